This is an optimization exercise on Yosys and OpenROAD, whose aim is small area, a short achievable clock period and few clock cycles per item, not a production implementation. RTL that was checked went through simulation tests only; none was proved equivalent to the original. Order is by start time. A run may have started before the one above it ended, and the first run may already hold edits. The series may have gaps, and a smaller design here may also do less where the tests do not look. Function not checked in runs 5, 7, 12, 13, 15 to 18, 23, 37 and 38: the RTL went through the layout flow alone. The clock port is modelled as an ideal driver; clocking choices that lean on that would not hold on a real chip. Power figures rest on the tool's default switching activity, not on a simulated workload.

==> flow/design.v <==
`timescale 1ns/1ps
module ma_core_ema(clk, rst, in_valid, in_price, out_valid, out_avg);
  parameter ALPHA_SH = 4;   
  input clk;
  input rst;
  input in_valid;
  input  [31:0] in_price;    
  output        out_valid;
  output [31:0] out_avg;     
  reg out_valid;
  reg [31:0] out_avg;
  reg seeded;
  reg [47:0] avg48, x48, delta48, step48, next48;
  task arshift48;
    inout [47:0] v;
    input integer sh;
    integer k;
    begin
      for (k = 0; k < sh; k = k + 1)
        v = {v[47], v[47:1]};   
    end
  endtask
  always @(posedge clk) begin
    if (rst) begin
      out_valid <= 1'b0;
      out_avg   <= 32'd0;
      seeded    <= 1'b0;
    end else begin
      out_valid <= 1'b0;
      if (in_valid) begin
        avg48   = {{16{out_avg[31]}}, out_avg};
        x48     = {{16{in_price[31]}}, in_price};
        delta48 = x48 + (~avg48 + 48'd1);
        step48  = delta48;
        arshift48(step48, ALPHA_SH);
        if (!seeded) begin
          out_avg <= in_price;
          seeded  <= 1'b1;
        end else begin
          next48  = avg48 + step48;
          out_avg <= next48[31:0];
        end
        out_valid <= 1'b1;
      end
    end
  end
endmodule
`timescale 1ns/1ps
module tick_pipeline(
  clk, rst, in_valid, in_price, out_valid, out_signal, fast_dbg, slow_dbg
);
  parameter FAST_ALPHA_SH = 1;  
  parameter SLOW_ALPHA_SH = 6;  
  input clk;
  input rst;
  input in_valid;
  input  [31:0] in_price;    
  output        out_valid;
  output [1:0]  out_signal;  
  output [31:0] fast_dbg;    
  output [31:0] slow_dbg;    
  wire v_fast, v_slow;
  wire [31:0] fast_avg, slow_avg;
  ma_core_ema #(.ALPHA_SH(FAST_ALPHA_SH)) u_fast (
    .clk(clk),
    .rst(rst),
    .in_valid(in_valid),
    .in_price(in_price),
    .out_valid(v_fast),
    .out_avg(fast_avg)
  );
  ma_core_ema #(.ALPHA_SH(SLOW_ALPHA_SH)) u_slow (
    .clk(clk),
    .rst(rst),
    .in_valid(in_valid),
    .in_price(in_price),
    .out_valid(v_slow),
    .out_avg(slow_avg)
  );
  wire v_both = v_fast & v_slow;   
  reg        out_valid_r;
  reg [1:0]  signal_r;
  reg [31:0] fast_q, slow_q;   
  always @(posedge clk) begin
    if (rst) begin
      fast_q      <= 32'd0;
      slow_q      <= 32'd0;
      out_valid_r <= 1'b0;
      signal_r    <= 2'b00;
    end else begin
      if (v_both) begin
        fast_q <= fast_avg;
        slow_q <= slow_avg;
      end
      if (v_both) begin
        if (fast_q > slow_q)
          signal_r <= 2'b01;       
        else if (fast_q < slow_q)
          signal_r <= 2'b11;       
        else
          signal_r <= 2'b00;       
        out_valid_r <= 1'b1;
      end else begin
        out_valid_r <= 1'b0;
      end
    end
  end
  assign out_valid  = out_valid_r;
  assign out_signal = signal_r;
  assign fast_dbg   = fast_q;
  assign slow_dbg   = slow_q;
endmodule
==> flow/run.sh <==
#!/bin/bash
# synth_recipe.tcl (not shown) runs the flow's synth.tcl, then flattens the netlist and writes it again
# the make line also repeats each setting of config.mk as NAME=value (left out here)
make -C /OpenROAD-flow-scripts/flow DESIGN_CONFIG=/design/flow/config.mk WORK_HOME=/design/flow/orfs CLKGATE_MAP_FILE= SYNTH_SCRIPT=/design/flow/synth_recipe.tcl finish
==> flow/config.mk <==
export PLATFORM = sky130hd
export DESIGN_NAME = tick_pipeline
export DESIGN_NICKNAME = tick_pipeline
export VERILOG_FILES = /design/flow/design.v
export SDC_FILE = /design/flow/constraint.sdc
export NUM_CORES = 4
export LEC_CHECK = 0
export CAP_MARGIN = 20
export CORE_MARGIN = 2
export CORE_UTILIZATION = 40
export SLEW_MARGIN = 20
==> flow/constraint.sdc <==
create_clock -name core_clock -period 5.5 [get_ports {clk}]
set_input_delay 1.1000 -clock core_clock [delete_from_list [all_inputs] [get_ports {clk}]]
set_output_delay 1.1000 -clock core_clock [all_outputs]
set_load 0.01 [all_outputs]
==> run notes, run 1 <==
- Most frequent cell after synthesis: nor2_1
- Type of the worst setup path: in -> reg
- CP Max Fanout: 4
- Hold WC Path Type: reg -> reg
- Syn. warnings: 3
- Initial antenna violation count: 0
- CTS tree: done
- Clk latency of the worst-skew pair: 0.44 ns
- Post-synth top area share: approximately 22%
- Met3 wire length: approximately 1.1 mm
- Root buffer cell: clkbuf_16
- Fraction of layout cells with a size suffix above 1: approximately 20%
- Most used DFF post-synth: dfxtp_1
- Max_cap viols: 0
- Post-synth top cells: nor2_1, ha_1, dfxtp_1, a21oi_1, inv_1
- Max VDD drop: 248 uV
- Met2 Wirelength: 17.0 mm
- Tcrit/Tclk final: around 96%
- Post-layout min period: 5.27 ns
- Post-route cell area: 16,000 um2
- Clock transition at path regs: around 0.060 ns
- # fillers: between 2,000 and 3,000
- Port bufs: between 100 and 150
- Initial Utilization: approximately 40%
- Htree depth: 4
- Crit path DAT: around 5.6 ns
- Worst-Margin Slew: 0.719 ns
- Iter 0 DRT Violations: around 630
- Placed insts: 2,180
- Final layout net count: slightly above 2,000
- Max-slew headroom: between 50% and 60%
- PwrDens: 332 nW/um2
- R2R Path Start: u_fast.out_avg[1]$_SDFFE_PP0P_
- Hold depth: 1
- Die Width: roughly 180 um
- Post-synth net total: 1,689
- GRT Total Usage: a little under a quarter
- Grt ovf: 0
- Worst setup skew after layout: 0.0108 ns
- Top post-synthesis cells by area: dfxtp_1, ha_1, mux2i_1
- Sequential share of the synthesized area: 22.4%
- Io pins: a little over 100
- DP Worst Slack: -0.602 ns
- Clk sinks: roughly 130
- Startpoint class of the critical path: input pin
- Wirelength per Cell: 16.2 um
- Vias in the first global route: 11,200
- Drt drc: 0
- Highest Signal Layer: met4
- Vias post-DR: 11,700
- Reg2Reg Depth: 23
- Synth unique cells: 76
- Hold Vio Cnt, Final: 0
- Core Footprint: 29,400 um2
- Reg2reg setup slack: 0.65 ns
- Drt pass-1 iters: 5
- Largest area contributor in the netlist: dfxtp_1
- Static leakage: between 7 and 8 nW
- Die area: 31,100 um2
- Syn Inst Count: 1,491
- FF+latch count, synth: 133
- Number of synthesized flops with an enable pin: 0
- Largest net degree at the start of global routing: 67
- Max Buffers Root-to-Sink: 2
- Dpl cell area: 15,000 um2
- DP Wirelength: 28.0 mm
- Slew Viols, Final: 0
- Sequential Area: 2670 um2
- WL met1: about 17 mm
- PnR worst setup slack: 0.230 ns
- Setup crit end kind: register
- Die Y: 176 um
- Post-route insts no fill: 2,218
- Status: complete, no violations
- Area taken by multi-input logic gates: 8820 um2
- Final setup vio count: 0
- Total wire length: 35.9 mm
- Synthesis-to-finish area growth: 34.5%
- Reg2reg end: u_fast.out_avg[31]$_SDFFE_PP0P_
- Average size of a mapped cell: between 7 and 8 um2
- Synth async-reset ratio: 0%
- First-pass GRT wire length: 57.7 mm
- FP Rows: 63
- Vias per inst: 5.28
- Post-route ant nets: 0
- Area of the mapped netlist: 11,900 um2
- CTS hold repair buffers: 0
- Hold-critical path endpoint: signal_r[1]$_SDFFE_PP0P_
- WP data required: 5.80 ns
- Max Freq: around 190 MHz
- Diodes inserted: 0
- CTS buffer count: 17
- Hold_sp: signal_r[1]$_SDFFE_PP0P_
- GP Congestion: 0.897
==> sequential cells by signal (all words and copies together) (netlist names) <==
name / flops
fast_q: 32
slow_q: 32
u_fast.out_avg: 32
u_slow.out_avg: 32
signal_r: 2
out_valid_r: 1
u_fast.seeded: 1
u_slow.out_valid: 1
==> layout by cell type (no fill, tap or decap), drive strengths merged, types with 15 or more instances in the layout <==
cell type and instances:
o21bai 17, nor2b 35, nand2 72, a311oi 18, nand3 25, buf 257
nand2b 30, a211oi 42, inv 126, xnor2 70, a21o 57, a21oi 129
xor2 32, nand4 15, nor2 188, ha 160, mux2i 81, nor3 26
o21a 17, clkbuf 19, clkdlybuf4s50 84, o21ai 58, dfxtp 133
==> kinds of logic after synthesis <==
logic type                 after synthesis  share of synthesized area, %
and+or+nand+nor                        440                          17.5
AOI/OAI and AO/OA                      399                          22.8
buffers and inverters                  172                          5.47
adders and majority gates              163                          17.4
DFF                                    133                          22.4
xor gates and xnor gates               102                          7.53
muxes                                   82                          6.93
==> per-layer routing <==
metal	track usage, %	vias to the layer above
met2	39.2	222
met3	2.63	29
li1	-	5978
met4	5.51	0
met1	31.3	5471
met5	0	-
==> worst max-delay path: stages <==
cell and delay (ns):
dlygate4sd2_1 0.29, ha_1 0.30, nand2_1 0.06, o21ai_2 0.13, a41oi_1 0.13, buf_4 0.16
a22o_4 0.23, buf_4 0.14, o21ba_2 0.20, o21bai_1 0.19, a21oi_1 0.11, xnor2_1 0.16
ha_1 0.34, a41o_1 0.22, nor3b_1 0.06, o31a_1 0.28, o31a_1 0.32, o21a_1 0.20
nand2b_1 0.17, a31oi_2 0.22, buf_4 0.16, o41ai_4 0.06, xor2_1 0.24, o22ai_1 0.12
==> repair_timing <==
item                                    CTS  global route
resized for setup                        16            55
buffers inserted                          1             5
endpoints found under the setup margin   13            26
pin swaps                                 8            33
==> cell type report <==
type	count	share of cell area (%)
Timing Repair Buffer	356	18.5
Multi-Input combinational cell	1186	55.2
Sequential cell	133	16.7
Clock buffer	19	2.85
Inverter	121	2.85
Clock inverter	13	0.752
Tap cell	390	3.06
==> metrics by stage <==
step                util (%)  power, W   TNS, ns  hold slack [ns]
global placement        51.2   0.00401    -10.08            0.481
global route            54.3   0.00566   -0.0274            0.535
finish                  54.3   0.00530         0            0.507
floorplan                  -   0.00287         0            0.481
detailed placement      51.2   0.00404    -11.21            0.489
CTS                     53.3   0.00524  -0.00256            0.507
==> where the power goes <==
part / leakage [nW] / internal (W) / switching, W / total [W]
Sequential: 1.09 / 0.00104 / 0.000113 / 0.00115
Clock: 0.284 / 0.000654 / 0.000497 / 0.00115
Combinational: 5.85 / 0.00152 / 0.00148 / 0.00299
Total: 7.23 / 0.00321 / 0.00209 / 0.00530
==> worst max path at each step <==
stage,from,end,cells after the start
2_1_floorplan,in_price[2],u_slow.out_avg[25]$_SDFFE_PP0P_,23
3_3_place_gp,in_price[1],u_slow.out_avg[30]$_SDFFE_PP0P_,26
3_5_place_dp,in_price[1],u_slow.out_avg[30]$_SDFFE_PP0P_,27
4_1_cts,in_price[2],u_slow.out_avg[30]$_SDFFE_PP0P_,24
5_1_grt,in_price[1],u_slow.out_avg[31]$_SDFFE_PP0P_,25
6_report,in_price[1],u_slow.out_avg[30]$_SDFFE_PP0P_,24
Testbench counts, summed over its fixed seeds: cycles 32,016, items 32,000.
==> run 2, diff against run 1 <==
==> flow/design.v (replaced) <==
`timescale 1ns/1ps
module ma_core_ema(clk, in_valid, seeded, in_price, out_avg);
  parameter ALPHA_SH = 4;
  localparam W = 32 + ALPHA_SH;
  input clk;
  input in_valid;
  input seeded;
  input  [31:0] in_price;
  output [31:0] out_avg;
  reg [31:0] out_avg;
  wire [W-1:0] x_ext = {{ALPHA_SH{in_price[31]}}, in_price};
  wire [W-1:0] a_ext = {{ALPHA_SH{out_avg[31]}}, out_avg};
  wire [W-1:0] t;
  generate
    if (ALPHA_SH == 1) begin : g_two
      assign t = x_ext + a_ext;
    end else begin : g_csa
      wire [W-1:0] p = {out_avg, {ALPHA_SH{1'b0}}};
      wire [W-1:0] n = ~a_ext;
      wire [W-1:0] s = x_ext ^ p ^ n;
      wire [W-1:0] c = (x_ext & p) | (x_ext & n) | (p & n);
      assign t = s + {c[W-2:0], 1'b1};
    end
  endgenerate
  always @(posedge clk)
    if (in_valid)
      out_avg <= seeded ? t[W-1:ALPHA_SH] : in_price;
endmodule
`timescale 1ns/1ps
module tick_pipeline(
  clk, rst, in_valid, in_price, out_valid, out_signal, fast_dbg, slow_dbg
);
  parameter FAST_ALPHA_SH = 1;
  parameter SLOW_ALPHA_SH = 6;
  input clk;
  input rst;
  input in_valid;
  input  [31:0] in_price;
  output        out_valid;
  output [1:0]  out_signal;
  output [31:0] fast_dbg;
  output [31:0] slow_dbg;
  wire accept = in_valid & ~rst;
  reg seeded;
  reg out_valid_r;
  reg [1:0] signal_r;
  wire [31:0] fast_avg, slow_avg;
  ma_core_ema #(.ALPHA_SH(FAST_ALPHA_SH)) u_fast (
    .clk(clk), .in_valid(accept), .seeded(seeded),
    .in_price(in_price), .out_avg(fast_avg)
  );
  ma_core_ema #(.ALPHA_SH(SLOW_ALPHA_SH)) u_slow (
    .clk(clk), .in_valid(accept), .seeded(seeded),
    .in_price(in_price), .out_avg(slow_avg)
  );
  always @(posedge clk) begin
    out_valid_r <= accept;
    seeded      <= ~rst & (seeded | in_valid);
    if (!seeded)
      signal_r <= 2'b00;
    else if (fast_avg > slow_avg)
      signal_r <= 2'b01;
    else if (fast_avg < slow_avg)
      signal_r <= 2'b11;
    else
      signal_r <= 2'b00;
  end
  assign out_valid  = out_valid_r;
  assign out_signal = signal_r;
  assign fast_dbg   = fast_avg;
  assign slow_dbg   = slow_avg;
endmodule
==> run notes, run 2 <==
- Max VDD drop: approximately 160 uV
- DP Wirelength: 18.6 mm
- Max Buffers Root-to-Sink: 2
- Total wire length: 23.0 mm
- CTS hold repair buffers: 0
- Synth async-reset ratio: 0%
- PwrDens: 277 nW/um2
- Final layout net count: about 1,200
- Post-CTS Setup Bufs: 0
- Mux share of post-synthesis cell area: under 10%
- Worst setup skew after layout: 0.00748 ns
- Post-layout min period: 4.52 ns
- Port bufs: 101
- Commonest non-fill, non-tap cells in the layout: inv_1, ha_1, nand2_1, clkdlybuf4s50_1, a21oi_1
- Syn Inst Count: 921
- Io pins: 102
- Clk sinks: 68
- Reg2Reg Depth: 13
- Simple-Gate Fraction of Synth Area: roughly an eighth
- Average size of a mapped cell: 8.62 um2
- Worst-Margin Slew: 0.901 ns
- Final setup vio count: 0
- Type of the worst setup path: in -> reg
- Adder-cell share of the synthesized area: 24.8%
- PnR worst setup slack: ~0.98 ns
- Max-slew headroom: 40.0%
- Most frequent cell after synthesis: inv_1
- FP Rows: 51
- CTS tree: done
- XOR/XNOR Fraction of Synth Area: 6.29%
- Largest net degree at the start of global routing: 86
- Status: complete, no violations
- Vias post-DR: 6,835
- Reg2reg end: u_slow.out_avg[19]$_DFFE_PP_
- Post-synth top area share: 24.2%
- Commonest non-fill, non-tap cell in the layout: inv_1
- Tcrit/Tclk final: just over 80%
- Hold WC Path Type: reg -> reg
- Hold depth: 3
- Synth unique cells: between 60 and 70
- FF+latch count, synth: roughly 70
- Sequential share of the synthesized area: between 20% and 30%
- RSZ-0062 raised after global routing: no
- Vias per inst: 5.34
- Post-route insts no fill: 1,281
- First-pass GRT wire length: 36.0 mm
- Reg2reg setup slack: around 1.8 ns
- Hold_sp: u_fast.out_avg[1]$_DFFE_PP_
- Initial antenna violation count: 0
- Htree depth: 3
- Placed insts: 1,265
- Regs by FF count: u_fast.out_avg (32), u_slow.out_avg (32), signal_r (2)
- Slew Viols, Final: 0
- Synthesis-to-finish area growth: 19.4%
- WP data required: 5.60 ns
- Vias in the first global route: 6,788
- CP Max Fanout: 7
- Die Y: 145 um
- Syn. warnings: 3
- Grt ovf: 0
- Die Width: 145 um
- Diodes inserted: 0
- Area of the mapped netlist: 7940 um2
- Number of synthesized flops with an enable pin: 64
- Root buffer cell: clkbuf_16
- Hold-critical path endpoint: u_fast.out_avg[0]$_DFFE_PP_
- R2R Path Start: u_slow.out_avg[6]$_DFFE_PP_
- Crit path DAT: 4.62 ns
- Post-synth top cells: inv_1, ha_1, nand2_1, a21oi_1, edfxtp_1
- Max Freq: 221 MHz
- Die area: about 21,000 um2
- Post_cts resized: 0
- Drt pass-1 iters: 5
- TNS Setup: 0 ns
- Static leakage: 4.37 nW
- Post-synth net total: 1,094
- Iter 0 DRT Violations: 309
- Largest area contributor in the netlist: edfxtp_1
- Drt drc: 0
- Fraction of layout cells with a size suffix above 1: between 2 and 3%
- GRT Total Usage: between 20 and 25%
- Clk latency of the worst-skew pair: 0.35 ns
- Core Footprint: ~20,000 um2
- Hold Vio Cnt, Final: 0
- Setup crit end kind: register
- Most used DFF post-synth: edfxtp_1
- Max_cap viols: 0
- Startpoint class of the critical path: input pin
- DP Worst Slack: 0.659 ns
- Clock transition at path regs: roughly 0.06 ns
- Synth Area in Compound Gates: a little over a fifth
- Largest family of logic cells by synthesized area: adder cells
- CTS buffer count: 9
- Top post-synthesis cells by area: edfxtp_1, ha_1, fa_1
- Post-route ant nets: 0
- Initial Utilization: 40.8%
- GP Congestion: 0.864
- Wirelength per Cell: 17.9 um
-- run 2: changes by cell type after synthesis, moves of 23 or more --
cell      change
edfxtp_1     +64
a211oi_1     -34
mux2i_1      -72
nor2b_1      -27
xnor2_1      -32
a21oi_1      -45
dfxtp_1     -129
fa_1         +29
ha_1         -54
nor3_1       -23
nand2_1      +30
nor2_1      -145
-- run 2: cells by family after synthesis --
| group | after synthesis |
|---|---|
| AOI/OAI and AO/OA | 257 |
| and+or+nand+nor | 225 |
| buffers and inverters | 165 |
| adders and majority gates | 138 |
| DFF | 68 |
| xor gates and xnor gates | 57 |
| muxes | 11 |
-- run 2: metrics by stage --
step / util (%) / total power [W] / hold slack [ns] / instance area (um2)
after floorplan: - / 0.00169 / 0.628 / 7940
after global placement: 47.3 / 0.00207 / 0.854 / 9210
after detailed placement: 47.3 / 0.00208 / 0.847 / 9210
after CTS: 48.7 / 0.00265 / 0.865 / 9480
after global routing: 48.7 / 0.00284 / 0.919 / 9480
final: 48.7 / 0.00263 / 0.851 / 9480
-- run 2: worst max-delay path, cell delays in order --
cell and delay, ns:
clkdlybuf4s50_1 0.48, inv_1 0.11, fa_1 0.54, inv_1 0.04
ha_1 0.35, a21oi_1 0.17, nor2b_1 0.18, and4bb_2 0.26
o31ai_4 0.40, a21oi_1 0.18, o21bai_1 0.28, a21oi_1 0.13
xnor2_1 0.13, mux2_2 0.26
-- run 2: worst max path at each step --
| stage | startpoint | end | cells after the start |
|---|---|---|---|
| detailed placement | in_price[12] | u_slow.out_avg[19]$_DFFE_PP_ | 14 |
| global placement | in_price[12] | u_slow.out_avg[19]$_DFFE_PP_ | 14 |
| global route | in_price[21] | u_slow.out_avg[27]$_DFFE_PP_ | 14 |
| CTS | in_price[12] | u_slow.out_avg[19]$_DFFE_PP_ | 14 |
| floorplan | rst | u_fast.out_avg[0]$_DFFE_PP_ | 1 |
| finish | in_price[12] | u_slow.out_avg[19]$_DFFE_PP_ | 14 |
-- run 2: cell type report --
class	instances	area (um2)
clock buffers	11	233
clock inverters	5	28.8
fillers	1943	9990
inverters	141	529
multi-input cells	688	5320
flip-flops and latches	68	2010
well taps	265	332
repair buffers	103	1030
-- run 2: power by group --
| part | switching, W | internal, W | total, W | leakage, nW |
|---|---|---|---|---|
| sequential | 0.0000607 | 0.000635 | 0.000696 | 0.637 |
| clock | 0.000251 | 0.000303 | 0.000554 | 0.123 |
| combinational | 0.000780 | 0.000598 | 0.00138 | 3.61 |
-- run 2: routing by layer --
layer / wire length (um) / track usage (%)
met1: 9790 / 27.3
met2: 11600 / 42.1
met3: 1020 / 3.39
met4: 563 / 6.75
met5: 0 / 0
Testbench counts for the RTL of run 2, summed over its fixed seeds: cycles 32,008, items 32,000.
==> run 3, diff against run 2 <==
--- a/flow/config.mk
+++ b/flow/config.mk
@@ -7,2 +7,3 @@
 export LEC_CHECK = 0
+export ABC_CLOCK_PERIOD_IN_PS = 3500
 export CAP_MARGIN = 20
@@ -10,2 +11,3 @@
 export CORE_UTILIZATION = 40
+export SETUP_SLACK_MARGIN = 1.5
 export SLEW_MARGIN = 20
==> run notes, run 3 <==
- Post-route ant nets: 0
- Slowest-stage cell, CP: fa_1
- Max_cap viols: 0
- Wirelength per Cell: 18.5 um
- Max-slew headroom: about half
- Crit-path leading delay family: adder cells
- Critical Path, Cell by Cell: clkdlybuf4s50_1 > inv_1 > fa_1 > inv_1 > ha_4 > nand4_1 > nand2b_4 > o31ai_4 > buf_6 > a21oi_2 > o21bai_2 > a21oi_2 > xnor2_1 > mux2_2
- Startpoint class of the critical path: input pin
- CTS buffer count: 9
- Clk latency of the worst-skew pair: 0.36 ns
- Worst-Margin Slew: 0.754 ns
- Average size of a mapped cell: ~8.6 um2
- Max Freq: 251 MHz
- Final setup vio count: 0
- Htree depth: 3
- Drt drc: 0
- Clock transition at path regs: roughly 0.060 ns
- Io pins: roughly 100
- RSZ-0062 raised after global routing: yes
- Post-synth net total: 1,094
- Initial antenna violation count: 0
- Commonest non-fill, non-tap cells in the layout: inv_1, nand2_1, ha_1, clkdlybuf4s50_1, a21oi_1
- Vias post-DR: ~7,100
- DP Worst Slack: 0.694 ns
- Worst setup skew after layout: between 0.008 and 0.009 ns
- Initial Utilization: 40.8%
- Total wire length: 24.0 mm
- Die area: 21,000 um2
- Post-layout min period: 3.99 ns
- # fillers: 1,831
- Fin util: 51.6%
- Setup crit end kind: register
- Synthesis-to-finish area growth: 26.6%
- Core Footprint: 19,500 um2
- CP Max Fanout: 5
- Type of the worst setup path: in -> reg
- Post-synth top area share: 24.2%
- Synth async-reset ratio: 0%
- Vias in the first global route: 7,087
- Die Y: 145 um
- Iter 0 DRT Violations: 353
- Largest net degree at the start of global routing: 60
- CP bufs+invs: 4
- DP Wirelength: about 19 mm
- Most used DFF post-synth: edfxtp_1
- Clk sinks: 68
- Final layout net count: 1,204
- PwrDens: 291 nW/um2
- Max VDD drop: 180 uV
- Slowest Stage Delay on Critical Path: 0.54 ns
- Most frequent cell after synthesis: inv_1
- Slew Viols, Final: 0
- GP Congestion: 0.886
- CTS hold repair buffers: 0
- Fraction of layout cells with a size suffix above 1: between 10% and 20%
- Sequential share of the synthesized area: between 20% and 30%
- Vias per inst: 5.43
- Syn. warnings: 3
- Synth unique cells: 62
- Root buffer cell: clkbuf_16
- Port bufs: 101
- Syn Inst Count: 921
- PnR worst setup slack: 1.51 ns
- Largest area contributor in the netlist: edfxtp_1
- Top post-synthesis cells by area: edfxtp_1, ha_1, fa_1
- Hold WC Path Type: reg -> reg
- Area of the mapped netlist: 7940 um2
- First-pass GRT wire length: 37.2 mm
- CTS tree: done
- Static leakage: around 4.6 nW
- Post-synth top cells: inv_1, ha_1, nand2_1, a21oi_1, edfxtp_1
- TNS Setup: 0 ns
- FP Rows: 51
- Max Buffers Root-to-Sink: 2
- Die Width: 145 um
- Diodes inserted: 0
- Status: complete, no violations
- Grt ovf: 0
- Tcrit/Tclk final: 72.5%
- Commonest non-fill, non-tap cell in the layout: inv_1
- Dpl cell area: 9210 um2
- Post-route cell area: between 10,000 and 15,000 um2
- Crit path DAT: between 4 and 5 ns
- Drt pass-1 iters: 5
- FF+latch count, synth: 68
- Regs by FF count: u_fast.out_avg (32), u_slow.out_avg (32), signal_r (2)
- Number of synthesized flops with an enable pin: between 60 and 70
- WP data required: 5.60 ns
- Hold Vio Cnt, Final: 0
- GRT Total Usage: 23.5%
run 3: logic make-up (layout without fill, tap and decap cells):
kind of cell    after synthesis  count (layout)  share of synthesized area (%)
buf+inv                     165             280                           7.81
compound gates              257             257                           21.3
fa+ha+maj                   138             138                           24.8
xor+xnor                     57              57                           6.29
simple gates                225             225                           13.2
flops                        68              68                           25.2
mux                          11              11                           1.42
run 3: cell type report:
class | instances | area [um2] | share of cell area, %
Multi-Input combinational cell | 688 | 5700 | 56.7
Tap cell | 265 | 332 | 3.30
Clock inverter | 5 | 52.6 | 0.523
Clock buffer | 11 | 233 | 2.32
Timing Repair Buffer | 123 | 1190 | 11.9
Sequential cell | 68 | 2010 | 20.0
Inverter | 141 | 529 | 5.27
run 3: stage by stage:
step | hold WS (ns) | cells | total power [W]
floorplan | 0.628 | 921 | 0.00169
global placement | 0.782 | 1265 | 0.00207
detailed placement | 0.775 | 1265 | 0.00207
CTS | 0.791 | 1297 | 0.00285
global route | 0.846 | 1301 | 0.00312
finish | 0.779 | 1301 | 0.00292
run 3: power breakdown:
group | internal [W] | switching (W)
clock | 0.000349 | 0.000261
combinational | 0.000747 | 0.000874
sequential | 0.000635 | 0.0000562
total | 0.00173 | 0.00119
run 3: metal layers:
layer / global-route usage (%) / wire length [um]
met1: 27.9 / 9800
met2: 42.1 / 12000
met3: 3.92 / 1300
met4: 9.71 / 932
met5: 0 / 0
run 3: path summary, 6_finish.rpt:
kind	start	to	slack, ns	depth (start not counted)
max reg2reg	u_slow.out_avg[6]$_DFFE_PP_	u_slow.out_avg[19]$_DFFE_PP_	2.10	14
min reg2reg	seeded$_DFF_P_	seeded$_DFF_P_	0.78	2
max	in_price[16]	u_slow.out_avg[19]$_DFFE_PP_	1.51	14
min	seeded$_DFF_P_	seeded$_DFF_P_	0.78	2
run 3: worst reg2reg max path: stages (launching register included):
cell and delay (ns):
edfxtp_1 0.46, inv_1 0.13, fa_1 0.52, inv_1 0.07, ha_4 0.31, a21oi_4 0.08
nor2b_2 0.16, and4bb_2 0.25, o31ai_4 0.25, buf_6 0.16, a21oi_2 0.08, o21bai_2 0.22
a21oi_2 0.09, xnor2_1 0.13, mux2_2 0.26
run 3: timing repair:
| item | 4_1_cts | 5_1_grt |
|---|---|---|
| setup buffers | 16 | 4 |
| pin swaps | 21 | 12 |
| gates cloned | 0 | 0 |
| setup endpoints to repair | 28 | 25 |
| resized for setup | 65 | 38 |
==> run 4, diff against run 3 <==
--- a/flow/config.mk
+++ b/flow/config.mk
@@ -7,3 +7,3 @@
 export LEC_CHECK = 0
-export ABC_CLOCK_PERIOD_IN_PS = 3500
+export ABC_CLOCK_PERIOD_IN_PS = 2500
 export CAP_MARGIN = 20
@@ -11,3 +11,3 @@
 export CORE_UTILIZATION = 40
-export SETUP_SLACK_MARGIN = 1.5
+export SETUP_SLACK_MARGIN = 2.5
 export SLEW_MARGIN = 20
==> run notes, run 4 <==
- Status: complete, no violations
- Clock transition at path regs: approximately 0.070 ns
- Core Footprint: about 19,000 um2
- Sw frac: 40.1%
- Critical Path, Cell by Cell: clkdlybuf4s15_2 > inv_2 > fa_1 > inv_1 > ha_4 > a21oi_4 > o22ai_2 > nor2_2 > o31ai_4 > buf_6 > a31oi_4 > o21ai_4 > a21oi_2 > xor2_1 > mux2i_1
- Startpoint class of the critical path: input pin
- Total wire length: 26.8 mm
- Most frequent cell after synthesis: inv_1
- TNS Setup: 0 ns
- FF+latch count, synth: 68
- Number of synthesized flops with an enable pin: 64
- Fin util: 59.9%
- Root buffer cell: clkbuf_16
- Vias per inst: 5.45
- Grt ovf: 0
- Max VDD drop: approximately 190 uV
- Combinational share of power: 62.7%
- Slowest Stage Delay on Critical Path: 0.54 ns
- Setup crit end kind: register
- Static leakage: between 5 and 6 nW
- Syn Inst Count: 921
- Type of the worst setup path: in -> reg
- GP Congestion: 0.905
- Worst setup skew after layout: 0.0147 ns
- Synth async-reset ratio: 0%
- Post-synth top cells: inv_1, ha_1, nand2_1, a21oi_1, edfxtp_1
- Iter 0 DRT Violations: 370
- Slew Viols, Final: 0
- Max-slew headroom: 48.1%
- Port bufs: around 100
- RSZ-0062 raised after global routing: yes
- Final layout net count: 1,272
- Max Buffers Root-to-Sink: 2
- Tcrit/Tclk final: 65.4%
- Sequential Area: 2010 um2
- Average size of a mapped cell: 8.62 um2
- Max_cap viols: 0
- CTS tree: done
- Die area: 21,000 um2
- # fillers: 1,683
- Net switching power: 0.00141 W
- Clock Power Share: between 10% and 20%
- Hold depth: 1
- Regs by FF count: u_fast.out_avg (32), u_slow.out_avg (32), signal_r (2)
- Drt pass-1 iters: 4
- Initial antenna violation count: 0
- Drt drc: 0
- DP Wirelength: 19.5 mm
- Vias in the first global route: 7,404
- Reg2Reg Depth: 13
- Post-synth top area share: 24.2%
- Wirelength per Cell: 19.6 um
- FP Rows: 51
- Synth unique cells: 62
- Tot Pwr: 0.00351 W
- Flop pwr share: about a fifth
- Top post-synthesis cells by area: edfxtp_1, ha_1, fa_1
- First-pass GRT wire length: 40.1 mm
- Htree depth: 3
- Post-route ant nets: 0
- Largest area contributor in the netlist: edfxtp_1
- Clk latency of the worst-skew pair: 0.35 ns
- Worst-Margin Slew: 0.778 ns
- CP Max Fanout: 5
- Hold Vio Cnt, Final: 0
- Largest net degree at the start of global routing: 65
- Sequential share of the synthesized area: 25.2%
- Post-layout min period: 3.59 ns
- WP data required: approximately 5.6 ns
- Hold WC Path Type: reg -> reg
- Io pins: 102
- GRT Total Usage: between 20 and 30%
- Max Freq: about 280 MHz
- Fraction of layout cells with a size suffix above 1: between 30 and 40%
- Area taken by multi-input logic gates: 6640 um2
- Die Width: 145 um
- Clk sinks: a little under 70
- Post-synth net total: around 1,100
- PwrDens: around 300 nW/um2
- Vias post-DR: 7,459
- Commonest non-fill, non-tap cells in the layout: inv_1, nand2_1, clkdlybuf4s50_1, edfxtp_1, buf_4
- Power Internal: 0.00210 W
- Syn. warnings: 3
- Crit path DAT: between 3 and 4 ns
- Synthesis-to-finish area growth: 47.0%
- Area of the mapped netlist: 7940 um2
- Most used DFF post-synth: edfxtp_1
- Final setup vio count: 0
- CTS buffer count: 9
- Die Y: 145 um
- Slowest-stage cell, CP: fa_1
- Initial Utilization: 40.8%
- Commonest non-fill, non-tap cell in the layout: inv_1
- Diodes inserted: 0
[run 4: changes by cell type in the layout (fill, tap and decap cells not counted), moves of 13 or more]
cell,change
inv_1,-21
buf_6,+36
ha_4,+31
o21ai_0,-24
buf_4,+42
ha_1,-31
a21oi_1,-18
xnor2_2,+13
xnor2_1,-13
[run 4: final cells by class]
type | count | area share [%]
multi-input combinational | 688 | 57.0
sequential | 68 | 17.2
timing repair buffer | 191 | 15.5
inverter | 141 | 4.97
tap | 265 | 2.84
clock buffer | 13 | 2.15
clock inverter | 3 | 0.343
[run 4: power groups by stage]
stage | registers [W] | clock network, W | logic [W]
floorplan | 0.000696 | 0 | 0.00112
global placement | 0.000707 | 0 | 0.00148
finish | 0.000697 | 0.000611 | 0.00220
global route | 0.000702 | 0.000632 | 0.00238
CTS | 0.000696 | 0.000612 | 0.00198
detailed placement | 0.000706 | 0 | 0.00149
[run 4: critical path: cells and delay by family]
kind,cells,cell delay [ns]
buf+inv,4,0.49
xor+xnor,1,0.20
fa+ha+maj,2,0.80
mux,1,0.09
simple gates,1,0.16
compound gates,6,0.82
[run 4: layer usage]
metal / vias to the layer above / track usage (%) / part of all wire, %
li1: 3580 / - / -
met1: 3583 / 28.7 / 39
met2: 235 / 47.7 / 52
met3: 61 / 3.13 / 4.5
met4: 0 / 12.4 / 4.6
met5: - / 0 / 0
[run 4: final timing paths]
path / start / slack, ns / endpoint
hold reg to reg: seeded$_DFF_P_ / 0.85 / signal_r[0]$_SDFF_PN0_
hold / removal: seeded$_DFF_P_ / 0.85 / signal_r[0]$_SDFF_PN0_
setup reg to reg: u_slow.out_avg[3]$_DFFE_PP_ / 2.19 / u_slow.out_avg[20]$_DFFE_PP_
setup / recovery: in_price[14] / 1.91 / u_slow.out_avg[27]$_DFFE_PP_
[run 4: logic make-up after synthesis]
family	after synthesis	synth area share (%)
xor+xnor	57	6.29
fa+ha+maj	138	24.8
simple gates	225	13.2
flops	68	25.2
mux	11	1.42
compound gates	257	21.3
buf+inv	165	7.81
[run 4: stage by stage]
step	worst slack (ns)	area (um2)	std cells	hold WS (ns)
after global routing	1.80	11700	1369	0.895
after floorplan	1.76	8410	921	0.628
after detailed placement	0.834	9620	1265	0.827
final	1.91	11700	1369	0.853
after global placement	0.884	9620	1265	0.828
after CTS	1.85	11200	1343	0.858
[run 4: what timing repair did]
item	4_1_cts	5_1_grt
endpoints found under the hold margin	0	0
hold buffers	0	0
setup buffers	62	26
setup endpoints to repair	56	52
gates resized for setup	314	66
pin swaps	98	64
==> run 5, diff against run 4 <==
--- a/flow/design.v
+++ b/flow/design.v
@@ -42,3 +42,8 @@
   output [31:0] slow_dbg;
-  wire accept = in_valid & ~rst;
+  reg        tick_v;
+  reg [31:0] tick_x;
+  always @(posedge clk) begin
+    tick_v <= in_valid & ~rst;
+    tick_x <= in_price;
+  end
   reg seeded;
@@ -48,12 +53,12 @@
   ma_core_ema #(.ALPHA_SH(FAST_ALPHA_SH)) u_fast (
-    .clk(clk), .in_valid(accept), .seeded(seeded),
-    .in_price(in_price), .out_avg(fast_avg)
+    .clk(clk), .in_valid(tick_v), .seeded(seeded),
+    .in_price(tick_x), .out_avg(fast_avg)
   );
   ma_core_ema #(.ALPHA_SH(SLOW_ALPHA_SH)) u_slow (
-    .clk(clk), .in_valid(accept), .seeded(seeded),
-    .in_price(in_price), .out_avg(slow_avg)
+    .clk(clk), .in_valid(tick_v), .seeded(seeded),
+    .in_price(tick_x), .out_avg(slow_avg)
   );
   always @(posedge clk) begin
-    out_valid_r <= accept;
-    seeded      <= ~rst & (seeded | in_valid);
+    out_valid_r <= tick_v & ~rst;
+    seeded      <= ~rst & (seeded | tick_v);
     if (!seeded)
--- a/flow/config.mk
+++ b/flow/config.mk
@@ -7,3 +7,3 @@
 export LEC_CHECK = 0
-export ABC_CLOCK_PERIOD_IN_PS = 2500
+export ABC_CLOCK_PERIOD_IN_PS = 3500
 export CAP_MARGIN = 20
@@ -11,3 +11,3 @@
 export CORE_UTILIZATION = 40
-export SETUP_SLACK_MARGIN = 2.5
+export SETUP_SLACK_MARGIN = 1.5
 export SLEW_MARGIN = 20
==> run notes, run 5 <==
- Max Buffers Root-to-Sink: 2
- Clk latency of the worst-skew pair: 0.37 ns
- XOR/XNOR Fraction of Synth Area: 4.73%
- Diodes inserted: 0
- Sequential share of the synthesized area: just under 30%
- GP Congestion: 0.898
- Slowest Stage Delay on Critical Path: about 0.61 ns
- Iter 0 DRT Violations: 662
- Crit-path leading delay family: adder cells
- Hold Vio Cnt, Final: 0
- Startpoint class of the critical path: register
- Core Footprint: 22,400 um2
- Max-slew headroom: 36.5%
- PnR worst setup slack: between 1.5 and 2 ns
- Combinational share of power: 45.0%
- Adder-cell share of the synthesized area: 21.7%
- Max Freq: 272 MHz
- Initial Utilization: approximately two fifths
- Post-synth top cells: inv_1, ha_1, a21oi_1, nand2_1, o21ai_0
- Sw frac: about two fifths
- Post_cts resized: 0
- Slowest-stage cell, CP: nor4_1
- Synth Area in Compound Gates: between 20 and 25%
- Critical Path, Cell by Cell: inv_1 > fa_1 > inv_1 > ha_1 > nand2_1 > nor4_1 > nand2_1 > a211o_1 > a21oi_1 > o21a_1 > o31ai_1
- Drt pass-1 iters: 5
- Flop pwr share: 32.3%
- # fillers: 2,181
- DP Wirelength: 22.0 mm
- Setup crit end kind: register
- Worst setup skew after layout: 0.0104 ns
- Port bufs: between 100 and 150
- CP Max Fanout: 8
- Top post-synthesis cells by area: edfxtp_1, ha_1, dfxtp_1
- TNS Setup: 0 ns
- RSZ-0062 raised after global routing: no
- Mux share of post-synthesis cell area: around 1.4%
- Fraction of layout cells with a size suffix above 1: 3.91%
- Synth unique cells: 76
- Post-CTS Setup Bufs: 0
- Initial antenna violation count: 0
- Post-layout min period: 3.68 ns
- CP bufs+invs: 2
- Post-route cell area: around 11,000 um2
- Dpl cell area: 10,300 um2
- Power Internal: 0.00172 W
- Post-route ant nets: 0
- Die area: 23,900 um2
- Type of the worst setup path: reg -> reg
- Synth async-reset ratio: 0%
- Final layout net count: ~1,300
- GRT Total Usage: approximately 23%
- CTS buffer count: 9
- Vias in the first global route: 7,630
- Average size of a mapped cell: 8.97 um2
- Largest net degree at the start of global routing: 71
- Area of the mapped netlist: 9070 um2
- Max VDD drop: ~160 uV
- Htree depth: 3
- FP Rows: 55
- Net switching power: ~0.0012 W
- Syn Inst Count: 1,011
- Clock transition at path regs: 0.08 ns
- Most frequent cell after synthesis: inv_1
- Total wire length: roughly 27 mm
- Post-synth top area share: 21.2%
- Hold WC Path Type: reg -> reg
- Syn. warnings: 3
- WP data required: roughly 5.6 ns
- Worst-Margin Slew: 0.953 ns
- Clock Power Share: 22.6%
- Die Width: 155 um
- PwrDens: 272 nW/um2
- First-pass GRT wire length: 42.6 mm
- Tcrit/Tclk final: 66.9%
- Commonest non-fill, non-tap cell in the layout: inv_1
- Clk sinks: 101
- Regs by FF count: tick_x (32), u_fast.out_avg (32), u_slow.out_avg (32)
- Slew Viols, Final: 0
- Drt drc: 0
- CTS hold repair buffers: 0
- Vias per inst: 5.69
- Vias post-DR: 7,883
- Static leakage: 4.71 nW
- Post-synth net total: around 1,200
- Max_cap viols: 0
- DP Worst Slack: 1.86 ns
- Wirelength per Cell: 19.8 um
- Grt ovf: 0
- CTS tree: done
- Largest area contributor in the netlist: edfxtp_1
- Status: complete, no violations
- Fin util: 47.1%
- Synthesis-to-finish area growth: 16.5%
- Simple-Gate Fraction of Synth Area: 13.2%
- Io pins: a little over 100
- Number of synthesized flops with an enable pin: 64
- Root buffer cell: clkbuf_16
- Tot Pwr: between 0.002 and 0.003 W
- Die Y: around 150 um
- Commonest non-fill, non-tap cells in the layout: inv_1, ha_1, clkdlybuf4s50_1, nand2_1, a21oi_1
- Largest family of logic cells by synthesized area: compound AO/OA/AOI/OAI gates
- Final setup vio count: 0
- Most used DFF post-synth: edfxtp_1
- Crit path DAT: between 3 and 4 ns
- FF+latch count, synth: 101
-- run 5: kinds of logic after synthesis --
group / Yosys count
adder cells (fa/ha/maj): 138
AND/OR/NAND/NOR: 247
XOR/XNOR: 49
buffers and inverters: 163
multiplexers: 12
flip-flops: 101
AO/OA/AOI/OAI: 301
-- run 5: through the flow --
step                hold slack (ns)  std cells
finish                        0.556       1385
global route                  0.573       1385
CTS                           0.555       1385
detailed placement            0.541       1369
global placement              0.537       1369
floorplan                     0.539       1011
-- run 5: routing by layer --
| metal | vias up | track usage (%) | share of wire, % |
|---|---|---|---|
| met5 | - | 0 | 0 |
| met4 | 0 | 6.17 | 1.8 |
| met2 | 232 | 34.0 | 42 |
| met3 | 27 | 2.02 | 4.7 |
| li1 | 3803 | - | - |
| met1 | 3821 | 35.9 | 51 |
-- run 5: final cells by class --
type | instances | area, um2 | share of cell area, %
Tap cell | 285 | 357 | 3.38
Multi-Input combinational cell | 747 | 5720 | 54.1
Clock buffer | 9 | 225 | 2.13
Sequential cell | 101 | 2670 | 25.2
Clock inverter | 7 | 68.8 | 0.651
Timing Repair Buffer | 104 | 1030 | 9.78
Inverter | 132 | 495 | 4.69
-- run 5: power by group through the flow --
| stage | combinational (W) | sequential [W] | clock, W |
|---|---|---|---|
| final | 0.00129 | 0.000928 | 0.000650 |
| after global routing | 0.00143 | 0.000935 | 0.000692 |
| after CTS | 0.00128 | 0.000928 | 0.000662 |
| after detailed placement | 0.00127 | 0.000945 | 0 |
| after global placement | 0.00127 | 0.000945 | 0 |
| after floorplan | 0.000913 | 0.000945 | 0 |
-- run 5: path summary, 6_finish.rpt --
check	depth (start not counted)	to	slack, ns	startpoint
max	11	u_slow.out_avg[31]$_DFFE_PP_	1.82	u_slow.out_avg[15]$_DFFE_PP_
min	2	seeded$_DFF_P_	0.56	seeded$_DFF_P_
max reg2reg	11	u_slow.out_avg[31]$_DFFE_PP_	1.82	u_slow.out_avg[15]$_DFFE_PP_
min reg2reg	2	seeded$_DFF_P_	0.56	seeded$_DFF_P_
-- run 5: worst reg2reg max path: stages, from the launching register on --
cell and delay (ns):
edfxtp_1 0.48, inv_1 0.14, fa_1 0.54, inv_1 0.04, ha_1 0.45, nand2_1 0.20
nor4_1 0.61, nand2_1 0.15, a211o_1 0.37, a21oi_1 0.21, o21a_1 0.16, o31ai_1 0.07
==> run 6, diff against run 5 <==
--- a/flow/design.v
+++ b/flow/design.v
@@ -42,8 +42,3 @@
   output [31:0] slow_dbg;
-  reg        tick_v;
-  reg [31:0] tick_x;
-  always @(posedge clk) begin
-    tick_v <= in_valid & ~rst;
-    tick_x <= in_price;
-  end
+  wire accept = in_valid & ~rst;
   reg seeded;
@@ -53,12 +48,12 @@
   ma_core_ema #(.ALPHA_SH(FAST_ALPHA_SH)) u_fast (
-    .clk(clk), .in_valid(tick_v), .seeded(seeded),
-    .in_price(tick_x), .out_avg(fast_avg)
+    .clk(clk), .in_valid(accept), .seeded(seeded),
+    .in_price(in_price), .out_avg(fast_avg)
   );
   ma_core_ema #(.ALPHA_SH(SLOW_ALPHA_SH)) u_slow (
-    .clk(clk), .in_valid(tick_v), .seeded(seeded),
-    .in_price(tick_x), .out_avg(slow_avg)
+    .clk(clk), .in_valid(accept), .seeded(seeded),
+    .in_price(in_price), .out_avg(slow_avg)
   );
   always @(posedge clk) begin
-    out_valid_r <= tick_v & ~rst;
-    seeded      <= ~rst & (seeded | tick_v);
+    out_valid_r <= accept;
+    seeded      <= ~rst & (seeded | in_valid);
     if (!seeded)
==> flow/flow/run.sh (new file) <==
#!/bin/bash
set -euo pipefail
bash standard.sh "BUFFER_PORTS_ARGS=-buffer_cell sky130_fd_sc_hd__buf_2" finish > flow.log 2>&1
==> flow/standard.sh (new file) <==
#!/bin/bash
# synth_recipe.tcl (not shown) runs the flow's synth.tcl, then flattens the netlist and writes it again
# the make line also repeats each setting of config.mk as NAME=value (left out here)
make -C /OpenROAD-flow-scripts/flow DESIGN_CONFIG=/design/flow/config.mk WORK_HOME=/design/flow/orfs CLKGATE_MAP_FILE= SYNTH_SCRIPT=/design/flow/synth_recipe.tcl "${@:-finish}"
removed: flow/run.sh
==> run notes, run 6 <==
- Final setup vio count: 0
- Reg2reg setup slack: 1.99 ns
- Area of the mapped netlist: 7940 um2
- Type of the worst setup path: in -> reg
- R2R Path Start: u_slow.out_avg[6]$_DFFE_PP_
- Critical Path Source: in_price[12]
- Max VDD drop: roughly 160 uV
- CTS tree: done
- Tcrit/Tclk final: between 70 and 80%
- Max-slew headroom: 35.2%
- Vias post-DR: 6,988
- Placed insts: 1,265
- Post-synth net total: 1,094
- Synth async-reset ratio: 0%
- Worst setup skew after layout: 0.0103 ns
- Setup crit end kind: register
- Slew Viols, Final: 0
- Average size of a mapped cell: 8.62 um2
- Hold depth: 2
- Max_cap viols: 0
- Hold_sp: seeded$_DFF_P_
- Clk sinks: 68
- Io pins: ~100
- Drt pass-1 iters: 5
- Clock transition at path regs: roughly 0.070 ns
- Core Footprint: 19,500 um2
- Post-synth top cells: inv_1, ha_1, nand2_1, a21oi_1, edfxtp_1
- PnR worst setup slack: 1.61 ns
- Post-route insts no fill: 1,286
- CP Max Fanout: 7
- Iter 0 DRT Violations: 429
- Wirelength per Cell: 18.0 um
- Max Buffers Root-to-Sink: 2
- GRT Total Usage: 22.7%
- Status: complete, no violations
- Static leakage: 4.44 nW
- Largest area contributor in the netlist: edfxtp_1
- Port bufs: 101
- Regs by FF count: u_fast.out_avg (32), u_slow.out_avg (32), signal_r (2)
- Dpl cell area: just under 9000 um2
- Commonest non-fill, non-tap cell in the layout: inv_1
- Commonest non-fill, non-tap cells in the layout: inv_1, ha_1, nand2_1, buf_2, a21oi_1
- Hold-critical path endpoint: seeded$_DFF_P_
- Worst-Margin Slew: 0.970 ns
- Post-layout min period: 3.89 ns
- First-pass GRT wire length: 36.2 mm
- Top post-synthesis cells by area: edfxtp_1, ha_1, fa_1
- WP data required: 5.58 ns
- Post-route ant nets: 0
- Syn. warnings: 3
- TNS Setup: 0 ns
- Die area: 21,000 um2
- Synthesis-to-finish area growth: 15.4%
- Final layout net count: about 1,200
- FP Rows: 51
- Drt drc: 0
- Synth unique cells: 62
- Most frequent cell after synthesis: inv_1
- Die Y: 145 um
- Syn Inst Count: 921
- Tot Pwr: 0.00275 W
- PwrDens: approximately 300 nW/um2
- Clk latency of the worst-skew pair: 0.35 ns
- RSZ-0062 raised after global routing: yes
- Post-synth top area share: 24.2%
- Number of synthesized flops with an enable pin: 64
- Hold WC Path Type: reg -> reg
- GP Congestion: 0.902
- Reg2Reg Depth: 15
- Hold Vio Cnt, Final: 0
- Largest net degree at the start of global routing: 72
- Initial Utilization: 40.8%
- Grt ovf: 0
- Vias per inst: between 5 and 6
- FF+latch count, synth: 68
- Post-route cell area: 9160 um2
- Root buffer cell: clkbuf_16
- Die Width: 145 um
- Vias in the first global route: 6,923
- Initial antenna violation count: 0
- Crit path DAT: 3.97 ns
- CTS hold repair buffers: 0
- Reg2reg end: u_slow.out_avg[28]$_DFFE_PP_
- DP Worst Slack: 1.06 ns
- Startpoint class of the critical path: input pin
- Fraction of layout cells with a size suffix above 1: 15.0%
- # fillers: 1,936
- Htree depth: 3
- Diodes inserted: 0
- Sequential share of the synthesized area: 25.2%
- Max Freq: about 260 MHz
- Sequential Area: 2010 um2
- Total wire length: 23.1 mm
- CTS buffer count: 9
- Most used DFF post-synth: edfxtp_1
- DP Wirelength: approximately 19 mm
- Area taken by multi-input logic gates: 5420 um2
## run 6: changes by cell type in the layout (fill, tap and decap cells not counted), sizes merged, moves of 7 or more
cell,previous run,this run
buf,3,108
nand2b,3,11
nand4,32,22
a21o,57,50
o21a,17,6
clkdlybuf4s50,101,0
dfxtp,37,4
o21ai,68,56
nor3,17,3
nand2,78,102
nor2,64,42
xnor2,30,38
## run 6: where the power goes
group | internal [W] | leakage (nW) | switching [W] | total, W
registers | 0.000635 | 0.637 | 0.0000535 | 0.000689
clock network | 0.000397 | 0.150 | 0.000254 | 0.000651
logic | 0.000591 | 3.65 | 0.000815 | 0.00141
total | 0.00162 | 4.44 | 0.00112 | 0.00275
## run 6: critical path, stage by stage
cell      delay [ns]
buf_2           0.09
inv_1           0.09
fa_1            0.54
inv_1           0.06
ha_2            0.32
a21oi_4         0.23
nor2b_2         0.19
and4bb_2        0.28
o31ai_4         0.08
buf_4           0.17
buf_4           0.13
a21o_4          0.21
a21oi_2         0.18
o211ai_1        0.11
nand3_1         0.10
o21ai_0         0.08
## run 6: metrics by stage
step	hold slack [ns]	utilization [%]
after floorplan	0.628	-
after global placement	0.723	44.7
after detailed placement	0.742	44.7
after CTS	0.754	46.5
after global routing	0.781	47.1
final	0.741	47.1
## run 6: area by class of cell
class | count | area share [%]
Clock buffer | 11 | 2.54
Clock inverter | 5 | 0.847
Inverter | 141 | 5.78
Multi-Input combinational cell | 688 | 59.2
Sequential cell | 68 | 21.9
Tap cell | 265 | 3.62
Timing Repair Buffer | 108 | 6.09
## run 6: timing repair
| item | in CTS | in global routing |
|---|---|---|
| pin swaps | 2 | 7 |
| gates resized for setup | 1 | 19 |
| gates cloned | 0 | 0 |
| endpoints found under the setup margin | 4 | 17 |
| buffers inserted | 3 | 2 |
## run 6: cell families after synthesis
kind of cell | synth area share (%)
AND/OR/NAND/NOR | 13.2
AO/OA/AOI/OAI | 21.3
adder cells (fa/ha/maj) | 24.8
XOR/XNOR | 6.29
multiplexers | 1.42
flip-flops | 25.2
buffers and inverters | 7.81
## run 6: per-layer routing
layer	wire length (um)	part of all wire, %	track usage (%)	vias up
li1	-	-	-	3421
met2	11500	50	41.1	215
met5	0	0	0	-
met3	1200	5.2	3.88	48
met4	779	3.4	8.12	0
met1	9690	42	27.0	3304
## run 6: worst max-delay path by stage
stage,endpoint,depth (start not counted)
3_5_place_dp,u_slow.out_avg[19]$_DFFE_PP_,14
2_1_floorplan,u_slow.out_avg[19]$_DFFE_PP_,13
4_1_cts,u_slow.out_avg[19]$_DFFE_PP_,14
5_1_grt,u_slow.out_avg[29]$_DFFE_PP_,16
6_report,u_slow.out_avg[28]$_DFFE_PP_,16
3_3_place_gp,u_slow.out_avg[19]$_DFFE_PP_,14
Testbench counts for the RTL of run 6, summed over its fixed seeds: cycles 32,008, items 32,000.
==> run 7, diff against run 6 <==
==> flow/design.v (replaced) <==
`timescale 1ns/1ps
module ma_core_ema(clk, upd, ld, in_price, out_avg);
  parameter ALPHA_SH = 4;
  localparam W = 32 + ALPHA_SH;
  input clk;
  input upd;                
  input ld;                 
  input  [31:0] in_price;
  output [31:0] out_avg;
  reg [31:0] out_avg;
  wire [W-1:0] x_ext = {{ALPHA_SH{in_price[31]}}, in_price};
  wire [W-1:0] x_shl = {in_price, {ALPHA_SH{1'b0}}};
  wire [W-1:0] a_ext = {{ALPHA_SH{out_avg[31]}}, out_avg};
  wire [W-1:0] a_shl = {out_avg, {ALPHA_SH{1'b0}}};
  wire [W-1:0] t;
  wire [W-1:0] opx = ({W{upd}} & x_ext) | ({W{ld}} & x_shl);
  generate
    if (ALPHA_SH == 1) begin : g_two
      wire [W-1:0] opa = ({W{upd}} & a_ext) | ({W{~upd & ~ld}} & a_shl);
      assign t = opx + opa;
    end else begin : g_csa
      wire [W-1:0] p = {W{~ld}} & a_shl;
      wire [W-1:0] n = {W{upd}} & ~a_ext;
      wire [W-1:0] s = opx ^ p ^ n;
      wire [W-1:0] c = (opx & p) | (opx & n) | (p & n);
      assign t = s + {c[W-2:0], upd};
    end
  endgenerate
  always @(posedge clk)
    out_avg <= t[W-1:ALPHA_SH];
endmodule
`timescale 1ns/1ps
module tick_pipeline(
  clk, rst, in_valid, in_price, out_valid, out_signal, fast_dbg, slow_dbg
);
  parameter FAST_ALPHA_SH = 1;
  parameter SLOW_ALPHA_SH = 6;
  input clk;
  input rst;
  input in_valid;
  input  [31:0] in_price;
  output        out_valid;
  output [1:0]  out_signal;
  output [31:0] fast_dbg;
  output [31:0] slow_dbg;
  reg seeded;
  wire accept   = in_valid & ~rst;
  wire tick_upd = accept & seeded;
  wire tick_ld  = accept & ~seeded;
  wire [31:0] tick_x = in_price;
  always @(posedge clk)
    seeded <= ~rst & (seeded | in_valid);
  reg out_valid_r;
  reg [1:0] signal_r;
  wire [31:0] fast_avg, slow_avg;
  ma_core_ema #(.ALPHA_SH(FAST_ALPHA_SH)) u_fast (
    .clk(clk), .upd(tick_upd), .ld(tick_ld),
    .in_price(tick_x), .out_avg(fast_avg)
  );
  ma_core_ema #(.ALPHA_SH(SLOW_ALPHA_SH)) u_slow (
    .clk(clk), .upd(tick_upd), .ld(tick_ld),
    .in_price(tick_x), .out_avg(slow_avg)
  );
  always @(posedge clk) begin
    out_valid_r <= (tick_upd | tick_ld) & ~rst;
    if (!tick_upd)
      signal_r <= 2'b00;
    else if (fast_avg > slow_avg)
      signal_r <= 2'b01;
    else if (fast_avg < slow_avg)
      signal_r <= 2'b11;
    else
      signal_r <= 2'b00;
  end
  assign out_valid  = out_valid_r;
  assign out_signal = signal_r;
  assign fast_dbg   = fast_avg;
  assign slow_dbg   = slow_avg;
endmodule
==> run notes, run 7 <==
- Io pins: 102
- Fin util: about 49%
- Htree depth: 3
- Die area: about 20,000 um2
- Regs by FF count: u_fast.out_avg (32), u_slow.out_avg (32), signal_r (2)
- Hold Vio Cnt, Final: 0
- Root buffer cell: clkbuf_16
- Synth unique cells: 55
- Grt ovf: 0
- Average size of a mapped cell: 7.63 um2
- CTS buffer count: 9
- Crit path DAT: 4.21 ns
- GP Congestion: between 0.9 and 1
- Hold WC Path Type: reg -> reg
- Max Buffers Root-to-Sink: 2
- CTS tree: done
- Synthesis-to-finish area growth: 21.2%
- Vias post-DR: about 7,400
- Max-slew headroom: 57.6%
- GRT Total Usage: 23.4%
- Tcrit/Tclk final: a little over 70%
- # fillers: roughly 1,900
- Fraction of layout cells with a size suffix above 1: 19.5%
- Hold_sp: u_fast.out_avg[0]$_DFF_P_
- Max VDD drop: 237 uV
- Clock transition at path regs: roughly 0.070 ns
- Slew Viols, Final: 0
- Area of the mapped netlist: 7600 um2
- Die Width: 142 um
- Most used DFF post-synth: dfxtp_1
- Worst setup skew after layout: 0.0122 ns
- Core Footprint: about 19,000 um2
- Total wire length: around 24 mm
- CP bufs+invs: 2
- Clk sinks: 68
- R2R Path Start: seeded$_DFF_P_
- FP Rows: 50
- TNS Setup: 0 ns
- Worst-Margin Slew: 0.630 ns
- Synth async-reset ratio: 0%
- Drt drc: 0
- Diodes inserted: 0
- Top post-synthesis cells by area: dfxtp_1, ha_1, fa_1
- Critical Path, Cell by Cell: buf_8 > nand2b_4 > nor2_4 > buf_12 > nor2_4 > fa_1 > ha_4 > nand4_1 > nor2_2 > a21o_1 > a41oi_2 > o21ai_1 > o211ai_1 > o31ai_1 > xor2_1
- WP data required: roughly 5.8 ns
- Commonest non-fill, non-tap cell in the layout: nand2_1
- Static leakage: around 4.7 nW
- Post-synth top area share: 17.9%
- Max Freq: 255 MHz
- Wirelength per Cell: 17.9 um
- CTS hold repair buffers: 0
- Global routing usage on met1: 30.2%
- Initial Utilization: between 40 and 50%
- Critical Path Source: rst
- Commonest non-fill, non-tap cells in the layout: nand2_1, a21oi_1, buf_2, nor2_1, ha_1
- DP Wirelength: 18.5 mm
- FF+latch count, synth: just under 70
- Largest area contributor in the netlist: dfxtp_1
- Slowest-stage cell, CP: fa_1
- Largest net degree at the start of global routing: 61
- Syn. warnings: 3
- Vias in the first global route: 6,992
- Post-route ant nets: 0
- Post-layout min period: 3.93 ns
- Post-synth top cells: nand2_1, a21oi_1, ha_1, nor2_1, dfxtp_1
- Initial antenna violation count: 0
- Port bufs: 101
- Post-synth net total: 1,168
- PwrDens: 461 nW/um2
- M3 GR Usage: 3.24%
- Max_cap viols: 0
- Die Y: 142 um
- Sequential share of the synthesized area: 17.9%
- First-pass GRT wire length: approximately 37 mm
- Final setup vio count: 0
- Final layout net count: 1,271
- Type of the worst setup path: in -> reg
- Clk latency of the worst-skew pair: about 0.35 ns
- Met2 Use GR: 41.0%
- Slowest Stage Delay on Critical Path: 0.48 ns
- Number of synthesized flops with an enable pin: 0
- CP Max Fanout: 8
- RSZ-0062 raised after global routing: yes
- Startpoint class of the critical path: input pin
- Drt pass-1 iters: 5
- Iter 0 DRT Violations: between 400 and 500
- Most frequent cell after synthesis: nand2_1
- Vias per inst: 5.53
- Most used routing layer: met2
- Setup crit end kind: register
- Most frequent CP cell: nor2_4
- Status: complete, no violations
- Crit-path leading delay family: compound AO/OA/AOI/OAI gates
- Syn Inst Count: 996
-- run 7: worst reg2reg max path, stage by stage, from the launching register on --
cell and delay, ns:
dfxtp_4 0.56, buf_4 0.42, nand2_1 0.16, a21oi_1 0.29, fa_1 0.44, ha_1 0.36, and4_1 0.22, a221oi_2 0.34
o21ai_2 0.15, a21o_1 0.21, a21oi_2 0.18, o211ai_1 0.11, xor2_1 0.15
-- run 7: area by class of cell --
cell class	count	area (um2)	area share, %
Clock buffer	10	239	2.59
Clock inverter	6	63.8	0.693
Inverter	52	208	2.25
Multi-Input combinational cell	839	6220	67.5
Sequential cell	68	1370	14.8
Tap cell	234	293	3.18
Timing Repair Buffer	129	827	8.98
-- run 7: worst paths after layout --
check                                     to  slack [ns]  cells past startpoint
hold reg to reg    u_fast.out_avg[0]$_DFF_P_        0.66                      3
hold / removal     u_fast.out_avg[0]$_DFF_P_        0.66                      3
setup / recovery  u_slow.out_avg[22]$_DFF_P_        1.57                     15
setup reg to reg  u_slow.out_avg[21]$_DFF_P_        1.77                     12
-- run 7: logic make-up after synthesis --
kind of cell / share of synthesized area, %
AOI/OAI and AO/OA: 22.7
xor gates and xnor gates: 6.57
adders and majority gates: 25.7
buffers and inverters: 4.51
DFF: 17.9
and+or+nand+nor: 22.6
-- run 7: routing by layer --
metal / up-vias / wire length [um]
li1: 3713 / -
met1: 3435 / 10700
met2: 221 / 11600
met3: 36 / 1130
met4: 0 / 512
met5: - / 0
-- run 7: per-stage QoR --
step           cell area (um2)  setup slack, ns  hold slack, ns  std cells  power, W
4_1_cts                   8780             1.51           0.661       1321   0.00413
5_1_grt                   9210             1.41           0.708       1338   0.00461
3_5_place_dp              8380            0.699           0.652       1298   0.00349
3_3_place_gp              8380            0.816           0.645       1298   0.00349
2_1_floorplan             7730             1.51           0.626        996   0.00270
6_report                  9210             1.57           0.660       1338   0.00425
-- run 7: what timing repair did --
| action | 4_1_cts | 5_1_grt |
|---|---|---|
| gates cloned | 2 | 2 |
| gates resized for setup | 11 | 61 |
| setup endpoints to repair | 27 | 23 |
| buffers inserted | 5 | 15 |
| hold endpoints to repair | 0 | 0 |
| pin swaps | 4 | 26 |
-- run 7: power by group --
group	total [W]	internal (W)	switching [W]
Combinational	0.00254	0.00112	0.00143
Sequential	0.00110	0.000745	0.000351
Clock	0.000607	0.000363	0.000245
==> run 8, diff against run 7 <==
--- a/flow/design.v
+++ b/flow/design.v
@@ -45,9 +45,13 @@
   output [31:0] slow_dbg;
-  reg seeded;
-  wire accept   = in_valid & ~rst;
-  wire tick_upd = accept & seeded;
-  wire tick_ld  = accept & ~seeded;
-  wire [31:0] tick_x = in_price;
-  always @(posedge clk)
-    seeded <= ~rst & (seeded | in_valid);
+  reg        seeded;
+  reg        tick_upd, tick_ld;
+  reg [31:0] tick_x;
+  wire accept = in_valid & ~rst;
+  wire seen   = seeded | tick_upd | tick_ld;
+  always @(posedge clk) begin
+    tick_upd <= accept & seen;
+    tick_ld  <= accept & ~seen;
+    tick_x   <= in_price;
+    seeded   <= ~rst & seen;
+  end
   reg out_valid_r;
==> run notes, run 8 <==
- Clock transition at path regs: 0.07 ns
- GP Congestion: 0.897
- FF+latch count, synth: 102
- Setup crit end kind: register
- Max_cap viols: 0
- Vias in the first global route: 6,734
- GRT Total Usage: 20.8%
- Worst setup skew after layout: 0.00854 ns
- CTS tree: done
- Synth async-reset ratio: 0%
- Initial antenna violation count: 0
- R2R Path Start: tick_upd$_DFF_P_
- CP bufs+invs: 1
- Startpoint class of the critical path: register
- Hold Vio Cnt, Final: 0
- Post-synth net total: 1,121
- CTS hold repair buffers: 0
- Post-synth top cells: nand2_1, ha_1, dfxtp_1, a21oi_1, nor2_1
- Syn. warnings: 3
- Max Buffers Root-to-Sink: 2
- Most frequent cell after synthesis: nand2_1
- Regs by FF count: tick_x (32), u_fast.out_avg (32), u_slow.out_avg (32)
- Most used DFF post-synth: dfxtp_1
- Core Footprint: 19,600 um2
- Max-slew headroom: 62.6%
- Post-layout min period: 3.73 ns
- Slowest-stage cell, CP: dfxtp_4
- Port bufs: 101
- Crit path DAT: 4.02 ns
- Die Width: roughly 150 um
- Post-route insts no fill: 1,305
- Grt ovf: 0
- Static leakage: 4.95 nW
- Iter 0 DRT Violations: about 280
- Clock Power Share: between 10% and 20%
- Post-route ant nets: 0
- Net switching power: 0.00210 W
- First-pass GRT wire length: between 30 and 40 mm
- Initial Utilization: roughly two fifths
- Slowest Stage Delay on Critical Path: 0.61 ns
- PwrDens: 501 nW/um2
- Clk latency of the worst-skew pair: 0.36 ns
- Die area: 21,300 um2
- Worst-Margin Slew: between 0.5 and 0.6 ns
- Vias post-DR: 6,928
- Tcrit/Tclk final: 67.8%
- RSZ-0062 raised after global routing: no
- Sw frac: a little under half
- Final setup vio count: 0
- Status: complete, no violations
- Average size of a mapped cell: ~8.5 um2
- Final layout net count: 1,208
- Area of the mapped netlist: 8050 um2
- Max VDD drop: 272 uV
- TNS Setup: 0 ns
- Commonest non-fill, non-tap cells in the layout: nand2_1, ha_1, buf_2, dfxtp_1, a21oi_1
- Hold_sp: seeded$_DFF_P_
- Root buffer cell: clkbuf_16
- Largest area contributor in the netlist: dfxtp_1
- Post-synth top area share: 25.4%
- DP Wirelength: 17.7 mm
- Critical Path, Cell by Cell: buf_6 > nor2b_1 > fa_1 > ha_1 > or4_1 > o21ai_0 > nor3b_1 > a211oi_2 > a21oi_2 > a31oi_2 > o21bai_1 > a21oi_1 > xnor2_1
- CTS buffer count: 9
- Placed insts: 1,289
- Synthesis-to-finish area growth: 13.2%
- FP Rows: 51
- Slew Viols, Final: 0
- Largest net degree at the start of global routing: 49
- Vias per inst: between 5 and 6
- Die Y: 146 um
- Syn Inst Count: 949
- Hold WC Path Type: reg -> reg
- Combinational share of power: 56.9%
- Top post-synthesis cells by area: dfxtp_1, ha_1, fa_1
- Clk sinks: 102
- Power Internal: 0.00247 W
- Fraction of layout cells with a size suffix above 1: 13.5%
- Max Freq: between 200 and 300 MHz
- Total wire length: 22.0 mm
- CP Max Fanout: 37
- Drt drc: 0
- Flop pwr share: 29.6%
- Htree depth: 3
- Critical Path Source: tick_upd$_DFF_P_
- Drt pass-1 iters: 5
- Crit-path leading delay family: compound AO/OA/AOI/OAI gates
- Io pins: 102
- Diodes inserted: 0
- Type of the worst setup path: reg -> reg
- WP data required: 5.79 ns
- Commonest non-fill, non-tap cell in the layout: nand2_1
- Wirelength per Cell: 16.8 um
- Number of synthesized flops with an enable pin: 0
- Sequential share of the synthesized area: about 25%
- Synth unique cells: 57
## run 8: cell count changes after synthesis, sizes merged, moves of 18 or more
| cell | previous run | this run |
|---|---|---|
| nor2 | 99 | 53 |
| dfxtp | 68 | 102 |
| nor2b | 6 | 41 |
| nand3 | 45 | 18 |
| a21oi | 120 | 69 |
| a22o | 0 | 31 |
| nand2b | 34 | 16 |
## run 8: per-layer routing
metal | share of wire, % | global-route usage, % | up-vias | wire length [um]
met5 | 0 | 0 | - | 0
met4 | 1.6 | 4.80 | 0 | 359
met3 | 3.5 | 3.42 | 20 | 771
met2 | 50 | 37.2 | 147 | 11000
met1 | 45 | 26.0 | 3252 | 9810
li1 | - | - | 3509 | -
## run 8: repair_timing
item | CTS | global route
pin swaps | 0 | 0
endpoints found under the hold margin | 0 | 0
setup buffers | 1 | 0
endpoints found under the setup margin | 7 | 4
gates resized for setup | 1 | 2
## run 8: cells by family after synthesis
logic type,after synthesis,synth area share (%)
flops,102,25.4
xor+xnor,63,6.86
buf+inv,80,3.73
compound gates,244,20.9
simple gates,323,18.8
fa+ha+maj,137,24.3
## run 8: power groups by stage
stage	Combinational [W]	Clock [W]	Sequential, W
CTS	0.00261	0.000635	0.00136
finish	0.00260	0.000618	0.00135
floorplan	0.00180	0	0.00133
global placement	0.00256	0	0.00139
global route	0.00294	0.000666	0.00139
detailed placement	0.00259	0	0.00138
## run 8: through the flow
stage | power [W] | setup WS [ns] | hold slack, ns | utilization [%] | instance area, um2
4_1_cts | 0.00461 | 1.67 | 0.415 | 46.5 | 9100
3_5_place_dp | 0.00397 | 1.45 | 0.406 | 44.9 | 8800
5_1_grt | 0.00500 | 1.51 | 0.434 | 46.5 | 9110
6_report | 0.00457 | 1.77 | 0.424 | 46.5 | 9110
2_1_floorplan | 0.00313 | 1.67 | 0.399 | - | 8050
3_3_place_gp | 0.00395 | 1.47 | 0.416 | 44.9 | 8800
## run 8: worst paths after layout
kind              depth (start not counted)  slack, ns                          to
setup reg to reg                         13       1.77  u_slow.out_avg[28]$_DFF_P_
hold / removal                            1       0.42             tick_ld$_DFF_P_
hold reg to reg                           1       0.42             tick_ld$_DFF_P_
setup / recovery                         13       1.77  u_slow.out_avg[28]$_DFF_P_
## run 8: layout make-up
class | instances | area (um2)
timing repair buffer | 105 | 552
sequential | 102 | 2050
tap | 265 | 332
clock inverter | 5 | 35.0
multi-input combinational | 767 | 5710
fill | 1985 | 10500
inverter | 51 | 191
clock buffer | 10 | 239
## run 8: worst register-to-register path, delay by kind of cell, from the launching register on
| family | cells | cell delay, ns |
|---|---|---|
| AOI/OAI and AO/OA | 6 | 1.15 |
| and+or+nand+nor | 3 | 0.81 |
| adders and majority gates | 2 | 0.68 |
| DFF | 1 | 0.61 |
| buffers and inverters | 1 | 0.31 |
| xor gates and xnor gates | 1 | 0.13 |
Testbench counts for the RTL of run 8, summed over its fixed seeds: cycles 32,016, items 32,000.
==> run 9, diff against run 8 <==
--- a/flow/config.mk
+++ b/flow/config.mk
@@ -7,3 +7,3 @@
 export LEC_CHECK = 0
-export ABC_CLOCK_PERIOD_IN_PS = 3500
+export ABC_CLOCK_PERIOD_IN_PS = 2500
 export CAP_MARGIN = 20
@@ -11,3 +11,3 @@
 export CORE_UTILIZATION = 40
-export SETUP_SLACK_MARGIN = 1.5
+export SETUP_SLACK_MARGIN = 2.5
 export SLEW_MARGIN = 20
==> run notes, run 9 <==
- Status: complete, no violations
- PwrDens: 488 nW/um2
- Clk latency of the worst-skew pair: 0.37 ns
- Slowest Stage Delay on Critical Path: roughly 0.53 ns
- Worst-Margin Slew: approximately 0.5 ns
- Syn. warnings: 3
- CP Max Fanout: 7
- GRT Total Usage: 23.3%
- Hold depth: 1
- Max Freq: 303 MHz
- Post-route ant nets: 0
- R2R Path Start: tick_upd$_DFF_P_
- Post-layout min period: 3.30 ns
- Hold WC Path Type: reg -> reg
- Hold_sp: seeded$_DFF_P_
- Post-route cell area: 10,800 um2
- Vias post-DR: 7,361
- FP Rows: 51
- Port bufs: just over 100
- CP bufs+invs: 4
- GP Congestion: 0.836
- Static leakage: 5.38 nW
- Clock transition at path regs: ~0.080 ns
- Post-synth net total: ~1,100
- Htree depth: 3
- Drt pass-1 iters: 5
- FF+latch count, synth: roughly 100
- Post-synth top cells: nand2_1, ha_1, dfxtp_1, a21oi_1, nor2_1
- First-pass GRT wire length: ~39 mm
- Top post-synthesis cells by area: dfxtp_1, ha_1, fa_1
- Reg2reg end: u_slow.out_avg[27]$_DFF_P_
- Die area: 21,300 um2
- Syn Inst Count: about 950
- Grt ovf: 0
- Most frequent cell after synthesis: nand2_1
- Synth async-reset ratio: 0%
- Final layout net count: 1,261
- Post-synth top area share: 25.4%
- Max-slew headroom: 65.8%
- Number of synthesized flops with an enable pin: 0
- Crit path DAT: 3.60 ns
- Crit-path leading delay family: adder cells
- Io pins: 102
- Sequential Area: 2050 um2
- Diodes inserted: 0
- Setup crit end kind: register
- Most used DFF post-synth: dfxtp_1
- Largest net degree at the start of global routing: 44
- Clk sinks: ~100
- Slowest-stage cell, CP: fa_1
- Type of the worst setup path: reg -> reg
- RSZ-0062 raised after global routing: yes
- WP data required: 5.80 ns
- Sequential share of the synthesized area: 25.4%
- Area taken by multi-input logic gates: 6670 um2
- Tcrit/Tclk final: between 60% and 70%
- Core Footprint: slightly below 20,000 um2
- CTS buffer count: 9
- Startpoint class of the critical path: register
- TNS Setup: 0 ns
- Reg2reg setup slack: around 2.2 ns
- Critical Path, Cell by Cell: buf_12 > buf_16 > nand2_2 > nand2_2 > fa_1 > ha_4 > inv_1 > or3_4 > nor3_4 > a211oi_4 > a21oi_2 > a31oi_4 > o21bai_1 > buf_4 > xor2_1
- Initial antenna violation count: 0
- Vias in the first global route: about 7,400
- Synth unique cells: 57
- Initial Utilization: 41.1%
- Hold Vio Cnt, Final: 0
- Hold-critical path endpoint: tick_ld$_DFF_P_
- Root buffer cell: clkbuf_16
- Drt drc: 0
- Final setup vio count: 0
- Die Width: 146 um
- Largest area contributor in the netlist: dfxtp_1
- Vias per inst: approximately 5.4
- Max Buffers Root-to-Sink: 2
- Slew Viols, Final: 0
- Wirelength per Cell: 18.5 um
- Commonest non-fill, non-tap cells in the layout: nand2_1, buf_2, dfxtp_1, ha_1, nor2_1
- Reg2Reg Depth: 15
- Synthesis-to-finish area growth: 33.7%
- Tot Pwr: between 0.005 and 0.006 W
- Area of the mapped netlist: a little over 8000 um2
- Iter 0 DRT Violations: 365
- CTS tree: done
- Critical Path Source: tick_upd$_DFF_P_
- Fraction of layout cells with a size suffix above 1: 31.4%
- Regs by FF count: tick_x (32), u_fast.out_avg (32), u_slow.out_avg (32)
- DP Wirelength: 18.0 mm
- Average size of a mapped cell: around 8.5 um2
- Worst setup skew after layout: 0.0119 ns
- Die Y: approximately 150 um
- Total wire length: 25.2 mm
- Dpl cell area: ~9000 um2
- Commonest non-fill, non-tap cell in the layout: nand2_1
- Most frequent CP cell: nand2_2
- Max VDD drop: ~240 uV
- Max_cap viols: 0
- # fillers: 1,818
==> run 9: layout make-up <==
class | count | share of cell area [%]
clock inverter | 7 | 0.605
tap | 265 | 3.08
clock buffer | 9 | 2.09
timing repair buffer | 158 | 11.3
inverter | 51 | 1.80
multi-input combinational | 767 | 62.0
sequential | 102 | 19.1
==> run 9: timing repair <==
item,CTS,global route
cloned,6,0
hold buffers,0,0
resized for setup,124,50
pin swaps,70,39
endpoints found under the setup margin,54,37
buffers inserted,41,8
==> run 9: cell families after synthesis <==
| logic type | after synthesis | synth area share, % |
|---|---|---|
| AOI/OAI and AO/OA | 244 | 20.9 |
| xor gates and xnor gates | 63 | 6.86 |
| adders and majority gates | 137 | 24.3 |
| buffers and inverters | 80 | 3.73 |
| DFF | 102 | 25.4 |
| and+or+nand+nor | 323 | 18.8 |
==> run 9: worst max-delay path by stage <==
| stage | slack [ns] | to | cells after the start |
|---|---|---|---|
| floorplan | 2.27 | u_slow.out_avg[25]$_DFF_P_ | 16 |
| detailed placement | 1.37 | u_fast.out_avg[26]$_DFF_P_ | 13 |
| global placement | 1.50 | u_fast.out_avg[22]$_DFF_P_ | 13 |
| global route | 2.10 | u_slow.out_avg[27]$_DFF_P_ | 15 |
| finish | 2.20 | u_slow.out_avg[27]$_DFF_P_ | 15 |
| CTS | 2.23 | u_slow.out_avg[27]$_DFF_P_ | 15 |
==> run 9: power breakdown <==
group          total [W]  switching, W  leakage (nW)  internal [W]
Sequential       0.00137      0.000359         0.859       0.00101
Combinational    0.00323       0.00171          4.37       0.00151
Clock           0.000653      0.000334         0.142      0.000319
Total            0.00525       0.00240          5.38       0.00285
==> run 9: routing by layer <==
layer	vias to the layer above	routed length (um)	track usage, %	share of wire [%]
li1	3606	-	-	-
met4	0	715	8.04	2.8
met3	46	1040	3.48	4.1
met2	199	12800	42.3	51
met1	3510	10700	28.0	42
met5	-	0	0	0
==> run 9: per-stage QoR <==
step	setup WS (ns)	hold WS, ns	utilization [%]	std cells
after CTS	2.23	0.420	53.4	1351
after global placement	1.50	0.400	45.9	1288
after floorplan	2.27	0.399	-	949
final	2.20	0.440	54.9	1359
after global routing	2.10	0.473	54.9	1359
after detailed placement	1.37	0.406	45.9	1288
==> run 10, diff against run 9 <==
==> flow/flow/run.sh (replaced) <==
#!/bin/bash
# The standard layout (standard.sh), with extra ORFS make variables, one per
# line, from flow/extra.txt: the port buffer cell, adder mapping and the like.
set -euo pipefail
args=()
if [[ -f flow/extra.txt ]]; then
  while IFS= read -r line; do
    [[ -n "$line" && "$line" != \#* ]] && args+=("$line")
  done < flow/extra.txt
fi
bash standard.sh "${args[@]}" finish > flow.log 2>&1
==> flow/flow/extra.txt (new file) <==
BUFFER_PORTS_ARGS=-buffer_cell sky130_fd_sc_hd__buf_2
ADDER_MAP_FILE=
--- a/flow/config.mk
+++ b/flow/config.mk
@@ -7,3 +7,2 @@
 export LEC_CHECK = 0
-export ABC_CLOCK_PERIOD_IN_PS = 2500
 export CAP_MARGIN = 20
@@ -11,3 +10,3 @@
 export CORE_UTILIZATION = 40
-export SETUP_SLACK_MARGIN = 2.5
+export SETUP_SLACK_MARGIN = 1.5
 export SLEW_MARGIN = 20
==> run notes, run 10 <==
- Largest net degree at the start of global routing: 70
- Htree depth: 3
- Most frequent cell after synthesis: a21oi_1
- Core Footprint: 29,600 um2
- Drt drc: 0
- Post-synth top area share: 17.0%
- Max-slew headroom: 37.2%
- Number of synthesized flops with an enable pin: 0
- WP data required: 5.76 ns
- Hold Vio Cnt, Final: 0
- Vias post-DR: roughly 13,000
- Clock transition at path regs: 0.08 ns
- GP Congestion: between 0.9 and 1
- Type of the worst setup path: reg -> reg
- Post-synth top cells: a21oi_1, nand2_1, nor2_1, dfxtp_1, clkbuf_1
- RSZ-0062 raised after global routing: no
- Commonest non-fill, non-tap cells in the layout: a21oi_1, nand2_1, nor2_1, buf_2, dfxtp_1
- Wirelength per Cell: 19.7 um
- Largest area contributor in the netlist: dfxtp_1
- Most used DFF post-synth: dfxtp_1
- Grt ovf: 0
- Diodes inserted: 0
- Slew Viols, Final: 0
- GRT Total Usage: 24.9%
- Drt pass-1 iters: 5
- Vias in the first global route: 11,000
- Initial Utilization: 40.6%
- Tot Pwr: roughly 0.006 W
- Top post-synthesis cells by area: dfxtp_1, a21oi_1, nand2_1
- Regs by FF count: tick_x (32), u_fast.out_avg (32), u_slow.out_avg (32)
- FP Rows: between 60 and 70
- Fraction of layout cells with a size suffix above 1: 13.7%
- Static leakage: 4.60 nW
- PwrDens: a little under 500 nW/um2
- # fillers: 3,058
- Hold_sp: seeded$_DFF_P_
- Max VDD drop: approximately 170 uV
- Fin util: 42.9%
- Hold WC Path Type: reg -> reg
- Total wire length: roughly 40 mm
- Iter 0 DRT Violations: 1,380
- Synthesis-to-finish area growth: 5.69%
- Port bufs: 101
- Critical Path Source: tick_ld$_DFF_P_
- First-pass GRT wire length: about 62 mm
- TNS Setup: 0 ns
- Max Buffers Root-to-Sink: 2
- CTS buffer count: 9
- FF+latch count, synth: 102
- Post-synth net total: 1,717
- Max Freq: approximately 250 MHz
- Setup crit end kind: register
- Final setup vio count: 0
- Root buffer cell: clkbuf_16
- Tcrit/Tclk final: between 70% and 80%
- Die Width: roughly 180 um
- Sequential share of the synthesized area: 17.0%
- Worst-Margin Slew: 0.930 ns
- Synth unique cells: 96
- Area of the mapped netlist: 12,000 um2
- Max_cap viols: 0
- R2R Path Start: tick_ld$_DFF_P_
- Post-route ant nets: 0
- Initial antenna violation count: 0
- Synth async-reset ratio: 0%
- Status: complete, no violations
- CTS hold repair buffers: 0
- Crit path DAT: roughly 4.2 ns
- Post-layout min period: 3.93 ns
- DP Wirelength: 28.5 mm
- Commonest non-fill, non-tap cell in the layout: a21oi_1
- CP Max Fanout: 67
- Clk latency of the worst-skew pair: 0.38 ns
- Die area: between 30,000 and 40,000 um2
- Final layout net count: approximately 1,700
- Startpoint class of the critical path: register
- Io pins: 102
- Syn. warnings: 3
- Syn Inst Count: 1,682
- Clk sinks: slightly above 100
- Average size of a mapped cell: 7.13 um2
- Vias per inst: 6.14
- CTS tree: done
- Worst setup skew after layout: 0.0104 ns
- Die Y: 177 um
==> run 10: logic make-up after synthesis <==
logic type / synth area share, %
buffers and inverters: 8.88
xor gates and xnor gates: 7.81
AOI/OAI and AO/OA: 32.2
and+or+nand+nor: 26.6
DFF: 17.0
adders and majority gates: 3.06
muxes: 4.43
==> run 10: critical path, stage by stage (launching register included) <==
cell	delay [ns]
dfxtp_4	0.49
buf_12	0.30
or4b_2	0.61
a31oi_1	0.23
nor3_1	0.10
xor2_1	0.34
nand4_1	0.21
or4_1	0.54
o221a_1	0.30
a21oi_2	0.26
a211o_1	0.21
a21oi_1	0.09
xnor2_1	0.12
==> run 10: timing repair <==
item / in CTS / in global routing
setup endpoints to repair: 9 / 8
pin swaps: 0 / 0
buffers inserted: 3 / 2
resized for setup: 1 / 15
==> run 10: per-layer routing <==
| layer | part of all wire, % | GRT usage (%) | wire (um) |
|---|---|---|---|
| met5 | 0 | 0 | 0 |
| met4 | 1.8 | 6.34 | 716 |
| met3 | 8.1 | 3.69 | 3250 |
| met2 | 40 | 34.8 | 16200 |
| met1 | 50 | 38.9 | 20000 |
==> run 10: path summary, 6_finish.rpt <==
kind / slack (ns) / end / cells after the start
setup / recovery: 1.57 / u_slow.out_avg[28]$_DFF_P_ / 12
hold / removal: 0.42 / tick_ld$_DFF_P_ / 1
setup reg to reg: 1.57 / u_slow.out_avg[28]$_DFF_P_ / 12
hold reg to reg: 0.42 / tick_ld$_DFF_P_ / 1
==> run 10: stage by stage <==
stage / hold slack (ns) / worst slack (ns) / instances / cell area (um2)
finish: 0.419 / 1.57 / 2041 / 12700
global route: 0.449 / 1.44 / 2041 / 12700
CTS: 0.421 / 1.54 / 2039 / 12600
detailed placement: 0.408 / 1.29 / 2020 / 12200
global placement: 0.402 / 1.33 / 2020 / 12200
floorplan: 0.399 / 2.20 / 1682 / 12000
==> run 10: power by group <==
group	internal [W]	switching [W]
clock network	0.000317	0.000341
registers	0.00101	0.000922
logic	0.00159	0.00200
total	0.00291	0.00327
==> run 10: area by class of cell <==
| class | count | area [um2] | share of cell area, % |
|---|---|---|---|
| sequential | 102 | 2060 | 16.3 |
| inverter | 54 | 206 | 1.63 |
| multi-input combinational | 1359 | 8910 | 70.3 |
| timing repair buffer | 120 | 724 | 5.72 |
| clock inverter | 6 | 52.6 | 0.415 |
| tap | 390 | 488 | 3.85 |
| clock buffer | 10 | 229 | 1.81 |
==> run 11, diff against run 10 <==
==> flow/flow/extra.txt (replaced) <==
BUFFER_PORTS_ARGS=-buffer_cell sky130_fd_sc_hd__buf_2
ABC_AREA=1
==> run notes, run 11 <==
- Die Y: 160 um
- Number of synthesized flops with an enable pin: 0
- FF+latch count, synth: 102
- Final setup vio count: 0
- Fraction of layout cells with a size suffix above 1: 11.1%
- Max-slew headroom: 34.3%
- Post-synth top cells: nand2_1, inv_1, nor2_1, ha_1, dfxtp_1
- RSZ-0062 raised after global routing: no
- Most frequent cell after synthesis: nand2_1
- Worst-Margin Slew: 0.984 ns
- Worst setup skew after layout: 0.0101 ns
- Wirelength per Cell: 16.0 um
- Largest net degree at the start of global routing: 91
- Post-layout min period: around 3.5 ns
- Die Width: 160 um
- Port bufs: 101
- Largest area contributor in the netlist: dfxtp_1
- Startpoint class of the critical path: register
- Area of the mapped netlist: around 10000 um2
- Initial Utilization: 40.4%
- Post-synth net total: 1,682
- First-pass GRT wire length: 49.2 mm
- Post-CTS Setup Bufs: 0
- Die area: 25,600 um2
- Commonest non-fill, non-tap cell in the layout: nand2_1
- Synth async-reset ratio: 0%
- TNS Setup: 0 ns
- CTS buffer count: 9
- Synthesis-to-finish area growth: 11.4%
- Top post-synthesis cells by area: dfxtp_1, nand2_1, ha_1
- Syn Inst Count: 1,510
- Initial antenna violation count: 0
- Type of the worst setup path: reg -> reg
- Diodes inserted: 0
- Max Buffers Root-to-Sink: 2
- Hold WC Path Type: reg -> reg
- DP Wirelength: 25.5 mm
- Post-route cell area: 10,800 um2
- CP Max Fanout: 63
- FP Rows: 57
- PnR worst setup slack: 2.04 ns
- WP data required: ~5.8 ns
- Post_cts resized: 0
- Max VDD drop: 218 uV
- Tcrit/Tclk final: 62.8%
- Setup crit end kind: register
- Iter 0 DRT Violations: 759
- Grt ovf: 0
- Post-synth top area share: 21.0%
- CTS tree: done
- Commonest non-fill, non-tap cells in the layout: nand2_1, inv_1, nor2_1, ha_1, dfxtp_1
- Regs by FF count: tick_x (32), u_fast.out_avg (32), u_slow.out_avg (32)
- M3 GR Usage: 3.45%
- Root buffer cell: clkbuf_16
- Vias post-DR: about 9,600
- CTS hold repair buffers: 0
- Syn. warnings: 3
- Most used DFF post-synth: dfxtp_1
- DP Worst Slack: around 2.2 ns
- Clk sinks: 102
- Vias per inst: 4.96
- Drt pass-1 iters: 7
- Io pins: 102
- Average size of a mapped cell: 6.44 um2
- Max Freq: 289 MHz
- PwrDens: around 470 nW/um2
- Vias in the first global route: 9,368
- Post-route ant nets: 0
- Sequential share of the synthesized area: 21.0%
- Slew Viols, Final: 0
- Most used routing layer: met2
- Tot Pwr: between 0.005 and 0.006 W
- Dpl cell area: 10,600 um2
- Hold_ws: 0.439 ns
- Clk latency of the worst-skew pair: 0.37 ns
- Crit path DAT: 3.72 ns
- Met2 Use GR: about two fifths
- GRT Total Usage: 24.4%
- Total wire length: 30.7 mm
- Max_cap viols: 0
- Synth unique cells: 39
- Final layout net count: 1,770
- Status: complete, no violations
- Clock transition at path regs: approximately 0.070 ns
- # fillers: 2,623
- Hold Vio Cnt, Final: 0
- Global routing usage on met1: 32.6%
- Htree depth: 3
- Static leakage: a little over 6 nW
- Area taken by multi-input logic gates: 6500 um2
- Core Footprint: approximately 24,000 um2
- Drt drc: 0
- Sequential Area: 2040 um2
- GP Congestion: 0.966
## run 11: worst max-delay path, stage by stage (launching register included)
cell     delay (ns)
dfxtp_1        0.32
inv_2          0.69
o22ai_1        0.28
fa_1           0.52
ha_1           0.37
a21oi_1        0.25
o21ai_0        0.20
a21oi_1        0.29
nor2_1         0.10
nor2_1         0.14
nand2_1        0.08
nand2_1        0.05
nand2_1        0.05
## run 11: cell families (layout without fill, tap and decap cells)
group	Yosys count	in the layout	synth area share, %
buf+inv	312	405	12.2
compound gates	243	243	14.1
xor+xnor	36	36	3.24
fa+ha+maj	137	137	20.1
flops	102	102	21.0
simple gates	680	680	29.4
## run 11: path summary, 6_finish.rpt
check	start	endpoint	slack, ns	cells past startpoint
worst max-delay path	tick_ld$_DFF_P_	u_slow.out_avg[26]$_DFF_P_	2.04	12
worst min-delay path	seeded$_DFF_P_	tick_ld$_DFF_P_	0.44	1
worst max register to register	tick_ld$_DFF_P_	u_slow.out_avg[26]$_DFF_P_	2.04	12
worst min register to register	seeded$_DFF_P_	tick_ld$_DFF_P_	0.44	1
## run 11: layout make-up
class,instances,area share (%)
timing repair buffer,104,4.99
inverter,285,9.88
multi-input combinational,1096,60.0
clock inverter,6,0.485
tap,324,3.74
clock buffer,10,2.11
sequential,102,18.8
## run 11: stage by stage
stage,cells,util (%)
final,1927,45.0
after global routing,1927,45.0
after CTS,1927,45.0
after detailed placement,1911,43.8
after global placement,1911,43.8
after floorplan,1510,-
## run 11: per-layer routing
metal	up-vias	wire length, um
met4	0	945
met2	284	13800
met5	-	0
li1	4966	-
met1	4257	14500
met3	53	1520
## run 11: power by group
group / internal (W) / switching (W) / total, W
sequential: 0.00102 / 0.000331 / 0.00135
combinational: 0.00113 / 0.00201 / 0.00314
clock: 0.000316 / 0.000344 / 0.000660
total: 0.00246 / 0.00268 / 0.00515
==> run 12, diff against run 11 <==
--- a/flow/design.v
+++ b/flow/design.v
@@ -1,11 +1,27 @@
 `timescale 1ns/1ps
-module ma_core_ema(clk, upd, ld, in_price, out_avg);
+module ma_core_ema(clk, rst, in_valid, seeded, in_price, out_avg);
   parameter ALPHA_SH = 4;
+  parameter NC = 4;
   localparam W = 32 + ALPHA_SH;
   input clk;
-  input upd;                
-  input ld;                 
-  input  [31:0] in_price;
+  input rst;
+  input in_valid;           
+  input seeded;             
+  input  [31:0] in_price;   
   output [31:0] out_avg;
   reg [31:0] out_avg;
+  reg [NC-1:0] upd_c, ld_c;
+  wire [NC-1:0] seen_c = {NC{seeded}} | upd_c | ld_c;
+  always @(posedge clk) begin
+    upd_c <= {NC{in_valid & ~rst}} & seen_c;
+    ld_c  <= {NC{in_valid & ~rst}} & ~seen_c;
+  end
+  wire [W-1:0] upd, ld;
+  genvar i;
+  generate
+    for (i = 0; i < W; i = i + 1) begin : g_mode
+      assign upd[i] = upd_c[i * NC / W];
+      assign ld[i]  = ld_c[i * NC / W];
+    end
+  endgenerate
   wire [W-1:0] x_ext = {{ALPHA_SH{in_price[31]}}, in_price};
@@ -15,13 +31,13 @@
   wire [W-1:0] t;
-  wire [W-1:0] opx = ({W{upd}} & x_ext) | ({W{ld}} & x_shl);
+  wire [W-1:0] opx = (upd & x_ext) | (ld & x_shl);
   generate
     if (ALPHA_SH == 1) begin : g_two
-      wire [W-1:0] opa = ({W{upd}} & a_ext) | ({W{~upd & ~ld}} & a_shl);
+      wire [W-1:0] opa = (upd & a_ext) | (~upd & ~ld & a_shl);
       assign t = opx + opa;
     end else begin : g_csa
-      wire [W-1:0] p = {W{~ld}} & a_shl;
-      wire [W-1:0] n = {W{upd}} & ~a_ext;
+      wire [W-1:0] p = ~ld & a_shl;
+      wire [W-1:0] n = upd & ~a_ext;
       wire [W-1:0] s = opx ^ p ^ n;
       wire [W-1:0] c = (opx & p) | (opx & n) | (p & n);
-      assign t = s + {c[W-2:0], upd};
+      assign t = s + {c[W-2:0], upd[0]};
     end
@@ -59,8 +75,8 @@
   wire [31:0] fast_avg, slow_avg;
-  ma_core_ema #(.ALPHA_SH(FAST_ALPHA_SH)) u_fast (
-    .clk(clk), .upd(tick_upd), .ld(tick_ld),
+  ma_core_ema #(.ALPHA_SH(FAST_ALPHA_SH), .NC(2)) u_fast (
+    .clk(clk), .rst(rst), .in_valid(in_valid), .seeded(seeded),
     .in_price(tick_x), .out_avg(fast_avg)
   );
-  ma_core_ema #(.ALPHA_SH(SLOW_ALPHA_SH)) u_slow (
-    .clk(clk), .upd(tick_upd), .ld(tick_ld),
+  ma_core_ema #(.ALPHA_SH(SLOW_ALPHA_SH), .NC(4)) u_slow (
+    .clk(clk), .rst(rst), .in_valid(in_valid), .seeded(seeded),
     .in_price(tick_x), .out_avg(slow_avg)
==> flow/flow/run.sh (replaced) <==
#!/bin/bash
set -euo pipefail
bash standard.sh "BUFFER_PORTS_ARGS=-buffer_cell sky130_fd_sc_hd__buf_2" finish > flow.log 2>&1
--- a/flow/config.mk
+++ b/flow/config.mk
@@ -10,3 +10,3 @@
 export CORE_UTILIZATION = 40
-export SETUP_SLACK_MARGIN = 1.5
+export SETUP_SLACK_MARGIN = 2.5
 export SLEW_MARGIN = 20
removed: flow/flow/extra.txt
==> run notes, run 12 <==
- Tcrit/Tclk final: 54.7%
- Sequential Area: 2330 um2
- WP data required: 5.87 ns
- Post-layout min period: 3.01 ns
- Critical Path Source: tick_x[10]$_DFF_P_
- Post-synth top area share: between 20% and 30%
- Final layout net count: 1,293
- Post-synth net total: 1,172
- WL met1: ~11 mm
- Die Y: 152 um
- Worst setup skew after layout: 0.00889 ns
- Most frequent cell after synthesis: dfxtp_1
- Commonest non-fill, non-tap cell in the layout: buf_2
- Synth unique cells: 65
- R2R Path Start: tick_x[10]$_DFF_P_
- Area taken by multi-input logic gates: 6560 um2
- Clk sinks: approximately 110
- CTS tree: done
- GP Congestion: 0.849
- Static leakage: between 5 and 6 nW
- Top post-synthesis cells by area: dfxtp_1, ha_1, a22o_1
- Post-route cell area: 10,900 um2
- Dpl cell area: 9510 um2
- Reg2reg end: u_slow.out_avg[26]$_DFF_P_
- Max_cap viols: 0
- Type of the worst setup path: reg -> reg
- Hold Vio Cnt, Final: 0
- Crit path DAT: 3.38 ns
- DP Worst Slack: between 1.5 and 2 ns
- Die area: 23,100 um2
- Iter 0 DRT Violations: between 400 and 500
- Reg2reg setup slack: about 2.5 ns
- Total wire length: about 26 mm
- # fillers: 2,042
- Hold WC Path Type: reg -> reg
- Post-route ant nets: 0
- Max Buffers Root-to-Sink: 2
- Htree depth: 4
- Vias per inst: roughly 5.6
- Max VDD drop: 267 uV
- Initial antenna violation count: 1
- CTS hold repair buffers: 0
- Most used DFF post-synth: dfxtp_1
- Clock transition at path regs: approximately 0.06 ns
- Wirelength per Cell: 18.4 um
- Syn. warnings: 3
- Drt pass-1 iters: 5
- Number of synthesized flops with an enable pin: 0
- Drt drc: 0
- Tot Pwr: 0.00572 W
- Die Width: 152 um
- FP Rows: 54
- Vias in the first global route: 7,669
- Vias post-DR: slightly below 8,000
- Grt ovf: 0
- Setup crit end kind: register
- Io pins: 102
- Startpoint class of the critical path: register
- Average size of a mapped cell: slightly below 9 um2
- Setup crit end: u_slow.out_avg[26]$_DFF_P_
- TNS Setup: 0 ns
- Reg2Reg Depth: 12
- Max-slew headroom: 55.7%
- Diodes inserted: 0
- Fraction of layout cells with a size suffix above 1: roughly 25%
- Clk latency of the worst-skew pair: 0.43 ns
- Post-synth top cells: dfxtp_1, ha_1, nor2_1, a22o_1, a21oi_1
- Synth async-reset ratio: 0%
- Port bufs: 101
- Commonest non-fill, non-tap cells in the layout: buf_2, dfxtp_1, a22o_1, ha_1, nor2_1
- Synthesis-to-finish area growth: 24.8%
- DP Wirelength: between 15 and 20 mm
- Core Footprint: between 20,000 and 25,000 um2
- Largest net degree at the start of global routing: 36
- Met3 wire length: about 1.1 mm
- Met2 Wirelength: about 13 mm
- FF+latch count, synth: around 110
- Status: complete, no violations
- Area of the mapped netlist: 8770 um2
- Final setup vio count: 0
- CTS buffer count: 17
- Sequential share of the synthesized area: 26.0%
- Root buffer cell: clkbuf_16
- Highest Signal Layer: met4
- Initial Utilization: 40.5%
- PwrDens: about 520 nW/um2
- PnR worst setup slack: about 2.5 ns
- First-pass GRT wire length: 40.4 mm
- Largest area contributor in the netlist: dfxtp_1
- GRT Total Usage: 21.8%
- Max Freq: around 330 MHz
- Slew Viols, Final: 0
- Syn Inst Count: 1,000
- Regs by FF count: tick_x (32), u_fast.out_avg (32), u_slow.out_avg (32)
- RSZ-0062 raised after global routing: yes
- Worst-Margin Slew: 0.665 ns
- CP Max Fanout: 8
run 12: changes by cell type in the layout (fill, tap and decap cells not counted), sizes merged, moves of 34 or more:
cell and delta:
nor2b +50, nor2 -88, o22ai -79, inv -229
nand2 -361, a22o +86, buf +35, nand3 -34
run 12: worst min-delay path by stage:
stage,start,end,cells after the start
finish,tick_ld$_DFF_P_,out_valid_r$_DFF_P_,2
global route,tick_ld$_DFF_P_,out_valid_r$_DFF_P_,2
CTS,tick_ld$_DFF_P_,out_valid_r$_DFF_P_,2
detailed placement,tick_ld$_DFF_P_,out_valid_r$_DFF_P_,2
global placement,tick_ld$_DFF_P_,seeded$_DFF_P_,2
floorplan,tick_ld$_DFF_P_,out_valid_r$_DFF_P_,2
run 12: layout make-up:
class	count	area share (%)
Clock buffer	22	4.33
Clock inverter	9	1.19
Inverter	59	2.06
Multi-Input combinational cell	789	59.9
Sequential cell	114	21.3
Tap cell	280	3.20
Timing Repair Buffer	140	8.00
run 12: timing repair:
item,4_1_cts,5_1_grt
setup buffers,11,25
endpoints found under the setup margin,45,29
pin swaps,16,39
endpoints found under the hold margin,0,0
cloned,1,1
resized for setup,53,77
run 12: per-layer routing:
metal	track usage, %	vias up
met4	5.38	0
met1	27.5	3753
li1	-	3867
met2	38.4	193
met3	4.31	30
met5	0	-
run 12: metrics by stage:
stage / util, % / cells / hold slack (ns)
6_report: 50.5 / 1413 / 0.488
5_1_grt: 50.5 / 1413 / 0.537
4_1_cts: 48.1 / 1387 / 0.485
3_5_place_dp: 43.9 / 1344 / 0.467
3_3_place_gp: 43.9 / 1344 / 0.479
2_1_floorplan: - / 1000 / 0.435
run 12: cells by family (layout without fill, tap and decap cells):
group / count (synthesis) / in the layout / synth area share [%]
compound gates: 299 / 299 / 24.8
simple gates: 293 / 294 / 16.7
fa+ha+maj: 137 / 137 / 22.3
flops: 114 / 114 / 26.0
buf+inv: 98 / 230 / 4.29
xor+xnor: 56 / 56 / 5.59
mux: 3 / 3 / 0.342
run 12: power by group:
part	internal (W)	switching, W	leakage [nW]
registers	0.00111	0.000390	0.963
clock network	0.000743	0.000412	0.284
logic	0.00140	0.00167	3.88
run 12: worst max-delay path, stage by stage (launching register included):
cell	delay [ns]
dfxtp_2	0.37
a22o_1	0.27
fa_1	0.59
ha_4	0.24
a21oi_2	0.13
nor2_1	0.07
a211oi_2	0.24
o21ai_2	0.12
a31oi_4	0.22
buf_12	0.15
o21ai_4	0.07
or4_1	0.40
nand4_1	0.09
==> run 13, diff against run 12 <==
--- a/flow/config.mk
+++ b/flow/config.mk
@@ -10,3 +10,3 @@
 export CORE_UTILIZATION = 40
-export SETUP_SLACK_MARGIN = 2.5
+export SETUP_SLACK_MARGIN = 1.5
 export SLEW_MARGIN = 20
==> run notes, run 13 <==
- Status: complete, no violations
- Worst setup skew after layout: 0.00854 ns
- Largest family of logic cells by synthesized area: compound AO/OA/AOI/OAI gates
- Average size of a mapped cell: between 8 and 9 um2
- Mux share of post-synthesis cell area: less than 1%
- FF+latch count, synth: 114
- Final layout net count: 1,255
- Synth unique cells: 65
- Die Y: 152 um
- First-pass GRT wire length: roughly 39 mm
- Max-slew headroom: 32.1%
- Initial antenna violation count: 0
- Vias in the first global route: 7,363
- Post-synth top area share: a little over a quarter
- Hold Vio Cnt, Final: 0
- Largest net degree at the start of global routing: 36
- Static leakage: 4.89 nW
- Vias post-DR: 7,584
- Slew Viols, Final: 0
- Synth Area in Compound Gates: 24.8%
- Iter 0 DRT Violations: 495
- Area of the mapped netlist: 8770 um2
- Root buffer cell: clkbuf_16
- Max_cap viols: 0
- FP Rows: 54
- Commonest non-fill, non-tap cells in the layout: dfxtp_1, ha_1, buf_2, a22o_1, nor2_1
- Die Width: 152 um
- CTS buffer count: 17
- Tcrit/Tclk final: 67.3%
- Hold WC Path Type: reg -> reg
- Post-synth net total: 1,172
- Total wire length: 24.4 mm
- Largest area contributor in the netlist: dfxtp_1
- Synth async-reset ratio: 0%
- PwrDens: 522 nW/um2
- XOR/XNOR Fraction of Synth Area: between 5 and 6%
- Syn Inst Count: 1,000
- Wirelength per Cell: 17.8 um
- Crit path DAT: 4.06 ns
- Htree depth: 4
- CTS hold repair buffers: 0
- Drt pass-1 iters: 5
- Io pins: between 100 and 150
- Clock transition at path regs: ~0.060 ns
- Sequential share of the synthesized area: 26.0%
- Max Buffers Root-to-Sink: 2
- Synthesis-to-finish area growth: 14.3%
- # fillers: roughly 2,100
- Vias per inst: 5.52
- TNS Setup: 0 ns
- Max VDD drop: about 260 uV
- Top post-synthesis cells by area: dfxtp_1, ha_1, a22o_1
- Fraction of layout cells with a size suffix above 1: 14.1%
- Type of the worst setup path: reg -> reg
- Syn. warnings: 3
- Setup crit end kind: register
- CTS tree: done
- Adder-cell share of the synthesized area: 22.3%
- Most frequent cell after synthesis: dfxtp_1
- Grt ovf: 0
- Final setup vio count: 0
- Port bufs: 101
- Diodes inserted: 0
- Post-route ant nets: 0
- GP Congestion: 0.832
- Most used DFF post-synth: dfxtp_1
- Initial Utilization: 40.5%
- Regs by FF count: tick_x (32), u_fast.out_avg (32), u_slow.out_avg (32)
- CP Max Fanout: 22
- Startpoint class of the critical path: register
- Hold_ws: 0.492 ns
- Commonest non-fill, non-tap cell in the layout: dfxtp_1
- Simple-Gate Fraction of Synth Area: around 17%
- DP Wirelength: 19.3 mm
- Number of synthesized flops with an enable pin: 0
- Core Footprint: 21,700 um2
- Clk sinks: 114
- Die area: 23,100 um2
- GRT Total Usage: 21.1%
- Clk latency of the worst-skew pair: roughly 0.42 ns
- Drt drc: 0
- Post-synth top cells: dfxtp_1, ha_1, nor2_1, a22o_1, a21oi_1
- Post-layout min period: about 3.7 ns
- Max Freq: 270 MHz
- RSZ-0062 raised after global routing: no
- WP data required: 5.86 ns
- Worst-Margin Slew: 1.01 ns
## run 13: cell types whose count changed in the layout (fill, tap and decap cells not counted), sizes merged
cell and delta:
clkinvlp -5, buf -36, bufinv -2, clkinv +4, nor2 -1, inv +1, clkbuf -1
## run 13: stage by stage
step / total power (W) / setup slack (ns) / utilization [%] / instance area (um2) / instances
floorplan: 0.00335 / 2.22 / - / 8770 / 1000
CTS: 0.00527 / 1.78 / 46.2 / 10000 / 1373
detailed placement: 0.00421 / 1.85 / 43.8 / 9490 / 1344
finish: 0.00523 / 1.80 / 46.2 / 10000 / 1373
global placement: 0.00419 / 1.92 / 43.8 / 9490 / 1344
global route: 0.00568 / 1.53 / 46.2 / 10000 / 1373
## run 13: layout make-up
type / count / area [um2] / share of cell area (%)
multi-input combinational: 788 / 6120 / 61.0
timing repair buffer: 103 / 520 / 5.19
sequential: 114 / 2280 / 22.8
clock buffer: 22 / 474 / 4.73
clock inverter: 7 / 60.1 / 0.599
inverter: 59 / 221 / 2.21
tap: 280 / 350 / 3.49
## run 13: path summary, 6_finish.rpt
path	cells after the start	to	startpoint	slack [ns]
setup reg to reg	12	u_slow.out_avg[26]$_DFF_P_	u_slow.upd_c[0]$_DFF_P_	1.80
hold reg to reg	2	seeded$_DFF_P_	tick_ld$_DFF_P_	0.49
hold / removal	2	seeded$_DFF_P_	tick_ld$_DFF_P_	0.49
setup / recovery	12	u_slow.out_avg[26]$_DFF_P_	u_slow.upd_c[0]$_DFF_P_	1.80
## run 13: power by group
group | total, W | switching [W] | internal, W
Clock | 0.00103 | 0.000392 | 0.000643
Sequential | 0.00149 | 0.000384 | 0.00111
Combinational | 0.00271 | 0.00152 | 0.00118
Total | 0.00523 | 0.00230 | 0.00293
## run 13: routing by layer
| layer | vias to the layer above | global-route usage [%] | part of all wire, % |
|---|---|---|---|
| li1 | 3785 | - | - |
| met5 | - | 0 | 0 |
| met1 | 3565 | 26.6 | 44 |
| met2 | 204 | 36.6 | 49 |
| met4 | 0 | 5.30 | 1.5 |
| met3 | 30 | 4.68 | 5.2 |
## run 13: what timing repair did
item	in CTS	in global routing
endpoints found under the setup margin	0	2
buffers inserted	0	0
gates resized for setup	0	1
## run 13: worst max-delay path: stages (launching register included)
cell and delay [ns]:
dfxtp_1 0.69, a22oi_1 0.22, fa_1 0.56, inv_1 0.04, ha_1 0.34, nand4_1 0.13
a211oi_1 0.05, nor3_1 0.42, o21ai_2 0.18, a31oi_4 0.34, o21ai_2 0.14, or4_1 0.42
nand4_1 0.10
## run 13: kinds of logic (layout without fill, tap and decap cells)
logic type | Yosys count | count (layout)
buffers and inverters | 98 | 191
adders and majority gates | 137 | 137
and+or+nand+nor | 293 | 293
AOI/OAI and AO/OA | 299 | 299
DFF | 114 | 114
muxes | 3 | 3
xor gates and xnor gates | 56 | 56
==> run 14, diff against run 13 <==
--- a/flow/design.v
+++ b/flow/design.v
@@ -1,27 +1,11 @@
 `timescale 1ns/1ps
-module ma_core_ema(clk, rst, in_valid, seeded, in_price, out_avg);
+module ma_core_ema(clk, upd, ld, in_price, out_avg);
   parameter ALPHA_SH = 4;
-  parameter NC = 4;
   localparam W = 32 + ALPHA_SH;
   input clk;
-  input rst;
-  input in_valid;           
-  input seeded;             
-  input  [31:0] in_price;   
+  input upd;                
+  input ld;                 
+  input  [31:0] in_price;
   output [31:0] out_avg;
   reg [31:0] out_avg;
-  reg [NC-1:0] upd_c, ld_c;
-  wire [NC-1:0] seen_c = {NC{seeded}} | upd_c | ld_c;
-  always @(posedge clk) begin
-    upd_c <= {NC{in_valid & ~rst}} & seen_c;
-    ld_c  <= {NC{in_valid & ~rst}} & ~seen_c;
-  end
-  wire [W-1:0] upd, ld;
-  genvar i;
-  generate
-    for (i = 0; i < W; i = i + 1) begin : g_mode
-      assign upd[i] = upd_c[i * NC / W];
-      assign ld[i]  = ld_c[i * NC / W];
-    end
-  endgenerate
   wire [W-1:0] x_ext = {{ALPHA_SH{in_price[31]}}, in_price};
@@ -31,13 +15,13 @@
   wire [W-1:0] t;
-  wire [W-1:0] opx = (upd & x_ext) | (ld & x_shl);
+  wire [W-1:0] opx = ({W{upd}} & x_ext) | ({W{ld}} & x_shl);
   generate
     if (ALPHA_SH == 1) begin : g_two
-      wire [W-1:0] opa = (upd & a_ext) | (~upd & ~ld & a_shl);
+      wire [W-1:0] opa = ({W{upd}} & a_ext) | ({W{~upd & ~ld}} & a_shl);
       assign t = opx + opa;
     end else begin : g_csa
-      wire [W-1:0] p = ~ld & a_shl;
-      wire [W-1:0] n = upd & ~a_ext;
+      wire [W-1:0] p = {W{~ld}} & a_shl;
+      wire [W-1:0] n = {W{upd}} & ~a_ext;
       wire [W-1:0] s = opx ^ p ^ n;
       wire [W-1:0] c = (opx & p) | (opx & n) | (p & n);
-      assign t = s + {c[W-2:0], upd[0]};
+      assign t = s + {c[W-2:0], upd};
     end
@@ -75,8 +59,8 @@
   wire [31:0] fast_avg, slow_avg;
-  ma_core_ema #(.ALPHA_SH(FAST_ALPHA_SH), .NC(2)) u_fast (
-    .clk(clk), .rst(rst), .in_valid(in_valid), .seeded(seeded),
+  ma_core_ema #(.ALPHA_SH(FAST_ALPHA_SH)) u_fast (
+    .clk(clk), .upd(tick_upd), .ld(tick_ld),
     .in_price(tick_x), .out_avg(fast_avg)
   );
-  ma_core_ema #(.ALPHA_SH(SLOW_ALPHA_SH), .NC(4)) u_slow (
-    .clk(clk), .rst(rst), .in_valid(in_valid), .seeded(seeded),
+  ma_core_ema #(.ALPHA_SH(SLOW_ALPHA_SH)) u_slow (
+    .clk(clk), .upd(tick_upd), .ld(tick_ld),
     .in_price(tick_x), .out_avg(slow_avg)
--- a/flow/config.mk
+++ b/flow/config.mk
@@ -10,3 +10,3 @@
 export CORE_UTILIZATION = 40
-export SETUP_SLACK_MARGIN = 1.5
+export SETUP_SLACK_MARGIN = 2.0
 export SLEW_MARGIN = 20
==> run notes, run 14 <==
- Reg2reg setup slack: approximately 2 ns
- PnR worst setup slack: 2.05 ns
- Die area: 21,300 um2
- Post-synth net total: between 1,000 and 1,500
- Critical Path Source: tick_upd$_DFF_P_
- Syn Inst Count: around 950
- Status: complete, no violations
- Simple-Gate Fraction of Synth Area: 18.8%
- R2R Path Start: tick_upd$_DFF_P_
- Root buffer cell: clkbuf_16
- GP Congestion: 0.877
- Hold WC Path Type: reg -> reg
- Drt drc: 0
- Clk sinks: 102
- Hold_sp: seeded$_DFF_P_
- Vias in the first global route: 6,940
- Port bufs: around 100
- Sequential share of the synthesized area: 25.4%
- Grt ovf: 0
- Die Y: 146 um
- DP Wirelength: between 15 and 20 mm
- Max-slew headroom: 42.8%
- Placed insts: 1,288
- Hold depth: 1
- Initial antenna violation count: 0
- FF+latch count, synth: 102
- CTS buffer count: 9
- Core Footprint: between 15,000 and 20,000 um2
- Clk latency of the worst-skew pair: 0.36 ns
- Fin util: a little under half
- Reg2reg end: u_slow.out_avg[28]$_DFF_P_
- Final setup vio count: 0
- Average size of a mapped cell: 8.48 um2
- Diodes inserted: 0
- Die Width: 146 um
- Max_cap viols: 0
- Type of the worst setup path: reg -> reg
- Worst-Margin Slew: 0.856 ns
- Synth async-reset ratio: 0%
- Iter 0 DRT Violations: 328
- Most used DFF post-synth: dfxtp_1
- Drt pass-1 iters: 4
- Post-layout min period: roughly 3.4 ns
- Wirelength per Cell: 17.1 um
- Most frequent CP cell: nand2_1
- Post-synth top cells: nand2_1, ha_1, dfxtp_1, a21oi_1, nor2_1
- # fillers: 1,984
- Largest net degree at the start of global routing: 54
- Commonest non-fill, non-tap cells in the layout: nand2_1, ha_1, buf_2, dfxtp_1, a21oi_1
- WP data required: 5.75 ns
- Final layout net count: 1,221
- Fraction of layout cells with a size suffix above 1: 15.4%
- Synthesis-to-finish area growth: 16.1%
- Synth unique cells: 57
- PwrDens: 497 nW/um2
- CTS tree: done
- RSZ-0062 raised after global routing: yes
- Setup crit end kind: register
- Top post-synthesis cells by area: dfxtp_1, ha_1, fa_1
- Max VDD drop: 216 uV
- Hold-critical path endpoint: tick_ld$_DFF_P_
- TNS Setup: 0 ns
- Hold Vio Cnt, Final: 0
- CP Max Fanout: 27
- Initial Utilization: 41.1%
- Total wire length: between 20 and 25 mm
- Max Buffers Root-to-Sink: 2
- XOR/XNOR Fraction of Synth Area: 6.86%
- Io pins: 102
- First-pass GRT wire length: 35.9 mm
- Slew Viols, Final: 0
- Largest family of logic cells by synthesized area: adder cells
- Htree depth: 3
- Number of synthesized flops with an enable pin: 0
- Slowest-stage cell, CP: fa_1
- FP Rows: 51
- Static leakage: 5.06 nW
- DP Worst Slack: 1.46 ns
- Commonest non-fill, non-tap cell in the layout: nand2_1
- Largest area contributor in the netlist: dfxtp_1
- Tcrit/Tclk final: 62.7%
- Regs by FF count: tick_x (32), u_fast.out_avg (32), u_slow.out_avg (32)
- Vias post-DR: 7,047
- Post-synth top area share: 25.4%
- Synth Area in Compound Gates: 20.9%
- Mux share of post-synthesis cell area: 0%
- Syn. warnings: 3
- Most frequent cell after synthesis: nand2_1
- Crit path DAT: approximately 3.7 ns
- Reg2Reg Depth: 15
- Worst setup skew after layout: 0.0101 ns
- Tot Pwr: between 0.004 and 0.005 W
- Critical Path, Cell by Cell: buf_4 > buf_8 > nand2_1 > nand2_1 > fa_1 > ha_1 > inv_1 > or3_1 > nor3_2 > a211oi_4 > a21oi_4 > a31oi_4 > o21bai_1 > a21oi_2 > xnor2_1
- Slowest Stage Delay on Critical Path: 0.44 ns
- GRT Total Usage: between 20% and 30%
- Vias per inst: 5.34
- Post-route ant nets: 0
- Adder-cell share of the synthesized area: about 24%
- Area of the mapped netlist: just over 8000 um2
- Max Freq: 290 MHz
- Clock transition at path regs: 0.07 ns
- Startpoint class of the critical path: register
- Post-route insts no fill: ~1,300
run 14: cell types whose count changed in the layout (fill, tap and decap cells not counted), sizes merged, moves of 9 or more:
cell    change
a21o       +15
a22o       -55
buf        +15
clkbuf     -11
dfxtp      -12
nand2      +86
nor2       -34
nor2b       -9
nor3       -11
run 14: how the worst max path moves through the flow:
stage                     slack (ns)  depth (start not counted)                          to
after detailed placement        1.46                         12  u_slow.out_avg[30]$_DFF_P_
final                           2.05                         15  u_slow.out_avg[28]$_DFF_P_
after floorplan                 2.00                         14  u_slow.out_avg[28]$_DFF_P_
after global routing            1.89                         13  u_slow.out_avg[28]$_DFF_P_
after global placement          1.53                         12  u_slow.out_avg[28]$_DFF_P_
after CTS                       2.01                         13  u_slow.out_avg[30]$_DFF_P_
run 14: cell families after synthesis:
family	Yosys count
simple gates	323
fa+ha+maj	137
flops	102
xor+xnor	63
buf+inv	80
compound gates	244
run 14: layout make-up:
class                   instances  area [um2]  area share, %
clock buffers                  11         243           2.60
clock inverters                 5        35.0          0.375
inverters                      51         191           2.05
multi-input cells             767        5790           62.0
flip-flops and latches        102        2050           21.9
well taps                     265         332           3.55
repair buffers                118         698           7.48
run 14: metal layers:
layer / part of all wire [%] / vias to the layer above / global-route usage (%)
li1: - / 3527 / -
met1: 43 / 3328 / 25.7
met2: 51 / 168 / 38.4
met3: 4.4 / 24 / 3.45
met4: 1.9 / 0 / 6.62
met5: 0 / - / 0
run 14: worst max-delay path: cells and delay by family (launching register included):
kind                     cells  cell delay [ns]
adder cells (fa/ha/maj)      2             0.79
flip-flops                   1             0.38
XOR/XNOR                     1             0.12
AO/OA/AOI/OAI                5             0.80
AND/OR/NAND/NOR              4             0.87
buffers and inverters        3             0.37
run 14: timing repair:
action                                  4_1_cts  5_1_grt
hold buffers                                  0        0
endpoints found under the setup margin       39       17
buffers inserted                              4       11
pin swaps                                     1        9
resized for setup                             4       19
gates cloned                                  0        0
run 14: per-stage QoR:
stage	cell area, um2	hold slack [ns]
detailed placement	8800	0.400
CTS	9140	0.407
global placement	8800	0.394
global route	9340	0.444
finish	9340	0.410
floorplan	8070	0.399
run 14: power breakdown:
group | internal, W | switching (W)
clock | 0.000320 | 0.000306
combinational | 0.00116 | 0.00151
sequential | 0.00101 | 0.000336
Testbench counts for the RTL of run 14, summed over its fixed seeds: cycles 32,016, items 32,000.
==> run 15, diff against run 14 <==
--- a/flow/design.v
+++ b/flow/design.v
@@ -1,11 +1,27 @@
 `timescale 1ns/1ps
-module ma_core_ema(clk, upd, ld, in_price, out_avg);
+module ma_core_ema(clk, rst, in_valid, seeded, in_price, out_avg);
   parameter ALPHA_SH = 4;
+  parameter NC = 4;
   localparam W = 32 + ALPHA_SH;
   input clk;
-  input upd;                
-  input ld;                 
-  input  [31:0] in_price;
+  input rst;
+  input in_valid;           
+  input seeded;             
+  input  [31:0] in_price;   
   output [31:0] out_avg;
   reg [31:0] out_avg;
+  reg [NC-1:0] upd_c, ld_c;
+  wire [NC-1:0] seen_c = {NC{seeded}} | upd_c | ld_c;
+  always @(posedge clk) begin
+    upd_c <= {NC{in_valid & ~rst}} & seen_c;
+    ld_c  <= {NC{in_valid & ~rst}} & ~seen_c;
+  end
+  wire [W-1:0] upd, ld;
+  genvar i;
+  generate
+    for (i = 0; i < W; i = i + 1) begin : g_mode
+      assign upd[i] = upd_c[i * NC / W];
+      assign ld[i]  = ld_c[i * NC / W];
+    end
+  endgenerate
   wire [W-1:0] x_ext = {{ALPHA_SH{in_price[31]}}, in_price};
@@ -15,13 +31,13 @@
   wire [W-1:0] t;
-  wire [W-1:0] opx = ({W{upd}} & x_ext) | ({W{ld}} & x_shl);
+  wire [W-1:0] opx = (upd & x_ext) | (ld & x_shl);
   generate
     if (ALPHA_SH == 1) begin : g_two
-      wire [W-1:0] opa = ({W{upd}} & a_ext) | ({W{~upd & ~ld}} & a_shl);
+      wire [W-1:0] opa = (upd & a_ext) | (~upd & ~ld & a_shl);
       assign t = opx + opa;
     end else begin : g_csa
-      wire [W-1:0] p = {W{~ld}} & a_shl;
-      wire [W-1:0] n = {W{upd}} & ~a_ext;
+      wire [W-1:0] p = ~ld & a_shl;
+      wire [W-1:0] n = upd & ~a_ext;
       wire [W-1:0] s = opx ^ p ^ n;
       wire [W-1:0] c = (opx & p) | (opx & n) | (p & n);
-      assign t = s + {c[W-2:0], upd};
+      assign t = s + {c[W-2:0], upd[0]};
     end
@@ -59,8 +75,8 @@
   wire [31:0] fast_avg, slow_avg;
-  ma_core_ema #(.ALPHA_SH(FAST_ALPHA_SH)) u_fast (
-    .clk(clk), .upd(tick_upd), .ld(tick_ld),
+  ma_core_ema #(.ALPHA_SH(FAST_ALPHA_SH), .NC(2)) u_fast (
+    .clk(clk), .rst(rst), .in_valid(in_valid), .seeded(seeded),
     .in_price(tick_x), .out_avg(fast_avg)
   );
-  ma_core_ema #(.ALPHA_SH(SLOW_ALPHA_SH)) u_slow (
-    .clk(clk), .upd(tick_upd), .ld(tick_ld),
+  ma_core_ema #(.ALPHA_SH(SLOW_ALPHA_SH), .NC(4)) u_slow (
+    .clk(clk), .rst(rst), .in_valid(in_valid), .seeded(seeded),
     .in_price(tick_x), .out_avg(slow_avg)
==> run notes, run 15 <==
- TNS Setup: 0 ns
- Setup crit end kind: register
- CTS tree: done
- Worst setup skew after layout: around 0.009 ns
- Reg2reg end: u_slow.out_avg[26]$_DFF_P_
- Tcrit/Tclk final: 61.1%
- Static leakage: between 4 and 5 nW
- Global routing usage on met1: 26.7%
- Max VDD drop: 262 uV
- Final layout net count: 1,258
- Sequential share of the synthesized area: 26.0%
- Most used DFF post-synth: dfxtp_1
- Hold WC Path Type: reg -> reg
- Syn Inst Count: 1,000
- Worst-Margin Slew: just over 0.7 ns
- Initial antenna violation count: 0
- Average size of a mapped cell: 8.77 um2
- Type of the worst setup path: reg -> reg
- Total wire length: 24.5 mm
- WP data required: 5.86 ns
- Setup crit end: u_slow.out_avg[26]$_DFF_P_
- Drt pass-1 iters: 6
- Vias in the first global route: about 7,400
- Commonest non-fill, non-tap cells in the layout: dfxtp_1, ha_1, buf_2, a22o_1, nor2_1
- Post-synth top area share: about a quarter
- CP Max Fanout: 22
- Post-synth net total: about 1,200
- Reg2reg setup slack: 2.14 ns
- Post-synth top cells: dfxtp_1, ha_1, nor2_1, a22o_1, a21oi_1
- Fraction of layout cells with a size suffix above 1: ~15%
- CP bufs+invs: 1
- FP Rows: 54
- Wirelength per Cell: 17.8 um
- Clock transition at path regs: 0.06 ns
- Syn. warnings: 3
- Die Width: 152 um
- Slowest-stage cell, CP: fa_1
- Most frequent cell after synthesis: dfxtp_1
- Synth unique cells: 65
- Top post-synthesis cells by area: dfxtp_1, ha_1, a22o_1
- FF+latch count, synth: 114
- Hold Vio Cnt, Final: 0
- Clk latency of the worst-skew pair: around 0.42 ns
- Crit-path leading delay family: simple AND/OR/NAND/NOR gates
- GP Congestion: 0.832
- Clk sinks: ~110
- Post-route ant nets: 0
- Max Buffers Root-to-Sink: 2
- Die Y: 152 um
- Iter 0 DRT Violations: roughly 480
- Slowest Stage Delay on Critical Path: 0.55 ns
- Status: complete, no violations
- Area taken by multi-input logic gates: approximately 6100 um2
- Grt ovf: 0
- CTS buffer count: 17
- Largest area contributor in the netlist: dfxtp_1
- Htree depth: 4
- Post-layout min period: 3.36 ns
- RSZ-0062 raised after global routing: yes
- Largest net degree at the start of global routing: 36
- Port bufs: approximately 100
- R2R Path Start: u_slow.upd_c[0]$_DFF_P_
- PwrDens: 520 nW/um2
- # fillers: 2,136
- DP Wirelength: around 19 mm
- Tot Pwr: roughly 0.0052 W
- Critical Path Source: u_slow.upd_c[0]$_DFF_P_
- Max Freq: between 200 and 300 MHz
- Drt drc: 0
- Vias per inst: 5.51
- Worst path depth: 12
- Synthesis-to-finish area growth: 14.7%
- Number of synthesized flops with an enable pin: 0
- Max_cap viols: 0
- Root buffer cell: clkbuf_16
- Io pins: around 100
- Reg2Reg Depth: 12
- Vias post-DR: 7,587
- Diodes inserted: 0
- Startpoint class of the critical path: register
- Area of the mapped netlist: 8770 um2
- Most used routing layer: met2
- Core Footprint: 21,700 um2
- Commonest non-fill, non-tap cell in the layout: dfxtp_1
- Crit path DAT: 3.72 ns
- Synth async-reset ratio: 0%
- Met2 Use GR: 36.6%
- Max-slew headroom: between 50% and 60%
- Initial Utilization: about two fifths
- GRT Total Usage: 21.1%
- Final setup vio count: 0
- Slew Viols, Final: 0
- Sequential Area: between 2000 and 2500 um2
- Critical Path, Cell by Cell: a22oi_1 > fa_1 > inv_1 > ha_1 > nand4_1 > a211oi_1 > nor3_2 > o21ai_2 > a31oi_4 > o21ai_2 > or4_1 > nand4_1
- M3 GR Usage: 4.68%
- First-pass GRT wire length: 39.0 mm
- Die area: about 23,000 um2
- Regs by FF count: tick_x (32), u_fast.out_avg (32), u_slow.out_avg (32)
==> run 15: cell types whose count changed after synthesis, moves of 9 or more <==
cell	previous run	this run
nor3_1	8	20
a22o_1	31	86
a21o_1	46	30
dfxtp_1	102	114
nor2_1	53	87
inv_1	50	59
nand2_1	142	57
clkbuf_1	25	35
==> run 15: stage by stage <==
step | hold WS [ns] | util, % | instance area [um2] | std cells | setup WS, ns
after global placement | 0.478 | 43.8 | 9490 | 1344 | 1.92
after CTS | 0.501 | 46.3 | 10000 | 1373 | 2.02
after floorplan | 0.435 | - | 8770 | 1000 | 2.22
after detailed placement | 0.487 | 43.8 | 9490 | 1344 | 1.85
after global routing | 0.521 | 46.4 | 10100 | 1376 | 1.89
final | 0.491 | 46.4 | 10100 | 1376 | 2.14
==> run 15: how the worst min path moves through the flow <==
| stage | end | cells after the start | start |
|---|---|---|---|
| 5_1_grt | tick_upd$_DFF_P_ | 2 | tick_ld$_DFF_P_ |
| 4_1_cts | tick_upd$_DFF_P_ | 2 | tick_ld$_DFF_P_ |
| 6_report | seeded$_DFF_P_ | 2 | tick_ld$_DFF_P_ |
| 3_3_place_gp | out_valid_r$_DFF_P_ | 2 | tick_ld$_DFF_P_ |
| 3_5_place_dp | tick_upd$_DFF_P_ | 2 | tick_ld$_DFF_P_ |
| 2_1_floorplan | out_valid_r$_DFF_P_ | 2 | tick_ld$_DFF_P_ |
==> run 15: area by class of cell <==
class	count	area share (%)
clock inverters	7	0.596
flip-flops and latches	114	22.7
repair buffers	105	5.32
inverters	59	2.20
well taps	280	3.48
multi-input cells	789	61.0
clock buffers	22	4.71
==> run 15: tightest hold or removal path: cells and delay by family, from the launching register on <==
kind	cells	cell delay, ns
flip-flops	1	0.32
AND/OR/NAND/NOR	2	0.13
==> run 15: per-layer routing <==
metal,up-vias,share of wire [%]
li1,3796,-
met1,3565,44
met2,200,49
met3,26,5.3
met4,0,1.4
met5,-,0
==> run 15: power by group <==
group,total [W],switching [W],internal [W]
Clock,0.00103,0.000389,0.000643
Sequential,0.00149,0.000387,0.00111
Combinational,0.00271,0.00152,0.00119
Total,0.00523,0.00230,0.00293
==> run 15: timing repair <==
action                     in CTS  in global routing
pin swaps                       0                  1
setup endpoints to repair      20                 22
cloned                          0                  1
resized for setup               4                  7
hold buffers                    0                  0
buffers inserted                0                  2
==> run 15: cells by family after synthesis <==
logic type,synth area share (%)
AOI/OAI and AO/OA,24.8
and+or+nand+nor,16.7
adders and majority gates,22.3
DFF,26.0
buffers and inverters,4.29
xor gates and xnor gates,5.59
muxes,0.342
==> run 16, diff against run 15 <==
--- a/flow/config.mk
+++ b/flow/config.mk
@@ -10,3 +10,3 @@
 export CORE_UTILIZATION = 40
-export SETUP_SLACK_MARGIN = 2.0
+export SETUP_SLACK_MARGIN = 3.0
 export SLEW_MARGIN = 20
==> run notes, run 16 <==
- Status: complete, no violations
- Worst-Margin Slew: between 0.6 and 0.7 ns
- Met3 wire length: 1.45 mm
- Type of the worst setup path: reg -> reg
- PwrDens: 519 nW/um2
- Max VDD drop: 247 uV
- Total wire length: 28.0 mm
- Post-synth net total: 1,172
- Reg2reg setup slack: around 2.5 ns
- Most frequent cell after synthesis: dfxtp_1
- Post-synth top cells: dfxtp_1, ha_1, nor2_1, a22o_1, a21oi_1
- CTS buffer count: 17
- Vias post-DR: roughly 8,300
- RSZ-0062 raised after global routing: yes
- DP Wirelength: 19.4 mm
- Syn Inst Count: around 1,000
- Fraction of layout cells with a size suffix above 1: 37.0%
- Reg2Reg Depth: 12
- Clk sinks: 114
- Clk latency of the worst-skew pair: between 0.4 and 0.5 ns
- Average size of a mapped cell: 8.77 um2
- Critical Path, Cell by Cell: buf_4 > a22o_1 > fa_1 > ha_4 > inv_1 > o31ai_1 > o21a_1 > a31oi_4 > buf_4 > buf_6 > o21bai_4 > xor2_1
- Io pins: between 100 and 150
- Commonest non-fill, non-tap cells in the layout: buf_2, dfxtp_1, a22o_1, nor2_1, ha_1
- Final layout net count: 1,349
- Max Freq: 334 MHz
- Iter 0 DRT Violations: just under 500
- CP Max Fanout: 7
- Root buffer cell: clkbuf_16
- Highest Signal Layer: met4
- Reg2reg end: u_slow.out_avg[16]$_DFF_P_
- WP data required: 5.84 ns
- R2R Path Start: u_slow.ld_c[2]$_DFF_P_
- Hold_sp: tick_ld$_DFF_P_
- Htree depth: 4
- Vias per inst: 5.67
- Largest net degree at the start of global routing: 35
- Tcrit/Tclk final: 54.4%
- Area of the mapped netlist: between 8000 and 9000 um2
- Flop pwr share: 23.8%
- Setup crit end kind: register
- FP Rows: 54
- Drt drc: 0
- GRT Total Usage: 23.1%
- Sw frac: 43.4%
- Die area: 23,100 um2
- CTS hold repair buffers: 0
- GP Congestion: 0.878
- Post-route insts no fill: 1,470
- Static leakage: 5.56 nW
- FF+latch count, synth: 114
- Post-synth top area share: 26.0%
- Grt ovf: 0
- Synth async-reset ratio: 0%
- Hold WC Path Type: reg -> reg
- Hold Vio Cnt, Final: 0
- Power Internal: 0.00359 W
- Hold-critical path endpoint: out_valid_r$_DFF_P_
- CTS tree: done
- Max-slew headroom: 56.2%
- Most used DFF post-synth: dfxtp_1
- Net switching power: 0.00275 W
- Slowest-stage cell, CP: fa_1
- Die Y: 152 um
- Die Width: 152 um
- Diodes inserted: 0
- Core Footprint: about 22,000 um2
- Sequential share of the synthesized area: a little over a quarter
- Post-route ant nets: 0
- Port bufs: 101
- Largest area contributor in the netlist: dfxtp_1
- Final setup vio count: 0
- Clock transition at path regs: roughly 0.060 ns
- Crit-path leading delay family: compound AO/OA/AOI/OAI gates
- Synthesis-to-finish area growth: 39.1%
- Regs by FF count: tick_x (32), u_fast.out_avg (32), u_slow.out_avg (32)
- Slew Viols, Final: 0
- Worst setup skew after layout: 0.0118 ns
- First-pass GRT wire length: 42.7 mm
- Drt pass-1 iters: 7
- Met2 Wirelength: 14.1 mm
- Synth unique cells: 65
- Commonest non-fill, non-tap cell in the layout: buf_2
- Most frequent CP cell: buf_4
- Syn. warnings: 3
- Hold depth: 2
- WL met1: 11.7 mm
- Post-layout min period: between 2 and 3 ns
- Startpoint class of the critical path: register
- Wirelength per Cell: around 19 um
- Clock Power Share: 19.5%
- Top post-synthesis cells by area: dfxtp_1, ha_1, a22o_1
- Vias in the first global route: 8,013
- Number of synthesized flops with an enable pin: 0
- Placed insts: 1,344
- Initial Utilization: 40.5%
- CP bufs+invs: 4
- Crit path DAT: approximately 3.3 ns
- Combinational share of power: between 50% and 60%
- TNS Setup: 0 ns
- Initial antenna violation count: 0
- Slowest Stage Delay on Critical Path: 0.49 ns
- Max Buffers Root-to-Sink: 2
- Max_cap viols: 0
==> run 16: cell types whose count changed in the layout (fill, tap and decap cells not counted), sizes merged <==
cell,previous run,this run
buf,105,194
inv,59,67
clkbuf,22,17
clkinv,6,2
bufinv,1,4
bufbuf,0,2
clkinvlp,0,1
==> run 16: area by class of cell <==
| type | instances | area [um2] |
|---|---|---|
| sequential | 114 | 2350 |
| clock inverter | 15 | 218 |
| timing repair buffer | 196 | 1410 |
| clock buffer | 17 | 425 |
| tap | 280 | 350 |
| fill | 1902 | 9490 |
| multi-input combinational | 789 | 7230 |
| inverter | 59 | 221 |
==> run 16: how the worst max path moves through the flow <==
stage / startpoint / end / slack (ns) / cells past startpoint
floorplan: u_slow.upd_c[1]$_DFF_P_ / u_slow.out_avg[26]$_DFF_P_ / 2.54 / 14
global placement: u_slow.upd_c[0]$_DFF_P_ / u_slow.out_avg[26]$_DFF_P_ / 2.11 / 12
detailed placement: u_slow.upd_c[0]$_DFF_P_ / u_slow.out_avg[26]$_DFF_P_ / 2.05 / 12
CTS: u_slow.upd_c[0]$_DFF_P_ / u_slow.out_avg[26]$_DFF_P_ / 2.57 / 11
global route: u_slow.ld_c[2]$_DFF_P_ / u_slow.out_avg[17]$_DFF_P_ / 2.43 / 13
finish: u_slow.ld_c[2]$_DFF_P_ / u_slow.out_avg[16]$_DFF_P_ / 2.51 / 12
==> run 16: timing repair <==
action / in CTS / in global routing
pin swaps: 76 / 85
endpoints found under the hold margin: 0 / 0
resized for setup: 130 / 137
setup buffers: 55 / 36
setup endpoints to repair: 56 / 50
gates cloned: 3 / 0
==> run 16: power groups by stage <==
| stage | sequential, W | clock, W | combinational (W) |
|---|---|---|---|
| 2_1_floorplan | 0.00143 | 0 | 0.00210 |
| 3_3_place_gp | 0.00153 | 0 | 0.00280 |
| 3_5_place_dp | 0.00152 | 0 | 0.00284 |
| 4_1_cts | 0.00150 | 0.00125 | 0.00321 |
| 5_1_grt | 0.00153 | 0.00129 | 0.00396 |
| 6_report | 0.00150 | 0.00124 | 0.00359 |
==> run 16: kinds of logic (layout without fill, tap and decap cells) <==
| group | after synthesis | count (layout) | synth area share [%] |
|---|---|---|---|
| xor+xnor | 56 | 56 | 5.59 |
| buf+inv | 98 | 287 | 4.29 |
| flops | 114 | 114 | 26.0 |
| fa+ha+maj | 137 | 137 | 22.3 |
| mux | 3 | 3 | 0.342 |
| compound gates | 299 | 299 | 24.8 |
| simple gates | 293 | 294 | 16.7 |
==> run 16: per-stage QoR <==
stage	hold slack, ns	util, %	total power, W	worst slack [ns]	instance area, um2
after floorplan	0.435	-	0.00353	2.54	9190
after detailed placement	0.485	44.9	0.00436	2.05	9740
after CTS	0.494	52.6	0.00596	2.57	11400
final	0.491	56.3	0.00633	2.51	12200
after global routing	0.522	56.3	0.00678	2.43	12200
after global placement	0.476	44.9	0.00433	2.11	9740
==> run 16: tightest hold or removal path: cells and delay by family (launching register included) <==
family	cells	cell delay [ns]
flops	1	0.33
simple gates	2	0.13
==> run 16: metal layers <==
metal	GRT usage, %	vias up
li1	-	3979
met1	28.7	4028
met2	40.5	271
met3	4.71	63
met4	6.45	0
met5	0	-
==> run 17, diff against run 16 <==
==> flow/design.v (replaced) <==
`timescale 1ns/1ps
module ma_core_ema(clk, upd, ld, in_price, out_avg);
  parameter ALPHA_SH = 4;
  parameter ARCH = 3;
  localparam W = 32 + ALPHA_SH;
  input clk;
  input upd;                
  input ld;                 
  input  [31:0] in_price;
  output [31:0] out_avg;
  reg [31:0] out_avg;
  wire [W-1:0] x_ext = {{ALPHA_SH{in_price[31]}}, in_price};
  wire [W-1:0] x_shl = {in_price, {ALPHA_SH{1'b0}}};
  wire [W-1:0] a_ext = {{ALPHA_SH{out_avg[31]}}, out_avg};
  wire [W-1:0] a_shl = {out_avg, {ALPHA_SH{1'b0}}};
  wire [W-1:0] t;
  wire [W-1:0] opx = ({W{upd}} & x_ext) | ({W{ld}} & x_shl);
  generate
    if (ALPHA_SH == 1) begin : g_two
      wire [W-1:0] opa = ({W{upd}} & a_ext) | ({W{~upd & ~ld}} & a_shl);
      prefix_add #(.W(W), .ARCH(ARCH)) u_add (.a(opx), .b(opa), .ci(1'b0), .s(t));
    end else begin : g_csa
      wire [W-1:0] p = {W{~ld}} & a_shl;
      wire [W-1:0] n = {W{upd}} & ~a_ext;
      wire [W-1:0] s = opx ^ p ^ n;
      wire [W-1:0] c = (opx & p) | (opx & n) | (p & n);
      prefix_add #(.W(W), .ARCH(ARCH)) u_add (.a(s), .b({c[W-2:0], 1'b0}), .ci(upd), .s(t));
    end
  endgenerate
  always @(posedge clk)
    out_avg <= t[W-1:ALPHA_SH];
endmodule
module prefix_add(a, b, ci, s);
  parameter W = 32;
  parameter ARCH = 3;
  localparam L = $clog2(W + 1);
  input  [W-1:0] a, b;
  input          ci;
  output [W-1:0] s;
  reg [W:0] g, p, gn, pn;
  integer k, i, j;
  always @* begin
    g = {a & b, ci};
    p = {a ^ b, 1'b0};
    if (ARCH == 0) begin
      for (k = 0; k < L; k = k + 1) begin
        gn = g; pn = p;
        for (i = 0; i <= W; i = i + 1)
          if ((i >> k) & 1) begin
            j = ((i >> k) << k) - 1;
            gn[i] = g[i] | (p[i] & g[j]);
            pn[i] = p[i] & p[j];
          end
        g = gn; p = pn;
      end
    end else if (ARCH == 1) begin
      for (k = 0; k < L; k = k + 1) begin
        gn = g; pn = p;
        for (i = 1 << k; i <= W; i = i + 1) begin
          gn[i] = g[i] | (p[i] & g[i - (1 << k)]);
          pn[i] = p[i] & p[i - (1 << k)];
        end
        g = gn; p = pn;
      end
    end else if (ARCH == 2) begin
      for (k = 0; k < L; k = k + 1)
        for (i = (2 << k) - 1; i <= W; i = i + (2 << k)) begin
          g[i] = g[i] | (p[i] & g[i - (1 << k)]);
          p[i] = p[i] & p[i - (1 << k)];
        end
      for (k = L - 1; k > 0; k = k - 1)
        for (i = (3 << (k - 1)) - 1; i <= W; i = i + (2 << (k - 1)))
          if (((i + 1) >> (k - 1)) % 2 == 1 && i >= (2 << (k - 1))) begin
            g[i] = g[i] | (p[i] & g[i - (1 << (k - 1))]);
            p[i] = p[i] & p[i - (1 << (k - 1))];
          end
    end else begin
      for (k = 0; k < L; k = k + 1) begin
        gn = g; pn = p;
        for (i = 1; i <= W; i = i + 2)
          if (i >= (1 << k)) begin
            gn[i] = g[i] | (p[i] & g[i - (1 << k)]);
            pn[i] = p[i] & p[i - (1 << k)];
          end
        g = gn; p = pn;
      end
      for (i = 2; i <= W; i = i + 2) begin
        g[i] = g[i] | (p[i] & g[i - 1]);
        p[i] = p[i] & p[i - 1];
      end
    end
  end
  assign s = (a ^ b) ^ g[W-1:0];
endmodule
`timescale 1ns/1ps
module tick_pipeline(
  clk, rst, in_valid, in_price, out_valid, out_signal, fast_dbg, slow_dbg
);
  parameter FAST_ALPHA_SH = 1;
  parameter SLOW_ALPHA_SH = 6;
  input clk;
  input rst;
  input in_valid;
  input  [31:0] in_price;
  output        out_valid;
  output [1:0]  out_signal;
  output [31:0] fast_dbg;
  output [31:0] slow_dbg;
  reg        seeded;
  reg        tick_upd, tick_ld;
  reg [31:0] tick_x;
  wire accept = in_valid & ~rst;
  wire seen   = seeded | tick_upd | tick_ld;
  always @(posedge clk) begin
    tick_upd <= accept & seen;
    tick_ld  <= accept & ~seen;
    tick_x   <= in_price;
    seeded   <= ~rst & seen;
  end
  reg out_valid_r;
  reg [1:0] signal_r;
  wire [31:0] fast_avg, slow_avg;
  ma_core_ema #(.ALPHA_SH(FAST_ALPHA_SH)) u_fast (
    .clk(clk), .upd(tick_upd), .ld(tick_ld),
    .in_price(tick_x), .out_avg(fast_avg)
  );
  ma_core_ema #(.ALPHA_SH(SLOW_ALPHA_SH)) u_slow (
    .clk(clk), .upd(tick_upd), .ld(tick_ld),
    .in_price(tick_x), .out_avg(slow_avg)
  );
  always @(posedge clk) begin
    out_valid_r <= (tick_upd | tick_ld) & ~rst;
    if (!tick_upd)
      signal_r <= 2'b00;
    else if (fast_avg > slow_avg)
      signal_r <= 2'b01;
    else if (fast_avg < slow_avg)
      signal_r <= 2'b11;
    else
      signal_r <= 2'b00;
  end
  assign out_valid  = out_valid_r;
  assign out_signal = signal_r;
  assign fast_dbg   = fast_avg;
  assign slow_dbg   = slow_avg;
endmodule
--- a/flow/config.mk
+++ b/flow/config.mk
@@ -10,3 +10,3 @@
 export CORE_UTILIZATION = 40
-export SETUP_SLACK_MARGIN = 3.0
+export SETUP_SLACK_MARGIN = 2.0
 export SLEW_MARGIN = 20
==> run notes, run 17 <==
- PwrDens: 486 nW/um2
- Slowest-stage cell, CP: fa_1
- Max VDD drop: roughly 230 uV
- Simple-Gate Fraction of Synth Area: 16.7%
- Vias in the first global route: 6,724
- TNS Setup: 0 ns
- Sequential share of the synthesized area: 26.2%
- Top post-synthesis cells by area: dfxtp_1, ha_1, fa_1
- Drt pass-1 iters: 5
- Most used DFF post-synth: dfxtp_1
- Worst setup skew after layout: 0.00907 ns
- Post-synth top area share: 26.2%
- Max-slew headroom: 63.0%
- Post-synth top cells: nand2_1, ha_1, dfxtp_1, inv_1, fa_1
- Global routing usage on met1: 28.7%
- Post-synth net total: 1,073
- Average size of a mapped cell: around 8.9 um2
- Most frequent cell after synthesis: nand2_1
- Worst-Margin Slew: between 0.5 and 0.6 ns
- Tcrit/Tclk final: 66.2%
- FF+latch count, synth: 102
- M3 GR Usage: between 3 and 4%
- Initial Utilization: 40.5%
- Regs by FF count: tick_x (32), u_fast.out_avg (32), u_slow.out_avg (32)
- Io pins: 102
- Type of the worst setup path: reg -> reg
- RSZ-0062 raised after global routing: yes
- Largest family of logic cells by synthesized area: adder cells
- Most used routing layer: met2
- Drt drc: 0
- GP Congestion: 0.922
- CTS tree: done
- Root buffer cell: clkbuf_16
- Die Width: 144 um
- Crit-path leading delay family: adder cells
- Synthesis-to-finish area growth: 22.9%
- Grt ovf: 0
- CP Max Fanout: 8
- Number of synthesized flops with an enable pin: 0
- Diodes inserted: 0
- First-pass GRT wire length: 34.9 mm
- Met2 Use GR: 38.7%
- Vias post-DR: 6,564
- Vias per inst: 5.18
- Port bufs: 101
- Area of the mapped netlist: 7800 um2
- Post-route ant nets: 0
- Hold Vio Cnt, Final: 0
- Commonest non-fill, non-tap cell in the layout: nand2_1
- Die Y: 144 um
- Initial antenna violation count: 0
- Final layout net count: about 1,200
- GRT Total Usage: ~22%
- Slowest Stage Delay on Critical Path: 0.49 ns
- CP bufs+invs: 3
- Die area: 20,600 um2
- Wirelength per Cell: 17.8 um
- Critical Path, Cell by Cell: buf_8 > nor2b_4 > fa_2 > ha_4 > nand2_4 > a21o_1 > a211oi_2 > o31a_1 > a21oi_4 > o21ai_4 > a41oi_2 > buf_4 > fa_1 > inv_1
- Placed insts: 1,218
- Max Buffers Root-to-Sink: 2
- Synth unique cells: 55
- XOR/XNOR Fraction of Synth Area: 3.82%
- Synth async-reset ratio: 0%
- Crit path DAT: 3.90 ns
- Clock transition at path regs: 0.07 ns
- Hold WC Path Type: reg -> reg
- Largest net degree at the start of global routing: 40
- Iter 0 DRT Violations: 330
- DP Wirelength: 17.0 mm
- Htree depth: 3
- Largest area contributor in the netlist: dfxtp_1
- Slew Viols, Final: 0
- Max_cap viols: 0
- Post-layout min period: 3.64 ns
- Clk sinks: approximately 100
- Setup crit end kind: register
- Total wire length: 22.5 mm
- Mux share of post-synthesis cell area: 0.128%
- Clk latency of the worst-skew pair: 0.36 ns
- FP Rows: just over 50
- Status: complete, no violations
- Static leakage: 4.99 nW
- Fraction of layout cells with a size suffix above 1: 21.9%
- Core Footprint: 19,300 um2
- CTS buffer count: 9
- Commonest non-fill, non-tap cells in the layout: nand2_1, buf_2, dfxtp_1, inv_1, ha_1
- Synth Area in Compound Gates: 14.7%
- Post-route insts no fill: 1,267
- Adder-cell share of the synthesized area: 32.6%
- Final setup vio count: 0
- WP data required: 5.76 ns
- Max Freq: 275 MHz
- Syn. warnings: 5
- Syn Inst Count: just under 900
- Startpoint class of the critical path: register
-- run 17: what timing repair did --
item	4_1_cts	5_1_grt
setup buffers	24	9
setup endpoints to repair	38	24
hold buffers	0	0
gates resized for setup	37	40
endpoints found under the hold margin	0	0
cloned	2	1
pin swaps	23	19
-- run 17: power breakdown --
part	internal, W	switching, W	leakage (nW)
Combinational	0.00121	0.00148	4.01
Sequential	0.00102	0.000362	0.859
Clock	0.000300	0.000290	0.117
Total	0.00253	0.00213	4.99
-- run 17: worst paths after layout --
kind,start,to,slack [ns],cells past startpoint
worst max register to register,tick_upd$_DFF_P_,u_slow.out_avg[27]$_DFF_P_,1.86,14
worst min-delay path,seeded$_DFF_P_,tick_ld$_DFF_P_,0.41,1
worst min register to register,seeded$_DFF_P_,tick_ld$_DFF_P_,0.41,1
worst max-delay path,tick_upd$_DFF_P_,u_slow.out_avg[27]$_DFF_P_,1.86,14
-- run 17: cells by family (layout without fill, tap and decap cells) --
kind of cell             Yosys count  after routing
AND/OR/NAND/NOR                  283            284
XOR/XNOR                          34             34
buffers and inverters            122            251
flip-flops                       102            102
AO/OA/AOI/OAI                    164            164
adder cells (fa/ha/maj)          166            166
multiplexers                       1              1
-- run 17: routing by layer --
layer,vias up,share of wire [%]
met2,160,49
met1,3207,44
met3,37,4.4
li1,3160,-
met4,0,2.3
met5,-,0
-- run 17: worst reg2reg max path: stages (launching register included) --
cell and delay [ns]:
dfxtp_4 0.46, buf_8 0.18, nor2b_4 0.17, fa_2 0.47, ha_4 0.30, nand2_4 0.05
a21o_1 0.18, a211oi_2 0.17, o31a_1 0.33, a21oi_4 0.13, o21ai_4 0.20, a41oi_2 0.20
buf_4 0.18, fa_1 0.49, inv_1 0.04
-- run 17: area by class of cell --
type                       count  area, um2
inverter                     100        375
fill                        1904       9680
sequential                   102       2050
timing repair buffer         138        926
multi-input combinational    649       5670
tap                          265        332
clock inverter                 2       12.5
clock buffer                  11        233
-- run 17: stage by stage --
stage	setup WS (ns)	area (um2)	util [%]	hold WS, ns	total power, W
final	1.86	9590	49.8	0.407	0.00466
after global routing	1.77	9590	49.8	0.459	0.00511
after CTS	1.84	9320	48.3	0.415	0.00458
after detailed placement	1.29	8640	44.8	0.402	0.00382
after global placement	1.37	8640	44.8	0.398	0.00378
after floorplan	2.00	7910	-	0.399	0.00300
==> run 18, diff against run 17 <==
--- a/flow/design.v
+++ b/flow/design.v
@@ -3,3 +3,3 @@
   parameter ALPHA_SH = 4;
-  parameter ARCH = 3;
+  parameter ARCH = 0;
   localparam W = 32 + ALPHA_SH;
@@ -34,3 +34,3 @@
   parameter W = 32;
-  parameter ARCH = 3;
+  parameter ARCH = 0;
   localparam L = $clog2(W + 1);
==> run notes, run 18 <==
- Status: complete, no violations
- GP Congestion: 0.852
- Most frequent cell after synthesis: ha_1
- Slew Viols, Final: 0
- First-pass GRT wire length: 36.6 mm
- CP Max Fanout: 7
- Sequential share of the synthesized area: 25.5%
- FP Rows: 51
- Setup crit end kind: register
- Top post-synthesis cells by area: dfxtp_1, ha_1, fa_1
- Iter 0 DRT Violations: 422
- Drt drc: 0
- Wirelength per Cell: 18.4 um
- Hold Vio Cnt, Final: 0
- Tot Pwr: 0.00500 W
- GRT Total Usage: 21.7%
- Synthesis-to-finish area growth: 24.5%
- Syn Inst Count: between 900 and 1,000
- Post-synth top cells: ha_1, dfxtp_1, inv_1, nand2_1, nor2_1
- Synth unique cells: 70
- Static leakage: 4.94 nW
- Max VDD drop: 209 uV
- Critical Path Source: tick_upd$_DFF_P_
- Post-route ant nets: 0
- Startpoint class of the critical path: register
- Max Buffers Root-to-Sink: 2
- Largest net degree at the start of global routing: 49
- Worst-Margin Slew: between 0.5 and 0.6 ns
- Final setup vio count: 0
- Final layout net count: 1,214
- Hold WC Path Type: reg -> reg
- RSZ-0062 raised after global routing: yes
- Area of the mapped netlist: about 8000 um2
- WP data required: 5.75 ns
- Post-synth net total: 1,095
- Most used DFF post-synth: dfxtp_1
- Core Footprint: 19,600 um2
- Type of the worst setup path: reg -> reg
- Root buffer cell: clkbuf_16
- Vias in the first global route: around 7,000
- Worst setup skew after layout: around 0.016 ns
- Total wire length: 24.0 mm
- Syn. warnings: 5
- Fraction of layout cells with a size suffix above 1: 21.9%
- Grt ovf: 0
- DP Wirelength: 17.5 mm
- Drt pass-1 iters: 5
- Number of synthesized flops with an enable pin: 0
- Die Width: between 100 and 150 um
- Crit path DAT: 3.69 ns
- Die area: ~21,000 um2
- FF+latch count, synth: 102
- R2R Path Start: tick_upd$_DFF_P_
- Initial Utilization: just over 40%
- Post-layout min period: 3.44 ns
- Max Freq: 290 MHz
- Synth async-reset ratio: 0%
- Vias post-DR: 7,111
- CTS tree: done
- Max_cap viols: 0
- Commonest non-fill, non-tap cells in the layout: buf_2, dfxtp_1, inv_1, nand2_1, ha_1
- Port bufs: 101
- Diodes inserted: 0
- PwrDens: 502 nW/um2
- Die Y: about 150 um
- Vias per inst: 5.44
- Post-synth top area share: between 20% and 30%
- CTS buffer count: 9
- Io pins: 102
- Clock transition at path regs: 0.07 ns
- Average size of a mapped cell: 8.74 um2
- Regs by FF count: tick_x (32), u_fast.out_avg (32), u_slow.out_avg (32)
- TNS Setup: 0 ns
- Clk sinks: roughly 100
- Initial antenna violation count: 0
- Tcrit/Tclk final: 62.6%
- Clk latency of the worst-skew pair: 0.36 ns
- Commonest non-fill, non-tap cell in the layout: buf_2
- Htree depth: 3
- Max-slew headroom: 61.9%
- Hold_sp: seeded$_DFF_P_
- Largest area contributor in the netlist: dfxtp_1
-- run 18: cell types whose count changed after synthesis, sizes merged, moves of 7 or more --
cell,previous run,this run
nor3,3,16
nand2b,15,23
fa,62,39
nor2b,37,30
nand3,6,15
a22oi,2,10
nand2,136,91
a22o,31,46
xnor2,21,29
-- run 18: cell families (layout without fill, tap and decap cells) --
| kind of cell | Yosys count | in the layout | share of synthesized area, % |
|---|---|---|---|
| AOI/OAI and AO/OA | 222 | 222 | 20.6 |
| buffers and inverters | 121 | 245 | 5.71 |
| DFF | 102 | 102 | 25.5 |
| muxes | 2 | 2 | 0.250 |
| and+or+nand+nor | 285 | 285 | 17.4 |
| adders and majority gates | 143 | 143 | 26.0 |
| xor gates and xnor gates | 42 | 42 | 4.59 |
-- run 18: area by class of cell --
class,instances,area (um2)
clock buffers,11,253
clock inverters,5,32.5
well taps,265,332
inverters,94,353
multi-input cells,694,5990
fillers,1897,9610
repair buffers,135,965
flip-flops and latches,102,2050
-- run 18: report_power, final --
group	switching (W)	internal, W
Combinational	0.00164	0.00136
Sequential	0.000352	0.00102
Clock	0.000302	0.000332
Total	0.00229	0.00271
-- run 18: path summary, 6_finish.rpt --
check,end,slack (ns),depth (start not counted)
setup / recovery,u_slow.out_avg[26]$_DFF_P_,2.06,14
hold / removal,tick_ld$_DFF_P_,0.42,1
setup reg to reg,u_slow.out_avg[26]$_DFF_P_,2.06,14
hold reg to reg,tick_ld$_DFF_P_,0.42,1
-- run 18: metal layers --
metal  global-route usage (%)  up-vias  wire, um
li1                         -     3447         -
met1                     29.9     3415     10900
met2                     35.4      224     11300
met3                     3.73       25      1440
met4                     5.54        0       297
met5                        0        -         0
-- run 18: what timing repair did --
action | 4_1_cts | 5_1_grt
hold buffers | 0 | 0
pin swaps | 8 | 34
cloned | 0 | 4
buffers inserted | 13 | 13
endpoints found under the setup margin | 40 | 14
resized for setup | 25 | 66
-- run 18: critical path: stages (launching register included) --
cell and delay (ns):
dfxtp_4 0.38, buf_12 0.15, clkbuf_16 0.15, nand2_1 0.07, fa_1 0.58, inv_1 0.05, ha_1 0.33, nand2_4 0.10
nor4_4 0.31, a2111oi_4 0.08, buf_6 0.16, a211oi_4 0.35, nor3_1 0.11, fa_1 0.39, xnor2_1 0.13
-- run 18: stage by stage --
stage | worst slack [ns] | utilization (%) | area [um2] | cells | hold WS [ns]
after floorplan | 2.01 | - | 8040 | 917 | 0.399
after global placement | 1.29 | 44.9 | 8790 | 1260 | 0.426
after detailed placement | 1.19 | 44.9 | 8790 | 1260 | 0.415
after CTS | 2.00 | 47.9 | 9380 | 1289 | 0.425
after global routing | 1.91 | 50.9 | 9980 | 1306 | 0.445
final | 2.06 | 50.9 | 9980 | 1306 | 0.424
==> run 19, diff against run 18 <==
==> flow/design.v: back to that of run 8 <==
--- a/flow/config.mk
+++ b/flow/config.mk
@@ -9,3 +9,4 @@
 export CORE_MARGIN = 2
-export CORE_UTILIZATION = 40
+export CORE_UTILIZATION = 65
+export PLACE_DENSITY = 0.8
 export SETUP_SLACK_MARGIN = 2.0
==> run notes, run 19 <==
- Drt pass-1 iters: 5
- Number of synthesized flops with an enable pin: 0
- Largest area contributor in the netlist: dfxtp_1
- DP Wirelength: 16.4 mm
- Post-synth top area share: between 20% and 30%
- Top post-synthesis cells by area: dfxtp_1, ha_1, fa_1
- Most used DFF post-synth: dfxtp_1
- Post-route insts no fill: 1,230
- Flop pwr share: between 20% and 30%
- Commonest non-fill, non-tap cell in the layout: nand2_1
- Slew Viols, Final: 0
- Max VDD drop: 305 uV
- CP Max Fanout: 7
- Post-route cell area: about 9300 um2
- First-pass GRT wire length: 34.2 mm
- Net switching power: ~0.0022 W
- Initial antenna violation count: 0
- WP data required: 5.79 ns
- CTS tree: done
- Critical Path, Cell by Cell: clkbuf_4 > nand2_1 > nand2_1 > fa_1 > ha_1 > nor4_1 > o221ai_1 > nor3b_1 > a211oi_2 > a21oi_2 > a31oi_4 > o21bai_2 > a21oi_2 > xnor2_1
- Port bufs: 101
- FP Rows: 40
- Core Footprint: about 12,000 um2
- Crit-path leading delay family: compound AO/OA/AOI/OAI gates
- Average size of a mapped cell: ~8.5 um2
- Commonest non-fill, non-tap cells in the layout: nand2_1, buf_2, ha_1, dfxtp_1, a21oi_1
- GRT Total Usage: around a third
- Type of the worst setup path: reg -> reg
- Synthesis-to-finish area growth: 16.1%
- Startpoint class of the critical path: register
- Drt drc: 0
- Fraction of layout cells with a size suffix above 1: between 10% and 20%
- Regs by FF count: tick_x (32), u_fast.out_avg (32), u_slow.out_avg (32)
- Die Y: ~120 um
- Wirelength per Cell: about 18 um
- Power Internal: about 0.0025 W
- Synth unique cells: 57
- Vias in the first global route: 7,070
- PwrDens: 503 nW/um2
- Crit path DAT: 3.67 ns
- Status: complete, no violations
- GP Congestion: 0.940
- FF+latch count, synth: just over 100
- Hold Vio Cnt, Final: 0
- Htree depth: 3
- Max Freq: around 300 MHz
- Post-synth net total: 1,121
- Hold WC Path Type: reg -> reg
- Diodes inserted: 0
- Root buffer cell: clkbuf_16
- TNS Setup: 0 ns
- Slowest Stage Delay on Critical Path: 0.49 ns
- Grt ovf: 0
- RSZ-0062 raised after global routing: yes
- Max-slew headroom: between 60% and 70%
- Vias post-DR: 7,352
- CTS hold repair buffers: 0
- Post-synth top cells: nand2_1, ha_1, dfxtp_1, a21oi_1, nor2_1
- PnR worst setup slack: about 2.1 ns
- Initial Utilization: 66.7%
- Max_cap viols: 0
- Most frequent cell after synthesis: nand2_1
- Iter 0 DRT Violations: 662
- Clk latency of the worst-skew pair: between 0.3 and 0.4 ns
- Synth async-reset ratio: 0%
- Largest net degree at the start of global routing: 46
- Area of the mapped netlist: 8050 um2
- Worst setup skew after layout: roughly 0.014 ns
- Max Buffers Root-to-Sink: 2
- Syn. warnings: 3
- Combinational share of power: 58.3%
- Placed insts: 1,192
- Sequential share of the synthesized area: 25.4%
- Sw frac: approximately 46%
- Dpl cell area: 8690 um2
- Final layout net count: 1,229
- Clk sinks: 102
- Post-route ant nets: 0
- Vias per inst: 5.98
- Worst-Margin Slew: about 0.57 ns
- Die area: approximately 13,000 um2
- Tcrit/Tclk final: approximately three fifths
- Slowest-stage cell, CP: fa_1
- Die Width: 115 um
- CP bufs+invs: 1
- Setup crit end kind: register
- Static leakage: ~5.1 nW
- Total wire length: 22.0 mm
- Clock transition at path regs: 0.07 ns
- Final setup vio count: 0
- CTS buffer count: 9
- DP Worst Slack: 1.47 ns
- Fin util: 77.5%
- Syn Inst Count: 949
- Clock Power Share: 13.2%
- Io pins: 102
- Post-layout min period: 3.38 ns
## run 19: cell types whose count changed after synthesis, sizes merged, moves of 9 or more
| cell | previous run | this run |
|---|---|---|
| a21o | 25 | 46 |
| a21oi | 50 | 69 |
| a22o | 46 | 31 |
| a22oi | 10 | 1 |
| inv | 94 | 51 |
| nand2 | 91 | 143 |
| nor2b | 30 | 41 |
| o21ai | 31 | 40 |
| xnor2 | 29 | 41 |
| xor2 | 13 | 22 |
## run 19: path summary, 6_finish.rpt
path / start / to / slack (ns) / cells past startpoint
max: tick_ld$_DFF_P_ / u_slow.out_avg[28]$_DFF_P_ / 2.12 / 14
min: seeded$_DFF_P_ / tick_ld$_DFF_P_ / 0.43 / 1
max reg2reg: tick_ld$_DFF_P_ / u_slow.out_avg[28]$_DFF_P_ / 2.12 / 14
min reg2reg: seeded$_DFF_P_ / tick_ld$_DFF_P_ / 0.43 / 1
## run 19: area by class of cell
type,instances,area [um2]
clock buffers,11,253
clock inverters,5,33.8
fillers,925,2720
inverters,51,191
multi-input cells,767,5820
flip-flops and latches,102,2050
well taps,168,210
repair buffers,126,785
## run 19: worst register-to-register path, stage by stage (launching register included)
cell      delay [ns]
dfxtp_4         0.40
clkbuf_4        0.19
nand2_1         0.12
nand2_1         0.09
fa_1            0.49
ha_1            0.26
nor4_1          0.37
o221ai_1        0.20
nor3b_1         0.18
a211oi_2        0.24
a21oi_2         0.14
a31oi_4         0.24
o21bai_2        0.11
a21oi_2         0.16
xnor2_1         0.12
## run 19: metrics by stage
step | hold slack (ns) | power, W
after floorplan | 0.399 | 0.00313
after global placement | 0.397 | 0.00388
after detailed placement | 0.419 | 0.00393
after CTS | 0.428 | 0.00459
after global routing | 0.454 | 0.00507
final | 0.432 | 0.00470
## run 19: kinds of logic after synthesis
family                   Yosys count  share of synthesized area [%]
XOR/XNOR                          63                           6.86
flip-flops                       102                           25.4
adder cells (fa/ha/maj)          137                           24.3
buffers and inverters             80                           3.73
AO/OA/AOI/OAI                    244                           20.9
AND/OR/NAND/NOR                  323                           18.8
## run 19: layer usage
metal	wire [um]	up-vias	global-route usage, %
li1	-	3542	-
met1	8620	3438	37.4
met2	11100	292	60.0
met3	1180	80	6.22
met4	1110	0	15.9
met5	0	-	0
## run 19: power by group through the flow
| stage | Combinational (W) | Sequential (W) | Clock, W |
|---|---|---|---|
| 2_1_floorplan | 0.00180 | 0.00133 | 0 |
| 3_3_place_gp | 0.00253 | 0.00135 | 0 |
| 3_5_place_dp | 0.00258 | 0.00135 | 0 |
| 4_1_cts | 0.00263 | 0.00133 | 0.000634 |
| 5_1_grt | 0.00306 | 0.00135 | 0.000660 |
| 6_report | 0.00274 | 0.00134 | 0.000623 |
## run 19: timing repair
action | in CTS | in global routing
setup buffers | 4 | 16
endpoints found under the setup margin | 35 | 14
gates cloned | 1 | 1
pin swaps | 1 | 11
gates resized for setup | 8 | 21
Testbench counts for the RTL of run 19, summed over its fixed seeds: cycles 32,016, items 32,000.
==> run 20, diff against run 19 <==
--- a/flow/config.mk
+++ b/flow/config.mk
@@ -10,3 +10,2 @@
 export CORE_UTILIZATION = 65
-export PLACE_DENSITY = 0.8
 export SETUP_SLACK_MARGIN = 2.0
==> run notes, run 20 <==
- Drt pass-1 iters: 7
- Die area: 13,300 um2
- CTS tree: done
- Max Buffers Root-to-Sink: 2
- Clock transition at path regs: 0.07 ns
- Vias per inst: 5.92
- RSZ-0062 raised after global routing: no
- Hold WC Path Type: reg -> reg
- Wirelength per Cell: around 18 um
- Synth unique cells: 57
- Max Freq: between 200 and 300 MHz
- FP Rows: 40
- Static leakage: 5.02 nW
- Worst-Margin Slew: roughly 0.51 ns
- Post-synth top cells: nand2_1, ha_1, dfxtp_1, a21oi_1, nor2_1
- Reg2Reg Depth: 13
- CTS hold repair buffers: 0
- Root buffer cell: clkbuf_16
- Largest area contributor in the netlist: dfxtp_1
- GP Congestion: 0.937
- Worst setup skew after layout: 0.00849 ns
- Htree depth: 3
- Hold_ws: between 0.4 and 0.5 ns
- Average size of a mapped cell: around 8.5 um2
- Die Width: 115 um
- Status: complete, no violations
- Regs by FF count: tick_x (32), u_fast.out_avg (32), u_slow.out_avg (32)
- First-pass GRT wire length: 33.3 mm
- Grt ovf: 0
- Post-route insts no fill: 1,220
- DP Wirelength: 16.5 mm
- Total wire length: 21.6 mm
- Vias in the first global route: approximately 6,800
- Hold Vio Cnt, Final: 0
- Diodes inserted: 0
- Port bufs: 101
- Vias post-DR: 7,228
- Post-layout min period: 3.41 ns
- R2R Path Start: tick_upd$_DFF_P_
- Final layout net count: 1,220
- Commonest non-fill, non-tap cell in the layout: nand2_1
- Startpoint class of the critical path: register
- Setup crit end kind: register
- Clk sinks: 102
- Max VDD drop: 312 uV
- Final setup vio count: 0
- GRT Total Usage: 32.5%
- PnR worst setup slack: 2.09 ns
- Post-route ant nets: 0
- DP Worst Slack: between 1 and 1.5 ns
- WP data required: between 5 and 6 ns
- Io pins: 102
- Top post-synthesis cells by area: dfxtp_1, ha_1, fa_1
- Crit path DAT: 3.66 ns
- Max_cap viols: 0
- Reg2reg end: u_slow.out_avg[19]$_DFF_P_
- Type of the worst setup path: reg -> reg
- Number of synthesized flops with an enable pin: 0
- Setup crit end: u_slow.out_avg[19]$_DFF_P_
- Sequential share of the synthesized area: 25.4%
- Initial Utilization: 66.7%
- Drt drc: 0
- Placed insts: 1,193
- PwrDens: 504 nW/um2
- Max-slew headroom: 66.0%
- Fraction of layout cells with a size suffix above 1: 15.8%
- Slew Viols, Final: 0
- TNS Setup: 0 ns
- Reg2reg setup slack: 2.09 ns
- Synth async-reset ratio: 0%
- CP Max Fanout: 10
- Clk latency of the worst-skew pair: 0.36 ns
- Area of the mapped netlist: 8050 um2
- FF+latch count, synth: 102
- Post-synth net total: 1,121
- Post-synth top area share: roughly a quarter
- Most frequent cell after synthesis: nand2_1
- Die Y: 115 um
- Syn. warnings: 3
- CTS buffer count: 9
- Largest net degree at the start of global routing: 36
- Core Footprint: around 12,000 um2
- Hold depth: 1
- Most used DFF post-synth: dfxtp_1
- Critical Path Source: tick_upd$_DFF_P_
- Synthesis-to-finish area growth: 14.5%
- Tcrit/Tclk final: slightly above 60%
- Syn Inst Count: 949
- Commonest non-fill, non-tap cells in the layout: nand2_1, buf_2, ha_1, dfxtp_1, a21oi_1
- Iter 0 DRT Violations: 511
- Initial antenna violation count: 0
-- run 20: cell counts after synthesis --
No cell type changed its count.
-- run 20: area by class of cell --
cell class | instances | area, um2
clock buffer | 14 | 264
clock inverter | 1 | 5.00
fill | 960 | 2850
inverter | 51 | 191
multi-input combinational | 767 | 5820
sequential | 102 | 2050
tap | 168 | 210
timing repair buffer | 117 | 678
-- run 20: worst max-delay path: stages, from the launching register on --
cell and delay [ns]:
dfxtp_4 0.42, buf_6 0.16, a22oi_1 0.11, fa_1 0.55, inv_1 0.05, ha_1 0.31
and3_1 0.18, a211o_1 0.35, a31o_2 0.32, a21oi_4 0.25, o21ai_1 0.17, a21oi_2 0.21
o21bai_1 0.09, xor2_1 0.14
-- run 20: logic make-up after synthesis --
family	count (synthesis)	share of synthesized area [%]
XOR/XNOR	63	6.86
buffers and inverters	80	3.73
flip-flops	102	25.4
adder cells (fa/ha/maj)	137	24.3
AO/OA/AOI/OAI	244	20.9
AND/OR/NAND/NOR	323	18.8
-- run 20: routing by layer --
layer	part of all wire (%)	global-route usage (%)	vias up
met5	0	0	-
met4	4.4	16.0	0
met3	5.8	5.90	67
met2	51	58.9	288
met1	39	36.5	3348
li1	-	-	3525
-- run 20: power breakdown --
| group | total, W | internal (W) | switching, W |
|---|---|---|---|
| clock network | 0.000613 | 0.000330 | 0.000284 |
| logic | 0.00270 | 0.00119 | 0.00152 |
| registers | 0.00133 | 0.00101 | 0.000314 |
| total | 0.00464 | 0.00253 | 0.00211 |
-- run 20: worst min-delay path by stage --
stage / start / endpoint / slack, ns
after global placement: seeded$_DFF_P_ / tick_ld$_DFF_P_ / 0.41
after detailed placement: seeded$_DFF_P_ / tick_ld$_DFF_P_ / 0.41
after floorplan: seeded$_DFF_P_ / tick_ld$_DFF_P_ / 0.40
final: seeded$_DFF_P_ / tick_ld$_DFF_P_ / 0.44
after global routing: seeded$_DFF_P_ / tick_ld$_DFF_P_ / 0.46
after CTS: seeded$_DFF_P_ / tick_ld$_DFF_P_ / 0.43
-- run 20: what timing repair did --
| item | in CTS | in global routing |
|---|---|---|
| resized for setup | 5 | 27 |
| buffers inserted | 6 | 6 |
| pin swaps | 1 | 9 |
| cloned | 0 | 0 |
| endpoints found under the setup margin | 41 | 21 |
-- run 20: through the flow --
stage,util [%],instance area [um2],total power [W]
final,76.4,9220,0.00464
after global routing,76.4,9220,0.00502
after CTS,75.0,9050,0.00456
after detailed placement,72.0,8690,0.00392
after global placement,72.0,8690,0.00389
after floorplan,-,8070,0.00313
==> run 21, diff against run 20 <==
==> flow/flow/run.sh (replaced) <==
#!/bin/bash
set -euo pipefail
bash standard.sh "BUFFER_PORTS_ARGS=-buffer_cell sky130_fd_sc_hd__buf_1" finish > flow.log 2>&1
--- a/flow/config.mk
+++ b/flow/config.mk
@@ -10,3 +10,4 @@
 export CORE_UTILIZATION = 65
-export SETUP_SLACK_MARGIN = 2.0
+export CTS_BUF_LIST = sky130_fd_sc_hd__clkbuf_4 sky130_fd_sc_hd__clkbuf_8
+export SETUP_SLACK_MARGIN = 1.5
 export SLEW_MARGIN = 20
==> run notes, run 21 <==
- Status: complete, no violations
- DP Wirelength: 16.6 mm
- First-pass GRT wire length: 33.3 mm
- Diodes inserted: 0
- Max_cap viols: 0
- Startpoint class of the critical path: register
- Die Width: 115 um
- CP bufs+invs: 1
- Syn Inst Count: 949
- CTS tree: done
- Met3 wire length: 956 um
- Final setup vio count: 0
- Flop pwr share: 30.1%
- Sequential share of the synthesized area: 25.4%
- Vias post-DR: between 7,000 and 8,000
- TNS Setup: 0 ns
- Post-route ant nets: 0
- Critical Path, Cell by Cell: buf_6 > nor2b_1 > fa_1 > ha_1 > a21o_1 > a21o_1 > a21o_1 > nor3_1 > a21oi_2 > a31oi_2 > o21bai_1 > a21oi_1 > xnor2_1
- Die area: 13,300 um2
- Crit path DAT: 4.03 ns
- CTS buffer count: 9
- Post-layout min period: 3.70 ns
- Drt drc: 0
- Clock Power Share: 12.6%
- Most frequent CP cell: a21o_1
- Hold Vio Cnt, Final: 0
- Commonest non-fill, non-tap cell in the layout: nand2_1
- Most used DFF post-synth: dfxtp_1
- Post-synth top area share: around 25%
- Root buffer cell: clkbuf_8
- Commonest non-fill, non-tap cells in the layout: nand2_1, ha_1, buf_1, dfxtp_1, a21oi_1
- Total wire length: 20.7 mm
- Worst path depth: 13
- Tcrit/Tclk final: 67.3%
- Post-synth top cells: nand2_1, ha_1, dfxtp_1, a21oi_1, nor2_1
- Combinational share of power: between 50% and 60%
- CP Max Fanout: between 40 and 50
- Slowest Stage Delay on Critical Path: 0.63 ns
- Die Y: approximately 120 um
- Largest area contributor in the netlist: dfxtp_1
- Initial antenna violation count: 0
- CTS hold repair buffers: 0
- DP Worst Slack: around 1.5 ns
- WL met1: 8.37 mm
- FP Rows: 40
- Fin util: 73.1%
- Most frequent cell after synthesis: nand2_1
- Io pins: 102
- Number of synthesized flops with an enable pin: 0
- Syn. warnings: 3
- GRT Total Usage: 32.4%
- Drt pass-1 iters: 7
- Top post-synthesis cells by area: dfxtp_1, ha_1, fa_1
- Setup crit end kind: register
- RSZ-0062 raised after global routing: yes
- Post-synth net total: 1,121
- Net switching power: roughly 0.0021 W
- FF+latch count, synth: 102
- Clock transition at path regs: 0.10 ns
- Hold_ws: 0.423 ns
- Fraction of layout cells with a size suffix above 1: 3.84%
- Static leakage: approximately 4.6 nW
- Synthesis-to-finish area growth: 9.61%
- Core Footprint: between 10,000 and 15,000 um2
- Worst setup skew after layout: around 0.017 ns
- Vias per inst: 5.88
- Average size of a mapped cell: 8.48 um2
- Synth unique cells: 57
- Hold depth: 1
- Worst-Margin Slew: approximately 0.84 ns
- Tot Pwr: 0.00443 W
- Reg2Reg Depth: 13
- Area of the mapped netlist: a little over 8000 um2
- Final layout net count: 1,209
- Clk sinks: 102
- Crit-path leading delay family: compound AO/OA/AOI/OAI gates
- Clk latency of the worst-skew pair: 0.40 ns
- Largest net degree at the start of global routing: between 40 and 50
- Type of the worst setup path: reg -> reg
- Hold WC Path Type: reg -> reg
- WP data required: 5.83 ns
- PwrDens: between 500 and 600 nW/um2
- Grt ovf: 0
- Max-slew headroom: 43.9%
- Power Internal: around 0.0024 W
- Slew Viols, Final: 0
- Max VDD drop: 375 uV
- Synth async-reset ratio: 0%
- Iter 0 DRT Violations: 458
- Met2 Wirelength: around 10 mm
- GP Congestion: around 0.94
- Post-CTS Setup Bufs: 0
- Wirelength per Cell: roughly 17 um
- Max Freq: 270 MHz
- Htree depth: 3
- Highest Signal Layer: met4
- Sw frac: around 47%
- Port bufs: 101
- Vias in the first global route: between 6,000 and 7,000
- Initial Utilization: 66.7%
- Max Buffers Root-to-Sink: 2
- Slowest-stage cell, CP: dfxtp_4
- Regs by FF count: tick_x (32), u_fast.out_avg (32), u_slow.out_avg (32)
- PnR worst setup slack: about 1.8 ns
==> run 21: cell counts after synthesis <==
No cell type changed its count.
==> run 21: cells by family (layout without fill, tap and decap cells) <==
| family | Yosys count | in the layout | share of synthesized area, % |
|---|---|---|---|
| simple gates | 323 | 323 | 18.8 |
| buf+inv | 80 | 173 | 3.73 |
| flops | 102 | 102 | 25.4 |
| compound gates | 244 | 244 | 20.9 |
| xor+xnor | 63 | 63 | 6.86 |
| fa+ha+maj | 137 | 137 | 24.3 |
==> run 21: power by group through the flow <==
stage	clock network (W)	logic, W	registers [W]
global route	0.000595	0.00287	0.00136
global placement	0	0.00248	0.00135
floorplan	0	0.00180	0.00133
finish	0.000557	0.00254	0.00134
CTS	0.000567	0.00254	0.00133
detailed placement	0	0.00252	0.00135
==> run 21: layer usage <==
metal	global-route usage [%]	up-vias
met4	14.6	0
met1	36.9	3304
met3	5.75	58
met2	59.1	240
met5	0	-
li1	-	3518
==> run 21: final timing paths <==
path,startpoint,to,slack [ns]
setup / recovery,tick_upd$_DFF_P_,u_slow.out_avg[28]$_DFF_P_,1.80
hold / removal,seeded$_DFF_P_,tick_ld$_DFF_P_,0.42
setup reg to reg,tick_upd$_DFF_P_,u_slow.out_avg[28]$_DFF_P_,1.80
hold reg to reg,seeded$_DFF_P_,tick_ld$_DFF_P_,0.42
==> run 21: final cells by class <==
cell class	instances	area, um2
Fill cell	1018	3240
Clock buffer	11	151
Inverter	51	191
Timing Repair Buffer	106	424
Sequential cell	102	2050
Multi-Input combinational cell	767	5710
Tap cell	168	210
Clock inverter	5	81.3
==> run 21: metrics by stage <==
step / area [um2] / cells
2_1_floorplan: 8050 / 949
5_1_grt: 8820 / 1210
3_5_place_dp: 8570 / 1194
3_3_place_gp: 8570 / 1194
6_report: 8820 / 1210
4_1_cts: 8800 / 1210
==> run 21: timing repair <==
| action | in CTS | in global routing |
|---|---|---|
| gates cloned | 0 | 0 |
| pin swaps | 0 | 0 |
| resized for setup | 1 | 4 |
| endpoints found under the setup margin | 2 | 10 |
==> run 21: worst register-to-register path: cells and delay by family (launching register included) <==
kind | cells | cell delay, ns
XOR/XNOR | 1 | 0.14
AND/OR/NAND/NOR | 2 | 0.46
adder cells (fa/ha/maj) | 2 | 0.83
flip-flops | 1 | 0.63
buffers and inverters | 1 | 0.33
AO/OA/AOI/OAI | 7 | 1.26
==> run 22, diff against run 21 <==
--- a/flow/config.mk
+++ b/flow/config.mk
@@ -11,3 +11,3 @@
 export CTS_BUF_LIST = sky130_fd_sc_hd__clkbuf_4 sky130_fd_sc_hd__clkbuf_8
-export SETUP_SLACK_MARGIN = 1.5
+export SETUP_SLACK_MARGIN = 2.5
 export SLEW_MARGIN = 20
==> run notes, run 22 <==
- Status: complete, no violations
- Reg2reg setup slack: 2.20 ns
- Crit-path leading delay family: compound AO/OA/AOI/OAI gates
- Slew Viols, Final: 0
- Die Width: 115 um
- Number of synthesized flops with an enable pin: 0
- Clk sinks: 102
- Post-synth top area share: 25.4%
- Initial Utilization: about 67%
- Die area: roughly 13,000 um2
- Slowest Stage Delay on Critical Path: between 0.5 and 0.6 ns
- Startpoint class of the critical path: register
- CP Max Fanout: 14
- First-pass GRT wire length: 35.5 mm
- Hold depth: 1
- Fraction of layout cells with a size suffix above 1: 12.5%
- CTS tree: done
- Flop pwr share: 28.6%
- Clk latency of the worst-skew pair: 0.40 ns
- R2R Path Start: tick_upd$_DFF_P_
- GP Congestion: 0.965
- Clock transition at path regs: 0.10 ns
- Combinational share of power: around 61%
- Wirelength per Cell: 18.3 um
- Area of the mapped netlist: 8050 um2
- Most frequent cell after synthesis: nand2_1
- CTS hold repair buffers: 0
- Grt ovf: 0
- Max-slew headroom: 64.9%
- Syn. warnings: 3
- Synth async-reset ratio: 0%
- Vias in the first global route: 7,088
- Slowest-stage cell, CP: fa_1
- GRT Total Usage: 34.5%
- Root buffer cell: clkbuf_8
- Largest net degree at the start of global routing: 54
- Drt drc: 0
- Most used DFF post-synth: dfxtp_1
- Syn Inst Count: 949
- Io pins: 102
- Final layout net count: ~1,200
- Regs by FF count: tick_x (32), u_fast.out_avg (32), u_slow.out_avg (32)
- Setup crit end kind: register
- DP Wirelength: 16.7 mm
- TNS Setup: 0 ns
- Post-layout min period: roughly 3.3 ns
- Hold Vio Cnt, Final: 0
- PwrDens: roughly 500 nW/um2
- Synth unique cells: 57
- Net switching power: between 0.002 and 0.0025 W
- Die Y: 115 um
- CP bufs+invs: 3
- Clock Power Share: 10.5%
- Core Footprint: approximately 12,000 um2
- RSZ-0062 raised after global routing: yes
- Type of the worst setup path: reg -> reg
- Hold WC Path Type: reg -> reg
- Largest area contributor in the netlist: dfxtp_1
- Vias per inst: 5.98
- Fin util: between 70% and 80%
- Total wire length: 22.7 mm
- Sequential share of the synthesized area: 25.4%
- Max_cap viols: 0
- Synthesis-to-finish area growth: 18.8%
- CTS buffer count: 9
- Reg2reg end: u_slow.out_avg[27]$_DFF_P_
- Max VDD drop: 320 uV
- Hold-critical path endpoint: tick_ld$_DFF_P_
- Average size of a mapped cell: 8.48 um2
- WP data required: 5.79 ns
- Static leakage: between 4 and 5 nW
- Post-synth top cells: nand2_1, ha_1, dfxtp_1, a21oi_1, nor2_1
- Max Buffers Root-to-Sink: 2
- Reg2Reg Depth: 13
- FF+latch count, synth: about 100
- Vias post-DR: 7,423
- Iter 0 DRT Violations: 470
- Top post-synthesis cells by area: dfxtp_1, ha_1, fa_1
- Htree depth: 3
- Port bufs: roughly 100
- Area taken by multi-input logic gates: 6130 um2
- Sequential Area: roughly 2000 um2
- Post-route ant nets: 0
- FP Rows: 40
- Commonest non-fill, non-tap cells in the layout: nand2_1, buf_1, dfxtp_1, ha_1, a21oi_1
- Critical Path, Cell by Cell: buf_12 > nand2_4 > fa_1 > inv_2 > ha_4 > and3_4 > a2111o_1 > a211oi_4 > a21oi_4 > a31oi_4 > o21bai_2 > buf_4 > xor2_1
- Worst setup skew after layout: between 0.01 and 0.015 ns
- Power Internal: 0.00248 W
- Hold_sp: seeded$_DFF_P_
- Post-synth net total: 1,121
- Tcrit/Tclk final: 60.0%
- Commonest non-fill, non-tap cell in the layout: nand2_1
- Crit path DAT: ~3.6 ns
- Initial antenna violation count: 0
- Final setup vio count: 0
- Worst-Margin Slew: 0.527 ns
- Max Freq: 303 MHz
- Drt pass-1 iters: 5
- Sw frac: 47.2%
- # fillers: 867
- Diodes inserted: 0
==> run 22: cell counts after synthesis <==
No cell type changed its count.
==> run 22: cell families after synthesis <==
family,count (synthesis),share of synthesized area (%)
simple gates,323,18.8
compound gates,244,20.9
fa+ha+maj,137,24.3
flops,102,25.4
buf+inv,80,3.73
xor+xnor,63,6.86
==> run 22: cell type report <==
| class | instances | area share, % |
|---|---|---|
| Clock buffer | 16 | 2.04 |
| Inverter | 51 | 2.00 |
| Multi-Input combinational cell | 767 | 64.1 |
| Sequential cell | 102 | 21.4 |
| Tap cell | 168 | 2.20 |
| Timing Repair Buffer | 137 | 8.17 |
==> run 22: repair_timing <==
action                     in CTS  in global routing
setup endpoints to repair      53                 36
gates cloned                    0                  1
setup buffers                  22                 11
pin swaps                      21                 12
hold endpoints to repair        0                  0
resized for setup              29                 23
==> run 22: worst max path at each step <==
stage / start / end / slack [ns] / depth (start not counted)
after global placement: tick_upd$_DFF_P_ / u_fast.out_avg[22]$_DFF_P_ / 1.64 / 12
final: tick_upd$_DFF_P_ / u_slow.out_avg[27]$_DFF_P_ / 2.20 / 13
after global routing: tick_upd$_DFF_P_ / u_slow.out_avg[25]$_DFF_P_ / 2.08 / 13
after CTS: tick_upd$_DFF_P_ / u_slow.out_avg[28]$_DFF_P_ / 2.26 / 13
after floorplan: tick_upd$_DFF_P_ / u_slow.out_avg[25]$_DFF_P_ / 2.27 / 16
after detailed placement: tick_upd$_DFF_P_ / u_fast.out_avg[22]$_DFF_P_ / 1.58 / 12
==> run 22: metal layers <==
layer / share of wire [%] / GRT usage [%]
met5: 0 / 0
met4: 5.0 / 17.0
met3: 5.1 / 5.01
met2: 50 / 60.4
met1: 40 / 41.4
==> run 22: stage by stage <==
step / instance area (um2) / std cells / setup slack, ns / hold slack (ns) / power, W
2_1_floorplan: 8320 / 949 / 2.27 / 0.399 / 0.00325
3_3_place_gp: 8750 / 1191 / 1.64 / 0.396 / 0.00393
3_5_place_dp: 8750 / 1191 / 1.58 / 0.407 / 0.00397
4_1_cts: 9350 / 1229 / 2.26 / 0.419 / 0.00458
5_1_grt: 9560 / 1241 / 2.08 / 0.451 / 0.00506
6_report: 9560 / 1241 / 2.20 / 0.428 / 0.00470
==> run 22: power groups by stage <==
stage	Sequential (W)	Combinational [W]	Clock, W
floorplan	0.00134	0.00191	0
global placement	0.00136	0.00257	0
detailed placement	0.00136	0.00261	0
CTS	0.00133	0.00276	0.000499
global route	0.00136	0.00318	0.000523
finish	0.00134	0.00286	0.000493
==> run 23, diff against run 22 <==
--- a/flow/design.v
+++ b/flow/design.v
@@ -1,11 +1,27 @@
 `timescale 1ns/1ps
-module ma_core_ema(clk, upd, ld, in_price, out_avg);
+module ma_core_ema(clk, rst, in_valid, seeded, in_price, out_avg);
   parameter ALPHA_SH = 4;
+  parameter NC = 4;
   localparam W = 32 + ALPHA_SH;
   input clk;
-  input upd;                
-  input ld;                 
-  input  [31:0] in_price;
+  input rst;
+  input in_valid;           
+  input seeded;             
+  input  [31:0] in_price;   
   output [31:0] out_avg;
   reg [31:0] out_avg;
+  reg [NC-1:0] upd_c, ld_c;
+  wire [NC-1:0] seen_c = {NC{seeded}} | upd_c | ld_c;
+  always @(posedge clk) begin
+    upd_c <= {NC{in_valid & ~rst}} & seen_c;
+    ld_c  <= {NC{in_valid & ~rst}} & ~seen_c;
+  end
+  wire [W-1:0] upd, ld;
+  genvar i;
+  generate
+    for (i = 0; i < W; i = i + 1) begin : g_mode
+      assign upd[i] = upd_c[i * NC / W];
+      assign ld[i]  = ld_c[i * NC / W];
+    end
+  endgenerate
   wire [W-1:0] x_ext = {{ALPHA_SH{in_price[31]}}, in_price};
@@ -15,13 +31,13 @@
   wire [W-1:0] t;
-  wire [W-1:0] opx = ({W{upd}} & x_ext) | ({W{ld}} & x_shl);
+  wire [W-1:0] opx = (upd & x_ext) | (ld & x_shl);
   generate
     if (ALPHA_SH == 1) begin : g_two
-      wire [W-1:0] opa = ({W{upd}} & a_ext) | ({W{~upd & ~ld}} & a_shl);
+      wire [W-1:0] opa = (upd & a_ext) | (~upd & ~ld & a_shl);
       assign t = opx + opa;
     end else begin : g_csa
-      wire [W-1:0] p = {W{~ld}} & a_shl;
-      wire [W-1:0] n = {W{upd}} & ~a_ext;
+      wire [W-1:0] p = ~ld & a_shl;
+      wire [W-1:0] n = upd & ~a_ext;
       wire [W-1:0] s = opx ^ p ^ n;
       wire [W-1:0] c = (opx & p) | (opx & n) | (p & n);
-      assign t = s + {c[W-2:0], upd};
+      assign t = s + {c[W-2:0], upd[0]};
     end
@@ -59,8 +75,8 @@
   wire [31:0] fast_avg, slow_avg;
-  ma_core_ema #(.ALPHA_SH(FAST_ALPHA_SH)) u_fast (
-    .clk(clk), .upd(tick_upd), .ld(tick_ld),
+  ma_core_ema #(.ALPHA_SH(FAST_ALPHA_SH), .NC(2)) u_fast (
+    .clk(clk), .rst(rst), .in_valid(in_valid), .seeded(seeded),
     .in_price(tick_x), .out_avg(fast_avg)
   );
-  ma_core_ema #(.ALPHA_SH(SLOW_ALPHA_SH)) u_slow (
-    .clk(clk), .upd(tick_upd), .ld(tick_ld),
+  ma_core_ema #(.ALPHA_SH(SLOW_ALPHA_SH), .NC(4)) u_slow (
+    .clk(clk), .rst(rst), .in_valid(in_valid), .seeded(seeded),
     .in_price(tick_x), .out_avg(slow_avg)
--- a/flow/config.mk
+++ b/flow/config.mk
@@ -11,3 +11,3 @@
 export CTS_BUF_LIST = sky130_fd_sc_hd__clkbuf_4 sky130_fd_sc_hd__clkbuf_8
-export SETUP_SLACK_MARGIN = 2.5
+export SETUP_SLACK_MARGIN = 2.0
 export SLEW_MARGIN = 20
==> run notes, run 23 <==
- Slowest Stage Delay on Critical Path: approximately 0.55 ns
- RSZ-0062 raised after global routing: yes
- Static leakage: 4.52 nW
- Post-route insts no fill: 1,271
- Max_cap viols: 0
- Commonest non-fill, non-tap cell in the layout: dfxtp_1
- R2R Path Start: u_slow.upd_c[0]$_DFF_P_
- Critical Path Source: u_slow.upd_c[0]$_DFF_P_
- Die Width: 120 um
- Max-slew headroom: between 50% and 60%
- Syn Inst Count: around 1,000
- Io pins: 102
- Final setup vio count: 0
- CTS buffer count: 17
- DP Wirelength: 17.9 mm
- Average size of a mapped cell: about 8.8 um2
- Dpl cell area: 9230 um2
- Max Buffers Root-to-Sink: 2
- CTS hold repair buffers: 0
- CP bufs+invs: 1
- Final layout net count: 1,255
- Area of the mapped netlist: between 8000 and 9000 um2
- Vias in the first global route: 7,154
- Sequential share of the synthesized area: 26.0%
- Iter 0 DRT Violations: 647
- Post_cts resized: 3
- Drt drc: 0
- Initial Utilization: 66.5%
- Worst setup skew after layout: approximately 0.0092 ns
- Crit-path leading delay family: simple AND/OR/NAND/NOR gates
- Fraction of layout cells with a size suffix above 1: 5.84%
- Die area: 14,400 um2
- Max Freq: 296 MHz
- Syn. warnings: 3
- Synthesis-to-finish area growth: 9.63%
- Post-synth net total: 1,172
- CTS tree: done
- GRT Total Usage: 32.4%
- Crit path DAT: 3.79 ns
- Post-CTS Setup Bufs: 0
- Clk sinks: 114
- Top post-synthesis cells by area: dfxtp_1, ha_1, a22o_1
- Diodes inserted: 0
- Startpoint class of the critical path: register
- Clock transition at path regs: 0.07 ns
- FP Rows: between 40 and 50
- Post-synth top cells: dfxtp_1, ha_1, nor2_1, a22o_1, a21oi_1
- Regs by FF count: tick_x (32), u_fast.out_avg (32), u_slow.out_avg (32)
- Post-route cell area: 9620 um2
- Placed insts: 1,240
- TNS Setup: 0 ns
- Synth async-reset ratio: 0%
- DP Worst Slack: ~1.8 ns
- PnR worst setup slack: ~2.1 ns
- Tcrit/Tclk final: roughly three fifths
- Vias post-DR: 7,893
- Hold_sp: tick_ld$_DFF_P_
- Most used DFF post-synth: dfxtp_1
- Initial antenna violation count: 0
- Post-route ant nets: 0
- PwrDens: 509 nW/um2
- Core Footprint: 13,200 um2
- Port bufs: about 100
- Critical Path, Cell by Cell: a22oi_1 > fa_1 > inv_1 > ha_1 > nand4_1 > a211oi_1 > nor3_2 > o21ai_2 > a31oi_4 > o21ai_2 > or4_1 > nand4_1
- Die Y: between 100 and 150 um
- Most frequent cell after synthesis: dfxtp_1
- GP Congestion: 0.976
- Slowest-stage cell, CP: fa_1
- Number of synthesized flops with an enable pin: 0
- First-pass GRT wire length: roughly 36 mm
- Setup crit end kind: register
- FF+latch count, synth: 114
- Post-synth top area share: 26.0%
- Type of the worst setup path: reg -> reg
- Status: complete, no violations
- Htree depth: 4
- Synth unique cells: 65
- Post-layout min period: 3.38 ns
- CP Max Fanout: 22
- Grt ovf: 0
- Largest area contributor in the netlist: dfxtp_1
- Hold Vio Cnt, Final: 0
- Max VDD drop: 340 uV
- Commonest non-fill, non-tap cells in the layout: dfxtp_1, ha_1, buf_1, a22o_1, nor2_1
- Slew Viols, Final: 0
- Drt pass-1 iters: 5
- WP data required: 5.91 ns
- Root buffer cell: clkbuf_8
- Clk latency of the worst-skew pair: 0.47 ns
- Hold WC Path Type: reg -> reg
- Total wire length: between 20 and 25 mm
- Largest net degree at the start of global routing: 36
- Vias per inst: 6.21
- Wirelength per Cell: 18.3 um
- Worst-Margin Slew: 0.627 ns
run 23: cell types whose count changed in the layout (fill, tap and decap cells not counted), sizes merged, moves of 9 or more:
cell,before,now
nand2,143,57
a22o,31,86
nor2,53,87
buf,136,103
a21o,46,31
dfxtp,102,114
nor3,9,20
clkbuf,17,26
nor2b,41,50
run 23: worst min-delay path: cells and delay by family, from the launching register on:
family / cells / cell delay [ns]
flip-flops: 1 / 0.34
AND/OR/NAND/NOR: 2 / 0.13
run 23: final cells by class:
cell class	instances	area, um2
clock buffer	26	339
clock inverter	5	25.0
fill	1091	3570
inverter	59	221
multi-input combinational	788	6130
sequential	114	2290
tap	176	220
timing repair buffer	103	394
run 23: power by group:
part | internal (W) | leakage (nW) | switching (W)
sequential | 0.00110 | 0.958 | 0.000377
combinational | 0.00113 | 3.36 | 0.00154
clock | 0.000392 | 0.199 | 0.000354
total | 0.00262 | 4.52 | 0.00227
run 23: cells by family (layout without fill, tap and decap cells):
| family | Yosys count | after routing | synth area share (%) |
|---|---|---|---|
| flops | 114 | 114 | 26.0 |
| simple gates | 293 | 293 | 16.7 |
| buf+inv | 98 | 193 | 4.29 |
| fa+ha+maj | 137 | 137 | 22.3 |
| xor+xnor | 56 | 56 | 5.59 |
| compound gates | 299 | 299 | 24.8 |
| mux | 3 | 3 | 0.342 |
run 23: metal layers:
metal,vias up,routed length (um),global-route usage [%]
li1,3774,-,-
met1,3715,9510,39.2
met2,337,11600,56.7
met3,67,1470,6.46
met4,0,737,12.4
met5,-,0,0
run 23: metrics by stage:
step | hold WS (ns) | util, % | total power, W
after floorplan | 0.435 | - | 0.00335
after global placement | 0.461 | 70.0 | 0.00407
after detailed placement | 0.470 | 70.0 | 0.00412
after CTS | 0.502 | 72.8 | 0.00488
after global routing | 0.538 | 72.9 | 0.00527
final | 0.507 | 72.9 | 0.00490
run 23: final timing paths:
path,cells after the start,slack (ns),end
worst min-delay path,2,0.51,out_valid_r$_DFF_P_
worst min register to register,2,0.51,out_valid_r$_DFF_P_
worst max register to register,12,2.12,u_slow.out_avg[26]$_DFF_P_
worst max-delay path,12,2.12,u_slow.out_avg[26]$_DFF_P_
==> run 24, diff against run 23 <==
--- a/flow/design.v
+++ b/flow/design.v
@@ -1,27 +1,11 @@
 `timescale 1ns/1ps
-module ma_core_ema(clk, rst, in_valid, seeded, in_price, out_avg);
+module ma_core_ema(clk, upd, ld, in_price, out_avg);
   parameter ALPHA_SH = 4;
-  parameter NC = 4;
   localparam W = 32 + ALPHA_SH;
   input clk;
-  input rst;
-  input in_valid;           
-  input seeded;             
-  input  [31:0] in_price;   
+  input upd;                
+  input ld;                 
+  input  [31:0] in_price;
   output [31:0] out_avg;
   reg [31:0] out_avg;
-  reg [NC-1:0] upd_c, ld_c;
-  wire [NC-1:0] seen_c = {NC{seeded}} | upd_c | ld_c;
-  always @(posedge clk) begin
-    upd_c <= {NC{in_valid & ~rst}} & seen_c;
-    ld_c  <= {NC{in_valid & ~rst}} & ~seen_c;
-  end
-  wire [W-1:0] upd, ld;
-  genvar i;
-  generate
-    for (i = 0; i < W; i = i + 1) begin : g_mode
-      assign upd[i] = upd_c[i * NC / W];
-      assign ld[i]  = ld_c[i * NC / W];
-    end
-  endgenerate
   wire [W-1:0] x_ext = {{ALPHA_SH{in_price[31]}}, in_price};
@@ -31,13 +15,13 @@
   wire [W-1:0] t;
-  wire [W-1:0] opx = (upd & x_ext) | (ld & x_shl);
+  wire [W-1:0] opx = ({W{upd}} & x_ext) | ({W{ld}} & x_shl);
   generate
     if (ALPHA_SH == 1) begin : g_two
-      wire [W-1:0] opa = (upd & a_ext) | (~upd & ~ld & a_shl);
+      wire [W-1:0] opa = ({W{upd}} & a_ext) | ({W{~upd & ~ld}} & a_shl);
       assign t = opx + opa;
     end else begin : g_csa
-      wire [W-1:0] p = ~ld & a_shl;
-      wire [W-1:0] n = upd & ~a_ext;
+      wire [W-1:0] p = {W{~ld}} & a_shl;
+      wire [W-1:0] n = {W{upd}} & ~a_ext;
       wire [W-1:0] s = opx ^ p ^ n;
       wire [W-1:0] c = (opx & p) | (opx & n) | (p & n);
-      assign t = s + {c[W-2:0], upd[0]};
+      assign t = s + {c[W-2:0], upd};
     end
@@ -75,8 +59,8 @@
   wire [31:0] fast_avg, slow_avg;
-  ma_core_ema #(.ALPHA_SH(FAST_ALPHA_SH), .NC(2)) u_fast (
-    .clk(clk), .rst(rst), .in_valid(in_valid), .seeded(seeded),
+  ma_core_ema #(.ALPHA_SH(FAST_ALPHA_SH)) u_fast (
+    .clk(clk), .upd(tick_upd), .ld(tick_ld),
     .in_price(tick_x), .out_avg(fast_avg)
   );
-  ma_core_ema #(.ALPHA_SH(SLOW_ALPHA_SH), .NC(4)) u_slow (
-    .clk(clk), .rst(rst), .in_valid(in_valid), .seeded(seeded),
+  ma_core_ema #(.ALPHA_SH(SLOW_ALPHA_SH)) u_slow (
+    .clk(clk), .upd(tick_upd), .ld(tick_ld),
     .in_price(tick_x), .out_avg(slow_avg)
--- a/flow/config.mk
+++ b/flow/config.mk
@@ -11,3 +11,3 @@
 export CTS_BUF_LIST = sky130_fd_sc_hd__clkbuf_4 sky130_fd_sc_hd__clkbuf_8
-export SETUP_SLACK_MARGIN = 2.0
+export SETUP_SLACK_MARGIN = 2.2
 export SLEW_MARGIN = 20
==> run notes, run 24 <==
- Port bufs: 101
- Total wire length: around 23 mm
- Startpoint class of the critical path: register
- Core Footprint: 12,100 um2
- Io pins: 102
- Htree depth: 3
- Post-synth top cells: nand2_1, ha_1, dfxtp_1, a21oi_1, nor2_1
- Final layout net count: 1,236
- Synthesis-to-finish area growth: 17.1%
- Final setup vio count: 0
- Worst setup skew after layout: around 0.021 ns
- Vias in the first global route: between 7,000 and 8,000
- Max-slew headroom: 64.8%
- Top post-synthesis cells by area: dfxtp_1, ha_1, fa_1
- CTS tree: done
- Post-synth net total: 1,121
- Hold Vio Cnt, Final: 0
- Commonest non-fill, non-tap cells in the layout: nand2_1, buf_1, dfxtp_1, ha_1, a21oi_1
- Hold WC Path Type: reg -> reg
- Initial antenna violation count: 0
- R2R Path Start: tick_ld$_DFF_P_
- Wirelength per Cell: 18.6 um
- FF+latch count, synth: 102
- GRT Total Usage: 33.3%
- Max Freq: 300 MHz
- Die area: 13,300 um2
- Sequential share of the synthesized area: approximately 25%
- DP Worst Slack: 1.59 ns
- Synth unique cells: 57
- Largest area contributor in the netlist: dfxtp_1
- CTS buffer count: 9
- Sequential Area: 2050 um2
- PwrDens: ~490 nW/um2
- Syn Inst Count: 949
- Tcrit/Tclk final: approximately three fifths
- WP data required: 5.78 ns
- Fraction of layout cells with a size suffix above 1: 11.6%
- Grt ovf: 0
- Static leakage: 4.78 nW
- Post-layout min period: 3.33 ns
- Hold_ws: 0.418 ns
- Drt pass-1 iters: 5
- Crit path DAT: 3.61 ns
- Status: complete, no violations
- Die Width: roughly 120 um
- Clk sinks: 102
- Most frequent cell after synthesis: nand2_1
- Tot Pwr: 0.00463 W
- Critical Path Source: tick_ld$_DFF_P_
- Post-synth top area share: 25.4%
- Clk latency of the worst-skew pair: 0.40 ns
- Post-route ant nets: 0
- Regs by FF count: tick_x (32), u_fast.out_avg (32), u_slow.out_avg (32)
- Area taken by multi-input logic gates: 6030 um2
- Hold_sp: seeded$_DFF_P_
- Max Buffers Root-to-Sink: 2
- TNS Setup: 0 ns
- CP Max Fanout: 7
- Slew Viols, Final: 0
- Vias per inst: about 6.1
- CTS hold repair buffers: 0
- Drt drc: 0
- Die Y: 115 um
- Average size of a mapped cell: approximately 8.5 um2
- Synth async-reset ratio: 0%
- Area of the mapped netlist: 8050 um2
- Diodes inserted: 0
- Most used DFF post-synth: dfxtp_1
- Max VDD drop: 318 uV
- Syn. warnings: 3
- GP Congestion: 0.929
- RSZ-0062 raised after global routing: yes
- Iter 0 DRT Violations: 658
- First-pass GRT wire length: 34.5 mm
- Setup crit end kind: register
- Vias post-DR: 7,561
- Commonest non-fill, non-tap cell in the layout: nand2_1
- Type of the worst setup path: reg -> reg
- # fillers: 876
- Worst-Margin Slew: 0.523 ns
- FP Rows: 40
- Clock transition at path regs: 0.11 ns
- Max_cap viols: 0
- DP Wirelength: 16.6 mm
- Fin util: 78.1%
- PnR worst setup slack: 2.17 ns
- Initial Utilization: 66.7%
- Largest net degree at the start of global routing: 38
- Number of synthesized flops with an enable pin: 0
- Root buffer cell: clkbuf_8
==> run 24: cell count changes after synthesis, sizes merged, moves of 6 or more <==
cell    before  now
nand2       57  143
a22o        86   31
nor2        87   53
a21o        31   46
dfxtp      114  102
nor3        20    9
clkbuf      35   25
nor2b       50   41
a31oi       14    6
inv         59   51
nand2b       8   16
and3         3   10
a211oi      11    5
==> run 24: report_power, final <==
group	internal, W	total [W]	switching [W]
registers	0.00101	0.00135	0.000341
logic	0.00122	0.00283	0.00160
clock network	0.000181	0.000453	0.000272
total	0.00241	0.00463	0.00222
==> run 24: cell families (layout without fill, tap and decap cells) <==
| logic type | after synthesis | after routing | synth area share, % |
|---|---|---|---|
| buf+inv | 80 | 200 | 3.73 |
| simple gates | 323 | 323 | 18.8 |
| compound gates | 244 | 244 | 20.9 |
| flops | 102 | 102 | 25.4 |
| fa+ha+maj | 137 | 137 | 24.3 |
| xor+xnor | 63 | 63 | 6.86 |
==> run 24: path summary, 6_finish.rpt <==
check / to / slack (ns) / depth (start not counted)
min reg2reg: tick_ld$_DFF_P_ / 0.42 / 1
max reg2reg: u_slow.out_avg[27]$_DFF_P_ / 2.17 / 13
min: tick_ld$_DFF_P_ / 0.42 / 1
max: u_slow.out_avg[27]$_DFF_P_ / 2.17 / 13
==> run 24: layout make-up <==
cell class	count	share of cell area (%)
inverters	51	2.03
multi-input cells	767	64.0
well taps	168	2.23
repair buffers	133	8.13
clock inverters	5	0.372
flip-flops and latches	102	21.7
clock buffers	11	1.54
==> run 24: through the flow <==
stage | std cells | cell area (um2)
floorplan | 949 | 8180
global placement | 1193 | 8650
detailed placement | 1193 | 8650
CTS | 1223 | 9030
global route | 1237 | 9420
finish | 1237 | 9420
==> run 24: worst max-delay path, stage by stage (launching register included) <==
cell and delay (ns):
dfxtp_4 0.41, clkbuf_4 0.19, nand2b_1 0.17, fa_1 0.51, inv_1 0.06, ha_4 0.22, and3_1 0.17, a2111o_1 0.41
a211oi_2 0.27, a21oi_2 0.12, a31oi_2 0.26, o21bai_1 0.14, buf_4 0.15, xor2_1 0.13
==> run 24: per-layer routing <==
metal	part of all wire, %	wire [um]	vias up	global-route usage, %
li1	-	-	3554	-
met1	39	9010	3562	38.8
met2	50	11400	355	59.6
met3	6.2	1420	90	5.32
met4	4.8	1100	0	16.1
met5	0	0	-	0
==> run 24: what timing repair did <==
action                                 CTS  global route
pin swaps                                9            26
resized for setup                       19            58
setup buffers                           13            11
setup endpoints to repair               41            26
gates cloned                             1             3
endpoints found under the hold margin    0             0
Testbench counts for the RTL of run 24, summed over its fixed seeds: cycles 32,016, items 32,000.
==> run 25, diff against run 24 <==
--- a/flow/config.mk
+++ b/flow/config.mk
@@ -11,3 +11,3 @@
 export CTS_BUF_LIST = sky130_fd_sc_hd__clkbuf_4 sky130_fd_sc_hd__clkbuf_8
-export SETUP_SLACK_MARGIN = 2.2
+export SETUP_SLACK_MARGIN = 2.0
 export SLEW_MARGIN = 20
==> run notes, run 25 <==
- Status: complete, no violations
- Number of synthesized flops with an enable pin: 0
- Clock transition at path regs: ~0.10 ns
- Max_cap viols: 0
- Die area: 13,300 um2
- Post-route ant nets: 0
- Global routing usage on met1: 37.8%
- Mux share of post-synthesis cell area: 0%
- Core Footprint: between 10,000 and 15,000 um2
- GP Congestion: 0.970
- Critical Path Source: tick_upd$_DFF_P_
- Largest family of logic cells by synthesized area: adder cells
- Startpoint class of the critical path: register
- GRT Total Usage: 33.0%
- Synth unique cells: 57
- WP data required: 5.77 ns
- CP Max Fanout: 15
- Diodes inserted: 0
- Hold_sp: seeded$_DFF_P_
- Top post-synthesis cells by area: dfxtp_1, ha_1, fa_1
- Synthesis-to-finish area growth: 12.7%
- Final layout net count: 1,223
- Syn Inst Count: around 950
- Synth Area in Compound Gates: 20.9%
- Average size of a mapped cell: approximately 8.5 um2
- Tcrit/Tclk final: 61.5%
- Regs by FF count: tick_x (32), u_fast.out_avg (32), u_slow.out_avg (32)
- FF+latch count, synth: 102
- Simple-Gate Fraction of Synth Area: a little under a fifth
- R2R Path Start: tick_upd$_DFF_P_
- Slowest Stage Delay on Critical Path: roughly 0.48 ns
- Max VDD drop: 313 uV
- First-pass GRT wire length: 33.7 mm
- Htree depth: 3
- CTS hold repair buffers: 0
- CTS tree: done
- Drt pass-1 iters: 5
- Type of the worst setup path: reg -> reg
- DP Wirelength: 16.7 mm
- Post-synth top area share: 25.4%
- Initial Utilization: 66.7%
- Total wire length: approximately 22 mm
- Max Buffers Root-to-Sink: 2
- Most used DFF post-synth: dfxtp_1
- Worst-Margin Slew: 0.500 ns
- Drt drc: 0
- CTS buffer count: 9
- Clk latency of the worst-skew pair: 0.40 ns
- Static leakage: between 4 and 5 nW
- Largest net degree at the start of global routing: 33
- Crit path DAT: 3.65 ns
- Vias in the first global route: 6,916
- Met2 Use GR: 58.5%
- Final setup vio count: 0
- Slew Viols, Final: 0
- Port bufs: 101
- Vias post-DR: 7,257
- Largest area contributor in the netlist: dfxtp_1
- Iter 0 DRT Violations: 481
- Post-synth top cells: nand2_1, ha_1, dfxtp_1, a21oi_1, nor2_1
- Hold Vio Cnt, Final: 0
- FP Rows: 40
- Initial antenna violation count: 0
- RSZ-0062 raised after global routing: yes
- Vias per inst: 5.94
- Clk sinks: 102
- Wirelength per Cell: 17.7 um
- Setup crit end kind: register
- Placed insts: about 1,200
- Post-layout min period: 3.38 ns
- TNS Setup: 0 ns
- Sequential share of the synthesized area: 25.4%
- M3 GR Usage: roughly 5.4%
- Die Width: 115 um
- Grt ovf: 0
- XOR/XNOR Fraction of Synth Area: under 10%
- Hold WC Path Type: reg -> reg
- Post-synth net total: 1,121
- Most used routing layer: met2
- Area of the mapped netlist: 8050 um2
- Most frequent cell after synthesis: nand2_1
- Die Y: 115 um
- Adder-cell share of the synthesized area: 24.3%
- Synth async-reset ratio: 0%
- Critical Path, Cell by Cell: buf_6 > nand2_1 > fa_1 > inv_1 > ha_1 > and3_1 > a211o_1 > a31o_2 > a21oi_4 > o21ai_1 > nor4b_2 > a311oi_2 > xor2_1
- Root buffer cell: clkbuf_8
- Post-route insts no fill: 1,222
- Max-slew headroom: 66.4%
- Syn. warnings: 3
- Commonest non-fill, non-tap cells in the layout: nand2_1, buf_1, dfxtp_1, ha_1, a21oi_1
- Worst setup skew after layout: ~0.015 ns
- PwrDens: ~500 nW/um2
- Io pins: 102
- Slowest-stage cell, CP: fa_1
- Commonest non-fill, non-tap cell in the layout: nand2_1
- Fraction of layout cells with a size suffix above 1: approximately 7%
- Max Freq: 296 MHz
==> run 25: changes by cell type in the layout (fill, tap and decap cells not counted), moves of 5 or more <==
cell	change
nor2b_2	-6
nor2b_1	+7
o21ai_2	-5
a21oi_2	-5
buf_4	-8
a21oi_1	+5
ha_1	+8
buf_12	-5
==> run 25: logic make-up (layout without fill, tap and decap cells) <==
family          after synthesis  in the layout
simple gates                323            324
compound gates              244            244
fa+ha+maj                   137            137
flops                       102            102
buf+inv                      80            184
xor+xnor                     63             63
==> run 25: what timing repair did <==
| action | CTS | global route |
|---|---|---|
| setup endpoints to repair | 38 | 21 |
| gates cloned | 0 | 1 |
| endpoints found under the hold margin | 0 | 0 |
| pin swaps | 1 | 6 |
| resized for setup | 4 | 35 |
| setup buffers | 4 | 10 |
==> run 25: final timing paths <==
path | to | slack [ns] | cells past startpoint
min reg2reg | tick_ld$_DFF_P_ | 0.43 | 1
max | u_slow.out_avg[25]$_DFF_P_ | 2.12 | 13
max reg2reg | u_slow.out_avg[25]$_DFF_P_ | 2.12 | 13
min | tick_ld$_DFF_P_ | 0.43 | 1
==> run 25: power by group <==
part           total [W]  internal, W  switching [W]
registers        0.00133      0.00101       0.000318
clock network   0.000484     0.000217       0.000266
logic            0.00268      0.00114        0.00155
==> run 25: routing by layer <==
layer / part of all wire, % / wire [um]
met5: 0 / 0
met4: 5.0 / 1080
met3: 5.5 / 1200
met2: 50 / 10800
met1: 40 / 8590
==> run 25: through the flow <==
stage	cell area (um2)	power (W)	setup slack [ns]	util (%)	hold slack (ns)
6_report	9070	0.00450	2.12	75.2	0.430
4_1_cts	8810	0.00438	2.00	73.0	0.420
3_5_place_dp	8560	0.00388	1.42	71.0	0.405
2_1_floorplan	8070	0.00313	2.00	-	0.399
3_3_place_gp	8560	0.00384	1.51	71.0	0.397
5_1_grt	9070	0.00489	1.94	75.2	0.470
==> run 25: critical path, delay by kind of cell (launching register included) <==
| kind | cells | cell delay, ns |
|---|---|---|
| buf+inv | 2 | 0.25 |
| xor+xnor | 1 | 0.16 |
| fa+ha+maj | 2 | 0.78 |
| simple gates | 3 | 0.53 |
| compound gates | 5 | 1.11 |
| flops | 1 | 0.43 |
==> run 25: final cells by class <==
class / instances / area, um2
multi-input cells: 768 / 5890
fillers: 991 / 2990
flip-flops and latches: 102 / 2050
repair buffers: 119 / 541
well taps: 168 / 210
inverters: 51 / 191
clock buffers: 10 / 138
clock inverters: 4 / 48.8
==> run 26, diff against run 25 <==
==> flow/flow/run.sh (replaced) <==
#!/bin/bash
# The standard layout (standard.sh), with small port buffers, and a post-CTS
# hook (flow/skew.tcl) that clocks the input-stage registers from their own
# clock buffer ahead of the tree's leaves.
set -euo pipefail
bash standard.sh "BUFFER_PORTS_ARGS=-buffer_cell sky130_fd_sc_hd__buf_1" \
  "POST_CTS_TCL=$(pwd)/flow/skew.tcl" finish > flow.log 2>&1
==> flow/flow/skew.tcl (new file) <==
# Post-CTS hook: clock the input-stage registers (the registered tick and its
# mode: tick_x, tick_upd, tick_ld, seeded) from their own clock buffer on the
# clock port, ahead of the tree's leaves. Their inputs come from the ports,
# where slack is ample; their outputs feed only the EMA registers inside the
# design, whose paths from them gain the time. Then repair timing again.
set block [ord::get_db_block]
set db [ord::get_db]
set master [$db findMaster sky130_fd_sc_hd__clkbuf_16]
set clknet [$block findNet clk]
if { $clknet == "NULL" } { error "skew.tcl: no clk net" }

set flops {}
foreach inst [$block getInsts] {
  set name [$inst getName]
  if { [regexp {^(tick_x|tick_upd|tick_ld|seeded)[\[$]} $name] } {
    lappend flops $inst
  }
}
puts "skew.tcl: [llength $flops] input-stage registers"
if { [llength $flops] == 0 } { error "skew.tcl: no input-stage registers found" }

# place the buffer at the registers' centroid; detailed placement legalizes it
set sx 0
set sy 0
foreach f $flops {
  set loc [$f getLocation]
  set sx [expr { $sx + [lindex $loc 0] }]
  set sy [expr { $sy + [lindex $loc 1] }]
}
set n [llength $flops]
set buf [odb::dbInst_create $block $master clkbuf_early]
$buf setLocation [expr { int($sx / $n) }] [expr { int($sy / $n) }]
$buf setPlacementStatus PLACED
set early [odb::dbNet_create $block clknet_early]
$early setSigType CLOCK
[$buf findITerm A] connect $clknet
[$buf findITerm X] connect $early
foreach f $flops {
  set it [$f findITerm CLK]
  $it disconnect
  $it connect $early
}
global_connect

detailed_placement
check_placement -verbose
estimate_parasitics -placement
report_clock_skew
repair_timing_helper
detailed_placement
check_placement -verbose
==> run notes, run 26 <==
- Port bufs: 101
- Status: complete, no violations
- Post-route ant nets: 0
- # fillers: 1,027
- Vias post-DR: approximately 7,000
- Post-layout min period: 3.26 ns
- Average size of a mapped cell: 8.48 um2
- FP Rows: 40
- Core Footprint: approximately 12,000 um2
- Synth async-reset ratio: 0%
- Crit path DAT: roughly 3.6 ns
- Syn Inst Count: 949
- Diodes inserted: 0
- Most used routing layer: met2
- Vias in the first global route: 6,919
- Synth unique cells: 57
- M3 GR Usage: 5.43%
- Max VDD drop: a little over 300 uV
- Initial antenna violation count: 0
- Setup crit end kind: register
- Max Freq: 307 MHz
- Global routing usage on met1: 37.8%
- Regs by FF count: tick_x (32), u_fast.out_avg (32), u_slow.out_avg (32)
- Clk sinks: 102
- Grt ovf: 0
- Post-synth net total: 1,121
- WP data required: between 5 and 6 ns
- Top post-synthesis cells by area: dfxtp_1, ha_1, fa_1
- DP Wirelength: 16.7 mm
- Met2 Use GR: between 50% and 60%
- PwrDens: approximately 500 nW/um2
- Iter 0 DRT Violations: roughly 520
- Most frequent cell after synthesis: nand2_1
- Drt pass-1 iters: 5
- Max-slew headroom: 45.0%
- TNS Setup: 0 ns
- FF+latch count, synth: 102
- Drt drc: 0
- Initial Utilization: 66.7%
- Largest net degree at the start of global routing: 33
- Type of the worst setup path: reg -> reg
- Die Y: around 120 um
- Startpoint class of the critical path: register
- CTS tree: done
- Wirelength per Cell: 17.4 um
- Worst-Margin Slew: 0.824 ns
- Io pins: roughly 100
- Final setup vio count: 0
- Static leakage: 4.66 nW
- Post-synth top area share: 25.4%
- Vias per inst: between 5 and 6
- Area of the mapped netlist: approximately 8000 um2
- GRT Total Usage: 33.1%
- Post-route cell area: 8870 um2
- Commonest non-fill, non-tap cell in the layout: nand2_1
- Largest area contributor in the netlist: dfxtp_1
- Max_cap viols: 0
- Commonest non-fill, non-tap cells in the layout: nand2_1, ha_1, buf_1, dfxtp_1, a21oi_1
- Clock transition at path regs: roughly 0.090 ns
- Number of synthesized flops with an enable pin: 0
- Total wire length: between 20 and 25 mm
- Worst setup skew after layout: around 0.29 ns
- Syn. warnings: 3
- Synthesis-to-finish area growth: 10.3%
- Dpl cell area: 8560 um2
- Final layout net count: between 1,000 and 1,500
- Hold_ws: approximately 0.44 ns
- Hold Vio Cnt, Final: 0
- Clk latency of the worst-skew pair: 0.39 ns
- First-pass GRT wire length: 33.7 mm
- Tcrit/Tclk final: 59.3%
- Most used DFF post-synth: dfxtp_1
- CP Max Fanout: 6
- Fraction of layout cells with a size suffix above 1: under 10%
- Die area: about 13,000 um2
- RSZ-0062 raised after global routing: no
- Slew Viols, Final: 0
- Die Width: 115 um
- Post-synth top cells: nand2_1, ha_1, dfxtp_1, a21oi_1, nor2_1
- Hold WC Path Type: reg -> reg
- Sequential share of the synthesized area: 25.4%
- GP Congestion: 0.970
## run 26: cell types whose count changed in the layout (fill, tap and decap cells not counted), sizes merged
cell | previous run | this run
buf | 118 | 110
nor2 | 54 | 53
## run 26: final cells by class, without the clock buffers
cell class	count	area, um2	share of cell area (%)
buffer	1	25.0	0.282
timing repair buffer	110	469	5.29
tap	168	210	2.37
clock inverter	4	48.8	0.550
multi-input combinational	767	5740	64.7
sequential	102	2050	23.1
inverter	51	191	2.16
## run 26: worst max-delay path, cell delays in order, from the launching register on
cell and delay, ns:
dfxtp_1 0.39, inv_1 0.12, nor2_2 0.14, fa_1 0.43, ha_2 0.41, nand3_1 0.11, or3_1 0.37, nor3_1 0.25
a211oi_2 0.13, a21oi_2 0.27, a31oi_4 0.14, o21bai_2 0.19, a21oi_1 0.10, xnor2_1 0.12
## run 26: final timing paths
| check | startpoint | to | slack [ns] | depth (start not counted) |
|---|---|---|---|---|
| max | u_slow.out_avg[5]$_DFF_P_ | u_slow.out_avg[28]$_DFF_P_ | 2.24 | 13 |
| min | seeded$_DFF_P_ | tick_ld$_DFF_P_ | 0.44 | 1 |
| max reg2reg | u_slow.out_avg[5]$_DFF_P_ | u_slow.out_avg[28]$_DFF_P_ | 2.24 | 13 |
| min reg2reg | seeded$_DFF_P_ | tick_ld$_DFF_P_ | 0.44 | 1 |
## run 26: metal layers
metal  part of all wire [%]  wire, um  up-vias
met5                      0         0        -
met3                    4.6       963       67
met2                     51     10700      254
met4                    4.7       996        0
li1                       -         -     3511
met1                     40      8480     3329
## run 26: power by group
| part | switching (W) | total (W) | internal, W |
|---|---|---|---|
| clock | 0.000262 | 0.000510 | 0.000248 |
| sequential | 0.000317 | 0.00133 | 0.00101 |
| combinational | 0.00150 | 0.00259 | 0.00109 |
| total | 0.00208 | 0.00443 | 0.00235 |
## run 26: through the flow
stage | setup slack [ns] | std cells | utilization (%) | power [W]
after floorplan | 2.00 | 949 | - | 0.00313
after global placement | 1.51 | 1193 | 71.0 | 0.00384
after detailed placement | 1.42 | 1193 | 71.0 | 0.00388
after global routing | 2.06 | 1213 | 73.6 | 0.00483
final | 2.24 | 1213 | 73.6 | 0.00443
## run 26: kinds of logic (layout without fill, tap and decap cells)
| group | Yosys count | count (layout) | share of synthesized area (%) |
|---|---|---|---|
| compound gates | 244 | 244 | 20.9 |
| xor+xnor | 63 | 63 | 6.86 |
| fa+ha+maj | 137 | 137 | 24.3 |
| buf+inv | 80 | 176 | 3.73 |
| flops | 102 | 102 | 25.4 |
| simple gates | 323 | 323 | 18.8 |
==> run 27, diff against run 26 <==
==> flow/flow/skew.tcl (replaced) <==
# Post-CTS hook: clock the input-stage registers (the registered tick and its
# mode: tick_x, tick_upd, tick_ld, seeded) from two clock buffers of their own on the
# clock port, ahead of the tree's leaves. Their inputs come from the ports,
# where slack is ample; their outputs feed only the EMA registers inside the
# design, whose paths from them gain the time. Then repair timing again.
set block [ord::get_db_block]
set db [ord::get_db]
set master [$db findMaster sky130_fd_sc_hd__clkbuf_16]
set clknet [$block findNet clk]
if { $clknet == "NULL" } { error "skew.tcl: no clk net" }

set flops {}
foreach inst [$block getInsts] {
  set name [$inst getName]
  if { [regexp {^(tick_x|tick_upd|tick_ld|seeded)\M} $name] } {
    lappend flops $inst
  }
}
puts "skew.tcl: [llength $flops] input-stage registers"
if { [llength $flops] == 0 } { error "skew.tcl: no input-stage registers found" }

# two buffers, each for the registers on one side of the group, placed at
# their centroid; detailed placement legalizes them
set sorted [lsort -command {apply {{a b} {
  expr { [lindex [$a getLocation] 0] - [lindex [$b getLocation] 0] }
}}} $flops]
set half [expr { ([llength $sorted] + 1) / 2 }]
set groups [list [lrange $sorted 0 [expr { $half - 1 }]] [lrange $sorted $half end]]
set k 0
foreach grp $groups {
  set sx 0
  set sy 0
  foreach f $grp {
    set loc [$f getLocation]
    set sx [expr { $sx + [lindex $loc 0] }]
    set sy [expr { $sy + [lindex $loc 1] }]
  }
  set n [llength $grp]
  set buf [odb::dbInst_create $block $master clkbuf_early_$k]
  $buf setLocation [expr { int($sx / $n) }] [expr { int($sy / $n) }]
  $buf setPlacementStatus PLACED
  set early [odb::dbNet_create $block clknet_early_$k]
  $early setSigType CLOCK
  [$buf findITerm A] connect $clknet
  [$buf findITerm X] connect $early
  foreach f $grp {
    set it [$f findITerm CLK]
    $it disconnect
    $it connect $early
  }
  incr k
}
global_connect

detailed_placement
check_placement -verbose
estimate_parasitics -placement
report_clock_skew
repair_timing_helper
detailed_placement
check_placement -verbose
--- a/flow/config.mk
+++ b/flow/config.mk
@@ -11,3 +11,3 @@
 export CTS_BUF_LIST = sky130_fd_sc_hd__clkbuf_4 sky130_fd_sc_hd__clkbuf_8
-export SETUP_SLACK_MARGIN = 2.0
+export SETUP_SLACK_MARGIN = 2.3
 export SLEW_MARGIN = 20
==> run notes, run 27 <==
- Status: complete, no violations
- Synthesis-to-finish area growth: 15.9%
- Final setup vio count: 0
- Synth unique cells: 57
- Largest area contributor in the netlist: dfxtp_1
- Die area: approximately 13,000 um2
- Io pins: around 100
- Fraction of layout cells with a size suffix above 1: 9.84%
- CP Max Fanout: 4
- Slowest-stage cell, CP: fa_1
- Syn. warnings: 3
- Hold WC Path Type: reg -> reg
- Worst-Margin Slew: 0.567 ns
- WP data required: 5.76 ns
- Startpoint class of the critical path: register
- Top post-synthesis cells by area: dfxtp_1, ha_1, fa_1
- Wirelength per Cell: 18.2 um
- CP bufs+invs: 2
- Critical Path, Cell by Cell: inv_1 > nor2_1 > fa_1 > ha_4 > or4_1 > o21ai_2 > nor3b_2 > a211oi_2 > a21oi_2 > a31oi_2 > o21bai_1 > buf_4 > xor2_1
- Post-route cell area: just over 9000 um2
- FF+latch count, synth: 102
- Vias post-DR: 7,285
- Vias per inst: 5.95
- Die Y: 115 um
- Initial Utilization: 66.7%
- DP Wirelength: 16.7 mm
- Max Freq: ~320 MHz
- Setup crit end kind: register
- CTS tree: done
- PwrDens: 497 nW/um2
- Hold Vio Cnt, Final: 0
- Average size of a mapped cell: approximately 8.5 um2
- Max-slew headroom: 62.2%
- Post-layout min period: 3.10 ns
- GRT Total Usage: approximately 35%
- Regs by FF count: tick_x (32), u_fast.out_avg (32), u_slow.out_avg (32)
- RSZ-0062 raised after global routing: no
- Vias in the first global route: 7,093
- Commonest non-fill, non-tap cells in the layout: nand2_1, buf_1, dfxtp_1, ha_1, a21oi_1
- Static leakage: about 4.7 nW
- Synth async-reset ratio: 0%
- Drt pass-1 iters: 5
- Syn Inst Count: 949
- Port bufs: 101
- Post-synth net total: 1,121
- Sequential share of the synthesized area: 25.4%
- Most used DFF post-synth: dfxtp_1
- Post-synth top area share: 25.4%
- Final layout net count: 1,225
- Diodes inserted: 0
- Iter 0 DRT Violations: roughly 650
- Clk sinks: 102
- First-pass GRT wire length: 35.2 mm
- Crit-path leading delay family: compound AO/OA/AOI/OAI gates
- Worst setup skew after layout: 0.245 ns
- Clk latency of the worst-skew pair: 0.39 ns
- Total wire length: 22.3 mm
- Max VDD drop: between 300 and 400 uV
- Largest net degree at the start of global routing: 37
- Dpl cell area: 8680 um2
- Grt ovf: 0
- Slew Viols, Final: 0
- Most frequent cell after synthesis: nand2_1
- TNS Setup: 0 ns
- FP Rows: 40
- Type of the worst setup path: reg -> reg
- Slowest Stage Delay on Critical Path: 0.48 ns
- Number of synthesized flops with an enable pin: 0
- Commonest non-fill, non-tap cell in the layout: nand2_1
- Initial antenna violation count: 0
- Post-synth top cells: nand2_1, ha_1, dfxtp_1, a21oi_1, nor2_1
- Crit path DAT: between 3 and 4 ns
- Die Width: 115 um
- Area of the mapped netlist: about 8000 um2
- Core Footprint: 12,100 um2
- Tcrit/Tclk final: roughly 56%
- Clock transition at path regs: approximately 0.090 ns
- Drt drc: 0
- Max_cap viols: 0
- Post-route ant nets: 0
- GP Congestion: 1.03
run 27: layout make-up, without the clock buffers:
cell class	count	area [um2]
Fill cell	944	2740
Sequential cell	102	2060
Timing Repair Buffer	120	637
Buffer	2	50.0
Clock inverter	4	22.5
Tap cell	168	210
Multi-Input combinational cell	767	6010
Inverter	51	191
run 27: through the flow:
stage | hold slack, ns | utilization (%) | setup slack (ns) | std cells | total power (W)
after floorplan | 0.399 | - | 2.25 | 949 | 0.00320
after global placement | 0.403 | 72.0 | 1.69 | 1192 | 0.00390
after detailed placement | 0.403 | 72.0 | 1.65 | 1192 | 0.00394
after global routing | 0.447 | 77.3 | 2.29 | 1225 | 0.00502
final | 0.414 | 77.3 | 2.40 | 1225 | 0.00464
run 27: report_power, final:
part | leakage [nW] | internal [W] | switching (W)
Sequential | 0.859 | 0.00102 | 0.000328
Clock | 0.116 | 0.000249 | 0.000280
Combinational | 3.77 | 0.00120 | 0.00156
Total | 4.74 | 0.00247 | 0.00217
run 27: path summary, 6_finish.rpt:
| check | startpoint | end | slack (ns) | cells after the start |
|---|---|---|---|---|
| max | u_slow.out_avg[7]$_DFF_P_ | u_slow.out_avg[27]$_DFF_P_ | 2.40 | 13 |
| min | seeded$_DFF_P_ | tick_ld$_DFF_P_ | 0.41 | 1 |
| max reg2reg | u_slow.out_avg[7]$_DFF_P_ | u_slow.out_avg[27]$_DFF_P_ | 2.40 | 13 |
| min reg2reg | seeded$_DFF_P_ | tick_ld$_DFF_P_ | 0.41 | 1 |
run 27: logic make-up (layout without fill, tap and decap cells):
kind of cell	Yosys count	after routing	share of synthesized area, %
simple gates	323	323	18.8
compound gates	244	244	20.9
flops	102	102	25.4
fa+ha+maj	137	137	24.3
xor+xnor	63	63	6.86
buf+inv	80	188	3.73
run 27: routing by layer:
layer / global-route usage, % / share of wire [%]
met5: 0 / 0
met4: 20.8 / 5.7
met3: 6.38 / 5.6
met2: 61.3 / 50
met1: 38.7 / 38
run 27: worst register-to-register path: stages, from the launching register on:
cell	delay, ns
dfxtp_1	0.41
inv_1	0.10
nor2_1	0.14
fa_1	0.48
ha_4	0.20
or4_1	0.48
o21ai_2	0.10
nor3b_2	0.07
a211oi_2	0.23
a21oi_2	0.12
a31oi_2	0.24
o21bai_1	0.13
buf_4	0.15
xor2_1	0.13
==> run 28, diff against run 27 <==
--- a/flow/config.mk
+++ b/flow/config.mk
@@ -11,3 +11,3 @@
 export CTS_BUF_LIST = sky130_fd_sc_hd__clkbuf_4 sky130_fd_sc_hd__clkbuf_8
-export SETUP_SLACK_MARGIN = 2.3
+export SETUP_SLACK_MARGIN = 2.0
 export SLEW_MARGIN = 20
==> run notes, run 28 <==
- Port bufs: 101
- Number of synthesized flops with an enable pin: 0
- FP Rows: 40
- Die Width: 115 um
- Synth unique cells: 57
- Largest net degree at the start of global routing: 33
- CTS tree: done
- Average size of a mapped cell: 8.48 um2
- Post-synth net total: 1,121
- Total wire length: around 21 mm
- TNS Setup: 0 ns
- Post-route insts no fill: between 1,000 and 1,500
- Core Footprint: 12,100 um2
- GP Congestion: approximately 0.97
- FF+latch count, synth: 102
- Type of the worst setup path: reg -> reg
- Slew Viols, Final: 0
- Largest area contributor in the netlist: dfxtp_1
- CP Max Fanout: 6
- Wirelength per Cell: 17.5 um
- Commonest non-fill, non-tap cell in the layout: nand2_1
- Status: complete, no violations
- Drt pass-1 iters: 5
- Syn Inst Count: 949
- Most frequent cell after synthesis: nand2_1
- Hold WC Path Type: reg -> reg
- Area of the mapped netlist: 8050 um2
- Iter 0 DRT Violations: approximately 520
- Crit path DAT: ~3.6 ns
- Initial Utilization: around 67%
- Vias in the first global route: 6,960
- GRT Total Usage: 33.3%
- Io pins: 102
- Placed insts: 1,193
- Hold_sp: seeded$_DFF_P_
- Critical Path Source: u_slow.out_avg[5]$_DFF_P_
- Synth async-reset ratio: 0%
- Tcrit/Tclk final: 59.8%
- Die area: 13,300 um2
- Post-synth top area share: 25.4%
- Fin util: 73.8%
- Fraction of layout cells with a size suffix above 1: under 10%
- Syn. warnings: 3
- WP data required: 5.76 ns
- Static leakage: 4.66 nW
- Clock transition at path regs: 0.08 ns
- Final setup vio count: 0
- Clk sinks: 102
- Startpoint class of the critical path: register
- Max-slew headroom: between 40% and 50%
- Max_cap viols: 0
- Vias per inst: 5.91
- Sequential share of the synthesized area: between 20% and 30%
- Most used DFF post-synth: dfxtp_1
- Commonest non-fill, non-tap cells in the layout: nand2_1, ha_1, buf_1, dfxtp_1, a21oi_1
- Max Freq: about 300 MHz
- Drt drc: 0
- Setup crit end kind: register
- First-pass GRT wire length: ~34 mm
- DP Wirelength: 16.7 mm
- Regs by FF count: tick_x (32), u_fast.out_avg (32), u_slow.out_avg (32)
- RSZ-0062 raised after global routing: no
- Worst-Margin Slew: 0.846 ns
- Synthesis-to-finish area growth: 10.6%
- Post-synth top cells: nand2_1, ha_1, dfxtp_1, a21oi_1, nor2_1
- Die Y: 115 um
- Initial antenna violation count: 0
- Worst setup skew after layout: 0.235 ns
- Vias post-DR: about 7,200
- Hold Vio Cnt, Final: 0
- Clk latency of the worst-skew pair: between 0.3 and 0.4 ns
- Final layout net count: 1,214
- PwrDens: 503 nW/um2
- Max VDD drop: 312 uV
- Top post-synthesis cells by area: dfxtp_1, ha_1, fa_1
- Post-route ant nets: 0
- Grt ovf: 0
- R2R Path Start: u_slow.out_avg[5]$_DFF_P_
- Post-layout min period: ~3.3 ns
[run 28: cell counts after synthesis]
No cell type changed its count.
[run 28: layout make-up, without the clock buffers]
| class | count | area, um2 |
|---|---|---|
| multi-input cells | 767 | 5740 |
| fillers | 1025 | 3170 |
| flip-flops and latches | 102 | 2050 |
| repair buffers | 109 | 465 |
| well taps | 168 | 210 |
| inverters | 51 | 191 |
| plain buffers | 2 | 50.0 |
| clock inverters | 4 | 48.8 |
| diodes | 1 | 2.50 |
[run 28: power by group]
part           leakage [nW]  switching, W  total (W)  internal, W
Sequential            0.859      0.000319    0.00133      0.00101
Combinational          3.68       0.00150    0.00259      0.00109
Clock                 0.123      0.000269   0.000551     0.000282
Total                  4.66       0.00209    0.00447      0.00238
[run 28: critical path: stages, from the launching register on]
cell and delay (ns):
dfxtp_1 0.38, inv_1 0.12, nor2_2 0.13, fa_1 0.43, ha_2 0.41, nand3_1 0.11
or3_1 0.37, nor3_1 0.25, a211oi_2 0.12, a21oi_2 0.26, a31oi_4 0.14, o21bai_1 0.23
a21oi_1 0.11, xnor2_1 0.13
[run 28: path summary, 6_finish.rpt]
check                           depth (start not counted)  slack (ns)                    endpoint
worst min register to register                          1        0.43             tick_ld$_DFF_P_
worst min-delay path                                    1        0.43             tick_ld$_DFF_P_
worst max-delay path                                   13        2.21  u_slow.out_avg[28]$_DFF_P_
worst max register to register                         13        2.21  u_slow.out_avg[28]$_DFF_P_
[run 28: stage by stage]
stage | instance area (um2) | total power [W] | hold slack [ns] | worst slack, ns
floorplan | 8070 | 0.00313 | 0.399 | 2.00
global placement | 8560 | 0.00384 | 0.397 | 1.51
detailed placement | 8560 | 0.00388 | 0.405 | 1.42
global route | 8890 | 0.00486 | 0.460 | 2.00
finish | 8900 | 0.00447 | 0.427 | 2.21
[run 28: cells by family after synthesis]
logic type	after synthesis	synth area share, %
AOI/OAI and AO/OA	244	20.9
adders and majority gates	137	24.3
and+or+nand+nor	323	18.8
xor gates and xnor gates	63	6.86
DFF	102	25.4
buffers and inverters	80	3.73
[run 28: per-layer routing]
metal | share of wire [%] | GRT usage, % | up-vias
met5 | 0 | 0 | -
met4 | 4.7 | 18.2 | 0
met3 | 5.9 | 6.64 | 71
met2 | 50 | 59.2 | 298
met1 | 39 | 37.5 | 3299
li1 | - | - | 3512
==> run 29, diff against run 28 <==
--- a/flow/flow/run.sh
+++ b/flow/flow/run.sh
@@ -2,3 +2,3 @@
 # The standard layout (standard.sh), with small port buffers, and a post-CTS
-# hook (flow/skew.tcl) that clocks the input-stage registers from their own
+# hook (flow/skew.tcl) that clocks the tick-mode registers from their own
 # clock buffer ahead of the tree's leaves.
==> flow/flow/skew.tcl (replaced) <==
# Post-CTS hook: clock the registers of the tick's mode (tick_upd, tick_ld,
# seeded) from their own clock buffer on the clock port, ahead of the tree's
# leaves. Their inputs come from the ports, where slack is ample; their
# outputs feed only registers inside the design (the EMAs and out_valid),
# whose paths from them gain the time. Then repair timing again.
set block [ord::get_db_block]
set db [ord::get_db]
set master [$db findMaster sky130_fd_sc_hd__clkbuf_16]
set clknet [$block findNet clk]
if { $clknet == "NULL" } { error "skew.tcl: no clk net" }

set flops {}
foreach inst [$block getInsts] {
  set name [$inst getName]
  if { [regexp {^(tick_upd|tick_ld|seeded)\$} $name] } {
    lappend flops $inst
  }
}
puts "skew.tcl: [llength $flops] mode registers"
if { [llength $flops] == 0 } { error "skew.tcl: no mode registers found" }

# place the buffer at the registers' centroid; detailed placement legalizes it
set sx 0
set sy 0
foreach f $flops {
  set loc [$f getLocation]
  set sx [expr { $sx + [lindex $loc 0] }]
  set sy [expr { $sy + [lindex $loc 1] }]
}
set n [llength $flops]
set buf [odb::dbInst_create $block $master clkbuf_early]
$buf setLocation [expr { int($sx / $n) }] [expr { int($sy / $n) }]
$buf setPlacementStatus PLACED
set early [odb::dbNet_create $block clknet_early]
$early setSigType CLOCK
[$buf findITerm A] connect $clknet
[$buf findITerm X] connect $early
foreach f $flops {
  set it [$f findITerm CLK]
  $it disconnect
  $it connect $early
}
global_connect

detailed_placement
check_placement -verbose
estimate_parasitics -placement
report_clock_skew
repair_timing_helper
detailed_placement
check_placement -verbose
==> run notes, run 29 <==
- Status: complete, no violations
- CP Max Fanout: 6
- Worst setup skew after layout: 0.290 ns
- Setup crit end kind: register
- Hold WC Path Type: reg -> reg
- Max-slew headroom: 45.0%
- Number of synthesized flops with an enable pin: 0
- Syn Inst Count: 949
- Sequential share of the synthesized area: 25.4%
- Regs by FF count: tick_x (32), u_fast.out_avg (32), u_slow.out_avg (32)
- Die Width: between 100 and 150 um
- Crit path DAT: 3.55 ns
- Hold Vio Cnt, Final: 0
- GRT Total Usage: 33.1%
- Reg2reg setup slack: 2.24 ns
- Grt ovf: 0
- Fraction of layout cells with a size suffix above 1: between 4 and 5%
- Clk latency of the worst-skew pair: 0.39 ns
- Total wire length: 21.1 mm
- Slowest Stage Delay on Critical Path: 0.43 ns
- Area of the mapped netlist: 8050 um2
- Drt drc: 0
- Vias in the first global route: ~6,900
- Crit-path leading delay family: simple AND/OR/NAND/NOR gates
- Hold-critical path endpoint: tick_ld$_DFF_P_
- Slowest-stage cell, CP: fa_1
- Synth unique cells: 57
- Static leakage: 4.66 nW
- Post-layout min period: 3.26 ns
- Port bufs: 101
- WP data required: 5.78 ns
- Max_cap viols: 0
- R2R Path Start: u_slow.out_avg[5]$_DFF_P_
- Post-route ant nets: 0
- Most used DFF post-synth: dfxtp_1
- Die Y: 115 um
- First-pass GRT wire length: 33.7 mm
- Max Freq: around 300 MHz
- Vias per inst: 5.90
- Hold_sp: seeded$_DFF_P_
- Syn. warnings: 3
- Clock transition at path regs: 0.09 ns
- Die area: approximately 13,000 um2
- CTS tree: done
- Synthesis-to-finish area growth: 10.3%
- Largest net degree at the start of global routing: 33
- Post-synth top cells: nand2_1, ha_1, dfxtp_1, a21oi_1, nor2_1
- Commonest non-fill, non-tap cell in the layout: nand2_1
- TNS Setup: 0 ns
- Diodes inserted: 0
- Initial antenna violation count: 0
- Average size of a mapped cell: about 8.5 um2
- Final setup vio count: 0
- Clk sinks: 102
- DP Wirelength: 16.7 mm
- Max VDD drop: 310 uV
- Largest area contributor in the netlist: dfxtp_1
- Top post-synthesis cells by area: dfxtp_1, ha_1, fa_1
- Wirelength per Cell: 17.4 um
- DP Worst Slack: 1.42 ns
- Initial Utilization: about two thirds
- Tcrit/Tclk final: between 50 and 60%
- # fillers: 1,027
- Most frequent cell after synthesis: nand2_1
- CP bufs+invs: 1
- Final layout net count: about 1,200
- Reg2reg end: u_slow.out_avg[28]$_DFF_P_
- FF+latch count, synth: about 100
- PnR worst setup slack: 2.24 ns
- Startpoint class of the critical path: register
- Commonest non-fill, non-tap cells in the layout: nand2_1, ha_1, buf_1, dfxtp_1, a21oi_1
- Post-synth top area share: 25.4%
- Type of the worst setup path: reg -> reg
- Hold depth: 1
- Slew Viols, Final: 0
- GP Congestion: roughly 0.97
- Reg2Reg Depth: 13
- FP Rows: 40
- Drt pass-1 iters: 5
- RSZ-0062 raised after global routing: no
- Post-synth net total: 1,121
- Io pins: between 100 and 150
- Core Footprint: 12,100 um2
- Critical Path, Cell by Cell: inv_1 > nor2_2 > fa_1 > ha_2 > nand3_1 > or3_1 > nor3_1 > a211oi_2 > a21oi_2 > a31oi_4 > o21bai_2 > a21oi_1 > xnor2_1
- Synth async-reset ratio: 0%
- Worst-Margin Slew: 0.824 ns
- Vias post-DR: 7,161
- PwrDens: 499 nW/um2
- Iter 0 DRT Violations: 518
run 29: worst max path at each step:
stage	from	to	slack (ns)	cells after the start
floorplan	tick_ld$_DFF_P_	u_slow.out_avg[28]$_DFF_P_	2.00	14
global placement	tick_upd$_DFF_P_	u_slow.out_avg[28]$_DFF_P_	1.51	14
detailed placement	tick_upd$_DFF_P_	u_slow.out_avg[28]$_DFF_P_	1.42	14
global route	u_slow.out_avg[5]$_DFF_P_	u_slow.out_avg[28]$_DFF_P_	2.06	13
finish	u_slow.out_avg[5]$_DFF_P_	u_slow.out_avg[28]$_DFF_P_	2.24	13
run 29: routing by layer:
layer  part of all wire (%)  routed length (um)  vias up  global-route usage, %
li1                       -                   -     3511                      -
met1                     40                8480     3329                   37.8
met2                     51               10700      254                   58.7
met3                    4.6                 963       67                   5.43
met4                    4.7                 996        0                   18.4
met5                      0                   0        -                      0
run 29: cells by family after synthesis:
family / synth area share [%]
AO/OA/AOI/OAI: 20.9
AND/OR/NAND/NOR: 18.8
XOR/XNOR: 6.86
adder cells (fa/ha/maj): 24.3
flip-flops: 25.4
buffers and inverters: 3.73
run 29: cell type report, without the clock buffers:
class	count	area, um2	share of cell area [%]
inverters	51	191	2.16
well taps	168	210	2.37
clock inverters	4	48.8	0.550
plain buffers	1	25.0	0.282
repair buffers	110	469	5.29
multi-input cells	767	5740	64.7
flip-flops and latches	102	2050	23.1
run 29: through the flow:
step	instance area (um2)	hold WS [ns]	std cells	total power (W)	util, %
after floorplan	8070	0.399	949	0.00313	-
after global placement	8560	0.397	1193	0.00384	71.0
after detailed placement	8560	0.405	1193	0.00388	71.0
after global routing	8870	0.467	1213	0.00483	73.6
final	8870	0.435	1213	0.00443	73.6
run 29: power by group:
group | switching [W] | internal [W]
combinational | 0.00150 | 0.00109
sequential | 0.000317 | 0.00101
clock | 0.000262 | 0.000248
==> run 30, diff against run 29 <==
==> flow/flow/run.sh (replaced) <==
#!/bin/bash
# The standard layout (standard.sh), with: the standard flow's synthesis except that ABC
# maps with flow/abc_a.script (flow/my_synth.tcl); small port buffers; and a
# post-CTS hook (flow/skew.tcl) that clocks the input-stage registers from
# clock buffers of their own ahead of the tree's leaves.
set -euo pipefail
export MY_ABC_SCRIPT=$(pwd)/flow/abc_a.script
bash standard.sh "SYNTH_SCRIPT=$(pwd)/flow/my_synth.tcl" \
  "BUFFER_PORTS_ARGS=-buffer_cell sky130_fd_sc_hd__buf_1" \
  "POST_CTS_TCL=$(pwd)/flow/skew.tcl" finish > flow.log 2>&1
==> flow/flow/abc_a.script (new file) <==
strash
dch
map {D}
topo
stime -c
buffer -c
upsize {D} -c
dnsize {D} -c
==> flow/flow/my_synth.tcl (new file) <==
# The standard synthesis (synth_recipe.tcl), except that ABC runs the
# script named by MY_ABC_SCRIPT instead of ORFS's abc_speed.script.
proc synth {args} { yosys synth -nofsm -noshare {*}$args }
set f [open $::env(SCRIPTS_DIR)/synth.tcl]
set txt [read $f]
close $f
set from {log_cmd abc {*}$abc_args}
set to {log_cmd abc {*}[lreplace $abc_args 1 1 $::env(MY_ABC_SCRIPT)]}
if { [string first $from $txt] < 0 } { error "my_synth.tcl: abc call not found in synth.tcl" }
eval [string map [list $from $to] $txt]
# left out here: clear keep_hierarchy, flatten, clean up, hide names made inside functions, write 1_2_yosys.v
==> flow/flow/skew.tcl (replaced) <==
# Post-CTS hook: clock the input-stage registers (the registered tick and its
# mode: tick_x, tick_upd, tick_ld, seeded) from two clock buffers of their own on the
# clock port, ahead of the tree's leaves. Their inputs come from the ports,
# where slack is ample; their outputs feed only the EMA registers inside the
# design, whose paths from them gain the time. Then repair timing again.
set block [ord::get_db_block]
set db [ord::get_db]
set master [$db findMaster sky130_fd_sc_hd__clkbuf_16]
set clknet [$block findNet clk]
if { $clknet == "NULL" } { error "skew.tcl: no clk net" }

set flops {}
foreach inst [$block getInsts] {
  set name [$inst getName]
  if { [regexp {^(tick_x|tick_upd|tick_ld|seeded)\M} $name] } {
    lappend flops $inst
  }
}
puts "skew.tcl: [llength $flops] input-stage registers"
if { [llength $flops] == 0 } { error "skew.tcl: no input-stage registers found" }

# two buffers, each for the registers on one side of the group, placed at
# their centroid; detailed placement legalizes them
set sorted [lsort -command {apply {{a b} {
  expr { [lindex [$a getLocation] 0] - [lindex [$b getLocation] 0] }
}}} $flops]
set half [expr { ([llength $sorted] + 1) / 2 }]
set groups [list [lrange $sorted 0 [expr { $half - 1 }]] [lrange $sorted $half end]]
set k 0
foreach grp $groups {
  set sx 0
  set sy 0
  foreach f $grp {
    set loc [$f getLocation]
    set sx [expr { $sx + [lindex $loc 0] }]
    set sy [expr { $sy + [lindex $loc 1] }]
  }
  set n [llength $grp]
  set buf [odb::dbInst_create $block $master clkbuf_early_$k]
  $buf setLocation [expr { int($sx / $n) }] [expr { int($sy / $n) }]
  $buf setPlacementStatus PLACED
  set early [odb::dbNet_create $block clknet_early_$k]
  $early setSigType CLOCK
  [$buf findITerm A] connect $clknet
  [$buf findITerm X] connect $early
  foreach f $grp {
    set it [$f findITerm CLK]
    $it disconnect
    $it connect $early
  }
  incr k
}
global_connect

detailed_placement
check_placement -verbose
estimate_parasitics -placement
report_clock_skew
repair_timing_helper
detailed_placement
check_placement -verbose
--- a/flow/config.mk
+++ b/flow/config.mk
@@ -11,3 +11,3 @@
 export CTS_BUF_LIST = sky130_fd_sc_hd__clkbuf_4 sky130_fd_sc_hd__clkbuf_8
-export SETUP_SLACK_MARGIN = 2.0
+export SETUP_SLACK_MARGIN = 2.3
 export SLEW_MARGIN = 20
==> run notes, run 30 <==
- Status: complete, no violations
- Vias post-DR: 10,000
- Drt pass-1 iters: 14
- Critical Path, Cell by Cell: inv_1 > nand2_1 > clkinvlp_4 > buf_4 > fa_1 > ha_4 > nand2_1 > nor3_4 > nand2_1 > nor4_1 > nand2_1 > nand3_1 > nand2_1 > nand2_1
- Die area: ~15,000 um2
- Grt ovf: 0
- GP Congestion: 0.990
- Initial Utilization: 66.8%
- CP Max Fanout: 6
- Slowest-stage cell, CP: fa_1
- RSZ-0062 raised after global routing: yes
- Most frequent cell after synthesis: nand2_1
- Die Width: 124 um
- Final setup vio count: 0
- Post-route ant nets: 0
- CTS tree: done
- First-pass GRT wire length: between 40 and 50 mm
- Number of synthesized flops with an enable pin: 0
- Max_cap viols: 0
- Initial antenna violation count: 0
- Final layout net count: 1,579
- Iter 0 DRT Violations: 1,169
- Largest area contributor in the netlist: dfxtp_1
- Slew Viols, Final: 0
- Vias in the first global route: 9,033
- Hold WC Path Type: reg -> reg
- Type of the worst setup path: reg -> reg
- TNS Setup: 0 ns
- Post-synth top area share: between 20% and 30%
- Max Freq: roughly 320 MHz
- Fraction of layout cells with a size suffix above 1: approximately 5.8%
- Synth async-reset ratio: 0%
- Synth unique cells: 56
- Diodes inserted: 0
- PwrDens: 507 nW/um2
- Post-synth top cells: nand2_1, inv_1, nor2_1, a21oi_1, ha_1
- Sequential share of the synthesized area: 21.9%
- Die Y: 124 um
- Most used DFF post-synth: dfxtp_1
- Clk sinks: 102
- Worst setup skew after layout: 0.267 ns
- GRT Total Usage: 41.6%
- Regs by FF count: tick_x (32), u_fast.out_avg (32), u_slow.out_avg (32)
- Slowest Stage Delay on Critical Path: 0.52 ns
- Top post-synthesis cells by area: dfxtp_1, ha_1, nand2_1
- Worst-Margin Slew: 0.617 ns
- Max VDD drop: 358 uV
- DP Worst Slack: approximately 1.9 ns
- Hold_ws: 0.481 ns
- Core Footprint: 13,900 um2
- FP Rows: 43
- PnR worst setup slack: 2.36 ns
- Global routing usage on met1: 55.5%
- Io pins: 102
- WP data required: 5.86 ns
- Most used routing layer: met2
- Wirelength per Cell: 19.7 um
- DP Wirelength: 24.6 mm
- Largest net degree at the start of global routing: between 60 and 70
- Post-synth net total: 1,482
- Syn. warnings: 3
- Most frequent CP cell: nand2_1
- Vias per inst: ~6.3
- Static leakage: 4.79 nW
- Post-layout min period: 3.14 ns
- Port bufs: 101
- Clk latency of the worst-skew pair: approximately 0.4 ns
- Area of the mapped netlist: 9310 um2
- Drt drc: 0
- Average size of a mapped cell: 7.11 um2
- Crit path DAT: 3.51 ns
- Tcrit/Tclk final: 57.1%
- Fin util: 73.5%
- Commonest non-fill, non-tap cells in the layout: nand2_1, inv_1, nor2_1, a21oi_1, dfxtp_1
- M3 GR Usage: 9.66%
- Clock transition at path regs: 0.11 ns
- Startpoint class of the critical path: register
- Commonest non-fill, non-tap cell in the layout: nand2_1
- Syn Inst Count: 1,310
- Total wire length: 31.4 mm
- FF+latch count, synth: 102
- Met2 Use GR: 64.3%
- Synthesis-to-finish area growth: 10.0%
- Hold Vio Cnt, Final: 0
- Max-slew headroom: 58.9%
- Setup crit end kind: register
[run 30: cell types whose count changed after synthesis, sizes merged, moves of 30 or more]
| cell | change |
|---|---|
| nor2 | +101 |
| nor2b | -41 |
| a21o | -30 |
| inv | +119 |
| a21oi | +64 |
| o22ai | +85 |
| a22o | -31 |
| nand2 | +58 |
| o21ai | +49 |
[run 30: cell families (layout without fill, tap and decap cells)]
logic type / after synthesis / count (layout) / share of synthesized area, %
AOI/OAI and AO/OA: 394 / 394 / 25.6
xor gates and xnor gates: 32 / 32 / 3.01
adders and majority gates: 137 / 137 / 21.0
buffers and inverters: 201 / 303 / 8.32
DFF: 102 / 102 / 21.9
and+or+nand+nor: 444 / 444 / 20.1
[run 30: worst max-delay path, delay by kind of cell (launching register included)]
| kind | cells | cell delay [ns] |
|---|---|---|
| fa+ha+maj | 2 | 0.84 |
| flops | 1 | 0.39 |
| simple gates | 9 | 1.30 |
| buf+inv | 3 | 0.54 |
[run 30: path summary, 6_finish.rpt]
kind | depth (start not counted) | slack [ns] | start | end
max | 14 | 2.36 | u_slow.out_avg[31]$_DFF_P_ | u_slow.out_avg[30]$_DFF_P_
min | 1 | 0.48 | seeded$_DFF_P_ | tick_ld$_DFF_P_
max reg2reg | 14 | 2.36 | u_slow.out_avg[31]$_DFF_P_ | u_slow.out_avg[30]$_DFF_P_
min reg2reg | 1 | 0.48 | seeded$_DFF_P_ | tick_ld$_DFF_P_
[run 30: layout make-up, without the clock buffers]
cell class,count,area [um2]
multi-input combinational,1007,6560
inverter,170,652
tap,180,225
timing repair inverter,1,7.51
timing repair buffer,114,509
clock inverter,7,78.8
buffer,2,50.0
sequential,102,2040
fill,1177,3690
[run 30: through the flow]
| stage | area, um2 | std cells | power, W |
|---|---|---|---|
| after floorplan | 9310 | 1310 | 0.00343 |
| after global placement | 9820 | 1565 | 0.00435 |
| after detailed placement | 9820 | 1565 | 0.00440 |
| after global routing | 10200 | 1592 | 0.00557 |
| final | 10200 | 1592 | 0.00520 |
[run 30: power by group]
group	leakage (nW)	switching, W	internal [W]
Clock	0.130	0.000336	0.000283
Combinational	3.80	0.00210	0.00114
Sequential	0.858	0.000319	0.00102
Total	4.79	0.00275	0.00244
[run 30: layer usage]
metal	wire length [um]	vias up
met3	3530	94
met1	12900	4541
met4	1270	0
met5	0	-
met2	13600	645
li1	-	4728
==> run 31, diff against run 30 <==
==> flow/flow/run.sh (replaced) <==
#!/bin/bash
# The standard layout (standard.sh), with small port buffers, and a post-CTS
# hook (flow/skew.tcl) that clocks the tick-mode registers from their own
# clock buffer ahead of the tree's leaves.
set -euo pipefail
bash standard.sh "BUFFER_PORTS_ARGS=-buffer_cell sky130_fd_sc_hd__buf_1" \
  "POST_CTS_TCL=$(pwd)/flow/skew.tcl" finish > flow.log 2>&1
==> flow/flow/skew.tcl (replaced) <==
# Post-CTS hook: clock the registers of the tick's mode (tick_upd, tick_ld,
# seeded) from their own clock buffer on the clock port, ahead of the tree's
# leaves. Their inputs come from the ports, where slack is ample; their
# outputs feed only registers inside the design (the EMAs and out_valid),
# whose paths from them gain the time. Then repair timing again.
set block [ord::get_db_block]
set db [ord::get_db]
set master [$db findMaster sky130_fd_sc_hd__clkbuf_16]
set clknet [$block findNet clk]
if { $clknet == "NULL" } { error "skew.tcl: no clk net" }

set flops {}
foreach inst [$block getInsts] {
  set name [$inst getName]
  if { [regexp {^(tick_upd|tick_ld|seeded)\$} $name] } {
    lappend flops $inst
  }
}
puts "skew.tcl: [llength $flops] mode registers"
if { [llength $flops] == 0 } { error "skew.tcl: no mode registers found" }

# place the buffer at the registers' centroid; detailed placement legalizes it
set sx 0
set sy 0
foreach f $flops {
  set loc [$f getLocation]
  set sx [expr { $sx + [lindex $loc 0] }]
  set sy [expr { $sy + [lindex $loc 1] }]
}
set n [llength $flops]
set buf [odb::dbInst_create $block $master clkbuf_early]
$buf setLocation [expr { int($sx / $n) }] [expr { int($sy / $n) }]
$buf setPlacementStatus PLACED
set early [odb::dbNet_create $block clknet_early]
$early setSigType CLOCK
[$buf findITerm A] connect $clknet
[$buf findITerm X] connect $early
foreach f $flops {
  set it [$f findITerm CLK]
  $it disconnect
  $it connect $early
}
global_connect

detailed_placement
check_placement -verbose
estimate_parasitics -placement
report_clock_skew
repair_timing_helper
detailed_placement
check_placement -verbose
--- a/flow/config.mk
+++ b/flow/config.mk
@@ -9,5 +9,5 @@
 export CORE_MARGIN = 2
-export CORE_UTILIZATION = 65
+export CORE_UTILIZATION = 80
 export CTS_BUF_LIST = sky130_fd_sc_hd__clkbuf_4 sky130_fd_sc_hd__clkbuf_8
-export SETUP_SLACK_MARGIN = 2.3
+export SETUP_SLACK_MARGIN = 2.0
 export SLEW_MARGIN = 20
removed: flow/flow/abc_a.script
removed: flow/flow/my_synth.tcl
==> run notes, run 31 <==
- Clk latency of the worst-skew pair: 0.41 ns
- TNS Setup: 0 ns
- Status: complete, no violations
- Vias post-DR: 8,134
- Reg2reg end: u_slow.out_avg[30]$_DFF_P_
- Max VDD drop: around 410 uV
- Most used DFF post-synth: dfxtp_1
- Hold-critical path endpoint: tick_ld$_DFF_P_
- Sequential share of the synthesized area: roughly 25%
- Synth async-reset ratio: 0%
- Setup crit end kind: register
- Iter 0 DRT Violations: roughly 960
- Post-layout min period: between 3 and 4 ns
- Wirelength per Cell: about 21 um
- Worst setup skew after layout: 0.306 ns
- Commonest non-fill, non-tap cell in the layout: nand2_1
- Initial antenna violation count: 0
- Slew Viols, Final: 0
- Startpoint class of the critical path: register
- Number of synthesized flops with an enable pin: 0
- Hold WC Path Type: reg -> reg
- R2R Path Start: u_slow.out_avg[4]$_DFF_P_
- CP Max Fanout: 6
- Fin util: 91.0%
- Post-synth top cells: nand2_1, ha_1, dfxtp_1, a21oi_1, nor2_1
- Drt pass-1 iters: 7
- Commonest non-fill, non-tap cells in the layout: nand2_1, ha_1, buf_1, dfxtp_1, a21oi_1
- Die area: 10,900 um2
- Grt ovf: 0
- Port bufs: just over 100
- Hold depth: 1
- Post-synth top area share: 25.4%
- Average size of a mapped cell: between 8 and 9 um2
- Worst-Margin Slew: 0.882 ns
- Diodes inserted: 0
- Drt drc: 0
- Io pins: between 100 and 150
- Final layout net count: 1,213
- Post-route ant nets: 0
- Synth unique cells: 57
- Synthesis-to-finish area growth: 10.6%
- Max_cap viols: 0
- Max Freq: 292 MHz
- Largest net degree at the start of global routing: 69
- GP Congestion: approximately 1
- Fraction of layout cells with a size suffix above 1: 5.26%
- Top post-synthesis cells by area: dfxtp_1, ha_1, fa_1
- PwrDens: 533 nW/um2
- RSZ-0062 raised after global routing: yes
- Largest area contributor in the netlist: dfxtp_1
- First-pass GRT wire length: 39.2 mm
- WP data required: 5.80 ns
- Crit path DAT: 3.73 ns
- # fillers: 446
- Final setup vio count: 0
- Area taken by multi-input logic gates: 5750 um2
- DP Wirelength: 16.8 mm
- FF+latch count, synth: 102
- Clk sinks: 102
- Initial Utilization: 82.3%
- Syn. warnings: 3
- Static leakage: 4.68 nW
- Post-synth net total: 1,121
- Die Y: between 100 and 150 um
- Clock transition at path regs: 0.10 ns
- Hold Vio Cnt, Final: 0
- Reg2Reg Depth: 13
- Max-slew headroom: between 40% and 50%
- Regs by FF count: tick_x (32), u_fast.out_avg (32), u_slow.out_avg (32)
- Hold_sp: seeded$_DFF_P_
- Total wire length: roughly 25 mm
- CTS tree: done
- FP Rows: 36
- Tot Pwr: 0.00474 W
- Reg2reg setup slack: around 2.1 ns
- Tcrit/Tclk final: 62.2%
- Area of the mapped netlist: between 8000 and 9000 um2
- GRT Total Usage: 45.7%
- Die Width: 104 um
- Vias per inst: 6.90
- Sequential Area: roughly 2100 um2
- Type of the worst setup path: reg -> reg
- Core Footprint: 9770 um2
- Most frequent cell after synthesis: nand2_1
- Syn Inst Count: approximately 950
- Vias in the first global route: 7,961
## run 31: cell count changes in the layout (fill, tap and decap cells not counted), sizes merged, moves of 11 or more
cell and delta:
inv -121, nor2 -101, o22ai -85, a21oi -64, nand2 -58, o21ai -49
nor2b +41, a22o +31, a21o +30, xnor2 +28, nand3 -20, nand2b +16
nand4 -11
## run 31: logic make-up (layout without fill, tap and decap cells)
kind of cell    Yosys count  in the layout  share of synthesized area (%)
buf+inv                  80            177                           3.73
simple gates            323            323                           18.8
flops                   102            102                           25.4
compound gates          244            244                           20.9
fa+ha+maj               137            137                           24.3
xor+xnor                 63             63                           6.86
## run 31: how the worst max path moves through the flow
stage                     cells after the start                 startpoint                    endpoint  slack (ns)
after global routing                         13  u_slow.out_avg[4]$_DFF_P_  u_slow.out_avg[31]$_DFF_P_        1.83
after detailed placement                     14           tick_upd$_DFF_P_  u_slow.out_avg[25]$_DFF_P_        1.42
after global placement                       14           tick_upd$_DFF_P_  u_slow.out_avg[28]$_DFF_P_        1.54
after floorplan                              14            tick_ld$_DFF_P_  u_slow.out_avg[28]$_DFF_P_        2.00
final                                        13  u_slow.out_avg[4]$_DFF_P_  u_slow.out_avg[30]$_DFF_P_        2.08
## run 31: through the flow
step                std cells  hold WS [ns]  area (um2)  worst slack, ns
global placement         1157         0.393        8510             1.54
floorplan                 949         0.399        8070             2.00
finish                   1179         0.450        8900             2.08
global route             1179         0.454        8900             1.83
detailed placement       1157         0.414        8510             1.42
## run 31: report_power, final
group / switching, W / total, W / internal [W]
registers: 0.000337 / 0.00135 / 0.00101
logic: 0.00167 / 0.00278 / 0.00111
clock network: 0.000279 / 0.000609 / 0.000330
total: 0.00229 / 0.00474 / 0.00245
## run 31: critical path: stages, from the launching register on
cell and delay (ns):
dfxtp_1 0.38, inv_1 0.13, nor2_2 0.20, fa_1 0.47, ha_1 0.41, nand3_1 0.13
or3_1 0.37, nor3_1 0.23, a211oi_2 0.13, a21oi_2 0.29, a31oi_4 0.16, o21ai_2 0.18
a21oi_1 0.10, xnor2_1 0.12
## run 31: layout make-up, without the clock buffers
class | count | area share [%]
sequential | 102 | 23.1
timing repair buffer | 109 | 5.30
inverter | 51 | 2.15
buffer | 1 | 0.281
multi-input combinational | 767 | 64.7
tap | 133 | 1.87
clock inverter | 7 | 1.27
## run 31: routing by layer
metal | vias to the layer above | track usage (%) | wire (um)
met5 | - | 0 | 0
met2 | 665 | 78.5 | 12200
li1 | 3523 | - | -
met3 | 230 | 9.77 | 2330
met4 | 0 | 33.1 | 2170
met1 | 3716 | 49.5 | 8390
==> run 32, diff against run 31 <==
--- a/flow/config.mk
+++ b/flow/config.mk
@@ -9,5 +9,5 @@
 export CORE_MARGIN = 2
-export CORE_UTILIZATION = 80
+export CORE_UTILIZATION = 65
 export CTS_BUF_LIST = sky130_fd_sc_hd__clkbuf_4 sky130_fd_sc_hd__clkbuf_8
-export SETUP_SLACK_MARGIN = 2.0
+export SETUP_SLACK_MARGIN = 2.3
 export SLEW_MARGIN = 20
==> run notes, run 32 <==
- Status: complete, no violations
- Die Y: 115 um
- RSZ-0062 raised after global routing: no
- Worst setup skew after layout: about 0.3 ns
- PwrDens: 493 nW/um2
- Clk sinks: 102
- Static leakage: around 4.7 nW
- Largest area contributor in the netlist: dfxtp_1
- Most used DFF post-synth: dfxtp_1
- Number of synthesized flops with an enable pin: 0
- Core Footprint: 12,100 um2
- Dpl cell area: ~8700 um2
- Wirelength per Cell: 17.9 um
- Initial antenna violation count: 0
- Hold WC Path Type: reg -> reg
- Drt pass-1 iters: 5
- Post-synth net total: 1,121
- Fraction of layout cells with a size suffix above 1: 9.56%
- Startpoint class of the critical path: register
- Area of the mapped netlist: 8050 um2
- Iter 0 DRT Violations: slightly below 700
- DP Wirelength: 16.7 mm
- Slew Viols, Final: 0
- Commonest non-fill, non-tap cell in the layout: nand2_1
- Top post-synthesis cells by area: dfxtp_1, ha_1, fa_1
- Total wire length: around 22 mm
- Post-synth top cells: nand2_1, ha_1, dfxtp_1, a21oi_1, nor2_1
- Port bufs: 101
- Clk latency of the worst-skew pair: 0.40 ns
- CP Max Fanout: 4
- Diodes inserted: 0
- Worst-Margin Slew: ~0.57 ns
- GRT Total Usage: 34.3%
- CTS tree: done
- Synthesis-to-finish area growth: 15.5%
- TNS Setup: 0 ns
- Die area: roughly 13,000 um2
- Post-synth top area share: 25.4%
- Synth async-reset ratio: 0%
- Post-route cell area: 9290 um2
- Vias post-DR: 7,298
- Type of the worst setup path: reg -> reg
- Commonest non-fill, non-tap cells in the layout: nand2_1, buf_1, dfxtp_1, ha_1, a21oi_1
- Vias in the first global route: about 7,100
- Syn. warnings: 3
- Synth unique cells: 57
- Regs by FF count: tick_x (32), u_fast.out_avg (32), u_slow.out_avg (32)
- Clock transition at path regs: ~0.09 ns
- Average size of a mapped cell: roughly 8.5 um2
- First-pass GRT wire length: 34.9 mm
- Grt ovf: 0
- Die Width: 115 um
- Largest net degree at the start of global routing: 37
- Reg2reg setup slack: 2.40 ns
- Final setup vio count: 0
- Sequential share of the synthesized area: 25.4%
- GP Congestion: 1.03
- Crit path DAT: between 3 and 4 ns
- # fillers: 949
- Slowest Stage Delay on Critical Path: about 0.54 ns
- Max VDD drop: around 320 uV
- Max-slew headroom: approximately 62%
- Sequential Area: 2050 um2
- Max Freq: 322 MHz
- FF+latch count, synth: a little over 100
- Setup crit end kind: register
- Final layout net count: 1,224
- Drt drc: 0
- Post-layout min period: 3.10 ns
- Initial Utilization: 66.7%
- Hold Vio Cnt, Final: 0
- Syn Inst Count: 949
- Vias per inst: around 6.0
- Io pins: 102
- Area taken by multi-input logic gates: 6000 um2
- Tcrit/Tclk final: 56.4%
- Max_cap viols: 0
- Slowest-stage cell, CP: or4_1
- Most frequent cell after synthesis: nand2_1
- Post-route ant nets: 0
- WP data required: 5.79 ns
- FP Rows: 40
- Critical Path, Cell by Cell: inv_1 > nor2_1 > fa_1 > ha_2 > or4_1 > o21ai_2 > nor3b_2 > a211oi_2 > a21oi_2 > a31oi_2 > o21bai_1 > buf_4 > xor2_1
[run 32: cell families (layout without fill, tap and decap cells)]
kind of cell	after synthesis	in the layout	share of synthesized area [%]
xor gates and xnor gates	63	63	6.86
DFF	102	102	25.4
and+or+nand+nor	323	323	18.8
buffers and inverters	80	187	3.73
adders and majority gates	137	137	24.3
AOI/OAI and AO/OA	244	244	20.9
[run 32: worst max-delay path: cells and delay by family (launching register included)]
kind / cells / cell delay [ns]
compound gates: 5 / 0.82
xor+xnor: 1 / 0.13
fa+ha+maj: 2 / 0.64
buf+inv: 2 / 0.26
flops: 1 / 0.40
simple gates: 3 / 0.75
[run 32: layout make-up, without the clock buffers]
class / count / share of cell area, %
plain buffers: 1 / 0.269
repair buffers: 120 / 6.85
inverters: 51 / 2.06
clock inverters: 4 / 0.242
flip-flops and latches: 102 / 22.1
well taps: 168 / 2.26
multi-input cells: 767 / 64.6
[run 32: metrics by stage]
| step | hold slack [ns] | util, % | power (W) | std cells | setup slack, ns |
|---|---|---|---|---|---|
| finish | 0.407 | 77.0 | 0.00458 | 1224 | 2.40 |
| global route | 0.439 | 77.0 | 0.00498 | 1224 | 2.29 |
| detailed placement | 0.403 | 72.0 | 0.00394 | 1192 | 1.65 |
| global placement | 0.403 | 72.0 | 0.00390 | 1192 | 1.69 |
| floorplan | 0.399 | - | 0.00320 | 949 | 2.25 |
[run 32: path summary, 6_finish.rpt]
path,from,endpoint,cells after the start
min reg2reg,seeded$_DFF_P_,tick_ld$_DFF_P_,1
max reg2reg,u_slow.out_avg[9]$_DFF_P_,u_slow.out_avg[27]$_DFF_P_,13
max,u_slow.out_avg[9]$_DFF_P_,u_slow.out_avg[27]$_DFF_P_,13
min,seeded$_DFF_P_,tick_ld$_DFF_P_,1
[run 32: power breakdown]
group          internal, W  switching, W  total (W)
Sequential         0.00102      0.000320    0.00134
Combinational      0.00120       0.00156    0.00276
Clock             0.000216      0.000270   0.000486
[run 32: metal layers]
| metal | up-vias | share of wire [%] | GRT usage (%) |
|---|---|---|---|
| li1 | 3548 | - | - |
| met1 | 3394 | 39 | 38.7 |
| met2 | 274 | 50 | 61.5 |
| met3 | 82 | 5.4 | 6.06 |
| met4 | 0 | 5.5 | 18.1 |
| met5 | - | 0 | 0 |
==> run 33, diff against run 32 <==
==> flow/flow/run.sh (replaced) <==
#!/bin/bash
# The standard layout (standard.sh), with small port buffers, a
# post-floorplan hook (flow/restructure.tcl) that resynthesizes the slowest
# paths for timing, and a post-CTS hook (flow/skew.tcl) that clocks the
# tick-mode registers from their own clock buffer ahead of the tree's leaves.
set -euo pipefail
export RST_WORK=$(pwd)/rst RST_SLACK=${RST_SLACK:-2.6} RST_DEPTH=${RST_DEPTH:-4}
bash standard.sh "BUFFER_PORTS_ARGS=-buffer_cell sky130_fd_sc_hd__buf_1" \
  "POST_FLOORPLAN_TCL=$(pwd)/flow/restructure.tcl" \
  "POST_CTS_TCL=$(pwd)/flow/skew.tcl" finish > flow.log 2>&1
==> flow/flow/restructure.tcl (new file) <==
# Post-floorplan hook: resynthesize the logic on the slowest paths for timing
# (OpenROAD's restructure), since synthesis maps for a period far above the
# one this design reaches.
set tielo "[lindex $::env(TIELO_CELL_AND_PORT) 0]/[lindex $::env(TIELO_CELL_AND_PORT) 1]"
set tiehi "[lindex $::env(TIEHI_CELL_AND_PORT) 0]/[lindex $::env(TIEHI_CELL_AND_PORT) 1]"
file mkdir $::env(RST_WORK)
report_worst_slack
report_design_area
restructure -target timing -liberty_file [lindex $::env(LIB_FILES) 0] \
  -slack_threshold $::env(RST_SLACK) -depth_threshold $::env(RST_DEPTH) \
  -tielo_port $tielo -tiehi_port $tiehi -work_dir $::env(RST_WORK) \
  -abc_logfile $::env(RST_WORK)/abc.log
report_worst_slack
report_design_area
--- a/flow/config.mk
+++ b/flow/config.mk
@@ -11,3 +11,3 @@
 export CTS_BUF_LIST = sky130_fd_sc_hd__clkbuf_4 sky130_fd_sc_hd__clkbuf_8
-export SETUP_SLACK_MARGIN = 2.3
+export SETUP_SLACK_MARGIN = 2.0
 export SLEW_MARGIN = 20
==> run notes, run 33 <==
- Status: complete, no violations
- DP Worst Slack: 1.42 ns
- Largest area contributor in the netlist: dfxtp_1
- Max Freq: slightly above 300 MHz
- Tcrit/Tclk final: approximately three fifths
- Hold Vio Cnt, Final: 0
- Synthesis-to-finish area growth: 10.3%
- Reg2Reg Depth: 13
- Area of the mapped netlist: around 8000 um2
- Iter 0 DRT Violations: 518
- Synth unique cells: 57
- WP data required: 5.78 ns
- Final setup vio count: 0
- Synth async-reset ratio: 0%
- Syn Inst Count: 949
- Die Y: 115 um
- Synth Area in Compound Gates: 20.9%
- Reg2reg end: u_slow.out_avg[28]$_DFF_P_
- Worst setup skew after layout: ~0.29 ns
- Average size of a mapped cell: 8.48 um2
- Sw frac: 47.0%
- CTS tree: done
- Startpoint class of the critical path: register
- Clk sinks: roughly 100
- Combinational share of power: 58.5%
- Simple-Gate Fraction of Synth Area: 18.8%
- Slew Viols, Final: 0
- Diodes inserted: 0
- Static leakage: between 4 and 5 nW
- Top post-synthesis cells by area: dfxtp_1, ha_1, fa_1
- Initial Utilization: 66.7%
- DP Wirelength: 16.7 mm
- Worst-Margin Slew: between 0.8 and 0.9 ns
- GRT Total Usage: between 30% and 40%
- Vias per inst: 5.90
- Core Footprint: 12,100 um2
- Syn. warnings: 3
- PwrDens: 499 nW/um2
- Initial antenna violation count: 0
- Fraction of layout cells with a size suffix above 1: 4.69%
- FP Rows: 40
- Power Internal: between 0.002 and 0.0025 W
- Drt pass-1 iters: 5
- Number of synthesized flops with an enable pin: 0
- Vias in the first global route: approximately 7,000
- Commonest non-fill, non-tap cell in the layout: nand2_1
- Largest family of logic cells by synthesized area: adder cells
- Mux share of post-synthesis cell area: 0%
- Final layout net count: between 1,000 and 1,500
- Crit path DAT: 3.55 ns
- Total wire length: 21.1 mm
- Most used DFF post-synth: dfxtp_1
- XOR/XNOR Fraction of Synth Area: 6.86%
- Largest net degree at the start of global routing: 33
- Hold_sp: seeded$_DFF_P_
- Sequential share of the synthesized area: 25.4%
- CP Max Fanout: 6
- Hold-critical path endpoint: tick_ld$_DFF_P_
- Post-layout min period: roughly 3.3 ns
- Most frequent cell after synthesis: nand2_1
- Reg2reg setup slack: 2.24 ns
- Die Width: between 100 and 150 um
- Io pins: 102
- Clk latency of the worst-skew pair: 0.39 ns
- Drt drc: 0
- Commonest non-fill, non-tap cells in the layout: nand2_1, ha_1, buf_1, dfxtp_1, a21oi_1
- RSZ-0062 raised after global routing: no
- R2R Path Start: u_slow.out_avg[5]$_DFF_P_
- Post-route ant nets: 0
- Grt ovf: 0
- Post-synth top cells: nand2_1, ha_1, dfxtp_1, a21oi_1, nor2_1
- Flop pwr share: a little under a third
- PnR worst setup slack: 2.24 ns
- GP Congestion: 0.970
- Max_cap viols: 0
- Critical Path Source: u_slow.out_avg[5]$_DFF_P_
- Post-synth top area share: 25.4%
- Setup crit end kind: register
- Max VDD drop: around 310 uV
- Port bufs: 101
- Vias post-DR: 7,161
- Wirelength per Cell: 17.4 um
- Net switching power: roughly 0.0021 W
- Clock transition at path regs: 0.09 ns
- Type of the worst setup path: reg -> reg
- Regs by FF count: tick_x (32), u_fast.out_avg (32), u_slow.out_avg (32)
- Die area: 13,300 um2
- Adder-cell share of the synthesized area: 24.3%
- Clock Power Share: a little under an eighth
- First-pass GRT wire length: ~34 mm
- FF+latch count, synth: 102
- Max-slew headroom: 45.0%
- TNS Setup: 0 ns
- Post-synth net total: about 1,100
- Hold WC Path Type: reg -> reg
- Hold depth: 1
run 33: cell counts after synthesis:
No cell type changed its count.
run 33: power groups by stage:
stage          clock [W]  combinational [W]  sequential (W)
3_3_place_gp           0            0.00249         0.00135
2_1_floorplan          0            0.00180         0.00133
5_1_grt         0.000549            0.00292         0.00136
6_report        0.000510            0.00259         0.00133
3_5_place_dp           0            0.00253         0.00135
run 33: final cells by class, without the clock buffers:
class | count | area (um2)
buffer | 1 | 25.0
clock inverter | 4 | 48.8
fill | 1027 | 3190
inverter | 51 | 191
multi-input combinational | 767 | 5740
sequential | 102 | 2050
tap | 168 | 210
timing repair buffer | 110 | 469
run 33: cells by family (layout without fill, tap and decap cells):
family | count (synthesis) | count (layout)
and+or+nand+nor | 323 | 323
AOI/OAI and AO/OA | 244 | 244
buffers and inverters | 80 | 176
DFF | 102 | 102
adders and majority gates | 137 | 137
xor gates and xnor gates | 63 | 63
run 33: how the worst max path moves through the flow:
stage,to,slack [ns],depth (start not counted)
2_1_floorplan,u_slow.out_avg[28]$_DFF_P_,2.00,14
3_5_place_dp,u_slow.out_avg[28]$_DFF_P_,1.42,14
6_report,u_slow.out_avg[28]$_DFF_P_,2.24,13
5_1_grt,u_slow.out_avg[28]$_DFF_P_,2.06,13
3_3_place_gp,u_slow.out_avg[28]$_DFF_P_,1.51,14
run 33: per-stage QoR:
step	hold slack [ns]	cell area (um2)	cells	power, W	utilization [%]
detailed placement	0.405	8560	1193	0.00388	71.0
global route	0.467	8870	1213	0.00483	73.6
finish	0.435	8870	1213	0.00443	73.6
global placement	0.397	8560	1193	0.00384	71.0
floorplan	0.399	8070	949	0.00313	-
run 33: metal layers:
layer  part of all wire (%)  vias up  global-route usage, %  wire, um
met1                     40     3329                   37.8      8480
met4                    4.7        0                   18.4       996
met2                     51      254                   58.7     10700
met5                      0        -                      0         0
li1                       -     3511                      -         -
met3                    4.6       67                   5.43       963
run 33: worst max-delay path: stages, from the launching register on:
cell      delay [ns]
dfxtp_1         0.39
inv_1           0.12
nor2_2          0.14
fa_1            0.43
ha_2            0.41
nand3_1         0.11
or3_1           0.37
nor3_1          0.25
a211oi_2        0.13
a21oi_2         0.27
a31oi_4         0.14
o21bai_2        0.19
a21oi_1         0.10
xnor2_1         0.12
==> run 34, diff against run 33 <==
==> flow/flow/run.sh (replaced) <==
#!/bin/bash
# The standard layout (standard.sh), with small port buffers, and a post-CTS
# hook (flow/skew.tcl) that clocks the input-stage registers from their own
# clock buffer ahead of the tree's leaves.
set -euo pipefail
bash standard.sh "BUFFER_PORTS_ARGS=-buffer_cell sky130_fd_sc_hd__buf_1" \
  "POST_CTS_TCL=$(pwd)/flow/skew.tcl" finish > flow.log 2>&1
==> flow/flow/skew.tcl (replaced) <==
# Post-CTS hook: clock the input-stage registers (the registered tick and its
# mode: tick_x, tick_upd, tick_ld, seeded) from two clock buffers of their own on the
# clock port, ahead of the tree's leaves. Their inputs come from the ports,
# where slack is ample; their outputs feed only the EMA registers inside the
# design, whose paths from them gain the time. Then repair timing again.
set block [ord::get_db_block]
set db [ord::get_db]
set master [$db findMaster sky130_fd_sc_hd__clkbuf_16]
set clknet [$block findNet clk]
if { $clknet == "NULL" } { error "skew.tcl: no clk net" }

set flops {}
foreach inst [$block getInsts] {
  set name [$inst getName]
  if { [regexp {^(tick_x|tick_upd|tick_ld|seeded)\M} $name] } {
    lappend flops $inst
  }
}
puts "skew.tcl: [llength $flops] input-stage registers"
if { [llength $flops] == 0 } { error "skew.tcl: no input-stage registers found" }

# two buffers, each for the registers on one side of the group, placed at
# their centroid; detailed placement legalizes them
set sorted [lsort -command {apply {{a b} {
  expr { [lindex [$a getLocation] 0] - [lindex [$b getLocation] 0] }
}}} $flops]
set half [expr { ([llength $sorted] + 1) / 2 }]
set groups [list [lrange $sorted 0 [expr { $half - 1 }]] [lrange $sorted $half end]]
set k 0
foreach grp $groups {
  set sx 0
  set sy 0
  foreach f $grp {
    set loc [$f getLocation]
    set sx [expr { $sx + [lindex $loc 0] }]
    set sy [expr { $sy + [lindex $loc 1] }]
  }
  set n [llength $grp]
  set buf [odb::dbInst_create $block $master clkbuf_early_$k]
  $buf setLocation [expr { int($sx / $n) }] [expr { int($sy / $n) }]
  $buf setPlacementStatus PLACED
  set early [odb::dbNet_create $block clknet_early_$k]
  $early setSigType CLOCK
  [$buf findITerm A] connect $clknet
  [$buf findITerm X] connect $early
  foreach f $grp {
    set it [$f findITerm CLK]
    $it disconnect
    $it connect $early
  }
  incr k
}
global_connect

detailed_placement
check_placement -verbose
estimate_parasitics -placement
report_clock_skew
repair_timing_helper
detailed_placement
check_placement -verbose
--- a/flow/config.mk
+++ b/flow/config.mk
@@ -11,3 +11,3 @@
 export CTS_BUF_LIST = sky130_fd_sc_hd__clkbuf_4 sky130_fd_sc_hd__clkbuf_8
-export SETUP_SLACK_MARGIN = 2.0
+export SETUP_SLACK_MARGIN = 2.5
 export SLEW_MARGIN = 20
removed: flow/flow/restructure.tcl
==> run notes, run 34 <==
- FP Rows: 40
- First-pass GRT wire length: 36.7 mm
- Commonest non-fill, non-tap cells in the layout: nand2_1, buf_1, dfxtp_1, ha_1, a21oi_1
- Combinational share of power: 61.1%
- Placed insts: 1,191
- Type of the worst setup path: reg -> reg
- Static leakage: between 4 and 5 nW
- WP data required: 5.77 ns
- Final layout net count: ~1,200
- Critical Path Source: u_slow.out_avg[6]$_DFF_P_
- CP Max Fanout: 3
- Drt drc: 0
- Post-synth net total: around 1,100
- # fillers: 808
- Synth unique cells: 57
- Net switching power: 0.00233 W
- Hold WC Path Type: reg -> reg
- Commonest non-fill, non-tap cell in the layout: nand2_1
- PwrDens: 506 nW/um2
- GRT Total Usage: 35.9%
- Tot Pwr: 0.00499 W
- Port bufs: 101
- Vias in the first global route: 7,408
- Post-layout min period: approximately 3.1 ns
- Synthesis-to-finish area growth: 22.5%
- Clk sinks: 102
- Total wire length: 24.0 mm
- Grt ovf: 0
- Post-synth top cells: nand2_1, ha_1, dfxtp_1, a21oi_1, nor2_1
- Regs by FF count: tick_x (32), u_fast.out_avg (32), u_slow.out_avg (32)
- RSZ-0062 raised after global routing: yes
- Syn Inst Count: 949
- Vias per inst: 6.14
- Hold_sp: seeded$_DFF_P_
- Sequential share of the synthesized area: 25.4%
- TNS Setup: 0 ns
- Die area: 13,300 um2
- Hold Vio Cnt, Final: 0
- Vias post-DR: 7,673
- Fraction of layout cells with a size suffix above 1: 17.9%
- Power Internal: 0.00266 W
- Number of synthesized flops with an enable pin: 0
- DP Wirelength: 16.7 mm
- Max VDD drop: 316 uV
- Sw frac: 46.6%
- Most frequent cell after synthesis: nand2_1
- Tcrit/Tclk final: between 50% and 60%
- Top post-synthesis cells by area: dfxtp_1, ha_1, fa_1
- Diodes inserted: 0
- Post-synth top area share: between 20% and 30%
- Status: complete, no violations
- Flop pwr share: 27.3%
- Io pins: just over 100
- Post-route ant nets: 0
- Sequential Area: between 2000 and 2500 um2
- Core Footprint: 12,100 um2
- Largest area contributor in the netlist: dfxtp_1
- Setup crit end kind: register
- Max_cap viols: 0
- Max-slew headroom: 64.2%
- Die Width: around 120 um
- Hold_ws: 0.426 ns
- Slew Viols, Final: 0
- Worst-Margin Slew: 0.536 ns
- PnR worst setup slack: 2.43 ns
- Die Y: 115 um
- Clock transition at path regs: 0.08 ns
- CTS tree: done
- Area taken by multi-input logic gates: 6320 um2
- GP Congestion: roughly 0.97
- Clk latency of the worst-skew pair: 0.39 ns
- Initial Utilization: between 60% and 70%
- Post-route insts no fill: 1,249
- Iter 0 DRT Violations: 561
- Wirelength per Cell: 19.2 um
- Worst setup skew after layout: 0.242 ns
- Startpoint class of the critical path: register
- Syn. warnings: 3
- Crit path DAT: 3.34 ns
- Max Freq: 325 MHz
- FF+latch count, synth: 102
- Area of the mapped netlist: about 8000 um2
- Most used DFF post-synth: dfxtp_1
- DP Worst Slack: about 1.6 ns
- Final setup vio count: 0
- Synth async-reset ratio: 0%
- R2R Path Start: u_slow.out_avg[6]$_DFF_P_
- Largest net degree at the start of global routing: 54
- Drt pass-1 iters: 4
- Initial antenna violation count: 0
- Clock Power Share: between 10% and 20%
- Average size of a mapped cell: ~8.5 um2
[run 34: area by class of cell, without the clock buffers]
cell class | instances | share of cell area (%)
buffer | 2 | 0.508
inverter | 51 | 1.97
multi-input combinational | 767 | 64.2
sequential | 102 | 21.0
tap | 168 | 2.13
timing repair buffer | 143 | 8.28
[run 34: routing by layer]
layer	wire length (um)	global-route usage [%]
met1	9380	41.5
met2	11800	62.5
met3	1410	6.22
met4	1370	20.9
met5	0	0
[run 34: metrics by stage]
stage / cell area, um2 / utilization (%)
after floorplan: 8320 / -
after global placement: 8750 / 72.5
after detailed placement: 8750 / 72.5
after global routing: 9860 / 81.7
final: 9860 / 81.7
[run 34: path summary, 6_finish.rpt]
path / slack (ns) / cells after the start / end
worst max register to register: 2.43 / 13 / u_slow.out_avg[27]$_DFF_P_
worst min-delay path: 0.43 / 1 / tick_ld$_DFF_P_
worst min register to register: 0.43 / 1 / tick_ld$_DFF_P_
worst max-delay path: 2.43 / 13 / u_slow.out_avg[27]$_DFF_P_
[run 34: power by group through the flow]
stage               clock network, W  registers, W  logic [W]
floorplan                          0       0.00134    0.00191
global placement                   0       0.00136    0.00257
detailed placement                 0       0.00136    0.00261
global route                0.000605       0.00138    0.00335
finish                      0.000575       0.00136    0.00305
[run 34: worst max-delay path, stage by stage, from the launching register on]
cell and delay (ns):
dfxtp_2 0.34, inv_4 0.08, nand2_4 0.05, fa_1 0.52, inv_2 0.05, ha_4 0.22, and3_4 0.16, a2111o_1 0.48
a211oi_4 0.34, a21oi_4 0.12, a31oi_4 0.22, o21bai_2 0.11, buf_4 0.14, xor2_1 0.13
[run 34: logic make-up after synthesis]
group | Yosys count | synth area share, %
simple gates | 323 | 18.8
compound gates | 244 | 20.9
fa+ha+maj | 137 | 24.3
xor+xnor | 63 | 6.86
flops | 102 | 25.4
buf+inv | 80 | 3.73
==> run 35, diff against run 34 <==
--- a/flow/flow/run.sh
+++ b/flow/flow/run.sh
@@ -2,3 +2,3 @@
 # The standard layout (standard.sh), with small port buffers, and a post-CTS
-# hook (flow/skew.tcl) that clocks the input-stage registers from their own
+# hook (flow/skew.tcl) that clocks the tick-mode registers from their own
 # clock buffer ahead of the tree's leaves.
==> flow/flow/skew.tcl (replaced) <==
# Post-CTS hook: clock the registers of the tick's mode (tick_upd, tick_ld,
# seeded) from their own clock buffer on the clock port, ahead of the tree's
# leaves. Their inputs come from the ports, where slack is ample; their
# outputs feed only registers inside the design (the EMAs and out_valid),
# whose paths from them gain the time. Then repair timing again.
set block [ord::get_db_block]
set db [ord::get_db]
set master [$db findMaster sky130_fd_sc_hd__clkbuf_16]
set clknet [$block findNet clk]
if { $clknet == "NULL" } { error "skew.tcl: no clk net" }

set flops {}
foreach inst [$block getInsts] {
  set name [$inst getName]
  if { [regexp {^(tick_upd|tick_ld|seeded)\$} $name] } {
    lappend flops $inst
  }
}
puts "skew.tcl: [llength $flops] mode registers"
if { [llength $flops] == 0 } { error "skew.tcl: no mode registers found" }

# place the buffer at the registers' centroid; detailed placement legalizes it
set sx 0
set sy 0
foreach f $flops {
  set loc [$f getLocation]
  set sx [expr { $sx + [lindex $loc 0] }]
  set sy [expr { $sy + [lindex $loc 1] }]
}
set n [llength $flops]
set buf [odb::dbInst_create $block $master clkbuf_early]
$buf setLocation [expr { int($sx / $n) }] [expr { int($sy / $n) }]
$buf setPlacementStatus PLACED
set early [odb::dbNet_create $block clknet_early]
$early setSigType CLOCK
[$buf findITerm A] connect $clknet
[$buf findITerm X] connect $early
foreach f $flops {
  set it [$f findITerm CLK]
  $it disconnect
  $it connect $early
}
global_connect

detailed_placement
check_placement -verbose
estimate_parasitics -placement
report_clock_skew
repair_timing_helper
detailed_placement
check_placement -verbose
--- a/flow/config.mk
+++ b/flow/config.mk
@@ -11,3 +11,3 @@
 export CTS_BUF_LIST = sky130_fd_sc_hd__clkbuf_4 sky130_fd_sc_hd__clkbuf_8
-export SETUP_SLACK_MARGIN = 2.5
+export SETUP_SLACK_MARGIN = 2.7
 export SLEW_MARGIN = 20
==> run notes, run 35 <==
- Vias per inst: ~6.5
- Slowest Stage Delay on Critical Path: 0.49 ns
- GRT Total Usage: about 39%
- Post-layout min period: around 3.3 ns
- Max-slew headroom: 60.4%
- Startpoint class of the critical path: register
- Type of the worst setup path: reg -> reg
- Max VDD drop: 387 uV
- Wirelength per Cell: approximately 22 um
- Combinational share of power: 62.7%
- Worst path depth: 13
- Worst setup skew after layout: 0.298 ns
- Number of synthesized flops with an enable pin: 0
- Grt ovf: 0
- Die area: 13,300 um2
- Reg2reg end: u_slow.out_avg[27]$_DFF_P_
- Initial antenna violation count: 1
- Hold WC Path Type: reg -> reg
- Core Footprint: 12,100 um2
- Clock Power Share: a little over a tenth
- R2R Path Start: tick_x[6]$_DFF_P_
- Port bufs: 101
- Worst-Margin Slew: 0.594 ns
- Setup crit end: u_slow.out_avg[27]$_DFF_P_
- Slew Viols, Final: 0
- Drt pass-1 iters: 8
- Slowest-stage cell, CP: fa_1
- Regs by FF count: tick_x (32), u_fast.out_avg (32), u_slow.out_avg (32)
- Vias post-DR: 8,250
- Commonest non-fill, non-tap cells in the layout: nand2_1, buf_1, dfxtp_1, ha_1, a21oi_1
- Most frequent cell after synthesis: nand2_1
- Hold Vio Cnt, Final: 0
- Area of the mapped netlist: 8050 um2
- Global routing usage on met1: 41.1%
- Most used routing layer: met2
- DP Wirelength: 16.7 mm
- TNS Setup: 0 ns
- # fillers: 677
- PnR worst setup slack: between 2 and 2.5 ns
- Post-route ant nets: 0
- Reg2Reg Depth: 13
- CP Max Fanout: 3
- GP Congestion: between 0.9 and 1
- FP Rows: 40
- M3 GR Usage: 11.5%
- Die Y: 115 um
- Critical Path Source: tick_x[6]$_DFF_P_
- Crit-path leading delay family: compound AO/OA/AOI/OAI gates
- Synth async-reset ratio: 0%
- Met2 Use GR: 68.6%
- RSZ-0062 raised after global routing: yes
- Synthesis-to-finish area growth: 28.1%
- Final setup vio count: 0
- Max Freq: 307 MHz
- Drt drc: 0
- Post-route insts no fill: about 1,300
- Final layout net count: ~1,300
- Clk sinks: 102
- Commonest non-fill, non-tap cell in the layout: nand2_1
- Crit path DAT: 3.55 ns
- Vias in the first global route: 7,833
- Fraction of layout cells with a size suffix above 1: 23.1%
- Die Width: 115 um
- Reg2reg setup slack: 2.24 ns
- Flop pwr share: 26.3%
- Tcrit/Tclk final: 59.3%
- Post-synth net total: 1,121
- Power Internal: 0.00281 W
- Clock transition at path regs: 0.10 ns
- DP Worst Slack: 1.60 ns
- CTS tree: done
- Post-synth top cells: nand2_1, ha_1, dfxtp_1, a21oi_1, nor2_1
- Largest net degree at the start of global routing: 36
- FF+latch count, synth: just over 100
- Iter 0 DRT Violations: 771
- Net switching power: 0.00254 W
- PwrDens: 519 nW/um2
- WP data required: 5.79 ns
- Synth unique cells: 57
- Post-synth top area share: 25.4%
- Top post-synthesis cells by area: dfxtp_1, ha_1, fa_1
- Static leakage: 5.06 nW
- Max_cap viols: 0
- Status: complete, no violations
- Largest area contributor in the netlist: dfxtp_1
- Io pins: 102
- Syn. warnings: 3
- Sw frac: 47.5%
- Syn Inst Count: 949
- Setup crit end kind: register
- CP bufs+invs: 2
- Total wire length: 28.2 mm
- Placed insts: between 1,000 and 1,500
- Initial Utilization: 66.7%
- First-pass GRT wire length: 39.9 mm
- Critical Path, Cell by Cell: a22oi_2 > fa_1 > inv_2 > ha_4 > o21ai_1 > nor2_1 > a2111o_1 > a211oi_2 > a21oi_2 > a31oi_4 > o21bai_2 > buf_4 > xor2_1
- Most used DFF post-synth: dfxtp_1
- Clk latency of the worst-skew pair: 0.40 ns
- Average size of a mapped cell: 8.48 um2
- Sequential share of the synthesized area: about a quarter
run 35: cell counts after synthesis:
No cell type changed its count.
run 35: stage by stage:
stage / utilization, % / hold WS, ns / cell area (um2) / total power, W
after detailed placement: 72.7 / 0.403 / 8770 / 0.00399
final: 85.4 / 0.449 / 10300 / 0.00535
after global placement: 72.7 / 0.399 / 8770 / 0.00395
after global routing: 85.4 / 0.453 / 10300 / 0.00565
after floorplan: - / 0.399 / 8350 / 0.00326
run 35: kinds of logic after synthesis:
logic type               synth area share [%]
flip-flops                               25.4
buffers and inverters                    3.73
AO/OA/AOI/OAI                            20.9
adder cells (fa/ha/maj)                  24.3
XOR/XNOR                                 6.86
AND/OR/NAND/NOR                          18.8
run 35: cell type report, without the clock buffers:
type / count / area, um2 / share of cell area, %
diodes: 1 / 2.50 / 0.0243
plain buffers: 1 / 25.0 / 0.243
multi-input cells: 767 / 6500 / 63.1
clock inverters: 5 / 82.6 / 0.801
repair buffers: 165 / 1050 / 10.2
well taps: 168 / 210 / 2.04
flip-flops and latches: 102 / 2090 / 20.2
inverters: 51 / 204 / 1.98
run 35: worst reg2reg max path, stage by stage, from the launching register on:
cell,delay (ns)
dfxtp_2,0.37
a22oi_2,0.29
fa_1,0.49
inv_2,0.08
ha_4,0.20
o21ai_1,0.09
nor2_1,0.09
a2111o_1,0.41
a211oi_2,0.35
a21oi_2,0.15
a31oi_4,0.25
o21bai_2,0.10
buf_4,0.14
xor2_1,0.13
run 35: per-layer routing:
layer | wire, um | share of wire, % | up-vias
li1 | - | - | 3626
met1 | 9820 | 35 | 3875
met2 | 13800 | 49 | 571
met3 | 2550 | 9.0 | 178
met4 | 2090 | 7.4 | 0
met5 | 0 | 0 | -
run 35: worst min-delay path by stage:
stage,start,end,depth (start not counted)
2_1_floorplan,seeded$_DFF_P_,tick_ld$_DFF_P_,1
3_3_place_gp,seeded$_DFF_P_,tick_ld$_DFF_P_,1
3_5_place_dp,seeded$_DFF_P_,tick_ld$_DFF_P_,1
5_1_grt,seeded$_DFF_P_,tick_ld$_DFF_P_,1
6_report,seeded$_DFF_P_,tick_ld$_DFF_P_,1
run 35: power groups by stage:
stage	Clock, W	Sequential (W)	Combinational [W]
after global placement	0	0.00136	0.00259
final	0.000587	0.00141	0.00335
after floorplan	0	0.00134	0.00192
after detailed placement	0	0.00136	0.00262
after global routing	0.000615	0.00141	0.00362
==> run 36, diff against run 35 <==
--- a/flow/config.mk
+++ b/flow/config.mk
@@ -11,3 +11,3 @@
 export CTS_BUF_LIST = sky130_fd_sc_hd__clkbuf_4 sky130_fd_sc_hd__clkbuf_8
-export SETUP_SLACK_MARGIN = 2.7
+export SETUP_SLACK_MARGIN = 2.5
 export SLEW_MARGIN = 20
==> run notes, run 36 <==
- Hold depth: 1
- Adder-cell share of the synthesized area: 24.3%
- GRT Total Usage: 35.6%
- Iter 0 DRT Violations: 633
- Max-slew headroom: 65.4%
- Area of the mapped netlist: 8050 um2
- Synthesis-to-finish area growth: 23.6%
- Worst-Margin Slew: 0.517 ns
- Regs by FF count: tick_x (32), u_fast.out_avg (32), u_slow.out_avg (32)
- Status: complete, no violations
- Largest family of logic cells by synthesized area: adder cells
- Reg2Reg Depth: 13
- Diodes inserted: 0
- Type of the worst setup path: reg -> reg
- Mux share of post-synthesis cell area: 0%
- FP Rows: 40
- Most used DFF post-synth: dfxtp_1
- Commonest non-fill, non-tap cell in the layout: nand2_1
- Syn Inst Count: 949
- Initial antenna violation count: 0
- Drt drc: 0
- Tcrit/Tclk final: 58.7%
- Vias post-DR: about 7,800
- Die Width: 115 um
- Commonest non-fill, non-tap cells in the layout: nand2_1, buf_1, ha_1, dfxtp_1, a21oi_1
- Vias in the first global route: roughly 7,300
- Clock transition at path regs: 0.10 ns
- Post-synth net total: 1,121
- Max VDD drop: 324 uV
- Initial Utilization: ~67%
- Hold_ws: between 0.4 and 0.5 ns
- Port bufs: 101
- FF+latch count, synth: 102
- Vias per inst: 6.22
- GP Congestion: between 0.9 and 1
- Die area: 13,300 um2
- Post-route ant nets: 0
- Drt pass-1 iters: 7
- Crit path DAT: 3.56 ns
- Synth async-reset ratio: 0%
- Setup crit end kind: register
- CP Max Fanout: 3
- Average size of a mapped cell: around 8.5 um2
- Syn. warnings: 3
- Most frequent cell after synthesis: nand2_1
- # fillers: 769
- Max_cap viols: 0
- Sequential share of the synthesized area: 25.4%
- Die Y: between 100 and 150 um
- Final layout net count: between 1,000 and 1,500
- Top post-synthesis cells by area: dfxtp_1, ha_1, fa_1
- Worst setup skew after layout: 0.296 ns
- RSZ-0062 raised after global routing: yes
- Core Footprint: 12,100 um2
- Tot Pwr: roughly 0.0050 W
- Final setup vio count: 0
- Clk latency of the worst-skew pair: 0.40 ns
- Number of synthesized flops with an enable pin: 0
- Post-layout min period: approximately 3.2 ns
- TNS Setup: 0 ns
- Largest area contributor in the netlist: dfxtp_1
- WP data required: 5.83 ns
- Max Freq: 310 MHz
- Total wire length: 24.3 mm
- Post-synth top area share: between 20% and 30%
- Synth Area in Compound Gates: between 20% and 30%
- Io pins: 102
- Slew Viols, Final: 0
- DP Wirelength: about 17 mm
- Hold WC Path Type: reg -> reg
- Post-synth top cells: nand2_1, ha_1, dfxtp_1, a21oi_1, nor2_1
- Grt ovf: 0
- Largest net degree at the start of global routing: 54
- Clk sinks: 102
- PwrDens: 504 nW/um2
- Wirelength per Cell: between 15 and 20 um
- Startpoint class of the critical path: register
- Synth unique cells: between 50 and 60
- CTS tree: done
- XOR/XNOR Fraction of Synth Area: 6.86%
- Static leakage: around 5 nW
- Hold Vio Cnt, Final: 0
- Fraction of layout cells with a size suffix above 1: 19.9%
- Simple-Gate Fraction of Synth Area: 18.8%
- First-pass GRT wire length: approximately 37 mm
[run 36: changes by cell type in the layout (fill, tap and decap cells not counted), moves of 6 or more]
cell / change
ha_1: +10
buf_4: -9
a21oi_1: +7
a21oi_2: -6
[run 36: layer usage]
metal  GRT usage, %  up-vias  wire [um]
met5              0        -          0
met4           20.0        0       1480
met3           5.43      126       1510
met2           62.3      411      11900
met1           41.5     3678       9420
li1               -     3603          -
[run 36: final cells by class, without the clock buffers]
class	count	area [um2]	area share, %
Multi-Input combinational cell	767	6320	63.6
Tap cell	168	210	2.11
Timing Repair Buffer	152	901	9.06
Inverter	51	199	2.00
Buffer	1	25.0	0.252
Sequential cell	102	2090	21.0
[run 36: final timing paths]
check | startpoint | endpoint | slack (ns)
worst max register to register | tick_x[6]$_DFF_P_ | u_slow.out_avg[28]$_DFF_P_ | 2.27
worst min register to register | seeded$_DFF_P_ | tick_ld$_DFF_P_ | 0.44
worst max-delay path | tick_x[6]$_DFF_P_ | u_slow.out_avg[28]$_DFF_P_ | 2.27
worst min-delay path | seeded$_DFF_P_ | tick_ld$_DFF_P_ | 0.44
[run 36: kinds of logic after synthesis]
kind of cell,count (synthesis)
fa+ha+maj,137
buf+inv,80
flops,102
compound gates,244
simple gates,323
xor+xnor,63
[run 36: through the flow]
| stage | instance area [um2] | instances | util (%) | worst slack, ns |
|---|---|---|---|---|
| finish | 9940 | 1257 | 82.4 | 2.27 |
| global route | 9940 | 1257 | 82.4 | 2.20 |
| detailed placement | 8750 | 1191 | 72.5 | 1.58 |
| global placement | 8750 | 1191 | 72.5 | 1.64 |
| floorplan | 8320 | 949 | - | 2.27 |
[run 36: critical path: stages (launching register included)]
cell and delay [ns]:
dfxtp_4 0.37, a22oi_2 0.24, fa_1 0.44, inv_2 0.08
ha_4 0.20, o21ai_1 0.11, nor2_1 0.11, a2111o_1 0.47
a211oi_2 0.33, a21oi_2 0.16, a31oi_4 0.27, o21bai_4 0.09
a21oi_2 0.17, xnor2_1 0.14
[run 36: power by group]
part | switching [W] | internal (W) | total (W)
logic | 0.00174 | 0.00139 | 0.00313
registers | 0.000338 | 0.00103 | 0.00137
clock network | 0.000264 | 0.000254 | 0.000518
==> run 37, diff against run 36 <==
--- a/flow/design.v
+++ b/flow/design.v
@@ -67,12 +67,7 @@
   );
+  wire gt = fast_avg > slow_avg;
+  wire eq = fast_avg == slow_avg;
   always @(posedge clk) begin
     out_valid_r <= (tick_upd | tick_ld) & ~rst;
-    if (!tick_upd)
-      signal_r <= 2'b00;
-    else if (fast_avg > slow_avg)
-      signal_r <= 2'b01;
-    else if (fast_avg < slow_avg)
-      signal_r <= 2'b11;
-    else
-      signal_r <= 2'b00;
+    signal_r    <= {tick_upd & ~gt & ~eq, tick_upd & ~eq};
   end
--- a/flow/config.mk
+++ b/flow/config.mk
@@ -11,3 +11,3 @@
 export CTS_BUF_LIST = sky130_fd_sc_hd__clkbuf_4 sky130_fd_sc_hd__clkbuf_8
-export SETUP_SLACK_MARGIN = 2.5
+export SETUP_SLACK_MARGIN = 2.0
 export SLEW_MARGIN = 20
==> run notes, run 37 <==
- Drt drc: 0
- Type of the worst setup path: reg -> reg
- Max-slew headroom: 66.5%
- DP Wirelength: between 15 and 20 mm
- Static leakage: ~4.6 nW
- Crit-path leading delay family: compound AO/OA/AOI/OAI gates
- Worst-Margin Slew: ~0.5 ns
- Core Footprint: 12,500 um2
- Slew Viols, Final: 0
- DP Worst Slack: approximately 1.5 ns
- Die area: 13,500 um2
- Placed insts: 1,236
- CP Max Fanout: 7
- Hold Vio Cnt, Final: 0
- Clock transition at path regs: 0.10 ns
- Final setup vio count: 0
- First-pass GRT wire length: about 36 mm
- PnR worst setup slack: 2.21 ns
- TNS Setup: 0 ns
- Total wire length: 22.3 mm
- Die Width: 116 um
- CTS tree: done
- Crit path DAT: ~3.6 ns
- Max_cap viols: 0
- Final layout net count: 1,253
- Synth async-reset ratio: 0%
- Synth unique cells: 63
- PwrDens: about 520 nW/um2
- Grt ovf: 0
- GP Congestion: 0.927
- Largest net degree at the start of global routing: 37
- Average size of a mapped cell: 8.20 um2
- WP data required: 5.80 ns
- Vias in the first global route: 7,197
- Sw frac: 48.0%
- Critical Path, Cell by Cell: inv_1 > nor2_1 > fa_1 > ha_1 > a21oi_1 > o21ai_0 > a21oi_1 > o21ai_1 > a311o_1 > a31oi_1 > o21ai_1 > xor2_1
- RSZ-0062 raised after global routing: no
- Startpoint class of the critical path: register
- Status: complete, no violations
- Iter 0 DRT Violations: 583
- Top post-synthesis cells by area: dfxtp_1, ha_1, fa_1
- Hold WC Path Type: reg -> reg
- Io pins: 102
- Die Y: 116 um
- Vias post-DR: 7,615
- Combinational share of power: 58.6%
- Drt pass-1 iters: 5
- Initial antenna violation count: 0
- Most frequent cell after synthesis: nand2_1
- Regs by FF count: tick_x (32), u_fast.out_avg (32), u_slow.out_avg (32)
- Area of the mapped netlist: 8200 um2
- Commonest non-fill, non-tap cells in the layout: nand2_1, ha_1, buf_1, dfxtp_1, nor2_1
- Sequential share of the synthesized area: about a quarter
- Setup crit end kind: register
- FF+latch count, synth: 102
- Number of synthesized flops with an enable pin: 0
- Vias per inst: 6.05
- Worst setup skew after layout: between 0.3 and 0.4 ns
- Max VDD drop: ~320 uV
- Max Freq: 304 MHz
- Syn Inst Count: 1,000
- Tcrit/Tclk final: around three fifths
- Syn. warnings: 3
- Net switching power: 0.00225 W
- Clk sinks: roughly 100
- Flop pwr share: 29.0%
- GRT Total Usage: 34.3%
- Slowest Stage Delay on Critical Path: roughly 0.46 ns
- Post-layout min period: roughly 3.3 ns
- Power Internal: 0.00244 W
- Commonest non-fill, non-tap cell in the layout: nand2_1
- Post-route ant nets: 0
- Synthesis-to-finish area growth: 10.1%
- Diodes inserted: 0
- Largest area contributor in the netlist: dfxtp_1
- Clk latency of the worst-skew pair: 0.40 ns
- Post-route insts no fill: 1,258
- Port bufs: roughly 100
- Post-synth top cells: nand2_1, ha_1, dfxtp_1, nor2_1, a21oi_1
- Most used DFF post-synth: dfxtp_1
- Post-synth top area share: 24.9%
- Post-synth net total: ~1,200
- Slowest-stage cell, CP: fa_1
- Wirelength per Cell: ~18 um
- CP bufs+invs: 1
- Initial Utilization: about 66%
- FP Rows: 41
- Fraction of layout cells with a size suffix above 1: 4.05%
- Clock Power Share: 12.4%
## run 37: kinds of logic (layout without fill, tap and decap cells)
logic type | after synthesis | after routing | share of synthesized area (%)
adder cells (fa/ha/maj) | 137 | 137 | 23.8
buffers and inverters | 84 | 170 | 3.97
flip-flops | 102 | 102 | 24.9
AND/OR/NAND/NOR | 359 | 359 | 19.4
multiplexers | 1 | 1 | 0.122
AO/OA/AOI/OAI | 256 | 256 | 21.3
XOR/XNOR | 61 | 61 | 6.51
## run 37: layer usage
metal	GRT usage (%)	up-vias	wire length (um)
li1	-	3705	-
met4	16.3	0	920
met3	7.16	66	1230
met1	39.9	3558	9010
met5	0	-	0
met2	60.4	286	11100
## run 37: per-stage QoR
step | hold slack (ns) | utilization (%) | instance area [um2] | power (W)
finish | 0.485 | 72.5 | 9030 | 0.00469
global route | 0.545 | 72.5 | 9030 | 0.00510
detailed placement | 0.470 | 69.5 | 8670 | 0.00405
global placement | 0.452 | 69.5 | 8670 | 0.00403
floorplan | 0.433 | - | 8200 | 0.00327
## run 37: path summary, 6_finish.rpt
check	startpoint	to	slack (ns)	depth (start not counted)
hold reg to reg	seeded$_DFF_P_	seeded$_DFF_P_	0.48	2
setup / recovery	u_slow.out_avg[7]$_DFF_P_	u_slow.out_avg[30]$_DFF_P_	2.21	12
setup reg to reg	u_slow.out_avg[7]$_DFF_P_	u_slow.out_avg[30]$_DFF_P_	2.21	12
hold / removal	seeded$_DFF_P_	seeded$_DFF_P_	0.48	2
## run 37: final cells by class, without the clock buffers
| class | count | area, um2 |
|---|---|---|
| fill | 1081 | 3430 |
| inverter | 44 | 169 |
| tap | 172 | 215 |
| timing repair inverter | 1 | 7.51 |
| sequential | 102 | 2050 |
| timing repair buffer | 108 | 480 |
| multi-input combinational | 814 | 5860 |
| clock inverter | 5 | 82.6 |
| buffer | 1 | 25.0 |
## run 37: worst register-to-register path: stages, from the launching register on
cell	delay [ns]
dfxtp_1	0.36
inv_1	0.08
nor2_1	0.16
fa_1	0.46
ha_1	0.40
a21oi_1	0.23
o21ai_0	0.14
a21oi_1	0.28
o21ai_1	0.15
a311o_1	0.37
a31oi_1	0.31
o21ai_1	0.12
xor2_1	0.15
## run 37: power groups by stage
stage	Clock (W)	Combinational [W]	Sequential, W
2_1_floorplan	0	0.00193	0.00134
6_report	0.000584	0.00275	0.00136
3_3_place_gp	0	0.00265	0.00138
5_1_grt	0.000621	0.00309	0.00138
3_5_place_dp	0	0.00267	0.00137
==> run 38, diff against run 37 <==
--- a/flow/config.mk
+++ b/flow/config.mk
@@ -11,3 +11,3 @@
 export CTS_BUF_LIST = sky130_fd_sc_hd__clkbuf_4 sky130_fd_sc_hd__clkbuf_8
-export SETUP_SLACK_MARGIN = 2.0
+export SETUP_SLACK_MARGIN = 2.3
 export SLEW_MARGIN = 20
==> run notes, run 38 <==
- Wirelength per Cell: 18.8 um
- Max Freq: 319 MHz
- First-pass GRT wire length: 37.6 mm
- Diodes inserted: 0
- Commonest non-fill, non-tap cells in the layout: nand2_1, buf_1, ha_1, nor2_1, dfxtp_1
- Initial Utilization: between 60% and 70%
- Final setup vio count: 0
- Die area: 13,500 um2
- Tcrit/Tclk final: 57.0%
- Clk latency of the worst-skew pair: 0.40 ns
- Die Y: around 120 um
- Total wire length: 24.0 mm
- Crit path DAT: 3.47 ns
- Type of the worst setup path: reg -> reg
- Core Footprint: ~12,000 um2
- Dpl cell area: 8740 um2
- Status: complete, no violations
- DP Wirelength: approximately 18 mm
- Most used DFF post-synth: dfxtp_1
- Vias per inst: between 6 and 7
- PnR worst setup slack: 2.36 ns
- # fillers: approximately 960
- GP Congestion: 0.956
- Largest area contributor in the netlist: dfxtp_1
- Top post-synthesis cells by area: dfxtp_1, ha_1, fa_1
- CTS tree: done
- Post-synth net total: 1,172
- Placed insts: 1,237
- GRT Total Usage: 36.1%
- Post-route cell area: approximately 9600 um2
- Area of the mapped netlist: 8200 um2
- Power Internal: between 0.002 and 0.003 W
- Io pins: 102
- Port bufs: 101
- Syn Inst Count: 1,000
- Average size of a mapped cell: 8.20 um2
- Most frequent cell after synthesis: nand2_1
- PwrDens: 511 nW/um2
- Post-layout min period: 3.14 ns
- Iter 0 DRT Violations: 696
- Clk sinks: between 100 and 150
- Static leakage: about 4.8 nW
- TNS Setup: 0 ns
- Max_cap viols: 0
- Fraction of layout cells with a size suffix above 1: 13.8%
- Vias post-DR: 7,933
- Area taken by multi-input logic gates: 6200 um2
- Synth unique cells: 63
- Worst-Margin Slew: 0.441 ns
- Reg2Reg Depth: 12
- Sequential share of the synthesized area: approximately 25%
- Hold WC Path Type: reg -> reg
- Flop pwr share: 28.4%
- Largest net degree at the start of global routing: 36
- Fin util: 77.0%
- RSZ-0062 raised after global routing: no
- WP data required: 5.83 ns
- Slew Viols, Final: 0
- Max VDD drop: 402 uV
- Post-route insts no fill: between 1,000 and 1,500
- Syn. warnings: 3
- Regs by FF count: tick_x (32), u_fast.out_avg (32), u_slow.out_avg (32)
- Number of synthesized flops with an enable pin: 0
- Sequential Area: 2080 um2
- Drt drc: 0
- Final layout net count: 1,277
- Worst setup skew after layout: 0.295 ns
- Post-route ant nets: 0
- Clock Power Share: 9.8%
- Max-slew headroom: approximately 70%
- Synthesis-to-finish area growth: 17.0%
- Startpoint class of the critical path: register
- Combinational share of power: 61.8%
- DP Worst Slack: ~1.5 ns
- Hold Vio Cnt, Final: 0
- Setup crit end kind: register
- Initial antenna violation count: 0
- Vias in the first global route: between 7,000 and 8,000
- Synth async-reset ratio: 0%
- FF+latch count, synth: 102
- Die Width: 116 um
- Hold depth: 3
- Drt pass-1 iters: 7
- Net switching power: 0.00238 W
- Sw frac: about half
- FP Rows: 41
- Grt ovf: 0
- CP Max Fanout: 4
- Post-synth top cells: nand2_1, ha_1, dfxtp_1, nor2_1, a21oi_1
- Commonest non-fill, non-tap cell in the layout: nand2_1
- Post-synth top area share: 24.9%
- Clock transition at path regs: 0.10 ns
[run 38: cell count changes in the layout (fill, tap and decap cells not counted), moves of 12 or more]
cell,change
dfxtp_1,-21
nand2_2,+17
dfxtp_2,+18
ha_1,-14
nand2_1,-19
buf_4,+20
ha_4,+12
nor2_1,-13
[run 38: kinds of logic (layout without fill, tap and decap cells)]
family	count (synthesis)	after routing	share of synthesized area, %
AND/OR/NAND/NOR	359	359	19.4
AO/OA/AOI/OAI	256	256	21.3
adder cells (fa/ha/maj)	137	137	23.8
flip-flops	102	102	24.9
buffers and inverters	84	193	3.97
XOR/XNOR	61	61	6.51
multiplexers	1	1	0.122
[run 38: area by class of cell, without the clock buffers]
cell class | instances | share of cell area, %
plain buffers | 1 | 0.261
clock inverters | 5 | 0.365
inverters | 44 | 1.76
multi-input cells | 814 | 64.6
flip-flops and latches | 102 | 21.7
well taps | 172 | 2.24
repair buffers | 132 | 7.61
repair inverters | 1 | 0.0782
[run 38: power by group through the flow]
stage                     combinational, W  clock [W]  sequential [W]
after floorplan                    0.00200          0         0.00134
after global placement             0.00268          0         0.00138
after detailed placement           0.00273          0         0.00138
after global routing               0.00337   0.000505         0.00141
final                              0.00303   0.000481         0.00139
[run 38: per-layer routing]
layer | vias up | share of wire [%] | global-route usage (%)
met1 | 3754 | 39 | 41.0
met3 | 87 | 5.5 | 5.76
met2 | 355 | 51 | 65.3
li1 | 3737 | - | -
met4 | 0 | 4.6 | 18.3
met5 | - | 0 | 0
[run 38: worst paths after layout]
check | slack, ns | startpoint | end
max reg2reg | 2.36 | tick_x[1]$_DFF_P_ | u_slow.out_avg[28]$_DFF_P_
min | 0.45 | tick_upd$_DFF_P_ | signal_r[0]$_DFF_P_
min reg2reg | 0.45 | tick_upd$_DFF_P_ | signal_r[0]$_DFF_P_
max | 2.36 | tick_x[1]$_DFF_P_ | u_slow.out_avg[28]$_DFF_P_
[run 38: worst max-delay path: stages, from the launching register on]
cell and delay [ns]:
dfxtp_1 0.33, nand2_1 0.10, nand2_1 0.10, fa_1 0.56, ha_4 0.23, a21o_1 0.24, a31oi_1 0.15, nand3_1 0.14
a41o_1 0.30, o31ai_4 0.34, o31ai_4 0.12, a221oi_2 0.29, xnor2_1 0.15
[run 38: per-stage QoR]
step / hold WS (ns) / total power (W)
6_report: 0.448 / 0.00491
5_1_grt: 0.450 / 0.00529
3_5_place_dp: 0.462 / 0.00410
3_3_place_gp: 0.458 / 0.00406
2_1_floorplan: 0.433 / 0.00334
==> run 39, diff against run 38 <==
--- a/flow/design.v
+++ b/flow/design.v
@@ -67,7 +67,12 @@
   );
-  wire gt = fast_avg > slow_avg;
-  wire eq = fast_avg == slow_avg;
   always @(posedge clk) begin
     out_valid_r <= (tick_upd | tick_ld) & ~rst;
-    signal_r    <= {tick_upd & ~gt & ~eq, tick_upd & ~eq};
+    if (!tick_upd)
+      signal_r <= 2'b00;
+    else if (fast_avg > slow_avg)
+      signal_r <= 2'b01;
+    else if (fast_avg < slow_avg)
+      signal_r <= 2'b11;
+    else
+      signal_r <= 2'b00;
   end
--- a/flow/config.mk
+++ b/flow/config.mk
@@ -11,3 +11,4 @@
 export CTS_BUF_LIST = sky130_fd_sc_hd__clkbuf_4 sky130_fd_sc_hd__clkbuf_8
-export SETUP_SLACK_MARGIN = 2.3
+export GPL_TIMING_DRIVEN = 1
+export SETUP_SLACK_MARGIN = 2.0
 export SLEW_MARGIN = 20
==> run notes, run 39 <==
- Area of the mapped netlist: 8050 um2
- Area taken by multi-input logic gates: 5740 um2
- Clock Power Share: roughly 12%
- GRT Total Usage: 33.1%
- RSZ-0062 raised after global routing: no
- Sequential share of the synthesized area: between 20% and 30%
- Flop pwr share: 30.0%
- Hold depth: 1
- Commonest non-fill, non-tap cells in the layout: nand2_1, ha_1, buf_1, dfxtp_1, a21oi_1
- Syn Inst Count: 949
- Post-synth net total: 1,121
- Total wire length: between 20 and 25 mm
- Vias in the first global route: 6,919
- Number of synthesized flops with an enable pin: 0
- WP data required: 5.78 ns
- FF+latch count, synth: 102
- Global routing usage on met1: 37.8%
- Max Freq: 307 MHz
- Max VDD drop: 310 uV
- Hold WC Path Type: reg -> reg
- Final setup vio count: 0
- Vias post-DR: 7,161
- Drt pass-1 iters: 5
- Max-slew headroom: between 40% and 50%
- Largest area contributor in the netlist: dfxtp_1
- Grt ovf: 0
- Initial antenna violation count: 0
- First-pass GRT wire length: roughly 34 mm
- Regs by FF count: tick_x (32), u_fast.out_avg (32), u_slow.out_avg (32)
- Sequential Area: 2050 um2
- Drt drc: 0
- Hold_sp: seeded$_DFF_P_
- Clk latency of the worst-skew pair: between 0.3 and 0.4 ns
- Most used DFF post-synth: dfxtp_1
- Die Y: 115 um
- DP Wirelength: 16.7 mm
- Most frequent cell after synthesis: nand2_1
- Static leakage: 4.66 nW
- Post-route ant nets: 0
- Wirelength per Cell: between 15 and 20 um
- Power Internal: 0.00235 W
- Post-synth top cells: nand2_1, ha_1, dfxtp_1, a21oi_1, nor2_1
- # fillers: 1,027
- Most used routing layer: met2
- Slew Viols, Final: 0
- M3 GR Usage: 5.43%
- Reg2reg end: u_slow.out_avg[28]$_DFF_P_
- Combinational share of power: 58.5%
- Hold-critical path endpoint: tick_ld$_DFF_P_
- Initial Utilization: 66.7%
- Fraction of layout cells with a size suffix above 1: 4.69%
- Startpoint class of the critical path: register
- Port bufs: 101
- Reg2Reg Depth: 13
- Worst setup skew after layout: 0.290 ns
- DP Worst Slack: 1.42 ns
- Post-layout min period: 3.26 ns
- Average size of a mapped cell: 8.48 um2
- Core Footprint: 12,100 um2
- Fin util: 73.6%
- Synth unique cells: 57
- Iter 0 DRT Violations: 518
- Hold Vio Cnt, Final: 0
- Clk sinks: 102
- PnR worst setup slack: between 2 and 2.5 ns
- Diodes inserted: 0
- Final layout net count: 1,214
- Synth async-reset ratio: 0%
- GP Congestion: 0.970
- Synthesis-to-finish area growth: 10.3%
- Worst-Margin Slew: 0.824 ns
- Net switching power: 0.00208 W
- Type of the worst setup path: reg -> reg
- Max_cap viols: 0
- Syn. warnings: 3
- Clock transition at path regs: 0.09 ns
- Met2 Use GR: 58.7%
- Reg2reg setup slack: between 2 and 2.5 ns
- Vias per inst: 5.90
- Setup crit end kind: register
- Top post-synthesis cells by area: dfxtp_1, ha_1, fa_1
- PwrDens: approximately 500 nW/um2
- Largest net degree at the start of global routing: 33
- CP Max Fanout: 6
- Io pins: 102
- Status: complete, no violations
- Die Width: between 100 and 150 um
- Tot Pwr: 0.00443 W
- Post-synth top area share: 25.4%
- R2R Path Start: u_slow.out_avg[5]$_DFF_P_
- Die area: 13,300 um2
- CTS tree: done
- Crit path DAT: 3.55 ns
- Sw frac: around 47%
- FP Rows: 40
- Commonest non-fill, non-tap cell in the layout: nand2_1
- TNS Setup: 0 ns
- Tcrit/Tclk final: 59.3%
[run 39: kinds of logic after synthesis]
group / synth area share (%)
xor gates and xnor gates: 6.86
and+or+nand+nor: 18.8
buffers and inverters: 3.73
adders and majority gates: 24.3
DFF: 25.4
AOI/OAI and AO/OA: 20.9
[run 39: final cells by class, without the clock buffers]
type | count | area share, %
buffer | 1 | 0.282
clock inverter | 4 | 0.550
inverter | 51 | 2.16
multi-input combinational | 767 | 64.7
sequential | 102 | 23.1
tap | 168 | 2.37
timing repair buffer | 110 | 5.29
[run 39: per-layer routing]
layer | up-vias | share of wire [%]
met4 | 0 | 4.7
met2 | 254 | 51
li1 | 3511 | -
met5 | - | 0
met3 | 67 | 4.6
met1 | 3329 | 40
[run 39: power by group through the flow]
stage                     Sequential, W  Combinational, W  Clock (W)
final                           0.00133           0.00259   0.000510
after global routing            0.00136           0.00292   0.000549
after detailed placement        0.00135           0.00253          0
after global placement          0.00135           0.00249          0
after floorplan                 0.00133           0.00180          0
[run 39: worst max-delay path by stage]
stage | from | end | slack [ns] | cells past startpoint
3_5_place_dp | tick_upd$_DFF_P_ | u_slow.out_avg[28]$_DFF_P_ | 1.42 | 14
5_1_grt | u_slow.out_avg[5]$_DFF_P_ | u_slow.out_avg[28]$_DFF_P_ | 2.06 | 13
2_1_floorplan | tick_ld$_DFF_P_ | u_slow.out_avg[28]$_DFF_P_ | 2.00 | 14
3_3_place_gp | tick_upd$_DFF_P_ | u_slow.out_avg[28]$_DFF_P_ | 1.51 | 14
6_report | u_slow.out_avg[5]$_DFF_P_ | u_slow.out_avg[28]$_DFF_P_ | 2.24 | 13
[run 39: through the flow]
| stage | hold WS, ns | cell area [um2] | std cells |
|---|---|---|---|
| 3_3_place_gp | 0.397 | 8560 | 1193 |
| 6_report | 0.435 | 8870 | 1213 |
| 5_1_grt | 0.467 | 8870 | 1213 |
| 2_1_floorplan | 0.399 | 8070 | 949 |
| 3_5_place_dp | 0.405 | 8560 | 1193 |
[run 39: worst max-delay path, stage by stage (launching register included)]
cell and delay (ns):
dfxtp_1 0.39, inv_1 0.12, nor2_2 0.14, fa_1 0.43
ha_2 0.41, nand3_1 0.11, or3_1 0.37, nor3_1 0.25
a211oi_2 0.13, a21oi_2 0.27, a31oi_4 0.14, o21bai_2 0.19
a21oi_1 0.10, xnor2_1 0.12
Testbench counts for the RTL of run 39, summed over its fixed seeds: cycles 32,016, items 32,000.
==> run 40, diff against run 39 <==
--- a/flow/config.mk
+++ b/flow/config.mk
@@ -12,3 +12,3 @@
 export GPL_TIMING_DRIVEN = 1
-export SETUP_SLACK_MARGIN = 2.0
+export SETUP_SLACK_MARGIN = 2.3
 export SLEW_MARGIN = 20
==> run notes, run 40 <==
- Status: complete, no violations
- Vias in the first global route: between 7,000 and 8,000
- Synth unique cells: between 50 and 60
- Port bufs: 101
- Synth async-reset ratio: 0%
- Final setup vio count: 0
- Slowest Stage Delay on Critical Path: between 0.5 and 0.6 ns
- Io pins: 102
- Commonest non-fill, non-tap cell in the layout: nand2_1
- Iter 0 DRT Violations: 675
- FF+latch count, synth: 102
- Hold depth: 1
- Total wire length: 22.0 mm
- Area of the mapped netlist: 8050 um2
- Post-synth top cells: nand2_1, ha_1, dfxtp_1, a21oi_1, nor2_1
- Drt drc: 0
- Sequential share of the synthesized area: 25.4%
- Commonest non-fill, non-tap cells in the layout: nand2_1, buf_1, dfxtp_1, ha_1, a21oi_1
- Drt pass-1 iters: 5
- Wirelength per Cell: between 15 and 20 um
- GRT Total Usage: between 30% and 40%
- Power Internal: 0.00243 W
- First-pass GRT wire length: 34.9 mm
- Clk latency of the worst-skew pair: ~0.40 ns
- PnR worst setup slack: between 2 and 2.5 ns
- Vias post-DR: ~7,300
- Diodes inserted: 0
- Worst-Margin Slew: between 0.5 and 0.6 ns
- FP Rows: 40
- Final layout net count: 1,224
- PwrDens: 493 nW/um2
- Slowest-stage cell, CP: or4_1
- Average size of a mapped cell: 8.48 um2
- Max Freq: 322 MHz
- Worst setup skew after layout: approximately 0.30 ns
- Max_cap viols: 0
- Reg2Reg Depth: 13
- Clk sinks: 102
- GP Congestion: 1.03
- Startpoint class of the critical path: register
- R2R Path Start: u_slow.out_avg[9]$_DFF_P_
- Static leakage: 4.73 nW
- Core Footprint: 12,100 um2
- Sw frac: a little under half
- Fraction of layout cells with a size suffix above 1: a little under a tenth
- Tcrit/Tclk final: a little under three fifths
- Most used DFF post-synth: dfxtp_1
- Max-slew headroom: 61.9%
- Grt ovf: 0
- Die area: roughly 13,000 um2
- Vias per inst: 5.96
- TNS Setup: 0 ns
- Largest net degree at the start of global routing: 37
- Clock Power Share: 10.6%
- Crit-path leading delay family: compound AO/OA/AOI/OAI gates
- Setup crit end kind: register
- Reg2reg end: u_slow.out_avg[27]$_DFF_P_
- Regs by FF count: tick_x (32), u_fast.out_avg (32), u_slow.out_avg (32)
- Top post-synthesis cells by area: dfxtp_1, ha_1, fa_1
- Net switching power: 0.00215 W
- CP Max Fanout: 4
- Most frequent cell after synthesis: nand2_1
- Largest area contributor in the netlist: dfxtp_1
- DP Wirelength: 16.7 mm
- Post-route ant nets: 0
- Syn. warnings: 3
- Type of the worst setup path: reg -> reg
- DP Worst Slack: 1.65 ns
- Die Y: around 120 um
- Flop pwr share: 29.1%
- CP bufs+invs: 2
- Synthesis-to-finish area growth: 15.5%
- Number of synthesized flops with an enable pin: 0
- Die Width: 115 um
- Reg2reg setup slack: 2.40 ns
- Hold WC Path Type: reg -> reg
- Hold Vio Cnt, Final: 0
- RSZ-0062 raised after global routing: no
- Post-layout min period: 3.10 ns
- Max VDD drop: 324 uV
- Crit path DAT: 3.39 ns
- Hold_sp: seeded$_DFF_P_
- Hold-critical path endpoint: tick_ld$_DFF_P_
- Initial Utilization: 66.7%
- Clock transition at path regs: about 0.09 ns
- Slew Viols, Final: 0
- Critical Path, Cell by Cell: inv_1 > nor2_1 > fa_1 > ha_2 > or4_1 > o21ai_2 > nor3b_2 > a211oi_2 > a21oi_2 > a31oi_2 > o21bai_1 > buf_4 > xor2_1
- Combinational share of power: 60.2%
- Syn Inst Count: 949
- Initial antenna violation count: 0
- WP data required: 5.79 ns
- CTS tree: done
- Post-synth net total: 1,121
- Post-synth top area share: 25.4%
==> run 40: metrics by stage <==
stage / power (W) / cell area, um2 / std cells / util (%) / hold WS, ns
3_5_place_dp: 0.00394 / 8680 / 1192 / 72.0 / 0.403
2_1_floorplan: 0.00320 / 8230 / 949 / - / 0.399
5_1_grt: 0.00498 / 9290 / 1224 / 77.0 / 0.439
3_3_place_gp: 0.00390 / 8680 / 1192 / 72.0 / 0.403
6_report: 0.00458 / 9290 / 1224 / 77.0 / 0.407
==> run 40: layout make-up, without the clock buffers <==
cell class / count / area, um2
buffer: 1 / 25.0
clock inverter: 4 / 22.5
fill: 949 / 2770
inverter: 51 / 191
multi-input combinational: 767 / 6000
sequential: 102 / 2050
tap: 168 / 210
timing repair buffer: 120 / 637
==> run 40: per-layer routing <==
metal	wire length, um	track usage [%]	up-vias
li1	-	-	3548
met1	8480	38.7	3394
met2	11100	61.5	274
met3	1200	6.06	82
met4	1220	18.1	0
met5	0	0	-
==> run 40: worst max-delay path by stage <==
stage	depth (start not counted)	slack (ns)	start	endpoint
after floorplan	15	2.25	tick_upd$_DFF_P_	u_slow.out_avg[28]$_DFF_P_
after global placement	12	1.69	tick_upd$_DFF_P_	u_slow.out_avg[31]$_DFF_P_
after detailed placement	14	1.65	tick_ld$_DFF_P_	u_slow.out_avg[28]$_DFF_P_
after global routing	13	2.29	u_slow.out_avg[9]$_DFF_P_	u_slow.out_avg[28]$_DFF_P_
final	13	2.40	u_slow.out_avg[9]$_DFF_P_	u_slow.out_avg[27]$_DFF_P_
==> run 40: worst register-to-register path: cells and delay by family, from the launching register on <==
family / cells / cell delay (ns)
AOI/OAI and AO/OA: 5 / 0.82
xor gates and xnor gates: 1 / 0.13
adders and majority gates: 2 / 0.64
buffers and inverters: 2 / 0.26
DFF: 1 / 0.40
and+or+nand+nor: 3 / 0.75
==> run 40: cells by family (layout without fill, tap and decap cells) <==
family	count (synthesis)	after routing	share of synthesized area [%]
and+or+nand+nor	323	323	18.8
xor gates and xnor gates	63	63	6.86
buffers and inverters	80	187	3.73
DFF	102	102	25.4
AOI/OAI and AO/OA	244	244	20.9
adders and majority gates	137	137	24.3
==> run 40: power groups by stage <==
| stage | sequential [W] | clock [W] | combinational, W |
|---|---|---|---|
| finish | 0.00134 | 0.000486 | 0.00276 |
| global route | 0.00136 | 0.000515 | 0.00310 |
| detailed placement | 0.00135 | 0 | 0.00259 |
| global placement | 0.00135 | 0 | 0.00254 |
| floorplan | 0.00133 | 0 | 0.00187 |
==> run 41, diff against run 40 <==
--- a/flow/config.mk
+++ b/flow/config.mk
@@ -9,6 +9,5 @@
 export CORE_MARGIN = 2
-export CORE_UTILIZATION = 65
+export CORE_UTILIZATION = 55
 export CTS_BUF_LIST = sky130_fd_sc_hd__clkbuf_4 sky130_fd_sc_hd__clkbuf_8
-export GPL_TIMING_DRIVEN = 1
-export SETUP_SLACK_MARGIN = 2.3
+export SETUP_SLACK_MARGIN = 2.1
 export SLEW_MARGIN = 20
==> run notes, run 41 <==
- Status: complete, no violations
- Static leakage: about 4.7 nW
- First-pass GRT wire length: 34.8 mm
- WL met1: 8.94 mm
- Drt pass-1 iters: 5
- Diodes inserted: 0
- Area of the mapped netlist: 8050 um2
- GP Congestion: 0.904
- Tcrit/Tclk final: 59.0%
- Max_cap viols: 0
- DP Wirelength: 17.3 mm
- Critical Path, Cell by Cell: a22oi_2 > fa_1 > inv_1 > ha_1 > o21ai_0 > nor2_1 > a211o_1 > a31o_4 > a21oi_4 > o21ai_1 > nor4b_2 > a311oi_1 > xor2_1
- Startpoint class of the critical path: register
- Tot Pwr: 0.00458 W
- Max-slew headroom: 67.7%
- WP data required: 5.76 ns
- Final setup vio count: 0
- Sw frac: 46.1%
- Wirelength per Cell: between 15 and 20 um
- Fraction of layout cells with a size suffix above 1: a little over 6%
- Top post-synthesis cells by area: dfxtp_1, ha_1, fa_1
- Regs by FF count: tick_x (32), u_fast.out_avg (32), u_slow.out_avg (32)
- Final layout net count: between 1,000 and 1,500
- Largest net degree at the start of global routing: 36
- CP Max Fanout: 5
- Grt ovf: 0
- Hold Vio Cnt, Final: 0
- Commonest non-fill, non-tap cells in the layout: nand2_1, ha_1, buf_1, dfxtp_1, a21oi_1
- Post-synth top cells: nand2_1, ha_1, dfxtp_1, a21oi_1, nor2_1
- FF+latch count, synth: about 100
- Slew Viols, Final: 0
- Most frequent cell after synthesis: nand2_1
- Post-layout min period: 3.25 ns
- Initial Utilization: roughly 56%
- Commonest non-fill, non-tap cell in the layout: nand2_1
- Met3 wire length: about 880 um
- Clock transition at path regs: 0.10 ns
- Type of the worst setup path: reg -> reg
- Max VDD drop: 326 uV
- Worst setup skew after layout: 0.299 ns
- Post-route insts no fill: 1,235
- Post-synth net total: 1,121
- Die Y: 125 um
- Vias in the first global route: 6,806
- Iter 0 DRT Violations: 483
- Crit path DAT: 3.51 ns
- Hold WC Path Type: reg -> reg
- Area taken by multi-input logic gates: between 5000 and 6000 um2
- Slowest Stage Delay on Critical Path: 0.54 ns
- Die area: 15,600 um2
- # fillers: 1,350
- Io pins: 102
- Core Footprint: between 10,000 and 15,000 um2
- Vias per inst: 5.71
- Post-synth top area share: 25.4%
- Max Freq: slightly above 300 MHz
- Die Width: between 100 and 150 um
- Syn. warnings: 3
- Synth async-reset ratio: 0%
- Clock Power Share: about 14%
- Sequential share of the synthesized area: 25.4%
- Number of synthesized flops with an enable pin: 0
- Syn Inst Count: 949
- Placed insts: 1,211
- Power Internal: 0.00247 W
- TNS Setup: 0 ns
- Post-route ant nets: 0
- Synth unique cells: 57
- Port bufs: 101
- CTS tree: done
- Highest Signal Layer: met4
- Met2 Wirelength: around 11 mm
- Vias post-DR: 7,046
- Flop pwr share: between 20% and 30%
- Clk sinks: about 100
- Initial antenna violation count: 0
- Hold depth: 1
- Average size of a mapped cell: between 8 and 9 um2
- Largest area contributor in the netlist: dfxtp_1
- FP Rows: 44
- Setup crit end kind: register
- Sequential Area: 2050 um2
- Drt drc: 0
- GRT Total Usage: 28.2%
- Most used DFF post-synth: dfxtp_1
- RSZ-0062 raised after global routing: yes
- PwrDens: 507 nW/um2
- Combinational share of power: 57.1%
- Clk latency of the worst-skew pair: 0.40 ns
- Reg2Reg Depth: 13
- Worst-Margin Slew: 0.480 ns
- Synthesis-to-finish area growth: 12.3%
- Slowest-stage cell, CP: fa_1
- Total wire length: 21.8 mm
- Net switching power: 0.00211 W
-- run 41: cell counts after synthesis --
Identical to the previous run, type by type.
-- run 41: power by group through the flow --
stage	Clock (W)	Combinational [W]	Sequential, W
after global routing	0.000666	0.00295	0.00137
after global placement	0	0.00253	0.00136
final	0.000623	0.00262	0.00134
after detailed placement	0	0.00254	0.00136
after floorplan	0	0.00181	0.00133
-- run 41: cells by family (layout without fill, tap and decap cells) --
| group | after synthesis | in the layout | share of synthesized area (%) |
|---|---|---|---|
| flip-flops | 102 | 102 | 25.4 |
| AND/OR/NAND/NOR | 323 | 323 | 18.8 |
| XOR/XNOR | 63 | 63 | 6.86 |
| AO/OA/AOI/OAI | 244 | 244 | 20.9 |
| buffers and inverters | 80 | 182 | 3.73 |
| adder cells (fa/ha/maj) | 137 | 137 | 24.3 |
-- run 41: area by class of cell, without the clock buffers --
| type | count | area share, % |
|---|---|---|
| sequential | 102 | 22.7 |
| clock inverter | 4 | 1.05 |
| buffer | 1 | 0.277 |
| timing repair buffer | 115 | 5.61 |
| tap | 184 | 2.55 |
| inverter | 51 | 2.12 |
| multi-input combinational | 767 | 64.1 |
-- run 41: path summary, 6_finish.rpt --
kind	from	to	slack, ns
min reg2reg	seeded$_DFF_P_	tick_ld$_DFF_P_	0.45
min	seeded$_DFF_P_	tick_ld$_DFF_P_	0.45
max	tick_x[6]$_DFF_P_	u_slow.out_avg[25]$_DFF_P_	2.25
max reg2reg	tick_x[6]$_DFF_P_	u_slow.out_avg[25]$_DFF_P_	2.25
-- run 41: worst max-delay path: cells and delay by family, from the launching register on --
| family | cells | cell delay [ns] |
|---|---|---|
| fa+ha+maj | 2 | 0.85 |
| simple gates | 2 | 0.36 |
| compound gates | 7 | 1.30 |
| xor+xnor | 1 | 0.16 |
| flops | 1 | 0.40 |
| buf+inv | 1 | 0.04 |
-- run 41: through the flow --
stage	setup WS, ns	area, um2	util, %	hold slack (ns)
2_1_floorplan	2.10	8100	-	0.399
3_3_place_gp	1.74	8610	59.7	0.424
3_5_place_dp	1.67	8610	59.7	0.430
5_1_grt	2.09	9040	62.7	0.466
6_report	2.25	9040	62.7	0.451
-- run 41: metal layers --
metal,track usage [%],vias up
met5,0,-
met4,12.9,0
met3,4.24,55
met2,51.0,202
met1,33.1,3268
li1,-,3521
==> run 42, diff against run 41 <==
==> flow/flow/run.sh (replaced) <==
#!/bin/bash
# The standard layout (standard.sh), with: the platform's don't-use cells
# plus slow many-input gates (flow/dont_use.txt), so that synthesis and repair
# build the adders from faster small gates; small port buffers; and a post-CTS
# hook (flow/skew.tcl) that clocks the tick-mode registers from their own
# clock buffer ahead of the tree's leaves.
set -euo pipefail
dont_use=$(tr '\n' ' ' < flow/dont_use.txt)
bash standard.sh "DONT_USE_CELLS=$dont_use" \
  "BUFFER_PORTS_ARGS=-buffer_cell sky130_fd_sc_hd__buf_1" \
  "POST_CTS_TCL=$(pwd)/flow/skew.tcl" finish > flow.log 2>&1
==> flow/flow/dont_use.txt (new file) <==
sky130_fd_sc_hd__probe_p_8
sky130_fd_sc_hd__probec_p_8
sky130_fd_sc_hd__lpflow_bleeder_1
sky130_fd_sc_hd__lpflow_clkbufkapwr_1
sky130_fd_sc_hd__lpflow_clkbufkapwr_16
sky130_fd_sc_hd__lpflow_clkbufkapwr_2
sky130_fd_sc_hd__lpflow_clkbufkapwr_4
sky130_fd_sc_hd__lpflow_clkbufkapwr_8
sky130_fd_sc_hd__lpflow_clkinvkapwr_1
sky130_fd_sc_hd__lpflow_clkinvkapwr_16
sky130_fd_sc_hd__lpflow_clkinvkapwr_2
sky130_fd_sc_hd__lpflow_clkinvkapwr_4
sky130_fd_sc_hd__lpflow_clkinvkapwr_8
sky130_fd_sc_hd__lpflow_decapkapwr_12
sky130_fd_sc_hd__lpflow_decapkapwr_3
sky130_fd_sc_hd__lpflow_decapkapwr_4
sky130_fd_sc_hd__lpflow_decapkapwr_6
sky130_fd_sc_hd__lpflow_decapkapwr_8
sky130_fd_sc_hd__lpflow_inputiso0n_1
sky130_fd_sc_hd__lpflow_inputiso0p_1
sky130_fd_sc_hd__lpflow_inputiso1n_1
sky130_fd_sc_hd__lpflow_inputiso1p_1
sky130_fd_sc_hd__lpflow_inputisolatch_1
sky130_fd_sc_hd__lpflow_isobufsrc_1
sky130_fd_sc_hd__lpflow_isobufsrc_16
sky130_fd_sc_hd__lpflow_isobufsrc_2
sky130_fd_sc_hd__lpflow_isobufsrc_4
sky130_fd_sc_hd__lpflow_isobufsrc_8
sky130_fd_sc_hd__lpflow_isobufsrckapwr_16
sky130_fd_sc_hd__lpflow_lsbuf_lh_hl_isowell_tap_1
sky130_fd_sc_hd__lpflow_lsbuf_lh_hl_isowell_tap_2
sky130_fd_sc_hd__lpflow_lsbuf_lh_hl_isowell_tap_4
sky130_fd_sc_hd__lpflow_lsbuf_lh_isowell_4
sky130_fd_sc_hd__lpflow_lsbuf_lh_isowell_tap_1
sky130_fd_sc_hd__lpflow_lsbuf_lh_isowell_tap_2
sky130_fd_sc_hd__lpflow_lsbuf_lh_isowell_tap_4
sky130_fd_sc_hd__fill_1
sky130_fd_sc_hd__fill_2
sky130_fd_sc_hd__fill_4
sky130_fd_sc_hd__fill_8
sky130_fd_sc_hd__a2111o_1
sky130_fd_sc_hd__a2111o_2
sky130_fd_sc_hd__a2111o_4
sky130_fd_sc_hd__a2111oi_0
sky130_fd_sc_hd__a2111oi_1
sky130_fd_sc_hd__a2111oi_2
sky130_fd_sc_hd__a2111oi_4
sky130_fd_sc_hd__a221o_1
sky130_fd_sc_hd__a221o_2
sky130_fd_sc_hd__a221o_4
sky130_fd_sc_hd__a221oi_1
sky130_fd_sc_hd__a221oi_2
sky130_fd_sc_hd__a221oi_4
sky130_fd_sc_hd__a222oi_1
sky130_fd_sc_hd__a2bb2o_1
sky130_fd_sc_hd__a2bb2o_2
sky130_fd_sc_hd__a2bb2o_4
sky130_fd_sc_hd__a2bb2oi_1
sky130_fd_sc_hd__a2bb2oi_2
sky130_fd_sc_hd__a2bb2oi_4
sky130_fd_sc_hd__a311o_1
sky130_fd_sc_hd__a311o_2
sky130_fd_sc_hd__a311o_4
sky130_fd_sc_hd__a311oi_1
sky130_fd_sc_hd__a311oi_2
sky130_fd_sc_hd__a311oi_4
sky130_fd_sc_hd__a31o_1
sky130_fd_sc_hd__a31o_2
sky130_fd_sc_hd__a31o_4
sky130_fd_sc_hd__a31oi_1
sky130_fd_sc_hd__a31oi_2
sky130_fd_sc_hd__a31oi_4
sky130_fd_sc_hd__a32o_1
sky130_fd_sc_hd__a32o_2
sky130_fd_sc_hd__a32o_4
sky130_fd_sc_hd__a32oi_1
sky130_fd_sc_hd__a32oi_2
sky130_fd_sc_hd__a32oi_4
sky130_fd_sc_hd__a41o_1
sky130_fd_sc_hd__a41o_2
sky130_fd_sc_hd__a41o_4
sky130_fd_sc_hd__a41oi_1
sky130_fd_sc_hd__a41oi_2
sky130_fd_sc_hd__a41oi_4
sky130_fd_sc_hd__and4_1
sky130_fd_sc_hd__and4_2
sky130_fd_sc_hd__and4_4
sky130_fd_sc_hd__and4b_1
sky130_fd_sc_hd__and4b_2
sky130_fd_sc_hd__and4b_4
sky130_fd_sc_hd__and4bb_1
sky130_fd_sc_hd__and4bb_2
sky130_fd_sc_hd__and4bb_4
sky130_fd_sc_hd__nand4_1
sky130_fd_sc_hd__nand4_2
sky130_fd_sc_hd__nand4_4
sky130_fd_sc_hd__nand4b_1
sky130_fd_sc_hd__nand4b_2
sky130_fd_sc_hd__nand4b_4
sky130_fd_sc_hd__nand4bb_1
sky130_fd_sc_hd__nand4bb_2
sky130_fd_sc_hd__nand4bb_4
sky130_fd_sc_hd__nor4_1
sky130_fd_sc_hd__nor4_2
sky130_fd_sc_hd__nor4_4
sky130_fd_sc_hd__nor4b_1
sky130_fd_sc_hd__nor4b_2
sky130_fd_sc_hd__nor4b_4
sky130_fd_sc_hd__nor4bb_1
sky130_fd_sc_hd__nor4bb_2
sky130_fd_sc_hd__nor4bb_4
sky130_fd_sc_hd__o2111a_1
sky130_fd_sc_hd__o2111a_2
sky130_fd_sc_hd__o2111a_4
sky130_fd_sc_hd__o2111ai_1
sky130_fd_sc_hd__o2111ai_2
sky130_fd_sc_hd__o2111ai_4
sky130_fd_sc_hd__o221a_1
sky130_fd_sc_hd__o221a_2
sky130_fd_sc_hd__o221a_4
sky130_fd_sc_hd__o221ai_1
sky130_fd_sc_hd__o221ai_2
sky130_fd_sc_hd__o221ai_4
sky130_fd_sc_hd__o2bb2a_1
sky130_fd_sc_hd__o2bb2a_2
sky130_fd_sc_hd__o2bb2a_4
sky130_fd_sc_hd__o2bb2ai_1
sky130_fd_sc_hd__o2bb2ai_2
sky130_fd_sc_hd__o2bb2ai_4
sky130_fd_sc_hd__o311a_1
sky130_fd_sc_hd__o311a_2
sky130_fd_sc_hd__o311a_4
sky130_fd_sc_hd__o311ai_0
sky130_fd_sc_hd__o311ai_1
sky130_fd_sc_hd__o311ai_2
sky130_fd_sc_hd__o311ai_4
sky130_fd_sc_hd__o31a_1
sky130_fd_sc_hd__o31a_2
sky130_fd_sc_hd__o31a_4
sky130_fd_sc_hd__o31ai_1
sky130_fd_sc_hd__o31ai_2
sky130_fd_sc_hd__o31ai_4
sky130_fd_sc_hd__o32a_1
sky130_fd_sc_hd__o32a_2
sky130_fd_sc_hd__o32a_4
sky130_fd_sc_hd__o32ai_1
sky130_fd_sc_hd__o32ai_2
sky130_fd_sc_hd__o32ai_4
sky130_fd_sc_hd__o41a_1
sky130_fd_sc_hd__o41a_2
sky130_fd_sc_hd__o41a_4
sky130_fd_sc_hd__o41ai_1
sky130_fd_sc_hd__o41ai_2
sky130_fd_sc_hd__o41ai_4
sky130_fd_sc_hd__or4_1
sky130_fd_sc_hd__or4_2
sky130_fd_sc_hd__or4_4
sky130_fd_sc_hd__or4b_1
sky130_fd_sc_hd__or4b_2
sky130_fd_sc_hd__or4b_4
sky130_fd_sc_hd__or4bb_1
sky130_fd_sc_hd__or4bb_2
sky130_fd_sc_hd__or4bb_4
--- a/flow/config.mk
+++ b/flow/config.mk
@@ -9,5 +9,5 @@
 export CORE_MARGIN = 2
-export CORE_UTILIZATION = 55
+export CORE_UTILIZATION = 65
 export CTS_BUF_LIST = sky130_fd_sc_hd__clkbuf_4 sky130_fd_sc_hd__clkbuf_8
-export SETUP_SLACK_MARGIN = 2.1
+export SETUP_SLACK_MARGIN = 2.0
 export SLEW_MARGIN = 20
==> run notes, run 42 <==
- Syn Inst Count: ~1,100
- Worst setup skew after layout: about 0.30 ns
- TNS Setup: 0 ns
- Slew Viols, Final: 0
- Fraction of layout cells with a size suffix above 1: 3.44%
- Vias in the first global route: 7,673
- DP Wirelength: 18.1 mm
- Fin util: about three quarters
- Static leakage: between 4 and 5 nW
- Synthesis-to-finish area growth: 9.53%
- Type of the worst setup path: reg -> reg
- Sequential share of the synthesized area: 23.8%
- WP data required: ~5.8 ns
- Post-synth top area share: 23.8%
- Average size of a mapped cell: approximately 8 um2
- Startpoint class of the critical path: register
- Crit path DAT: between 3 and 4 ns
- Initial antenna violation count: 0
- Largest net degree at the start of global routing: 39
- Clk sinks: 102
- GP Congestion: around 0.9
- PwrDens: 482 nW/um2
- Sequential Area: 2050 um2
- Post-route insts no fill: 1,336
- GRT Total Usage: 33.3%
- Regs by FF count: tick_x (32), u_fast.out_avg (32), u_slow.out_avg (32)
- Most frequent cell after synthesis: nand2_1
- Total wire length: 23.2 mm
- Diodes inserted: 0
- Post-layout min period: 3.35 ns
- Hold_ws: 0.449 ns
- Io pins: 102
- Die Y: 119 um
- First-pass GRT wire length: 37.4 mm
- Post-route ant nets: 0
- Die Width: 119 um
- # fillers: 1,066
- CTS tree: done
- Syn. warnings: 3
- Drt pass-1 iters: 5
- Top post-synthesis cells by area: dfxtp_1, ha_1, nand2_1
- Die area: 14,100 um2
- Post-synth top cells: nand2_1, ha_1, dfxtp_1, a21oi_1, nor2_1
- Commonest non-fill, non-tap cell in the layout: nand2_1
- Final setup vio count: 0
- Worst-Margin Slew: 0.866 ns
- Clock transition at path regs: 0.10 ns
- Iter 0 DRT Violations: about 710
- Initial Utilization: 67.3%
- Most used DFF post-synth: dfxtp_1
- FF+latch count, synth: 102
- Synth unique cells: 52
- Hold Vio Cnt, Final: 0
- Post-synth net total: 1,243
- Wirelength per Cell: 17.4 um
- Largest area contributor in the netlist: dfxtp_1
- Hold WC Path Type: reg -> reg
- Max-slew headroom: 42.2%
- Status: complete, no violations
- Vias post-DR: just under 8,000
- Core Footprint: 12,700 um2
- Port bufs: 101
- Max VDD drop: 301 uV
- Area taken by multi-input logic gates: between 6000 and 7000 um2
- Clk latency of the worst-skew pair: about 0.40 ns
- Grt ovf: 0
- CP Max Fanout: 6
- Area of the mapped netlist: ~8600 um2
- Setup crit end kind: register
- Placed insts: 1,318
- Number of synthesized flops with an enable pin: 0
- Commonest non-fill, non-tap cells in the layout: nand2_1, ha_1, buf_1, dfxtp_1, a21oi_1
- Drt drc: 0
- Tcrit/Tclk final: about three fifths
- RSZ-0062 raised after global routing: no
- Max Freq: 299 MHz
- FP Rows: a little over 40
- Final layout net count: 1,332
- Max_cap viols: 0
- Synth async-reset ratio: 0%
- Vias per inst: 5.95
[run 42: cell count changes in the layout (fill, tap and decap cells not counted), moves of 9 or more]
cell      before  now
a21oi_1       65   79
nor3_1         8   27
nor2_1        49   77
nand4_1       13    0
a211oi_1       4   13
nand2_1      142  174
[run 42: final timing paths]
| kind | depth (start not counted) | slack, ns | to | from |
|---|---|---|---|---|
| worst min register to register | 1 | 0.45 | tick_ld$_DFF_P_ | seeded$_DFF_P_ |
| worst max-delay path | 12 | 2.15 | u_slow.out_avg[19]$_DFF_P_ | u_slow.out_avg[5]$_DFF_P_ |
| worst max register to register | 12 | 2.15 | u_slow.out_avg[19]$_DFF_P_ | u_slow.out_avg[5]$_DFF_P_ |
| worst min-delay path | 1 | 0.45 | tick_ld$_DFF_P_ | seeded$_DFF_P_ |
[run 42: layout make-up, without the clock buffers]
class | count | share of cell area, %
plain buffers | 1 | 0.267
inverters | 57 | 2.28
flip-flops and latches | 102 | 21.8
multi-input cells | 882 | 66.0
clock inverters | 6 | 1.19
repair buffers | 107 | 4.82
well taps | 172 | 2.29
[run 42: layer usage]
layer | wire length (um) | up-vias | GRT usage [%]
met5 | 0 | - | 0
met4 | 735 | 0 | 12.8
met3 | 1320 | 55 | 4.92
met2 | 11600 | 314 | 60.3
met1 | 9520 | 3709 | 39.5
li1 | - | 3875 | -
[run 42: stage by stage]
stage	setup slack [ns]	area, um2	power (W)
after detailed placement	1.50	9070	0.00387
after global placement	1.62	9070	0.00382
after floorplan	2.01	8570	0.00313
final	2.15	9380	0.00452
after global routing	2.01	9380	0.00489
[run 42: cells by family after synthesis]
group	share of synthesized area, %
AOI/OAI and AO/OA	20.4
xor gates and xnor gates	5.01
adders and majority gates	22.8
buffers and inverters	3.99
DFF	23.8
muxes	0.730
and+or+nand+nor	23.2
[run 42: power breakdown]
group	leakage, nW	total, W	internal, W	switching, W
clock	0.128	0.000613	0.000331	0.000282
combinational	3.91	0.00260	0.00109	0.00152
sequential	0.857	0.00130	0.000993	0.000312
total	4.90	0.00452	0.00241	0.00211
[run 42: critical path, cell delays in order, from the launching register on]
cell      delay, ns
dfxtp_1        0.39
inv_1          0.11
nor2_1         0.14
fa_1           0.43
ha_1           0.37
a21oi_1        0.28
o22ai_1        0.15
o21ai_0        0.24
o21ai_2        0.14
a211oi_2       0.38
o21ai_1        0.17
a21oi_1        0.25
xnor2_1        0.18
==> run 43, diff against run 42 <==
--- a/flow/config.mk
+++ b/flow/config.mk
@@ -11,3 +11,3 @@
 export CTS_BUF_LIST = sky130_fd_sc_hd__clkbuf_4 sky130_fd_sc_hd__clkbuf_8
-export SETUP_SLACK_MARGIN = 2.0
+export SETUP_SLACK_MARGIN = 2.6
 export SLEW_MARGIN = 20
==> run notes, run 43 <==
- Post-synth top area share: 23.8%
- Static leakage: between 5 and 6 nW
- Post-layout min period: 3.17 ns
- Clock transition at path regs: 0.10 ns
- Clk latency of the worst-skew pair: 0.40 ns
- Regs by FF count: tick_x (32), u_fast.out_avg (32), u_slow.out_avg (32)
- Met2 Use GR: 63.0%
- Setup crit end kind: register
- GRT Total Usage: 35.9%
- Iter 0 DRT Violations: 872
- Wirelength per Cell: 20.4 um
- Most frequent cell after synthesis: nand2_1
- Top post-synthesis cells by area: dfxtp_1, ha_1, nand2_1
- Tot Pwr: 0.00508 W
- Type of the worst setup path: reg -> reg
- Post-synth net total: 1,243
- FP Rows: around 40
- TNS Setup: 0 ns
- Tcrit/Tclk final: 57.7%
- DP Wirelength: 18.3 mm
- Max-slew headroom: 71.9%
- Post-route ant nets: 0
- Area of the mapped netlist: 8560 um2
- WP data required: 5.78 ns
- Vias in the first global route: 8,053
- Most used routing layer: met2
- Vias per inst: 6.34
- Status: complete, no violations
- Most used DFF post-synth: dfxtp_1
- Commonest non-fill, non-tap cells in the layout: nand2_1, buf_1, ha_1, dfxtp_1, a21oi_1
- Vias post-DR: 8,673
- Drt drc: 0
- Grt ovf: 0
- Final layout net count: 1,363
- Fraction of layout cells with a size suffix above 1: between 10% and 20%
- Average size of a mapped cell: 8.00 um2
- Initial Utilization: 67.3%
- Startpoint class of the critical path: register
- Initial antenna violation count: 0
- M3 GR Usage: 5.84%
- Synth unique cells: 52
- Worst-Margin Slew: 0.417 ns
- Largest area contributor in the netlist: dfxtp_1
- Clk sinks: 102
- CTS tree: done
- Die Y: ~120 um
- Die area: 14,100 um2
- Syn. warnings: 3
- Commonest non-fill, non-tap cell in the layout: nand2_1
- PwrDens: 490 nW/um2
- Largest net degree at the start of global routing: 38
- Hold Vio Cnt, Final: 0
- Slew Viols, Final: 0
- FF+latch count, synth: roughly 100
- GP Congestion: 0.948
- Crit path DAT: ~3.5 ns
- Io pins: 102
- Reg2reg setup slack: 2.33 ns
- Die Width: 119 um
- Synth async-reset ratio: 0%
- Hold WC Path Type: reg -> reg
- First-pass GRT wire length: around 40 mm
- Sequential share of the synthesized area: 23.8%
- Core Footprint: 12,700 um2
- CP Max Fanout: 3
- Synthesis-to-finish area growth: 21.1%
- Worst setup skew after layout: ~0.30 ns
- RSZ-0062 raised after global routing: yes
- Max Freq: 315 MHz
- Global routing usage on met1: 40.6%
- Max_cap viols: 0
- Drt pass-1 iters: 6
- Final setup vio count: 0
- Number of synthesized flops with an enable pin: 0
- Diodes inserted: 0
- Post-synth top cells: nand2_1, ha_1, dfxtp_1, a21oi_1, nor2_1
- Max VDD drop: between 300 and 400 uV
- Syn Inst Count: around 1,100
- Port bufs: ~100
- Total wire length: 27.9 mm
-- run 43: area by class of cell, without the clock buffers --
| class | instances | area [um2] |
|---|---|---|
| Multi-Input combinational cell | 882 | 6810 |
| Fill cell | 824 | 2350 |
| Sequential cell | 102 | 2080 |
| Timing Repair Buffer | 138 | 800 |
| Inverter | 57 | 221 |
| Tap cell | 172 | 215 |
| Clock inverter | 4 | 70.1 |
| Buffer | 1 | 25.0 |
-- run 43: per-stage QoR --
step | instances | hold WS, ns | instance area [um2] | worst slack [ns] | util (%)
floorplan | 1071 | 0.397 | 8720 | 2.40 | -
global placement | 1318 | 0.397 | 9170 | 1.77 | 72.1
detailed placement | 1318 | 0.406 | 9170 | 1.70 | 72.1
global route | 1368 | 0.435 | 10400 | 2.22 | 81.5
finish | 1368 | 0.410 | 10400 | 2.33 | 81.5
-- run 43: cells by family after synthesis --
group                    after synthesis  synth area share, %
AND/OR/NAND/NOR                      423                 23.2
buffers and inverters                 87                 3.99
flip-flops                           102                 23.8
XOR/XNOR                              49                 5.01
adder cells (fa/ha/maj)              137                 22.8
multiplexers                           6                0.730
AO/OA/AOI/OAI                        267                 20.4
-- run 43: worst paths after layout --
check	startpoint	endpoint	depth (start not counted)
min	seeded$_DFF_P_	tick_ld$_DFF_P_	1
min reg2reg	seeded$_DFF_P_	tick_ld$_DFF_P_	1
max	tick_x[9]$_DFF_P_	u_slow.out_avg[24]$_DFF_P_	12
max reg2reg	tick_x[9]$_DFF_P_	u_slow.out_avg[24]$_DFF_P_	12
-- run 43: worst max-delay path, stage by stage (launching register included) --
cell and delay (ns):
dfxtp_1 0.43, nand2_2 0.10, nand2_1 0.12, fa_1 0.47, ha_4 0.21, nor3_4 0.40, nand2b_1 0.18, o21ai_2 0.19
o21ai_4 0.11, a211o_1 0.33, a211oi_2 0.26, o21ai_1 0.12, xor2_1 0.15
-- run 43: where the power goes --
group	leakage, nW	internal [W]	switching [W]	total, W
Combinational	4.15	0.00135	0.00180	0.00315
Clock	0.130	0.000309	0.000281	0.000590
Sequential	0.859	0.00101	0.000331	0.00134
Total	5.14	0.00267	0.00241	0.00508
-- run 43: metal layers --
layer  wire (um)  vias to the layer above
met2       13300                      518
met5           0                        -
li1            -                     3953
met1       10300                     4023
met3        2260                      179
met4        2090                        0
==> run 44, diff against run 43 <==
--- a/flow/config.mk
+++ b/flow/config.mk
@@ -11,3 +11,3 @@
 export CTS_BUF_LIST = sky130_fd_sc_hd__clkbuf_4 sky130_fd_sc_hd__clkbuf_8
-export SETUP_SLACK_MARGIN = 2.6
+export SETUP_SLACK_MARGIN = 2.3
 export SLEW_MARGIN = 20
==> run notes, run 44 <==
- Most frequent CP cell: and3_1
- Post-synth top area share: a little under a quarter
- # fillers: 1,043
- Max-slew headroom: around 65%
- Vias per inst: 5.87
- Setup crit end kind: register
- Crit-path leading delay family: simple AND/OR/NAND/NOR gates
- First-pass GRT wire length: 36.7 mm
- Max_cap viols: 0
- Type of the worst setup path: reg -> reg
- Vias post-DR: 7,863
- Vias in the first global route: 7,515
- Synth unique cells: 52
- Regs by FF count: tick_x (32), u_fast.out_avg (32), u_slow.out_avg (32)
- Static leakage: ~4.9 nW
- Tcrit/Tclk final: a little under three fifths
- Post-synth net total: around 1,200
- Clk sinks: slightly above 100
- Syn Inst Count: ~1,100
- Average size of a mapped cell: 8.00 um2
- Drt pass-1 iters: 5
- Port bufs: 101
- Critical Path, Cell by Cell: inv_1 > nor2_1 > fa_1 > ha_4 > and3_1 > and3_1 > nand2_1 > o21ai_4 > a211oi_4 > o21a_1 > or3_1 > nand3_1
- Largest area contributor in the netlist: dfxtp_1
- Wirelength per Cell: approximately 17 um
- Hold Vio Cnt, Final: 0
- Slowest Stage Delay on Critical Path: 0.49 ns
- Iter 0 DRT Violations: just over 600
- Hold WC Path Type: reg -> reg
- Core Footprint: roughly 13,000 um2
- CP bufs+invs: 1
- Most frequent cell after synthesis: nand2_1
- Fraction of layout cells with a size suffix above 1: approximately 4.5%
- CTS tree: done
- Post-synth top cells: nand2_1, ha_1, dfxtp_1, a21oi_1, nor2_1
- Hold_ws: 0.413 ns
- DP Wirelength: around 18 mm
- Clock transition at path regs: 0.09 ns
- FP Rows: 41
- Commonest non-fill, non-tap cell in the layout: nand2_1
- Post-route ant nets: 0
- TNS Setup: 0 ns
- Post-route insts no fill: 1,339
- Total wire length: 22.7 mm
- Crit path DAT: 3.42 ns
- GP Congestion: around 0.92
- Area of the mapped netlist: between 8000 and 9000 um2
- Initial antenna violation count: 0
- Synth async-reset ratio: 0%
- GRT Total Usage: 32.7%
- PwrDens: 473 nW/um2
- RSZ-0062 raised after global routing: no
- Die area: 14,100 um2
- FF+latch count, synth: 102
- Slew Viols, Final: 0
- Drt drc: 0
- Slowest-stage cell, CP: fa_1
- Fin util: 74.3%
- Clk latency of the worst-skew pair: 0.40 ns
- Post-layout min period: about 3.1 ns
- Io pins: 102
- Startpoint class of the critical path: register
- Commonest non-fill, non-tap cells in the layout: nand2_1, ha_1, buf_1, dfxtp_1, nor2_1
- Largest net degree at the start of global routing: 62
- Worst setup skew after layout: 0.296 ns
- Placed insts: 1,317
- Final layout net count: 1,334
- Top post-synthesis cells by area: dfxtp_1, ha_1, nand2_1
- Grt ovf: 0
- Die Width: 119 um
- CP Max Fanout: 6
- Syn. warnings: 3
- Most used DFF post-synth: dfxtp_1
- Die Y: 119 um
- Number of synthesized flops with an enable pin: 0
- Max VDD drop: 385 uV
- Worst-Margin Slew: between 0.5 and 0.6 ns
- WP data required: between 5 and 6 ns
- Sequential share of the synthesized area: 23.8%
- Max Freq: 324 MHz
- Initial Utilization: roughly two thirds
- Final setup vio count: 0
- Diodes inserted: 0
- Synthesis-to-finish area growth: 10.3%
- Status: complete, no violations
run 44: cell count changes in the layout (fill, tap and decap cells not counted), sizes merged:
cell | previous run | this run
buf | 136 | 109
bufbuf | 1 | 0
bufinv | 2 | 1
clkbuf | 14 | 12
clkinv | 2 | 3
clkinvlp | 0 | 1
run 44: final timing paths:
check	startpoint	slack [ns]	endpoint	depth (start not counted)
worst min register to register	seeded$_DFF_P_	0.41	tick_ld$_DFF_P_	1
worst max-delay path	u_slow.out_avg[4]$_DFF_P_	2.42	u_slow.out_avg[31]$_DFF_P_	12
worst min-delay path	seeded$_DFF_P_	0.41	tick_ld$_DFF_P_	1
worst max register to register	u_slow.out_avg[4]$_DFF_P_	2.42	u_slow.out_avg[31]$_DFF_P_	12
run 44: kinds of logic after synthesis:
kind of cell	synth area share [%]
flops	23.8
simple gates	23.2
buf+inv	3.99
compound gates	20.4
mux	0.730
xor+xnor	5.01
fa+ha+maj	22.8
run 44: power breakdown:
group / switching (W) / internal, W / leakage, nW / total [W]
combinational: 0.00153 / 0.00111 / 3.93 / 0.00264
sequential: 0.000306 / 0.000993 / 0.857 / 0.00130
clock: 0.000276 / 0.000253 / 0.113 / 0.000529
run 44: area by class of cell, without the clock buffers:
cell class                 instances  area [um2]  share of cell area (%)
multi-input combinational        882        6270                    66.4
sequential                       102        2050                    21.7
timing repair buffer             109         470                    4.98
tap                              172         215                    2.28
inverter                          57         214                    2.26
clock inverter                     5        60.1                   0.636
buffer                             1        25.0                   0.265
run 44: per-stage QoR:
| stage | area (um2) | setup slack [ns] | power, W |
|---|---|---|---|
| after floorplan | 8620 | 2.32 | 0.00315 |
| after global placement | 9100 | 1.74 | 0.00383 |
| after detailed placement | 9100 | 1.66 | 0.00387 |
| after global routing | 9450 | 2.31 | 0.00485 |
| final | 9450 | 2.42 | 0.00447 |
run 44: layer usage:
metal	global-route usage [%]	routed length [um]	vias to the layer above
met5	0	0	-
met4	13.1	892	0
met3	5.45	1210	66
met2	58.6	11300	288
met1	38.7	9310	3617
li1	-	-	3892
==> run 45, diff against run 44 <==
==> flow/flow/run.sh (replaced) <==
#!/bin/bash
# The standard layout (standard.sh), with small port buffers, and a post-CTS
# hook (flow/skew.tcl) that clocks the tick-mode registers from their own
# clock buffer ahead of the tree's leaves.
set -euo pipefail
bash standard.sh "BUFFER_PORTS_ARGS=-buffer_cell sky130_fd_sc_hd__buf_1" \
  "POST_CTS_TCL=$(pwd)/flow/skew.tcl" finish > flow.log 2>&1
--- a/flow/flow/skew.tcl
+++ b/flow/flow/skew.tcl
@@ -7,3 +7,3 @@
 set db [ord::get_db]
-set master [$db findMaster sky130_fd_sc_hd__clkbuf_16]
+set master [$db findMaster sky130_fd_sc_hd__clkbuf_4]
 set clknet [$block findNet clk]
--- a/flow/config.mk
+++ b/flow/config.mk
@@ -11,3 +11,3 @@
 export CTS_BUF_LIST = sky130_fd_sc_hd__clkbuf_4 sky130_fd_sc_hd__clkbuf_8
-export SETUP_SLACK_MARGIN = 2.3
+export SETUP_SLACK_MARGIN = 2.0
 export SLEW_MARGIN = 20
removed: flow/flow/dont_use.txt
==> run notes, run 45 <==
- Status: complete, no violations
- Vias per inst: 5.89
- Post-route ant nets: 0
- RSZ-0062 raised after global routing: no
- Syn Inst Count: 949
- GP Congestion: 0.970
- Average size of a mapped cell: 8.48 um2
- Grt ovf: 0
- Port bufs: roughly 100
- Synth async-reset ratio: 0%
- Worst setup skew after layout: 0.282 ns
- WP data required: 5.79 ns
- Area of the mapped netlist: 8050 um2
- DP Wirelength: 16.7 mm
- Fraction of layout cells with a size suffix above 1: 4.59%
- Initial Utilization: 66.7%
- Max_cap viols: 0
- Sequential share of the synthesized area: between 20% and 30%
- Commonest non-fill, non-tap cells in the layout: nand2_1, ha_1, buf_1, dfxtp_1, a21oi_1
- Total wire length: 21.1 mm
- Startpoint class of the critical path: register
- Drt drc: 0
- Clk latency of the worst-skew pair: 0.39 ns
- Type of the worst setup path: reg -> reg
- Die Width: 115 um
- Vias post-DR: 7,150
- Io pins: 102
- Synthesis-to-finish area growth: 10.0%
- Diodes inserted: 0
- Final setup vio count: 0
- Largest net degree at the start of global routing: 33
- Most used DFF post-synth: dfxtp_1
- Largest area contributor in the netlist: dfxtp_1
- Synth unique cells: 57
- TNS Setup: 0 ns
- Static leakage: 4.65 nW
- CP Max Fanout: 6
- Wirelength per Cell: ~17 um
- Hold_ws: 0.419 ns
- Clk sinks: 102
- Tcrit/Tclk final: roughly three fifths
- Worst-Margin Slew: 0.845 ns
- Syn. warnings: 3
- Post-synth top cells: nand2_1, ha_1, dfxtp_1, a21oi_1, nor2_1
- Hold WC Path Type: reg -> reg
- Final layout net count: around 1,200
- Max Freq: 301 MHz
- First-pass GRT wire length: 33.7 mm
- Most frequent cell after synthesis: nand2_1
- GRT Total Usage: around a third
- Max VDD drop: 313 uV
- Commonest non-fill, non-tap cell in the layout: nand2_1
- Core Footprint: approximately 12,000 um2
- Initial antenna violation count: 0
- Max-slew headroom: 43.5%
- Post-layout min period: 3.32 ns
- Fin util: 73.4%
- CTS tree: done
- Slew Viols, Final: 0
- Iter 0 DRT Violations: between 500 and 600
- Drt pass-1 iters: 5
- Clock transition at path regs: 0.09 ns
- FF+latch count, synth: 102
- Die Y: 115 um
- Crit path DAT: 3.61 ns
- Die area: about 13,000 um2
- FP Rows: 40
- Post-synth net total: around 1,100
- PwrDens: approximately 500 nW/um2
- Post-synth top area share: 25.4%
- Regs by FF count: tick_x (32), u_fast.out_avg (32), u_slow.out_avg (32)
- Hold Vio Cnt, Final: 0
- Number of synthesized flops with an enable pin: 0
- Vias in the first global route: 6,920
- Top post-synthesis cells by area: dfxtp_1, ha_1, fa_1
- Setup crit end kind: register
run 45: changes by cell type after synthesis, moves of 8 or more:
cell	before	now
a211oi_1	13	4
a21oi_1	79	67
nand2_1	174	142
nand3_1	26	18
nand4_1	0	13
nor2_1	78	53
nor3_1	27	8
o21a_1	13	5
run 45: per-stage QoR:
stage          setup WS (ns)  area [um2]  total power, W  std cells
3_3_place_gp            1.51        8560         0.00384       1193
5_1_grt                 1.99        8850         0.00480       1213
6_report                2.18        8850         0.00441       1213
3_5_place_dp            1.42        8560         0.00388       1193
2_1_floorplan           2.00        8070         0.00313        949
run 45: area by class of cell, without the clock buffers:
type | count | area, um2
tap | 168 | 210
inverter | 51 | 191
timing repair buffer | 110 | 469
clock inverter | 4 | 48.8
fill | 1026 | 3210
buffer | 1 | 7.51
sequential | 102 | 2050
multi-input combinational | 767 | 5740
run 45: final timing paths:
path | startpoint | end | slack [ns] | depth (start not counted)
max | u_slow.out_avg[5]$_DFF_P_ | u_slow.out_avg[28]$_DFF_P_ | 2.18 | 13
min | seeded$_DFF_P_ | tick_ld$_DFF_P_ | 0.42 | 1
max reg2reg | u_slow.out_avg[5]$_DFF_P_ | u_slow.out_avg[28]$_DFF_P_ | 2.18 | 13
min reg2reg | seeded$_DFF_P_ | tick_ld$_DFF_P_ | 0.42 | 1
run 45: where the power goes:
group | leakage [nW] | total (W) | switching (W) | internal [W]
combinational | 3.69 | 0.00259 | 0.00150 | 0.00109
sequential | 0.859 | 0.00133 | 0.000318 | 0.00101
clock | 0.103 | 0.000489 | 0.000263 | 0.000225
run 45: critical path, cell delays in order (launching register included):
cell      delay [ns]
dfxtp_1         0.40
inv_1           0.12
nor2_2          0.13
fa_1            0.43
ha_2            0.41
nand3_1         0.11
or3_1           0.37
nor3_1          0.25
a211oi_2        0.13
a21oi_2         0.27
a31oi_4         0.14
o21bai_1        0.23
a21oi_1         0.12
xnor2_1         0.13
run 45: per-layer routing:
layer / vias up / global-route usage, % / routed length (um)
li1: 3508 / - / -
met1: 3293 / 37.9 / 8360
met2: 285 / 58.5 / 10600
met3: 64 / 5.43 / 1100
met4: 0 / 18.4 / 994
met5: - / 0 / 0
run 45: logic make-up (layout without fill, tap and decap cells):
family / Yosys count / after routing / share of synthesized area (%)
xor gates and xnor gates: 63 / 63 / 6.86
buffers and inverters: 80 / 176 / 3.73
adders and majority gates: 137 / 137 / 24.3
and+or+nand+nor: 323 / 323 / 18.8
AOI/OAI and AO/OA: 244 / 244 / 20.9
DFF: 102 / 102 / 25.4
==> run 46, diff against run 45 <==
--- a/flow/flow/skew.tcl
+++ b/flow/flow/skew.tcl
@@ -7,3 +7,3 @@
 set db [ord::get_db]
-set master [$db findMaster sky130_fd_sc_hd__clkbuf_4]
+set master [$db findMaster sky130_fd_sc_hd__clkbuf_16]
 set clknet [$block findNet clk]
--- a/flow/config.mk
+++ b/flow/config.mk
@@ -11,3 +11,3 @@
 export CTS_BUF_LIST = sky130_fd_sc_hd__clkbuf_4 sky130_fd_sc_hd__clkbuf_8
-export SETUP_SLACK_MARGIN = 2.0
+export SETUP_SLACK_MARGIN = 2.15
 export SLEW_MARGIN = 20
==> run notes, run 46 <==
- Status: complete, no violations
- Final layout net count: 1,219
- Post-synth net total: 1,121
- Slowest Stage Delay on Critical Path: about 0.46 ns
- Die Y: about 120 um
- Area taken by multi-input logic gates: 5850 um2
- TNS Setup: 0 ns
- Fin util: approximately three quarters
- Synthesis-to-finish area growth: 13.3%
- Max_cap viols: 0
- Slew Viols, Final: 0
- Largest area contributor in the netlist: dfxtp_1
- Io pins: 102
- Highest Signal Layer: met4
- Sequential Area: 2050 um2
- Syn. warnings: 3
- WL met1: 8.56 mm
- PwrDens: 507 nW/um2
- R2R Path Start: u_slow.out_avg[2]$_DFF_P_
- WP data required: 5.83 ns
- Commonest non-fill, non-tap cell in the layout: nand2_1
- RSZ-0062 raised after global routing: no
- Area of the mapped netlist: 8050 um2
- Most frequent cell after synthesis: nand2_1
- Post-route ant nets: 0
- Post-synth top area share: between 20% and 30%
- Met2 Wirelength: ~11 mm
- Startpoint class of the critical path: register
- Vias in the first global route: 7,149
- Met3 wire length: 1.12 mm
- GRT Total Usage: approximately a third
- # fillers: 960
- Fraction of layout cells with a size suffix above 1: about 6.6%
- Tot Pwr: 0.00462 W
- Slowest-stage cell, CP: fa_1
- Crit path DAT: 3.52 ns
- Clk latency of the worst-skew pair: about 0.4 ns
- Post-layout min period: between 3 and 4 ns
- Post-route cell area: approximately 9000 um2
- First-pass GRT wire length: approximately 35 mm
- Tcrit/Tclk final: 58.0%
- GP Congestion: 0.950
- Diodes inserted: 0
- FF+latch count, synth: 102
- Max-slew headroom: 60.8%
- Die area: roughly 13,000 um2
- Port bufs: between 100 and 150
- Initial Utilization: 66.7%
- Synth unique cells: 57
- Hold_sp: seeded$_DFF_P_
- Drt pass-1 iters: 5
- Static leakage: between 4 and 5 nW
- Grt ovf: 0
- Synth async-reset ratio: 0%
- Crit-path leading delay family: adder cells
- Critical Path Source: u_slow.out_avg[2]$_DFF_P_
- Number of synthesized flops with an enable pin: 0
- Die Width: roughly 120 um
- Most used DFF post-synth: dfxtp_1
- Largest net degree at the start of global routing: 42
- Critical Path, Cell by Cell: inv_1 > nor2_1 > fa_1 > ha_1 > inv_1 > or3_1 > nor3_2 > a211oi_4 > a21oi_2 > a31oi_4 > o21bai_1 > buf_4 > xor2_1
- Setup crit end kind: register
- CTS tree: done
- Type of the worst setup path: reg -> reg
- Top post-synthesis cells by area: dfxtp_1, ha_1, fa_1
- Syn Inst Count: ~950
- Average size of a mapped cell: 8.48 um2
- Final setup vio count: 0
- Hold WC Path Type: reg -> reg
- Vias per inst: 5.88
- Regs by FF count: tick_x (32), u_fast.out_avg (32), u_slow.out_avg (32)
- CP bufs+invs: 3
- Initial antenna violation count: 0
- Wirelength per Cell: approximately 18 um
- FP Rows: 40
- Sequential share of the synthesized area: 25.4%
- Worst setup skew after layout: a little under 0.3 ns
- Max Freq: 313 MHz
- Worst-Margin Slew: 0.582 ns
- Max VDD drop: 397 uV
- Hold Vio Cnt, Final: 0
- Iter 0 DRT Violations: 579
- Drt drc: 0
- CP Max Fanout: 3
- Core Footprint: 12,100 um2
- Hold_ws: 0.432 ns
- Post-synth top cells: nand2_1, ha_1, dfxtp_1, a21oi_1, nor2_1
- Dpl cell area: 8620 um2
- Clock transition at path regs: around 0.1 ns
- Total wire length: 21.6 mm
- Commonest non-fill, non-tap cells in the layout: nand2_1, buf_1, dfxtp_1, ha_1, a21oi_1
- Most frequent CP cell: inv_1
- DP Wirelength: 16.7 mm
- Clk sinks: 102
- Vias post-DR: 7,172
## run 46: changes by cell type in the layout (fill, tap and decap cells not counted), sizes merged
cell      change
inv           +2
clkbuf        -1
clkinvlp      +1
buf           +5
bufinv        +2
clkinv        -2
## run 46: final cells by class, without the clock buffers
cell class,instances,area share (%)
sequential,102,22.5
buffer,1,0.275
inverter,51,2.10
timing repair buffer,115,6.01
tap,168,2.31
clock inverter,7,1.32
multi-input combinational,767,64.1
## run 46: cell families after synthesis
group / after synthesis / share of synthesized area, %
simple gates: 323 / 18.8
compound gates: 244 / 20.9
fa+ha+maj: 137 / 24.3
flops: 102 / 25.4
buf+inv: 80 / 3.73
xor+xnor: 63 / 6.86
## run 46: routing by layer
layer  up-vias  global-route usage (%)
met4         0                    19.1
met5         -                       0
li1       3523                       -
met3        80                    5.43
met2       263                    60.7
met1      3306                    37.9
## run 46: power by group
group	leakage, nW	switching [W]	internal (W)
combinational	3.73	0.00153	0.00113
sequential	0.859	0.000319	0.00101
clock	0.133	0.000292	0.000336
total	4.72	0.00214	0.00248
## run 46: worst paths after layout
| path | slack [ns] | cells after the start | end |
|---|---|---|---|
| worst max-delay path | 2.31 | 13 | u_slow.out_avg[27]$_DFF_P_ |
| worst min-delay path | 0.43 | 1 | tick_ld$_DFF_P_ |
| worst max register to register | 2.31 | 13 | u_slow.out_avg[27]$_DFF_P_ |
| worst min register to register | 0.43 | 1 | tick_ld$_DFF_P_ |
## run 46: through the flow
stage | std cells | setup slack, ns
floorplan | 949 | 2.15
global placement | 1193 | 1.58
detailed placement | 1193 | 1.52
global route | 1220 | 2.14
finish | 1220 | 2.31
## run 46: worst reg2reg max path, delay by kind of cell (launching register included)
family | cells | cell delay (ns)
AO/OA/AOI/OAI | 4 | 0.72
XOR/XNOR | 1 | 0.14
buffers and inverters | 3 | 0.31
flip-flops | 1 | 0.39
adder cells (fa/ha/maj) | 2 | 0.81
AND/OR/NAND/NOR | 3 | 0.78
==> run 47, diff against run 46 <==
--- a/flow/flow/skew.tcl
+++ b/flow/flow/skew.tcl
@@ -7,3 +7,3 @@
 set db [ord::get_db]
-set master [$db findMaster sky130_fd_sc_hd__clkbuf_16]
+set master [$db findMaster sky130_fd_sc_hd__clkbuf_4]
 set clknet [$block findNet clk]
--- a/flow/config.mk
+++ b/flow/config.mk
@@ -11,3 +11,4 @@
 export CTS_BUF_LIST = sky130_fd_sc_hd__clkbuf_4 sky130_fd_sc_hd__clkbuf_8
-export SETUP_SLACK_MARGIN = 2.15
+export CTS_CLUSTER_SIZE = 25
+export SETUP_SLACK_MARGIN = 2.0
 export SLEW_MARGIN = 20
==> run notes, run 47 <==
- Regs by FF count: tick_x (32), u_fast.out_avg (32), u_slow.out_avg (32)
- FP Rows: 40
- Sequential share of the synthesized area: between 20% and 30%
- Status: complete, no violations
- Critical Path, Cell by Cell: inv_1 > nor2_2 > fa_1 > ha_2 > nand3_1 > or3_1 > nor3_1 > a211oi_2 > a21oi_2 > a31oi_4 > o21bai_1 > a21oi_1 > xnor2_1
- Core Footprint: 12,100 um2
- Post-layout min period: 3.32 ns
- Synth unique cells: 57
- Fraction of layout cells with a size suffix above 1: 4.59%
- Slowest-stage cell, CP: fa_1
- Wirelength per Cell: 17.4 um
- PnR worst setup slack: 2.18 ns
- Top post-synthesis cells by area: dfxtp_1, ha_1, fa_1
- Met2 Wirelength: approximately 11 mm
- Area of the mapped netlist: 8050 um2
- Sequential Area: 2050 um2
- Type of the worst setup path: reg -> reg
- GP Congestion: 0.970
- Max-slew headroom: 43.5%
- WL met1: 8.36 mm
- Clock transition at path regs: 0.09 ns
- TNS Setup: 0 ns
- Post-synth net total: 1,121
- GRT Total Usage: 33.1%
- Port bufs: between 100 and 150
- Tcrit/Tclk final: 60.4%
- Worst setup skew after layout: around 0.28 ns
- Met3 wire length: roughly 1.1 mm
- Grt ovf: 0
- Synthesis-to-finish area growth: 10.0%
- Hold WC Path Type: reg -> reg
- Vias in the first global route: 6,920
- WP data required: slightly below 6 ns
- Largest net degree at the start of global routing: 33
- FF+latch count, synth: ~100
- Syn Inst Count: between 900 and 1,000
- Largest area contributor in the netlist: dfxtp_1
- Drt pass-1 iters: 5
- Commonest non-fill, non-tap cells in the layout: nand2_1, ha_1, buf_1, dfxtp_1, a21oi_1
- Setup crit end kind: register
- Average size of a mapped cell: 8.48 um2
- Clk sinks: between 100 and 150
- # fillers: 1,026
- Die Width: roughly 120 um
- Startpoint class of the critical path: register
- Die area: 13,300 um2
- Clk latency of the worst-skew pair: 0.39 ns
- First-pass GRT wire length: 33.7 mm
- Most used DFF post-synth: dfxtp_1
- Hold_ws: between 0.4 and 0.5 ns
- CP Max Fanout: 6
- PwrDens: 498 nW/um2
- Post-synth top cells: nand2_1, ha_1, dfxtp_1, a21oi_1, nor2_1
- Slowest Stage Delay on Critical Path: between 0.4 and 0.5 ns
- Io pins: 102
- Static leakage: 4.65 nW
- Initial antenna violation count: 0
- CTS tree: done
- Die Y: 115 um
- Diodes inserted: 0
- Reg2reg setup slack: around 2.2 ns
- Total wire length: 21.1 mm
- Post-route ant nets: 0
- Synth async-reset ratio: 0%
- Highest Signal Layer: met4
- Drt drc: 0
- DP Wirelength: around 17 mm
- Worst-Margin Slew: 0.845 ns
- Tot Pwr: between 0.004 and 0.005 W
- Max_cap viols: 0
- Area taken by multi-input logic gates: 5740 um2
- Iter 0 DRT Violations: 526
- Max VDD drop: approximately 310 uV
- Initial Utilization: 66.7%
- RSZ-0062 raised after global routing: no
- Final layout net count: 1,214
- Syn. warnings: 3
- Post-synth top area share: between 20% and 30%
- Number of synthesized flops with an enable pin: 0
- Vias per inst: 5.89
- Vias post-DR: between 7,000 and 8,000
- Commonest non-fill, non-tap cell in the layout: nand2_1
- Final setup vio count: 0
- DP Worst Slack: 1.42 ns
- Crit path DAT: 3.61 ns
- Slew Viols, Final: 0
- Max Freq: 301 MHz
- Hold Vio Cnt, Final: 0
- Most frequent cell after synthesis: nand2_1
-- run 47: cell counts after synthesis --
Identical to the previous run, type by type.
-- run 47: critical path, delay by kind of cell, from the launching register on --
family | cells | cell delay, ns
AO/OA/AOI/OAI | 5 | 0.89
AND/OR/NAND/NOR | 4 | 0.86
adder cells (fa/ha/maj) | 2 | 0.84
flip-flops | 1 | 0.40
XOR/XNOR | 1 | 0.13
buffers and inverters | 1 | 0.12
-- run 47: kinds of logic after synthesis --
logic type	Yosys count	synth area share, %
AOI/OAI and AO/OA	244	20.9
xor gates and xnor gates	63	6.86
adders and majority gates	137	24.3
buffers and inverters	80	3.73
DFF	102	25.4
and+or+nand+nor	323	18.8
-- run 47: stage by stage --
stage	cells	cell area, um2	util [%]
global route	1213	8850	73.4
floorplan	949	8070	-
detailed placement	1193	8560	71.0
finish	1213	8850	73.4
global placement	1193	8560	71.0
-- run 47: metal layers --
metal,vias to the layer above,track usage (%)
met3,64,5.43
met4,0,18.4
met1,3293,37.9
met2,285,58.5
met5,-,0
li1,3508,-
-- run 47: worst paths after layout --
kind	from	endpoint	cells past startpoint
hold reg to reg	seeded$_DFF_P_	tick_ld$_DFF_P_	1
setup / recovery	u_slow.out_avg[5]$_DFF_P_	u_slow.out_avg[28]$_DFF_P_	13
hold / removal	seeded$_DFF_P_	tick_ld$_DFF_P_	1
setup reg to reg	u_slow.out_avg[5]$_DFF_P_	u_slow.out_avg[28]$_DFF_P_	13
-- run 47: area by class of cell, without the clock buffers --
type / count / share of cell area, %
timing repair buffer: 110 / 5.30
buffer: 1 / 0.0848
sequential: 102 / 23.2
tap: 168 / 2.37
clock inverter: 4 / 0.551
inverter: 51 / 2.16
multi-input combinational: 767 / 64.8
-- run 47: power breakdown --
part           internal (W)  leakage (nW)  switching [W]
Sequential          0.00101         0.859       0.000318
Clock              0.000225         0.103       0.000263
Combinational       0.00109          3.69        0.00150
Total               0.00232          4.65        0.00208

==> static timing again, ports no longer ideal <==
No port has a modelled driver above. Below, the same layouts with a new extraction and two added sets of constraints. Step 1: set_driving_cell puts a clkbuf_16 on clk and a buf_2 on each other input, an assumption about the parent block. Step 2, shift: input delay + t, output delay - t, t = (earliest + latest rising clock arrival at the registers) / 2. This alone moves slack from input paths to output paths. a / b / c = ideal ports / drivers / drivers and shift; a / b = the first two.
| run | t, ns | slack for setup (ns) | worst setup path after step 2 | clock arrival spread, ns |
|---|---|---|---|---|
| run 1 | 0.479 | 0.230 / 0.248 / -0.231 | input to register | 0.013 / 0.013 |
| run 2 | 0.388 | 0.980 / 0.996 / 0.609 | input to register | 0.007 / 0.007 |
| run 3 | 0.393 | 1.514 / 1.525 / 1.133 | input to register | 0.009 / 0.009 |
| run 4 | 0.383 | 1.905 / 1.903 / 1.520 | input to register | 0.015 / 0.014 |
| run 5 | 0.401 | 1.822 / 1.822 / 1.822 | register to register | 0.011 / 0.011 |
| run 6 | 0.390 | 1.615 / 1.628 / 1.238 | input to register | 0.010 / 0.010 |
| run 7 | 0.389 | 1.572 / 1.576 / 1.187 | input to register | 0.012 / 0.012 |
| run 8 | 0.396 | 1.770 / 1.770 / 1.770 | register to register | 0.010 / 0.009 |
| run 9 | 0.407 | 2.200 / 2.200 / 2.200 | register to register | 0.012 / 0.012 |
| run 10 | 0.422 | 1.567 / 1.567 / 1.567 | register to register | 0.010 / 0.011 |
| run 11 | 0.423 | 2.045 / 2.045 / 2.045 | register to register | 0.011 / 0.010 |
| run 12 | 0.471 | 2.490 / 2.490 / 2.490 | register to register | 0.009 / 0.009 |
| run 13 | 0.464 | 1.798 / 1.798 / 1.798 | register to register | 0.009 / 0.009 |
| run 14 | 0.404 | 2.052 / 2.052 / 2.052 | register to register | 0.010 / 0.010 |
| run 15 | 0.465 | 2.138 / 2.138 / 2.138 | register to register | 0.010 / 0.010 |
| run 16 | 0.472 | 2.509 / 2.509 / 2.509 | register to register | 0.012 / 0.012 |
| run 17 | 0.402 | 1.859 / 1.859 / 1.859 | register to register | 0.009 / 0.009 |
| run 18 | 0.400 | 2.057 / 2.057 / 2.057 | register to register | 0.017 / 0.016 |
| run 19 | 0.395 | 2.124 / 2.124 / 2.124 | register to register | 0.014 / 0.014 |
| run 20 | 0.401 | 2.087 / 2.087 / 2.087 | register to register | 0.009 / 0.009 |
| run 21 | 0.426 | 1.799 / 1.799 / 1.799 | register to register | 0.017 / 0.017 |
| run 22 | 0.430 | 2.200 / 2.200 / 2.200 | register to register | 0.012 / 0.013 |
| run 23 | 0.508 | 2.123 / 2.123 / 2.123 | register to register | 0.011 / 0.011 |
| run 24 | 0.423 | 2.169 / 2.169 / 2.169 | register to register | 0.022 / 0.022 |
| run 25 | 0.426 | 2.117 / 2.117 / 2.117 | register to register | 0.015 / 0.015 |
| run 26 | 0.295 | 2.238 / 2.238 / 2.238 | register to register | 0.291 / 0.291 |
| run 27 | 0.333 | 2.403 / 2.403 / 2.403 | register to register | 0.245 / 0.245 |
| run 28 | 0.327 | 2.211 / 2.211 / 2.211 | register to register | 0.236 / 0.236 |
| run 29 | 0.295 | 2.238 / 2.238 / 2.238 | register to register | 0.291 / 0.291 |
| run 30 | 0.349 | 2.357 / 2.357 / 2.357 | register to register | 0.267 / 0.267 |
| run 31 | 0.305 | 2.078 / 2.078 / 2.078 | register to register | 0.306 / 0.307 |
| run 32 | 0.299 | 2.398 / 2.398 / 2.398 | register to register | 0.295 / 0.295 |
| run 33 | 0.295 | 2.238 / 2.238 / 2.238 | register to register | 0.291 / 0.291 |
| run 34 | 0.337 | 2.426 / 2.426 / 2.426 | register to register | 0.243 / 0.242 |
| run 35 | 0.304 | 2.239 / 2.239 / 2.239 | register to register | 0.298 / 0.298 |
| run 36 | 0.300 | 2.271 / 2.271 / 2.271 | register to register | 0.296 / 0.297 |
| run 37 | 0.306 | 2.210 / 2.210 / 2.210 | register to register | 0.300 / 0.300 |
| run 38 | 0.301 | 2.364 / 2.364 / 2.364 | register to register | 0.295 / 0.295 |
| run 39 | 0.295 | 2.238 / 2.238 / 2.238 | register to register | 0.291 / 0.291 |
| run 40 | 0.299 | 2.398 / 2.398 / 2.398 | register to register | 0.295 / 0.295 |
| run 41 | 0.302 | 2.254 / 2.254 / 2.254 | register to register | 0.300 / 0.300 |
| run 42 | 0.304 | 2.151 / 2.151 / 2.151 | register to register | 0.300 / 0.300 |
| run 43 | 0.309 | 2.328 / 2.328 / 2.328 | register to register | 0.302 / 0.302 |
| run 44 | 0.300 | 2.416 / 2.416 / 2.416 | register to register | 0.295 / 0.296 |
| run 45 | 0.296 | 2.180 / 2.180 / 2.180 | register to register | 0.282 / 0.282 |
| run 46 | 0.300 | 2.310 / 2.310 / 2.310 | register to register | 0.298 / 0.297 |
| run 47 | 0.296 | 2.180 / 2.180 / 2.180 | register to register | 0.282 / 0.282 |
In 5 of these runs the clock reaches the registers at very different times; t lies between them, and the last value is a rough guide only. Met with ideal ports but missed after step 2: setup timing in run 1. The setup slack of run 1, which loses most, moves by +0.018 ns with the drivers and by -0.461 ns with both steps.
